Background: an optimization exercise with open tools, aiming at small area. Do not read the settings as production practice.
At most, simulation tests tie the RTL to the original design; equivalence was not proved.
Order is by start time. A run may have started before the one above it ended, and the first run may already hold edits.
Some runs may be left out. An edit can pass the tests and still lose a function that they never use.
The RTL of runs 3, 8, 9 and 17 was laid out without a check of its function.
No activity file was given, so power comes from the tool's default toggle rates.

==> run.sh <==
#!/bin/bash
# synth_recipe.tcl (not shown) runs the flow's synth.tcl, then flattens the netlist and writes it again
# the make line also repeats each setting of config.mk as NAME=value (left out here)
make -C /OpenROAD-flow-scripts/flow DESIGN_CONFIG=/design/flow/config.mk WORK_HOME=/design/flow/orfs CLKGATE_MAP_FILE= SYNTH_SCRIPT=/design/flow/synth_recipe.tcl finish
==> config.mk <==
export PLATFORM = sky130hd
export DESIGN_NAME = ARM7Execute
export DESIGN_NICKNAME = ARM7Execute
export VERILOG_FILES = /design/flow/design.v
export SDC_FILE = /design/flow/constraint.sdc
export NUM_CORES = 4
export LEC_CHECK = 0
export CAP_MARGIN = 20
export CORE_MARGIN = 2
export CORE_UTILIZATION = 30
export SLEW_MARGIN = 20
==> constraint.sdc <==
create_clock -name core_clock -period 13.0 [get_ports {clk}]
set_input_delay 2.6000 -clock core_clock [delete_from_list [all_inputs] [get_ports {clk}]]
set_output_delay 2.6000 -clock core_clock [all_outputs]
set_load 0.01 [all_outputs]
==> design.v <==
module AddModuleALU(
	input[31:0] firstInput,
	input[31:0] secondInput,
	output[31:0] result,
	input carryFlag,
	input countCarry,
	output newCarryFlag,
	output newOverflowFlag
);
	wire[31:0] tempResult;
	assign tempResult = firstInput + secondInput;
	assign result = countCarry ? tempResult + carryFlag : tempResult;
	assign newCarryFlag = (firstInput[31] & secondInput[31]) | (secondInput[31] & ~result[31]) | (firstInput[31] & ~result[31]);
	assign newOverflowFlag = (firstInput[31] & secondInput[31] & ~result[31]) | (~firstInput[31] & ~secondInput[31] & result[31]);
endmodule
module SubtractModuleALU (
	input[31:0] firstInput,
	input[31:0] secondInput,
	output[31:0] result,
	input carryFlag,
	input countCarry,
	input reverseInputs,
	output newCarryFlag,
	output newOverflowFlag
);
	wire[31:0] actualFirstInput, actualSecondInput, tempResult;
	assign actualFirstInput = reverseInputs ? secondInput : firstInput;
	assign actualSecondInput = reverseInputs ? firstInput : secondInput;
	assign tempResult = actualFirstInput - actualSecondInput;
	assign result = countCarry ? tempResult + carryFlag - 1 : tempResult;
	assign newCarryFlag = (actualFirstInput[31] & ~actualSecondInput[31]) | (~actualSecondInput[31] & ~result[31]) | (actualFirstInput[31] & ~result[31]);
	assign newOverflowFlag = (actualFirstInput[31] & ~actualSecondInput[31] & ~result[31]) | (~actualFirstInput[31] & actualSecondInput[31] & result[31]);										
endmodule
module ALU (
	input[31:0] aBus,
	input[31:0] barrelOutput,
	input clk,
	input[3:0] aluOp,
	input updateFlags,
	input carryFlag, zeroFlag, overflowFlag, negativeFlag,
	output newCarryFlag, newZeroFlag, newOverflowFlag, newNegativeFlag,
	output[31:0] aluBus
);
    logic opAnd, opEor, opSub, opRsb, opAdd, opAdc, opSbc, opRsc, opTst, opTeq, opCmp, opCmn, opOrr, opMov, opBic, opMvn;
    always @(posedge clk) begin
        opAnd = 1'b0;
        opEor = 1'b0;
        opSub = 1'b0;
        opRsb = 1'b0;
        opAdd = 1'b0;
        opAdc = 1'b0;
        opSbc = 1'b0;
        opRsc = 1'b0;
        opTst = 1'b0;
        opTeq = 1'b0;
        opCmp = 1'b0;
        opCmn = 1'b0;
        opOrr = 1'b0;
        opMov = 1'b0;
        opBic = 1'b0;
        opMvn = 1'b0;
        case(aluOp)
            4'b0000: begin
                opAnd = 1'b1;
            end
            4'b0001: begin
                opEor = 1'b1;
            end
            4'b0010: begin
                opSub = 1'b1;
            end
            4'b0011: begin
                opRsb = 1'b1;
            end
            4'b0100: begin
                opAdd = 1'b1;
            end
            4'b0101: begin
                opAdc = 1'b1;
            end
            4'b0110: begin
                opSbc = 1'b1;
            end
            4'b0111: begin
                opRsc = 1'b1;
            end
            4'b1000: begin
                opTst = 1'b1;
            end
            4'b1001: begin
                opTeq = 1'b1;
            end
            4'b1010: begin
                opCmp = 1'b1;
            end
            4'b1011: begin
                opCmn = 1'b1;
            end
            4'b1100: begin
                opOrr = 1'b1;
            end
            4'b1101: begin
                opMov = 1'b1;
            end
            4'b1110: begin
                opBic = 1'b1;
            end
            4'b1111: begin
                opMvn = 1'b1;
            end
        endcase
    end
	wire[31:0] outputValue;
	wire canOutput;
	assign canOutput = opAnd | opEor | opSub | opRsb | opAdd | opAdc | opSbc | opRsc | opTst | opTeq | opCmp | opCmn | opOrr | opMov | opBic | opMvn;
	assign aluBus = outputValue;
	wire considerCarryFlag;
	assign considerCarryFlag = opAdc | opSbc | opRsc;
	wire[31:0] addModuleResult;
	wire addModuleNewCarryFlag, addModuleNewOverflowFlag;
	AddModuleALU addModuleAlu(
		.firstInput(aBus),
		.secondInput(barrelOutput),
		.result(addModuleResult),
		.carryFlag(carryFlag),
		.countCarry(considerCarryFlag),
		.newCarryFlag(addModuleNewCarryFlag),
		.newOverflowFlag(addModuleNewOverflowFlag)
	);
	wire[31:0] subtractModuleResult;
	wire subtractModuleNewCarryFlag, subtractModuleNewOverflowFlag;
	wire reverseInputs;
	assign reverseInputs = opRsb | opRsc;
	SubtractModuleALU subtractModuleAlu(
		.firstInput(aBus),
		.secondInput(barrelOutput),
		.result(subtractModuleResult),
		.carryFlag(carryFlag),
		.countCarry(considerCarryFlag),
		.reverseInputs(reverseInputs),
		.newCarryFlag(subtractModuleNewCarryFlag),
		.newOverflowFlag(subtractModuleNewOverflowFlag)
	);
	wire[31:0] andResult;
	assign andResult = aBus & barrelOutput;
	wire[31:0] eorResult;
	assign eorResult = aBus ^ barrelOutput;
	wire[31:0] orrResult;
	assign orrResult = aBus | barrelOutput;
	wire[31:0] movResult;
	assign movResult = barrelOutput;
	wire[31:0] bicResult;
	assign bicResult = aBus & (~barrelOutput);
	wire[31:0] mvnResult;
	assign mvnResult = ~barrelOutput;
	assign outputValue = opAdd ? addModuleResult :
								opAdc ? addModuleResult :
								opCmn ? addModuleResult :
								opSbc ? subtractModuleResult :
								opRsc ? subtractModuleResult :
								opRsb ? subtractModuleResult :
								opSub ? subtractModuleResult :
								opCmp ? subtractModuleResult :
								opAnd ? andResult :
								opTst ? andResult :
								opEor ? eorResult :
								opTeq ? eorResult :
								opOrr ? orrResult :
								opMov ? movResult :
								opBic ? bicResult :
								opMvn ? mvnResult :
								32'h0;
	assign newCarryFlag = updateFlags ? (opAdd ? addModuleNewCarryFlag :
													 opAdc ? addModuleNewCarryFlag :
													 opCmn ? addModuleNewCarryFlag :
													 opSbc ? subtractModuleNewCarryFlag :
													 opRsc ? subtractModuleNewCarryFlag :
													 opRsb ? subtractModuleNewCarryFlag :
													 opSub ? subtractModuleNewCarryFlag :
													 opCmp ? subtractModuleNewCarryFlag :
													 1'b0)
												 : carryFlag;
	assign newZeroFlag = updateFlags ? outputValue == 0 : zeroFlag;
	assign newOverflowFlag = updateFlags ? (opAdd ? addModuleNewOverflowFlag :
														 opAdc ? addModuleNewOverflowFlag :
														 opCmn ? addModuleNewOverflowFlag :
														 opSbc ? subtractModuleNewOverflowFlag :
														 opRsc ? subtractModuleNewOverflowFlag :
														 opRsb ? subtractModuleNewOverflowFlag :
														 opSub ? subtractModuleNewOverflowFlag :
														 opCmp ? subtractModuleNewOverflowFlag :
														 1'b0)
													 : overflowFlag;
	assign newNegativeFlag = updateFlags ? outputValue[31] == 1 : negativeFlag;
endmodule
`timescale 1ns / 1ps
module BarrelShifter(
    input clk,
    input[31:0] b_bus,
    input[1:0] shift_type,
    input[4:0] shift_amount_imm,
    input[7:0] shift_amount_reg,
    input reg_shift,
    output logic [31:0] alu_input
);  
    logic [31:0] register_shift_output, imm_shift_output;
    always_ff @(posedge clk) begin
        case (shift_type)
         2'b00: begin
            register_shift_output = b_bus << shift_amount_reg;
         end
         2'b01: begin
            register_shift_output = b_bus >> shift_amount_reg;
         end
         2'b10: begin
            register_shift_output = $signed(b_bus) >>> shift_amount_reg;
         end
         2'b11: begin
            register_shift_output = (b_bus >> shift_amount_reg[4:0]) | (b_bus << (32 - shift_amount_reg[4:0]));
         end
        endcase
    end
    always_comb begin
        case (shift_type)
         2'b00: begin
            imm_shift_output = b_bus << shift_amount_imm;
         end
         2'b01: begin
            imm_shift_output = b_bus >> shift_amount_imm;
         end
         2'b10: begin
            imm_shift_output = $signed(b_bus) >>> shift_amount_imm;
         end
         2'b11: begin
            imm_shift_output = (b_bus >> shift_amount_imm) | (b_bus << (32 - shift_amount_imm));
         end
        endcase
    end
    always_comb begin
        if (reg_shift == 1'b1) begin
            alu_input = register_shift_output;
        end else begin
            alu_input = imm_shift_output;
        end
    end
endmodule
`timescale 1ns / 1ps
module BranchHandler (
    input overflow_flag,
    input carry_flag,
    input zero_flag,
    input negative_flag,
    input[3:0] op_condition_flag,
    output logic should_branch
);
    always_comb begin
        case(op_condition_flag)
            4'b0000: should_branch = zero_flag == 1;
            4'b0001: should_branch = zero_flag == 0;
            4'b0010: should_branch = carry_flag == 1;
            4'b0011: should_branch = carry_flag == 0;
            4'b0100: should_branch = negative_flag == 1;
            4'b0101: should_branch = negative_flag == 0;
            4'b0110: should_branch = overflow_flag == 1;
            4'b0111: should_branch = overflow_flag == 0;
            4'b1000: should_branch = carry_flag == 1 && zero_flag == 0;
            4'b1001: should_branch = carry_flag == 0 || zero_flag == 1;
            4'b1010: should_branch = negative_flag == overflow_flag;
            4'b1011: should_branch = negative_flag != overflow_flag;
            4'b1100: should_branch = zero_flag == 0 && (negative_flag == overflow_flag);
            4'b1101: should_branch = zero_flag == 1 || (negative_flag != overflow_flag);
            4'b1110: should_branch = 1;
            4'b1111: should_branch = 0;
        endcase      
    end
endmodule
module ARM7Execute (
    input         clk,
    input  [31:0] a_bus,
    input  [31:0] b_bus,
    input  [1:0]  shift_type,
    input  [4:0]  shift_amount_imm,
    input  [7:0]  shift_amount_reg,
    input         reg_shift,
    input  [3:0]  alu_op,
    input         update_flags,
    input         carry_flag,
    input         zero_flag,
    input         overflow_flag,
    input         negative_flag,
    input  [3:0]  cond,
    output [31:0] alu_bus,
    output        new_carry_flag,
    output        new_zero_flag,
    output        new_overflow_flag,
    output        new_negative_flag,
    output        cond_pass
);
    wire [31:0] shifter_out;
    BarrelShifter barrelShifter (
        .clk(clk),
        .b_bus(b_bus),
        .shift_type(shift_type),
        .shift_amount_imm(shift_amount_imm),
        .shift_amount_reg(shift_amount_reg),
        .reg_shift(reg_shift),
        .alu_input(shifter_out)
    );
    ALU alu (
        .aBus(a_bus),
        .barrelOutput(shifter_out),
        .clk(clk),
        .aluOp(alu_op),
        .updateFlags(update_flags),
        .carryFlag(carry_flag),
        .zeroFlag(zero_flag),
        .overflowFlag(overflow_flag),
        .negativeFlag(negative_flag),
        .newCarryFlag(new_carry_flag),
        .newZeroFlag(new_zero_flag),
        .newOverflowFlag(new_overflow_flag),
        .newNegativeFlag(new_negative_flag),
        .aluBus(alu_bus)
    );
    BranchHandler branchHandler (
        .overflow_flag(overflow_flag),
        .carry_flag(carry_flag),
        .zero_flag(zero_flag),
        .negative_flag(negative_flag),
        .op_condition_flag(cond),
        .should_branch(cond_pass)
    );
endmodule
==> results of run 1 <==
worst max-delay path, stage by stage:
cell,delay [ns]
clkdlybuf4s50_1,0.50
buf_4,0.24
mux2_2,0.29
mux2i_1,0.59
o21ai_0,0.27
a32oi_1,0.30
o21a_1,0.28
nor2_1,0.06
a21oi_1,0.16
ha_1,0.27
buf_4,0.18
and3b_1,0.17
or3_1,0.40
a221oi_1,0.31
xnor3_1,0.30
o21ai_0,0.26
nor4bb_1,0.12
or4_1,0.63
or4_4,0.46
nor4_2,0.23
nand4bb_1,0.21
nor4_2,0.32
buf_4,0.15
nand3_1,0.16
o22ai_2,0.13
clkdlybuf4s50_1,0.57
per-stage QoR:
stage	total power (uW)	std cells	area, sq um
final	2410	4723	28700
after global routing	2550	4723	28700
after CTS	2330	4722	28500
after detailed placement	2140	4714	28300
after global placement	2150	4714	28300
after floorplan	1390	3518	24600
power breakdown:
part	internal [uW]	switching, uW	total, uW
registers	160	11.5	172
logic	840	1220	2060
clock network	111	68.1	179
total	1110	1300	2410
final cells by class:
type / instances / share of cell area
inverter: 120 / 0.0157
sequential: 48 / 0.0335
tap: 1060 / 0.0462
clock buffer: 5 / 0.00436
clock inverter: 3 / 0.00240
timing repair buffer: 475 / 0.138
multi-input combinational: 3012 / 0.760
metal layers:
layer	vias up	GRT usage	routed length (microns)
li1	13616	-	-
met5	-	0	0
met2	1938	0.453	55900
met1	14545	0.407	54700
met4	0	0.117	5900
met3	293	0.0519	13300
layout by cell type, fill, tap and decap left out, types with 33 or more instances in the layout:
cell type | netlist | final
a21oi_1 | 299 | 297
mux2_2 | 108 | 108
nand3_1 | 68 | 68
nor3_1 | 97 | 94
o211ai_1 | 61 | 61
o22ai_1 | 50 | 49
mux4_2 | 116 | 116
nor2_1 | 353 | 350
a211oi_1 | 66 | 65
buf_4 | 11 | 338
xnor2_1 | 46 | 42
dfxtp_1 | 48 | 48
clkdlybuf4s50_1 | 0 | 118
inv_1 | 112 | 112
o21ai_0 | 246 | 246
mux2i_1 | 151 | 149
nand2_1 | 407 | 407
nand2b_1 | 38 | 38
a31oi_1 | 53 | 53
or2_2 | 33 | 33
ha_1 | 134 | 133
cell families (layout without fill, tap and decap cells):
| logic type | Yosys count | in the layout | synth area share |
|---|---|---|---|
| AND/OR/NAND/NOR | 1241 | 1241 | 0.241 |
| AO/OA/AOI/OAI | 1187 | 1187 | 0.323 |
| buffers and inverters | 458 | 603 | 0.0817 |
| multiplexers | 377 | 377 | 0.218 |
| adder cells (fa/ha/maj) | 136 | 136 | 0.0699 |
| XOR/XNOR | 71 | 71 | 0.0273 |
| flip-flops | 48 | 48 | 0.0391 |
worst paths after layout:
path	startpoint	to	cells past startpoint
hold / removal	alu_op[1]	alu.opOrr	2
setup / recovery	b_bus[2]	new_zero_flag	26
repair_timing:
item                       4_1_cts  5_1_grt
setup endpoints to repair        0        8
gates resized for setup          0       33
setup buffers                    0        0
==> out/qor.log, run 1 <==
INFO  sta            fin_crit=12.81ns
INFO  synthesis      syn_area=0.0246sqmm
INFO  synthesis      synth-edff-count=0
INFO  sta            final.period_utilization=0.985
INFO  synthesis      synth.yosys.warnings=3
INFO  sta            fmaxAchievable=0.0781GHz
INFO  layout         antennaDiodeCount=0
INFO  synthesis      yosys.cell_count.top_type=nand2_1
INFO  clock_network  postCtsHoldBufs=0
INFO  clock_network  cts_buffers=5
INFO  layout         synthToLayoutAreaGrowth=16.9%
INFO  sta            slew_headroom=0.332
INFO  synthesis      yosys_register_bits=48
INFO  outcome        outcome=finished clean
INFO  power          cellPowerDensity=84.0mW/mm^2
INFO  clock_network  tritoncts=done
INFO  critical_path  arrival=10.21ns
INFO  power          largest_vdd_supply_drop=0.0607mV
INFO  critical_path  required_time_at_the_endpoint_of_the_critical_path=10.40ns
INFO  sta            worst_slew_pin_slew=0.974ns
INFO  clock_network  htree_levels=2
INFO  layout         n_fill_cell=8660
INFO  detailed_routing drt_iter0_markers=4126
INFO  synthesis      synth_flop_cell=dfxtp_1
INFO  synthesis      synth_area_leaders=mux4_2 (11%), ha_1 (6.8%), nand2_1 (6.2%)
INFO  sta            setup_ws=0.192ns
INFO  placed_design  placement.setup.worst_slack=0.0940ns
INFO  detailed_routing detailroute.via_count=30392
INFO  die            core_area=0.0808sqmm
INFO  layout         postLayoutCoreUtil=0.355
INFO  critical_path  crit_type=in2out
INFO  sta            hold_violations=0
INFO  grt            maximum_number_of_pins_on_one_net_before_global_route_repair=83
INFO  synthesis      synth_largest_type_area_fraction=0.106
INFO  synthesis      synthCells=3518
INFO  clock_network  clock_sinks=48
INFO  die            floorplan.die.height=290microns
INFO  synthesis      dominant_cell_type_by_area_after_synthesis=mux4_2
INFO  clock_network  clock_path_buffers=2
INFO  sta            setup_viol=0
INFO  sta            timing.hold.ws=3.00ns
INFO  detailed_routing wl_per_cell=27.5microns
INFO  die            floorplan.rows=104
INFO  critical_path  critical_path.startpoint_type=input port
INFO  layout         area.sequential=961squm
INFO  die            io_pins=131
INFO  run            max_cap_violations=0
INFO  layout         final_nets=3892
INFO  die            initial_core_util=0.304
INFO  synthesis      syn_area_per_cell=6.98squm
INFO  synthesis      synthTopCellsByCount=nand2_1 (407), nor2_1 (353), a21oi_1 (299)
INFO  detailed_routing drt.antenna.violating_nets=0
INFO  clock_network  root_buffer=clkbuf_16
INFO  sta            grt_setup_unrepaired=no
INFO  grt            grt_pass1_vias=27832
INFO  detailed_routing remaining_drc_errors=0
INFO  placed_design  io_buffers=130
INFO  grt            total_global_routing_overflow=0
INFO  grt            overall_track_demand_over_capacity_in_global_routing=0.295
INFO  synthesis      synth_seq_area_share=0.0391
INFO  die            die_area=0.0841sqmm
INFO  layout         drive_above_1_share=0.195
INFO  die            die_width=290microns
INFO  detailed_routing drt-total-wl=130mm
INFO  grt            grt_first_pass_wirelength=190mm
INFO  clock_network  clkSlewWorstSetupHoldPaths=0.08ns
INFO  worst_hold_path hold_path.class=in2reg
INFO  sta            timing.setup.tns=0ns
INFO  power          leakage=0.0112uW
INFO  synthesis      async_flop_share=0
INFO  critical_path  timing.critical_path.fanout_max=14
INFO  layout         multi_input_area=0.0218sqmm
INFO  detailed_routing drt_pass1_iterations=6
INFO  detailed_routing vias_per_cell=6.43
INFO  placed_design  hpwl=101mm
INFO  grt            grt_antenna_before_repair=1
INFO  sta            finalMaxSlewViolations=0
INFO  critical_path  crit_path_end_kind=primary output
INFO  placed_design  finalWeightedCongestion=1.04
INFO  synthesis      netlist-cell-type-count=124
INFO  layout         largest_register_ffs=32
==> inputs of run 2 (changes only) <==
==> design.v (replaced) <==
module ALU (
    input [31:0] aBus,
    input [31:0] barrelOutput,
    input clk,
    input [3:0] aluOp,
    input updateFlags,
    input carryFlag, zeroFlag, overflowFlag, negativeFlag,
    output newCarryFlag, newZeroFlag, newOverflowFlag, newNegativeFlag,
    output [31:0] aluBus
);
    logic [3:0] op;
    always_ff @(posedge clk) op <= aluOp;
    wire arith = (op[3:2] == 2'b01) | (op[3:1] == 3'b001) | (op[3:1] == 3'b101);
    wire useC  = (op[3:2] == 2'b01) & (op[1:0] != 2'b00);    
    wire invA  = (op == 4'd3) | (op == 4'd7);                 
    wire invS  = (op == 4'd2) | (op == 4'd6) | (op == 4'd10) | (op == 4'd14) | (op == 4'd15);
    wire cin   = useC ? carryFlag : (op == 4'd2) | (op == 4'd3) | (op == 4'd10);
    wire [31:0] x = aBus ^ {32{invA}};
    wire [31:0] y = barrelOutput ^ {32{invS}};
    wire [32:0] sum = {1'b0, x} + {1'b0, y} + {32'd0, cin};
    wire cout = sum[32];
    wire ovf  = (x[31] == y[31]) & (sum[31] != x[31]);
    logic [31:0] res;
    always_comb begin
        case (op)
            4'd0, 4'd8, 4'd14: res = x & y;
            4'd1, 4'd9:        res = x ^ y;
            4'd12:             res = x | y;
            4'd13, 4'd15:      res = y;
            default:           res = sum[31:0];
        endcase
    end
    assign aluBus = res;
    assign newCarryFlag    = updateFlags ? (arith & cout) : carryFlag;
    assign newOverflowFlag = updateFlags ? (arith & ovf) : overflowFlag;
    assign newZeroFlag     = updateFlags ? (res == 32'd0) : zeroFlag;
    assign newNegativeFlag = updateFlags ? res[31] : negativeFlag;
endmodule
module BarrelShifter(
    input clk,
    input [31:0] b_bus,
    input [1:0] shift_type,
    input [4:0] shift_amount_imm,
    input [7:0] shift_amount_reg,
    input reg_shift,
    output logic [31:0] alu_input
);
    logic [31:0] b_q;
    logic [1:0]  t_q;
    logic [4:0]  n_q;
    logic        big_q;
    always_ff @(posedge clk) begin
        b_q   <= b_bus;
        t_q   <= shift_type;
        n_q   <= shift_amount_reg[4:0];
        big_q <= |shift_amount_reg[7:5];
    end
    wire [31:0] b   = reg_shift ? b_q : b_bus;
    wire [1:0]  t   = reg_shift ? t_q : shift_type;
    wire [4:0]  n   = reg_shift ? n_q : shift_amount_imm;
    wire        big = reg_shift & big_q;
    wire left = (t == 2'b00);
    wire ror  = (t == 2'b11);
    wire [4:0] r = left ? (5'd0 - n) : n;
    logic [31:0] rot;
    always_comb begin
        rot = b;
        for (int k = 0; k < 5; k++)
            if (r[k]) rot = {rot, rot} >> (1 << k);
    end
    logic [31:0] keep;
    always_comb begin
        for (int i = 0; i < 32; i++)
            keep[i] = ror | (~big & (left ? (n <= i) : (n <= 31 - i)));
    end
    wire fill = (t == 2'b10) & b[31];
    assign alu_input = (rot & keep) | ({32{fill}} & ~keep);
endmodule
`timescale 1ns / 1ps
module BranchHandler (
    input overflow_flag,
    input carry_flag,
    input zero_flag,
    input negative_flag,
    input[3:0] op_condition_flag,
    output logic should_branch
);
    always_comb begin
        case(op_condition_flag)
            4'b0000: should_branch = zero_flag == 1;
            4'b0001: should_branch = zero_flag == 0;
            4'b0010: should_branch = carry_flag == 1;
            4'b0011: should_branch = carry_flag == 0;
            4'b0100: should_branch = negative_flag == 1;
            4'b0101: should_branch = negative_flag == 0;
            4'b0110: should_branch = overflow_flag == 1;
            4'b0111: should_branch = overflow_flag == 0;
            4'b1000: should_branch = carry_flag == 1 && zero_flag == 0;
            4'b1001: should_branch = carry_flag == 0 || zero_flag == 1;
            4'b1010: should_branch = negative_flag == overflow_flag;
            4'b1011: should_branch = negative_flag != overflow_flag;
            4'b1100: should_branch = zero_flag == 0 && (negative_flag == overflow_flag);
            4'b1101: should_branch = zero_flag == 1 || (negative_flag != overflow_flag);
            4'b1110: should_branch = 1;
            4'b1111: should_branch = 0;
        endcase      
    end
endmodule
module ARM7Execute (
    input         clk,
    input  [31:0] a_bus,
    input  [31:0] b_bus,
    input  [1:0]  shift_type,
    input  [4:0]  shift_amount_imm,
    input  [7:0]  shift_amount_reg,
    input         reg_shift,
    input  [3:0]  alu_op,
    input         update_flags,
    input         carry_flag,
    input         zero_flag,
    input         overflow_flag,
    input         negative_flag,
    input  [3:0]  cond,
    output [31:0] alu_bus,
    output        new_carry_flag,
    output        new_zero_flag,
    output        new_overflow_flag,
    output        new_negative_flag,
    output        cond_pass
);
    wire [31:0] shifter_out;
    BarrelShifter barrelShifter (
        .clk(clk),
        .b_bus(b_bus),
        .shift_type(shift_type),
        .shift_amount_imm(shift_amount_imm),
        .shift_amount_reg(shift_amount_reg),
        .reg_shift(reg_shift),
        .alu_input(shifter_out)
    );
    ALU alu (
        .aBus(a_bus),
        .barrelOutput(shifter_out),
        .clk(clk),
        .aluOp(alu_op),
        .updateFlags(update_flags),
        .carryFlag(carry_flag),
        .zeroFlag(zero_flag),
        .overflowFlag(overflow_flag),
        .negativeFlag(negative_flag),
        .newCarryFlag(new_carry_flag),
        .newZeroFlag(new_zero_flag),
        .newOverflowFlag(new_overflow_flag),
        .newNegativeFlag(new_negative_flag),
        .aluBus(alu_bus)
    );
    BranchHandler branchHandler (
        .overflow_flag(overflow_flag),
        .carry_flag(carry_flag),
        .zero_flag(zero_flag),
        .negative_flag(negative_flag),
        .op_condition_flag(cond),
        .should_branch(cond_pass)
    );
endmodule
--- a/config.mk
+++ b/config.mk
@@ -7,2 +7,3 @@
 export LEC_CHECK = 0
+export ABC_AREA = 1
 export CAP_MARGIN = 20
==> out/qor.log, run 2 <==
INFO  outcome        outcome=finished clean [unchanged]
INFO  clock_network  cts_post_setup_buffers_inserted=0 [unchanged]
INFO  run            max_cap_violations=0 [unchanged]
INFO  critical_path  required_time_at_the_endpoint_of_the_critical_path=10.40ns [about the same]
INFO  critical_path  arrival=9.25ns [was 10.21 ns]
INFO  layout         synthToLayoutAreaGrowth=16.5% [was 16.9%]
INFO  grt            grt_antenna_before_repair=0 [was 1]
INFO  placed_design  hpwl=32.2mm [was 101 mm]
INFO  grt            grt_first_pass_wirelength=61.9mm [was 190 mm]
INFO  placed_design  finalWeightedCongestion=0.968 [was 1.04]
INFO  sta            finalMaxSlewViolations=0 [unchanged]
INFO  die            initial_core_util=0.304 [about the same]
INFO  grt            maximum_number_of_pins_on_one_net_before_global_route_repair=56 [was 83]
INFO  power          clockPowerShare=0.128 [was 0.074]
INFO  sta            fmaxAchievable=0.0844GHz [was 0.0781 GHz]
INFO  detailed_routing wl_per_cell=16.7microns [was 27.5 microns]
INFO  synthesis      synth-edff-count=0 [unchanged]
INFO  clock_network  cts_buffers=5 [unchanged]
INFO  power          total_switching_power=672uW [was 1300 uW]
INFO  sta            setup_viol=0 [unchanged]
INFO  grt            grt_pass1_vias=11469 [was 27832]
INFO  synthesis      async_flop_share=0 [unchanged]
INFO  layout         n_fill_cell=3708 [was 8660]
INFO  sta            timing.setup.tns=0ns [unchanged]
INFO  sta            slew_headroom=0.282 [was 0.332]
INFO  critical_path  slowest_stage=clkdlybuf4s50_1 [was or4_1]
INFO  detailed_routing detailroute.via_count=12360 [was 30392]
INFO  synthesis      synth_flop_cell=dfxtp_1 [unchanged]
INFO  sta            final.period_utilization=0.912 [was 0.985]
INFO  placed_design  io_buffers=130 [unchanged]
INFO  layout         largest_register_ffs=32 [unchanged]
INFO  die            core_area=0.0325sqmm [was 0.0808 sq mm]
INFO  placed_design  placement.setup.worst_slack=1.28ns [was 0.0940 ns]
INFO  sta            hold_violations=0 [unchanged]
INFO  synthesis      dominant_cell_type_by_area_after_synthesis=nand2_1 [was mux4_2]
INFO  synthesis      synthCells=1874 [was 3518]
INFO  power          p_comb_frac=0.756 [was 0.854]
INFO  synthesis      synth_largest_type_area_fraction=0.258 [was 0.106]
INFO  clock_network  postCtsHoldBufs=0 [unchanged]
INFO  detailed_routing drt_iter0_markers=1299 [was 4126]
INFO  detailed_routing remaining_drc_errors=0 [unchanged]
INFO  critical_path  timing.critical_path.from=reg_shift [was b_bus[2]]
INFO  die            io_pins=131 [unchanged]
INFO  sta            timing.hold.ws=2.74ns [was 3.00 ns]
INFO  detailed_routing drt-total-wl=39.8mm [was 130 mm]
INFO  die            die_width=186microns [was 290 microns]
INFO  detailed_routing drt_pass1_iterations=6 [unchanged]
INFO  sta            setup_ws=1.15ns [was 0.192 ns]
INFO  critical_path  crit_type=in2out [unchanged]
INFO  detailed_routing vias_per_cell=5.20 [was 6.43]
INFO  worst_hold_path worstHoldStart=shift_amount_reg[2] [was alu_op[1]]
INFO  grt            total_global_routing_overflow=0 [unchanged]
INFO  sta            fin_crit=11.85ns [was 12.81 ns]
INFO  clock_network  clock_sinks=44 [was 48]
INFO  layout         final_cell_mix=nand2_1 (679), nand3_1 (359), inv_1 (206) [was nand2_1 (407), nor2_1 (350), buf_4 (338)]
INFO  clock_network  htree_levels=2 [unchanged]
INFO  die            die_area=0.0344sqmm [was 0.0841 sq mm]
INFO  clock_network  clkSlewWorstSetupHoldPaths=0.07ns [was 0.08 ns]
INFO  synthesis      syn_area=0.00989sqmm [was 0.0246 sq mm]
INFO  critical_path  slowest_delay=0.53ns [was 0.63 ns]
INFO  grt            overall_track_demand_over_capacity_in_global_routing=0.229 [was 0.295]
INFO  sta            worst_slew_pin_slew=1.07ns [was 0.974 ns]
INFO  critical_path  critical_path.startpoint_type=input port [unchanged]
INFO  synthesis      synthTopCellsByCount=nand2_1 (679), nand3_1 (359), inv_1 (206) [was nand2_1 (407), nor2_1 (353), a21oi_1 (299)]
INFO  critical_path  crit_path_end_kind=primary output [unchanged]
INFO  die            floorplan.die.height=186microns [was 290 microns]
INFO  synthesis      yosys.cell_count.top_type=nand2_1 [unchanged]
INFO  placed_design  placement.cell_area=0.0113sqmm [was 0.0283 sq mm]
INFO  synthesis      synth_area_leaders=nand2_1 (26%), nand3_1 (18%), dfxtp_1 (8.9%) [was mux4_2 (11%), ha_1 (6.8%), nand2_1 (6.2%)]
INFO  clock_network  tritoncts=done [unchanged]
INFO  detailed_routing drt.antenna.violating_nets=0 [unchanged]
INFO  synthesis      synth_seq_area_share=0.0891 [was 0.0391]
INFO  power          largest_vdd_supply_drop=0.0466mV [was 0.0607 mV]
INFO  worst_hold_path hold_path.class=in2reg [unchanged]
INFO  critical_path  crit_top_cell=nand2_1 [was buf_4]
INFO  layout         antennaDiodeCount=0 [unchanged]
INFO  layout         stdcell_area=0.0115sqmm [was 0.0287 sq mm]
INFO  synthesis      syn_area_per_cell=5.28squm [was 6.98 sq um]
INFO  die            floorplan.rows=66 [was 104]
INFO  synthesis      netlist-cell-type-count=49 [was 124]
INFO  layout         drive_above_1_share=0.0387 [was 0.195]
INFO  clock_network  cts_repair_resize_count=0 [unchanged]
INFO  power          internal-power=571uW [was 1110 uW]
INFO  power          cellPowerDensity=108mW/mm^2 [was 84.0 mW/mm^2]
INFO  layout         final_nets=2100 [was 3892]
INFO  synthesis      synth.yosys.warnings=3 [unchanged]
INFO  layout         postLayoutCoreUtil=0.354 [was 0.355]
INFO  clock_network  clock_path_buffers=2 [unchanged]
INFO  power          leakage=0.00605uW [was 0.0112 uW]
INFO  synthesis      yosys_register_bits=44 [was 48]
INFO  power          power.sequential.fraction=0.116 [was 0.071]
INFO  critical_path  timing.critical_path.fanout_max=45 [was 14]
INFO  power          netSwitchingFraction=0.541 [was 0.539]
INFO  clock_network  root_buffer=clkbuf_16 [unchanged]
INFO  sta            grt_setup_unrepaired=no [unchanged]
INFO  layout         most_common_library_cell_in_the_layout_ignoring_fill_and_taps=nand2_1 [unchanged]
run 2: cell count changes in the layout (fill, tap and decap cells not counted), sizes merged, moves of 101 or more:
cell   delta
buf     -345
nand2   +294
nand3   +293
nor2    -268
a21oi   -229
o21ai   -159
mux2i   -151
mux4    -116
mux2    -110
inv     +101
run 2: final cells by class:
class                   count  area, sq um  area share
multi-input cells        1528         7720       0.670
repair buffers            140         1380       0.119
flip-flops and latches     44          881      0.0764
inverters                 216          816      0.0708
well taps                 442          553      0.0480
clock buffers               6          139      0.0121
clock inverters             2         38.8     0.00337
run 2: kinds of logic after synthesis:
logic type / synth area share
buffers and inverters: 0.131
flip-flops: 0.0891
AND/OR/NAND/NOR: 0.518
AO/OA/AOI/OAI: 0.137
XOR/XNOR: 0.0336
adder cells (fa/ha/maj): 0.0906
run 2: critical path: cells and delay by family:
kind	cells	cell delay, ns
AND/OR/NAND/NOR	27	3.31
buffers and inverters	5	1.63
AO/OA/AOI/OAI	4	1.07
adder cells (fa/ha/maj)	2	0.59
run 2: routing by layer:
metal  vias to the layer above  share of wire  global-route usage
met5                         -              0                   0
met1                      5677           0.46               0.310
met3                        78          0.063              0.0338
li1                       6212              -                   -
met2                       393           0.44               0.369
met4                         0          0.035              0.0794
run 2: power groups by stage:
| stage | logic, uW | registers (uW) | clock network (uW) |
|---|---|---|---|
| 6_report | 940 | 144 | 158 |
| 5_1_grt | 1050 | 145 | 167 |
| 4_1_cts | 927 | 144 | 160 |
| 3_5_place_dp | 923 | 148 | 0 |
| 3_3_place_gp | 920 | 148 | 0 |
| 2_1_floorplan | 624 | 147 | 0 |
run 2: path summary, 6_finish.rpt:
kind	endpoint	cells after the start
max	new_zero_flag	38
min	barrelShifter.n_q[2]	1
run 2: metrics by stage:
| stage | power, uW | cells |
|---|---|---|
| after floorplan | 771 | 1874 |
| after global routing | 1360 | 2378 |
| final | 1240 | 2378 |
| after CTS | 1230 | 2378 |
| after global placement | 1070 | 2370 |
| after detailed placement | 1070 | 2370 |
==> inputs of run 3 (changes only) <==
--- a/design.v
+++ b/design.v
@@ -1 +1,35 @@
+module PrefixCarry (
+    input  [31:0] g,
+    input  [31:0] p,
+    input         cin,
+    output [32:0] c
+);
+    logic [31:0] G [0:5];
+    logic [31:0] P [0:5];
+    always_comb begin
+        G[0] = g;
+        P[0] = p;
+        G[0][0] = g[0] | (p[0] & cin);
+        for (int l = 0; l < 5; l++) begin
+            G[l+1] = G[l];
+            P[l+1] = P[l];
+            for (int i = 0; i < 32; i++)
+                if ((i % (2 << l)) == (2 << l) - 1) begin
+                    G[l+1][i] = G[l][i] | (P[l][i] & G[l][i - (1 << l)]);
+                    P[l+1][i] = P[l][i] & P[l][i - (1 << l)];
+                end
+        end
+    end
+    logic [31:0] D [0:4];
+    always_comb begin
+        D[4] = G[5];
+        for (int l = 3; l >= 0; l--) begin
+            D[l] = D[l+1];
+            for (int i = 0; i < 32; i++)
+                if ((i % (2 << l)) == (1 << l) - 1 && i >= (2 << l))
+                    D[l][i] = D[l+1][i] | (P[l][i] & D[l+1][i - (1 << l)]);
+        end
+    end
+    assign c = {D[0], cin};
+endmodule
 module ALU (
@@ -19,5 +53,9 @@
     wire [31:0] y = barrelOutput ^ {32{invS}};
-    wire [32:0] sum = {1'b0, x} + {1'b0, y} + {32'd0, cin};
-    wire cout = sum[32];
-    wire ovf  = (x[31] == y[31]) & (sum[31] != x[31]);
+    wire [31:0] g0 = x & y;
+    wire [31:0] p0 = x ^ y;
+    wire [32:0] c;
+    PrefixCarry pc (.g(g0), .p(p0), .cin(cin), .c(c));
+    wire [31:0] sum = p0 ^ c[31:0];
+    wire cout = c[32];
+    wire ovf  = c[32] ^ c[31];
     logic [31:0] res;
@@ -25,7 +63,7 @@
         case (op)
-            4'd0, 4'd8, 4'd14: res = x & y;
-            4'd1, 4'd9:        res = x ^ y;
+            4'd0, 4'd8, 4'd14: res = g0;
+            4'd1, 4'd9:        res = p0;
             4'd12:             res = x | y;
             4'd13, 4'd15:      res = y;
-            default:           res = sum[31:0];
+            default:           res = sum;
         endcase
==> flow/run.sh (new file) <==
#!/bin/bash
# Standard ORFS layout, with one change to synthesis: ABC maps for area with
# the script in flow/abc_area.script, and Yosys's full-adder extraction is
# skipped (ADDER_MAP_FILE empty). Every later step is the standard one.
set -euo pipefail
W=$PWD
mkdir -p "$W/orfs_scripts"
cp -r "$FLOW_HOME/scripts/." "$W/orfs_scripts/"
cp "$W/flow/abc_area.script" "$W/orfs_scripts/abc_area.script"
bash standard.sh SCRIPTS_DIR="$W/orfs_scripts" ABC_AREA=1 ADDER_MAP_FILE= synth > "$W/synth.log" 2>&1
bash standard.sh > "$W/layout.log" 2>&1
==> flow/abc_area.script (new file) <==
strash
dch -f
amap
topo
==> standard.sh (new file) <==
#!/bin/bash
# synth_recipe.tcl (not shown) runs the flow's synth.tcl, then flattens the netlist and writes it again
# the make line also repeats each setting of config.mk as NAME=value (left out here)
make -C /OpenROAD-flow-scripts/flow DESIGN_CONFIG=/design/flow/config.mk WORK_HOME=/design/flow/orfs CLKGATE_MAP_FILE= SYNTH_SCRIPT=/design/flow/synth_recipe.tcl "${@:-finish}"
removed: run.sh
==> out/qor.log, run 3 <==
INFO  outcome        outcome=finished clean [unchanged]
INFO  sta            timing.hold.ws=2.74ns [about the same]
INFO  clock_network  postCtsHoldBufs=0 [unchanged]
INFO  layout         largest_register_ffs=32 [unchanged]
INFO  power          total_switching_power=465uW [was 672 uW]
INFO  synthesis      dominant_combinational_cell_family_by_area_after_synthesis=compound AO/OA/AOI/OAI gates [was simple AND/OR/NAND/NOR gates]
INFO  placed_design  hpwl=19.9mm [was 32.2 mm]
INFO  sta            fin_crit=12.29ns [was 11.85 ns]
INFO  run            max_cap_violations=0 [unchanged]
INFO  critical_path  timing.critical_path.buf_inv=10 [was 5]
INFO  grt            globalRouteMet3Util=0.0230 [was 0.0338]
INFO  sta            slew_headroom=0.260 [was 0.282]
INFO  clock_network  clock_path_buffers=2 [unchanged]
INFO  detailed_routing detailroute.via_count=8608 [was 12360]
INFO  layout         area.sequential=881squm [unchanged]
INFO  synthesis      syn_area_per_cell=6.27squm [was 5.28 sq um]
INFO  layout         multi_input_area=0.00530sqmm [was 0.00772 sq mm]
INFO  detailed_routing drt-total-wl=25.7mm [was 39.8 mm]
INFO  synthesis      netlist-cell-type-count=37 [was 49]
INFO  die            die_area=0.0220sqmm [was 0.0344 sq mm]
INFO  grt            total_global_routing_overflow=0 [unchanged]
INFO  critical_path  cpLargestDelayFamily=compound AO/OA/AOI/OAI gates [was simple AND/OR/NAND/NOR gates]
INFO  sta            fmaxAchievable=0.0814GHz [was 0.0844 GHz]
INFO  layout         final_cell_mix=nor2_1 (172), clkdlybuf4s50_1 (129), o22a_1 (102) [was nand2_1 (679), nand3_1 (359), inv_1 (206)]
INFO  synthesis      synth_fa_ha_area_frac=0 [was 0.0906]
INFO  synthesis      synth_area_leaders=o22a_1 (14%), dfxtp_1 (14%), o22ai_1 (11%) [was nand2_1 (26%), nand3_1 (18%), dfxtp_1 (8.9%)]
INFO  power          netSwitchingFraction=0.469 [was 0.541]
INFO  critical_path  crit_path_end_kind=primary output [unchanged]
INFO  power          largest_vdd_supply_drop=0.0504mV [was 0.0466 mV]
INFO  critical_path  timing.critical_path.fanout_max=32 [was 45]
INFO  synthesis      synthCells=996 [was 1874]
INFO  grt            grt_pass1_vias=7795 [was 11469]
INFO  sta            finalMaxSlewViolations=0 [unchanged]
INFO  power          p_comb_frac=0.697 [was 0.756]
INFO  detailed_routing remaining_drc_errors=0 [unchanged]
INFO  clock_network  htree_levels=2 [unchanged]
INFO  grt            maximum_number_of_pins_on_one_net_before_global_route_repair=55 [was 56]
INFO  sta            hold_violations=0 [unchanged]
INFO  layout         finalNonFillerCells=1457 [was 2378]
INFO  power          internal-power=526uW [was 571 uW]
INFO  detailed_routing vias_per_cell=5.91 [was 5.20]
INFO  sta            grt_setup_unrepaired=no [unchanged]
INFO  grt            grt_util_met2=0.367 [was 0.369]
INFO  grt            grt_first_pass_wirelength=40.8mm [was 61.9 mm]
INFO  synthesis      async_flop_share=0 [unchanged]
INFO  sta            final.period_utilization=0.946 [was 0.912]
INFO  grt            overall_track_demand_over_capacity_in_global_routing=0.225 [was 0.229]
INFO  critical_path  arrival=9.69ns [was 9.25 ns]
INFO  layout         final_nets=1280 [was 2100]
INFO  die            floorplan.die.height=148microns [was 186 microns]
INFO  synthesis      yosys.cell_count.top_type=nor2_1 [was nand2_1]
INFO  layout         postLayoutCoreUtil=0.425 [was 0.354]
INFO  synthesis      synthMuxAreaShare=0 [unchanged]
INFO  grt            met1_usage=0.316 [was 0.310]
INFO  detailed_routing drt.antenna.violating_nets=0 [unchanged]
INFO  grt            globalRoute.busiestLayer=met2 [unchanged]
INFO  sta            worst_slew_pin_slew=1.10ns [was 1.07 ns]
INFO  die            die_width=148microns [was 186 microns]
INFO  grt            grt_antenna_before_repair=0 [unchanged]
INFO  synthesis      synth_flop_cell=dfxtp_1 [unchanged]
INFO  critical_path  required_time_at_the_endpoint_of_the_critical_path=10.40ns [about the same]
INFO  layout         synthToLayoutAreaGrowth=38.5% [was 16.5%]
INFO  detailed_routing wl_per_cell=17.7microns [was 16.7 microns]
INFO  sta            setup_viol=0 [unchanged]
INFO  synthesis      synth_largest_type_area_fraction=0.143 [was 0.258]
INFO  die            floorplan.rows=52 [was 66]
INFO  placed_design  dp_cells=1448 [was 2370]
INFO  synthesis      yosys.area_share.xor_xnor=0.00140 [was 0.0336]
INFO  layout         most_common_library_cell_in_the_layout_ignoring_fill_and_taps=nor2_1 [was nand2_1]
INFO  die            core_area=0.0204sqmm [was 0.0325 sq mm]
INFO  layout         antennaDiodeCount=0 [unchanged]
INFO  power          power.sequential.fraction=0.146 [was 0.116]
INFO  synthesis      syn_area=0.00625sqmm [was 0.00989 sq mm]
INFO  sta            timing.setup.tns=0ns [unchanged]
INFO  critical_path  slowest_delay=0.60ns [was 0.53 ns]
INFO  layout         stdcell_area=0.00865sqmm [was 0.0115 sq mm]
INFO  placed_design  finalWeightedCongestion=0.909 [was 0.968]
INFO  die            io_pins=131 [unchanged]
INFO  critical_path  crit_top_cell=buf_4 [was nand2_1]
INFO  critical_path  slowest_stage=clkdlybuf4s50_1 [unchanged]
INFO  clock_network  clock_sinks=44 [unchanged]
INFO  placed_design  io_buffers=130 [unchanged]
INFO  worst_hold_path hold_path.class=in2reg [unchanged]
INFO  layout         n_fill_cell=2159 [was 3708]
INFO  synthesis      synth_seq_area_share=0.141 [was 0.0891]
INFO  power          leakage=0.00302uW [was 0.00605 uW]
INFO  synthesis      synth.yosys.warnings=7 [was 3]
INFO  power          clockPowerShare=0.157 [was 0.128]
INFO  synthesis      synthTopCellsByCount=nor2_1 (174), o22ai_1 (105), a21oi_1 (102), o22a_1 (102), nand2_1 (97) [was nand2_1 (679), nand3_1 (359), inv_1 (206)]
INFO  clock_network  root_buffer=clkbuf_16 [unchanged]
INFO  critical_path  critical_path.startpoint_type=input port [unchanged]
INFO  clock_network  cts_buffers=5 [unchanged]
INFO  layout         drive_above_1_share=0.0733 [was 0.0387]
INFO  placed_design  placement.cell_area=0.00839sqmm [was 0.0113 sq mm]
INFO  die            initial_core_util=0.307 [was 0.304]
INFO  critical_path  crit_type=in2out [unchanged]
INFO  clock_network  tritoncts=done [unchanged]
INFO  synthesis      yosys_register_bits=44 [unchanged]
INFO  synthesis      synthSimpleGateAreaFrac=0.244 [was 0.518]
INFO  detailed_routing drt_pass1_iterations=5 [was 6]
INFO  synthesis      dominant_cell_type_by_area_after_synthesis=o22a_1 [was nand2_1]
INFO  clock_network  clkSlewWorstSetupHoldPaths=0.07ns [about the same]
INFO  detailed_routing drt_iter0_markers=746 [was 1299]
INFO  power          cellPowerDensity=115mW/mm^2 [was 108 mW/mm^2]
INFO  synthesis      synth-edff-count=0 [unchanged]
INFO  synthesis      synth_compound_gate_area_share=0.579 [was 0.137]
-- run 3: worst paths after layout --
kind                           startpoint              endpoint  cells past startpoint
worst max-delay path            reg_shift     new_overflow_flag                     36
worst min-delay path  shift_amount_reg[0]  barrelShifter.n_q[0]                      1
-- run 3: power groups by stage --
stage / registers, uW / clock network (uW) / logic [uW]
after floorplan: 147 / 0 / 417
after global placement: 148 / 0 / 661
final: 145 / 156 / 690
after CTS: 145 / 157 / 669
after global routing: 146 / 164 / 753
after detailed placement: 148 / 0 / 662
-- run 3: per-stage QoR --
| stage | total power [uW] | worst slack [ns] |
|---|---|---|
| after floorplan | 564 | 0.0592 |
| after global placement | 809 | 0.151 |
| after detailed placement | 810 | -0.137 |
| after CTS | 971 | 0.0201 |
| after global routing | 1060 | 0.0932 |
| final | 991 | 0.708 |
-- run 3: final cells by class --
cell class	instances	share of cell area
well taps	270	0.0391
clock buffers	6	0.0161
flip-flops and latches	44	0.102
clock inverters	2	0.00448
inverters	58	0.0263
multi-input cells	894	0.613
repair buffers	183	0.200
-- run 3: cell families after synthesis --
group	after synthesis
XOR/XNOR	1
buffers and inverters	58
AND/OR/NAND/NOR	355
flip-flops	44
AO/OA/AOI/OAI	538
-- run 3: layer usage --
metal | part of all wire | up-vias
li1 | - | 4353
met1 | 0.47 | 3882
met2 | 0.45 | 325
met3 | 0.058 | 48
met4 | 0.023 | 0
met5 | 0 | -
-- run 3: repair_timing --
action                     CTS  global route
setup buffers                1             0
pin swaps                    2             3
resized for setup            3            15
setup endpoints to repair    1             3
==> inputs of run 4 (changes only) <==
--- a/design.v
+++ b/design.v
@@ -46,29 +46,37 @@
     always_ff @(posedge clk) op <= aluOp;
-    wire arith = (op[3:2] == 2'b01) | (op[3:1] == 3'b001) | (op[3:1] == 3'b101);
-    wire useC  = (op[3:2] == 2'b01) & (op[1:0] != 2'b00);    
-    wire invA  = (op == 4'd3) | (op == 4'd7);                 
-    wire invS  = (op == 4'd2) | (op == 4'd6) | (op == 4'd10) | (op == 4'd14) | (op == 4'd15);
-    wire cin   = useC ? carryFlag : (op == 4'd2) | (op == 4'd3) | (op == 4'd10);
-    wire [31:0] x = aBus ^ {32{invA}};
-    wire [31:0] y = barrelOutput ^ {32{invS}};
-    wire [31:0] g0 = x & y;
-    wire [31:0] p0 = x ^ y;
+    logic [3:0] k;
+    logic arith, invA, cinOne, useC;
+    always_comb begin
+        arith = 1'b1; invA = 1'b0; cinOne = 1'b0; useC = 1'b0;
+        case (op)
+            4'd0, 4'd8: begin k = 4'b1000; arith = 1'b0; end   
+            4'd1, 4'd9: begin k = 4'b0110; arith = 1'b0; end   
+            4'd2, 4'd10: begin k = 4'b1001; cinOne = 1'b1; end  
+            4'd3: begin k = 4'b1001; invA = 1'b1; cinOne = 1'b1; end  
+            4'd4, 4'd11: k = 4'b0110;                            
+            4'd5: begin k = 4'b0110; useC = 1'b1; end            
+            4'd6: begin k = 4'b1001; useC = 1'b1; end            
+            4'd7: begin k = 4'b1001; invA = 1'b1; useC = 1'b1; end  
+            4'd12: begin k = 4'b1110; arith = 1'b0; end          
+            4'd13: begin k = 4'b1010; arith = 1'b0; end          
+            4'd14: begin k = 4'b0100; arith = 1'b0; end          
+            default: begin k = 4'b0101; arith = 1'b0; end        
+        endcase
+    end
+    wire gA  = arith & ~invA;
+    wire gNA = arith & invA;
+    wire cin = cinOne | (useC & carryFlag);
+    logic [31:0] p, g;
+    always_comb begin
+        for (int i = 0; i < 32; i++) begin
+            p[i] = k[{aBus[i], barrelOutput[i]}];
+            g[i] = ~p[i] & (aBus[i] ? gA : gNA);
+        end
+    end
     wire [32:0] c;
-    PrefixCarry pc (.g(g0), .p(p0), .cin(cin), .c(c));
-    wire [31:0] sum = p0 ^ c[31:0];
-    wire cout = c[32];
-    wire ovf  = c[32] ^ c[31];
-    logic [31:0] res;
-    always_comb begin
-        case (op)
-            4'd0, 4'd8, 4'd14: res = g0;
-            4'd1, 4'd9:        res = p0;
-            4'd12:             res = x | y;
-            4'd13, 4'd15:      res = y;
-            default:           res = sum;
-        endcase
-    end
+    PrefixCarry pc (.g(g), .p(p), .cin(cin), .c(c));
+    wire [31:0] res = p ^ c[31:0];
     assign aluBus = res;
-    assign newCarryFlag    = updateFlags ? (arith & cout) : carryFlag;
-    assign newOverflowFlag = updateFlags ? (arith & ovf) : overflowFlag;
+    assign newCarryFlag    = updateFlags ? c[32] : carryFlag;
+    assign newOverflowFlag = updateFlags ? (c[32] ^ c[31]) : overflowFlag;
     assign newZeroFlag     = updateFlags ? (res == 32'd0) : zeroFlag;
@@ -99,4 +107,6 @@
     wire        big = reg_shift & big_q;
-    wire left = (t == 2'b00);
-    wire ror  = (t == 2'b11);
+    wire left  = (t == 2'b00);
+    wire ror   = (t == 2'b11);
+    wire right = t[1] ^ t[0];
+    wire none  = big & ~ror;
     wire [4:0] r = left ? (5'd0 - n) : n;
@@ -108,11 +118,23 @@
     end
+    logic [7:0] LT, EQL, EQR;
+    logic [3:0] LEL, LER;
+    always_comb begin
+        for (int h = 0; h < 8; h++) begin
+            LT[h]  = ror | ~none & (left & (n[4:2] < h) | right & (n[4:2] < 7 - h));
+            EQL[h] = ~none & left & (n[4:2] == h);
+            EQR[h] = ~none & right & (n[4:2] == 7 - h);
+        end
+        for (int l = 0; l < 4; l++) begin
+            LEL[l] = (n[1:0] <= l);
+            LER[l] = (n[1:0] <= 3 - l);
+        end
+    end
+    wire fill = (t == 2'b10) & b[31];
     logic [31:0] keep;
-    always_comb begin
-        for (int i = 0; i < 32; i++)
-            keep[i] = ror | (~big & (left ? (n <= i) : (n <= 31 - i)));
-    end
-    wire fill = (t == 2'b10) & b[31];
-    assign alu_input = (rot & keep) | ({32{fill}} & ~keep);
-endmodule
-`timescale 1ns / 1ps
+    always_comb
+        for (int i = 0; i < 32; i++) begin
+            keep[i] = LT[i/4] | EQL[i/4] & LEL[i%4] | EQR[i/4] & LER[i%4];
+            alu_input[i] = keep[i] ? rot[i] : fill;
+        end
+endmodule
 module BranchHandler (
@@ -125,22 +147,17 @@
 );
-    always_comb begin
-        case(op_condition_flag)
-            4'b0000: should_branch = zero_flag == 1;
-            4'b0001: should_branch = zero_flag == 0;
-            4'b0010: should_branch = carry_flag == 1;
-            4'b0011: should_branch = carry_flag == 0;
-            4'b0100: should_branch = negative_flag == 1;
-            4'b0101: should_branch = negative_flag == 0;
-            4'b0110: should_branch = overflow_flag == 1;
-            4'b0111: should_branch = overflow_flag == 0;
-            4'b1000: should_branch = carry_flag == 1 && zero_flag == 0;
-            4'b1001: should_branch = carry_flag == 0 || zero_flag == 1;
-            4'b1010: should_branch = negative_flag == overflow_flag;
-            4'b1011: should_branch = negative_flag != overflow_flag;
-            4'b1100: should_branch = zero_flag == 0 && (negative_flag == overflow_flag);
-            4'b1101: should_branch = zero_flag == 1 || (negative_flag != overflow_flag);
-            4'b1110: should_branch = 1;
-            4'b1111: should_branch = 0;
-        endcase      
-    end
+    logic base;
+    wire nv = negative_flag ~^ overflow_flag;
+    always_comb begin
+        case (op_condition_flag[3:1])
+            3'd0: base = zero_flag;
+            3'd1: base = carry_flag;
+            3'd2: base = negative_flag;
+            3'd3: base = overflow_flag;
+            3'd4: base = carry_flag & ~zero_flag;
+            3'd5: base = nv;
+            3'd6: base = ~zero_flag & nv;
+            default: base = 1'b1;
+        endcase
+    end
+    assign should_branch = base ^ op_condition_flag[0];
 endmodule
==> flow/run.sh (replaced) <==
#!/bin/bash
# Standard ORFS layout with two changes: synthesis maps with ABC's area
# mapper (flow/abc_area.script) and skips Yosys's full-adder extraction, and
# the port buffers are the library's smallest buffer (buf_1). Every other
# step is the standard one.
set -euo pipefail
W=$PWD
mkdir -p "$W/orfs_scripts"
cp -r "$FLOW_HOME/scripts/." "$W/orfs_scripts/"
cp "$W/flow/abc_area.script" "$W/orfs_scripts/abc_area.script"
bash standard.sh SCRIPTS_DIR="$W/orfs_scripts" ABC_AREA=1 ADDER_MAP_FILE= synth > "$W/synth.log" 2>&1
bash standard.sh "BUFFER_PORTS_ARGS=-buffer_cell sky130_fd_sc_hd__buf_1" > "$W/layout.log" 2>&1
--- a/config.mk
+++ b/config.mk
@@ -11,2 +11,3 @@
 export CORE_UTILIZATION = 30
+export GPL_TIMING_DRIVEN = 0
 export SLEW_MARGIN = 20
==> out/qor.log, run 4 <==
INFO  outcome        outcome=finished clean [unchanged]
INFO  clock_network  root_buffer=clkbuf_16 [unchanged]
INFO  die            die_area=0.0203sqmm [was 0.0220 sq mm]
INFO  sta            timing.hold.ws=2.39ns [was 2.74 ns]
INFO  placed_design  hpwl=16.1mm [was 19.9 mm]
INFO  die            initial_core_util=0.307 [about the same]
INFO  sta            worst_slew_pin_slew=1.00ns [was 1.10 ns]
INFO  clock_network  htree_levels=2 [unchanged]
INFO  synthesis      synthTopCellsByCount=o22ai_1 (180), clkinv_1 (153), o22a_1 (117) [was nor2_1 (174), o22ai_1 (105), a21oi_1 (102), o22a_1 (102), nand2_1 (97)]
INFO  layout         antennaDiodeCount=0 [unchanged]
INFO  die            io_pins=131 [unchanged]
INFO  sta            slew_headroom=0.329 [was 0.260]
INFO  detailed_routing drt_iter0_markers=469 [was 746]
INFO  grt            grt_pass1_vias=6672 [was 7795]
INFO  layout         largest_register_ffs=32 [unchanged]
INFO  clock_network  postCtsHoldBufs=0 [unchanged]
INFO  grt            grt_antenna_before_repair=0 [unchanged]
INFO  placed_design  finalWeightedCongestion=0.928 [was 0.909]
INFO  detailed_routing drt.antenna.violating_nets=0 [unchanged]
INFO  synthesis      async_flop_share=0 [unchanged]
INFO  detailed_routing detailroute.via_count=7772 [was 8608]
INFO  worst_hold_path hold_path.class=in2reg [unchanged]
INFO  worst_hold_path timing.hold.worst_path_depth=1 [unchanged]
INFO  clock_network  tritoncts=done [unchanged]
INFO  critical_path  slowest_delay=0.41ns [was 0.60 ns]
INFO  die            die_width=143microns [was 148 microns]
INFO  synthesis      yosys.cell_count.top_type=o22ai_1 [was nor2_1]
INFO  critical_path  crit_top_cell=nand2_1 [was buf_4]
INFO  run            max_cap_violations=0 [unchanged]
INFO  sta            finalMaxSlewViolations=0 [unchanged]
INFO  grt            overall_track_demand_over_capacity_in_global_routing=0.207 [was 0.225]
INFO  sta            final.period_utilization=0.956 [was 0.946]
INFO  sta            hold_violations=0 [unchanged]
INFO  power          leakage=0.00233uW [was 0.00302 uW]
INFO  synthesis      synth.yosys.warnings=7 [unchanged]
INFO  synthesis      yosys_register_bits=48 [was 44]
INFO  critical_path  required_time_at_the_endpoint_of_the_critical_path=10.40ns [about the same]
INFO  grt            total_global_routing_overflow=0 [unchanged]
INFO  grt            grt_first_pass_wirelength=34.5mm [was 40.8 mm]
INFO  synthesis      synth_largest_type_area_fraction=0.196 [was 0.143]
INFO  layout         postLayoutCoreUtil=0.389 [was 0.425]
INFO  worst_hold_path min_delay_endpoint=barrelShifter.n_q[2] [was barrelShifter.n_q[0]]
INFO  sta            grt_setup_unrepaired=no [unchanged]
INFO  detailed_routing vias_per_cell=6.12 [was 5.91]
INFO  critical_path  critical_path.startpoint_type=input port [unchanged]
INFO  detailed_routing drt-total-wl=22.1mm [was 25.7 mm]
INFO  critical_path  slowest_stage=a32oi_1 [was clkdlybuf4s50_1]
INFO  die            floorplan.rows=50 [was 52]
INFO  layout         final_nets=1128 [was 1280]
INFO  critical_path  arrival=9.83ns [was 9.69 ns]
INFO  synthesis      syn_area_per_cell=6.62squm [was 6.27 sq um]
INFO  worst_hold_path worstHoldStart=shift_amount_reg[2] [was shift_amount_reg[0]]
INFO  placed_design  io_buffers=130 [unchanged]
INFO  grt            maximum_number_of_pins_on_one_net_before_global_route_repair=42 [was 55]
INFO  synthesis      synth-edff-count=0 [unchanged]
INFO  layout         most_common_library_cell_in_the_layout_ignoring_fill_and_taps=o22ai_1 [was nor2_1]
INFO  synthesis      syn_area=0.00576sqmm [was 0.00625 sq mm]
INFO  detailed_routing drt_pass1_iterations=5 [unchanged]
INFO  synthesis      synth_seq_area_share=0.167 [was 0.141]
INFO  detailed_routing remaining_drc_errors=0 [unchanged]
INFO  sta            setup_viol=0 [unchanged]
INFO  layout         drive_above_1_share=0.0773 [was 0.0733]
INFO  clock_network  clock_path_buffers=2 [unchanged]
INFO  power          largest_vdd_supply_drop=0.0576mV [was 0.0504 mV]
INFO  sta            fin_crit=12.43ns [was 12.29 ns]
INFO  synthesis      synthCells=869 [was 996]
INFO  clock_network  clkSlewWorstSetupHoldPaths=0.07ns [about the same]
INFO  synthesis      netlist-cell-type-count=39 [was 37]
INFO  layout         synthToLayoutAreaGrowth=26.8% [was 38.5%]
INFO  layout         stdcell_area=0.00730sqmm [was 0.00865 sq mm]
INFO  detailed_routing wl_per_cell=17.4microns [was 17.7 microns]
INFO  die            floorplan.die.height=143microns [was 148 microns]
INFO  synthesis      synth_flop_cell=dfxtp_1 [unchanged]
INFO  synthesis      synth_area_leaders=o22ai_1 (20%), o22a_1 (18%), dfxtp_1 (17%) [was o22a_1 (14%), dfxtp_1 (14%), o22ai_1 (11%)]
INFO  placed_design  placement.cell_area=0.00666sqmm [was 0.00839 sq mm]
INFO  sta            fmaxAchievable=0.0804GHz [was 0.0814 GHz]
INFO  layout         final_cell_mix=o22ai_1 (170), clkinv_1 (138), buf_1 (129) [was nor2_1 (172), clkdlybuf4s50_1 (129), o22a_1 (102)]
INFO  critical_path  crit_path_end_kind=primary output [unchanged]
INFO  synthesis      dominant_cell_type_by_area_after_synthesis=o22ai_1 [was o22a_1]
INFO  power          cellPowerDensity=128mW/mm^2 [was 115 mW/mm^2]
INFO  clock_network  cts_buffers=5 [unchanged]
INFO  critical_path  timing.critical_path.fanout_max=40 [was 32]
INFO  critical_path  crit_type=in2out [unchanged]
INFO  die            core_area=0.0188sqmm [was 0.0204 sq mm]
INFO  clock_network  clock_sinks=48 [was 44]
-- run 4: cell count changes after synthesis, moves of 17 or more --
cell and delta:
a21oi_1 -67, a22oi_1 +30, a31oi_1 -17, and2_0 -27, clkinv_1 +95, nand2_1 -34, nor2_1 -113, o21ai_0 -35
o22ai_1 +75
-- run 4: area by class of cell --
cell class / instances / area (sq um)
fillers: 2037 / 11500
multi-input cells: 673 / 4520
flip-flops and latches: 48 / 961
repair buffers: 151 / 702
inverters: 153 / 637
well taps: 234 / 293
clock buffers: 5 / 125
clock inverters: 3 / 46.3
repair inverters: 2 / 15.0
-- run 4: kinds of logic after synthesis --
family,after synthesis,share of synthesized area
AOI/OAI and AO/OA,502,0.610
and+or+nand+nor,166,0.123
buffers and inverters,153,0.0998
DFF,48,0.167
-- run 4: repair_timing --
item | in CTS | in global routing
endpoints found under the setup margin | 28 | 2
pin swaps | 8 | 7
gates cloned | 6 | 3
setup buffers | 9 | 7
resized for setup | 39 | 17
-- run 4: how the worst max path moves through the flow --
stage | start | end | slack (ns) | depth (start not counted)
2_1_floorplan | reg_shift | new_zero_flag | 0.04 | 38
3_5_place_dp | reg_shift | new_zero_flag | -3.21 | 38
5_1_grt | reg_shift | new_zero_flag | 0.01 | 42
4_1_cts | reg_shift | new_zero_flag | 0.05 | 40
6_report | reg_shift | new_zero_flag | 0.57 | 40
3_3_place_gp | reg_shift | new_zero_flag | -4.91 | 37
-- run 4: through the flow --
step           cells  power, uW  setup slack, ns  TNS [ns]
3_5_place_dp    1236        733            -3.21    -36.87
4_1_cts         1259        910           0.0501         0
2_1_floorplan    869        583           0.0405         0
5_1_grt         1269       1000           0.0101         0
6_report        1269        932            0.567         0
3_3_place_gp    1233        724            -4.91    -91.00
-- run 4: power by group --
group / switching, uW / internal, uW
logic: 388 / 229
clock network: 60.9 / 91.5
registers: 7.15 / 155
-- run 4: layer usage --
layer / vias up / GRT usage / part of all wire
met3: 35 / 0.0249 / 0.064
met2: 299 / 0.344 / 0.46
met1: 3541 / 0.283 / 0.45
met4: 0 / 0.0537 / 0.022
li1: 3897 / - / -
met5: - / 0 / 0
-- run 4: worst max-delay path: cells and delay by family --
family	cells	cell delay [ns]
AO/OA/AOI/OAI	15	3.15
AND/OR/NAND/NOR	14	2.24
buffers and inverters	11	1.79
==> inputs of run 5 (changes only) <==
--- a/config.mk
+++ b/config.mk
@@ -11,3 +11,2 @@
 export CORE_UTILIZATION = 30
-export GPL_TIMING_DRIVEN = 0
 export SLEW_MARGIN = 20
==> out/qor.log, run 5 <==
INFO  critical_path  crit_path_end_kind=primary output [unchanged]
INFO  die            floorplan.rows=50 [unchanged]
INFO  sta            timing.setup.tns=0ns [unchanged]
INFO  clock_network  tritoncts=done [unchanged]
INFO  critical_path  arrival=9.75ns [was 9.83 ns]
INFO  sta            worst_slew_pin_slew=0.779ns [was 1.00 ns]
INFO  layout         antennaDiodeCount=0 [unchanged]
INFO  sta            fmaxAchievable=0.0810GHz [was 0.0804 GHz]
INFO  die            floorplan.die.height=143microns [unchanged]
INFO  synthesis      synth.yosys.warnings=7 [unchanged]
INFO  synthesis      yosys_register_bits=48 [unchanged]
INFO  synthesis      synthTopCellsByCount=o22ai_1 (180), clkinv_1 (153), o22a_1 (117) [unchanged]
INFO  layout         finalNonFillerCells=1264 [was 1269]
INFO  layout         n_fill_cell=2049 [was 2037]
INFO  layout         final_nets=1123 [was 1128]
INFO  power          cellPowerDensity=131mW/mm^2 [was 128 mW/mm^2]
INFO  critical_path  slowest_delay=0.38ns [was 0.41 ns]
INFO  layout         drive_above_1_share=0.0563 [was 0.0773]
INFO  sta            setup_viol=0 [unchanged]
INFO  sta            final.period_utilization=0.950 [was 0.956]
INFO  critical_path  critical_path.startpoint_type=input port [unchanged]
INFO  critical_path  slowest_stage=nor4_2 [was a32oi_1]
INFO  die            die_width=143microns [unchanged]
INFO  detailed_routing drt.antenna.violating_nets=0 [unchanged]
INFO  layout         final_cell_mix=o22ai_1 (175), clkinv_1 (146), buf_1 (129) [was o22ai_1 (170), clkinv_1 (138), buf_1 (129)]
INFO  detailed_routing drt-total-wl=20.9mm [was 22.1 mm]
INFO  synthesis      dominant_cell_type_by_area_after_synthesis=o22ai_1 [unchanged]
INFO  power          largest_vdd_supply_drop=0.0616mV [was 0.0576 mV]
INFO  synthesis      syn_area_per_cell=6.62squm [unchanged]
INFO  detailed_routing drt_pass1_iterations=6 [was 5]
INFO  synthesis      async_flop_share=0 [unchanged]
INFO  critical_path  required_time_at_the_endpoint_of_the_critical_path=10.40ns [about the same]
INFO  synthesis      netlist-cell-type-count=39 [unchanged]
INFO  sta            grt_setup_unrepaired=no [unchanged]
INFO  synthesis      syn_area=0.00576sqmm [unchanged]
INFO  outcome        outcome=finished clean [unchanged]
INFO  grt            grt_first_pass_wirelength=32.8mm [was 34.5 mm]
INFO  critical_path  cpLargestDelayFamily=compound AO/OA/AOI/OAI gates [unchanged]
INFO  critical_path  crit_type=in2out [unchanged]
INFO  clock_network  clock_path_buffers=2 [unchanged]
INFO  clock_network  clkSlewWorstSetupHoldPaths=0.07ns [about the same]
INFO  clock_network  cts_buffers=5 [unchanged]
INFO  placed_design  finalWeightedCongestion=1.01 [was 0.928]
INFO  clock_network  root_buffer=clkbuf_16 [unchanged]
INFO  die            io_pins=131 [unchanged]
INFO  synthesis      synth_flop_cell=dfxtp_1 [unchanged]
INFO  sta            finalMaxSlewViolations=0 [unchanged]
INFO  grt            grt_antenna_before_repair=0 [unchanged]
INFO  placed_design  dp_cells=1254 [was 1236]
INFO  critical_path  timing.critical_path.fanout_max=33 [was 40]
INFO  synthesis      synth-edff-count=0 [unchanged]
INFO  die            die_area=0.0203sqmm [unchanged]
INFO  detailed_routing vias_per_cell=5.97 [was 6.12]
INFO  critical_path  timing.critical_path.buf_inv=12 [was 11]
INFO  synthesis      synth_largest_type_area_fraction=0.196 [unchanged]
INFO  grt            total_global_routing_overflow=0 [unchanged]
INFO  layout         largest_register_ffs=32 [unchanged]
INFO  worst_hold_path hold_path.class=in2reg [unchanged]
INFO  synthesis      synth_area_leaders=o22ai_1 (20%), o22a_1 (18%), dfxtp_1 (17%) [unchanged]
INFO  sta            fin_crit=12.35ns [was 12.43 ns]
INFO  synthesis      synthCells=869 [unchanged]
INFO  clock_network  clock_sinks=48 [unchanged]
INFO  detailed_routing detailroute.via_count=7543 [was 7772]
INFO  placed_design  hpwl=16.5mm [was 16.1 mm]
INFO  placed_design  io_buffers=130 [unchanged]
INFO  sta            slew_headroom=0.480 [was 0.329]
INFO  synthesis      synth_seq_area_share=0.167 [unchanged]
INFO  die            initial_core_util=0.307 [unchanged]
INFO  clock_network  postCtsHoldBufs=0 [unchanged]
INFO  clock_network  htree_levels=2 [unchanged]
INFO  detailed_routing remaining_drc_errors=0 [unchanged]
INFO  grt            maximum_number_of_pins_on_one_net_before_global_route_repair=34 [was 42]
INFO  sta            hold_violations=0 [unchanged]
INFO  grt            overall_track_demand_over_capacity_in_global_routing=0.196 [was 0.207]
INFO  layout         synthToLayoutAreaGrowth=22.8% [was 26.8%]
INFO  run            max_cap_violations=0 [unchanged]
INFO  grt            grt_pass1_vias=6495 [was 6672]
INFO  power          leakage=0.00228uW [was 0.00233 uW]
INFO  detailed_routing wl_per_cell=16.5microns [was 17.4 microns]
INFO  detailed_routing drt_iter0_markers=503 [was 469]
INFO  die            core_area=0.0188sqmm [unchanged]
INFO  layout         most_common_library_cell_in_the_layout_ignoring_fill_and_taps=o22ai_1 [unchanged]
INFO  synthesis      yosys.cell_count.top_type=o22ai_1 [unchanged]
-- run 5: per-stage QoR --
| step | total power, uW | utilization | instance area, sq um | hold slack [ns] | worst slack, ns |
|---|---|---|---|---|---|
| 4_1_cts | 913 | 0.372 | 6980 | 2.39 | 0.0918 |
| 3_5_place_dp | 742 | 0.361 | 6770 | 2.70 | -0.188 |
| 5_1_grt | 1000 | 0.377 | 7070 | 2.40 | 0.0221 |
| 2_1_floorplan | 583 | - | 5830 | 2.63 | 0.0405 |
| 3_3_place_gp | 738 | 0.361 | 6770 | 2.70 | 0.138 |
| 6_report | 927 | 0.377 | 7070 | 2.40 | 0.651 |
-- run 5: per-layer routing --
metal | share of wire | GRT usage | up-vias
met1 | 0.46 | 0.279 | 3327
met3 | 0.081 | 0.0212 | 28
li1 | - | - | 3865
met4 | 0.017 | 0.0537 | 0
met2 | 0.44 | 0.315 | 323
met5 | 0 | 0 | -
-- run 5: cell type report --
type	instances	area, sq um	share of cell area
inverter	153	609	0.0862
sequential	48	961	0.136
tap	234	293	0.0414
clock buffer	5	125	0.0177
multi-input combinational	668	4340	0.614
timing repair buffer	153	668	0.0945
clock inverter	3	68.8	0.00974
-- run 5: final timing paths --
path,startpoint,to,slack (ns),cells after the start
setup / recovery,reg_shift,new_zero_flag,0.65,42
hold / removal,shift_amount_reg[0],barrelShifter.n_q[0],2.40,1
-- run 5: cells by family after synthesis --
kind of cell	Yosys count	synth area share
AO/OA/AOI/OAI	502	0.610
AND/OR/NAND/NOR	166	0.123
buffers and inverters	153	0.0998
flip-flops	48	0.167
-- run 5: report_power, final --
group	internal, uW	switching (uW)	total [uW]
combinational	222	377	598
clock	111	56.1	167
sequential	155	6.79	162
total	488	439	927
-- run 5: what timing repair did --
| action | in CTS | in global routing |
|---|---|---|
| buffers inserted | 0 | 2 |
| gates cloned | 0 | 0 |
| pin swaps | 0 | 2 |
| setup endpoints to repair | 1 | 2 |
| gates resized for setup | 3 | 18 |
==> inputs of run 6 (changes only) <==
--- a/design.v
+++ b/design.v
@@ -46,21 +46,14 @@
     always_ff @(posedge clk) op <= aluOp;
-    logic [3:0] k;
-    logic arith, invA, cinOne, useC;
-    always_comb begin
-        arith = 1'b1; invA = 1'b0; cinOne = 1'b0; useC = 1'b0;
-        case (op)
-            4'd0, 4'd8: begin k = 4'b1000; arith = 1'b0; end   
-            4'd1, 4'd9: begin k = 4'b0110; arith = 1'b0; end   
-            4'd2, 4'd10: begin k = 4'b1001; cinOne = 1'b1; end  
-            4'd3: begin k = 4'b1001; invA = 1'b1; cinOne = 1'b1; end  
-            4'd4, 4'd11: k = 4'b0110;                            
-            4'd5: begin k = 4'b0110; useC = 1'b1; end            
-            4'd6: begin k = 4'b1001; useC = 1'b1; end            
-            4'd7: begin k = 4'b1001; invA = 1'b1; useC = 1'b1; end  
-            4'd12: begin k = 4'b1110; arith = 1'b0; end          
-            4'd13: begin k = 4'b1010; arith = 1'b0; end          
-            4'd14: begin k = 4'b0100; arith = 1'b0; end          
-            default: begin k = 4'b0101; arith = 1'b0; end        
-        endcase
-    end
+    function automatic logic member(input logic [3:0] v, input logic [15:0] set);
+        member = set[v];
+    endfunction
+    wire [3:0] k;
+    assign k[0] = member(op, 16'b1000_0100_1100_1100);   
+    assign k[1] = member(op, 16'b0011_1010_0011_0010);   
+    assign k[2] = member(op, 16'b1101_1010_0011_0010);   
+    assign k[3] = member(op, 16'b0011_0101_1100_1101);   
+    wire arith  = member(op, 16'b0000_1100_1111_1100);
+    wire invA   = member(op, 16'b0000_0000_1000_1000);   
+    wire cinOne = member(op, 16'b0000_0100_0000_1100);   
+    wire useC   = member(op, 16'b0000_0000_1110_0000);   
     wire gA  = arith & ~invA;
==> out/qor.log, run 6 <==
INFO  layout         most_common_library_cell_in_the_layout_ignoring_fill_and_taps=o22ai_1 [unchanged]
INFO  worst_hold_path hold_path.class=in2reg [unchanged]
INFO  grt            grt_first_pass_wirelength=32.0mm [was 32.8 mm]
INFO  placed_design  io_buffers=130 [unchanged]
INFO  grt            maximum_number_of_pins_on_one_net_before_global_route_repair=34 [unchanged]
INFO  synthesis      synthSimpleGateAreaFrac=0.120 [was 0.123]
INFO  placed_design  finalWeightedCongestion=0.951 [was 1.01]
INFO  sta            hold_violations=0 [unchanged]
INFO  synthesis      synth_flop_cell=dfxtp_1 [unchanged]
INFO  detailed_routing drt-total-wl=20.1mm [was 20.9 mm]
INFO  synthesis      synth_area_leaders=o22ai_1 (19%), o22a_1 (18%), dfxtp_1 (16%) [was o22ai_1 (20%), o22a_1 (18%), dfxtp_1 (17%)]
INFO  grt            globalRoute.busiestLayer=met2 [unchanged]
INFO  layout         largest_register_ffs=32 [unchanged]
INFO  placed_design  hpwl=16.1mm [was 16.5 mm]
INFO  layout         finalNonFillerCells=1247 [was 1264]
INFO  detailed_routing drt_pass1_iterations=6 [unchanged]
INFO  synthesis      synthTopCellsByCount=o22ai_1 (171), clkinv_1 (149), o22a_1 (117) [was o22ai_1 (180), clkinv_1 (153), o22a_1 (117)]
INFO  synthesis      dominant_cell_type_by_area_after_synthesis=o22ai_1 [unchanged]
INFO  critical_path  crit_type=in2out [unchanged]
INFO  grt            overall_track_demand_over_capacity_in_global_routing=0.194 [was 0.196]
INFO  synthesis      synth.yosys.warnings=7 [unchanged]
INFO  sta            grt_setup_unrepaired=no [unchanged]
INFO  synthesis      yosys.area_share.xor_xnor=0 [unchanged]
INFO  synthesis      syn_area=0.00563sqmm [was 0.00576 sq mm]
INFO  clock_network  cts_buffers=5 [unchanged]
INFO  die            floorplan.die.height=141microns [was 143 microns]
INFO  layout         final_nets=1106 [was 1123]
INFO  sta            final.period_utilization=0.937 [was 0.950]
INFO  sta            fmaxAchievable=0.0821GHz [was 0.0810 GHz]
INFO  synthesis      netlist-cell-type-count=35 [was 39]
INFO  sta            fin_crit=12.18ns [was 12.35 ns]
INFO  run            max_cap_violations=0 [unchanged]
INFO  grt            met1_usage=0.262 [was 0.279]
INFO  clock_network  tritoncts=done [unchanged]
INFO  die            core_area=0.0186sqmm [was 0.0188 sq mm]
INFO  grt            total_global_routing_overflow=0 [unchanged]
INFO  critical_path  timing.critical_path.fanout_max=32 [was 33]
INFO  synthesis      synthMuxAreaShare=0 [unchanged]
INFO  synthesis      synth_largest_type_area_fraction=0.190 [was 0.196]
INFO  critical_path  required_time_at_the_endpoint_of_the_critical_path=10.40ns [about the same]
INFO  clock_network  clkSlewWorstSetupHoldPaths=0.07ns [about the same]
INFO  layout         antennaDiodeCount=0 [unchanged]
INFO  clock_network  postCtsHoldBufs=0 [unchanged]
INFO  detailed_routing detailroute.via_count=7396 [was 7543]
INFO  die            io_pins=131 [unchanged]
INFO  layout         final_cell_mix=o22ai_1 (167), clkinv_1 (141), buf_1 (129) [was o22ai_1 (175), clkinv_1 (146), buf_1 (129)]
INFO  synthesis      syn_area_per_cell=6.58squm [was 6.62 sq um]
INFO  clock_network  clock_sinks=44 [was 48]
INFO  detailed_routing remaining_drc_errors=0 [unchanged]
INFO  layout         multi_input_area=0.00429sqmm [was 0.00434 sq mm]
INFO  sta            worst_slew_pin_slew=0.976ns [was 0.779 ns]
INFO  sta            timing.setup.tns=0ns [unchanged]
INFO  sta            finalMaxSlewViolations=0 [unchanged]
INFO  synthesis      synthCells=856 [was 869]
INFO  synthesis      yosys_register_bits=44 [was 48]
INFO  grt            grt_antenna_before_repair=0 [unchanged]
INFO  clock_network  root_buffer=clkbuf_16 [unchanged]
INFO  clock_network  cts_repair_resize_count=0 [was 3]
INFO  detailed_routing drt_iter0_markers=553 [was 503]
INFO  clock_network  htree_levels=2 [unchanged]
INFO  critical_path  critical_path.startpoint_type=input port [unchanged]
INFO  grt            grt_util_met2=0.312 [was 0.315]
INFO  die            die_area=0.0199sqmm [was 0.0203 sq mm]
INFO  synthesis      synth-edff-count=0 [unchanged]
INFO  clock_network  cts_post_setup_buffers_inserted=0 [unchanged]
INFO  placed_design  placement.cell_area=0.00664sqmm [was 0.00677 sq mm]
INFO  power          leakage=0.00220uW [was 0.00228 uW]
INFO  layout         area.sequential=881squm [was 961 sq um]
INFO  critical_path  slowest_delay=0.41ns [was 0.38 ns]
INFO  power          cellPowerDensity=130mW/mm^2 [was 131 mW/mm^2]
INFO  grt            globalRouteMet3Util=0.0353 [was 0.0212]
INFO  power          largest_vdd_supply_drop=0.0534mV [was 0.0616 mV]
INFO  detailed_routing wl_per_cell=16.1microns [was 16.5 microns]
INFO  synthesis      yosys.cell_count.top_type=o22ai_1 [unchanged]
INFO  sta            slew_headroom=0.348 [was 0.480]
INFO  die            die_width=141microns [was 143 microns]
INFO  outcome        outcome=finished clean [unchanged]
INFO  clock_network  clock_path_buffers=2 [unchanged]
INFO  synthesis      dominant_combinational_cell_family_by_area_after_synthesis=compound AO/OA/AOI/OAI gates [unchanged]
INFO  synthesis      synth_fa_ha_area_frac=0 [unchanged]
INFO  critical_path  arrival=9.58ns [was 9.75 ns]
INFO  critical_path  crit_path_end_kind=primary output [unchanged]
INFO  critical_path  slowest_stage=o22ai_1 [was nor4_2]
INFO  synthesis      synth_compound_gate_area_share=0.625 [was 0.610]
INFO  die            initial_core_util=0.303 [was 0.307]
INFO  sta            setup_viol=0 [unchanged]
INFO  placed_design  dp_cells=1239 [was 1254]
INFO  synthesis      async_flop_share=0 [unchanged]
INFO  detailed_routing vias_per_cell=5.93 [was 5.97]
INFO  layout         stdcell_area=0.00687sqmm [was 0.00707 sq mm]
INFO  detailed_routing drt.antenna.violating_nets=0 [unchanged]
INFO  layout         drive_above_1_share=0.0503 [was 0.0563]
INFO  synthesis      synth_seq_area_share=0.156 [was 0.167]
INFO  die            floorplan.rows=50 [unchanged]
INFO  layout         n_fill_cell=2056 [was 2049]
INFO  grt            grt_pass1_vias=6531 [was 6495]
INFO  layout         synthToLayoutAreaGrowth=21.9% [was 22.8%]
[run 6: cell count changes in the layout (fill, tap and decap cells not counted), sizes merged, moves of 3 or more]
| cell | before | now |
|---|---|---|
| a32oi | 7 | 4 |
| a31oi | 3 | 6 |
| nand2 | 63 | 51 |
| a221oi | 17 | 13 |
| buf | 152 | 148 |
| a21oi | 35 | 45 |
| clkinv | 149 | 146 |
| dfxtp | 48 | 44 |
| o21ai | 60 | 54 |
| a22oi | 43 | 62 |
| nor2 | 61 | 69 |
| o22ai | 180 | 171 |
[run 6: cell families (layout without fill, tap and decap cells)]
kind of cell,Yosys count,count (layout)
compound gates,505,505
simple gates,158,158
buf+inv,149,306
flops,44,44
[run 6: power by group]
group / internal, uW / switching (uW)
logic: 218 / 376
clock network: 96.2 / 54.9
registers: 142 / 2.79
total: 457 / 434
[run 6: final cells by class]
cell class              instances  area share
clock inverters                 2     0.00565
well taps                     234      0.0426
clock buffers                   6      0.0202
repair buffers                149      0.0935
flip-flops and latches         44       0.128
inverters                     149      0.0851
multi-input cells             663       0.625
[run 6: worst paths after layout]
| check | from | cells past startpoint | to | slack, ns |
|---|---|---|---|---|
| max | reg_shift | 37 | new_zero_flag | 0.82 |
| min | alu_op[1] | 1 | alu.op[1] | 2.39 |
[run 6: critical path, delay by kind of cell]
kind | cells | cell delay (ns)
and+or+nand+nor | 12 | 1.84
AOI/OAI and AO/OA | 16 | 3.47
buffers and inverters | 9 | 1.65
[run 6: stage by stage]
stage	total power, uW	hold slack, ns	setup slack [ns]	util
after floorplan	572	2.63	0.114	-
after global placement	725	2.69	0.288	0.357
after detailed placement	729	2.70	0.0574	0.357
after CTS	883	2.38	0.00223	0.367
after global routing	966	2.39	0.0111	0.370
final	891	2.39	0.821	0.370
[run 6: per-layer routing]
layer / share of wire / wire length [microns]
met3: 0.072 / 1450
met5: 0 / 0
met4: 0.030 / 612
met1: 0.46 / 9220
met2: 0.44 / 8790
==> inputs of run 7 (changes only) <==
--- a/config.mk
+++ b/config.mk
@@ -8,5 +8,5 @@
 export ABC_AREA = 1
-export CAP_MARGIN = 20
+export CAP_MARGIN = 0
 export CORE_MARGIN = 2
-export CORE_UTILIZATION = 30
-export SLEW_MARGIN = 20
+export CORE_UTILIZATION = 50
+export SLEW_MARGIN = 0
==> out/qor.log, run 7 <==
INFO  worst_hold_path timing.hold.worst_path_depth=1 [unchanged]
INFO  grt            globalRouteMet3Util=0.0282 [was 0.0353]
INFO  synthesis      synthTopCellsByCount=o22ai_1 (171), clkinv_1 (149), o22a_1 (117) [unchanged]
INFO  power          cellPowerDensity=129mW/mm^2 [was 130 mW/mm^2]
INFO  grt            maximum_number_of_pins_on_one_net_before_global_route_repair=34 [unchanged]
INFO  die            core_area=0.0109sqmm [was 0.0186 sq mm]
INFO  layout         antennaDiodeCount=0 [unchanged]
INFO  sta            timing.hold.ws=2.40ns [was 2.39 ns]
INFO  critical_path  crit_path_end_kind=primary output [unchanged]
INFO  layout         largest_register_ffs=32 [unchanged]
INFO  detailed_routing drt_pass1_iterations=5 [was 6]
INFO  critical_path  crit_type=in2out [unchanged]
INFO  detailed_routing drt.antenna.violating_nets=0 [unchanged]
INFO  synthesis      synth-edff-count=0 [unchanged]
INFO  placed_design  dp_cells=1150 [was 1239]
INFO  sta            worst_slew_pin_slew=1.00ns [was 0.976 ns]
INFO  power          leakage=0.00220uW [about the same]
INFO  sta            fin_crit=12.44ns [was 12.18 ns]
INFO  critical_path  timing.critical_path.fanout_max=33 [was 32]
INFO  critical_path  required_time_at_the_endpoint_of_the_critical_path=10.40ns [about the same]
INFO  layout         n_fill_cell=1037 [was 2056]
INFO  grt            overall_track_demand_over_capacity_in_global_routing=0.325 [was 0.194]
INFO  outcome        outcome=finished clean [unchanged]
INFO  clock_network  clock_path_buffers=2 [unchanged]
INFO  placed_design  placement.setup.worst_slack=0.142ns [was 0.0574 ns]
INFO  die            floorplan.rows=38 [was 50]
INFO  power          largest_vdd_supply_drop=0.165mV [was 0.0534 mV]
INFO  synthesis      synth_flop_cell=dfxtp_1 [unchanged]
INFO  placed_design  io_buffers=130 [unchanged]
INFO  clock_network  root_buffer=clkbuf_16 [unchanged]
INFO  synthesis      syn_area_per_cell=6.58squm [unchanged]
INFO  detailed_routing detailroute.via_count=7600 [was 7396]
INFO  die            floorplan.die.height=110microns [was 141 microns]
INFO  synthesis      synth_seq_area_share=0.156 [unchanged]
INFO  sta            hold_violations=0 [unchanged]
INFO  detailed_routing drt_iter0_markers=541 [was 553]
INFO  sta            timing.setup.tns=0ns [unchanged]
INFO  die            die_width=110microns [was 141 microns]
INFO  grt            total_global_routing_overflow=0 [unchanged]
INFO  placed_design  placement.cell_area=0.00656sqmm [was 0.00664 sq mm]
INFO  worst_hold_path hold_path.class=in2reg [unchanged]
INFO  clock_network  clkSlewWorstSetupHoldPaths=0.06ns [was 0.07 ns]
INFO  run            max_cap_violations=0 [unchanged]
INFO  detailed_routing remaining_drc_errors=0 [unchanged]
INFO  grt            globalRoute.busiestLayer=met2 [unchanged]
INFO  grt            met1_usage=0.402 [was 0.262]
INFO  synthesis      async_flop_share=0 [unchanged]
INFO  die            initial_core_util=0.515 [was 0.303]
INFO  sta            final.period_utilization=0.957 [was 0.937]
INFO  detailed_routing drt-total-wl=20.6mm [was 20.1 mm]
INFO  layout         drive_above_1_share=0.0501 [was 0.0503]
INFO  sta            grt_setup_unrepaired=no [unchanged]
INFO  synthesis      synth.yosys.warnings=7 [unchanged]
INFO  layout         synthToLayoutAreaGrowth=19.4% [was 21.9%]
INFO  layout         most_common_library_cell_in_the_layout_ignoring_fill_and_taps=o22ai_1 [unchanged]
INFO  sta            setup_viol=0 [unchanged]
INFO  clock_network  postCtsHoldBufs=0 [unchanged]
INFO  critical_path  slowest_stage=a311oi_2 [was o22ai_1]
INFO  die            die_area=0.0121sqmm [was 0.0199 sq mm]
INFO  synthesis      synthCells=856 [unchanged]
INFO  clock_network  cts_buffers=5 [unchanged]
INFO  synthesis      syn_area=0.00563sqmm [unchanged]
INFO  placed_design  hpwl=16.3mm [was 16.1 mm]
INFO  clock_network  tritoncts=done [unchanged]
INFO  critical_path  arrival=9.84ns [was 9.58 ns]
INFO  sta            finalMaxSlewViolations=0 [unchanged]
INFO  grt            grt_first_pass_wirelength=31.4mm [was 32.0 mm]
INFO  detailed_routing vias_per_cell=6.57 [was 5.93]
INFO  synthesis      yosys.cell_count.top_type=o22ai_1 [unchanged]
INFO  synthesis      synth_largest_type_area_fraction=0.190 [unchanged]
INFO  synthesis      dominant_cell_type_by_area_after_synthesis=o22ai_1 [unchanged]
INFO  layout         final_cell_mix=o22ai_1 (166), clkinv_1 (142), buf_1 (129) [was o22ai_1 (167), clkinv_1 (141), buf_1 (129)]
INFO  die            io_pins=131 [unchanged]
INFO  synthesis      synth_area_leaders=o22ai_1 (19%), o22a_1 (18%), dfxtp_1 (16%) [unchanged]
INFO  critical_path  critical_path.startpoint_type=input port [unchanged]
INFO  sta            fmaxAchievable=0.0804GHz [was 0.0821 GHz]
INFO  synthesis      yosys_register_bits=44 [unchanged]
INFO  clock_network  clock_sinks=44 [unchanged]
INFO  grt            grt_antenna_before_repair=0 [unchanged]
INFO  placed_design  finalWeightedCongestion=1.01 [was 0.951]
INFO  sta            slew_headroom=0.330 [was 0.348]
INFO  clock_network  htree_levels=2 [unchanged]
INFO  layout         final_nets=1111 [was 1106]
INFO  layout         stdcell_area=0.00672sqmm [was 0.00687 sq mm]
INFO  detailed_routing wl_per_cell=17.8microns [was 16.1 microns]
INFO  layout         finalNonFillerCells=1157 [was 1247]
INFO  synthesis      netlist-cell-type-count=35 [unchanged]
INFO  critical_path  slowest_delay=0.39ns [was 0.41 ns]
INFO  grt            grt_pass1_vias=6602 [was 6531]
INFO  sta            setup_ws=0.561ns [was 0.821 ns]
INFO  grt            grt_util_met2=0.574 [was 0.312]
## run 7: cell counts after synthesis
No cell type changed its count.
## run 7: metal layers
layer,wire (microns),part of all wire
met1,8830,0.43
met2,9820,0.48
met3,1190,0.058
met4,741,0.036
met5,0,0
## run 7: final timing paths
path	slack, ns	start	end
worst min-delay path	2.40	alu_op[2]	alu.op[2]
worst max-delay path	0.56	reg_shift	new_zero_flag
## run 7: power breakdown
part           internal (uW)  switching (uW)  total [uW]
Combinational            219             384         603
Clock                   69.7            47.5         117
Sequential               142            3.01         145
## run 7: what timing repair did
action | CTS | global route
buffers inserted | 0 | 0
endpoints found under the hold margin | 0 | 0
endpoints found under the setup margin | 0 | 1
resized for setup | 0 | 9
## run 7: cells by family after synthesis
kind of cell / share of synthesized area
DFF: 0.156
buffers and inverters: 0.0993
AOI/OAI and AO/OA: 0.625
and+or+nand+nor: 0.120
## run 7: stage by stage
step,total power (uW),utilization
floorplan,572,-
global placement,719,0.600
detailed placement,734,0.600
CTS,850,0.612
global route,928,0.615
finish,865,0.615
## run 7: critical path: cells and delay by family
kind	cells	cell delay [ns]
buffers and inverters	10	1.81
and+or+nand+nor	12	1.94
AOI/OAI and AO/OA	17	3.48
## run 7: layout make-up
class / count / area [sq um] / share of cell area
timing repair buffer: 154 / 673 / 0.100
clock inverter: 1 / 5.00 / 0.000744
clock buffer: 6 / 129 / 0.0192
tap: 140 / 175 / 0.0261
inverter: 149 / 578 / 0.0860
sequential: 44 / 881 / 0.131
multi-input combinational: 663 / 4280 / 0.637
==> inputs of run 8 (changes only) <==
--- a/design.v
+++ b/design.v
@@ -90,2 +90,3 @@
     logic        big_q;
+    wire reg_big = |shift_amount_reg[7:5];
     always_ff @(posedge clk) begin
@@ -93,4 +94,4 @@
         t_q   <= shift_type;
-        n_q   <= shift_amount_reg[4:0];
-        big_q <= |shift_amount_reg[7:5];
+        n_q   <= shift_amount_reg[4:0] | {5{reg_big & (shift_type == 2'b10)}};
+        big_q <= reg_big & ~shift_type[1];
     end
@@ -99,34 +100,34 @@
     wire [4:0]  n   = reg_shift ? n_q : shift_amount_imm;
-    wire        big = reg_shift & big_q;
-    wire left  = (t == 2'b00);
-    wire ror   = (t == 2'b11);
-    wire right = t[1] ^ t[0];
-    wire none  = big & ~ror;
+    wire        zero = reg_shift & big_q;
+    wire left = (t == 2'b00);
+    wire wrap = (t == 2'b11) | left;    
+    wire fill = (t == 2'b10) & b[31];
+    logic [7:0] LT, EQ;
+    logic [3:0] LE;
+    always_comb begin
+        for (int h = 0; h < 8; h++) begin
+            LT[h] = ~zero & (~left | (n[4:2] < 7 - h));
+            EQ[h] = ~zero & left & (n[4:2] == 7 - h);
+        end
+        for (int l = 0; l < 4; l++)
+            LE[l] = (n[1:0] <= 3 - l);
+    end
+    logic [31:0] bm;
+    always_comb
+        for (int i = 0; i < 32; i++)
+            bm[i] = b[i] & (LT[i/4] | EQ[i/4] & LE[i%4]);
     wire [4:0] r = left ? (5'd0 - n) : n;
-    logic [31:0] rot;
-    always_comb begin
-        rot = b;
-        for (int k = 0; k < 5; k++)
-            if (r[k]) rot = {rot, rot} >> (1 << k);
-    end
-    logic [7:0] LT, EQL, EQR;
-    logic [3:0] LEL, LER;
-    always_comb begin
-        for (int h = 0; h < 8; h++) begin
-            LT[h]  = ror | ~none & (left & (n[4:2] < h) | right & (n[4:2] < 7 - h));
-            EQL[h] = ~none & left & (n[4:2] == h);
-            EQR[h] = ~none & right & (n[4:2] == 7 - h);
-        end
-        for (int l = 0; l < 4; l++) begin
-            LEL[l] = (n[1:0] <= l);
-            LER[l] = (n[1:0] <= 3 - l);
-        end
-    end
-    wire fill = (t == 2'b10) & b[31];
-    logic [31:0] keep;
-    always_comb
-        for (int i = 0; i < 32; i++) begin
-            keep[i] = LT[i/4] | EQL[i/4] & LEL[i%4] | EQR[i/4] & LER[i%4];
-            alu_input[i] = keep[i] ? rot[i] : fill;
-        end
+    logic [31:0] s [0:5];
+    assign s[0] = bm;
+    genvar k, i;
+    generate for (k = 0; k < 5; k++) begin : st
+        for (i = 0; i < 32; i++) begin : bt
+            if (i + (1 << k) < 32) begin : in_range
+                assign s[k+1][i] = r[k] ? s[k][i + (1 << k)] : s[k][i];
+            end else begin : wrapped
+                assign s[k+1][i] = r[k] ? (wrap ? s[k][i + (1 << k) - 32] : fill) : s[k][i];
+            end
+        end
+    end endgenerate
+    assign alu_input = s[5];
 endmodule
--- a/config.mk
+++ b/config.mk
@@ -8,5 +8,5 @@
 export ABC_AREA = 1
-export CAP_MARGIN = 0
+export CAP_MARGIN = 20
 export CORE_MARGIN = 2
-export CORE_UTILIZATION = 50
-export SLEW_MARGIN = 0
+export CORE_UTILIZATION = 30
+export SLEW_MARGIN = 20
==> out/qor.log, run 8 <==
INFO  synthesis      synth_seq_area_share=0.162 [was 0.156]
INFO  synthesis      netlist-cell-type-count=40 [was 35]
INFO  placed_design  hpwl=15.4mm [was 16.3 mm]
INFO  critical_path  crit_type=in2out [unchanged]
INFO  critical_path  critical_path.startpoint_type=input port [unchanged]
INFO  sta            fmaxAchievable=0.0807GHz [was 0.0804 GHz]
INFO  placed_design  placement.setup.worst_slack=-0.134ns [was 0.142 ns]
INFO  power          clockPowerShare=0.149 [was 0.135]
INFO  critical_path  cpLargestDelayFamily=compound AO/OA/AOI/OAI gates [unchanged]
INFO  synthesis      synth-edff-count=0 [unchanged]
INFO  layout         drive_above_1_share=0.111 [was 0.0501]
INFO  clock_network  cts_buffers=5 [unchanged]
INFO  synthesis      yosys_register_bits=44 [unchanged]
INFO  layout         antennaDiodeCount=0 [unchanged]
INFO  detailed_routing drt_pass1_iterations=5 [unchanged]
INFO  detailed_routing drt.antenna.violating_nets=0 [unchanged]
INFO  grt            grt_antenna_before_repair=0 [unchanged]
INFO  layout         largest_register_ffs=32 [unchanged]
INFO  synthesis      syn_area=0.00544sqmm [was 0.00563 sq mm]
INFO  sta            fin_crit=12.39ns [was 12.44 ns]
INFO  critical_path  timing.critical_path.fanout_max=8 [was 33]
INFO  outcome        outcome=finished clean [unchanged]
INFO  layout         multi_input_area=0.00436sqmm [was 0.00428 sq mm]
INFO  grt            overall_track_demand_over_capacity_in_global_routing=0.193 [was 0.325]
INFO  critical_path  crit_top_cell=clkinv_1
INFO  die            core_area=0.0178sqmm [was 0.0109 sq mm]
INFO  critical_path  arrival=9.79ns [was 9.84 ns]
INFO  detailed_routing remaining_drc_errors=0 [unchanged]
INFO  placed_design  finalWeightedCongestion=0.880 [was 1.01]
INFO  placed_design  io_buffers=130 [unchanged]
INFO  layout         n_fill_cell=1882 [was 1037]
INFO  clock_network  htree_levels=2 [unchanged]
INFO  critical_path  required_time_at_the_endpoint_of_the_critical_path=10.40ns [about the same]
INFO  sta            timing.setup.tns=0ns [unchanged]
INFO  detailed_routing vias_per_cell=5.74 [was 6.57]
INFO  run            max_cap_violations=0 [unchanged]
INFO  synthesis      yosys.cell_count.top_type=o22a_1 [was o22ai_1]
INFO  critical_path  timing.critical_path.from=reg_shift [unchanged]
INFO  critical_path  slowest_stage=or4_4 [was a311oi_2]
INFO  die            initial_core_util=0.305 [was 0.515]
INFO  synthesis      synth_area_leaders=o22a_1 (23%), o22ai_1 (16%), dfxtp_1 (16%) [was o22ai_1 (19%), o22a_1 (18%), dfxtp_1 (16%)]
INFO  clock_network  clock_sinks=44 [unchanged]
INFO  critical_path  timing.critical_path.buf_inv=11 [was 10]
INFO  grt            maximum_number_of_pins_on_one_net_before_global_route_repair=35 [was 34]
INFO  power          total_switching_power=471uW [was 434 uW]
INFO  synthesis      dominant_cell_type_by_area_after_synthesis=o22a_1 [was o22ai_1]
INFO  power          largest_vdd_supply_drop=0.110mV [was 0.165 mV]
INFO  sta            finalMaxSlewViolations=0 [unchanged]
INFO  critical_path  slowest_delay=0.58ns [was 0.39 ns]
INFO  grt            grt_first_pass_wirelength=31.5mm [was 31.4 mm]
INFO  detailed_routing drt-total-wl=19.6mm [was 20.6 mm]
INFO  synthesis      async_flop_share=0 [unchanged]
INFO  layout         final_cell_mix=o22a_1 (144), o22ai_1 (131), buf_1 (129) [was o22ai_1 (166), clkinv_1 (142), buf_1 (129)]
INFO  clock_network  postCtsHoldBufs=0 [unchanged]
INFO  layout         area.sequential=881squm [unchanged]
INFO  synthesis      synth_largest_type_area_fraction=0.232 [was 0.190]
INFO  clock_network  tritoncts=done [unchanged]
INFO  critical_path  cp-endpoint=new_zero_flag [unchanged]
INFO  die            floorplan.rows=49 [was 38]
INFO  power          power.sequential.fraction=0.149 [was 0.168]
INFO  sta            slew_headroom=0.576 [was 0.330]
INFO  power          leakage=0.00231uW [was 0.00220 uW]
INFO  layout         synthToLayoutAreaGrowth=31.0% [was 19.4%]
INFO  clock_network  root_buffer=clkbuf_16 [unchanged]
INFO  critical_path  timing.critical_path.depth=39 [unchanged]
INFO  die            die_area=0.0192sqmm [was 0.0121 sq mm]
INFO  sta            worst_slew_pin_slew=0.629ns [was 1.00 ns]
INFO  critical_path  crit_path_end_kind=primary output [unchanged]
INFO  clock_network  clock_path_buffers=2 [unchanged]
INFO  die            die_width=139microns [was 110 microns]
INFO  layout         stdcell_area=0.00712sqmm [was 0.00672 sq mm]
INFO  power          cellPowerDensity=137mW/mm^2 [was 129 mW/mm^2]
INFO  die            io_pins=131 [unchanged]
INFO  layout         final_nets=1108 [was 1111]
INFO  detailed_routing detailroute.via_count=7135 [was 7600]
INFO  synthesis      synthTopCellsByCount=o22a_1 (144), o22ai_1 (141), clkinv_1 (133) [was o22ai_1 (171), clkinv_1 (149), o22a_1 (117)]
INFO  layout         most_common_library_cell_in_the_layout_ignoring_fill_and_taps=o22a_1 [was o22ai_1]
INFO  synthesis      synth.yosys.warnings=8 [was 7]
INFO  sta            setup_ws=0.607ns [was 0.561 ns]
INFO  power          internal-power=506uW [was 431 uW]
INFO  die            floorplan.die.height=139microns [was 110 microns]
INFO  grt            grt_pass1_vias=6423 [was 6602]
INFO  synthesis      synthCells=822 [was 856]
INFO  detailed_routing drt_iter0_markers=508 [was 541]
INFO  synthesis      synth_flop_cell=dfxtp_1 [unchanged]
INFO  worst_hold_path hold_path.class=in2reg [unchanged]
INFO  power          netSwitchingFraction=0.482 [was 0.502]
INFO  clock_network  clkSlewWorstSetupHoldPaths=0.06ns [about the same]
INFO  synthesis      syn_area_per_cell=6.61squm [was 6.58 sq um]
INFO  placed_design  placement.cell_area=0.00673sqmm [was 0.00656 sq mm]
INFO  sta            final.period_utilization=0.953 [was 0.957]
INFO  sta            setup_viol=0 [unchanged]
INFO  power          p_comb_frac=0.702 [was 0.697]
INFO  grt            total_global_routing_overflow=0 [unchanged]
INFO  detailed_routing wl_per_cell=15.8microns [was 17.8 microns]
INFO  sta            hold_violations=0 [unchanged]
INFO  sta            timing.hold.ws=2.40ns [about the same]
==> run 8: cell types whose count changed after synthesis, sizes merged, moves of 12 or more <==
| cell | change |
|---|---|
| o22a | +27 |
| o21ai | -12 |
| nor2 | +30 |
| o22ai | -30 |
| a22oi | -46 |
| clkinv | -16 |
==> run 8: cell families after synthesis <==
family,count (synthesis),share of synthesized area
compound gates,460,0.600
buf+inv,133,0.0919
flops,44,0.162
simple gates,185,0.146
==> run 8: area by class of cell <==
class,instances,area share
Sequential cell,44,0.124
Timing Repair Buffer,185,0.128
Clock inverter,3,0.00650
Multi-Input combinational cell,645,0.612
Tap cell,229,0.0402
Inverter,133,0.0722
Clock buffer,5,0.0176
==> run 8: repair_timing <==
action	CTS	global route
endpoints found under the setup margin	1	4
resized for setup	4	43
buffers inserted	0	1
gates cloned	0	0
pin swaps	0	5
endpoints found under the hold margin	0	0
==> run 8: worst min-delay path by stage <==
stage / depth (start not counted) / to / slack, ns / start
2_1_floorplan: 0 / alu.op[0] / 2.63 / alu_op[0]
3_3_place_gp: 1 / alu.op[3] / 2.70 / alu_op[3]
3_5_place_dp: 1 / alu.op[1] / 2.70 / alu_op[1]
4_1_cts: 1 / alu.op[1] / 2.39 / alu_op[1]
5_1_grt: 1 / alu.op[3] / 2.40 / alu_op[3]
6_report: 1 / alu.op[3] / 2.40 / alu_op[3]
==> run 8: routing by layer <==
| layer | wire [microns] | global-route usage |
|---|---|---|
| met5 | 0 | 0 |
| met4 | 432 | 0.0553 |
| met3 | 1020 | 0.0214 |
| met2 | 8990 | 0.322 |
| met1 | 9180 | 0.263 |
==> run 8: power groups by stage <==
stage	registers (uW)	logic, uW	clock network (uW)
floorplan	147	452	0
global route	146	759	153
CTS	146	654	149
global placement	148	643	0
detailed placement	149	648	0
finish	146	686	146
==> run 8: metrics by stage <==
step,std cells,utilization,power [uW]
floorplan,822,-,600
global placement,1235,0.377,792
detailed placement,1235,0.377,797
CTS,1243,0.388,948
global route,1244,0.399,1060
finish,1244,0.399,977
==> inputs of run 9 (changes only) <==
--- a/config.mk
+++ b/config.mk
@@ -8,5 +8,5 @@
 export ABC_AREA = 1
-export CAP_MARGIN = 20
+export CAP_MARGIN = 0
 export CORE_MARGIN = 2
-export CORE_UTILIZATION = 30
-export SLEW_MARGIN = 20
+export CORE_UTILIZATION = 50
+export SLEW_MARGIN = 0
==> out/qor.log, run 9 <==
INFO  power          cellPowerDensity=136mW/mm^2 [was 137 mW/mm^2]
INFO  critical_path  crit_path_end_kind=primary output [unchanged]
INFO  clock_network  htree_levels=2 [unchanged]
INFO  sta            slew_headroom=0.482 [was 0.576]
INFO  layout         drive_above_1_share=0.105 [was 0.111]
INFO  synthesis      synthCells=822 [unchanged]
INFO  synthesis      synthTopCellsByCount=o22a_1 (144), o22ai_1 (141), clkinv_1 (133) [unchanged]
INFO  worst_hold_path hold_path.class=in2reg [unchanged]
INFO  synthesis      yosys.cell_count.top_type=o22a_1 [unchanged]
INFO  synthesis      synth_area_leaders=o22a_1 (23%), o22ai_1 (16%), dfxtp_1 (16%) [unchanged]
INFO  critical_path  slowest_stage=or4_1 [was or4_4]
INFO  synthesis      synth-edff-count=0 [unchanged]
INFO  power          leakage=0.00226uW [was 0.00231 uW]
INFO  synthesis      syn_area_per_cell=6.61squm [unchanged]
INFO  grt            overall_track_demand_over_capacity_in_global_routing=0.326 [was 0.193]
INFO  synthesis      dominant_cell_type_by_area_after_synthesis=o22a_1 [unchanged]
INFO  sta            fin_crit=12.52ns [was 12.39 ns]
INFO  detailed_routing wl_per_cell=17.0microns [was 15.8 microns]
INFO  layout         antennaDiodeCount=0 [unchanged]
INFO  detailed_routing drt.antenna.violating_nets=0 [unchanged]
INFO  die            die_width=108microns [was 139 microns]
INFO  layout         most_common_library_cell_in_the_layout_ignoring_fill_and_taps=o22a_1 [unchanged]
INFO  power          pwr_total=940uW [was 977 uW]
INFO  placed_design  hpwl=15.2mm [was 15.4 mm]
INFO  synthesis      synth_seq_area_share=0.162 [unchanged]
INFO  die            die_area=0.0117sqmm [was 0.0192 sq mm]
INFO  grt            maximum_number_of_pins_on_one_net_before_global_route_repair=35 [unchanged]
INFO  layout         synthToLayoutAreaGrowth=26.9% [was 31.0%]
INFO  layout         final_nets=1101 [was 1108]
INFO  detailed_routing detailroute.via_count=7387 [was 7135]
INFO  synthesis      synth_largest_type_area_fraction=0.232 [unchanged]
INFO  critical_path  timing.critical_path.fanout_max=11 [was 8]
INFO  critical_path  slowest_delay=0.60ns [was 0.58 ns]
INFO  detailed_routing remaining_drc_errors=0 [unchanged]
INFO  synthesis      syn_area=0.00544sqmm [unchanged]
INFO  sta            final.period_utilization=0.963 [was 0.953]
INFO  clock_network  clkSlewWorstSetupHoldPaths=0.08ns [was 0.06 ns]
INFO  detailed_routing drt-total-wl=19.5mm [was 19.6 mm]
INFO  sta            setup_viol=0 [unchanged]
INFO  synthesis      netlist-cell-type-count=40 [unchanged]
INFO  outcome        outcome=finished clean [unchanged]
INFO  detailed_routing drt_iter0_markers=557 [was 508]
INFO  critical_path  crit_top_cell=clkinv_1 [unchanged]
INFO  die            floorplan.die.height=108microns [was 139 microns]
INFO  grt            total_global_routing_overflow=0 [unchanged]
INFO  sta            worst_slew_pin_slew=0.774ns [was 0.629 ns]
INFO  grt            grt_pass1_vias=6594 [was 6423]
INFO  layout         postLayoutCoreUtil=0.642 [was 0.399]
INFO  die            floorplan.rows=38 [was 49]
INFO  layout         largest_register_ffs=32 [unchanged]
INFO  placed_design  finalWeightedCongestion=0.956 [was 0.880]
INFO  run            max_cap_violations=0 [unchanged]
INFO  critical_path  critical_path.startpoint_type=input port [unchanged]
INFO  die            core_area=0.0107sqmm [was 0.0178 sq mm]
INFO  clock_network  tritoncts=done [unchanged]
INFO  synthesis      synth.yosys.warnings=8 [unchanged]
INFO  synthesis      async_flop_share=0 [unchanged]
INFO  clock_network  root_buffer=clkbuf_8 [was clkbuf_16]
INFO  layout         final_cell_mix=o22a_1 (144), buf_1 (129), o22ai_1 (127) [was o22a_1 (144), o22ai_1 (131), buf_1 (129)]
INFO  clock_network  clock_sinks=44 [unchanged]
INFO  synthesis      synth_flop_cell=dfxtp_1 [unchanged]
INFO  detailed_routing vias_per_cell=6.43 [was 5.74]
INFO  sta            hold_violations=0 [unchanged]
INFO  clock_network  postCtsHoldBufs=0 [unchanged]
INFO  clock_network  clock_path_buffers=2 [unchanged]
INFO  sta            fmaxAchievable=0.0799GHz [was 0.0807 GHz]
INFO  critical_path  crit_type=in2out [unchanged]
INFO  critical_path  arrival=9.92ns [was 9.79 ns]
INFO  power          largest_vdd_supply_drop=0.111mV [was 0.110 mV]
INFO  die            io_pins=131 [unchanged]
INFO  grt            grt_antenna_before_repair=0 [unchanged]
INFO  critical_path  required_time_at_the_endpoint_of_the_critical_path=10.40ns [about the same]
INFO  placed_design  io_buffers=130 [unchanged]
INFO  die            initial_core_util=0.506 [was 0.305]
INFO  detailed_routing drt_pass1_iterations=5 [unchanged]
INFO  grt            grt_first_pass_wirelength=31.3mm [was 31.5 mm]
INFO  sta            finalMaxSlewViolations=0 [unchanged]
INFO  synthesis      yosys_register_bits=44 [unchanged]
INFO  clock_network  cts_buffers=5 [unchanged]
-- run 9: stage by stage --
stage          hold slack, ns  area (sq um)  instances  TNS [ns]  worst slack (ns)
2_1_floorplan            2.63          5510        822         0            0.0561
3_3_place_gp             2.69          6560       1139   -0.0142           -0.0142
3_5_place_dp             2.69          6560       1139    -0.384            -0.384
4_1_cts                  2.37          6750       1147         0            0.0165
5_1_grt                  2.37          6900       1148   -0.0405           -0.0405
6_report                 2.38          6900       1148         0             0.477
-- run 9: cell families (layout without fill, tap and decap cells) --
family	count (synthesis)	count (layout)	synth area share
buffers and inverters	133	319	0.0919
flip-flops	44	44	0.162
AND/OR/NAND/NOR	185	185	0.146
AO/OA/AOI/OAI	460	460	0.600
-- run 9: path summary, 6_finish.rpt --
check	from	to	cells after the start
worst max-delay path	reg_shift	new_zero_flag	40
worst min-delay path	alu_op[3]	alu.op[3]	1
-- run 9: what timing repair did --
| action | CTS | global route |
|---|---|---|
| resized for setup | 9 | 35 |
| hold endpoints to repair | 0 | 0 |
| buffers inserted | 0 | 1 |
| pin swaps | 0 | 4 |
| setup endpoints to repair | 1 | 3 |
-- run 9: where the power goes --
part | switching, uW | internal, uW | total, uW | leakage [uW]
Combinational | 418 | 263 | 681 | 0.00183
Clock | 45.9 | 67.8 | 114 | 0.0000645
Sequential | 3.14 | 142 | 145 | 0.000371
Total | 467 | 473 | 940 | 0.00226
-- run 9: metal layers --
layer  GRT usage  wire (microns)  vias to the layer above
met3      0.0338             892                       51
met1       0.389            8290                     3426
met5           0               0                        -
met2       0.606            9750                      274
met4       0.106             578                        0
li1            -               -                     3636
-- run 9: worst max-delay path, delay by kind of cell --
| family | cells | cell delay, ns |
|---|---|---|
| compound gates | 18 | 3.85 |
| buf+inv | 12 | 1.41 |
| simple gates | 10 | 2.06 |
-- run 9: cell type report --
class                   count  area (sq um)
repair buffers            178           852
clock buffers               7          96.3
well taps                 140           175
fillers                   980          3850
inverters                 133           515
multi-input cells         645          4350
clock inverters             1          30.0
flip-flops and latches     44           881
==> inputs of run 10 (changes only) <==
--- a/design.v
+++ b/design.v
@@ -104,19 +104,5 @@
     wire fill = (t == 2'b10) & b[31];
-    logic [7:0] LT, EQ;
-    logic [3:0] LE;
-    always_comb begin
-        for (int h = 0; h < 8; h++) begin
-            LT[h] = ~zero & (~left | (n[4:2] < 7 - h));
-            EQ[h] = ~zero & left & (n[4:2] == 7 - h);
-        end
-        for (int l = 0; l < 4; l++)
-            LE[l] = (n[1:0] <= 3 - l);
-    end
-    logic [31:0] bm;
-    always_comb
-        for (int i = 0; i < 32; i++)
-            bm[i] = b[i] & (LT[i/4] | EQ[i/4] & LE[i%4]);
     wire [4:0] r = left ? (5'd0 - n) : n;
     logic [31:0] s [0:5];
-    assign s[0] = bm;
+    assign s[0] = b;
     genvar k, i;
@@ -131,3 +117,15 @@
     end endgenerate
-    assign alu_input = s[5];
+    logic [7:0] LT, EQ;
+    logic [3:0] LE;
+    always_comb begin
+        for (int h = 0; h < 8; h++) begin
+            LT[h] = ~zero & (~left | (n[4:2] < h));
+            EQ[h] = ~zero & left & (n[4:2] == h);
+        end
+        for (int l = 0; l < 4; l++)
+            LE[l] = (n[1:0] <= l);
+    end
+    always_comb
+        for (int i = 0; i < 32; i++)
+            alu_input[i] = s[5][i] & (LT[i/4] | EQ[i/4] & LE[i%4]);
 endmodule
--- a/config.mk
+++ b/config.mk
@@ -8,5 +8,5 @@
 export ABC_AREA = 1
-export CAP_MARGIN = 0
+export CAP_MARGIN = 20
 export CORE_MARGIN = 2
-export CORE_UTILIZATION = 50
-export SLEW_MARGIN = 0
+export CORE_UTILIZATION = 30
+export SLEW_MARGIN = 20
==> out/qor.log, run 10 <==
INFO  outcome        outcome=finished clean [unchanged]
INFO  sta            fin_crit=12.24ns [was 12.52 ns]
INFO  sta            finalMaxSlewViolations=0 [unchanged]
INFO  synthesis      synthSimpleGateAreaFrac=0.154 [was 0.146]
INFO  critical_path  crit_top_cell=clkinv_1 [unchanged]
INFO  grt            total_global_routing_overflow=0 [unchanged]
INFO  synthesis      synth_compound_gate_area_share=0.590 [was 0.600]
INFO  detailed_routing drt_iter0_markers=472 [was 557]
INFO  layout         final_cell_mix=o22ai_1 (151), o22a_1 (144), buf_1 (129) [was o22a_1 (144), buf_1 (129), o22ai_1 (127)]
INFO  die            initial_core_util=0.303 [was 0.506]
INFO  die            core_area=0.0178sqmm [was 0.0107 sq mm]
INFO  grt            maximum_number_of_pins_on_one_net_before_global_route_repair=35 [unchanged]
INFO  synthesis      yosys.cell_count.top_type=o22ai_1 [was o22a_1]
INFO  power          clockPowerShare=0.142 [was 0.121]
INFO  die            io_pins=131 [unchanged]
INFO  power          cellPowerDensity=132mW/mm^2 [was 136 mW/mm^2]
INFO  placed_design  hpwl=15.7mm [was 15.2 mm]
INFO  layout         postLayoutCoreUtil=0.379 [was 0.642]
INFO  sta            worst_slew_pin_slew=0.922ns [was 0.774 ns]
INFO  power          largest_vdd_supply_drop=0.0816mV [was 0.111 mV]
INFO  power          power.sequential.fraction=0.163 [was 0.155]
INFO  critical_path  timing.critical_path.fanout_max=32 [was 11]
INFO  clock_network  root_buffer=clkbuf_16 [was clkbuf_8]
INFO  worst_hold_path hold_path.class=in2reg [unchanged]
INFO  synthesis      synthTopCellsByCount=o22ai_1 (163), o22a_1 (144), clkinv_1 (134) [was o22a_1 (144), o22ai_1 (141), clkinv_1 (133)]
INFO  die            die_width=138microns [was 108 microns]
INFO  synthesis      synth_fa_ha_area_frac=0 [unchanged]
INFO  synthesis      synth.yosys.warnings=8 [unchanged]
INFO  detailed_routing drt_pass1_iterations=5 [unchanged]
INFO  clock_network  tritoncts=done [unchanged]
INFO  grt            grt_antenna_before_repair=0 [unchanged]
INFO  die            die_area=0.0191sqmm [was 0.0117 sq mm]
INFO  detailed_routing detailroute.via_count=7130 [was 7387]
INFO  critical_path  slowest_stage=a41oi_4 [was or4_1]
INFO  detailed_routing drt.antenna.violating_nets=0 [unchanged]
INFO  sta            final.period_utilization=0.942 [was 0.963]
INFO  synthesis      yosys_register_bits=44 [unchanged]
INFO  sta            slew_headroom=0.385 [was 0.482]
INFO  die            floorplan.die.height=138microns [was 108 microns]
INFO  critical_path  crit_path_end_kind=primary output [unchanged]
INFO  layout         antennaDiodeCount=0 [unchanged]
INFO  synthesis      async_flop_share=0 [unchanged]
INFO  power          p_comb_frac=0.694 [was 0.724]
INFO  layout         drive_above_1_share=0.0695 [was 0.105]
INFO  detailed_routing drt-total-wl=20.2mm [was 19.5 mm]
INFO  placed_design  io_buffers=130 [unchanged]
INFO  synthesis      synthMuxAreaShare=0 [unchanged]
INFO  detailed_routing vias_per_cell=5.90 [was 6.43]
INFO  detailed_routing remaining_drc_errors=0 [unchanged]
INFO  critical_path  required_time_at_the_endpoint_of_the_critical_path=10.40ns [about the same]
INFO  grt            grt_first_pass_wirelength=32.1mm [was 31.3 mm]
INFO  placed_design  finalWeightedCongestion=0.938 [was 0.956]
INFO  clock_network  cts_buffers=5 [unchanged]
INFO  critical_path  cpLargestDelayFamily=compound AO/OA/AOI/OAI gates [unchanged]
INFO  detailed_routing wl_per_cell=16.7microns [was 17.0 microns]
INFO  clock_network  clock_sinks=44 [unchanged]
INFO  synthesis      synth-edff-count=0 [unchanged]
INFO  synthesis      synthCells=821 [was 822]
INFO  synthesis      syn_area_per_cell=6.57squm [was 6.61 sq um]
INFO  clock_network  clkSlewWorstSetupHoldPaths=0.06ns [was 0.08 ns]
INFO  layout         most_common_library_cell_in_the_layout_ignoring_fill_and_taps=o22ai_1 [was o22a_1]
INFO  run            max_cap_violations=0 [unchanged]
INFO  layout         area.sequential=881squm [unchanged]
INFO  grt            grt_pass1_vias=6364 [was 6594]
INFO  power          leakage=0.00214uW [was 0.00226 uW]
INFO  clock_network  htree_levels=2 [unchanged]
INFO  die            floorplan.rows=49 [was 38]
INFO  sta            setup_viol=0 [unchanged]
INFO  power          internal-power=443uW [was 473 uW]
INFO  synthesis      synth_area_leaders=o22a_1 (23%), o22ai_1 (19%), dfxtp_1 (16%) [was o22a_1 (23%), o22ai_1 (16%), dfxtp_1 (16%)]
INFO  synthesis      synth_largest_type_area_fraction=0.234 [was 0.232]
INFO  clock_network  clock_path_buffers=2 [unchanged]
INFO  power          netSwitchingFraction=0.503 [was 0.497]
INFO  synthesis      dominant_cell_type_by_area_after_synthesis=o22a_1 [unchanged]
INFO  grt            overall_track_demand_over_capacity_in_global_routing=0.201 [was 0.326]
INFO  sta            hold_violations=0 [unchanged]
INFO  power          total_switching_power=448uW [was 467 uW]
INFO  critical_path  timing.critical_path.buf_inv=11 [was 12]
INFO  synthesis      dominant_combinational_cell_family_by_area_after_synthesis=compound AO/OA/AOI/OAI gates [unchanged]
INFO  sta            fmaxAchievable=0.0817GHz [was 0.0799 GHz]
INFO  layout         n_fill_cell=1959 [was 980]
INFO  layout         multi_input_area=0.00426sqmm [was 0.00435 sq mm]
INFO  synthesis      synth_seq_area_share=0.163 [was 0.162]
INFO  critical_path  critical_path.startpoint_type=input port [unchanged]
INFO  clock_network  postCtsHoldBufs=0 [unchanged]
INFO  layout         largest_register_ffs=32 [unchanged]
INFO  synthesis      netlist-cell-type-count=32 [was 40]
INFO  layout         final_nets=1072 [was 1101]
INFO  critical_path  crit_type=in2out [unchanged]
INFO  synthesis      syn_area=0.00539sqmm [was 0.00544 sq mm]
INFO  clock_network  cts_post_setup_buffers_inserted=0 [unchanged]
INFO  critical_path  arrival=9.64ns [was 9.92 ns]
INFO  synthesis      yosys.area_share.xor_xnor=0 [unchanged]
INFO  sta            timing.setup.tns=0ns [unchanged]
INFO  synthesis      synth_flop_cell=dfxtp_1 [unchanged]
INFO  layout         synthToLayoutAreaGrowth=25.1% [was 26.9%]
INFO  critical_path  slowest_delay=0.33ns [was 0.60 ns]
-- run 10: cell types whose count changed after synthesis, sizes merged, moves of 5 or more --
| cell | before | now |
|---|---|---|
| nor2 | 99 | 112 |
| o211ai | 6 | 0 |
| o221ai | 7 | 12 |
| o21ai | 42 | 33 |
| nor2b | 11 | 5 |
| o22ai | 141 | 163 |
| a22o | 6 | 0 |
| a22oi | 16 | 1 |
| nand2 | 47 | 36 |
| nor3 | 3 | 12 |
-- run 10: cells by family after synthesis --
kind of cell           after synthesis
AO/OA/AOI/OAI                      449
AND/OR/NAND/NOR                    194
buffers and inverters              134
flip-flops                          44
-- run 10: stage by stage --
step	total power, uW	setup WS, ns	instances	area [sq um]	hold slack, ns
final	891	0.756	1208	6750	2.39
after global placement	734	0.309	1200	6430	2.69
after CTS	865	0.0202	1208	6580	2.38
after global routing	960	-0.0295	1208	6750	2.39
after detailed placement	737	0.0452	1200	6430	2.69
after floorplan	573	0.0395	821	5460	2.63
-- run 10: routing by layer --
metal | up-vias | GRT usage | share of wire
met3 | 24 | 0.0294 | 0.059
li1 | 3609 | - | -
met2 | 237 | 0.326 | 0.45
met1 | 3260 | 0.277 | 0.47
met4 | 0 | 0.0623 | 0.019
met5 | - | 0 | 0
-- run 10: worst paths after layout --
check,start,to,depth (start not counted)
setup / recovery,reg_shift,new_zero_flag,38
hold / removal,alu_op[1],alu.op[1],1
-- run 10: repair_timing --
| action | 4_1_cts | 5_1_grt |
|---|---|---|
| setup endpoints to repair | 0 | 5 |
| resized for setup | 0 | 35 |
| endpoints found under the hold margin | 0 | 0 |
-- run 10: area by class of cell --
class	instances	area share
multi-input cells	643	0.631
flip-flops and latches	44	0.131
repair buffers	150	0.0970
inverters	134	0.0773
well taps	229	0.0425
clock buffers	5	0.0185
clock inverters	3	0.00278
-- run 10: power by group through the flow --
stage	clock network (uW)	logic, uW	registers [uW]
after floorplan	0	426	147
after global placement	0	586	148
after detailed placement	0	588	149
after CTS	129	590	146
after global routing	134	680	146
final	127	619	146
==> inputs of run 11 (changes only) <==
--- a/config.mk
+++ b/config.mk
@@ -8,5 +8,6 @@
 export ABC_AREA = 1
-export CAP_MARGIN = 20
+export CAP_MARGIN = 0
 export CORE_MARGIN = 2
-export CORE_UTILIZATION = 30
-export SLEW_MARGIN = 20
+export CORE_UTILIZATION = 50
+export CTS_BUF_LIST = sky130_fd_sc_hd__clkbuf_8
+export SLEW_MARGIN = 0
==> out/qor.log, run 11 <==
INFO  critical_path  required_time_at_the_endpoint_of_the_critical_path=10.40ns [about the same]
INFO  grt            grt_antenna_before_repair=0 [unchanged]
INFO  layout         drive_above_1_share=0.0702 [was 0.0695]
INFO  placed_design  io_buffers=130 [unchanged]
INFO  clock_network  htree_levels=2 [unchanged]
INFO  power          pwr_total=885uW [was 891 uW]
INFO  grt            total_global_routing_overflow=0 [unchanged]
INFO  synthesis      dominant_cell_type_by_area_after_synthesis=o22a_1 [unchanged]
INFO  detailed_routing vias_per_cell=6.70 [was 5.90]
INFO  synthesis      yosys_register_bits=44 [unchanged]
INFO  clock_network  clock_sinks=44 [unchanged]
INFO  sta            finalMaxSlewViolations=0 [unchanged]
INFO  synthesis      netlist-cell-type-count=32 [unchanged]
INFO  detailed_routing wl_per_cell=18.2microns [was 16.7 microns]
INFO  sta            hold_violations=0 [unchanged]
INFO  grt            overall_track_demand_over_capacity_in_global_routing=0.336 [was 0.201]
INFO  worst_hold_path hold_path.class=in2reg [unchanged]
INFO  die            core_area=0.0104sqmm [was 0.0178 sq mm]
INFO  synthesis      syn_area_per_cell=6.57squm [unchanged]
INFO  grt            grt_first_pass_wirelength=32.0mm [was 32.1 mm]
INFO  synthesis      yosys.cell_count.top_type=o22ai_1 [unchanged]
INFO  critical_path  critical_path.startpoint_type=input port [unchanged]
INFO  power          largest_vdd_supply_drop=0.0729mV [was 0.0816 mV]
INFO  sta            final.period_utilization=0.955 [was 0.942]
INFO  layout         final_cell_mix=o22ai_1 (153), o22a_1 (144), buf_1 (129) [was o22ai_1 (151), o22a_1 (144), buf_1 (129)]
INFO  layout         synthToLayoutAreaGrowth=21.9% [was 25.1%]
INFO  grt            grt_pass1_vias=6808 [was 6364]
INFO  clock_network  root_buffer=clkbuf_8 [was clkbuf_16]
INFO  synthesis      syn_area=0.00539sqmm [unchanged]
INFO  sta            fmaxAchievable=0.0806GHz [was 0.0817 GHz]
INFO  detailed_routing drt-total-wl=20.3mm [was 20.2 mm]
INFO  synthesis      synth_flop_cell=dfxtp_1 [unchanged]
INFO  die            floorplan.rows=37 [was 49]
INFO  sta            timing.hold.ws=2.37ns [was 2.39 ns]
INFO  clock_network  tritoncts=done [unchanged]
INFO  placed_design  hpwl=15.9mm [was 15.7 mm]
INFO  synthesis      synthCells=821 [unchanged]
INFO  critical_path  timing.critical_path.from=reg_shift [unchanged]
INFO  synthesis      synth_largest_type_area_fraction=0.234 [unchanged]
INFO  synthesis      synth.yosys.warnings=8 [unchanged]
INFO  critical_path  slowest_stage=a41oi_2 [was a41oi_4]
INFO  clock_network  postCtsHoldBufs=0 [unchanged]
INFO  critical_path  cp-endpoint=new_zero_flag [unchanged]
INFO  synthesis      synth_area_leaders=o22a_1 (23%), o22ai_1 (19%), dfxtp_1 (16%) [unchanged]
INFO  sta            slew_headroom=0.516 [was 0.385]
INFO  sta            fin_crit=12.41ns [was 12.24 ns]
INFO  die            die_width=108microns [was 138 microns]
INFO  detailed_routing detailroute.via_count=7497 [was 7130]
INFO  critical_path  timing.critical_path.fanout_max=33 [was 32]
INFO  critical_path  crit_type=in2out [unchanged]
INFO  sta            setup_viol=0 [unchanged]
INFO  outcome        outcome=finished clean [unchanged]
INFO  detailed_routing remaining_drc_errors=0 [unchanged]
INFO  detailed_routing drt.antenna.violating_nets=0 [unchanged]
INFO  clock_network  clock_path_buffers=2 [unchanged]
INFO  synthesis      synth_seq_area_share=0.163 [unchanged]
INFO  clock_network  clkSlewWorstSetupHoldPaths=0.09ns [was 0.06 ns]
INFO  synthesis      synthTopCellsByCount=o22ai_1 (163), o22a_1 (144), clkinv_1 (134) [unchanged]
INFO  die            die_area=0.0116sqmm [was 0.0191 sq mm]
INFO  grt            maximum_number_of_pins_on_one_net_before_global_route_repair=34 [was 35]
INFO  layout         largest_register_ffs=32 [unchanged]
INFO  critical_path  slowest_delay=0.32ns [was 0.33 ns]
INFO  critical_path  arrival=9.81ns [was 9.64 ns]
INFO  detailed_routing drt_iter0_markers=625 [was 472]
INFO  synthesis      synth-edff-count=0 [unchanged]
INFO  detailed_routing drt_pass1_iterations=5 [unchanged]
INFO  critical_path  crit_path_end_kind=primary output [unchanged]
INFO  die            initial_core_util=0.518 [was 0.303]
INFO  sta            timing.setup.tns=0ns [unchanged]
INFO  sta            worst_slew_pin_slew=0.727ns [was 0.922 ns]
INFO  synthesis      async_flop_share=0 [unchanged]
INFO  power          leakage=0.00214uW [about the same]
INFO  die            floorplan.die.height=108microns [was 138 microns]
INFO  placed_design  finalWeightedCongestion=0.938 [about the same]
INFO  power          cellPowerDensity=135mW/mm^2 [was 132 mW/mm^2]
INFO  layout         antennaDiodeCount=0 [unchanged]
INFO  die            io_pins=131 [unchanged]
INFO  layout         final_nets=1076 [was 1072]
INFO  clock_network  cts_buffers=5 [unchanged]
INFO  run            max_cap_violations=0 [unchanged]
INFO  layout         most_common_library_cell_in_the_layout_ignoring_fill_and_taps=o22ai_1 [unchanged]
## run 11: where the power goes
part / internal, uW / leakage [uW] / switching (uW)
Combinational: 228 / 0.00170 / 395
Clock: 63.0 / 0.0000614 / 53.4
Sequential: 142 / 0.000371 / 3.05
Total: 433 / 0.00214 / 451
## run 11: cell families after synthesis
family	share of synthesized area
DFF	0.163
AOI/OAI and AO/OA	0.590
and+or+nand+nor	0.154
buffers and inverters	0.0932
## run 11: per-stage QoR
step	instance area (sq um)	util	std cells	setup slack (ns)
3_3_place_gp	6320	0.607	1110	0.392
5_1_grt	6580	0.631	1119	-0.00765
4_1_cts	6460	0.621	1118	0.0572
6_report	6580	0.631	1119	0.586
3_5_place_dp	6320	0.607	1110	-0.0765
2_1_floorplan	5460	-	821	0.0395
## run 11: worst min-delay path by stage
stage | from | endpoint | slack, ns | cells past startpoint
3_3_place_gp | alu_op[0] | alu.op[0] | 2.69 | 1
5_1_grt | alu_op[3] | alu.op[3] | 2.37 | 1
6_report | alu_op[3] | alu.op[3] | 2.37 | 1
4_1_cts | alu_op[0] | alu.op[0] | 2.37 | 1
3_5_place_dp | alu_op[0] | alu.op[0] | 2.69 | 1
2_1_floorplan | alu_op[0] | alu.op[0] | 2.63 | 0
## run 11: cell type report
cell class | instances | area [sq um]
Fill cell | 1007 | 3840
Timing Repair Buffer | 154 | 677
Clock buffer | 6 | 82.6
Sequential cell | 44 | 881
Multi-Input combinational cell | 643 | 4200
Inverter | 134 | 523
Clock inverter | 2 | 38.8
Tap cell | 136 | 170
## run 11: worst max-delay path: cells and delay by family
| kind | cells | cell delay (ns) |
|---|---|---|
| AOI/OAI and AO/OA | 18 | 3.85 |
| buffers and inverters | 13 | 2.25 |
| and+or+nand+nor | 8 | 1.14 |
## run 11: layer usage
metal,GRT usage,part of all wire,vias up
li1,-,-,3624
met1,0.406,0.42,3490
met2,0.615,0.49,329
met3,0.0387,0.066,54
met4,0.104,0.029,0
met5,0,0,-
## run 11: repair_timing
action                     CTS  global route
pin swaps                    0             2
resized for setup            3            29
setup endpoints to repair    1             2
setup buffers                0             1
==> inputs of run 12 (changes only) <==
==> flow/run.sh (replaced) <==
#!/bin/bash
# Standard ORFS layout with two changes: synthesis maps with ABC's area
# mapper (flow/abc_area.script) and skips Yosys's full-adder extraction, and
# the port buffers are the library's smallest buffer (buf_1), and after
# global routing non-critical gates are downsized (RECOVER_POWER). Every other
# step is the standard one.
set -euo pipefail
W=$PWD
mkdir -p "$W/orfs_scripts"
cp -r "$FLOW_HOME/scripts/." "$W/orfs_scripts/"
cp "$W/flow/abc_area.script" "$W/orfs_scripts/abc_area.script"
bash standard.sh SCRIPTS_DIR="$W/orfs_scripts" ABC_AREA=1 ADDER_MAP_FILE= synth > "$W/synth.log" 2>&1
bash standard.sh "BUFFER_PORTS_ARGS=-buffer_cell sky130_fd_sc_hd__buf_1" RECOVER_POWER=100 > "$W/layout.log" 2>&1
--- a/config.mk
+++ b/config.mk
@@ -8,6 +8,5 @@
 export ABC_AREA = 1
-export CAP_MARGIN = 0
+export CAP_MARGIN = 20
 export CORE_MARGIN = 2
-export CORE_UTILIZATION = 50
-export CTS_BUF_LIST = sky130_fd_sc_hd__clkbuf_8
-export SLEW_MARGIN = 0
+export CORE_UTILIZATION = 30
+export SLEW_MARGIN = 20
==> out/qor.log, run 12 <==
INFO  outcome        outcome=finished clean [unchanged]
INFO  sta            hold_violations=0 [unchanged]
INFO  power          largest_vdd_supply_drop=0.0816mV [was 0.0729 mV]
INFO  die            floorplan.rows=49 [was 37]
INFO  synthesis      syn_area=0.00539sqmm [unchanged]
INFO  critical_path  timing.critical_path.fanout_max=32 [was 33]
INFO  synthesis      yosys_register_bits=44 [unchanged]
INFO  synthesis      synth-edff-count=0 [unchanged]
INFO  synthesis      synth_seq_area_share=0.163 [unchanged]
INFO  critical_path  crit_top_cell=clkinv_1
INFO  critical_path  crit_type=in2out [unchanged]
INFO  worst_hold_path timing.hold.worst_path_depth=1 [unchanged]
INFO  detailed_routing remaining_drc_errors=0 [unchanged]
INFO  die            io_pins=131 [unchanged]
INFO  grt            maximum_number_of_pins_on_one_net_before_global_route_repair=35 [was 34]
INFO  die            core_area=0.0178sqmm [was 0.0104 sq mm]
INFO  detailed_routing drt_iter0_markers=472 [was 625]
INFO  synthesis      synthTopCellsByCount=o22ai_1 (163), o22a_1 (144), clkinv_1 (134) [unchanged]
INFO  sta            worst_slew_pin_slew=0.922ns [was 0.727 ns]
INFO  detailed_routing wl_per_cell=16.7microns [was 18.2 microns]
INFO  critical_path  slowest_stage=a41oi_4 [was a41oi_2]
INFO  clock_network  clock_sinks=44 [unchanged]
INFO  synthesis      synth_largest_type_area_fraction=0.234 [unchanged]
INFO  worst_hold_path hold_path.class=in2reg [unchanged]
INFO  power          netSwitchingFraction=0.503 [was 0.510]
INFO  placed_design  finalWeightedCongestion=0.938 [about the same]
INFO  synthesis      yosys.cell_count.top_type=o22ai_1 [unchanged]
INFO  power          p_comb_frac=0.694 [was 0.704]
INFO  power          cellPowerDensity=132mW/mm^2 [was 135 mW/mm^2]
INFO  synthesis      synth.yosys.warnings=8 [unchanged]
INFO  detailed_routing vias_per_cell=5.90 [was 6.70]
INFO  grt            grt_pass1_vias=6364 [was 6808]
INFO  layout         final_cell_mix=o22ai_1 (151), o22a_1 (144), buf_1 (129) [was o22ai_1 (153), o22a_1 (144), buf_1 (129)]
INFO  critical_path  crit_path_end_kind=primary output [unchanged]
INFO  placed_design  io_buffers=130 [unchanged]
INFO  critical_path  arrival=9.64ns [was 9.81 ns]
INFO  synthesis      syn_area_per_cell=6.57squm [unchanged]
INFO  detailed_routing drt_pass1_iterations=5 [unchanged]
INFO  detailed_routing detailroute.via_count=7130 [was 7497]
INFO  power          clockPowerShare=0.142 [was 0.132]
INFO  layout         antennaDiodeCount=0 [unchanged]
INFO  worst_hold_path min_delay_endpoint=alu.op[1] [was alu.op[3]]
INFO  grt            grt_antenna_before_repair=0 [unchanged]
INFO  layout         final_nets=1072 [was 1076]
INFO  synthesis      synthCells=821 [unchanged]
INFO  clock_network  cts_post_setup_buffers_inserted=0 [unchanged]
INFO  power          internal-power=443uW [was 433 uW]
INFO  placed_design  hpwl=15.7mm [was 15.9 mm]
INFO  sta            finalMaxSlewViolations=0 [unchanged]
INFO  worst_hold_path worstHoldStart=alu_op[1] [was alu_op[3]]
INFO  die            die_width=138microns [was 108 microns]
INFO  sta            fmaxAchievable=0.0817GHz [was 0.0806 GHz]
INFO  sta            timing.setup.tns=0ns [unchanged]
INFO  sta            slew_headroom=0.385 [was 0.516]
INFO  critical_path  required_time_at_the_endpoint_of_the_critical_path=10.40ns [about the same]
INFO  run            max_cap_violations=0 [unchanged]
INFO  die            floorplan.die.height=138microns [was 108 microns]
INFO  layout         largest_register_ffs=32 [unchanged]
INFO  grt            total_global_routing_overflow=0 [unchanged]
INFO  critical_path  slowest_delay=0.33ns [was 0.32 ns]
INFO  synthesis      dominant_cell_type_by_area_after_synthesis=o22a_1 [unchanged]
INFO  sta            final.period_utilization=0.942 [was 0.955]
INFO  synthesis      synth_flop_cell=dfxtp_1 [unchanged]
INFO  die            die_area=0.0191sqmm [was 0.0116 sq mm]
INFO  clock_network  clock_path_buffers=2 [unchanged]
INFO  detailed_routing drt-total-wl=20.2mm [was 20.3 mm]
INFO  power          total_switching_power=448uW [was 451 uW]
INFO  grt            grt_first_pass_wirelength=32.1mm [was 32.0 mm]
INFO  clock_network  cts_buffers=5 [unchanged]
INFO  detailed_routing drt.antenna.violating_nets=0 [unchanged]
INFO  sta            setup_viol=0 [unchanged]
INFO  clock_network  clkSlewWorstSetupHoldPaths=0.06ns [was 0.09 ns]
INFO  critical_path  critical_path.startpoint_type=input port [unchanged]
INFO  synthesis      synth_area_leaders=o22a_1 (23%), o22ai_1 (19%), dfxtp_1 (16%) [unchanged]
INFO  layout         most_common_library_cell_in_the_layout_ignoring_fill_and_taps=o22ai_1 [unchanged]
INFO  clock_network  root_buffer=clkbuf_16 [was clkbuf_8]
INFO  synthesis      netlist-cell-type-count=32 [unchanged]
INFO  die            initial_core_util=0.303 [was 0.518]
INFO  layout         drive_above_1_share=0.0695 [was 0.0702]
INFO  sta            fin_crit=12.24ns [was 12.41 ns]
INFO  grt            overall_track_demand_over_capacity_in_global_routing=0.201 [was 0.336]
INFO  power          power.sequential.fraction=0.163 [was 0.164]
INFO  clock_network  htree_levels=2 [unchanged]
INFO  power          leakage=0.00214uW [about the same]
INFO  synthesis      async_flop_share=0 [unchanged]
INFO  layout         synthToLayoutAreaGrowth=25.1% [was 21.9%]
INFO  power          pwr_total=891uW [was 885 uW]
INFO  clock_network  tritoncts=done [unchanged]
run 12: cell count changes in the layout (fill, tap and decap cells not counted), moves of 3 or more:
| cell | change |
|---|---|
| clkbuf_16 | +5 |
| clkbuf_8 | -6 |
| o21ai_0 | +3 |
| o21ai_1 | -3 |
| buf_4 | -5 |
run 12: layout make-up:
cell class	instances	area [sq um]
fillers	1959	11000
clock inverters	3	18.8
inverters	134	522
repair buffers	150	654
well taps	229	287
multi-input cells	643	4260
clock buffers	5	125
flip-flops and latches	44	881
run 12: how the worst max path moves through the flow:
stage	start	end	slack, ns	cells past startpoint
2_1_floorplan	reg_shift	new_zero_flag	0.04	34
3_3_place_gp	reg_shift	new_zero_flag	0.31	39
3_5_place_dp	reg_shift	new_zero_flag	0.05	38
4_1_cts	reg_shift	new_zero_flag	0.02	38
5_1_grt	reg_shift	new_zero_flag	-0.03	39
6_report	reg_shift	new_zero_flag	0.76	38
run 12: stage by stage:
stage	cell area (sq um)	setup WS (ns)	utilization	instances	hold slack [ns]
floorplan	5460	0.0395	-	821	2.63
global placement	6430	0.309	0.362	1200	2.69
detailed placement	6430	0.0452	0.362	1200	2.69
CTS	6580	0.0202	0.370	1208	2.38
global route	6750	-0.0295	0.379	1208	2.39
finish	6750	0.756	0.379	1208	2.39
run 12: kinds of logic (layout without fill, tap and decap cells):
| family | after synthesis | count (layout) | share of synthesized area |
|---|---|---|---|
| buffers and inverters | 134 | 292 | 0.0932 |
| flip-flops | 44 | 44 | 0.163 |
| AO/OA/AOI/OAI | 449 | 449 | 0.590 |
| AND/OR/NAND/NOR | 194 | 194 | 0.154 |
run 12: power by group through the flow:
| stage | registers, uW | clock network, uW | logic (uW) |
|---|---|---|---|
| final | 146 | 127 | 619 |
| after global routing | 146 | 134 | 680 |
| after CTS | 146 | 129 | 590 |
| after detailed placement | 149 | 0 | 588 |
| after global placement | 148 | 0 | 586 |
| after floorplan | 147 | 0 | 426 |
run 12: layer usage:
layer / global-route usage / wire length (microns) / share of wire / vias up
met1: 0.277 / 9510 / 0.47 / 3260
met2: 0.326 / 9080 / 0.45 / 237
met5: 0 / 0 / 0 / -
met3: 0.0294 / 1190 / 0.059 / 24
li1: - / - / - / 3609
met4: 0.0623 / 385 / 0.019 / 0
run 12: critical path, delay by kind of cell:
kind	cells	cell delay (ns)
AOI/OAI and AO/OA	18	3.85
and+or+nand+nor	9	1.36
buffers and inverters	11	1.81
run 12: repair_timing:
item | 4_1_cts | 5_1_grt
setup endpoints to repair | 0 | 5
resized for setup | 0 | 35
hold buffers | 0 | 0
==> inputs of run 13 (changes only) <==
--- a/design.v
+++ b/design.v
@@ -33,2 +33,28 @@
     assign c = {D[0], cin};
+endmodule
+module ShiftCore (
+    input  [31:0] bq,
+    input  [31:0] bb,
+    input         sel,
+    input  [4:0]  r,
+    input         wrap,
+    input         asr,
+    input  [31:0] keep,
+    output [31:0] yn
+);
+    wire [31:0] b = sel ? bq : bb;
+    wire fill = asr & b[31];
+    logic [31:0] s [0:5];
+    assign s[0] = b;
+    genvar k, i;
+    generate for (k = 0; k < 5; k++) begin : st
+        for (i = 0; i < 32; i++) begin : bt
+            if (i + (1 << k) < 32) begin : in_range
+                assign s[k+1][i] = r[k] ? s[k][i + (1 << k)] : s[k][i];
+            end else begin : wrapped
+                assign s[k+1][i] = r[k] ? (wrap ? s[k][i + (1 << k) - 32] : fill) : s[k][i];
+            end
+        end
+    end endgenerate
+    assign yn = ~(s[5] & keep);
 endmodule
@@ -97,5 +123,4 @@
     end
-    wire [31:0] b   = reg_shift ? b_q : b_bus;
-    wire [1:0]  t   = reg_shift ? t_q : shift_type;
-    wire [4:0]  n   = reg_shift ? n_q : shift_amount_imm;
+    wire [1:0]  t    = reg_shift ? t_q : shift_type;
+    wire [4:0]  n    = reg_shift ? n_q : shift_amount_imm;
     wire        zero = reg_shift & big_q;
@@ -103,16 +128,4 @@
     wire wrap = (t == 2'b11) | left;    
-    wire fill = (t == 2'b10) & b[31];
+    wire asr  = (t == 2'b10);
     wire [4:0] r = left ? (5'd0 - n) : n;
-    logic [31:0] s [0:5];
-    assign s[0] = b;
-    genvar k, i;
-    generate for (k = 0; k < 5; k++) begin : st
-        for (i = 0; i < 32; i++) begin : bt
-            if (i + (1 << k) < 32) begin : in_range
-                assign s[k+1][i] = r[k] ? s[k][i + (1 << k)] : s[k][i];
-            end else begin : wrapped
-                assign s[k+1][i] = r[k] ? (wrap ? s[k][i + (1 << k) - 32] : fill) : s[k][i];
-            end
-        end
-    end endgenerate
     logic [7:0] LT, EQ;
@@ -127,5 +140,12 @@
     end
+    logic [31:0] keep;
     always_comb
         for (int i = 0; i < 32; i++)
-            alu_input[i] = s[5][i] & (LT[i/4] | EQ[i/4] & LE[i%4]);
+            keep[i] = LT[i/4] | EQ[i/4] & LE[i%4];
+    wire [31:0] yn;
+    ShiftCore core (
+        .bq(b_q), .bb(b_bus), .sel(reg_shift), .r(r),
+        .wrap(wrap), .asr(asr), .keep(keep), .yn(yn)
+    );
+    assign alu_input = ~yn;
 endmodule
==> flow/run.sh (replaced) <==
#!/bin/bash
# Standard ORFS layout with these changes:
# - the design's ShiftCore module is replaced by flow/ShiftCore_mapped.v, the
#   same function already mapped to sky130hd cells (written by
#   gen/gen_shiftcore.py); synthesis keeps those cells as they are;
# - synthesis maps the rest with ABC's area mapper (flow/abc_area.script)
#   and skips Yosys's full-adder extraction;
# - the port buffers are the library's smallest buffer (buf_1).
# Every other step is the standard one.
set -euo pipefail
W=$PWD
mkdir -p "$W/orfs_scripts"
cp -r "$FLOW_HOME/scripts/." "$W/orfs_scripts/"
cp "$W/flow/abc_area.script" "$W/orfs_scripts/abc_area.script"
awk '/^module ShiftCore/{skip=1} !skip{print} /^endmodule/{skip=0}' "$W/design.v" > "$W/design_mapped.v"
cat "$W/flow/ShiftCore_mapped.v" >> "$W/design_mapped.v"
grep -c "sky130_fd_sc_hd__" "$W/design_mapped.v" > "$W/mapped_cells.txt"
bash standard.sh VERILOG_FILES="$W/design_mapped.v" SCRIPTS_DIR="$W/orfs_scripts" ABC_AREA=1 ADDER_MAP_FILE= synth > "$W/synth.log" 2>&1
bash standard.sh VERILOG_FILES="$W/design_mapped.v" "BUFFER_PORTS_ARGS=-buffer_cell sky130_fd_sc_hd__buf_1" > "$W/layout.log" 2>&1
==> flow/ShiftCore_mapped.v (new file) <==
module ShiftCore (
  input  [31:0] bq,
  input  [31:0] bb,
  input         sel,
  input  [4:0]  r,
  input         wrap,
  input         asr,
  input  [31:0] keep,
  output [31:0] yn
);
  wire seln;
  wire [4:0] rn;
  wire [31:0] x0;
  wire fill;
  wire wfi;
  wire wft;
  wire [31:0] x1;
  wire w0_31;
  wire [31:0] x2;
  wire w1_30;
  wire w1_31;
  wire [31:0] x3;
  wire w2_28;
  wire w2_29;
  wire w2_30;
  wire w2_31;
  wire [31:0] x4;
  wire w3_24;
  wire w3_25;
  wire w3_26;
  wire w3_27;
  wire w3_28;
  wire w3_29;
  wire w3_30;
  wire w3_31;
  wire [31:0] x5;
  wire w4_16;
  wire w4_17;
  wire w4_18;
  wire w4_19;
  wire w4_20;
  wire w4_21;
  wire w4_22;
  wire w4_23;
  wire w4_24;
  wire w4_25;
  wire w4_26;
  wire w4_27;
  wire w4_28;
  wire w4_29;
  wire w4_30;
  wire w4_31;
  sky130_fd_sc_hd__clkinv_1 u_seln (.A(sel), .Y(seln));
  sky130_fd_sc_hd__clkinv_1 u_rn0 (.A(r[0]), .Y(rn[0]));
  sky130_fd_sc_hd__clkinv_1 u_rn1 (.A(r[1]), .Y(rn[1]));
  sky130_fd_sc_hd__clkinv_1 u_rn2 (.A(r[2]), .Y(rn[2]));
  sky130_fd_sc_hd__clkinv_1 u_rn3 (.A(r[3]), .Y(rn[3]));
  sky130_fd_sc_hd__clkinv_1 u_rn4 (.A(r[4]), .Y(rn[4]));
  sky130_fd_sc_hd__o22ai_1 u_s0_0 (.A1(bb[0]), .A2(sel), .B1(bq[0]), .B2(seln), .Y(x0[0]));
  sky130_fd_sc_hd__o22ai_1 u_s0_1 (.A1(bb[1]), .A2(sel), .B1(bq[1]), .B2(seln), .Y(x0[1]));
  sky130_fd_sc_hd__o22ai_1 u_s0_2 (.A1(bb[2]), .A2(sel), .B1(bq[2]), .B2(seln), .Y(x0[2]));
  sky130_fd_sc_hd__o22ai_1 u_s0_3 (.A1(bb[3]), .A2(sel), .B1(bq[3]), .B2(seln), .Y(x0[3]));
  sky130_fd_sc_hd__o22ai_1 u_s0_4 (.A1(bb[4]), .A2(sel), .B1(bq[4]), .B2(seln), .Y(x0[4]));
  sky130_fd_sc_hd__o22ai_1 u_s0_5 (.A1(bb[5]), .A2(sel), .B1(bq[5]), .B2(seln), .Y(x0[5]));
  sky130_fd_sc_hd__o22ai_1 u_s0_6 (.A1(bb[6]), .A2(sel), .B1(bq[6]), .B2(seln), .Y(x0[6]));
  sky130_fd_sc_hd__o22ai_1 u_s0_7 (.A1(bb[7]), .A2(sel), .B1(bq[7]), .B2(seln), .Y(x0[7]));
  sky130_fd_sc_hd__o22ai_1 u_s0_8 (.A1(bb[8]), .A2(sel), .B1(bq[8]), .B2(seln), .Y(x0[8]));
  sky130_fd_sc_hd__o22ai_1 u_s0_9 (.A1(bb[9]), .A2(sel), .B1(bq[9]), .B2(seln), .Y(x0[9]));
  sky130_fd_sc_hd__o22ai_1 u_s0_10 (.A1(bb[10]), .A2(sel), .B1(bq[10]), .B2(seln), .Y(x0[10]));
  sky130_fd_sc_hd__o22ai_1 u_s0_11 (.A1(bb[11]), .A2(sel), .B1(bq[11]), .B2(seln), .Y(x0[11]));
  sky130_fd_sc_hd__o22ai_1 u_s0_12 (.A1(bb[12]), .A2(sel), .B1(bq[12]), .B2(seln), .Y(x0[12]));
  sky130_fd_sc_hd__o22ai_1 u_s0_13 (.A1(bb[13]), .A2(sel), .B1(bq[13]), .B2(seln), .Y(x0[13]));
  sky130_fd_sc_hd__o22ai_1 u_s0_14 (.A1(bb[14]), .A2(sel), .B1(bq[14]), .B2(seln), .Y(x0[14]));
  sky130_fd_sc_hd__o22ai_1 u_s0_15 (.A1(bb[15]), .A2(sel), .B1(bq[15]), .B2(seln), .Y(x0[15]));
  sky130_fd_sc_hd__o22ai_1 u_s0_16 (.A1(bb[16]), .A2(sel), .B1(bq[16]), .B2(seln), .Y(x0[16]));
  sky130_fd_sc_hd__o22ai_1 u_s0_17 (.A1(bb[17]), .A2(sel), .B1(bq[17]), .B2(seln), .Y(x0[17]));
  sky130_fd_sc_hd__o22ai_1 u_s0_18 (.A1(bb[18]), .A2(sel), .B1(bq[18]), .B2(seln), .Y(x0[18]));
  sky130_fd_sc_hd__o22ai_1 u_s0_19 (.A1(bb[19]), .A2(sel), .B1(bq[19]), .B2(seln), .Y(x0[19]));
  sky130_fd_sc_hd__o22ai_1 u_s0_20 (.A1(bb[20]), .A2(sel), .B1(bq[20]), .B2(seln), .Y(x0[20]));
  sky130_fd_sc_hd__o22ai_1 u_s0_21 (.A1(bb[21]), .A2(sel), .B1(bq[21]), .B2(seln), .Y(x0[21]));
  sky130_fd_sc_hd__o22ai_1 u_s0_22 (.A1(bb[22]), .A2(sel), .B1(bq[22]), .B2(seln), .Y(x0[22]));
  sky130_fd_sc_hd__o22ai_1 u_s0_23 (.A1(bb[23]), .A2(sel), .B1(bq[23]), .B2(seln), .Y(x0[23]));
  sky130_fd_sc_hd__o22ai_1 u_s0_24 (.A1(bb[24]), .A2(sel), .B1(bq[24]), .B2(seln), .Y(x0[24]));
  sky130_fd_sc_hd__o22ai_1 u_s0_25 (.A1(bb[25]), .A2(sel), .B1(bq[25]), .B2(seln), .Y(x0[25]));
  sky130_fd_sc_hd__o22ai_1 u_s0_26 (.A1(bb[26]), .A2(sel), .B1(bq[26]), .B2(seln), .Y(x0[26]));
  sky130_fd_sc_hd__o22ai_1 u_s0_27 (.A1(bb[27]), .A2(sel), .B1(bq[27]), .B2(seln), .Y(x0[27]));
  sky130_fd_sc_hd__o22ai_1 u_s0_28 (.A1(bb[28]), .A2(sel), .B1(bq[28]), .B2(seln), .Y(x0[28]));
  sky130_fd_sc_hd__o22ai_1 u_s0_29 (.A1(bb[29]), .A2(sel), .B1(bq[29]), .B2(seln), .Y(x0[29]));
  sky130_fd_sc_hd__o22ai_1 u_s0_30 (.A1(bb[30]), .A2(sel), .B1(bq[30]), .B2(seln), .Y(x0[30]));
  sky130_fd_sc_hd__o22ai_1 u_s0_31 (.A1(bb[31]), .A2(sel), .B1(bq[31]), .B2(seln), .Y(x0[31]));
  sky130_fd_sc_hd__nor2b_1 u_fill (.A(x0[31]), .B_N(asr), .Y(fill));
  sky130_fd_sc_hd__nor2_1 u_wfi (.A(wrap), .B(fill), .Y(wfi));
  sky130_fd_sc_hd__nor2b_1 u_wft (.A(wrap), .B_N(fill), .Y(wft));
  sky130_fd_sc_hd__o22ai_1 u_r0_0 (.A1(x0[0]), .A2(r[0]), .B1(x0[1]), .B2(rn[0]), .Y(x1[0]));
  sky130_fd_sc_hd__o22ai_1 u_r0_1 (.A1(x0[1]), .A2(r[0]), .B1(x0[2]), .B2(rn[0]), .Y(x1[1]));
  sky130_fd_sc_hd__o22ai_1 u_r0_2 (.A1(x0[2]), .A2(r[0]), .B1(x0[3]), .B2(rn[0]), .Y(x1[2]));
  sky130_fd_sc_hd__o22ai_1 u_r0_3 (.A1(x0[3]), .A2(r[0]), .B1(x0[4]), .B2(rn[0]), .Y(x1[3]));
  sky130_fd_sc_hd__o22ai_1 u_r0_4 (.A1(x0[4]), .A2(r[0]), .B1(x0[5]), .B2(rn[0]), .Y(x1[4]));
  sky130_fd_sc_hd__o22ai_1 u_r0_5 (.A1(x0[5]), .A2(r[0]), .B1(x0[6]), .B2(rn[0]), .Y(x1[5]));
  sky130_fd_sc_hd__o22ai_1 u_r0_6 (.A1(x0[6]), .A2(r[0]), .B1(x0[7]), .B2(rn[0]), .Y(x1[6]));
  sky130_fd_sc_hd__o22ai_1 u_r0_7 (.A1(x0[7]), .A2(r[0]), .B1(x0[8]), .B2(rn[0]), .Y(x1[7]));
  sky130_fd_sc_hd__o22ai_1 u_r0_8 (.A1(x0[8]), .A2(r[0]), .B1(x0[9]), .B2(rn[0]), .Y(x1[8]));
  sky130_fd_sc_hd__o22ai_1 u_r0_9 (.A1(x0[9]), .A2(r[0]), .B1(x0[10]), .B2(rn[0]), .Y(x1[9]));
  sky130_fd_sc_hd__o22ai_1 u_r0_10 (.A1(x0[10]), .A2(r[0]), .B1(x0[11]), .B2(rn[0]), .Y(x1[10]));
  sky130_fd_sc_hd__o22ai_1 u_r0_11 (.A1(x0[11]), .A2(r[0]), .B1(x0[12]), .B2(rn[0]), .Y(x1[11]));
  sky130_fd_sc_hd__o22ai_1 u_r0_12 (.A1(x0[12]), .A2(r[0]), .B1(x0[13]), .B2(rn[0]), .Y(x1[12]));
  sky130_fd_sc_hd__o22ai_1 u_r0_13 (.A1(x0[13]), .A2(r[0]), .B1(x0[14]), .B2(rn[0]), .Y(x1[13]));
  sky130_fd_sc_hd__o22ai_1 u_r0_14 (.A1(x0[14]), .A2(r[0]), .B1(x0[15]), .B2(rn[0]), .Y(x1[14]));
  sky130_fd_sc_hd__o22ai_1 u_r0_15 (.A1(x0[15]), .A2(r[0]), .B1(x0[16]), .B2(rn[0]), .Y(x1[15]));
  sky130_fd_sc_hd__o22ai_1 u_r0_16 (.A1(x0[16]), .A2(r[0]), .B1(x0[17]), .B2(rn[0]), .Y(x1[16]));
  sky130_fd_sc_hd__o22ai_1 u_r0_17 (.A1(x0[17]), .A2(r[0]), .B1(x0[18]), .B2(rn[0]), .Y(x1[17]));
  sky130_fd_sc_hd__o22ai_1 u_r0_18 (.A1(x0[18]), .A2(r[0]), .B1(x0[19]), .B2(rn[0]), .Y(x1[18]));
  sky130_fd_sc_hd__o22ai_1 u_r0_19 (.A1(x0[19]), .A2(r[0]), .B1(x0[20]), .B2(rn[0]), .Y(x1[19]));
  sky130_fd_sc_hd__o22ai_1 u_r0_20 (.A1(x0[20]), .A2(r[0]), .B1(x0[21]), .B2(rn[0]), .Y(x1[20]));
  sky130_fd_sc_hd__o22ai_1 u_r0_21 (.A1(x0[21]), .A2(r[0]), .B1(x0[22]), .B2(rn[0]), .Y(x1[21]));
  sky130_fd_sc_hd__o22ai_1 u_r0_22 (.A1(x0[22]), .A2(r[0]), .B1(x0[23]), .B2(rn[0]), .Y(x1[22]));
  sky130_fd_sc_hd__o22ai_1 u_r0_23 (.A1(x0[23]), .A2(r[0]), .B1(x0[24]), .B2(rn[0]), .Y(x1[23]));
  sky130_fd_sc_hd__o22ai_1 u_r0_24 (.A1(x0[24]), .A2(r[0]), .B1(x0[25]), .B2(rn[0]), .Y(x1[24]));
  sky130_fd_sc_hd__o22ai_1 u_r0_25 (.A1(x0[25]), .A2(r[0]), .B1(x0[26]), .B2(rn[0]), .Y(x1[25]));
  sky130_fd_sc_hd__o22ai_1 u_r0_26 (.A1(x0[26]), .A2(r[0]), .B1(x0[27]), .B2(rn[0]), .Y(x1[26]));
  sky130_fd_sc_hd__o22ai_1 u_r0_27 (.A1(x0[27]), .A2(r[0]), .B1(x0[28]), .B2(rn[0]), .Y(x1[27]));
  sky130_fd_sc_hd__o22ai_1 u_r0_28 (.A1(x0[28]), .A2(r[0]), .B1(x0[29]), .B2(rn[0]), .Y(x1[28]));
  sky130_fd_sc_hd__o22ai_1 u_r0_29 (.A1(x0[29]), .A2(r[0]), .B1(x0[30]), .B2(rn[0]), .Y(x1[29]));
  sky130_fd_sc_hd__o22ai_1 u_r0_30 (.A1(x0[30]), .A2(r[0]), .B1(x0[31]), .B2(rn[0]), .Y(x1[30]));
  sky130_fd_sc_hd__a21o_1 u_w0_31 (.A1(wrap), .A2(x0[0]), .B1(wfi), .X(w0_31));
  sky130_fd_sc_hd__o22ai_1 u_r0_31 (.A1(x0[31]), .A2(r[0]), .B1(w0_31), .B2(rn[0]), .Y(x1[31]));
  sky130_fd_sc_hd__o22ai_1 u_r1_0 (.A1(x1[0]), .A2(r[1]), .B1(x1[2]), .B2(rn[1]), .Y(x2[0]));
  sky130_fd_sc_hd__o22ai_1 u_r1_1 (.A1(x1[1]), .A2(r[1]), .B1(x1[3]), .B2(rn[1]), .Y(x2[1]));
  sky130_fd_sc_hd__o22ai_1 u_r1_2 (.A1(x1[2]), .A2(r[1]), .B1(x1[4]), .B2(rn[1]), .Y(x2[2]));
  sky130_fd_sc_hd__o22ai_1 u_r1_3 (.A1(x1[3]), .A2(r[1]), .B1(x1[5]), .B2(rn[1]), .Y(x2[3]));
  sky130_fd_sc_hd__o22ai_1 u_r1_4 (.A1(x1[4]), .A2(r[1]), .B1(x1[6]), .B2(rn[1]), .Y(x2[4]));
  sky130_fd_sc_hd__o22ai_1 u_r1_5 (.A1(x1[5]), .A2(r[1]), .B1(x1[7]), .B2(rn[1]), .Y(x2[5]));
  sky130_fd_sc_hd__o22ai_1 u_r1_6 (.A1(x1[6]), .A2(r[1]), .B1(x1[8]), .B2(rn[1]), .Y(x2[6]));
  sky130_fd_sc_hd__o22ai_1 u_r1_7 (.A1(x1[7]), .A2(r[1]), .B1(x1[9]), .B2(rn[1]), .Y(x2[7]));
  sky130_fd_sc_hd__o22ai_1 u_r1_8 (.A1(x1[8]), .A2(r[1]), .B1(x1[10]), .B2(rn[1]), .Y(x2[8]));
  sky130_fd_sc_hd__o22ai_1 u_r1_9 (.A1(x1[9]), .A2(r[1]), .B1(x1[11]), .B2(rn[1]), .Y(x2[9]));
  sky130_fd_sc_hd__o22ai_1 u_r1_10 (.A1(x1[10]), .A2(r[1]), .B1(x1[12]), .B2(rn[1]), .Y(x2[10]));
  sky130_fd_sc_hd__o22ai_1 u_r1_11 (.A1(x1[11]), .A2(r[1]), .B1(x1[13]), .B2(rn[1]), .Y(x2[11]));
  sky130_fd_sc_hd__o22ai_1 u_r1_12 (.A1(x1[12]), .A2(r[1]), .B1(x1[14]), .B2(rn[1]), .Y(x2[12]));
  sky130_fd_sc_hd__o22ai_1 u_r1_13 (.A1(x1[13]), .A2(r[1]), .B1(x1[15]), .B2(rn[1]), .Y(x2[13]));
  sky130_fd_sc_hd__o22ai_1 u_r1_14 (.A1(x1[14]), .A2(r[1]), .B1(x1[16]), .B2(rn[1]), .Y(x2[14]));
  sky130_fd_sc_hd__o22ai_1 u_r1_15 (.A1(x1[15]), .A2(r[1]), .B1(x1[17]), .B2(rn[1]), .Y(x2[15]));
  sky130_fd_sc_hd__o22ai_1 u_r1_16 (.A1(x1[16]), .A2(r[1]), .B1(x1[18]), .B2(rn[1]), .Y(x2[16]));
  sky130_fd_sc_hd__o22ai_1 u_r1_17 (.A1(x1[17]), .A2(r[1]), .B1(x1[19]), .B2(rn[1]), .Y(x2[17]));
  sky130_fd_sc_hd__o22ai_1 u_r1_18 (.A1(x1[18]), .A2(r[1]), .B1(x1[20]), .B2(rn[1]), .Y(x2[18]));
  sky130_fd_sc_hd__o22ai_1 u_r1_19 (.A1(x1[19]), .A2(r[1]), .B1(x1[21]), .B2(rn[1]), .Y(x2[19]));
  sky130_fd_sc_hd__o22ai_1 u_r1_20 (.A1(x1[20]), .A2(r[1]), .B1(x1[22]), .B2(rn[1]), .Y(x2[20]));
  sky130_fd_sc_hd__o22ai_1 u_r1_21 (.A1(x1[21]), .A2(r[1]), .B1(x1[23]), .B2(rn[1]), .Y(x2[21]));
  sky130_fd_sc_hd__o22ai_1 u_r1_22 (.A1(x1[22]), .A2(r[1]), .B1(x1[24]), .B2(rn[1]), .Y(x2[22]));
  sky130_fd_sc_hd__o22ai_1 u_r1_23 (.A1(x1[23]), .A2(r[1]), .B1(x1[25]), .B2(rn[1]), .Y(x2[23]));
  sky130_fd_sc_hd__o22ai_1 u_r1_24 (.A1(x1[24]), .A2(r[1]), .B1(x1[26]), .B2(rn[1]), .Y(x2[24]));
  sky130_fd_sc_hd__o22ai_1 u_r1_25 (.A1(x1[25]), .A2(r[1]), .B1(x1[27]), .B2(rn[1]), .Y(x2[25]));
  sky130_fd_sc_hd__o22ai_1 u_r1_26 (.A1(x1[26]), .A2(r[1]), .B1(x1[28]), .B2(rn[1]), .Y(x2[26]));
  sky130_fd_sc_hd__o22ai_1 u_r1_27 (.A1(x1[27]), .A2(r[1]), .B1(x1[29]), .B2(rn[1]), .Y(x2[27]));
  sky130_fd_sc_hd__o22ai_1 u_r1_28 (.A1(x1[28]), .A2(r[1]), .B1(x1[30]), .B2(rn[1]), .Y(x2[28]));
  sky130_fd_sc_hd__o22ai_1 u_r1_29 (.A1(x1[29]), .A2(r[1]), .B1(x1[31]), .B2(rn[1]), .Y(x2[29]));
  sky130_fd_sc_hd__a21o_1 u_w1_30 (.A1(wrap), .A2(x1[0]), .B1(wft), .X(w1_30));
  sky130_fd_sc_hd__o22ai_1 u_r1_30 (.A1(x1[30]), .A2(r[1]), .B1(w1_30), .B2(rn[1]), .Y(x2[30]));
  sky130_fd_sc_hd__a21o_1 u_w1_31 (.A1(wrap), .A2(x1[1]), .B1(wft), .X(w1_31));
  sky130_fd_sc_hd__o22ai_1 u_r1_31 (.A1(x1[31]), .A2(r[1]), .B1(w1_31), .B2(rn[1]), .Y(x2[31]));
  sky130_fd_sc_hd__o22ai_1 u_r2_0 (.A1(x2[0]), .A2(r[2]), .B1(x2[4]), .B2(rn[2]), .Y(x3[0]));
  sky130_fd_sc_hd__o22ai_1 u_r2_1 (.A1(x2[1]), .A2(r[2]), .B1(x2[5]), .B2(rn[2]), .Y(x3[1]));
  sky130_fd_sc_hd__o22ai_1 u_r2_2 (.A1(x2[2]), .A2(r[2]), .B1(x2[6]), .B2(rn[2]), .Y(x3[2]));
  sky130_fd_sc_hd__o22ai_1 u_r2_3 (.A1(x2[3]), .A2(r[2]), .B1(x2[7]), .B2(rn[2]), .Y(x3[3]));
  sky130_fd_sc_hd__o22ai_1 u_r2_4 (.A1(x2[4]), .A2(r[2]), .B1(x2[8]), .B2(rn[2]), .Y(x3[4]));
  sky130_fd_sc_hd__o22ai_1 u_r2_5 (.A1(x2[5]), .A2(r[2]), .B1(x2[9]), .B2(rn[2]), .Y(x3[5]));
  sky130_fd_sc_hd__o22ai_1 u_r2_6 (.A1(x2[6]), .A2(r[2]), .B1(x2[10]), .B2(rn[2]), .Y(x3[6]));
  sky130_fd_sc_hd__o22ai_1 u_r2_7 (.A1(x2[7]), .A2(r[2]), .B1(x2[11]), .B2(rn[2]), .Y(x3[7]));
  sky130_fd_sc_hd__o22ai_1 u_r2_8 (.A1(x2[8]), .A2(r[2]), .B1(x2[12]), .B2(rn[2]), .Y(x3[8]));
  sky130_fd_sc_hd__o22ai_1 u_r2_9 (.A1(x2[9]), .A2(r[2]), .B1(x2[13]), .B2(rn[2]), .Y(x3[9]));
  sky130_fd_sc_hd__o22ai_1 u_r2_10 (.A1(x2[10]), .A2(r[2]), .B1(x2[14]), .B2(rn[2]), .Y(x3[10]));
  sky130_fd_sc_hd__o22ai_1 u_r2_11 (.A1(x2[11]), .A2(r[2]), .B1(x2[15]), .B2(rn[2]), .Y(x3[11]));
  sky130_fd_sc_hd__o22ai_1 u_r2_12 (.A1(x2[12]), .A2(r[2]), .B1(x2[16]), .B2(rn[2]), .Y(x3[12]));
  sky130_fd_sc_hd__o22ai_1 u_r2_13 (.A1(x2[13]), .A2(r[2]), .B1(x2[17]), .B2(rn[2]), .Y(x3[13]));
  sky130_fd_sc_hd__o22ai_1 u_r2_14 (.A1(x2[14]), .A2(r[2]), .B1(x2[18]), .B2(rn[2]), .Y(x3[14]));
  sky130_fd_sc_hd__o22ai_1 u_r2_15 (.A1(x2[15]), .A2(r[2]), .B1(x2[19]), .B2(rn[2]), .Y(x3[15]));
  sky130_fd_sc_hd__o22ai_1 u_r2_16 (.A1(x2[16]), .A2(r[2]), .B1(x2[20]), .B2(rn[2]), .Y(x3[16]));
  sky130_fd_sc_hd__o22ai_1 u_r2_17 (.A1(x2[17]), .A2(r[2]), .B1(x2[21]), .B2(rn[2]), .Y(x3[17]));
  sky130_fd_sc_hd__o22ai_1 u_r2_18 (.A1(x2[18]), .A2(r[2]), .B1(x2[22]), .B2(rn[2]), .Y(x3[18]));
  sky130_fd_sc_hd__o22ai_1 u_r2_19 (.A1(x2[19]), .A2(r[2]), .B1(x2[23]), .B2(rn[2]), .Y(x3[19]));
  sky130_fd_sc_hd__o22ai_1 u_r2_20 (.A1(x2[20]), .A2(r[2]), .B1(x2[24]), .B2(rn[2]), .Y(x3[20]));
  sky130_fd_sc_hd__o22ai_1 u_r2_21 (.A1(x2[21]), .A2(r[2]), .B1(x2[25]), .B2(rn[2]), .Y(x3[21]));
  sky130_fd_sc_hd__o22ai_1 u_r2_22 (.A1(x2[22]), .A2(r[2]), .B1(x2[26]), .B2(rn[2]), .Y(x3[22]));
  sky130_fd_sc_hd__o22ai_1 u_r2_23 (.A1(x2[23]), .A2(r[2]), .B1(x2[27]), .B2(rn[2]), .Y(x3[23]));
  sky130_fd_sc_hd__o22ai_1 u_r2_24 (.A1(x2[24]), .A2(r[2]), .B1(x2[28]), .B2(rn[2]), .Y(x3[24]));
  sky130_fd_sc_hd__o22ai_1 u_r2_25 (.A1(x2[25]), .A2(r[2]), .B1(x2[29]), .B2(rn[2]), .Y(x3[25]));
  sky130_fd_sc_hd__o22ai_1 u_r2_26 (.A1(x2[26]), .A2(r[2]), .B1(x2[30]), .B2(rn[2]), .Y(x3[26]));
  sky130_fd_sc_hd__o22ai_1 u_r2_27 (.A1(x2[27]), .A2(r[2]), .B1(x2[31]), .B2(rn[2]), .Y(x3[27]));
  sky130_fd_sc_hd__a21o_1 u_w2_28 (.A1(wrap), .A2(x2[0]), .B1(wfi), .X(w2_28));
  sky130_fd_sc_hd__o22ai_1 u_r2_28 (.A1(x2[28]), .A2(r[2]), .B1(w2_28), .B2(rn[2]), .Y(x3[28]));
  sky130_fd_sc_hd__a21o_1 u_w2_29 (.A1(wrap), .A2(x2[1]), .B1(wfi), .X(w2_29));
  sky130_fd_sc_hd__o22ai_1 u_r2_29 (.A1(x2[29]), .A2(r[2]), .B1(w2_29), .B2(rn[2]), .Y(x3[29]));
  sky130_fd_sc_hd__a21o_1 u_w2_30 (.A1(wrap), .A2(x2[2]), .B1(wfi), .X(w2_30));
  sky130_fd_sc_hd__o22ai_1 u_r2_30 (.A1(x2[30]), .A2(r[2]), .B1(w2_30), .B2(rn[2]), .Y(x3[30]));
  sky130_fd_sc_hd__a21o_1 u_w2_31 (.A1(wrap), .A2(x2[3]), .B1(wfi), .X(w2_31));
  sky130_fd_sc_hd__o22ai_1 u_r2_31 (.A1(x2[31]), .A2(r[2]), .B1(w2_31), .B2(rn[2]), .Y(x3[31]));
  sky130_fd_sc_hd__o22ai_1 u_r3_0 (.A1(x3[0]), .A2(r[3]), .B1(x3[8]), .B2(rn[3]), .Y(x4[0]));
  sky130_fd_sc_hd__o22ai_1 u_r3_1 (.A1(x3[1]), .A2(r[3]), .B1(x3[9]), .B2(rn[3]), .Y(x4[1]));
  sky130_fd_sc_hd__o22ai_1 u_r3_2 (.A1(x3[2]), .A2(r[3]), .B1(x3[10]), .B2(rn[3]), .Y(x4[2]));
  sky130_fd_sc_hd__o22ai_1 u_r3_3 (.A1(x3[3]), .A2(r[3]), .B1(x3[11]), .B2(rn[3]), .Y(x4[3]));
  sky130_fd_sc_hd__o22ai_1 u_r3_4 (.A1(x3[4]), .A2(r[3]), .B1(x3[12]), .B2(rn[3]), .Y(x4[4]));
  sky130_fd_sc_hd__o22ai_1 u_r3_5 (.A1(x3[5]), .A2(r[3]), .B1(x3[13]), .B2(rn[3]), .Y(x4[5]));
  sky130_fd_sc_hd__o22ai_1 u_r3_6 (.A1(x3[6]), .A2(r[3]), .B1(x3[14]), .B2(rn[3]), .Y(x4[6]));
  sky130_fd_sc_hd__o22ai_1 u_r3_7 (.A1(x3[7]), .A2(r[3]), .B1(x3[15]), .B2(rn[3]), .Y(x4[7]));
  sky130_fd_sc_hd__o22ai_1 u_r3_8 (.A1(x3[8]), .A2(r[3]), .B1(x3[16]), .B2(rn[3]), .Y(x4[8]));
  sky130_fd_sc_hd__o22ai_1 u_r3_9 (.A1(x3[9]), .A2(r[3]), .B1(x3[17]), .B2(rn[3]), .Y(x4[9]));
  sky130_fd_sc_hd__o22ai_1 u_r3_10 (.A1(x3[10]), .A2(r[3]), .B1(x3[18]), .B2(rn[3]), .Y(x4[10]));
  sky130_fd_sc_hd__o22ai_1 u_r3_11 (.A1(x3[11]), .A2(r[3]), .B1(x3[19]), .B2(rn[3]), .Y(x4[11]));
  sky130_fd_sc_hd__o22ai_1 u_r3_12 (.A1(x3[12]), .A2(r[3]), .B1(x3[20]), .B2(rn[3]), .Y(x4[12]));
  sky130_fd_sc_hd__o22ai_1 u_r3_13 (.A1(x3[13]), .A2(r[3]), .B1(x3[21]), .B2(rn[3]), .Y(x4[13]));
  sky130_fd_sc_hd__o22ai_1 u_r3_14 (.A1(x3[14]), .A2(r[3]), .B1(x3[22]), .B2(rn[3]), .Y(x4[14]));
  sky130_fd_sc_hd__o22ai_1 u_r3_15 (.A1(x3[15]), .A2(r[3]), .B1(x3[23]), .B2(rn[3]), .Y(x4[15]));
  sky130_fd_sc_hd__o22ai_1 u_r3_16 (.A1(x3[16]), .A2(r[3]), .B1(x3[24]), .B2(rn[3]), .Y(x4[16]));
  sky130_fd_sc_hd__o22ai_1 u_r3_17 (.A1(x3[17]), .A2(r[3]), .B1(x3[25]), .B2(rn[3]), .Y(x4[17]));
  sky130_fd_sc_hd__o22ai_1 u_r3_18 (.A1(x3[18]), .A2(r[3]), .B1(x3[26]), .B2(rn[3]), .Y(x4[18]));
  sky130_fd_sc_hd__o22ai_1 u_r3_19 (.A1(x3[19]), .A2(r[3]), .B1(x3[27]), .B2(rn[3]), .Y(x4[19]));
  sky130_fd_sc_hd__o22ai_1 u_r3_20 (.A1(x3[20]), .A2(r[3]), .B1(x3[28]), .B2(rn[3]), .Y(x4[20]));
  sky130_fd_sc_hd__o22ai_1 u_r3_21 (.A1(x3[21]), .A2(r[3]), .B1(x3[29]), .B2(rn[3]), .Y(x4[21]));
  sky130_fd_sc_hd__o22ai_1 u_r3_22 (.A1(x3[22]), .A2(r[3]), .B1(x3[30]), .B2(rn[3]), .Y(x4[22]));
  sky130_fd_sc_hd__o22ai_1 u_r3_23 (.A1(x3[23]), .A2(r[3]), .B1(x3[31]), .B2(rn[3]), .Y(x4[23]));
  sky130_fd_sc_hd__a21o_1 u_w3_24 (.A1(wrap), .A2(x3[0]), .B1(wft), .X(w3_24));
  sky130_fd_sc_hd__o22ai_1 u_r3_24 (.A1(x3[24]), .A2(r[3]), .B1(w3_24), .B2(rn[3]), .Y(x4[24]));
  sky130_fd_sc_hd__a21o_1 u_w3_25 (.A1(wrap), .A2(x3[1]), .B1(wft), .X(w3_25));
  sky130_fd_sc_hd__o22ai_1 u_r3_25 (.A1(x3[25]), .A2(r[3]), .B1(w3_25), .B2(rn[3]), .Y(x4[25]));
  sky130_fd_sc_hd__a21o_1 u_w3_26 (.A1(wrap), .A2(x3[2]), .B1(wft), .X(w3_26));
  sky130_fd_sc_hd__o22ai_1 u_r3_26 (.A1(x3[26]), .A2(r[3]), .B1(w3_26), .B2(rn[3]), .Y(x4[26]));
  sky130_fd_sc_hd__a21o_1 u_w3_27 (.A1(wrap), .A2(x3[3]), .B1(wft), .X(w3_27));
  sky130_fd_sc_hd__o22ai_1 u_r3_27 (.A1(x3[27]), .A2(r[3]), .B1(w3_27), .B2(rn[3]), .Y(x4[27]));
  sky130_fd_sc_hd__a21o_1 u_w3_28 (.A1(wrap), .A2(x3[4]), .B1(wft), .X(w3_28));
  sky130_fd_sc_hd__o22ai_1 u_r3_28 (.A1(x3[28]), .A2(r[3]), .B1(w3_28), .B2(rn[3]), .Y(x4[28]));
  sky130_fd_sc_hd__a21o_1 u_w3_29 (.A1(wrap), .A2(x3[5]), .B1(wft), .X(w3_29));
  sky130_fd_sc_hd__o22ai_1 u_r3_29 (.A1(x3[29]), .A2(r[3]), .B1(w3_29), .B2(rn[3]), .Y(x4[29]));
  sky130_fd_sc_hd__a21o_1 u_w3_30 (.A1(wrap), .A2(x3[6]), .B1(wft), .X(w3_30));
  sky130_fd_sc_hd__o22ai_1 u_r3_30 (.A1(x3[30]), .A2(r[3]), .B1(w3_30), .B2(rn[3]), .Y(x4[30]));
  sky130_fd_sc_hd__a21o_1 u_w3_31 (.A1(wrap), .A2(x3[7]), .B1(wft), .X(w3_31));
  sky130_fd_sc_hd__o22ai_1 u_r3_31 (.A1(x3[31]), .A2(r[3]), .B1(w3_31), .B2(rn[3]), .Y(x4[31]));
  sky130_fd_sc_hd__o22ai_1 u_r4_0 (.A1(x4[0]), .A2(r[4]), .B1(x4[16]), .B2(rn[4]), .Y(x5[0]));
  sky130_fd_sc_hd__o22ai_1 u_r4_1 (.A1(x4[1]), .A2(r[4]), .B1(x4[17]), .B2(rn[4]), .Y(x5[1]));
  sky130_fd_sc_hd__o22ai_1 u_r4_2 (.A1(x4[2]), .A2(r[4]), .B1(x4[18]), .B2(rn[4]), .Y(x5[2]));
  sky130_fd_sc_hd__o22ai_1 u_r4_3 (.A1(x4[3]), .A2(r[4]), .B1(x4[19]), .B2(rn[4]), .Y(x5[3]));
  sky130_fd_sc_hd__o22ai_1 u_r4_4 (.A1(x4[4]), .A2(r[4]), .B1(x4[20]), .B2(rn[4]), .Y(x5[4]));
  sky130_fd_sc_hd__o22ai_1 u_r4_5 (.A1(x4[5]), .A2(r[4]), .B1(x4[21]), .B2(rn[4]), .Y(x5[5]));
  sky130_fd_sc_hd__o22ai_1 u_r4_6 (.A1(x4[6]), .A2(r[4]), .B1(x4[22]), .B2(rn[4]), .Y(x5[6]));
  sky130_fd_sc_hd__o22ai_1 u_r4_7 (.A1(x4[7]), .A2(r[4]), .B1(x4[23]), .B2(rn[4]), .Y(x5[7]));
  sky130_fd_sc_hd__o22ai_1 u_r4_8 (.A1(x4[8]), .A2(r[4]), .B1(x4[24]), .B2(rn[4]), .Y(x5[8]));
  sky130_fd_sc_hd__o22ai_1 u_r4_9 (.A1(x4[9]), .A2(r[4]), .B1(x4[25]), .B2(rn[4]), .Y(x5[9]));
  sky130_fd_sc_hd__o22ai_1 u_r4_10 (.A1(x4[10]), .A2(r[4]), .B1(x4[26]), .B2(rn[4]), .Y(x5[10]));
  sky130_fd_sc_hd__o22ai_1 u_r4_11 (.A1(x4[11]), .A2(r[4]), .B1(x4[27]), .B2(rn[4]), .Y(x5[11]));
  sky130_fd_sc_hd__o22ai_1 u_r4_12 (.A1(x4[12]), .A2(r[4]), .B1(x4[28]), .B2(rn[4]), .Y(x5[12]));
  sky130_fd_sc_hd__o22ai_1 u_r4_13 (.A1(x4[13]), .A2(r[4]), .B1(x4[29]), .B2(rn[4]), .Y(x5[13]));
  sky130_fd_sc_hd__o22ai_1 u_r4_14 (.A1(x4[14]), .A2(r[4]), .B1(x4[30]), .B2(rn[4]), .Y(x5[14]));
  sky130_fd_sc_hd__o22ai_1 u_r4_15 (.A1(x4[15]), .A2(r[4]), .B1(x4[31]), .B2(rn[4]), .Y(x5[15]));
  sky130_fd_sc_hd__a21o_1 u_w4_16 (.A1(wrap), .A2(x4[0]), .B1(wfi), .X(w4_16));
  sky130_fd_sc_hd__o22ai_1 u_r4_16 (.A1(x4[16]), .A2(r[4]), .B1(w4_16), .B2(rn[4]), .Y(x5[16]));
  sky130_fd_sc_hd__a21o_1 u_w4_17 (.A1(wrap), .A2(x4[1]), .B1(wfi), .X(w4_17));
  sky130_fd_sc_hd__o22ai_1 u_r4_17 (.A1(x4[17]), .A2(r[4]), .B1(w4_17), .B2(rn[4]), .Y(x5[17]));
  sky130_fd_sc_hd__a21o_1 u_w4_18 (.A1(wrap), .A2(x4[2]), .B1(wfi), .X(w4_18));
  sky130_fd_sc_hd__o22ai_1 u_r4_18 (.A1(x4[18]), .A2(r[4]), .B1(w4_18), .B2(rn[4]), .Y(x5[18]));
  sky130_fd_sc_hd__a21o_1 u_w4_19 (.A1(wrap), .A2(x4[3]), .B1(wfi), .X(w4_19));
  sky130_fd_sc_hd__o22ai_1 u_r4_19 (.A1(x4[19]), .A2(r[4]), .B1(w4_19), .B2(rn[4]), .Y(x5[19]));
  sky130_fd_sc_hd__a21o_1 u_w4_20 (.A1(wrap), .A2(x4[4]), .B1(wfi), .X(w4_20));
  sky130_fd_sc_hd__o22ai_1 u_r4_20 (.A1(x4[20]), .A2(r[4]), .B1(w4_20), .B2(rn[4]), .Y(x5[20]));
  sky130_fd_sc_hd__a21o_1 u_w4_21 (.A1(wrap), .A2(x4[5]), .B1(wfi), .X(w4_21));
  sky130_fd_sc_hd__o22ai_1 u_r4_21 (.A1(x4[21]), .A2(r[4]), .B1(w4_21), .B2(rn[4]), .Y(x5[21]));
  sky130_fd_sc_hd__a21o_1 u_w4_22 (.A1(wrap), .A2(x4[6]), .B1(wfi), .X(w4_22));
  sky130_fd_sc_hd__o22ai_1 u_r4_22 (.A1(x4[22]), .A2(r[4]), .B1(w4_22), .B2(rn[4]), .Y(x5[22]));
  sky130_fd_sc_hd__a21o_1 u_w4_23 (.A1(wrap), .A2(x4[7]), .B1(wfi), .X(w4_23));
  sky130_fd_sc_hd__o22ai_1 u_r4_23 (.A1(x4[23]), .A2(r[4]), .B1(w4_23), .B2(rn[4]), .Y(x5[23]));
  sky130_fd_sc_hd__a21o_1 u_w4_24 (.A1(wrap), .A2(x4[8]), .B1(wfi), .X(w4_24));
  sky130_fd_sc_hd__o22ai_1 u_r4_24 (.A1(x4[24]), .A2(r[4]), .B1(w4_24), .B2(rn[4]), .Y(x5[24]));
  sky130_fd_sc_hd__a21o_1 u_w4_25 (.A1(wrap), .A2(x4[9]), .B1(wfi), .X(w4_25));
  sky130_fd_sc_hd__o22ai_1 u_r4_25 (.A1(x4[25]), .A2(r[4]), .B1(w4_25), .B2(rn[4]), .Y(x5[25]));
  sky130_fd_sc_hd__a21o_1 u_w4_26 (.A1(wrap), .A2(x4[10]), .B1(wfi), .X(w4_26));
  sky130_fd_sc_hd__o22ai_1 u_r4_26 (.A1(x4[26]), .A2(r[4]), .B1(w4_26), .B2(rn[4]), .Y(x5[26]));
  sky130_fd_sc_hd__a21o_1 u_w4_27 (.A1(wrap), .A2(x4[11]), .B1(wfi), .X(w4_27));
  sky130_fd_sc_hd__o22ai_1 u_r4_27 (.A1(x4[27]), .A2(r[4]), .B1(w4_27), .B2(rn[4]), .Y(x5[27]));
  sky130_fd_sc_hd__a21o_1 u_w4_28 (.A1(wrap), .A2(x4[12]), .B1(wfi), .X(w4_28));
  sky130_fd_sc_hd__o22ai_1 u_r4_28 (.A1(x4[28]), .A2(r[4]), .B1(w4_28), .B2(rn[4]), .Y(x5[28]));
  sky130_fd_sc_hd__a21o_1 u_w4_29 (.A1(wrap), .A2(x4[13]), .B1(wfi), .X(w4_29));
  sky130_fd_sc_hd__o22ai_1 u_r4_29 (.A1(x4[29]), .A2(r[4]), .B1(w4_29), .B2(rn[4]), .Y(x5[29]));
  sky130_fd_sc_hd__a21o_1 u_w4_30 (.A1(wrap), .A2(x4[14]), .B1(wfi), .X(w4_30));
  sky130_fd_sc_hd__o22ai_1 u_r4_30 (.A1(x4[30]), .A2(r[4]), .B1(w4_30), .B2(rn[4]), .Y(x5[30]));
  sky130_fd_sc_hd__a21o_1 u_w4_31 (.A1(wrap), .A2(x4[15]), .B1(wfi), .X(w4_31));
  sky130_fd_sc_hd__o22ai_1 u_r4_31 (.A1(x4[31]), .A2(r[4]), .B1(w4_31), .B2(rn[4]), .Y(x5[31]));
  sky130_fd_sc_hd__nand2_1 u_k0 (.A(x5[0]), .B(keep[0]), .Y(yn[0]));
  sky130_fd_sc_hd__nand2_1 u_k1 (.A(x5[1]), .B(keep[1]), .Y(yn[1]));
  sky130_fd_sc_hd__nand2_1 u_k2 (.A(x5[2]), .B(keep[2]), .Y(yn[2]));
  sky130_fd_sc_hd__nand2_1 u_k3 (.A(x5[3]), .B(keep[3]), .Y(yn[3]));
  sky130_fd_sc_hd__nand2_1 u_k4 (.A(x5[4]), .B(keep[4]), .Y(yn[4]));
  sky130_fd_sc_hd__nand2_1 u_k5 (.A(x5[5]), .B(keep[5]), .Y(yn[5]));
  sky130_fd_sc_hd__nand2_1 u_k6 (.A(x5[6]), .B(keep[6]), .Y(yn[6]));
  sky130_fd_sc_hd__nand2_1 u_k7 (.A(x5[7]), .B(keep[7]), .Y(yn[7]));
  sky130_fd_sc_hd__nand2_1 u_k8 (.A(x5[8]), .B(keep[8]), .Y(yn[8]));
  sky130_fd_sc_hd__nand2_1 u_k9 (.A(x5[9]), .B(keep[9]), .Y(yn[9]));
  sky130_fd_sc_hd__nand2_1 u_k10 (.A(x5[10]), .B(keep[10]), .Y(yn[10]));
  sky130_fd_sc_hd__nand2_1 u_k11 (.A(x5[11]), .B(keep[11]), .Y(yn[11]));
  sky130_fd_sc_hd__nand2_1 u_k12 (.A(x5[12]), .B(keep[12]), .Y(yn[12]));
  sky130_fd_sc_hd__nand2_1 u_k13 (.A(x5[13]), .B(keep[13]), .Y(yn[13]));
  sky130_fd_sc_hd__nand2_1 u_k14 (.A(x5[14]), .B(keep[14]), .Y(yn[14]));
  sky130_fd_sc_hd__nand2_1 u_k15 (.A(x5[15]), .B(keep[15]), .Y(yn[15]));
  sky130_fd_sc_hd__nand2_1 u_k16 (.A(x5[16]), .B(keep[16]), .Y(yn[16]));
  sky130_fd_sc_hd__nand2_1 u_k17 (.A(x5[17]), .B(keep[17]), .Y(yn[17]));
  sky130_fd_sc_hd__nand2_1 u_k18 (.A(x5[18]), .B(keep[18]), .Y(yn[18]));
  sky130_fd_sc_hd__nand2_1 u_k19 (.A(x5[19]), .B(keep[19]), .Y(yn[19]));
  sky130_fd_sc_hd__nand2_1 u_k20 (.A(x5[20]), .B(keep[20]), .Y(yn[20]));
  sky130_fd_sc_hd__nand2_1 u_k21 (.A(x5[21]), .B(keep[21]), .Y(yn[21]));
  sky130_fd_sc_hd__nand2_1 u_k22 (.A(x5[22]), .B(keep[22]), .Y(yn[22]));
  sky130_fd_sc_hd__nand2_1 u_k23 (.A(x5[23]), .B(keep[23]), .Y(yn[23]));
  sky130_fd_sc_hd__nand2_1 u_k24 (.A(x5[24]), .B(keep[24]), .Y(yn[24]));
  sky130_fd_sc_hd__nand2_1 u_k25 (.A(x5[25]), .B(keep[25]), .Y(yn[25]));
  sky130_fd_sc_hd__nand2_1 u_k26 (.A(x5[26]), .B(keep[26]), .Y(yn[26]));
  sky130_fd_sc_hd__nand2_1 u_k27 (.A(x5[27]), .B(keep[27]), .Y(yn[27]));
  sky130_fd_sc_hd__nand2_1 u_k28 (.A(x5[28]), .B(keep[28]), .Y(yn[28]));
  sky130_fd_sc_hd__nand2_1 u_k29 (.A(x5[29]), .B(keep[29]), .Y(yn[29]));
  sky130_fd_sc_hd__nand2_1 u_k30 (.A(x5[30]), .B(keep[30]), .Y(yn[30]));
  sky130_fd_sc_hd__nand2_1 u_k31 (.A(x5[31]), .B(keep[31]), .Y(yn[31]));
endmodule
==> out/qor.log, run 13 <==
INFO  sta            finalMaxSlewViolations=0 [unchanged]
INFO  sta            slew_headroom=0.402 [was 0.385]
INFO  clock_network  clock_path_buffers=2 [unchanged]
INFO  synthesis      synth-edff-count=0 [unchanged]
INFO  layout         antennaDiodeCount=0 [unchanged]
INFO  critical_path  slowest_stage=nor4_1 [was a41oi_4]
INFO  placed_design  hpwl=15.5mm [was 15.7 mm]
INFO  power          leakage=0.00214uW [about the same]
INFO  critical_path  critical_path.startpoint_type=input port [unchanged]
INFO  detailed_routing remaining_drc_errors=0 [unchanged]
INFO  power          largest_vdd_supply_drop=0.0574mV [was 0.0816 mV]
INFO  critical_path  timing.critical_path.fanout_max=32 [unchanged]
INFO  worst_hold_path worstHoldStart=alu_op[1] [unchanged]
INFO  power          cellPowerDensity=131mW/mm^2 [was 132 mW/mm^2]
INFO  critical_path  required_time_at_the_endpoint_of_the_critical_path=10.40ns [about the same]
INFO  synthesis      synth_largest_type_area_fraction=0.324 [was 0.234]
INFO  grt            globalRoute.busiestLayer=met2 [unchanged]
INFO  clock_network  cts_buffers=5 [unchanged]
INFO  synthesis      synth.yosys.warnings=7 [was 8]
INFO  clock_network  htree_levels=2 [unchanged]
INFO  synthesis      yosys.cell_count.top_type=o22ai_1 [unchanged]
INFO  synthesis      syn_area_per_cell=6.14squm [was 6.57 sq um]
INFO  detailed_routing drt_iter0_markers=626 [was 472]
INFO  die            io_pins=131 [unchanged]
INFO  detailed_routing vias_per_cell=5.81 [was 5.90]
INFO  outcome        outcome=finished clean [unchanged]
INFO  clock_network  clock_sinks=44 [unchanged]
INFO  grt            globalRouteMet3Util=0.0288 [was 0.0294]
INFO  sta            final.period_utilization=0.931 [was 0.942]
INFO  synthesis      synth_seq_area_share=0.170 [was 0.163]
INFO  die            floorplan.rows=48 [was 49]
INFO  worst_hold_path hold_path.class=in2reg [unchanged]
INFO  synthesis      netlist-cell-type-count=35 [was 32]
INFO  critical_path  arrival=9.50ns [was 9.64 ns]
INFO  layout         finalNonFillerCells=1232 [was 1208]
INFO  layout         stdcell_area=0.00642sqmm [was 0.00675 sq mm]
INFO  detailed_routing drt_pass1_iterations=6 [was 5]
INFO  synthesis      yosys_register_bits=44 [unchanged]
INFO  synthesis      synth_flop_cell=dfxtp_1 [unchanged]
INFO  grt            grt_pass1_vias=6345 [was 6364]
INFO  layout         drive_above_1_share=0.0546 [was 0.0695]
INFO  critical_path  crit_top_cell=o22ai_1 [was clkinv_1]
INFO  clock_network  postCtsHoldBufs=0 [unchanged]
INFO  grt            overall_track_demand_over_capacity_in_global_routing=0.211 [was 0.201]
INFO  layout         synthToLayoutAreaGrowth=23.9% [was 25.1%]
INFO  sta            worst_slew_pin_slew=0.895ns [was 0.922 ns]
INFO  critical_path  timing.critical_path.from=reg_shift [unchanged]
INFO  grt            grt_first_pass_wirelength=31.7mm [was 32.1 mm]
INFO  grt            grt_antenna_before_repair=0 [unchanged]
INFO  sta            grt_setup_unrepaired=no
INFO  die            floorplan.die.height=135microns [was 138 microns]
INFO  synthesis      async_flop_share=0 [unchanged]
INFO  grt            maximum_number_of_pins_on_one_net_before_global_route_repair=38 [was 35]
INFO  placed_design  finalWeightedCongestion=0.933 [was 0.938]
INFO  die            core_area=0.0171sqmm [was 0.0178 sq mm]
INFO  detailed_routing drt.antenna.violating_nets=0 [unchanged]
INFO  critical_path  crit_path_end_kind=primary output [unchanged]
INFO  placed_design  placement.cell_area=0.00616sqmm [was 0.00643 sq mm]
INFO  layout         largest_register_ffs=32 [unchanged]
INFO  detailed_routing detailroute.via_count=7163 [was 7130]
INFO  sta            fmaxAchievable=0.0827GHz [was 0.0817 GHz]
INFO  sta            hold_violations=0 [unchanged]
INFO  clock_network  clkSlewWorstSetupHoldPaths=0.06ns [about the same]
INFO  grt            total_global_routing_overflow=0 [unchanged]
INFO  layout         final_nets=1100 [was 1072]
INFO  placed_design  io_buffers=130 [unchanged]
INFO  clock_network  tritoncts=done [unchanged]
INFO  layout         final_cell_mix=o22ai_1 (265), buf_1 (129), nor2_1 (114) [was o22ai_1 (151), o22a_1 (144), buf_1 (129)]
INFO  placed_design  dp_cells=1221 [was 1200]
INFO  sta            fin_crit=12.10ns [was 12.24 ns]
INFO  layout         most_common_library_cell_in_the_layout_ignoring_fill_and_taps=o22ai_1 [unchanged]
INFO  grt            grt_util_met2=0.354 [was 0.326]
INFO  run            max_cap_violations=0 [unchanged]
INFO  critical_path  crit_type=in2out [unchanged]
INFO  detailed_routing drt-total-wl=20.3mm [was 20.2 mm]
INFO  die            initial_core_util=0.304 [was 0.303]
INFO  die            die_area=0.0183sqmm [was 0.0191 sq mm]
INFO  sta            setup_viol=0 [unchanged]
INFO  synthesis      synthCells=843 [was 821]
INFO  die            die_width=135microns [was 138 microns]
INFO  sta            timing.setup.tns=0ns [unchanged]
INFO  synthesis      synth_area_leaders=o22ai_1 (32%), dfxtp_1 (17%), nor2_1 (8.5%) [was o22a_1 (23%), o22ai_1 (19%), dfxtp_1 (16%)]
INFO  clock_network  root_buffer=clkbuf_16 [unchanged]
INFO  layout         postLayoutCoreUtil=0.376 [was 0.379]
INFO  synthesis      synthTopCellsByCount=o22ai_1 (268), nor2_1 (117), clkinv_1 (105) [was o22ai_1 (163), o22a_1 (144), clkinv_1 (134)]
INFO  synthesis      dominant_cell_type_by_area_after_synthesis=o22ai_1 [was o22a_1]
INFO  synthesis      syn_area=0.00518sqmm [was 0.00539 sq mm]
INFO  critical_path  slowest_delay=0.29ns [was 0.33 ns]
INFO  grt            met1_usage=0.288 [was 0.277]
INFO  detailed_routing wl_per_cell=16.5microns [was 16.7 microns]
==> run 13: changes by cell type after synthesis, sizes merged, moves of 5 or more <==
cell	change
nand2	+32
o22ai	+105
nor2	+5
o21ai	+8
o221ai	-9
a211oi	-5
o22a	-141
a31oi	+21
clkinv	-29
a21o	+31
nor3	-5
a22oi	+12
==> run 13: worst max-delay path: cells and delay by family <==
kind	cells	cell delay (ns)
AND/OR/NAND/NOR	16	2.64
buffers and inverters	10	1.56
AO/OA/AOI/OAI	15	2.68
==> run 13: layout make-up <==
| cell class | instances | area, sq um |
|---|---|---|
| Timing Repair inverter | 1 | 7.51 |
| Timing Repair Buffer | 155 | 684 |
| Sequential cell | 44 | 881 |
| Tap cell | 225 | 282 |
| Inverter | 105 | 408 |
| Clock inverter | 2 | 35.0 |
| Fill cell | 1933 | 10600 |
| Multi-Input combinational cell | 694 | 3990 |
| Clock buffer | 6 | 129 |
==> run 13: per-stage QoR <==
step / power [uW] / setup slack [ns] / hold WS, ns
after floorplan: 528 / 0.109 / 2.63
after global placement: 680 / 0.586 / 2.69
after detailed placement: 683 / 0.256 / 2.69
after CTS: 823 / 0.233 / 2.40
after global routing: 906 / 0.0272 / 2.41
final: 838 / 0.902 / 2.40
==> run 13: path summary, 6_finish.rpt <==
check	endpoint	slack, ns	cells after the start
min	alu.op[1]	2.40	1
max	new_zero_flag	0.90	41
==> run 13: cells by family after synthesis <==
family          share of synthesized area
simple gates                        0.179
compound gates                      0.575
buf+inv                            0.0761
flops                               0.170
==> run 13: power by group <==
part | internal, uW | switching, uW | leakage, uW
sequential | 142 | 2.46 | 0.000371
clock | 90.3 | 49.2 | 0.0000808
combinational | 191 | 362 | 0.00169
==> run 13: routing by layer <==
layer | wire [microns] | vias up
met5 | 0 | -
met4 | 413 | 0
met2 | 9030 | 258
li1 | - | 3697
met1 | 9430 | 3175
met3 | 1410 | 33
==> run 13: repair_timing <==
| action | in CTS | in global routing |
|---|---|---|
| resized for setup | 0 | 19 |
| buffers inserted | 0 | 2 |
| endpoints found under the setup margin | 0 | 1 |
==> inputs of run 14 (changes only) <==
--- a/config.mk
+++ b/config.mk
@@ -8,5 +8,6 @@
 export ABC_AREA = 1
-export CAP_MARGIN = 20
+export CAP_MARGIN = 0
 export CORE_MARGIN = 2
-export CORE_UTILIZATION = 30
-export SLEW_MARGIN = 20
+export CORE_UTILIZATION = 50
+export CTS_BUF_LIST = sky130_fd_sc_hd__clkbuf_8
+export SLEW_MARGIN = 0
==> out/qor.log, run 14 <==
INFO  die            core_area=0.0102sqmm [was 0.0171 sq mm]
INFO  grt            total_global_routing_overflow=0 [unchanged]
INFO  detailed_routing remaining_drc_errors=0 [unchanged]
INFO  critical_path  timing.critical_path.fanout_max=14 [was 32]
INFO  detailed_routing detailroute.wirelength.met2=8.91mm [was 9.03 mm]
INFO  grt            grt_pass1_vias=6654 [was 6345]
INFO  detailed_routing vias_per_cell=6.61 [was 5.81]
INFO  sta            setup_viol=0 [unchanged]
INFO  power          total_switching_power=411uW [was 414 uW]
INFO  power          pwr_total=789uW [was 838 uW]
INFO  run            max_cap_violations=0 [unchanged]
INFO  critical_path  crit_path_end_kind=primary output [unchanged]
INFO  grt            overall_track_demand_over_capacity_in_global_routing=0.340 [was 0.211]
INFO  critical_path  required_time_at_the_endpoint_of_the_critical_path=10.40ns [about the same]
INFO  die            die_area=0.0112sqmm [was 0.0183 sq mm]
INFO  synthesis      synth_area_leaders=o22ai_1 (32%), dfxtp_1 (17%), nor2_1 (8.5%) [unchanged]
INFO  critical_path  crit_top_cell=o22ai_1 [unchanged]
INFO  synthesis      synth_largest_type_area_fraction=0.324 [unchanged]
INFO  sta            timing.setup.tns=0ns [unchanged]
INFO  sta            fmaxAchievable=0.0810GHz [was 0.0827 GHz]
INFO  critical_path  slowest_stage=clkinvlp_4 [was nor4_1]
INFO  detailed_routing drt.antenna.violating_nets=0 [unchanged]
INFO  critical_path  timing.critical_path.buf_inv=12 [was 10]
INFO  synthesis      synth_seq_area_share=0.170 [unchanged]
INFO  placed_design  dp_cells=1136 [was 1221]
INFO  detailed_routing drt_iter0_markers=855 [was 626]
INFO  synthesis      synth-edff-count=0 [unchanged]
INFO  power          p_comb_frac=0.703 [was 0.660]
INFO  critical_path  slowest_delay=0.29ns [about the same]
INFO  layout         final_cell_mix=o22ai_1 (265), buf_1 (129), nor2_1 (114) [unchanged]
INFO  power          netSwitchingFraction=0.521 [was 0.494]
INFO  synthesis      syn_area_per_cell=6.14squm [unchanged]
INFO  clock_network  tritoncts=done [unchanged]
INFO  placed_design  finalWeightedCongestion=0.971 [was 0.933]
INFO  clock_network  htree_levels=2 [unchanged]
INFO  clock_network  clkSlewWorstSetupHoldPaths=0.07ns [was 0.06 ns]
INFO  placed_design  io_buffers=130 [unchanged]
INFO  power          clockPowerShare=0.113 [was 0.166]
INFO  grt            grt_first_pass_wirelength=31.5mm [was 31.7 mm]
INFO  detailed_routing drt-total-wl=19.9mm [was 20.3 mm]
INFO  sta            final.period_utilization=0.950 [was 0.931]
INFO  synthesis      yosys_register_bits=44 [unchanged]
INFO  layout         finalNonFillerCells=1147 [was 1232]
INFO  grt            maximum_number_of_pins_on_one_net_before_global_route_repair=34 [was 38]
INFO  synthesis      async_flop_share=0 [unchanged]
INFO  synthesis      syn_area=0.00518sqmm [unchanged]
INFO  sta            worst_slew_pin_slew=0.773ns [was 0.895 ns]
INFO  critical_path  crit_type=in2out [unchanged]
INFO  placed_design  hpwl=15.4mm [was 15.5 mm]
INFO  synthesis      synthTopCellsByCount=o22ai_1 (268), nor2_1 (117), clkinv_1 (105) [unchanged]
INFO  detailed_routing met3_length=1.71mm [was 1.41 mm]
INFO  detailed_routing routedLengthMet1=8.66mm [was 9.43 mm]
INFO  sta            fin_crit=12.35ns [was 12.10 ns]
INFO  clock_network  clock_path_buffers=2 [unchanged]
INFO  die            floorplan.die.height=106microns [was 135 microns]
INFO  critical_path  critical_path.startpoint_type=input port [unchanged]
INFO  detailed_routing drt_pass1_iterations=5 [was 6]
INFO  layout         antennaDiodeCount=0 [unchanged]
INFO  power          power.sequential.fraction=0.184 [was 0.173]
INFO  critical_path  arrival=9.75ns [was 9.50 ns]
INFO  sta            slew_headroom=0.478 [was 0.402]
INFO  clock_network  root_buffer=clkbuf_8 [was clkbuf_16]
INFO  layout         postLayoutCoreUtil=0.614 [was 0.376]
INFO  synthesis      dominant_cell_type_by_area_after_synthesis=o22ai_1 [unchanged]
INFO  die            io_pins=131 [unchanged]
INFO  die            floorplan.rows=37 [was 48]
INFO  power          leakage=0.00214uW [about the same]
INFO  synthesis      yosys.cell_count.top_type=o22ai_1 [unchanged]
INFO  power          largest_vdd_supply_drop=0.0843mV [was 0.0574 mV]
INFO  synthesis      synthCells=843 [unchanged]
INFO  detailed_routing wl_per_cell=17.4microns [was 16.5 microns]
INFO  die            initial_core_util=0.508 [was 0.304]
INFO  power          internal-power=378uW [was 424 uW]
INFO  synthesis      netlist-cell-type-count=35 [unchanged]
INFO  outcome        outcome=finished clean [unchanged]
INFO  layout         largest_register_ffs=32 [unchanged]
INFO  worst_hold_path hold_path.class=in2reg [unchanged]
INFO  die            die_width=106microns [was 135 microns]
INFO  layout         final_nets=1104 [was 1100]
INFO  sta            timing.hold.ws=2.38ns [was 2.40 ns]
INFO  detailed_routing detailroute.via_count=7576 [was 7163]
INFO  layout         synthToLayoutAreaGrowth=20.8% [was 23.9%]
INFO  critical_path  cpLargestDelayFamily=compound AO/OA/AOI/OAI gates [unchanged]
INFO  clock_network  cts_buffers=5 [unchanged]
INFO  grt            grt_antenna_before_repair=0 [unchanged]
INFO  layout         drive_above_1_share=0.0574 [was 0.0546]
INFO  synthesis      synth.yosys.warnings=7 [unchanged]
INFO  power          cellPowerDensity=126mW/mm^2 [was 131 mW/mm^2]
INFO  clock_network  clock_sinks=44 [unchanged]
INFO  detailed_routing dr_top_layer=met4 [unchanged]
INFO  sta            hold_violations=0 [unchanged]
INFO  layout         most_common_library_cell_in_the_layout_ignoring_fill_and_taps=o22ai_1 [unchanged]
INFO  synthesis      synth_flop_cell=dfxtp_1 [unchanged]
INFO  sta            finalMaxSlewViolations=0 [unchanged]
==> run 14: what timing repair did <==
item / CTS / global route
resized for setup: 0 / 19
setup endpoints to repair: 0 / 4
setup buffers: 0 / 3
hold buffers: 0 / 0
==> run 14: logic make-up after synthesis <==
logic type | synth area share
AOI/OAI and AO/OA | 0.575
buffers and inverters | 0.0761
DFF | 0.170
and+or+nand+nor | 0.179
==> run 14: final timing paths <==
path	from	end	cells past startpoint
max	reg_shift	new_zero_flag	42
min	alu_op[1]	alu.op[1]	1
==> run 14: layout make-up <==
type | instances | area [sq um]
clock inverters | 2 | 10.0
fillers | 1005 | 3930
well taps | 136 | 170
multi-input cells | 694 | 3980
flip-flops and latches | 44 | 881
inverters | 105 | 403
repair buffers | 160 | 727
clock buffers | 6 | 82.6
==> run 14: layer usage <==
metal | global-route usage | up-vias
li1 | - | 3699
met1 | 0.463 | 3429
met2 | 0.553 | 392
met3 | 0.0421 | 56
met4 | 0.119 | 0
met5 | 0 | -
==> run 14: power by group through the flow <==
stage	sequential (uW)	clock (uW)	combinational (uW)
2_1_floorplan	148	0	380
3_3_place_gp	148	0	524
3_5_place_dp	148	0	534
4_1_cts	145	89.3	536
5_1_grt	146	96.1	608
6_report	145	89.5	554
==> run 14: through the flow <==
| step | setup slack (ns) | cell area (sq um) |
|---|---|---|
| final | 0.655 | 6250 |
| after global routing | -0.0905 | 6250 |
| after CTS | 0.00340 | 6160 |
| after detailed placement | 0.0357 | 6070 |
| after global placement | 0.513 | 6070 |
| after floorplan | 0.109 | 5200 |
==> inputs of run 15 (changes only) <==
==> flow/abc_area.script (replaced) <==
strash
dc2
dch -f
amap
topo
strash
dc2
dch -f
amap
topo
--- a/config.mk
+++ b/config.mk
@@ -8,6 +8,5 @@
 export ABC_AREA = 1
-export CAP_MARGIN = 0
+export CAP_MARGIN = 20
 export CORE_MARGIN = 2
-export CORE_UTILIZATION = 50
-export CTS_BUF_LIST = sky130_fd_sc_hd__clkbuf_8
-export SLEW_MARGIN = 0
+export CORE_UTILIZATION = 30
+export SLEW_MARGIN = 20
==> out/qor.log, run 15 <==
INFO  sta            hold_violations=0 [unchanged]
INFO  clock_network  htree_levels=2 [unchanged]
INFO  critical_path  timing.critical_path.fanout_max=7 [was 14]
INFO  die            die_area=0.0177sqmm [was 0.0112 sq mm]
INFO  sta            timing.hold.ws=2.40ns [was 2.38 ns]
INFO  outcome        outcome=failed layout checks [was finished clean]
INFO  power          clockPowerShare=0.125 [was 0.113]
INFO  grt            grt_pass1_vias=7360 [was 6654]
INFO  die            initial_core_util=0.304 [was 0.508]
INFO  power          total_switching_power=525uW [was 411 uW]
INFO  critical_path  slowest_delay=0.33ns [was 0.29 ns]
INFO  synthesis      yosys_register_bits=44 [unchanged]
INFO  sta            worst_slew_pin_slew=0.751ns [was 0.773 ns]
INFO  die            io_pins=131 [unchanged]
INFO  synthesis      async_flop_share=0 [unchanged]
INFO  layout         postLayoutCoreUtil=0.550 [was 0.614]
INFO  sta            setup_ws=-0.734ns [was 0.655 ns]
INFO  sta            slew_headroom=0.498 [was 0.478]
INFO  critical_path  critical_path.startpoint_type=input port [unchanged]
INFO  power          internal-power=664uW [was 378 uW]
INFO  layout         final_cell_mix=buf_4 (212), o22ai_1 (166), buf_1 (118) [was o22ai_1 (265), buf_1 (129), nor2_1 (114)]
INFO  layout         largest_register_ffs=32 [unchanged]
INFO  critical_path  slowest_stage=nor4b_4 [was clkinvlp_4]
INFO  clock_network  clkSlewWorstSetupHoldPaths=0.06ns [was 0.07 ns]
INFO  clock_network  cts_buffers=5 [unchanged]
INFO  layout         synthToLayoutAreaGrowth=80.8% [was 20.8%]
INFO  detailed_routing drt.antenna.violating_nets=0 [unchanged]
INFO  sta            fmaxAchievable=0.0728GHz [was 0.0810 GHz]
INFO  detailed_routing drt_pass1_iterations=5 [unchanged]
INFO  grt            total_global_routing_overflow=0 [unchanged]
INFO  sta            grt_setup_unrepaired=yes
INFO  layout         area.sequential=881squm [unchanged]
INFO  grt            grt_first_pass_wirelength=35.6mm [was 31.5 mm]
INFO  detailed_routing vias_per_cell=5.81 [was 6.61]
INFO  synthesis      synthCells=800 [was 843]
INFO  layout         most_common_library_cell_in_the_layout_ignoring_fill_and_taps=buf_4 [was o22ai_1]
INFO  clock_network  tritoncts=done [unchanged]
INFO  power          leakage=0.00366uW [was 0.00214 uW]
INFO  clock_network  clock_path_buffers=2 [unchanged]
INFO  synthesis      yosys.cell_count.top_type=o22ai_1 [unchanged]
INFO  die            core_area=0.0164sqmm [was 0.0102 sq mm]
INFO  layout         final_nets=1271 [was 1104]
INFO  detailed_routing drt_iter0_markers=822 [was 855]
INFO  synthesis      dominant_cell_type_by_area_after_synthesis=o22ai_1 [unchanged]
INFO  synthesis      synthTopCellsByCount=o22ai_1 (240), clkinv_1 (117), nand2_1 (114) [was o22ai_1 (268), nor2_1 (117), clkinv_1 (105)]
INFO  detailed_routing wl_per_cell=16.6microns [was 17.4 microns]
INFO  grt            grt_antenna_before_repair=0 [unchanged]
INFO  power          largest_vdd_supply_drop=0.0677mV [was 0.0843 mV]
INFO  sta            fin_crit=13.73ns [was 12.35 ns]
INFO  grt            met1_usage=0.307 [was 0.463]
INFO  grt            grt_util_met2=0.415 [was 0.553]
INFO  synthesis      synth_largest_type_area_fraction=0.301 [was 0.324]
INFO  sta            finalMaxSlewViolations=0 [unchanged]
INFO  die            floorplan.die.height=133microns [was 106 microns]
INFO  power          pwr_total=1190uW [was 789 uW]
INFO  die            die_width=133microns [was 106 microns]
INFO  synthesis      synth.yosys.warnings=7 [unchanged]
INFO  layout         multi_input_area=0.00455sqmm [was 0.00398 sq mm]
INFO  layout         drive_above_1_share=0.339 [was 0.0574]
INFO  power          power.sequential.fraction=0.122 [was 0.184]
INFO  clock_network  root_buffer=clkbuf_16 [was clkbuf_8]
INFO  synthesis      synth_area_leaders=o22ai_1 (30%), dfxtp_1 (18%), clkinv_1 (8.8%) [was o22ai_1 (32%), dfxtp_1 (17%), nor2_1 (8.5%)]
INFO  sta            setup_viol=8 [was 0]
INFO  placed_design  hpwl=15.9mm [was 15.4 mm]
INFO  outcome        violatedChecks=setup timing
INFO  detailed_routing detailroute.via_count=8119 [was 7576]
INFO  detailed_routing remaining_drc_errors=0 [unchanged]
INFO  clock_network  postCtsHoldBufs=0 [unchanged]
INFO  synthesis      synth_seq_area_share=0.177 [was 0.170]
INFO  critical_path  required_time_at_the_endpoint_of_the_critical_path=10.40ns [about the same]
INFO  sta            timing.setup.tns=-4.25ns [was 0 ns]
INFO  grt            globalRouteMet3Util=0.0421 [about the same]
INFO  layout         n_fill_cell=1505 [was 1005]
INFO  synthesis      netlist-cell-type-count=29 [was 35]
INFO  worst_hold_path hold_path.class=in2reg [unchanged]
INFO  critical_path  arrival=11.13ns [was 9.75 ns]
INFO  placed_design  io_buffers=130 [unchanged]
INFO  critical_path  crit_type=in2out [unchanged]
INFO  placed_design  finalWeightedCongestion=0.965 [was 0.971]
INFO  grt            globalRoute.busiestLayer=met2 [unchanged]
INFO  die            floorplan.rows=47 [was 37]
INFO  sta            final.period_utilization=1.06 [was 0.950]
INFO  synthesis      synth_flop_cell=dfxtp_1 [unchanged]
INFO  layout         antennaDiodeCount=0 [unchanged]
INFO  power          cellPowerDensity=132mW/mm^2 [was 126 mW/mm^2]
INFO  clock_network  clock_sinks=44 [unchanged]
INFO  synthesis      synth-edff-count=0 [unchanged]
INFO  grt            overall_track_demand_over_capacity_in_global_routing=0.241 [was 0.340]
INFO  synthesis      syn_area_per_cell=6.24squm [was 6.14 sq um]
INFO  critical_path  crit_path_end_kind=primary output [unchanged]
INFO  run            max_cap_violations=0 [unchanged]
INFO  power          p_comb_frac=0.753 [was 0.703]
INFO  critical_path  crit_top_cell=o22ai_2 [was o22ai_1]
INFO  synthesis      syn_area=0.00499sqmm [was 0.00518 sq mm]
INFO  grt            maximum_number_of_pins_on_one_net_before_global_route_repair=33 [was 34]
INFO  detailed_routing drt-total-wl=23.2mm [was 19.9 mm]
INFO  power          netSwitchingFraction=0.442 [was 0.521]
## run 15: changes by cell type after synthesis, sizes merged, moves of 7 or more
cell,previous run,this run
a22oi,13,28
nor2,117,57
o22ai,268,240
nand2,68,114
a21oi,48,24
nor4,8,1
clkinv,105,117
a221oi,11,22
## run 15: stage by stage
step / worst slack [ns] / instance area, sq um / instances
floorplan: -1.06 / 5280 / 800
global placement: -0.743 / 7470 / 1326
detailed placement: -1.05 / 7470 / 1326
CTS: -0.566 / 8510 / 1381
global route: -1.24 / 9020 / 1398
finish: -0.734 / 9020 / 1398
## run 15: power by group through the flow
stage / Sequential, uW / Clock [uW] / Combinational (uW)
6_report: 146 / 148 / 896
5_1_grt: 146 / 158 / 958
4_1_cts: 145 / 151 / 785
3_5_place_dp: 148 / 0 / 679
3_3_place_gp: 148 / 0 / 670
2_1_floorplan: 148 / 0 / 388
## run 15: worst paths after layout
kind      start       endpoint  cells after the start
max   reg_shift  new_zero_flag                     62
min   alu_op[1]      alu.op[1]                      1
## run 15: worst max-delay path, delay by kind of cell
family / cells / cell delay (ns)
AO/OA/AOI/OAI: 37 / 5.35
buffers and inverters: 10 / 1.22
AND/OR/NAND/NOR: 15 / 1.96
## run 15: logic make-up after synthesis
logic type             synth area share
AO/OA/AOI/OAI                     0.569
AND/OR/NAND/NOR                   0.166
buffers and inverters            0.0880
flip-flops                        0.177
## run 15: layer usage
layer / wire length, microns / up-vias
met3: 1740 / 73
met5: 0 / -
met4: 718 / 0
met2: 11300 / 380
li1: - / 3937
met1: 9440 / 3729
## run 15: what timing repair did
item | CTS | global route
buffers inserted | 43 | 26
setup endpoints to repair | 9 | 12
pin swaps | 28 | 30
cloned | 4 | 3
resized for setup | 87 | 77
## run 15: cell type report
cell class | count | share of cell area
Clock buffer | 6 | 0.0154
Multi-Input combinational cell | 639 | 0.504
Timing Repair inverter | 1 | 0.000555
Inverter | 117 | 0.0546
Clock inverter | 2 | 0.00430
Timing Repair Buffer | 369 | 0.293
Sequential cell | 44 | 0.0976
Tap cell | 220 | 0.0305
==> inputs of run 16 (changes only) <==
--- a/config.mk
+++ b/config.mk
@@ -8,5 +8,6 @@
 export ABC_AREA = 1
-export CAP_MARGIN = 20
+export CAP_MARGIN = 0
 export CORE_MARGIN = 2
-export CORE_UTILIZATION = 30
-export SLEW_MARGIN = 20
+export CORE_UTILIZATION = 50
+export CTS_BUF_LIST = sky130_fd_sc_hd__clkbuf_8
+export SLEW_MARGIN = 0
==> out/qor.log, run 16 <==
INFO  outcome        outcome=aborted with a tool error [was failed layout checks]
INFO  outcome        flow.stopped_at=global routing
INFO  outcome        tool.error=[ERROR GRT-0232] Routing congestion too high. Check the congestion heatmap in the GUI.
INFO  synthesis      yosys.cell_count.top_type=o22ai_1 [unchanged]
INFO  synthesis      yosys_register_bits=44 [unchanged]
INFO  die            io_pins=131 [unchanged]
INFO  synthesis      synth.yosys.warnings=7 [unchanged]
INFO  synthesis      synth_largest_type_area_fraction=0.301 [unchanged]
INFO  placed_design  finalWeightedCongestion=0.983 [was 0.965]
INFO  die            floorplan.rows=36 [was 47]
INFO  clock_network  cts_buffers=5 [unchanged]
INFO  die            initial_core_util=0.513 [was 0.304]
INFO  synthesis      synth_seq_area_share=0.177 [unchanged]
INFO  synthesis      synth_flop_cell=dfxtp_1 [unchanged]
INFO  clock_network  clock_sinks=44 [unchanged]
INFO  sta            last_worst_endpoint_in_the_global_route_repair_timing=new_overflow_flag
INFO  clock_network  htree_levels=2 [unchanged]
INFO  sta            worst-ep-kind=output port
INFO  synthesis      async_flop_share=0 [unchanged]
INFO  synthesis      syn_area=0.00499sqmm [unchanged]
INFO  die            floorplan.die.height=104microns [was 133 microns]
INFO  grt            overall_track_demand_over_capacity_in_global_routing=0.767
INFO  grt            maximum_number_of_pins_on_one_net_before_global_route_repair=33
INFO  synthesis      synth_area_leaders=o22ai_1 (30%), dfxtp_1 (18%), clkinv_1 (8.8%) [unchanged]
INFO  synthesis      dominant_cell_type_by_area_after_synthesis=o22ai_1 [unchanged]
INFO  synthesis      syn_area_per_cell=6.24squm [unchanged]
INFO  die            die_width=104microns [was 133 microns]
INFO  clock_network  clock_path_buffers=2 [unchanged]
INFO  synthesis      synthTopCellsByCount=o22ai_1 (240), clkinv_1 (117), nand2_1 (114) [unchanged]
INFO  synthesis      netlist-cell-type-count=29 [unchanged]
INFO  placed_design  io_buffers=130 [unchanged]
INFO  clock_network  root_buffer=clkbuf_8 [was clkbuf_16]
INFO  synthesis      synthCells=800 [unchanged]
INFO  synthesis      synth-edff-count=0 [unchanged]
INFO  placed_design  hpwl=16.4mm [was 15.9 mm]
INFO  grt            total_global_routing_overflow=140
INFO  placed_design  dp_cells=1236 [was 1326]
INFO  placed_design  placement.cell_area=0.00731sqmm [was 0.00747 sq mm]
[run 16: worst max-delay path by stage]
stage | to | slack (ns) | cells past startpoint
detailed placement | new_overflow_flag | -1.19 | 65
CTS | new_overflow_flag | -0.66 | 64
floorplan | new_zero_flag | -1.06 | 60
global placement | new_overflow_flag | -0.62 | 61
[run 16: power by group through the flow]
stage / logic (uW) / clock network (uW) / registers, uW
4_1_cts: 758 / 91.1 / 146
3_5_place_dp: 667 / 0 / 149
3_3_place_gp: 643 / 0 / 148
2_1_floorplan: 388 / 0 / 148
[run 16: timing repair]
item,CTS
setup buffers,48
setup endpoints to repair,9
cloned,1
resized for setup,57
hold buffers,0
pin swaps,20
[run 16: layer usage]
layer,track usage,GRT overflow
met1,0.750,4
met2,0.985,85
met3,0.551,1
met4,0.817,50
met5,0.157,0
[run 16: per-stage QoR]
step	total power [uW]	setup TNS (ns)	setup slack, ns
CTS	994	-3.80	-0.656
detailed placement	816	-8.17	-1.19
global placement	791	-3.58	-0.620
floorplan	536	-6.56	-1.06
[run 16: kinds of logic after synthesis]
kind of cell           count (synthesis)  synth area share
AOI/OAI and AO/OA                    438             0.569
and+or+nand+nor                      201             0.166
buffers and inverters                117            0.0880
DFF                                   44             0.177
==> inputs of run 17 (changes only) <==
--- a/design.v
+++ b/design.v
@@ -41,3 +41,5 @@
     input         asr,
-    input  [31:0] keep,
+    input  [7:0]  LT,
+    input  [7:0]  EQ,
+    input  [3:0]  LE,
     output [31:0] yn
@@ -58,2 +60,6 @@
     end endgenerate
+    logic [31:0] keep;
+    always_comb
+        for (int j = 0; j < 32; j++)
+            keep[j] = LT[j/4] | EQ[j/4] & LE[j%4];
     assign yn = ~(s[5] & keep);
@@ -140,6 +146,2 @@
     end
-    logic [31:0] keep;
-    always_comb
-        for (int i = 0; i < 32; i++)
-            keep[i] = LT[i/4] | EQ[i/4] & LE[i%4];
     wire [31:0] yn;
@@ -147,3 +149,3 @@
         .bq(b_q), .bb(b_bus), .sel(reg_shift), .r(r),
-        .wrap(wrap), .asr(asr), .keep(keep), .yn(yn)
+        .wrap(wrap), .asr(asr), .LT(LT), .EQ(EQ), .LE(LE), .yn(yn)
     );
--- a/flow/ShiftCore_mapped.v
+++ b/flow/ShiftCore_mapped.v
@@ -7,3 +7,5 @@
   input         asr,
-  input  [31:0] keep,
+  input  [7:0]  LT,
+  input  [7:0]  EQ,
+  input  [3:0]  LE,
   output [31:0] yn
@@ -284,34 +286,34 @@
   sky130_fd_sc_hd__o22ai_1 u_r4_31 (.A1(x4[31]), .A2(r[4]), .B1(w4_31), .B2(rn[4]), .Y(x5[31]));
-  sky130_fd_sc_hd__nand2_1 u_k0 (.A(x5[0]), .B(keep[0]), .Y(yn[0]));
-  sky130_fd_sc_hd__nand2_1 u_k1 (.A(x5[1]), .B(keep[1]), .Y(yn[1]));
-  sky130_fd_sc_hd__nand2_1 u_k2 (.A(x5[2]), .B(keep[2]), .Y(yn[2]));
-  sky130_fd_sc_hd__nand2_1 u_k3 (.A(x5[3]), .B(keep[3]), .Y(yn[3]));
-  sky130_fd_sc_hd__nand2_1 u_k4 (.A(x5[4]), .B(keep[4]), .Y(yn[4]));
-  sky130_fd_sc_hd__nand2_1 u_k5 (.A(x5[5]), .B(keep[5]), .Y(yn[5]));
-  sky130_fd_sc_hd__nand2_1 u_k6 (.A(x5[6]), .B(keep[6]), .Y(yn[6]));
-  sky130_fd_sc_hd__nand2_1 u_k7 (.A(x5[7]), .B(keep[7]), .Y(yn[7]));
-  sky130_fd_sc_hd__nand2_1 u_k8 (.A(x5[8]), .B(keep[8]), .Y(yn[8]));
-  sky130_fd_sc_hd__nand2_1 u_k9 (.A(x5[9]), .B(keep[9]), .Y(yn[9]));
-  sky130_fd_sc_hd__nand2_1 u_k10 (.A(x5[10]), .B(keep[10]), .Y(yn[10]));
-  sky130_fd_sc_hd__nand2_1 u_k11 (.A(x5[11]), .B(keep[11]), .Y(yn[11]));
-  sky130_fd_sc_hd__nand2_1 u_k12 (.A(x5[12]), .B(keep[12]), .Y(yn[12]));
-  sky130_fd_sc_hd__nand2_1 u_k13 (.A(x5[13]), .B(keep[13]), .Y(yn[13]));
-  sky130_fd_sc_hd__nand2_1 u_k14 (.A(x5[14]), .B(keep[14]), .Y(yn[14]));
-  sky130_fd_sc_hd__nand2_1 u_k15 (.A(x5[15]), .B(keep[15]), .Y(yn[15]));
-  sky130_fd_sc_hd__nand2_1 u_k16 (.A(x5[16]), .B(keep[16]), .Y(yn[16]));
-  sky130_fd_sc_hd__nand2_1 u_k17 (.A(x5[17]), .B(keep[17]), .Y(yn[17]));
-  sky130_fd_sc_hd__nand2_1 u_k18 (.A(x5[18]), .B(keep[18]), .Y(yn[18]));
-  sky130_fd_sc_hd__nand2_1 u_k19 (.A(x5[19]), .B(keep[19]), .Y(yn[19]));
-  sky130_fd_sc_hd__nand2_1 u_k20 (.A(x5[20]), .B(keep[20]), .Y(yn[20]));
-  sky130_fd_sc_hd__nand2_1 u_k21 (.A(x5[21]), .B(keep[21]), .Y(yn[21]));
-  sky130_fd_sc_hd__nand2_1 u_k22 (.A(x5[22]), .B(keep[22]), .Y(yn[22]));
-  sky130_fd_sc_hd__nand2_1 u_k23 (.A(x5[23]), .B(keep[23]), .Y(yn[23]));
-  sky130_fd_sc_hd__nand2_1 u_k24 (.A(x5[24]), .B(keep[24]), .Y(yn[24]));
-  sky130_fd_sc_hd__nand2_1 u_k25 (.A(x5[25]), .B(keep[25]), .Y(yn[25]));
-  sky130_fd_sc_hd__nand2_1 u_k26 (.A(x5[26]), .B(keep[26]), .Y(yn[26]));
-  sky130_fd_sc_hd__nand2_1 u_k27 (.A(x5[27]), .B(keep[27]), .Y(yn[27]));
-  sky130_fd_sc_hd__nand2_1 u_k28 (.A(x5[28]), .B(keep[28]), .Y(yn[28]));
-  sky130_fd_sc_hd__nand2_1 u_k29 (.A(x5[29]), .B(keep[29]), .Y(yn[29]));
-  sky130_fd_sc_hd__nand2_1 u_k30 (.A(x5[30]), .B(keep[30]), .Y(yn[30]));
-  sky130_fd_sc_hd__nand2_1 u_k31 (.A(x5[31]), .B(keep[31]), .Y(yn[31]));
+  sky130_fd_sc_hd__a32oi_1 u_k0 (.A1(x5[0]), .A2(EQ[0]), .A3(LE[0]), .B1(x5[0]), .B2(LT[0]), .Y(yn[0]));
+  sky130_fd_sc_hd__a32oi_1 u_k1 (.A1(x5[1]), .A2(EQ[0]), .A3(LE[1]), .B1(x5[1]), .B2(LT[0]), .Y(yn[1]));
+  sky130_fd_sc_hd__a32oi_1 u_k2 (.A1(x5[2]), .A2(EQ[0]), .A3(LE[2]), .B1(x5[2]), .B2(LT[0]), .Y(yn[2]));
+  sky130_fd_sc_hd__a32oi_1 u_k3 (.A1(x5[3]), .A2(EQ[0]), .A3(LE[3]), .B1(x5[3]), .B2(LT[0]), .Y(yn[3]));
+  sky130_fd_sc_hd__a32oi_1 u_k4 (.A1(x5[4]), .A2(EQ[1]), .A3(LE[0]), .B1(x5[4]), .B2(LT[1]), .Y(yn[4]));
+  sky130_fd_sc_hd__a32oi_1 u_k5 (.A1(x5[5]), .A2(EQ[1]), .A3(LE[1]), .B1(x5[5]), .B2(LT[1]), .Y(yn[5]));
+  sky130_fd_sc_hd__a32oi_1 u_k6 (.A1(x5[6]), .A2(EQ[1]), .A3(LE[2]), .B1(x5[6]), .B2(LT[1]), .Y(yn[6]));
+  sky130_fd_sc_hd__a32oi_1 u_k7 (.A1(x5[7]), .A2(EQ[1]), .A3(LE[3]), .B1(x5[7]), .B2(LT[1]), .Y(yn[7]));
+  sky130_fd_sc_hd__a32oi_1 u_k8 (.A1(x5[8]), .A2(EQ[2]), .A3(LE[0]), .B1(x5[8]), .B2(LT[2]), .Y(yn[8]));
+  sky130_fd_sc_hd__a32oi_1 u_k9 (.A1(x5[9]), .A2(EQ[2]), .A3(LE[1]), .B1(x5[9]), .B2(LT[2]), .Y(yn[9]));
+  sky130_fd_sc_hd__a32oi_1 u_k10 (.A1(x5[10]), .A2(EQ[2]), .A3(LE[2]), .B1(x5[10]), .B2(LT[2]), .Y(yn[10]));
+  sky130_fd_sc_hd__a32oi_1 u_k11 (.A1(x5[11]), .A2(EQ[2]), .A3(LE[3]), .B1(x5[11]), .B2(LT[2]), .Y(yn[11]));
+  sky130_fd_sc_hd__a32oi_1 u_k12 (.A1(x5[12]), .A2(EQ[3]), .A3(LE[0]), .B1(x5[12]), .B2(LT[3]), .Y(yn[12]));
+  sky130_fd_sc_hd__a32oi_1 u_k13 (.A1(x5[13]), .A2(EQ[3]), .A3(LE[1]), .B1(x5[13]), .B2(LT[3]), .Y(yn[13]));
+  sky130_fd_sc_hd__a32oi_1 u_k14 (.A1(x5[14]), .A2(EQ[3]), .A3(LE[2]), .B1(x5[14]), .B2(LT[3]), .Y(yn[14]));
+  sky130_fd_sc_hd__a32oi_1 u_k15 (.A1(x5[15]), .A2(EQ[3]), .A3(LE[3]), .B1(x5[15]), .B2(LT[3]), .Y(yn[15]));
+  sky130_fd_sc_hd__a32oi_1 u_k16 (.A1(x5[16]), .A2(EQ[4]), .A3(LE[0]), .B1(x5[16]), .B2(LT[4]), .Y(yn[16]));
+  sky130_fd_sc_hd__a32oi_1 u_k17 (.A1(x5[17]), .A2(EQ[4]), .A3(LE[1]), .B1(x5[17]), .B2(LT[4]), .Y(yn[17]));
+  sky130_fd_sc_hd__a32oi_1 u_k18 (.A1(x5[18]), .A2(EQ[4]), .A3(LE[2]), .B1(x5[18]), .B2(LT[4]), .Y(yn[18]));
+  sky130_fd_sc_hd__a32oi_1 u_k19 (.A1(x5[19]), .A2(EQ[4]), .A3(LE[3]), .B1(x5[19]), .B2(LT[4]), .Y(yn[19]));
+  sky130_fd_sc_hd__a32oi_1 u_k20 (.A1(x5[20]), .A2(EQ[5]), .A3(LE[0]), .B1(x5[20]), .B2(LT[5]), .Y(yn[20]));
+  sky130_fd_sc_hd__a32oi_1 u_k21 (.A1(x5[21]), .A2(EQ[5]), .A3(LE[1]), .B1(x5[21]), .B2(LT[5]), .Y(yn[21]));
+  sky130_fd_sc_hd__a32oi_1 u_k22 (.A1(x5[22]), .A2(EQ[5]), .A3(LE[2]), .B1(x5[22]), .B2(LT[5]), .Y(yn[22]));
+  sky130_fd_sc_hd__a32oi_1 u_k23 (.A1(x5[23]), .A2(EQ[5]), .A3(LE[3]), .B1(x5[23]), .B2(LT[5]), .Y(yn[23]));
+  sky130_fd_sc_hd__a32oi_1 u_k24 (.A1(x5[24]), .A2(EQ[6]), .A3(LE[0]), .B1(x5[24]), .B2(LT[6]), .Y(yn[24]));
+  sky130_fd_sc_hd__a32oi_1 u_k25 (.A1(x5[25]), .A2(EQ[6]), .A3(LE[1]), .B1(x5[25]), .B2(LT[6]), .Y(yn[25]));
+  sky130_fd_sc_hd__a32oi_1 u_k26 (.A1(x5[26]), .A2(EQ[6]), .A3(LE[2]), .B1(x5[26]), .B2(LT[6]), .Y(yn[26]));
+  sky130_fd_sc_hd__a32oi_1 u_k27 (.A1(x5[27]), .A2(EQ[6]), .A3(LE[3]), .B1(x5[27]), .B2(LT[6]), .Y(yn[27]));
+  sky130_fd_sc_hd__a32oi_1 u_k28 (.A1(x5[28]), .A2(EQ[7]), .A3(LE[0]), .B1(x5[28]), .B2(LT[7]), .Y(yn[28]));
+  sky130_fd_sc_hd__a32oi_1 u_k29 (.A1(x5[29]), .A2(EQ[7]), .A3(LE[1]), .B1(x5[29]), .B2(LT[7]), .Y(yn[29]));
+  sky130_fd_sc_hd__a32oi_1 u_k30 (.A1(x5[30]), .A2(EQ[7]), .A3(LE[2]), .B1(x5[30]), .B2(LT[7]), .Y(yn[30]));
+  sky130_fd_sc_hd__a32oi_1 u_k31 (.A1(x5[31]), .A2(EQ[7]), .A3(LE[3]), .B1(x5[31]), .B2(LT[7]), .Y(yn[31]));
 endmodule
==> flow/abc_area.script (replaced) <==
strash
dch -f
amap
topo
--- a/config.mk
+++ b/config.mk
@@ -10,3 +10,3 @@
 export CORE_MARGIN = 2
-export CORE_UTILIZATION = 50
+export CORE_UTILIZATION = 40
 export CTS_BUF_LIST = sky130_fd_sc_hd__clkbuf_8
==> out/qor.log, run 17 <==
INFO  outcome        outcome=finished clean [was aborted with a tool error]
INFO  placed_design  finalWeightedCongestion=1.00 [was 0.983]
INFO  sta            finalMaxSlewViolations=0
INFO  layout         drive_above_1_share=0.0567
INFO  sta            worst_slew_pin_slew=1.00ns
INFO  die            initial_core_util=0.411 [was 0.513]
INFO  sta            final.period_utilization=0.937
INFO  layout         most_common_library_cell_in_the_layout_ignoring_fill_and_taps=o22ai_1
INFO  clock_network  clkSlewWorstSetupHoldPaths=0.10ns
INFO  power          cellPowerDensity=128mW/mm^2
INFO  critical_path  timing.critical_path.fanout_max=12
INFO  synthesis      dominant_combinational_cell_family_by_area_after_synthesis=compound AO/OA/AOI/OAI gates [unchanged]
INFO  synthesis      synth_area_leaders=o22ai_1 (31%), dfxtp_1 (17%), clkinv_1 (7.1%) [was o22ai_1 (30%), dfxtp_1 (18%), clkinv_1 (8.8%)]
INFO  clock_network  clock_path_buffers=2 [unchanged]
INFO  layout         antennaDiodeCount=0
INFO  die            core_area=0.0127sqmm
INFO  grt            grt_first_pass_wirelength=30.9mm
INFO  critical_path  required_time_at_the_endpoint_of_the_critical_path=10.40ns
INFO  placed_design  placement.cell_area=0.00617sqmm [was 0.00731 sq mm]
INFO  critical_path  crit_type=in2out
INFO  detailed_routing drt.antenna.violating_nets=0
INFO  detailed_routing wl_per_cell=16.6microns
INFO  synthesis      dominant_cell_type_by_area_after_synthesis=o22ai_1 [unchanged]
INFO  synthesis      yosys_register_bits=44 [unchanged]
INFO  grt            overall_track_demand_over_capacity_in_global_routing=0.263
INFO  clock_network  root_buffer=clkbuf_8 [unchanged]
INFO  layout         stdcell_area=0.00635sqmm
INFO  run            max_cap_violations=0
INFO  synthesis      synth_seq_area_share=0.169 [was 0.177]
INFO  detailed_routing drt_pass1_iterations=6
INFO  synthesis      synthSimpleGateAreaFrac=0.149 [was 0.166]
INFO  die            die_width=118microns [was 104 microns]
INFO  critical_path  crit_top_cell=o22ai_1
INFO  worst_hold_path hold_path.class=in2reg
INFO  die            floorplan.die.height=118microns [was 104 microns]
INFO  layout         synthToLayoutAreaGrowth=22.0%
INFO  layout         finalNonFillerCells=1159
INFO  critical_path  timing.critical_path.buf_inv=9
INFO  critical_path  slowest_stage=o31ai_1
INFO  power          pwr_total=814uW
INFO  layout         postLayoutCoreUtil=0.501
INFO  placed_design  io_buffers=130 [unchanged]
INFO  sta            setup_ws=0.814ns
INFO  synthesis      synthTopCellsByCount=o22ai_1 (260), clkinv_1 (98), nor2_1 (93) [was o22ai_1 (240), clkinv_1 (117), nand2_1 (114)]
INFO  critical_path  cpLargestDelayFamily=compound AO/OA/AOI/OAI gates
INFO  die            floorplan.rows=41 [was 36]
INFO  synthesis      synth_largest_type_area_fraction=0.312 [was 0.301]
INFO  sta            hold_violations=0
INFO  sta            fmaxAchievable=0.0821GHz
INFO  grt            grt_antenna_before_repair=0
INFO  placed_design  hpwl=14.9mm [was 16.4 mm]
INFO  clock_network  tritoncts=done
INFO  clock_network  cts_buffers=5 [unchanged]
INFO  critical_path  arrival=9.59ns
INFO  synthesis      yosys.area_share.xor_xnor=0 [unchanged]
INFO  clock_network  postCtsHoldBufs=0 [unchanged]
INFO  detailed_routing remaining_drc_errors=0
INFO  synthesis      synth_fa_ha_area_frac=0 [unchanged]
INFO  critical_path  slowest_delay=0.40ns
INFO  power          largest_vdd_supply_drop=0.0610mV
INFO  placed_design  dp_cells=1147 [was 1236]
INFO  layout         final_nets=1081
INFO  synthesis      synth_flop_cell=dfxtp_1 [unchanged]
INFO  layout         largest_register_ffs=32
INFO  synthesis      netlist-cell-type-count=35 [was 29]
INFO  detailed_routing drt_iter0_markers=702
INFO  clock_network  htree_levels=2 [unchanged]
INFO  grt            grt_pass1_vias=6164
INFO  synthesis      synth-edff-count=0 [unchanged]
INFO  critical_path  critical_path.startpoint_type=input port
INFO  die            die_area=0.0139sqmm
INFO  sta            fin_crit=12.19ns
INFO  placed_design  placement.setup.worst_slack=0.182ns [was -1.19 ns]
INFO  synthesis      syn_area_per_cell=6.41squm [was 6.24 sq um]
INFO  synthesis      syn_area=0.00521sqmm [was 0.00499 sq mm]
INFO  detailed_routing vias_per_cell=6.23
INFO  detailed_routing drt-total-wl=19.2mm
INFO  sta            slew_headroom=0.327
INFO  layout         final_cell_mix=o22ai_1 (256), buf_1 (130), clkinv_1 (94)
INFO  synthesis      synth.yosys.warnings=7 [unchanged]
INFO  grt            maximum_number_of_pins_on_one_net_before_global_route_repair=33
INFO  die            io_pins=131 [unchanged]
INFO  synthesis      synthMuxAreaShare=0 [unchanged]
INFO  grt            total_global_routing_overflow=0
INFO  detailed_routing detailroute.via_count=7221
INFO  synthesis      synth_compound_gate_area_share=0.610 [was 0.569]
INFO  power          leakage=0.00207uW
INFO  synthesis      synthCells=812 [was 800]
INFO  critical_path  crit_path_end_kind=primary output
INFO  synthesis      yosys.cell_count.top_type=o22ai_1 [unchanged]
INFO  clock_network  clock_sinks=44 [unchanged]
INFO  synthesis      async_flop_share=0 [unchanged]
INFO  sta            setup_viol=0
==> run 17: power breakdown <==
group          internal (uW)  switching (uW)
Combinational            205             376
Clock                   36.5            52.3
Sequential               142            2.43
Total                    384             430
==> run 17: metrics by stage <==
stage	hold WS [ns]	TNS, ns
after CTS	2.36	0
after global routing	2.36	-0.0232
after floorplan	2.63	0
final	2.37	0
after global placement	2.69	0
after detailed placement	2.69	0
==> run 17: area by class of cell <==
type	count	area (sq um)
Multi-Input combinational cell	677	4070
Clock inverter	2	12.5
Fill cell	1322	6320
Sequential cell	44	881
Inverter	98	377
Timing Repair Buffer	160	721
Timing Repair inverter	1	7.51
Clock buffer	5	68.8
Tap cell	172	215
==> run 17: path summary, 6_finish.rpt <==
kind | from | end | slack (ns) | cells past startpoint
setup / recovery | reg_shift | new_zero_flag | 0.81 | 37
hold / removal | alu_op[2] | alu.op[2] | 2.37 | 1
==> run 17: timing repair <==
item,CTS,global route
setup buffers,0,4
gates resized for setup,0,15
setup endpoints to repair,0,9
==> run 17: kinds of logic (layout without fill, tap and decap cells) <==
family,after synthesis,count (layout)
flops,44,44
compound gates,488,488
buf+inv,98,266
other cells,1,8
simple gates,181,181
==> run 17: metal layers <==
metal | wire length, microns | share of wire | up-vias | GRT usage
met2 | 8580 | 0.45 | 278 | 0.415
met1 | 9040 | 0.47 | 3213 | 0.377
li1 | - | - | 3708 | -
met3 | 1360 | 0.070 | 22 | 0.0373
met5 | 0 | 0 | - | 0
met4 | 268 | 0.014 | 0 | 0.0587
==> inputs of run 18 (changes only) <==
--- a/design.v
+++ b/design.v
@@ -41,5 +41,3 @@
     input         asr,
-    input  [7:0]  LT,
-    input  [7:0]  EQ,
-    input  [3:0]  LE,
+    input  [31:0] keep,
     output [31:0] yn
@@ -60,6 +58,2 @@
     end endgenerate
-    logic [31:0] keep;
-    always_comb
-        for (int j = 0; j < 32; j++)
-            keep[j] = LT[j/4] | EQ[j/4] & LE[j%4];
     assign yn = ~(s[5] & keep);
@@ -146,2 +140,6 @@
     end
+    logic [31:0] keep;
+    always_comb
+        for (int i = 0; i < 32; i++)
+            keep[i] = LT[i/4] | EQ[i/4] & LE[i%4];
     wire [31:0] yn;
@@ -149,3 +147,3 @@
         .bq(b_q), .bb(b_bus), .sel(reg_shift), .r(r),
-        .wrap(wrap), .asr(asr), .LT(LT), .EQ(EQ), .LE(LE), .yn(yn)
+        .wrap(wrap), .asr(asr), .keep(keep), .yn(yn)
     );
==> flow/ShiftCore_mapped.v: back to that of run 13 <==
==> out/qor.log, run 18 <==
INFO  layout         synthToLayoutAreaGrowth=21.7% [was 22.0%]
INFO  layout         multi_input_area=0.00399sqmm [was 0.00407 sq mm]
INFO  synthesis      syn_area=0.00518sqmm [was 0.00521 sq mm]
INFO  detailed_routing remaining_drc_errors=0 [unchanged]
INFO  synthesis      yosys.cell_count.top_type=o22ai_1 [unchanged]
INFO  grt            maximum_number_of_pins_on_one_net_before_global_route_repair=34 [was 33]
INFO  detailed_routing detailroute.via_count=7095 [was 7221]
INFO  synthesis      synth-edff-count=0 [unchanged]
INFO  critical_path  timing.critical_path.fanout_max=16 [was 12]
INFO  synthesis      synthCells=843 [was 812]
INFO  outcome        outcome=finished clean [unchanged]
INFO  clock_network  root_buffer=clkbuf_8 [unchanged]
INFO  power          leakage=0.00213uW [was 0.00207 uW]
INFO  placed_design  placement.cell_area=0.00611sqmm [was 0.00617 sq mm]
INFO  synthesis      yosys_register_bits=44 [unchanged]
INFO  layout         final_nets=1104 [was 1081]
INFO  layout         antennaDiodeCount=0 [unchanged]
INFO  detailed_routing drt_pass1_iterations=6 [unchanged]
INFO  synthesis      synthTopCellsByCount=o22ai_1 (268), nor2_1 (117), clkinv_1 (105) [was o22ai_1 (260), clkinv_1 (98), nor2_1 (93)]
INFO  worst_hold_path timing.hold.worst_path_depth=1 [unchanged]
INFO  critical_path  critical_path.startpoint_type=input port [unchanged]
INFO  synthesis      async_flop_share=0 [unchanged]
INFO  synthesis      syn_area_per_cell=6.14squm [was 6.41 sq um]
INFO  sta            grt_setup_unrepaired=no
INFO  layout         n_fill_cell=1398 [was 1322]
INFO  worst_hold_path min_delay_endpoint=alu.op[0] [was alu.op[2]]
INFO  layout         largest_register_ffs=32 [unchanged]
INFO  synthesis      synth_seq_area_share=0.170 [was 0.169]
INFO  sta            timing.setup.tns=0ns [unchanged]
INFO  layout         most_common_library_cell_in_the_layout_ignoring_fill_and_taps=o22ai_1 [unchanged]
INFO  sta            fmaxAchievable=0.0819GHz [was 0.0821 GHz]
INFO  layout         area.sequential=881squm [unchanged]
INFO  critical_path  crit_path_end_kind=primary output [unchanged]
INFO  sta            fin_crit=12.21ns [was 12.19 ns]
INFO  layout         stdcell_area=0.00630sqmm [was 0.00635 sq mm]
INFO  grt            total_global_routing_overflow=0 [unchanged]
INFO  critical_path  required_time_at_the_endpoint_of_the_critical_path=10.40ns [about the same]
INFO  placed_design  finalWeightedCongestion=0.941 [was 1.00]
INFO  clock_network  clock_sinks=44 [unchanged]
INFO  synthesis      synth_area_leaders=o22ai_1 (32%), dfxtp_1 (17%), nor2_1 (8.5%) [was o22ai_1 (31%), dfxtp_1 (17%), clkinv_1 (7.1%)]
INFO  placed_design  hpwl=14.2mm [was 14.9 mm]
INFO  clock_network  clock_path_buffers=2 [unchanged]
INFO  synthesis      synth_flop_cell=dfxtp_1 [unchanged]
INFO  critical_path  slowest_stage=o311ai_1 [was o31ai_1]
INFO  die            floorplan.rows=41 [unchanged]
INFO  critical_path  crit_type=in2out [unchanged]
INFO  synthesis      dominant_cell_type_by_area_after_synthesis=o22ai_1 [unchanged]
INFO  synthesis      synth_largest_type_area_fraction=0.324 [was 0.312]
INFO  layout         final_cell_mix=o22ai_1 (265), buf_1 (129), nor2_1 (114) [was o22ai_1 (256), buf_1 (130), clkinv_1 (94)]
INFO  sta            final.period_utilization=0.939 [was 0.937]
INFO  sta            hold_violations=0 [unchanged]
INFO  critical_path  slowest_delay=0.61ns [was 0.40 ns]
INFO  detailed_routing vias_per_cell=6.00 [was 6.23]
INFO  synthesis      netlist-cell-type-count=35 [unchanged]
INFO  detailed_routing drt-total-wl=18.7mm [was 19.2 mm]
INFO  die            io_pins=131 [unchanged]
INFO  power          largest_vdd_supply_drop=0.0561mV [was 0.0610 mV]
INFO  detailed_routing drt.antenna.violating_nets=0 [unchanged]
INFO  worst_hold_path worstHoldStart=alu_op[0] [was alu_op[2]]
INFO  layout         postLayoutCoreUtil=0.499 [was 0.501]
INFO  die            core_area=0.0126sqmm [was 0.0127 sq mm]
INFO  die            floorplan.die.height=118microns [about the same]
INFO  critical_path  crit_top_cell=o22ai_1 [unchanged]
INFO  sta            finalMaxSlewViolations=0 [unchanged]
INFO  die            die_width=118microns [about the same]
INFO  clock_network  cts_buffers=5 [unchanged]
INFO  grt            overall_track_demand_over_capacity_in_global_routing=0.256 [was 0.263]
INFO  worst_hold_path hold_path.class=in2reg [unchanged]
INFO  layout         drive_above_1_share=0.0593 [was 0.0567]
INFO  die            initial_core_util=0.410 [was 0.411]
INFO  clock_network  htree_levels=2 [unchanged]
INFO  sta            slew_headroom=0.378 [was 0.327]
INFO  detailed_routing wl_per_cell=15.8microns [was 16.6 microns]
INFO  grt            grt_antenna_before_repair=0 [unchanged]
INFO  sta            worst_slew_pin_slew=0.931ns [was 1.00 ns]
INFO  die            die_area=0.0139sqmm [about the same]
INFO  detailed_routing drt_iter0_markers=692 [was 702]
INFO  clock_network  postCtsHoldBufs=0 [unchanged]
INFO  clock_network  clkSlewWorstSetupHoldPaths=0.07ns [was 0.10 ns]
INFO  grt            grt_pass1_vias=6048 [was 6164]
INFO  clock_network  tritoncts=done [unchanged]
INFO  power          cellPowerDensity=123mW/mm^2 [was 128 mW/mm^2]
INFO  critical_path  arrival=9.61ns [was 9.59 ns]
INFO  grt            grt_first_pass_wirelength=30.0mm [was 30.9 mm]
INFO  placed_design  io_buffers=130 [unchanged]
INFO  run            max_cap_violations=0 [unchanged]
INFO  sta            setup_viol=0 [unchanged]
INFO  synthesis      synth.yosys.warnings=7 [unchanged]
run 18: cell types whose count changed after synthesis, sizes merged, moves of 4 or more:
cell and change:
o221ai -9, o22ai +8, nor2 +24, a32oi -31
nor3 -6, nand3 +4, nand2 +25, clkinv +7
a21oi +6, a221oi +5
run 18: cells by family (layout without fill, tap and decap cells):
| group | after synthesis | in the layout | synth area share |
|---|---|---|---|
| AOI/OAI and AO/OA | 470 | 470 | 0.575 |
| and+or+nand+nor | 224 | 224 | 0.179 |
| buffers and inverters | 105 | 273 | 0.0761 |
| DFF | 44 | 44 | 0.170 |
run 18: per-layer routing:
layer	GRT usage	vias up	routed length (microns)
met5	0	-	0
met4	0.0610	0	370
met3	0.0460	33	1560
met2	0.392	285	7980
met1	0.372	3081	8790
li1	-	3696	-
run 18: worst max-delay path by stage:
stage	startpoint	end	slack, ns	cells past startpoint
finish	reg_shift	new_zero_flag	0.79	34
global route	reg_shift	new_zero_flag	0.007	41
CTS	reg_shift	new_zero_flag	0.09	40
detailed placement	reg_shift	new_zero_flag	0.13	40
global placement	reg_shift	new_zero_flag	0.41	40
floorplan	reg_shift	new_zero_flag	0.11	36
run 18: area by class of cell:
| type | count | area share |
|---|---|---|
| multi-input combinational | 694 | 0.633 |
| sequential | 44 | 0.140 |
| timing repair buffer | 158 | 0.112 |
| inverter | 105 | 0.0648 |
| tap | 172 | 0.0342 |
| clock buffer | 6 | 0.0131 |
| timing repair inverter | 2 | 0.00159 |
| clock inverter | 2 | 0.00119 |
run 18: worst max-delay path: cells and delay by family:
family,cells,cell delay (ns)
AO/OA/AOI/OAI,14,3.36
AND/OR/NAND/NOR,12,1.99
buffers and inverters,8,1.67
run 18: repair_timing:
| item | in CTS | in global routing |
|---|---|---|
| setup endpoints to repair | 0 | 4 |
| buffers inserted | 0 | 3 |
| gates resized for setup | 0 | 21 |
run 18: where the power goes:
part	total (uW)	leakage, uW	switching, uW	internal (uW)
registers	145	0.000371	2.31	142
clock network	85.6	0.0000538	43.9	41.7
logic	545	0.00170	354	191
run 18: metrics by stage:
step           total power [uW]  hold WS (ns)  instances  worst slack [ns]
3_5_place_dp                674          2.69       1170             0.128
5_1_grt                     845          2.38       1183           0.00682
6_report                    775          2.39       1183             0.789
3_3_place_gp                674          2.70       1170             0.406
2_1_floorplan               528          2.63        843             0.109
4_1_cts                     759          2.38       1178            0.0928
==> inputs of run 19 (changes only) <==
--- a/config.mk
+++ b/config.mk
@@ -12,2 +12,4 @@
 export CTS_BUF_LIST = sky130_fd_sc_hd__clkbuf_8
+export CTS_CLUSTER_DIAMETER = 200
+export CTS_CLUSTER_SIZE = 24
 export SLEW_MARGIN = 0
==> out/qor.log, run 19 <==
INFO  synthesis      synth_flop_cell=dfxtp_1 [unchanged]
INFO  sta            setup_viol=0 [unchanged]
INFO  sta            timing.setup.tns=0ns [unchanged]
INFO  synthesis      dominant_combinational_cell_family_by_area_after_synthesis=compound AO/OA/AOI/OAI gates [unchanged]
INFO  power          cellPowerDensity=123mW/mm^2 [unchanged]
INFO  critical_path  required_time_at_the_endpoint_of_the_critical_path=10.40ns [about the same]
INFO  placed_design  io_buffers=130 [unchanged]
INFO  layout         largest_register_ffs=32 [unchanged]
INFO  sta            worst_slew_pin_slew=0.931ns [unchanged]
INFO  synthesis      dominant_cell_type_by_area_after_synthesis=o22ai_1 [unchanged]
INFO  synthesis      synthCells=843 [unchanged]
INFO  synthesis      synthMuxAreaShare=0 [unchanged]
INFO  synthesis      synth.yosys.warnings=7 [unchanged]
INFO  critical_path  crit_path_end_kind=primary output [unchanged]
INFO  grt            grt_pass1_vias=6048 [unchanged]
INFO  clock_network  clock_path_buffers=2 [unchanged]
INFO  worst_hold_path hold_path.class=in2reg [unchanged]
INFO  detailed_routing drt_iter0_markers=692 [unchanged]
INFO  synthesis      yosys.cell_count.top_type=o22ai_1 [unchanged]
INFO  critical_path  timing.critical_path.buf_inv=8 [unchanged]
INFO  grt            maximum_number_of_pins_on_one_net_before_global_route_repair=34 [unchanged]
INFO  clock_network  postCtsHoldBufs=0 [unchanged]
INFO  detailed_routing drt_pass1_iterations=6 [unchanged]
INFO  synthesis      syn_area_per_cell=6.14squm [unchanged]
INFO  grt            total_global_routing_overflow=0 [unchanged]
INFO  critical_path  arrival=9.61ns [about the same]
INFO  layout         final_nets=1104 [unchanged]
INFO  run            max_cap_violations=0 [unchanged]
INFO  clock_network  htree_levels=2 [unchanged]
INFO  layout         final_cell_mix=o22ai_1 (265), buf_1 (129), nor2_1 (114) [unchanged]
INFO  synthesis      synth_largest_type_area_fraction=0.324 [unchanged]
INFO  die            initial_core_util=0.410 [unchanged]
INFO  synthesis      synthTopCellsByCount=o22ai_1 (268), nor2_1 (117), clkinv_1 (105) [unchanged]
INFO  power          internal-power=375uW [unchanged]
INFO  power          netSwitchingFraction=0.516 [unchanged]
INFO  critical_path  cpLargestDelayFamily=compound AO/OA/AOI/OAI gates [unchanged]
INFO  detailed_routing remaining_drc_errors=0 [unchanged]
INFO  synthesis      synth_compound_gate_area_share=0.575 [unchanged]
INFO  sta            fin_crit=12.21ns [unchanged]
INFO  die            die_width=118microns [unchanged]
INFO  clock_network  clock_sinks=44 [unchanged]
INFO  grt            grt_antenna_before_repair=0 [unchanged]
INFO  detailed_routing detailroute.via_count=7095 [unchanged]
INFO  critical_path  slowest_delay=0.61ns [about the same]
INFO  power          largest_vdd_supply_drop=0.0561mV [unchanged]
INFO  synthesis      synth_seq_area_share=0.170 [unchanged]
INFO  critical_path  critical_path.startpoint_type=input port [unchanged]
INFO  critical_path  slowest_stage=o311ai_1 [unchanged]
INFO  sta            setup_ws=0.789ns [unchanged]
INFO  die            die_area=0.0139sqmm [unchanged]
INFO  synthesis      yosys_register_bits=44 [unchanged]
INFO  synthesis      synth-edff-count=0 [unchanged]
INFO  synthesis      async_flop_share=0 [unchanged]
INFO  layout         most_common_library_cell_in_the_layout_ignoring_fill_and_taps=o22ai_1 [unchanged]
INFO  detailed_routing drt-total-wl=18.7mm [unchanged]
INFO  clock_network  clkSlewWorstSetupHoldPaths=0.07ns [about the same]
INFO  clock_network  root_buffer=clkbuf_8 [unchanged]
INFO  critical_path  timing.critical_path.depth=34 [unchanged]
INFO  detailed_routing vias_per_cell=6.00 [unchanged]
INFO  critical_path  crit_type=in2out [unchanged]
INFO  synthesis      yosys.area_share.xor_xnor=0 [unchanged]
INFO  sta            final.period_utilization=0.939 [unchanged]
INFO  die            floorplan.rows=41 [unchanged]
INFO  power          clockPowerShare=0.110 [about the same]
INFO  synthesis      synth_area_leaders=o22ai_1 (32%), dfxtp_1 (17%), nor2_1 (8.5%) [unchanged]
INFO  placed_design  finalWeightedCongestion=0.941 [unchanged]
INFO  layout         antennaDiodeCount=0 [unchanged]
INFO  die            core_area=0.0126sqmm [unchanged]
INFO  critical_path  timing.critical_path.fanout_max=16 [unchanged]
INFO  layout         synthToLayoutAreaGrowth=21.7% [unchanged]
INFO  layout         n_fill_cell=1398 [unchanged]
INFO  layout         drive_above_1_share=0.0593 [unchanged]
INFO  placed_design  hpwl=14.2mm [unchanged]
INFO  clock_network  tritoncts=done [unchanged]
INFO  sta            slew_headroom=0.378 [unchanged]
INFO  critical_path  crit_top_cell=o22ai_1 [unchanged]
INFO  grt            overall_track_demand_over_capacity_in_global_routing=0.256 [unchanged]
INFO  power          power.sequential.fraction=0.186 [about the same]
INFO  grt            grt_first_pass_wirelength=30.0mm [unchanged]
INFO  sta            grt_setup_unrepaired=no [unchanged]
INFO  detailed_routing drt.antenna.violating_nets=0 [unchanged]
INFO  synthesis      netlist-cell-type-count=35 [unchanged]
INFO  synthesis      syn_area=0.00518sqmm [unchanged]
INFO  die            io_pins=131 [unchanged]
INFO  worst_hold_path worstHoldStart=alu_op[0] [unchanged]
INFO  placed_design  placement.setup.worst_slack=0.128ns [unchanged]
INFO  detailed_routing wl_per_cell=15.8microns [unchanged]
INFO  sta            fmaxAchievable=0.0819GHz [unchanged]
INFO  power          leakage=0.00213uW [unchanged]
INFO  outcome        outcome=finished clean [unchanged]
INFO  die            floorplan.die.height=118microns [unchanged]
INFO  synthesis      synthSimpleGateAreaFrac=0.179 [unchanged]
INFO  sta            finalMaxSlewViolations=0 [unchanged]
INFO  worst_hold_path timing.hold.worst_path_depth=1 [unchanged]
INFO  power          p_comb_frac=0.703 [about the same]
INFO  worst_hold_path min_delay_endpoint=alu.op[0] [unchanged]
INFO  sta            hold_violations=0 [unchanged]
INFO  synthesis      synth_fa_ha_area_frac=0 [unchanged]
INFO  power          total_switching_power=400uW [unchanged]
INFO  clock_network  cts_buffers=5 [unchanged]
==> run 19: cell counts in the layout (fill, tap and decap cells not counted) <==
No cell type changed its count.
==> run 19: per-stage QoR <==
| step | cells | hold WS, ns | utilization | cell area (sq um) | total power, uW |
|---|---|---|---|---|---|
| 6_report | 1183 | 2.39 | 0.499 | 6300 | 775 |
| 5_1_grt | 1183 | 2.38 | 0.499 | 6300 | 845 |
| 4_1_cts | 1178 | 2.38 | 0.492 | 6200 | 759 |
| 3_5_place_dp | 1170 | 2.69 | 0.484 | 6110 | 674 |
| 3_3_place_gp | 1170 | 2.70 | 0.484 | 6110 | 674 |
| 2_1_floorplan | 843 | 2.63 | - | 5200 | 528 |
==> run 19: worst max path at each step <==
stage               from            end
2_1_floorplan  reg_shift  new_zero_flag
3_3_place_gp   reg_shift  new_zero_flag
3_5_place_dp   reg_shift  new_zero_flag
4_1_cts        reg_shift  new_zero_flag
5_1_grt        reg_shift  new_zero_flag
6_report       reg_shift  new_zero_flag
==> run 19: cell type report <==
type	count	area, sq um	share of cell area
well taps	172	215	0.0342
multi-input cells	694	3990	0.633
clock buffers	6	82.6	0.0131
flip-flops and latches	44	881	0.140
clock inverters	2	7.51	0.00119
repair inverters	2	10.0	0.00159
inverters	105	408	0.0648
repair buffers	158	707	0.112
==> run 19: cell families (layout without fill, tap and decap cells) <==
logic type | count (synthesis) | in the layout
and+or+nand+nor | 224 | 224
DFF | 44 | 44
buffers and inverters | 105 | 273
AOI/OAI and AO/OA | 470 | 470
==> run 19: per-layer routing <==
metal / vias to the layer above / track usage / share of wire
met5: - / 0 / 0
li1: 3696 / - / -
met1: 3081 / 0.372 / 0.47
met3: 33 / 0.0460 / 0.084
met4: 0 / 0.0610 / 0.020
met2: 285 / 0.392 / 0.43
==> run 19: repair_timing <==
action	CTS	global route
setup endpoints to repair	0	4
resized for setup	0	21
buffers inserted	0	3
hold endpoints to repair	0	0
==> run 19: power by group through the flow <==
stage	Sequential [uW]	Combinational (uW)	Clock [uW]
3_5_place_dp	148	526	0
2_1_floorplan	148	380	0
5_1_grt	145	606	93.9
6_report	145	545	85.6
3_3_place_gp	148	526	0
4_1_cts	144	528	86.9
==> inputs of run 20 (changes only) <==
==> flow/abc_area.script (replaced) <==
strash
dch -f
amap
strash
dch -f
amap
topo
--- a/config.mk
+++ b/config.mk
@@ -12,4 +12,2 @@
 export CTS_BUF_LIST = sky130_fd_sc_hd__clkbuf_8
-export CTS_CLUSTER_DIAMETER = 200
-export CTS_CLUSTER_SIZE = 24
 export SLEW_MARGIN = 0
==> out/qor.log, run 20 <==
INFO  outcome        outcome=finished clean [unchanged]
INFO  placed_design  finalWeightedCongestion=0.980 [was 0.941]
INFO  sta            worst_slew_pin_slew=0.757ns [was 0.931 ns]
INFO  run            max_cap_violations=0 [unchanged]
INFO  synthesis      yosys_register_bits=44 [unchanged]
INFO  worst_hold_path min_delay_endpoint=alu.op[0] [unchanged]
INFO  critical_path  required_time_at_the_endpoint_of_the_critical_path=10.40ns [about the same]
INFO  synthesis      synth.yosys.warnings=7 [unchanged]
INFO  layout         antennaDiodeCount=0 [unchanged]
INFO  power          power.sequential.fraction=0.179 [was 0.186]
INFO  die            floorplan.die.height=117microns [was 118 microns]
INFO  power          clockPowerShare=0.109 [was 0.110]
INFO  detailed_routing vias_per_cell=6.15 [was 6.00]
INFO  critical_path  arrival=9.71ns [was 9.61 ns]
INFO  synthesis      async_flop_share=0 [unchanged]
INFO  sta            fmaxAchievable=0.0812GHz [was 0.0819 GHz]
INFO  clock_network  clkSlewWorstSetupHoldPaths=0.08ns [was 0.07 ns]
INFO  die            io_pins=131 [unchanged]
INFO  detailed_routing wl_per_cell=16.3microns [was 15.8 microns]
INFO  worst_hold_path timing.hold.worst_path_depth=1 [unchanged]
INFO  layout         largest_register_ffs=32 [unchanged]
INFO  clock_network  root_buffer=clkbuf_8 [unchanged]
INFO  grt            grt_first_pass_wirelength=28.8mm [was 30.0 mm]
INFO  power          largest_vdd_supply_drop=0.0611mV [was 0.0561 mV]
INFO  die            initial_core_util=0.407 [was 0.410]
INFO  die            die_area=0.0136sqmm [was 0.0139 sq mm]
INFO  power          cellPowerDensity=129mW/mm^2 [was 123 mW/mm^2]
INFO  critical_path  crit_path_end_kind=primary output [unchanged]
INFO  grt            grt_pass1_vias=5818 [was 6048]
INFO  sta            fin_crit=12.31ns [was 12.21 ns]
INFO  sta            slew_headroom=0.490 [was 0.378]
INFO  power          leakage=0.00214uW [was 0.00213 uW]
INFO  power          total_switching_power=421uW [was 400 uW]
INFO  placed_design  hpwl=14.4mm [was 14.2 mm]
INFO  critical_path  crit_type=in2out [unchanged]
INFO  clock_network  cts_buffers=5 [unchanged]
INFO  synthesis      yosys.cell_count.top_type=o22ai_1 [unchanged]
INFO  clock_network  htree_levels=2 [unchanged]
INFO  worst_hold_path hold_path.class=in2reg [unchanged]
INFO  layout         stdcell_area=0.00626sqmm [was 0.00630 sq mm]
INFO  placed_design  io_buffers=130 [unchanged]
INFO  detailed_routing remaining_drc_errors=0 [unchanged]
INFO  synthesis      synth_largest_type_area_fraction=0.348 [was 0.324]
INFO  clock_network  clock_sinks=44 [unchanged]
INFO  grt            grt_antenna_before_repair=0 [unchanged]
INFO  synthesis      synth-edff-count=0 [unchanged]
INFO  critical_path  slowest_stage=o22ai_1 [was o311ai_1]
INFO  power          netSwitchingFraction=0.520 [was 0.516]
INFO  layout         most_common_library_cell_in_the_layout_ignoring_fill_and_taps=o22ai_1 [unchanged]
INFO  sta            timing.setup.tns=0ns [unchanged]
INFO  critical_path  critical_path.startpoint_type=input port [unchanged]
INFO  sta            setup_viol=0 [unchanged]
INFO  synthesis      synthCells=810 [was 843]
INFO  detailed_routing drt-total-wl=18.8mm [was 18.7 mm]
INFO  critical_path  crit_top_cell=o22ai_1 [unchanged]
INFO  clock_network  tritoncts=done [unchanged]
INFO  grt            total_global_routing_overflow=0 [unchanged]
INFO  layout         final_nets=1073 [was 1104]
INFO  layout         finalNonFillerCells=1152 [was 1183]
INFO  sta            final.period_utilization=0.947 [was 0.939]
INFO  detailed_routing detailroute.via_count=7088 [was 7095]
INFO  grt            overall_track_demand_over_capacity_in_global_routing=0.261 [was 0.256]
INFO  synthesis      netlist-cell-type-count=27 [was 35]
INFO  power          p_comb_frac=0.712 [was 0.703]
INFO  layout         final_cell_mix=o22ai_1 (278), buf_1 (129), clkinv_1 (122) [was o22ai_1 (265), buf_1 (129), nor2_1 (114)]
INFO  synthesis      syn_area=0.00509sqmm [was 0.00518 sq mm]
INFO  critical_path  slowest_delay=0.32ns [was 0.61 ns]
INFO  placed_design  placement.cell_area=0.00604sqmm [was 0.00611 sq mm]
INFO  critical_path  timing.critical_path.fanout_max=16 [unchanged]
INFO  clock_network  clock_path_buffers=2 [unchanged]
INFO  synthesis      dominant_cell_type_by_area_after_synthesis=o22ai_1 [unchanged]
INFO  synthesis      synth_seq_area_share=0.173 [was 0.170]
INFO  synthesis      syn_area_per_cell=6.29squm [was 6.14 sq um]
INFO  placed_design  dp_cells=1139 [was 1170]
INFO  die            floorplan.rows=41 [unchanged]
INFO  die            core_area=0.0125sqmm [was 0.0126 sq mm]
INFO  detailed_routing drt_pass1_iterations=6 [unchanged]
INFO  detailed_routing drt_iter0_markers=752 [was 692]
INFO  synthesis      synth_area_leaders=o22ai_1 (35%), dfxtp_1 (17%), clkinv_1 (9.3%) [was o22ai_1 (32%), dfxtp_1 (17%), nor2_1 (8.5%)]
INFO  grt            maximum_number_of_pins_on_one_net_before_global_route_repair=35 [was 34]
INFO  sta            hold_violations=0 [unchanged]
INFO  worst_hold_path worstHoldStart=alu_op[0] [unchanged]
INFO  power          internal-power=389uW [was 375 uW]
INFO  detailed_routing drt.antenna.violating_nets=0 [unchanged]
INFO  die            die_width=117microns [was 118 microns]
INFO  synthesis      synth_flop_cell=dfxtp_1 [unchanged]
INFO  layout         synthToLayoutAreaGrowth=22.9% [was 21.7%]
INFO  sta            finalMaxSlewViolations=0 [unchanged]
INFO  synthesis      synthTopCellsByCount=o22ai_1 (283), clkinv_1 (126), nor2_1 (74) [was o22ai_1 (268), nor2_1 (117), clkinv_1 (105)]
INFO  layout         drive_above_1_share=0.0622 [was 0.0593]
==> run 20: worst max path at each step <==
stage / cells after the start / end / from / slack [ns]
floorplan: 35 / new_zero_flag / reg_shift / 0.009
global placement: 38 / new_zero_flag / reg_shift / 0.31
detailed placement: 38 / new_zero_flag / reg_shift / -0.0002
CTS: 39 / new_zero_flag / reg_shift / 0.06
global route: 37 / new_zero_flag / reg_shift / -0.009
finish: 37 / new_zero_flag / reg_shift / 0.69
==> run 20: logic make-up after synthesis <==
family	share of synthesized area
buf+inv	0.0929
simple gates	0.133
compound gates	0.601
flops	0.173
==> run 20: layout make-up <==
type / instances / area [sq um]
clock buffer: 6 / 82.6
timing repair buffer: 161 / 734
inverter: 126 / 484
sequential: 44 / 881
multi-input combinational: 640 / 3850
fill: 1398 / 6260
clock inverter: 2 / 10.0
timing repair inverter: 1 / 5.00
tap: 172 / 215
==> run 20: layer usage <==
layer / global-route usage / up-vias / share of wire
met5: 0 / - / 0
met4: 0.0604 / 0 / 0.016
met3: 0.0427 / 34 / 0.087
met2: 0.401 / 339 / 0.44
met1: 0.383 / 3111 / 0.46
li1: - / 3604 / -
==> run 20: power groups by stage <==
stage,combinational (uW),clock [uW],sequential (uW)
4_1_cts,551,89.9,145
3_5_place_dp,548,0,148
3_3_place_gp,548,0,148
5_1_grt,638,96.8,146
2_1_floorplan,394,0,147
6_report,577,88.2,145
==> run 20: what timing repair did <==
| action | 4_1_cts | 5_1_grt |
|---|---|---|
| gates resized for setup | 2 | 18 |
| cloned | 0 | 1 |
| setup buffers | 0 | 4 |
| pin swaps | 0 | 2 |
| setup endpoints to repair | 1 | 4 |
| hold buffers | 0 | 0 |
==> run 20: critical path: cells and delay by family <==
kind | cells | cell delay (ns)
AOI/OAI and AO/OA | 19 | 4.08
buffers and inverters | 11 | 1.81
and+or+nand+nor | 7 | 1.20
==> run 20: stage by stage <==
stage / hold slack (ns) / worst slack (ns) / power, uW / utilization
3_5_place_dp: 2.70 / -0.000195 / 696 / 0.482
4_1_cts: 2.38 / 0.0564 / 786 / 0.491
3_3_place_gp: 2.69 / 0.312 / 696 / 0.482
5_1_grt: 2.37 / -0.00925 / 881 / 0.500
2_1_floorplan: 2.63 / 0.00881 / 542 / -
6_report: 2.39 / 0.686 / 810 / 0.500
==> inputs of run 21 (changes only) <==
--- a/flow/ShiftCore_mapped.v
+++ b/flow/ShiftCore_mapped.v
@@ -17,37 +17,16 @@
   wire [31:0] x1;
-  wire w0_31;
+  wire wfr0;
+  wire gk0;
   wire [31:0] x2;
-  wire w1_30;
-  wire w1_31;
+  wire wfr1;
+  wire gk1;
   wire [31:0] x3;
-  wire w2_28;
-  wire w2_29;
-  wire w2_30;
-  wire w2_31;
+  wire wfr2;
+  wire gk2;
   wire [31:0] x4;
-  wire w3_24;
-  wire w3_25;
-  wire w3_26;
-  wire w3_27;
-  wire w3_28;
-  wire w3_29;
-  wire w3_30;
-  wire w3_31;
+  wire wfr3;
+  wire gk3;
   wire [31:0] x5;
-  wire w4_16;
-  wire w4_17;
-  wire w4_18;
-  wire w4_19;
-  wire w4_20;
-  wire w4_21;
-  wire w4_22;
-  wire w4_23;
-  wire w4_24;
-  wire w4_25;
-  wire w4_26;
-  wire w4_27;
-  wire w4_28;
-  wire w4_29;
-  wire w4_30;
-  wire w4_31;
+  wire wfr4;
+  wire gk4;
   sky130_fd_sc_hd__clkinv_1 u_seln (.A(sel), .Y(seln));
@@ -93,2 +72,4 @@
   sky130_fd_sc_hd__nor2b_1 u_wft (.A(wrap), .B_N(fill), .Y(wft));
+  sky130_fd_sc_hd__or2_0 u_wfr0 (.A(wfi), .B(rn[0]), .X(wfr0));
+  sky130_fd_sc_hd__or2_0 u_gk0 (.A(wrap), .B(wfr0), .X(gk0));
   sky130_fd_sc_hd__o22ai_1 u_r0_0 (.A1(x0[0]), .A2(r[0]), .B1(x0[1]), .B2(rn[0]), .Y(x1[0]));
@@ -124,4 +105,5 @@
   sky130_fd_sc_hd__o22ai_1 u_r0_30 (.A1(x0[30]), .A2(r[0]), .B1(x0[31]), .B2(rn[0]), .Y(x1[30]));
-  sky130_fd_sc_hd__a21o_1 u_w0_31 (.A1(wrap), .A2(x0[0]), .B1(wfi), .X(w0_31));
-  sky130_fd_sc_hd__o22ai_1 u_r0_31 (.A1(x0[31]), .A2(r[0]), .B1(w0_31), .B2(rn[0]), .Y(x1[31]));
+  sky130_fd_sc_hd__o221ai_1 u_r0_31 (.A1(x0[31]), .A2(r[0]), .B1(x0[0]), .B2(wfr0), .C1(gk0), .Y(x1[31]));
+  sky130_fd_sc_hd__or2_0 u_wfr1 (.A(wft), .B(rn[1]), .X(wfr1));
+  sky130_fd_sc_hd__or2_0 u_gk1 (.A(wrap), .B(wfr1), .X(gk1));
   sky130_fd_sc_hd__o22ai_1 u_r1_0 (.A1(x1[0]), .A2(r[1]), .B1(x1[2]), .B2(rn[1]), .Y(x2[0]));
@@ -156,6 +138,6 @@
   sky130_fd_sc_hd__o22ai_1 u_r1_29 (.A1(x1[29]), .A2(r[1]), .B1(x1[31]), .B2(rn[1]), .Y(x2[29]));
-  sky130_fd_sc_hd__a21o_1 u_w1_30 (.A1(wrap), .A2(x1[0]), .B1(wft), .X(w1_30));
-  sky130_fd_sc_hd__o22ai_1 u_r1_30 (.A1(x1[30]), .A2(r[1]), .B1(w1_30), .B2(rn[1]), .Y(x2[30]));
-  sky130_fd_sc_hd__a21o_1 u_w1_31 (.A1(wrap), .A2(x1[1]), .B1(wft), .X(w1_31));
-  sky130_fd_sc_hd__o22ai_1 u_r1_31 (.A1(x1[31]), .A2(r[1]), .B1(w1_31), .B2(rn[1]), .Y(x2[31]));
+  sky130_fd_sc_hd__o221ai_1 u_r1_30 (.A1(x1[30]), .A2(r[1]), .B1(x1[0]), .B2(wfr1), .C1(gk1), .Y(x2[30]));
+  sky130_fd_sc_hd__o221ai_1 u_r1_31 (.A1(x1[31]), .A2(r[1]), .B1(x1[1]), .B2(wfr1), .C1(gk1), .Y(x2[31]));
+  sky130_fd_sc_hd__or2_0 u_wfr2 (.A(wfi), .B(rn[2]), .X(wfr2));
+  sky130_fd_sc_hd__or2_0 u_gk2 (.A(wrap), .B(wfr2), .X(gk2));
   sky130_fd_sc_hd__o22ai_1 u_r2_0 (.A1(x2[0]), .A2(r[2]), .B1(x2[4]), .B2(rn[2]), .Y(x3[0]));
@@ -188,10 +170,8 @@
   sky130_fd_sc_hd__o22ai_1 u_r2_27 (.A1(x2[27]), .A2(r[2]), .B1(x2[31]), .B2(rn[2]), .Y(x3[27]));
-  sky130_fd_sc_hd__a21o_1 u_w2_28 (.A1(wrap), .A2(x2[0]), .B1(wfi), .X(w2_28));
-  sky130_fd_sc_hd__o22ai_1 u_r2_28 (.A1(x2[28]), .A2(r[2]), .B1(w2_28), .B2(rn[2]), .Y(x3[28]));
-  sky130_fd_sc_hd__a21o_1 u_w2_29 (.A1(wrap), .A2(x2[1]), .B1(wfi), .X(w2_29));
-  sky130_fd_sc_hd__o22ai_1 u_r2_29 (.A1(x2[29]), .A2(r[2]), .B1(w2_29), .B2(rn[2]), .Y(x3[29]));
-  sky130_fd_sc_hd__a21o_1 u_w2_30 (.A1(wrap), .A2(x2[2]), .B1(wfi), .X(w2_30));
-  sky130_fd_sc_hd__o22ai_1 u_r2_30 (.A1(x2[30]), .A2(r[2]), .B1(w2_30), .B2(rn[2]), .Y(x3[30]));
-  sky130_fd_sc_hd__a21o_1 u_w2_31 (.A1(wrap), .A2(x2[3]), .B1(wfi), .X(w2_31));
-  sky130_fd_sc_hd__o22ai_1 u_r2_31 (.A1(x2[31]), .A2(r[2]), .B1(w2_31), .B2(rn[2]), .Y(x3[31]));
+  sky130_fd_sc_hd__o221ai_1 u_r2_28 (.A1(x2[28]), .A2(r[2]), .B1(x2[0]), .B2(wfr2), .C1(gk2), .Y(x3[28]));
+  sky130_fd_sc_hd__o221ai_1 u_r2_29 (.A1(x2[29]), .A2(r[2]), .B1(x2[1]), .B2(wfr2), .C1(gk2), .Y(x3[29]));
+  sky130_fd_sc_hd__o221ai_1 u_r2_30 (.A1(x2[30]), .A2(r[2]), .B1(x2[2]), .B2(wfr2), .C1(gk2), .Y(x3[30]));
+  sky130_fd_sc_hd__o221ai_1 u_r2_31 (.A1(x2[31]), .A2(r[2]), .B1(x2[3]), .B2(wfr2), .C1(gk2), .Y(x3[31]));
+  sky130_fd_sc_hd__or2_0 u_wfr3 (.A(wft), .B(rn[3]), .X(wfr3));
+  sky130_fd_sc_hd__or2_0 u_gk3 (.A(wrap), .B(wfr3), .X(gk3));
   sky130_fd_sc_hd__o22ai_1 u_r3_0 (.A1(x3[0]), .A2(r[3]), .B1(x3[8]), .B2(rn[3]), .Y(x4[0]));
@@ -220,18 +200,12 @@
   sky130_fd_sc_hd__o22ai_1 u_r3_23 (.A1(x3[23]), .A2(r[3]), .B1(x3[31]), .B2(rn[3]), .Y(x4[23]));
-  sky130_fd_sc_hd__a21o_1 u_w3_24 (.A1(wrap), .A2(x3[0]), .B1(wft), .X(w3_24));
-  sky130_fd_sc_hd__o22ai_1 u_r3_24 (.A1(x3[24]), .A2(r[3]), .B1(w3_24), .B2(rn[3]), .Y(x4[24]));
-  sky130_fd_sc_hd__a21o_1 u_w3_25 (.A1(wrap), .A2(x3[1]), .B1(wft), .X(w3_25));
-  sky130_fd_sc_hd__o22ai_1 u_r3_25 (.A1(x3[25]), .A2(r[3]), .B1(w3_25), .B2(rn[3]), .Y(x4[25]));
-  sky130_fd_sc_hd__a21o_1 u_w3_26 (.A1(wrap), .A2(x3[2]), .B1(wft), .X(w3_26));
-  sky130_fd_sc_hd__o22ai_1 u_r3_26 (.A1(x3[26]), .A2(r[3]), .B1(w3_26), .B2(rn[3]), .Y(x4[26]));
-  sky130_fd_sc_hd__a21o_1 u_w3_27 (.A1(wrap), .A2(x3[3]), .B1(wft), .X(w3_27));
-  sky130_fd_sc_hd__o22ai_1 u_r3_27 (.A1(x3[27]), .A2(r[3]), .B1(w3_27), .B2(rn[3]), .Y(x4[27]));
-  sky130_fd_sc_hd__a21o_1 u_w3_28 (.A1(wrap), .A2(x3[4]), .B1(wft), .X(w3_28));
-  sky130_fd_sc_hd__o22ai_1 u_r3_28 (.A1(x3[28]), .A2(r[3]), .B1(w3_28), .B2(rn[3]), .Y(x4[28]));
-  sky130_fd_sc_hd__a21o_1 u_w3_29 (.A1(wrap), .A2(x3[5]), .B1(wft), .X(w3_29));
-  sky130_fd_sc_hd__o22ai_1 u_r3_29 (.A1(x3[29]), .A2(r[3]), .B1(w3_29), .B2(rn[3]), .Y(x4[29]));
-  sky130_fd_sc_hd__a21o_1 u_w3_30 (.A1(wrap), .A2(x3[6]), .B1(wft), .X(w3_30));
-  sky130_fd_sc_hd__o22ai_1 u_r3_30 (.A1(x3[30]), .A2(r[3]), .B1(w3_30), .B2(rn[3]), .Y(x4[30]));
-  sky130_fd_sc_hd__a21o_1 u_w3_31 (.A1(wrap), .A2(x3[7]), .B1(wft), .X(w3_31));
-  sky130_fd_sc_hd__o22ai_1 u_r3_31 (.A1(x3[31]), .A2(r[3]), .B1(w3_31), .B2(rn[3]), .Y(x4[31]));
+  sky130_fd_sc_hd__o221ai_1 u_r3_24 (.A1(x3[24]), .A2(r[3]), .B1(x3[0]), .B2(wfr3), .C1(gk3), .Y(x4[24]));
+  sky130_fd_sc_hd__o221ai_1 u_r3_25 (.A1(x3[25]), .A2(r[3]), .B1(x3[1]), .B2(wfr3), .C1(gk3), .Y(x4[25]));
+  sky130_fd_sc_hd__o221ai_1 u_r3_26 (.A1(x3[26]), .A2(r[3]), .B1(x3[2]), .B2(wfr3), .C1(gk3), .Y(x4[26]));
+  sky130_fd_sc_hd__o221ai_1 u_r3_27 (.A1(x3[27]), .A2(r[3]), .B1(x3[3]), .B2(wfr3), .C1(gk3), .Y(x4[27]));
+  sky130_fd_sc_hd__o221ai_1 u_r3_28 (.A1(x3[28]), .A2(r[3]), .B1(x3[4]), .B2(wfr3), .C1(gk3), .Y(x4[28]));
+  sky130_fd_sc_hd__o221ai_1 u_r3_29 (.A1(x3[29]), .A2(r[3]), .B1(x3[5]), .B2(wfr3), .C1(gk3), .Y(x4[29]));
+  sky130_fd_sc_hd__o221ai_1 u_r3_30 (.A1(x3[30]), .A2(r[3]), .B1(x3[6]), .B2(wfr3), .C1(gk3), .Y(x4[30]));
+  sky130_fd_sc_hd__o221ai_1 u_r3_31 (.A1(x3[31]), .A2(r[3]), .B1(x3[7]), .B2(wfr3), .C1(gk3), .Y(x4[31]));
+  sky130_fd_sc_hd__or2_0 u_wfr4 (.A(wfi), .B(rn[4]), .X(wfr4));
+  sky130_fd_sc_hd__or2_0 u_gk4 (.A(wrap), .B(wfr4), .X(gk4));
   sky130_fd_sc_hd__o22ai_1 u_r4_0 (.A1(x4[0]), .A2(r[4]), .B1(x4[16]), .B2(rn[4]), .Y(x5[0]));
@@ -252,34 +226,18 @@
   sky130_fd_sc_hd__o22ai_1 u_r4_15 (.A1(x4[15]), .A2(r[4]), .B1(x4[31]), .B2(rn[4]), .Y(x5[15]));
-  sky130_fd_sc_hd__a21o_1 u_w4_16 (.A1(wrap), .A2(x4[0]), .B1(wfi), .X(w4_16));
-  sky130_fd_sc_hd__o22ai_1 u_r4_16 (.A1(x4[16]), .A2(r[4]), .B1(w4_16), .B2(rn[4]), .Y(x5[16]));
-  sky130_fd_sc_hd__a21o_1 u_w4_17 (.A1(wrap), .A2(x4[1]), .B1(wfi), .X(w4_17));
-  sky130_fd_sc_hd__o22ai_1 u_r4_17 (.A1(x4[17]), .A2(r[4]), .B1(w4_17), .B2(rn[4]), .Y(x5[17]));
-  sky130_fd_sc_hd__a21o_1 u_w4_18 (.A1(wrap), .A2(x4[2]), .B1(wfi), .X(w4_18));
-  sky130_fd_sc_hd__o22ai_1 u_r4_18 (.A1(x4[18]), .A2(r[4]), .B1(w4_18), .B2(rn[4]), .Y(x5[18]));
-  sky130_fd_sc_hd__a21o_1 u_w4_19 (.A1(wrap), .A2(x4[3]), .B1(wfi), .X(w4_19));
-  sky130_fd_sc_hd__o22ai_1 u_r4_19 (.A1(x4[19]), .A2(r[4]), .B1(w4_19), .B2(rn[4]), .Y(x5[19]));
-  sky130_fd_sc_hd__a21o_1 u_w4_20 (.A1(wrap), .A2(x4[4]), .B1(wfi), .X(w4_20));
-  sky130_fd_sc_hd__o22ai_1 u_r4_20 (.A1(x4[20]), .A2(r[4]), .B1(w4_20), .B2(rn[4]), .Y(x5[20]));
-  sky130_fd_sc_hd__a21o_1 u_w4_21 (.A1(wrap), .A2(x4[5]), .B1(wfi), .X(w4_21));
-  sky130_fd_sc_hd__o22ai_1 u_r4_21 (.A1(x4[21]), .A2(r[4]), .B1(w4_21), .B2(rn[4]), .Y(x5[21]));
-  sky130_fd_sc_hd__a21o_1 u_w4_22 (.A1(wrap), .A2(x4[6]), .B1(wfi), .X(w4_22));
-  sky130_fd_sc_hd__o22ai_1 u_r4_22 (.A1(x4[22]), .A2(r[4]), .B1(w4_22), .B2(rn[4]), .Y(x5[22]));
-  sky130_fd_sc_hd__a21o_1 u_w4_23 (.A1(wrap), .A2(x4[7]), .B1(wfi), .X(w4_23));
-  sky130_fd_sc_hd__o22ai_1 u_r4_23 (.A1(x4[23]), .A2(r[4]), .B1(w4_23), .B2(rn[4]), .Y(x5[23]));
-  sky130_fd_sc_hd__a21o_1 u_w4_24 (.A1(wrap), .A2(x4[8]), .B1(wfi), .X(w4_24));
-  sky130_fd_sc_hd__o22ai_1 u_r4_24 (.A1(x4[24]), .A2(r[4]), .B1(w4_24), .B2(rn[4]), .Y(x5[24]));
-  sky130_fd_sc_hd__a21o_1 u_w4_25 (.A1(wrap), .A2(x4[9]), .B1(wfi), .X(w4_25));
-  sky130_fd_sc_hd__o22ai_1 u_r4_25 (.A1(x4[25]), .A2(r[4]), .B1(w4_25), .B2(rn[4]), .Y(x5[25]));
-  sky130_fd_sc_hd__a21o_1 u_w4_26 (.A1(wrap), .A2(x4[10]), .B1(wfi), .X(w4_26));
-  sky130_fd_sc_hd__o22ai_1 u_r4_26 (.A1(x4[26]), .A2(r[4]), .B1(w4_26), .B2(rn[4]), .Y(x5[26]));
-  sky130_fd_sc_hd__a21o_1 u_w4_27 (.A1(wrap), .A2(x4[11]), .B1(wfi), .X(w4_27));
-  sky130_fd_sc_hd__o22ai_1 u_r4_27 (.A1(x4[27]), .A2(r[4]), .B1(w4_27), .B2(rn[4]), .Y(x5[27]));
-  sky130_fd_sc_hd__a21o_1 u_w4_28 (.A1(wrap), .A2(x4[12]), .B1(wfi), .X(w4_28));
-  sky130_fd_sc_hd__o22ai_1 u_r4_28 (.A1(x4[28]), .A2(r[4]), .B1(w4_28), .B2(rn[4]), .Y(x5[28]));
-  sky130_fd_sc_hd__a21o_1 u_w4_29 (.A1(wrap), .A2(x4[13]), .B1(wfi), .X(w4_29));
-  sky130_fd_sc_hd__o22ai_1 u_r4_29 (.A1(x4[29]), .A2(r[4]), .B1(w4_29), .B2(rn[4]), .Y(x5[29]));
-  sky130_fd_sc_hd__a21o_1 u_w4_30 (.A1(wrap), .A2(x4[14]), .B1(wfi), .X(w4_30));
-  sky130_fd_sc_hd__o22ai_1 u_r4_30 (.A1(x4[30]), .A2(r[4]), .B1(w4_30), .B2(rn[4]), .Y(x5[30]));
-  sky130_fd_sc_hd__a21o_1 u_w4_31 (.A1(wrap), .A2(x4[15]), .B1(wfi), .X(w4_31));
-  sky130_fd_sc_hd__o22ai_1 u_r4_31 (.A1(x4[31]), .A2(r[4]), .B1(w4_31), .B2(rn[4]), .Y(x5[31]));
+  sky130_fd_sc_hd__o221ai_1 u_r4_16 (.A1(x4[16]), .A2(r[4]), .B1(x4[0]), .B2(wfr4), .C1(gk4), .Y(x5[16]));
+  sky130_fd_sc_hd__o221ai_1 u_r4_17 (.A1(x4[17]), .A2(r[4]), .B1(x4[1]), .B2(wfr4), .C1(gk4), .Y(x5[17]));
+  sky130_fd_sc_hd__o221ai_1 u_r4_18 (.A1(x4[18]), .A2(r[4]), .B1(x4[2]), .B2(wfr4), .C1(gk4), .Y(x5[18]));
+  sky130_fd_sc_hd__o221ai_1 u_r4_19 (.A1(x4[19]), .A2(r[4]), .B1(x4[3]), .B2(wfr4), .C1(gk4), .Y(x5[19]));
+  sky130_fd_sc_hd__o221ai_1 u_r4_20 (.A1(x4[20]), .A2(r[4]), .B1(x4[4]), .B2(wfr4), .C1(gk4), .Y(x5[20]));
+  sky130_fd_sc_hd__o221ai_1 u_r4_21 (.A1(x4[21]), .A2(r[4]), .B1(x4[5]), .B2(wfr4), .C1(gk4), .Y(x5[21]));
+  sky130_fd_sc_hd__o221ai_1 u_r4_22 (.A1(x4[22]), .A2(r[4]), .B1(x4[6]), .B2(wfr4), .C1(gk4), .Y(x5[22]));
+  sky130_fd_sc_hd__o221ai_1 u_r4_23 (.A1(x4[23]), .A2(r[4]), .B1(x4[7]), .B2(wfr4), .C1(gk4), .Y(x5[23]));
+  sky130_fd_sc_hd__o221ai_1 u_r4_24 (.A1(x4[24]), .A2(r[4]), .B1(x4[8]), .B2(wfr4), .C1(gk4), .Y(x5[24]));
+  sky130_fd_sc_hd__o221ai_1 u_r4_25 (.A1(x4[25]), .A2(r[4]), .B1(x4[9]), .B2(wfr4), .C1(gk4), .Y(x5[25]));
+  sky130_fd_sc_hd__o221ai_1 u_r4_26 (.A1(x4[26]), .A2(r[4]), .B1(x4[10]), .B2(wfr4), .C1(gk4), .Y(x5[26]));
+  sky130_fd_sc_hd__o221ai_1 u_r4_27 (.A1(x4[27]), .A2(r[4]), .B1(x4[11]), .B2(wfr4), .C1(gk4), .Y(x5[27]));
+  sky130_fd_sc_hd__o221ai_1 u_r4_28 (.A1(x4[28]), .A2(r[4]), .B1(x4[12]), .B2(wfr4), .C1(gk4), .Y(x5[28]));
+  sky130_fd_sc_hd__o221ai_1 u_r4_29 (.A1(x4[29]), .A2(r[4]), .B1(x4[13]), .B2(wfr4), .C1(gk4), .Y(x5[29]));
+  sky130_fd_sc_hd__o221ai_1 u_r4_30 (.A1(x4[30]), .A2(r[4]), .B1(x4[14]), .B2(wfr4), .C1(gk4), .Y(x5[30]));
+  sky130_fd_sc_hd__o221ai_1 u_r4_31 (.A1(x4[31]), .A2(r[4]), .B1(x4[15]), .B2(wfr4), .C1(gk4), .Y(x5[31]));
   sky130_fd_sc_hd__nand2_1 u_k0 (.A(x5[0]), .B(keep[0]), .Y(yn[0]));
==> out/qor.log, run 21 <==
INFO  synthesis      synth_area_leaders=o22ai_1 (32%), dfxtp_1 (18%), clkinv_1 (9.5%) [was o22ai_1 (35%), dfxtp_1 (17%), clkinv_1 (9.3%)]
INFO  synthesis      synth-edff-count=0 [unchanged]
INFO  sta            setup_viol=0 [unchanged]
INFO  sta            final.period_utilization=0.945 [was 0.947]
INFO  detailed_routing drt_pass1_iterations=5 [was 6]
INFO  synthesis      synthSimpleGateAreaFrac=0.148 [was 0.133]
INFO  synthesis      synthTopCellsByCount=o22ai_1 (252), clkinv_1 (126), nor2_1 (74) [was o22ai_1 (283), clkinv_1 (126), nor2_1 (74)]
INFO  sta            finalMaxSlewViolations=0 [unchanged]
INFO  layout         most_common_library_cell_in_the_layout_ignoring_fill_and_taps=o22ai_1 [unchanged]
INFO  die            die_width=116microns [was 117 microns]
INFO  synthesis      yosys_register_bits=44 [unchanged]
INFO  die            core_area=0.0121sqmm [was 0.0125 sq mm]
INFO  synthesis      synth.yosys.warnings=7 [unchanged]
INFO  sta            setup_ws=0.712ns [was 0.686 ns]
INFO  sta            timing.hold.ws=2.39ns [about the same]
INFO  grt            maximum_number_of_pins_on_one_net_before_global_route_repair=35 [unchanged]
INFO  detailed_routing drt.antenna.violating_nets=0 [unchanged]
INFO  placed_design  hpwl=14.7mm [was 14.4 mm]
INFO  critical_path  critical_path.startpoint_type=input port [unchanged]
INFO  die            initial_core_util=0.413 [was 0.407]
INFO  die            floorplan.die.height=116microns [was 117 microns]
INFO  layout         n_fill_cell=1328 [was 1398]
INFO  layout         final_cell_mix=o22ai_1 (247), buf_1 (129), clkinv_1 (123) [was o22ai_1 (278), buf_1 (129), clkinv_1 (122)]
INFO  die            io_pins=131 [unchanged]
INFO  synthesis      synthCells=789 [was 810]
INFO  power          cellPowerDensity=133mW/mm^2 [was 129 mW/mm^2]
INFO  power          largest_vdd_supply_drop=0.0640mV [was 0.0611 mV]
INFO  clock_network  postCtsHoldBufs=0 [unchanged]
INFO  critical_path  crit_top_cell=clkinv_1 [was o22ai_1]
INFO  critical_path  timing.critical_path.fanout_max=29 [was 16]
INFO  clock_network  tritoncts=done [unchanged]
INFO  die            floorplan.rows=40 [was 41]
INFO  critical_path  crit_type=in2out [unchanged]
INFO  synthesis      netlist-cell-type-count=26 [was 27]
INFO  sta            fmaxAchievable=0.0814GHz [was 0.0812 GHz]
INFO  critical_path  crit_path_end_kind=primary output [unchanged]
INFO  clock_network  htree_levels=2 [unchanged]
INFO  sta            fin_crit=12.29ns [was 12.31 ns]
INFO  placed_design  finalWeightedCongestion=0.985 [was 0.980]
INFO  layout         drive_above_1_share=0.0587 [was 0.0622]
INFO  synthesis      synth_largest_type_area_fraction=0.315 [was 0.348]
INFO  synthesis      synth_fa_ha_area_frac=0 [unchanged]
INFO  detailed_routing drt-total-wl=18.8mm [about the same]
INFO  power          leakage=0.00192uW [was 0.00214 uW]
INFO  run            max_cap_violations=0 [unchanged]
INFO  sta            hold_violations=0 [unchanged]
INFO  synthesis      yosys.area_share.xor_xnor=0 [unchanged]
INFO  critical_path  slowest_stage=or2_0 [was o22ai_1]
INFO  grt            grt_first_pass_wirelength=29.3mm [was 28.8 mm]
INFO  detailed_routing remaining_drc_errors=0 [unchanged]
INFO  layout         largest_register_ffs=32 [unchanged]
INFO  synthesis      synth_flop_cell=dfxtp_1 [unchanged]
INFO  critical_path  arrival=9.69ns [was 9.71 ns]
INFO  detailed_routing detailroute.via_count=6975 [was 7088]
INFO  sta            worst_slew_pin_slew=0.806ns [was 0.757 ns]
INFO  sta            timing.setup.tns=0ns [unchanged]
INFO  synthesis      synth_seq_area_share=0.176 [was 0.173]
INFO  grt            grt_pass1_vias=5967 [was 5818]
INFO  grt            total_global_routing_overflow=0 [unchanged]
INFO  clock_network  root_buffer=clkbuf_8 [unchanged]
INFO  synthesis      dominant_cell_type_by_area_after_synthesis=o22ai_1 [unchanged]
INFO  grt            overall_track_demand_over_capacity_in_global_routing=0.269 [was 0.261]
INFO  synthesis      synth_compound_gate_area_share=0.581 [was 0.601]
INFO  clock_network  cts_buffers=5 [unchanged]
INFO  layout         postLayoutCoreUtil=0.506 [was 0.500]
INFO  synthesis      async_flop_share=0 [unchanged]
INFO  synthesis      syn_area_per_cell=6.34squm [was 6.29 sq um]
INFO  detailed_routing drt_iter0_markers=604 [was 752]
INFO  layout         synthToLayoutAreaGrowth=22.6% [was 22.9%]
INFO  synthesis      yosys.cell_count.top_type=o22ai_1 [unchanged]
INFO  synthesis      dominant_combinational_cell_family_by_area_after_synthesis=compound AO/OA/AOI/OAI gates [unchanged]
INFO  synthesis      synthMuxAreaShare=0 [unchanged]
INFO  critical_path  slowest_delay=0.32ns [about the same]
INFO  clock_network  clock_path_buffers=2 [unchanged]
INFO  layout         final_nets=1047 [was 1073]
INFO  layout         finalNonFillerCells=1123 [was 1152]
INFO  detailed_routing wl_per_cell=16.8microns [was 16.3 microns]
INFO  synthesis      syn_area=0.00500sqmm [was 0.00509 sq mm]
INFO  worst_hold_path hold_path.class=in2reg [unchanged]
INFO  die            die_area=0.0134sqmm [was 0.0136 sq mm]
INFO  placed_design  io_buffers=130 [unchanged]
INFO  placed_design  dp_cells=1111 [was 1139]
INFO  detailed_routing vias_per_cell=6.21 [was 6.15]
INFO  critical_path  required_time_at_the_endpoint_of_the_critical_path=10.40ns [about the same]
INFO  clock_network  clock_sinks=44 [unchanged]
INFO  grt            grt_antenna_before_repair=1 [was 0]
INFO  outcome        outcome=finished clean [unchanged]
INFO  sta            slew_headroom=0.457 [was 0.490]
INFO  placed_design  placement.setup.worst_slack=0.00573ns [was -0.000195 ns]
INFO  clock_network  clkSlewWorstSetupHoldPaths=0.08ns [about the same]
-- run 21: cell types whose count changed after synthesis --
cell | previous run | this run
or2_0 | 8 | 18
o22ai_1 | 283 | 252
o221ai_1 | 11 | 42
a21o_1 | 31 | 0
-- run 21: where the power goes --
group / internal (uW) / switching [uW]
Sequential: 142 / 2.60
Clock: 42.4 / 45.3
Combinational: 200 / 382
-- run 21: worst paths after layout --
path,startpoint,endpoint,slack [ns],cells past startpoint
setup / recovery,reg_shift,new_zero_flag,0.71,37
hold / removal,alu_op[2],alu.op[2],2.39,1
-- run 21: layout make-up --
class / count / area [sq um] / area share
multi-input combinational: 619 / 3750 / 0.611
sequential: 44 / 881 / 0.144
clock inverter: 2 / 10.0 / 0.00163
timing repair buffer: 156 / 704 / 0.115
tap: 168 / 210 / 0.0343
inverter: 126 / 487 / 0.0794
antenna: 1 / 2.50 / 0.000408
timing repair inverter: 1 / 5.00 / 0.000817
clock buffer: 6 / 82.6 / 0.0135
-- run 21: metrics by stage --
| step | power, uW | area (sq um) |
|---|---|---|
| 6_report | 815 | 6130 |
| 5_1_grt | 885 | 6130 |
| 4_1_cts | 795 | 6010 |
| 3_5_place_dp | 705 | 5910 |
| 3_3_place_gp | 706 | 5910 |
| 2_1_floorplan | 543 | 5020 |
-- run 21: what timing repair did --
| item | 4_1_cts | 5_1_grt |
|---|---|---|
| buffers inserted | 0 | 2 |
| pin swaps | 0 | 2 |
| endpoints found under the setup margin | 1 | 4 |
| cloned | 0 | 1 |
| resized for setup | 2 | 26 |
-- run 21: worst max-delay path: cells and delay by family --
| kind | cells | cell delay (ns) |
|---|---|---|
| AOI/OAI and AO/OA | 15 | 3.37 |
| buffers and inverters | 11 | 1.70 |
| and+or+nand+nor | 11 | 1.97 |
-- run 21: layer usage --
layer	share of wire	global-route usage	wire (microns)
met5	0	0	0
met4	0.010	0.0413	194
met3	0.095	0.0586	1780
met2	0.44	0.427	8320
met1	0.45	0.384	8530
-- run 21: logic make-up (layout without fill, tap and decap cells) --
family / Yosys count / count (layout)
and+or+nand+nor: 172 / 172
buffers and inverters: 126 / 291
other: 0 / 1
AOI/OAI and AO/OA: 447 / 447
DFF: 44 / 44
==> inputs of run 22 (changes only) <==
--- a/config.mk
+++ b/config.mk
@@ -12,2 +12,3 @@
 export CTS_BUF_LIST = sky130_fd_sc_hd__clkbuf_8
+export SETUP_SLACK_MARGIN = -0.3
 export SLEW_MARGIN = 0
==> out/qor.log, run 22 <==
INFO  placed_design  io_buffers=130 [unchanged]
INFO  power          p_comb_frac=0.701 [was 0.715]
INFO  power          clockPowerShare=0.124 [was 0.108]
INFO  critical_path  slowest_delay=0.45ns [was 0.32 ns]
INFO  sta            final.period_utilization=0.959 [was 0.945]
INFO  layout         largest_register_ffs=32 [unchanged]
INFO  die            die_width=116microns [unchanged]
INFO  detailed_routing detailroute.via_count=6951 [was 6975]
INFO  synthesis      synth_seq_area_share=0.176 [unchanged]
INFO  critical_path  timing.critical_path.buf_inv=11 [unchanged]
INFO  synthesis      dominant_cell_type_by_area_after_synthesis=o22ai_1 [unchanged]
INFO  power          internal-power=399uW [was 385 uW]
INFO  grt            total_global_routing_overflow=0 [unchanged]
INFO  placed_design  hpwl=14.4mm [was 14.7 mm]
INFO  detailed_routing drt_iter0_markers=676 [was 604]
INFO  sta            fin_crit=12.47ns [was 12.29 ns]
INFO  power          largest_vdd_supply_drop=0.0684mV [was 0.0640 mV]
INFO  power          total_switching_power=424uW [was 430 uW]
INFO  grt            maximum_number_of_pins_on_one_net_before_global_route_repair=35 [unchanged]
INFO  power          netSwitchingFraction=0.515 [was 0.528]
INFO  sta            fmaxAchievable=0.0802GHz [was 0.0814 GHz]
INFO  detailed_routing drt.antenna.violating_nets=0 [unchanged]
INFO  worst_hold_path min_delay_endpoint=alu.op[2] [unchanged]
INFO  clock_network  clkSlewWorstSetupHoldPaths=0.08ns [about the same]
INFO  critical_path  required_time_at_the_endpoint_of_the_critical_path=10.40ns [about the same]
INFO  layout         antennaDiodeCount=0 [was 1]
INFO  worst_hold_path timing.hold.worst_path_depth=1 [unchanged]
INFO  layout         synthToLayoutAreaGrowth=22.5% [was 22.6%]
INFO  critical_path  cpLargestDelayFamily=compound AO/OA/AOI/OAI gates [unchanged]
INFO  power          power.sequential.fraction=0.176 [was 0.178]
INFO  layout         postLayoutCoreUtil=0.506 [about the same]
INFO  clock_network  postCtsHoldBufs=0 [unchanged]
INFO  critical_path  critical_path.startpoint_type=input port [unchanged]
INFO  synthesis      yosys_register_bits=44 [unchanged]
INFO  grt            grt_antenna_before_repair=0 [was 1]
INFO  clock_network  clock_path_buffers=2 [unchanged]
INFO  sta            slew_headroom=0.466 [was 0.457]
INFO  synthesis      synth.yosys.warnings=7 [unchanged]
INFO  power          leakage=0.00192uW [about the same]
INFO  critical_path  crit_top_cell=clkinv_1 [unchanged]
INFO  synthesis      synth-edff-count=0 [unchanged]
INFO  layout         final_nets=1050 [was 1047]
INFO  critical_path  crit_type=in2out [unchanged]
INFO  synthesis      syn_area=0.00500sqmm [unchanged]
INFO  clock_network  tritoncts=done [unchanged]
INFO  synthesis      netlist-cell-type-count=26 [unchanged]
INFO  synthesis      synth_largest_type_area_fraction=0.315 [unchanged]
INFO  die            floorplan.die.height=116microns [unchanged]
INFO  die            io_pins=131 [unchanged]
INFO  detailed_routing vias_per_cell=6.18 [was 6.21]
INFO  sta            worst_slew_pin_slew=0.792ns [was 0.806 ns]
INFO  sta            finalMaxSlewViolations=0 [unchanged]
INFO  synthesis      synthCells=789 [unchanged]
INFO  sta            hold_violations=0 [unchanged]
INFO  layout         drive_above_1_share=0.0543 [was 0.0587]
INFO  critical_path  crit_path_end_kind=primary output [unchanged]
INFO  grt            grt_first_pass_wirelength=29.6mm [was 29.3 mm]
INFO  synthesis      synthTopCellsByCount=o22ai_1 (252), clkinv_1 (126), nor2_1 (74) [unchanged]
INFO  clock_network  htree_levels=2 [unchanged]
INFO  critical_path  timing.critical_path.fanout_max=9 [was 29]
INFO  synthesis      yosys.cell_count.top_type=o22ai_1 [unchanged]
INFO  power          cellPowerDensity=134mW/mm^2 [was 133 mW/mm^2]
INFO  grt            grt_pass1_vias=6020 [was 5967]
INFO  sta            timing.hold.ws=2.39ns [about the same]
INFO  detailed_routing drt-total-wl=18.7mm [was 18.8 mm]
INFO  clock_network  root_buffer=clkbuf_8 [unchanged]
INFO  outcome        outcome=finished clean [unchanged]
INFO  placed_design  finalWeightedCongestion=0.966 [was 0.985]
INFO  critical_path  arrival=9.87ns [was 9.69 ns]
INFO  layout         n_fill_cell=1322 [was 1328]
INFO  clock_network  clock_sinks=44 [unchanged]
INFO  critical_path  slowest_stage=or2_0 [unchanged]
INFO  layout         most_common_library_cell_in_the_layout_ignoring_fill_and_taps=o22ai_1 [unchanged]
INFO  synthesis      synth_area_leaders=o22ai_1 (32%), dfxtp_1 (18%), clkinv_1 (9.5%) [unchanged]
INFO  worst_hold_path hold_path.class=in2reg [unchanged]
INFO  clock_network  cts_buffers=5 [unchanged]
INFO  die            core_area=0.0121sqmm [unchanged]
INFO  die            initial_core_util=0.413 [unchanged]
INFO  die            die_area=0.0134sqmm [unchanged]
INFO  grt            overall_track_demand_over_capacity_in_global_routing=0.270 [was 0.269]
INFO  detailed_routing remaining_drc_errors=0 [unchanged]
INFO  synthesis      synth_flop_cell=dfxtp_1 [unchanged]
INFO  die            floorplan.rows=40 [unchanged]
INFO  run            max_cap_violations=0 [unchanged]
INFO  synthesis      async_flop_share=0 [unchanged]
INFO  synthesis      syn_area_per_cell=6.34squm [unchanged]
INFO  sta            setup_viol=0 [unchanged]
INFO  layout         final_cell_mix=o22ai_1 (247), buf_1 (130), clkinv_1 (124) [was o22ai_1 (247), buf_1 (129), clkinv_1 (123)]
INFO  detailed_routing wl_per_cell=16.6microns [was 16.8 microns]
INFO  detailed_routing drt_pass1_iterations=5 [unchanged]
INFO  worst_hold_path worstHoldStart=alu_op[2] [unchanged]
## run 22: cell counts after synthesis
No cell type changed its count.
## run 22: repair_timing
action / 4_1_cts / 5_1_grt
gates resized for setup: 0 / 14
buffers inserted: 0 / 2
setup endpoints to repair: 0 / 1
## run 22: metrics by stage
stage / TNS [ns] / worst slack [ns] / cell area [sq um] / power [uW] / std cells
final: 0 / 0.529 / 6120 / 823 / 1125
after global routing: -0.293 / -0.293 / 6120 / 896 / 1125
after CTS: 0 / 0.130 / 6040 / 808 / 1122
after detailed placement: 0 / 0.194 / 5930 / 705 / 1114
after global placement: 0 / 0.534 / 5930 / 706 / 1114
after floorplan: -0.244 / -0.244 / 5020 / 543 / 789
## run 22: final cells by class
type                       count  area [sq um]  area share
timing repair buffer         159           717       0.117
inverter                     126           480      0.0784
tap                          168           210      0.0343
timing repair inverter         1          7.51     0.00123
clock buffer                   5          68.8      0.0112
multi-input combinational    619          3720       0.608
sequential                    44           881       0.144
clock inverter                 3          38.8     0.00633
## run 22: power by group through the flow
stage | combinational (uW) | sequential [uW] | clock [uW]
final | 576 | 145 | 102
after global routing | 641 | 146 | 110
after CTS | 559 | 145 | 105
after detailed placement | 557 | 148 | 0
after global placement | 558 | 148 | 0
after floorplan | 395 | 147 | 0
## run 22: metal layers
metal,vias up,part of all wire,track usage
li1,3528,-,-
met1,3079,0.46,0.400
met2,323,0.44,0.418
met3,21,0.090,0.0439
met4,0,0.011,0.0500
met5,-,0,0
## run 22: logic make-up after synthesis
logic type	after synthesis	share of synthesized area
AOI/OAI and AO/OA	447	0.581
buffers and inverters	126	0.0946
DFF	44	0.176
and+or+nand+nor	172	0.148
## run 22: worst max path at each step
| stage | slack [ns] | startpoint | depth (start not counted) | end |
|---|---|---|---|---|
| global route | -0.29 | reg_shift | 35 | new_zero_flag |
| finish | 0.53 | reg_shift | 37 | new_zero_flag |
| floorplan | -0.24 | reg_shift | 35 | new_zero_flag |
| CTS | 0.13 | reg_shift | 38 | new_zero_flag |
| global placement | 0.53 | reg_shift | 38 | new_zero_flag |
| detailed placement | 0.19 | reg_shift | 38 | new_zero_flag |

re-timing with driven ports:
No port has a modelled driver above. Below, the same layouts with a new extraction and two added sets of constraints. Step 1 assumes that a clkbuf_16 drives the clock port and a buf_2 every other input. Step 2 adds t to the input delays and takes it off the output delays; t is the mean of the earliest and latest rising clock arrival at the registers after step 1. Input paths then give back, and output paths get back, about the clock's delay inside the block. Slacks: ideal / step 1 / step 2; pairs: ideal / step 1.
| run | t (ns) | slack for setup (ns) | clock arrival spread, ns | worst register clock-pin slew, ns |
|---|---|---|---|---|
| run 1 | 0.369 | 0.192 / 0.171 / 0.171 | 0.008 / 0.008 | 0.08 / 0.08 |
| run 2 | 0.339 | 1.147 / 1.125 / 1.125 | 0.009 / 0.008 | 0.07 / 0.07 |
| run 3 | 0.335 | 0.708 / 0.675 / 0.675 | 0.007 / 0.007 | 0.07 / 0.07 |
| run 4 | 0.331 | 0.567 / 0.539 / 0.539 | 0.008 / 0.008 | 0.07 / 0.07 |
| run 5 | 0.323 | 0.651 / 0.626 / 0.626 | 0.005 / 0.004 | 0.07 / 0.07 |
| run 6 | 0.336 | 0.821 / 0.789 / 0.789 | 0.010 / 0.010 | 0.07 / 0.07 |
| run 7 | 0.315 | 0.561 / 0.536 / 0.536 | 0.004 / 0.004 | 0.06 / 0.06 |
| run 8 | 0.324 | 0.607 / 0.574 / 0.574 | 0.009 / 0.008 | 0.07 / 0.07 |
| run 9 | 0.329 | 0.477 / 0.452 / 0.452 | 0.003 / 0.004 | 0.08 / 0.08 |
| run 10 | 0.341 | 0.756 / 0.725 / 0.725 | 0.005 / 0.005 | 0.06 / 0.06 |
| run 11 | 0.333 | 0.586 / 0.564 / 0.564 | 0.008 / 0.008 | 0.09 / 0.09 |
| run 12 | 0.341 | 0.756 / 0.725 / 0.725 | 0.005 / 0.005 | 0.06 / 0.06 |
| run 13 | 0.320 | 0.902 / 0.852 / 0.852 | 0.003 / 0.003 | 0.06 / 0.06 |
| run 14 | 0.333 | 0.655 / 0.616 / 0.616 | 0.010 / 0.009 | 0.08 / 0.08 |
| run 15 | 0.318 | -0.734 / -0.775 / -0.775 | 0.010 / 0.009 | 0.07 / 0.07 |
| run 17 | 0.345 | 0.814 / 0.790 / 0.790 | 0.012 / 0.011 | 0.10 / 0.10 |
| run 18 | 0.334 | 0.789 / 0.754 / 0.754 | 0.006 / 0.007 | 0.08 / 0.08 |
| run 19 | 0.334 | 0.789 / 0.754 / 0.754 | 0.006 / 0.007 | 0.08 / 0.08 |
| run 20 | 0.329 | 0.686 / 0.651 / 0.651 | 0.007 / 0.007 | 0.08 / 0.08 |
| run 21 | 0.326 | 0.712 / 0.680 / 0.680 | 0.014 / 0.013 | 0.09 / 0.09 |
| run 22 | 0.330 | 0.529 / 0.495 / 0.495 | 0.011 / 0.010 | 0.08 / 0.08 |
The setup slack of run 13, which loses most, moves by -0.050 ns with the drivers and by -0.050 ns with both steps.
